This is an optimization exercise on Yosys and OpenROAD, whose aim is small area, a short achievable clock period and few clock cycles, not a production implementation.
RTL that was checked went through simulation tests only; none was proved equivalent to the original.
The runs stand in the order in which they began. Some may have run side by side, so a run need not build on the results above it, and the first need not be the original design.
The series may have gaps, and a smaller design here may also do less where the tests do not look.
Function not checked in runs 5 to 10, 15, 18 and 20 to 23: the RTL went through the layout flow alone.
No activity file was given, so power comes from the tool's default toggle rates.

## flow/run.sh

```bash
#!/bin/bash
# synth_recipe.tcl (not shown) runs the flow's synth.tcl, then flattens the netlist and writes it again
# the make line also repeats each setting of config.mk as NAME=value (left out here)
make -C /OpenROAD-flow-scripts/flow DESIGN_CONFIG=/design/flow/config.mk WORK_HOME=/design/flow/orfs CLKGATE_MAP_FILE= SYNTH_SCRIPT=/design/flow/synth_recipe.tcl finish
```

## flow/config.mk

```make
export PLATFORM = sky130hd
export DESIGN_NAME = Core
export DESIGN_NICKNAME = Core
export VERILOG_FILES = /design/flow/design.v
export SDC_FILE = /design/flow/constraint.sdc
export NUM_CORES = 4
export LEC_CHECK = 0
export CAP_MARGIN = 20
export CORE_MARGIN = 2
export CORE_UTILIZATION = 40
export SLEW_MARGIN = 20
```

## flow/constraint.sdc

```tcl
create_clock -name core_clock -period 4.0 [get_ports {clk}]
set_input_delay 0.8000 -clock core_clock [delete_from_list [all_inputs] [get_ports {clk}]]
set_output_delay 0.8000 -clock core_clock [all_outputs]
set_load 0.01 [all_outputs]
```

## flow/design.v

```verilog
module ALU (
    A,
    B,
    cin,
    ALUOP,
    product,
    cout,
    Zero
);
parameter TERMINAL_RANGE = 8;
input [TERMINAL_RANGE-1:0] A, B;
input cin, ALUOP;
output reg [TERMINAL_RANGE-1:0] product;
output reg cout, Zero;
wire [TERMINAL_RANGE-1:0] cleaned_B;
assign cleaned_B = ALUOP ? -B : B;
always @(*) begin
    {cout, product} = A + cleaned_B + cin;
    Zero = (product == 0);
end
endmodule
module MUX (
    select,
    a,
    b,
    out
);
parameter WORD_RANGE = 16;
input select;
input [WORD_RANGE-1:0] a;
input [WORD_RANGE-1:0] b;
output reg [WORD_RANGE-1:0] out;
always @(select, a, b) begin
    if (~select) begin
        out = a;
    end else begin
        out = b;
    end
end
endmodule
module Stack(Clk, RstN, Enable, Data_in, Push, Pop, Data_out, Full, Empty);
	parameter WORD_RANGE = 8;
	parameter WORD_COUNT = 8;
	localparam PTR_BITS = $clog2(WORD_COUNT + 1);
	input Clk, RstN, Enable, Push, Pop;
	input [WORD_RANGE-1:0] Data_in;
	output reg [WORD_RANGE-1:0] Data_out;
	output reg Full, Empty;
	reg [PTR_BITS-1:0] ptr;
	reg [WORD_RANGE-1:0] vars[WORD_COUNT-1:0];
	always @(posedge Clk) begin
		if(RstN) begin
			ptr <= 0;
			Empty <= 1;
			Full <= 0;
			Data_out <= 0;
		end
		else begin
			if (Enable) begin
				if(Pop) begin
					if(~Empty) begin
						Full <= 0;
						ptr <= ptr - 1;
						Data_out <= vars[ptr - 1];
						if(ptr == 1)
							Empty <= 1;
					end else begin
						Data_out <= 0;
					end
				end
				else if(Push & ~Full) begin
					Empty <= 0;
					vars[ptr] <= Data_in;
					ptr <= ptr + 1;
					if(ptr == WORD_COUNT - 1)
						Full <= 1;
				end
			end
		end
	end
endmodule
module DataPath (
    clk,
    rst,
    data_in,
    load_a,
    push_alu_not_data,
    ALUOP,
    pop_operand,
    push_result,
    update_flags,
    datapath_stack_out,
    flags
);
parameter WORD_RANGE = 8;
parameter STACK_WORD_COUNT = 8;
parameter FLAGS_COUNT = 2;
input clk, rst;
input [WORD_RANGE-1:0] data_in;
input load_a, push_alu_not_data, ALUOP, pop_operand;
input push_result, update_flags;
output [WORD_RANGE-1:0] datapath_stack_out;
output reg [FLAGS_COUNT-1:0] flags;
reg [WORD_RANGE-1:0] cache_a;
wire [WORD_RANGE-1:0] alu_out;
wire [WORD_RANGE-1:0] stack_out;
wire cout, zero;
ALU alu(
    cache_a,
    stack_out,
    1'b0,
    ALUOP,
    alu_out,
    cout,
    zero
);
defparam alu.TERMINAL_RANGE = WORD_RANGE;
always @(posedge clk) begin
    if (rst) begin
        cache_a <= {WORD_RANGE{1'b0}};
        flags <= {FLAGS_COUNT{1'b0}};
    end else begin
        if (load_a)
            cache_a <= stack_out;
        if (update_flags) begin
            flags[0] <= zero;
            flags[1] <= alu_out[WORD_RANGE-1];
        end
    end
end
wire stack_enable;
assign stack_enable = push_result || pop_operand;
wire [WORD_RANGE-1:0] stack_in;
MUX push_mux(
    push_alu_not_data,
    data_in,
    alu_out,
    stack_in
);
defparam push_mux.WORD_RANGE = WORD_RANGE;
wire stack_full, stack_empty;
Stack stack(
	clk, rst, stack_enable, stack_in, push_result, pop_operand, stack_out,
	stack_full, stack_empty
);
defparam stack.WORD_RANGE = WORD_RANGE;
defparam stack.WORD_COUNT = STACK_WORD_COUNT;
assign datapath_stack_out = stack_out;
endmodule
module ControlUnit (
    clk,
    rst,
    init_PC,
    imem_addr,
    imem_rdata,
    dmem_rdata,
    stack_out,
    flags,
    load_a,
    push_alu_not_data,
    ALUOP,
    pop_operand,
    push_result,
    update_flags,
    datapath_in,
    data_memory_addr,
    write_mem_result,
    halted
);
parameter DATA_RANGE = 8;
parameter INST_RANGE = 12;
parameter OP_CODE_RANGE = 4;
parameter FLAGS_COUNT = 2;
localparam FETCH = 3'b000;
localparam START = 3'b001;
localparam MID = 3'b010;
localparam END = 3'b100;
localparam HALT = 3'b111;
input clk, rst;
input [DATA_RANGE-1:0] init_PC;
output [DATA_RANGE-1:0] imem_addr;
input [INST_RANGE-1:0] imem_rdata;
input [DATA_RANGE-1:0] dmem_rdata;
input [DATA_RANGE-1:0] stack_out;
input [FLAGS_COUNT-1:0] flags;
output reg load_a, push_alu_not_data, ALUOP, pop_operand, push_result, update_flags;
output reg write_mem_result;
output reg [DATA_RANGE-1:0] datapath_in;
output [DATA_RANGE-1:0] data_memory_addr;
output reg halted;
reg [2:0] states;
reg [DATA_RANGE-1:0] PC;
reg [INST_RANGE-1:0] IR;
wire [INST_RANGE-1:0] inst;
assign inst = (states == START) ? imem_rdata : IR;
wire [OP_CODE_RANGE-1:0] op_code;
assign op_code = inst[INST_RANGE-1:INST_RANGE-OP_CODE_RANGE];
assign imem_addr = PC;
assign data_memory_addr = inst[DATA_RANGE-1:0];
always @(posedge clk) begin
    if (rst) begin
        states <= FETCH;
        PC <= init_PC;
        IR <= {INST_RANGE{1'b0}};
        halted <= 1'b0;
    end else begin
        case (states)
            FETCH: states <= START;
            START: begin
                IR <= imem_rdata;
                case (op_code)
                    4'b0000: begin
                        PC <= PC + 1;
                        states <= FETCH;
                    end
                    4'b0001, 4'b0010, 4'b0011, 4'b0100, 4'b0101, 4'b0110, 4'b0111:
                        states <= MID;
                    default: begin
                        halted <= 1'b1;
                        states <= HALT;
                    end
                endcase
            end
            MID: begin
                case (op_code)
                    4'b0001, 4'b0010: begin
                        PC <= PC + 1;
                        states <= FETCH;
                    end
                    4'b0011: begin
                        PC <= stack_out;
                        states <= FETCH;
                    end
                    4'b0100: begin
                        PC <= flags[0] ? stack_out : PC + 1;
                        states <= FETCH;
                    end
                    4'b0101: begin
                        PC <= flags[1] ? stack_out : PC + 1;
                        states <= FETCH;
                    end
                    default: states <= END;
                endcase
            end
            END: begin
                PC <= PC + 1;
                states <= FETCH;
            end
            default: states <= HALT;
        endcase
    end
end
always @(*) begin
    load_a = 0;
    push_alu_not_data = 0;
    ALUOP = op_code[0];
    pop_operand = 0;
    push_result = 0;
    update_flags = 0;
    write_mem_result = 0;
    datapath_in = inst[DATA_RANGE-1:0];
    case (states)
        START: begin
            case (op_code)
                4'b0000: push_result = 1;
                4'b0010, 4'b0011, 4'b0100, 4'b0101, 4'b0110, 4'b0111:
                    pop_operand = 1;
                default: ;
            endcase
        end
        MID: begin
            case (op_code)
                4'b0001: begin
                    datapath_in = dmem_rdata;
                    push_result = 1;
                end
                4'b0010: write_mem_result = 1;
                4'b0110, 4'b0111: begin
                    load_a = 1;
                    pop_operand = 1;
                end
                default: ;
            endcase
        end
        END: begin
            push_alu_not_data = 1;
            push_result = 1;
            update_flags = 1;
        end
        default: ;
    endcase
end
endmodule
module Core (
    clk,
    rst,
    init_PC,
    imem_addr,
    imem_rdata,
    dmem_addr,
    dmem_we,
    dmem_wdata,
    dmem_rdata,
    halted
);
parameter WORD_RANGE = 8;
parameter STACK_WORD_COUNT = 8;
parameter INST_RANGE = 12;
parameter OP_CODE_RANGE = 4;
input clk;
input rst;
input [WORD_RANGE-1:0] init_PC;
output [WORD_RANGE-1:0] imem_addr;
input [INST_RANGE-1:0] imem_rdata;
output [WORD_RANGE-1:0] dmem_addr;
output dmem_we;
output [WORD_RANGE-1:0] dmem_wdata;
input [WORD_RANGE-1:0] dmem_rdata;
output halted;
wire [WORD_RANGE-1:0] datapath_in, datapath_stack_out;
wire [1:0] flags;
wire load_a, push_alu_not_data, ALUOP, pop_operand, push_result, update_flags;
DataPath dp(
    clk,
    rst,
    datapath_in,
    load_a,
    push_alu_not_data,
    ALUOP,
    pop_operand,
    push_result,
    update_flags,
    datapath_stack_out,
    flags
);
defparam dp.WORD_RANGE = WORD_RANGE;
defparam dp.STACK_WORD_COUNT = STACK_WORD_COUNT;
ControlUnit cu(
    clk,
    rst,
    init_PC,
    imem_addr,
    imem_rdata,
    dmem_rdata,
    datapath_stack_out,
    flags,
    load_a,
    push_alu_not_data,
    ALUOP,
    pop_operand,
    push_result,
    update_flags,
    datapath_in,
    dmem_addr,
    dmem_we,
    halted
);
defparam cu.DATA_RANGE = WORD_RANGE;
defparam cu.INST_RANGE = INST_RANGE;
defparam cu.OP_CODE_RANGE = OP_CODE_RANGE;
assign dmem_wdata = datapath_stack_out;
endmodule
```

==> impl_metrics.csv, run 1 <==
group,metric,value,unit
status,status,"finished clean",
layout,final_common_cell,"edfxtp_1",
clock_tree,cts_root_buffer,"clkbuf_16",
setup_path,r2r-start,"cu.states[0]$_SDFF_PP0_",
layout,drive_above_1_share,0.1711,
setup_path,worstRegToRegCells,10,
detailed_routing,via_per_inst,5.406,
floorplanning,core_area,0.01399,sq mm
global_routing,track_usage,0.1878,
place,dp.final_hpwl,9692,microns
timing,fmax,0.2788,GHz
detailed_routing,route.vias.total,4038,
setup_path,r2r_slack,0.54,ns
power_and_ir_drop,clkPwrFrac,0.325,
min_path,whs_endpoint,"cu.halted$_SDFFE_PP0P_",
logic_synthesis,synth_edf_count,72,
setup_path,cp.depth,11,
detailed_routing,drc,0,
global_routing,antenna_found_initial,0,
setup_path,worst-path-max-fanout,8,
min_path,min_path_type,"flop to flop",
setup_path,path_cells,"clkdlybuf4s50_1, and4bb_2, a21oi_1, nor2_1, xor2_1, ha_1, a211oi_1, o21ai_0, a21oi_1, xor2_1, a21oi_1",
floorplanning,io-pin-count,56,
power_and_ir_drop,swShare,0.2748,
global_routing,use_met2,0.3156,
layout,nFillCells,1285,
setup_path,crit_type,"input port to flop",
layout,nNetsFinal,605,
power_and_ir_drop,power_leakage,2.399,nW
floorplanning,initial_core_util,0.4127,
global_routing,grt_pass1_vias,3977,
global_routing,grt_max_degree,31,
timing,fin_crit_sh,0.8966,
place,port_buffers,55,
timing,rsz0062_at_grt,"no",
clock_tree,hold_buffers,0,
logic_synthesis,postSynthCellCount,500,
setup_path,endpoint_kind,"flop",
min_path,min_path_cells,2,
layout,final_cell_mix,"edfxtp_1 (72), clkdlybuf4s50_1 (55), nor2_1 (48)",
clock_tree,clock_path_buffers,2,
logic_synthesis,syn_area,0.005773,sq mm
detailed_routing,drt_iter0_drc,249,
timing,finalHoldViolations,0,
setup_path,crit_path_max_incr_delay,0.48,ns
clock_tree,post_cts_buffers,0,
logic_synthesis,avgSynthCellArea,11.55,sq um
floorplanning,die_area,0.01541,sq mm
detailed_routing,wl,13490,microns
global_routing,grt-busiest-layer,"met2",
power_and_ir_drop,p_comb_frac,0.180,
timing,period_needed,3.586,ns
floorplanning,rows,43,
clock_tree,cts_buffers,9,
power_and_ir_drop,p_int,0.001978,W
floorplanning,die_x,124.1,microns
timing,finalSetupViolations,0,
global_routing,overflow,0,
logic_synthesis,synth.area.top_cells,"edfxtp_1 (37%), dfxtp_1 (14%), mux4_2 (6.2%)",
logic_synthesis,synthArstFlopShare,0,
logic_synthesis,yosysTopAreaCell,"edfxtp_1",
setup_path,start_kind,"input port",
logic_synthesis,synth.top_cell.area_share,0.3745,
detailed_routing,wire_per_inst,18.06,microns
setup_path,critPathSlowestCell,"a21oi_1",
place,routabilityCongestion,0.8396,
timing,worst_pin_slew,0.8494,ns
global_routing,grt_util_met3,0.03297,
detailed_routing,ant_nets,0,
power_and_ir_drop,p_per_area,395.9,mW/mm^2
job,max_cap_viol_count,0,
setup_path,crit_required,4.09,ns
logic_synthesis,ys_seq_area_frac,0.5132,
setup_path,worst-path-buf-inv,1,
logic_synthesis,yosys_register_bits,112,
timing,slew_viol_final,0,
setup_path,arrival,3.68,ns
power_and_ir_drop,p_switching,0.0007496,W
timing,skew,0.01380,ns
timing,slew_headroom,0.4337,
place,place_area,0.006590,sq mm
logic_synthesis,synth-warning-count,5,
min_path,min_from,"cu.halted$_SDFFE_PP0P_",
global_routing,grt_pass1_wl,21530,microns
clock_tree,cts_sinks,112,
clock_tree,htree_levels,3,
power_and_ir_drop,peakVddDrop,0.3029,mV
floorplanning,die_h,124.1,microns
logic_synthesis,syn-num-nets,543,
clock_tree,cts_tree,"done",
setup_path,crit_family,"compound AO/OA/AOI/OAI gates",
setup_path,r2r-end,"dp.stack.vars[4][7]$_DFFE_PP_",
power_and_ir_drop,pwr-share-seq,0.495,
clock_tree,ctsResizeCount,0,
clock_tree,insertion_delay,0.36,ns
layout,areaGrowthSynthToFinish,19.35,%
clock_tree,clkTransAtPathRegs,0.08,ns
layout,n_antenna_cell,0,
detailed_routing,dr.pass1.iters,4,
layout,final_cell_area,0.006890,sq mm
logic_synthesis,synthDistinctLibCells,69,
setup_path,crit_path_frequent_cell,"a21oi_1",
timing,totalNegativeSetupSlack,0,ns
global_routing,global_route.usage.met1,0.2490,
logic_synthesis,yosys_most_used_dff,"edfxtp_1",
[Yosys cell counts, drive strengths merged, types with 9 or more instances]
library cell / number
nand3: 11
a21oi: 28
mux2i: 14
and2: 9
a22oi: 9
mux4: 16
ha: 12
clkbuf: 17
xor2: 9
inv: 19
nor3: 20
edfxtp: 72
dfxtp: 40
buf: 18
o21ai: 15
nor2: 50
nand2: 29
mux2: 22
[worst max-delay path by stage]
stage                  start                            end  slack [ns]
3_3_place_gp   imem_rdata[8]  dp.stack.vars[1][6]$_DFFE_PP_        0.13
5_1_grt        imem_rdata[8]  dp.stack.vars[4][7]$_DFFE_PP_        0.11
4_1_cts        imem_rdata[8]  dp.stack.vars[4][7]$_DFFE_PP_        0.45
3_5_place_dp   imem_rdata[8]  dp.stack.vars[2][7]$_DFFE_PP_        0.09
2_1_floorplan  imem_rdata[8]  dp.stack.vars[0][7]$_DFFE_PP_        0.80
6_report       imem_rdata[8]  dp.stack.vars[4][7]$_DFFE_PP_        0.41
[metal layers]
layer	wire [microns]	part of all wire
met1	6284	0.47
met2	6607	0.49
met3	522	0.039
met4	78	0.0058
met5	0	0
[metrics by stage]
stage | std cells | total power, W | utilization | setup slack, ns | hold slack (ns)
2_1_floorplan | 500 | 0.001695 | - | 0.7964 | 0.4646
3_3_place_gp | 731 | 0.001864 | 0.4711 | 0.1349 | 0.4564
3_5_place_dp | 731 | 0.001872 | 0.4711 | 0.08689 | 0.4623
4_1_cts | 747 | 0.002760 | 0.4926 | 0.4481 | 0.4890
5_1_grt | 747 | 0.002851 | 0.4926 | 0.1099 | 0.5308
6_report | 747 | 0.002728 | 0.4926 | 0.4136 | 0.4843
[cells by family (layout without fill, tap and decap cells)]
kind of cell,count (synthesis),after routing,share of synthesized area
buffers and inverters,54,121,0.04551
flip-flops,112,112,0.5132
multiplexers,52,52,0.1303
AND/OR/NAND/NOR,156,156,0.1422
adder cells (fa/ha/maj),13,13,0.02947
XOR/XNOR,17,17,0.02579
AO/OA/AOI/OAI,96,96,0.1136
[power groups by stage]
stage          clock (W)  combinational [W]  sequential, W
2_1_floorplan          0           0.000333        0.00136
3_3_place_gp           0           0.000489        0.00138
3_5_place_dp           0           0.000495        0.00138
4_1_cts         0.000913           0.000497        0.00135
5_1_grt         0.000952           0.000541        0.00136
6_report        0.000886           0.000491        0.00135
[layout make-up]
| cell class | instances | area [sq um] | share of cell area |
|---|---|---|---|
| clock buffers | 9 | 225.2 | 0.03269 |
| clock inverters | 7 | 75.07 | 0.01090 |
| repair buffers | 86 | 783.3 | 0.1137 |
| multi-input cells | 334 | 2547 | 0.3697 |
| inverters | 19 | 71.32 | 0.01035 |
| flip-flops and latches | 112 | 2963 | 0.4300 |
| well taps | 180 | 225.2 | 0.03269 |
[registers in the layout, summed over array words and instances, names as in the netlist]
register / count
cu.IR: 12
cu.PC: 8
cu.halted: 1
cu.states: 3
dp.cache_a: 8
dp.flags: 2
dp.stack.Data_out: 8
dp.stack.Empty: 1
dp.stack.Full: 1
dp.stack.ptr: 4
dp.stack.vars: 64
[worst reg2reg max path: stages (launching register included)]
cell and delay [ns]:
dfxtp_1 0.55, or3b_1 0.44, a21oi_1 0.36, nor2_1 0.09, xor2_1 0.16, ha_1 0.27, a211oi_1 0.30, o21ai_0 0.14
a21oi_1 0.26, xor2_1 0.14, a21oi_1 0.48
Testbench counts, summed over its fixed seeds: cycles 92,608.
==> run 2, diff against run 1 <==
==> flow/design.v (replaced) <==
module Core (
    clk,
    rst,
    init_PC,
    imem_addr,
    imem_rdata,
    dmem_addr,
    dmem_we,
    dmem_wdata,
    dmem_rdata,
    halted
);
input clk;
input rst;
input [7:0] init_PC;
output [7:0] imem_addr;
input [11:0] imem_rdata;
output [7:0] dmem_addr;
output dmem_we;
output [7:0] dmem_wdata;
input [7:0] dmem_rdata;
output reg halted;
reg [7:0] sa;        
reg fv;              
reg [3:0] op;
reg [7:0] imm;
reg xv;              
reg pend;            
reg z, n;
reg [3:0] cnt;       
reg [7:0] s0, s1, s2, s3, s4, s5, s6, s7;
wire full = cnt[3];
wire is_push = (op[3:1] == 3'b000);
wire is_ld   = (op == 4'd1);
wire is_st   = (op == 4'd2);
wire is_pop  = (op[3:1] == 3'b001) | (op[3:1] == 3'b010);
wire is_alu  = (op[3:1] == 3'b011);
wire uses_tos = is_pop | is_alu;
wire stall = pend & xv & uses_tos;
wire go = xv & ~stall;
wire taken = go & ((op == 4'd3) | ((op == 4'd4) & z) | ((op == 4'd5) & n));
assign imem_addr = taken ? s0 : sa;
assign dmem_addr = imm;
assign dmem_we = go & is_st;
assign dmem_wdata = s0;
wire [3:0] rop = imem_rdata[11:8];
wire capture = fv & ~stall & ~taken & ~halted;
wire r_halt = rop[3];
wire r_uses = (rop[3:1] != 3'b000);
wire push_go = go & is_push & ~full;
wire shift_up = go & (is_pop | is_alu);
wire stall_next = go & is_ld & ~full & capture & r_uses & ~r_halt;
wire [7:0] alu_r = op[0] ? (s0 - s1) : (s0 + s1);
always @(posedge clk) begin
    if (rst) begin
        sa <= init_PC;
        fv <= 1'b0;
        xv <= 1'b0;
        pend <= 1'b0;
        halted <= 1'b0;
        z <= 1'b0;
        n <= 1'b0;
        cnt <= 4'd0;
        s0 <= 8'd0;
        s1 <= 8'd0;
    end else begin
        fv <= 1'b1;
        if (taken)
            sa <= s0 + 8'd1;
        else if (!stall_next)
            sa <= sa + 8'd1;
        if (!stall) begin
            op <= rop;
            imm <= imem_rdata[7:0];
            xv <= capture & ~r_halt;
        end
        if (capture & r_halt)
            halted <= 1'b1;
        pend <= go & is_ld & ~full;
        if (push_go)
            cnt <= cnt + 4'd1;
        else if (go & is_pop & (cnt != 4'd0))
            cnt <= cnt - 4'd1;
        else if (go & is_alu & (cnt != 4'd1))
            cnt <= (cnt == 4'd0) ? 4'd1 : cnt - 4'd1;
        if (push_go)
            s0 <= imm;
        else if (go & is_pop)
            s0 <= s1;
        else if (go & is_alu)
            s0 <= alu_r;
        else if (pend)
            s0 <= dmem_rdata;
        if (push_go)
            s1 <= pend ? dmem_rdata : s0;
        else if (shift_up)
            s1 <= (cnt[3] | (cnt[1] & cnt[0]) | cnt[2]) ? s2 : 8'd0;
        if (go & is_alu) begin
            z <= (alu_r == 8'd0);
            n <= alu_r[7];
        end
    end
end
always @(posedge clk) begin
    if (push_go) begin
        s2 <= s1; s3 <= s2; s4 <= s3; s5 <= s4; s6 <= s5; s7 <= s6;
    end else if (shift_up) begin
        s2 <= s3; s3 <= s4; s4 <= s5; s5 <= s6; s6 <= s7;
    end
end
endmodule
==> run 2 against run 1 <==
Compared with the run above: flip-flop and latch count is 18 lower; clock skew decreased by 0.0045 ns; register-to-register slack improved by 0.50 ns; clock power down 7.6%.
==> impl_metrics.csv, run 2 <==
group,metric,value,unit
logic_synthesis,synthDistinctLibCells,63,
floorplanning,die_x,115.8,microns
clock_tree,cts_root_buffer,"clkbuf_16",
setup_path,worst-path-max-fanout,11,
floorplanning,core_area,0.01211,sq mm
power_and_ir_drop,clkPwrFrac,0.370,
logic_synthesis,yosys_register_bits,94,
layout,drive_above_1_share,0.06491,
detailed_routing,ant_nets,0,
layout,final_cell_mix,"nand2_1 (146), edfxtp_1 (68), clkdlybuf4s50_1 (55)",
logic_synthesis,postSynthCellCount,522,
clock_tree,htree_levels,3,
place,port_buffers,55,
global_routing,grt_pass1_wl,19190,microns
timing,slew_headroom,0.5289,
floorplanning,io-pin-count,56,
place,dp.final_hpwl,8456,microns
timing,skew,0.009304,ns
power_and_ir_drop,p_comb_frac,0.128,
detailed_routing,wl,12110,microns
power_and_ir_drop,p_switching,0.0005700,W
clock_tree,clkTransAtPathRegs,0.07,ns
detailed_routing,dr.max_layer_used,"met4",
clock_tree,ctsResizeCount,0,
status,status,"finished clean",
clock_tree,insertion_delay,0.35,ns
place,routabilityCongestion,0.8768,
timing,totalNegativeSetupSlack,0,ns
clock_tree,cts_buffers,9,
global_routing,track_usage,0.1844,
floorplanning,die_area,0.01340,sq mm
layout,final_cell_area,0.005939,sq mm
logic_synthesis,yosys_most_used_dff,"edfxtp_1",
power_and_ir_drop,swShare,0.2572,
power_and_ir_drop,pwr-share-seq,0.503,
global_routing,grt_max_degree,70,
logic_synthesis,post-synth-top-count-cell,"nand2_1",
timing,finalSetupViolations,0,
logic_synthesis,syn-num-nets,565,
logic_synthesis,synth-warning-count,1,
floorplanning,rows,40,
clock_tree,post_cts_buffers,0,
global_routing,overflow,0,
power_and_ir_drop,p_per_area,373.1,mW/mm^2
detailed_routing,dr.pass1.iters,6,
layout,areaGrowthSynthToFinish,18.85,%
logic_synthesis,synth_commonest_cells,"nand2_1 (146), edfxtp_1 (68), nor2_1 (39), dfxtp_1 (26), o21ai_0 (24)",
timing,slew_viol_final,0,
logic_synthesis,yosysTopAreaCell,"edfxtp_1",
setup_path,arrival,2.64,ns
logic_synthesis,synth_edf_count,68,
detailed_routing,drc,0,
logic_synthesis,synth.area.top_cells,"edfxtp_1 (41%), nand2_1 (11%), dfxtp_1 (10%)",
detailed_routing,drt_iter0_drc,426,
power_and_ir_drop,p_int,0.001646,W
timing,fin_crit_sh,0.8589,
clock_tree,clock_path_buffers,2,
min_path,min_path_type,"flop to flop",
clock_tree,hold_buffers,0,
logic_synthesis,avgSynthCellArea,9.573,sq um
place,place_area,0.005659,sq mm
floorplanning,die_h,115.8,microns
setup_path,start_kind,"flop",
floorplanning,initial_core_util,0.4126,
detailed_routing,wl_met2,5546,microns
timing,period_needed,3.436,ns
timing,worst_pin_slew,0.7067,ns
global_routing,antenna_found_initial,0,
setup_path,crit_type,"flop to output pin",
timing,rsz0062_at_grt,"no",
detailed_routing,wire_per_inst,16.40,microns
job,max_cap_viol_count,0,
power_and_ir_drop,peakVddDrop,0.1691,mV
layout,final_common_cell,"nand2_1",
logic_synthesis,syn_area,0.004997,sq mm
layout,nNetsFinal,608,
detailed_routing,via_per_inst,5.423,
detailed_routing,route.vias.total,4002,
logic_synthesis,ys_seq_area_frac,0.5128,
clock_tree,cts_sinks,94,
clock_tree,cts_tree,"done",
setup_path,crit_required,3.20,ns
logic_synthesis,synthArstFlopShare,0,
detailed_routing,m1WireLength,5712,microns
detailed_routing,route.met3.wl,551,microns
layout,n_antenna_cell,0,
timing,fmax,0.2911,GHz
timing,finalHoldViolations,0,
setup_path,endpoint_kind,"output pin",
logic_synthesis,synth.top_cell.area_share,0.4086,
power_and_ir_drop,power_leakage,2.225,nW
global_routing,grt_pass1_vias,3732,
[run 2: cell types whose count changed after synthesis, sizes merged, moves of 12 or more]
cell	change
mux4	-16
a311oi	+12
dfxtp	-14
nand2	+118
a21oi	-14
mux2	-15
nor3	-14
[run 2: logic make-up after synthesis]
family          count (synthesis)  share of synthesized area
buf+inv                        45                    0.04006
flops                          94                     0.5128
compound gates                 98                     0.1400
fa+ha+maj                      13                    0.03405
xor+xnor                       16                    0.02804
simple gates                  238                     0.2073
mux                            18                    0.03781
[run 2: metrics by stage]
stage | std cells | hold WS (ns) | setup WS (ns) | utilization | total power [W]
global placement | 722 | 0.4301 | 1.002 | 0.4673 | 0.001409
global route | 738 | 0.4699 | 0.3661 | 0.4904 | 0.002301
finish | 738 | 0.4535 | 0.5643 | 0.4904 | 0.002216
CTS | 738 | 0.4509 | 0.5903 | 0.4904 | 0.002232
detailed placement | 722 | 0.4320 | 0.9741 | 0.4673 | 0.001415
floorplan | 522 | 0.4262 | 1.352 | - | 0.001292
[run 2: metal layers]
layer  vias to the layer above  global-route usage
met4                         0             0.08492
met2                       126              0.2901
met3                        17             0.03033
met5                         -                   0
met1                      1905              0.2509
li1                       1954                   -
[run 2: worst paths after layout]
check	from	to	slack, ns	cells after the start
setup / recovery	op[0]$_DFFE_PP_	imem_addr[0]	0.56	5
hold / removal	s6[4]$_DFFE_PP_	s7[4]$_DFFE_PP_	0.45	0
setup reg to reg	op[0]$_DFFE_PP_	sa[6]$_DFFE_PP_	1.04	9
hold reg to reg	s6[4]$_DFFE_PP_	s7[4]$_DFFE_PP_	0.45	0
[run 2: power groups by stage]
| stage | registers (W) | logic (W) | clock network, W |
|---|---|---|---|
| floorplan | 0.00112 | 0.000168 | 0 |
| global placement | 0.00113 | 0.000274 | 0 |
| detailed placement | 0.00114 | 0.000280 | 0 |
| CTS | 0.00111 | 0.000282 | 0.000837 |
| global route | 0.00112 | 0.000310 | 0.000872 |
| finish | 0.00111 | 0.000283 | 0.000819 |
[run 2: cell type report]
cell class,instances,area [sq um]
inverter,17,63.81
sequential,94,2562
tap,168,210.2
clock inverter,7,55.05
clock buffer,9,225.2
multi-input combinational,383,2235
fill,1144,6172
timing repair buffer,60,588.1
[run 2: worst max-delay path: stages (launching register included)]
cell and delay (ns):
edfxtp_1 0.60, mux2i_1 0.18, o22ai_2 0.33, nand2_2 0.25
o21ai_0 0.34, clkdlybuf4s50_1 0.61
Testbench counts for the RTL of run 2, summed over its fixed seeds: cycles 39,427.
==> run 3, diff against run 2 <==
--- a/flow/config.mk
+++ b/flow/config.mk
@@ -5,7 +5,9 @@
 export SDC_FILE = /design/flow/constraint.sdc
 export NUM_CORES = 4
 export LEC_CHECK = 0
+export ABC_CLOCK_PERIOD_IN_PS = 2500
 export CAP_MARGIN = 20
 export CORE_MARGIN = 2
 export CORE_UTILIZATION = 40
+export SETUP_SLACK_MARGIN = 1.5
 export SLEW_MARGIN = 20
==> run 3 against run 2 <==
Compared with the run above: cell count grew 4.9%; largest cell class unchanged; highest routed layer unchanged; die area is the same; sequential power is essentially flat; global-route usage grew 1.1 points; total power grew 11%; sequential share of layout area shrank 3.5 points; non-clock buffer count grew 36.
==> impl_metrics.csv, run 3 <==
group,metric,value,unit
status,status,"finished clean",
timing,skew,0.01184,ns
job,max_cap_viol_count,0,
detailed_routing,drc,0,
logic_synthesis,synthArstFlopShare,0,
layout,drive_above_1_share,0.1848,
clock_tree,insertion_delay,0.35,ns
power_and_ir_drop,p_per_area,378.2,mW/mm^2
logic_synthesis,yosys_register_bits,94,
logic_synthesis,synthDistinctLibCells,63,
layout,final_cell_area,0.006500,sq mm
clock_tree,htree_levels,3,
place,routabilityCongestion,0.8629,
timing,worst_pin_slew,0.7015,ns
floorplanning,initial_core_util,0.4126,
logic_synthesis,syn-num-nets,565,
layout,final_cell_mix,"nand2_1 (145), edfxtp_1 (68), clkdlybuf4s50_1 (46)",
floorplanning,rows,40,
setup_path,crit_path_max_incr_delay,0.44,ns
setup_path,endpoint_kind,"output pin",
logic_synthesis,post-synth-top-count-cell,"nand2_1",
layout,nNetsFinal,644,
timing,finalSetupViolations,0,
min_path,min_path_type,"flop to flop",
clock_tree,clkTransAtPathRegs,0.07,ns
floorplanning,core_area,0.01211,sq mm
place,port_buffers,55,
logic_synthesis,synth_edf_count,68,
logic_synthesis,synth.top_cell.area_share,0.4086,
timing,period_needed,2.679,ns
floorplanning,die_h,115.8,microns
power_and_ir_drop,peakVddDrop,0.1963,mV
timing,slew_headroom,0.5323,
layout,final_common_cell,"nand2_1",
setup_path,r2r-start,"op[0]$_DFFE_PP_",
logic_synthesis,yosys_most_used_dff,"edfxtp_1",
min_path,min_from,"s6[0]$_DFFE_PP_",
setup_path,crit_required,3.20,ns
power_and_ir_drop,p_comb_frac,0.143,
power_and_ir_drop,power_leakage,2.494,nW
power_and_ir_drop,total_power,0.002458,W
timing,timing.hold.ws,0.4486,ns
global_routing,track_usage,0.1954,
power_and_ir_drop,clkPwrFrac,0.404,
timing,finalHoldViolations,0,
clock_tree,cts_sinks,94,
timing,fin_crit_sh,0.6698,
clock_tree,cts_root_buffer,"clkbuf_16",
logic_synthesis,postSynthCellCount,522,
floorplanning,die_x,115.8,microns
power_and_ir_drop,pwr-share-seq,0.453,
layout,n_antenna_cell,0,
logic_synthesis,synth-warning-count,1,
power_and_ir_drop,p_switching,0.0005843,W
detailed_routing,wire_per_inst,16.73,microns
layout,final_core_utilization,0.5367,
global_routing,overflow,0,
timing,totalNegativeSetupSlack,0,ns
global_routing,grt_pass1_vias,3953,
layout,areaGrowthSynthToFinish,30.07,%
global_routing,grt_pass1_wl,20130,microns
floorplanning,io-pin-count,56,
place,dp.final_hpwl,8285,microns
detailed_routing,drt_iter0_drc,353,
detailed_routing,wl,12950,microns
setup_path,path_cells,"o21a_2, nor2_4, nand2_4, buf_6, mux2_4, buf_6",
timing,slew_viol_final,0,
detailed_routing,via_per_inst,5.399,
setup_path,crit_path_start,"op[2]$_DFFE_PP_",
setup_path,start_kind,"flop",
global_routing,antenna_found_initial,0,
timing,fmax,0.3732,GHz
logic_synthesis,avgSynthCellArea,9.573,sq um
global_routing,grt_max_degree,70,
power_and_ir_drop,p_int,0.001874,W
clock_tree,cts_tree,"done",
logic_synthesis,synth.area.top_cells,"edfxtp_1 (41%), nand2_1 (11%), dfxtp_1 (10%)",
setup_path,critPathSlowestCell,"edfxtp_1",
clock_tree,clock_path_buffers,2,
setup_path,crit_type,"flop to output pin",
timing,rsz0062_at_grt,"yes",
clock_tree,cts_buffers,9,
floorplanning,die_area,0.01340,sq mm
place,place_area,0.005663,sq mm
detailed_routing,route.vias.total,4179,
setup_path,crit_path_frequent_cell,"buf_6",
setup_path,arrival,1.88,ns
logic_synthesis,synth_commonest_cells,"nand2_1 (146), edfxtp_1 (68), nor2_1 (39), dfxtp_1 (26), o21ai_0 (24)",
setup_path,worst-path-max-fanout,5,
logic_synthesis,yosysTopAreaCell,"edfxtp_1",
detailed_routing,ant_nets,0,
logic_synthesis,ys_seq_area_frac,0.5128,
detailed_routing,dr.pass1.iters,7,
logic_synthesis,syn_area,0.004997,sq mm
power_and_ir_drop,swShare,0.2377,
[run 3: per-stage QoR]
step / cells / worst slack, ns
floorplan: 522 / 1.552
global placement: 722 / 1.051
detailed placement: 722 / 0.9697
CTS: 766 / 1.336
global route: 774 / 1.268
finish: 774 / 1.321
[run 3: cell type report]
class,count,area [sq um]
flip-flops and latches,94,2574
clock buffers,10,229.0
repair buffers,96,874.6
inverters,17,63.81
clock inverters,6,116.4
fillers,1064,5612
multi-input cells,383,2432
well taps,168,210.2
[run 3: power by group through the flow]
stage	sequential (W)	clock [W]	combinational, W
2_1_floorplan	0.00112	0	0.000169
4_1_cts	0.00111	0.00101	0.000332
3_5_place_dp	0.00114	0	0.000280
5_1_grt	0.00112	0.00106	0.000379
6_report	0.00111	0.000992	0.000352
3_3_place_gp	0.00114	0	0.000278
[run 3: path summary, 6_finish.rpt]
check,end,slack (ns),cells after the start
max,imem_addr[1],1.32,6
min,s7[0]$_DFFE_PP_,0.45,0
max reg2reg,s0[6]$_SDFF_PP0_,1.44,9
min reg2reg,s7[0]$_DFFE_PP_,0.45,0
[run 3: cell families (layout without fill, tap and decap cells)]
family,Yosys count,count (layout),share of synthesized area
XOR/XNOR,16,16,0.02804
buffers and inverters,45,129,0.04006
adder cells (fa/ha/maj),13,13,0.03405
flip-flops,94,94,0.5128
AO/OA/AOI/OAI,98,98,0.1400
AND/OR/NAND/NOR,238,238,0.2073
multiplexers,18,18,0.03781
[run 3: worst max-delay path: cells and delay by family (launching register included)]
family | cells | cell delay, ns
AO/OA/AOI/OAI | 1 | 0.26
buffers and inverters | 2 | 0.25
flip-flops | 1 | 0.44
multiplexers | 1 | 0.30
AND/OR/NAND/NOR | 2 | 0.28
[run 3: layer usage]
layer	vias to the layer above	wire length, microns	global-route usage	share of wire
met5	-	0	0	0
met1	1983	5981	0.2612	0.46
met4	0	261	0.07381	0.020
met3	26	736	0.04184	0.057
li1	2028	-	-	-
met2	142	5968	0.3135	0.46
[run 3: what timing repair did]
action	in CTS	in global routing
resized for setup	76	21
hold buffers	0	0
setup buffers	28	8
pin swaps	14	14
setup endpoints to repair	17	19
==> run 4, diff against run 3 <==
==> flow/config.mk (replaced) <==
export PLATFORM = sky130hd
export DESIGN_NAME = Core
export DESIGN_NICKNAME = Core
export VERILOG_FILES = /design/flow/design.v
export SDC_FILE = /design/flow/constraint.sdc
export NUM_CORES = 4
export LEC_CHECK = 0
export ABC_CLOCK_PERIOD_IN_PS = 1799
export CAP_MARGIN = 20
export CORE_MARGIN = 2
export CORE_UTILIZATION = 40
export SETUP_SLACK_MARGIN = 2.2
export SLEW_MARGIN = 20
==> run 4 against run 3 <==
Compared with the run above: combinational power up 46%; fmax down 2.2%; setup slack worse by 0.061 ns; total power up 2.4%; first-iteration DRC count up 10%; largest power group unchanged; sequential power about the same; flip-flop and latch count unchanged; critical endpoint unchanged; design area up 33%; synthesized cell count unchanged; register-to-register slack worse by 0.08 ns; die area unchanged; hold slack better by 0.019 ns.
==> impl_metrics.csv, run 4 <==
group,metric,value,unit
place,port_buffers,55,
power_and_ir_drop,pwr-share-seq,0.444,
timing,finalHoldViolations,0,
global_routing,track_usage,0.2527,
global_routing,grt-busiest-layer,"met2",
place,routabilityCongestion,0.8316,
setup_path,arrival,1.94,ns
timing,fin_crit_sh,0.6850,
logic_synthesis,yosys_register_bits,94,
power_and_ir_drop,power_leakage,3.383,nW
power_and_ir_drop,p_int,0.001838,W
timing,skew,0.009739,ns
global_routing,grt_pass1_wl,25550,microns
detailed_routing,wl,18480,microns
timing,worst_pin_slew,0.4997,ns
floorplanning,die_x,115.8,microns
logic_synthesis,post-synth-top-count-cell,"nand2_1",
detailed_routing,drc,0,
logic_synthesis,postSynthCellCount,522,
setup_path,start_kind,"flop",
clock_tree,cts_sinks,94,
logic_synthesis,yosysTopAreaCell,"edfxtp_1",
detailed_routing,drt_iter0_drc,389,
job,max_cap_viol_count,0,
timing,slew_headroom,0.6660,
timing,period_needed,2.740,ns
global_routing,grt_pass1_vias,4755,
logic_synthesis,syn_area,0.004997,sq mm
global_routing,use_met2,0.4347,
floorplanning,die_area,0.01340,sq mm
clock_tree,cts_tree,"done",
clock_tree,cts_buffers,9,
floorplanning,initial_core_util,0.4126,
setup_path,endpoint_kind,"output pin",
power_and_ir_drop,p_comb_frac,0.204,
detailed_routing,ant_nets,0,
logic_synthesis,syn-num-nets,565,
clock_tree,cts_root_buffer,"clkbuf_16",
power_and_ir_drop,p_switching,0.0006790,W
detailed_routing,via_per_inst,5.729,
logic_synthesis,yosys_most_used_dff,"edfxtp_1",
detailed_routing,wire_per_inst,21.19,microns
setup_path,worst-path-max-fanout,4,
detailed_routing,route.vias.total,4996,
layout,final_cell_area,0.008675,sq mm
clock_tree,clock_path_buffers,2,
global_routing,overflow,0,
timing,totalNegativeSetupSlack,0,ns
logic_synthesis,synth-warning-count,1,
logic_synthesis,synthArstFlopShare,0,
setup_path,worstRegToRegCells,12,
detailed_routing,dr.pass1.iters,5,
setup_path,crit_type,"flop to output pin",
layout,n_antenna_cell,0,
clock_tree,insertion_delay,0.36,ns
timing,rsz0062_at_grt,"yes",
status,status,"finished clean",
logic_synthesis,synth.area.top_cells,"edfxtp_1 (41%), nand2_1 (11%), dfxtp_1 (10%)",
layout,drive_above_1_share,0.5071,
logic_synthesis,synth.top_cell.area_share,0.4086,
logic_synthesis,synth_commonest_cells,"nand2_1 (146), edfxtp_1 (68), nor2_1 (39), dfxtp_1 (26), o21ai_0 (24)",
layout,final_cell_mix,"nand2_1 (81), edfxtp_1 (68), buf_4 (56)",
timing,slew_viol_final,0,
logic_synthesis,synthDistinctLibCells,63,
global_routing,grt_max_degree,20,
setup_path,r2r_slack,1.36,ns
floorplanning,rows,40,
global_routing,antenna_found_initial,0,
min_path,min_path_cells,0,
power_and_ir_drop,peakVddDrop,0.2598,mV
timing,fmax,0.3649,GHz
power_and_ir_drop,clkPwrFrac,0.352,
layout,nNetsFinal,742,
clock_tree,htree_levels,3,
layout,areaGrowthSynthToFinish,73.59,%
timing,finalSetupViolations,0,
global_routing,grt_util_met3,0.05073,
clock_tree,hold_buffers,0,
power_and_ir_drop,p_per_area,290.2,mW/mm^2
layout,final_common_cell,"nand2_1",
floorplanning,io-pin-count,56,
logic_synthesis,ys_seq_area_frac,0.5128,
min_path,min_path_type,"flop to flop",
floorplanning,die_h,115.8,microns
logic_synthesis,avgSynthCellArea,9.573,sq um
place,place_area,0.005807,sq mm
clock_tree,clkTransAtPathRegs,0.07,ns
setup_path,crit_required,3.20,ns
floorplanning,core_area,0.01211,sq mm
power_and_ir_drop,swShare,0.2697,
global_routing,global_route.usage.met1,0.3001,
place,dp.final_hpwl,8539,microns
logic_synthesis,synth_edf_count,68,
-- run 4: worst max-delay path, cell delays in order, from the launching register on --
cell	delay, ns
edfxtp_1	0.45
mux2i_2	0.34
o22ai_4	0.15
nand2_4	0.11
buf_6	0.11
mux2_4	0.30
buf_6	0.12
-- run 4: cells by family after synthesis --
| kind of cell | Yosys count | share of synthesized area |
|---|---|---|
| buffers and inverters | 45 | 0.04006 |
| adder cells (fa/ha/maj) | 13 | 0.03405 |
| AO/OA/AOI/OAI | 98 | 0.1400 |
| flip-flops | 94 | 0.5128 |
| XOR/XNOR | 16 | 0.02804 |
| multiplexers | 18 | 0.03781 |
| AND/OR/NAND/NOR | 238 | 0.2073 |
-- run 4: stage by stage --
stage | utilization | power, W | worst slack [ns] | cells | hold slack [ns]
2_1_floorplan | - | 0.001317 | 1.782 | 522 | 0.4262
3_3_place_gp | 0.4794 | 0.001433 | 1.121 | 722 | 0.4294
3_5_place_dp | 0.4794 | 0.001437 | 1.094 | 722 | 0.4343
4_1_cts | 0.6566 | 0.002448 | 1.344 | 837 | 0.4526
5_1_grt | 0.7162 | 0.002592 | 1.217 | 872 | 0.5000
6_report | 0.7162 | 0.002517 | 1.260 | 872 | 0.4676
-- run 4: routing by layer --
metal  wire length [microns]  up-vias
li1                        -     2236
met1                    7099     2439
met2                    9360      248
met3                    1144       73
met4                     872        0
met5                       0        -
-- run 4: power groups by stage --
| stage | Sequential (W) | Clock (W) | Combinational (W) |
|---|---|---|---|
| after floorplan | 0.00113 | 0 | 0.000191 |
| after global routing | 0.00112 | 0.000930 | 0.000542 |
| after CTS | 0.00111 | 0.000893 | 0.000445 |
| after detailed placement | 0.00114 | 0 | 0.000298 |
| final | 0.00112 | 0.000887 | 0.000514 |
| after global placement | 0.00114 | 0 | 0.000296 |
-- run 4: timing repair --
| action | CTS | global route |
|---|---|---|
| endpoints found under the setup margin | 156 | 149 |
| pin swaps | 90 | 59 |
| resized for setup | 271 | 138 |
| cloned | 17 | 5 |
| buffers inserted | 82 | 30 |
-- run 4: final cells by class --
class                      count  area (sq um)
timing repair inverter         1         8.758
multi-input combinational    383          3209
timing repair buffer         193          2270
clock inverter                 7         72.57
sequential                    94          2599
fill                         747          3437
inverter                      17         80.08
tap                          168         210.2
clock buffer                   9         225.2
-- run 4: path summary, 6_finish.rpt --
kind                        start         endpoint
hold / removal    s6[6]$_DFFE_PP_  s7[6]$_DFFE_PP_
setup / recovery  op[0]$_DFFE_PP_     imem_addr[1]
hold reg to reg   s6[6]$_DFFE_PP_  s7[6]$_DFFE_PP_
setup reg to reg  op[0]$_DFFE_PP_  sa[4]$_DFFE_PP_
==> run 5, diff against run 4 <==
--- a/flow/design.v
+++ b/flow/design.v
@@ -22,14 +22,17 @@
 output reg halted;
 reg [7:0] sa;        
 reg fv;              
+reg kill;            
 reg [3:0] op;
 reg [7:0] imm;
 reg xv;              
+reg jres;            
 reg pend;            
 reg z, n;
 reg [3:0] cnt;       
 reg [7:0] s0, s1, s2, s3, s4, s5, s6, s7;
 wire full = cnt[3];
+wire is_pushi = (op == 4'd0);
 wire is_push = (op[3:1] == 3'b000);
 wire is_ld   = (op == 4'd1);
 wire is_st   = (op == 4'd2);
@@ -38,16 +41,22 @@
 wire uses_tos = is_pop | is_alu;
 wire stall = pend & xv & uses_tos;
 wire go = xv & ~stall;
-wire taken = go & ((op == 4'd3) | ((op == 4'd4) & z) | ((op == 4'd5) & n));
-assign imem_addr = taken ? s0 : sa;
+wire ex_taken = go & ~jres & ((op == 4'd3) | ((op == 4'd4) & z) | ((op == 4'd5) & n));
+assign imem_addr = sa;
 assign dmem_addr = imm;
 assign dmem_we = go & is_st;
 assign dmem_wdata = s0;
 wire [3:0] rop = imem_rdata[11:8];
-wire capture = fv & ~stall & ~taken & ~halted;
 wire r_halt = rop[3];
 wire r_uses = (rop[3:1] != 3'b000);
+wire r_jmp = (rop == 4'd3);
+wire r_jz = (rop == 4'd4);
+wire r_jn = (rop == 4'd5);
+wire capture = fv & ~kill & ~halted & ~stall & ~ex_taken;
 wire push_go = go & is_push & ~full;
+wire early_ok = capture & xv & is_pushi & ~full;
+wire early_res = early_ok & (r_jmp | r_jz | r_jn);
+wire early_taken = early_ok & (r_jmp | (r_jz & z) | (r_jn & n));
 wire shift_up = go & (is_pop | is_alu);
 wire stall_next = go & is_ld & ~full & capture & r_uses & ~r_halt;
 wire [7:0] alu_r = op[0] ? (s0 - s1) : (s0 + s1);
@@ -55,6 +64,7 @@
     if (rst) begin
         sa <= init_PC;
         fv <= 1'b0;
+        kill <= 1'b0;
         xv <= 1'b0;
         pend <= 1'b0;
         halted <= 1'b0;
@@ -65,14 +75,18 @@
         s1 <= 8'd0;
     end else begin
         fv <= 1'b1;
-        if (taken)
-            sa <= s0 + 8'd1;
+        kill <= ex_taken | early_taken;
+        if (ex_taken)
+            sa <= s0;
+        else if (early_taken)
+            sa <= imm;
         else if (!stall_next)
             sa <= sa + 8'd1;
         if (!stall) begin
             op <= rop;
             imm <= imem_rdata[7:0];
             xv <= capture & ~r_halt;
+            jres <= early_res;
         end
         if (capture & r_halt)
             halted <= 1'b1;
@@ -94,7 +108,7 @@
         if (push_go)
             s1 <= pend ? dmem_rdata : s0;
         else if (shift_up)
-            s1 <= (cnt[3] | (cnt[1] & cnt[0]) | cnt[2]) ? s2 : 8'd0;
+            s1 <= (cnt[3] | cnt[2] | (cnt[1] & cnt[0])) ? s2 : 8'd0;
         if (go & is_alu) begin
             z <= (alu_r == 8'd0);
             n <= alu_r[7];
==> flow/config.mk (replaced) <==
export PLATFORM = sky130hd
export DESIGN_NAME = Core
export DESIGN_NICKNAME = Core
export VERILOG_FILES = /design/flow/design.v
export SDC_FILE = /design/flow/constraint.sdc
export NUM_CORES = 4
export LEC_CHECK = 0
export ABC_CLOCK_PERIOD_IN_PS = 2000
export CAP_MARGIN = 20
export CORE_MARGIN = 2
export CORE_UTILIZATION = 40
export SETUP_SLACK_MARGIN = 2.0
export SLEW_MARGIN = 20
==> run 5 against run 4 <==
Compared with the run above: combinational power fell by 39%; still clean; largest cell class is now sequential cells; synthesized area decreased by 0.35%; global-route usage shrank 4.2 points; first-iteration DRC count decreased by 14%; flip-flop and latch count rose by 2.
==> impl_metrics.csv, run 5 <==
group,metric,value,unit
setup_path,worst-path-max-fanout,4,
detailed_routing,dr.pass1.iters,7,
logic_synthesis,avgSynthCellArea,10.10,sq um
clock_tree,cts_root_buffer,"clkbuf_16",
setup_path,arrival,2.85,ns
place,dp.final_hpwl,8174,microns
timing,fin_crit_sh,0.6372,
logic_synthesis,syn-num-nets,536,
setup_path,worst-path-buf-inv,4,
detailed_routing,route.vias.total,4200,
global_routing,grt_pass1_wl,21690,microns
logic_synthesis,synth_commonest_cells,"nand2_1 (137), edfxtp_1 (69), nor2_1 (34), dfxtp_1 (27), xnor2_1 (15)",
setup_path,path_cells,"buf_6, a21oi_4, xnor2_2, ha_1, nor2b_4, a221o_1, a211oi_2, buf_4, buf_6, buf_6, a41o_1",
logic_synthesis,synthArstFlopShare,0,
logic_synthesis,ys_seq_area_frac,0.5246,
global_routing,track_usage,0.2110,
logic_synthesis,syn_area,0.004980,sq mm
timing,skew,0.007325,ns
global_routing,overflow,0,
global_routing,grt_util_met3,0.04916,
logic_synthesis,yosysTopAreaCell,"edfxtp_1",
status,status,"finished clean",
layout,final_common_cell,"nand2_1",
logic_synthesis,post-synth-top-count-cell,"nand2_1",
clock_tree,clkTransAtPathRegs,0.07,ns
layout,drive_above_1_share,0.3149,
logic_synthesis,yosys_register_bits,96,
layout,final_cell_mix,"nand2_1 (135), edfxtp_1 (69), buf_4 (38)",
floorplanning,rows,40,
logic_synthesis,yosys_most_used_dff,"edfxtp_1",
floorplanning,core_area,0.01206,sq mm
global_routing,global_route.usage.met1,0.2805,
timing,slew_headroom,0.5804,
setup_path,crit_type,"flop to flop",
timing,fmax,0.3924,GHz
timing,rsz0062_at_grt,"yes",
power_and_ir_drop,power_leakage,2.818,nW
detailed_routing,wl,14040,microns
job,max_cap_viol_count,0,
setup_path,crit_path_frequent_cell,"buf_6",
global_routing,antenna_found_initial,0,
clock_tree,insertion_delay,0.36,ns
clock_tree,clock_path_buffers,2,
logic_synthesis,synthDistinctLibCells,70,
global_routing,grt_max_degree,47,
logic_synthesis,synth.area.top_cells,"edfxtp_1 (42%), dfxtp_1 (11%), nand2_1 (10%)",
floorplanning,die_area,0.01336,sq mm
global_routing,grt_pass1_vias,4120,
logic_synthesis,postSynthCellCount,493,
floorplanning,io-pin-count,56,
timing,totalNegativeSetupSlack,0,ns
setup_path,endpoint_kind,"flop",
detailed_routing,via_per_inst,5.357,
min_path,min_path_type,"flop to flop",
setup_path,crit_path_max_incr_delay,0.55,ns
place,routabilityCongestion,0.9086,
timing,finalHoldViolations,0,
timing,slew_viol_final,0,
clock_tree,cts_tree,"done",
power_and_ir_drop,p_per_area,324.1,mW/mm^2
power_and_ir_drop,peakVddDrop,0.3536,mV
floorplanning,die_h,115.6,microns
layout,n_antenna_cell,0,
clock_tree,htree_levels,3,
logic_synthesis,synth.top_cell.area_share,0.4161,
setup_path,crit_family,"compound AO/OA/AOI/OAI gates",
layout,nNetsFinal,654,
detailed_routing,drc,0,
detailed_routing,wire_per_inst,17.90,microns
floorplanning,initial_core_util,0.4129,
clock_tree,cts_buffers,9,
clock_tree,cts_sinks,96,
timing,timing.hold.ws,0.4538,ns
timing,period_needed,2.549,ns
timing,worst_pin_slew,0.6271,ns
logic_synthesis,synth_edf_count,69,
setup_path,crit_required,4.30,ns
timing,finalSetupViolations,0,
layout,areaGrowthSynthToFinish,43.34,%
global_routing,use_met2,0.3458,
global_routing,grt-busiest-layer,"met2",
setup_path,start_kind,"flop",
setup_path,critPathSlowestCell,"edfxtp_1",
detailed_routing,drt_iter0_drc,335,
place,port_buffers,55,
logic_synthesis,synth-warning-count,1,
floorplanning,die_x,115.6,microns
detailed_routing,ant_nets,0,
[run 5: cell types whose count changed in the layout (fill, tap and decap cells not counted), sizes merged, moves of 8 or more]
cell         previous run  this run
inv                    18        10
dlygate4sd2             0        24
clkbuf                 21        10
nand3                  12         2
a311oi                 13         0
o21ai                  26        16
nand2                 147       138
buf                   151        73
[run 5: cell type report]
cell class | count | area, sq um
Clock inverter | 7 | 70.07
Timing Repair inverter | 6 | 45.04
Multi-Input combinational cell | 361 | 2620
Fill cell | 1006 | 4923
Inverter | 11 | 57.56
Sequential cell | 96 | 2634
Tap cell | 168 | 210.2
Timing Repair Buffer | 126 | 1276
Clock buffer | 9 | 225.2
[run 5: final timing paths]
| kind | depth (start not counted) | slack (ns) | start | to |
|---|---|---|---|---|
| max | 11 | 1.45 | op[0]$_DFFE_PP_ | z$_SDFFE_PP0P_ |
| min | 0 | 0.45 | s6[5]$_DFFE_PP_ | s7[5]$_DFFE_PP_ |
| max reg2reg | 11 | 1.45 | op[0]$_DFFE_PP_ | z$_SDFFE_PP0P_ |
| min reg2reg | 0 | 0.45 | s6[5]$_DFFE_PP_ | s7[5]$_DFFE_PP_ |
[run 5: metrics by stage]
stage          instance area [sq um]  setup slack [ns]  utilization  instances  power, W
6_report                        7138             1.451       0.5918        784  0.002313
5_1_grt                         7138             1.362       0.5918        784  0.002393
4_1_cts                         6705             1.544       0.5559        764  0.002304
3_5_place_dp                    5741            0.7404       0.4759        693  0.001384
3_3_place_gp                    5741            0.7825       0.4759        693  0.001382
2_1_floorplan                   5119             1.563            -        493  0.001280
[run 5: kinds of logic (layout without fill, tap and decap cells)]
kind of cell	Yosys count	in the layout	synth area share
simple gates	227	228	0.2108
buf+inv	37	159	0.03593
fa+ha+maj	13	13	0.03417
compound gates	84	84	0.1246
mux	17	17	0.03643
xor+xnor	19	19	0.03342
flops	96	96	0.5246
[run 5: power breakdown]
part           total, W  internal, W  leakage [nW]  switching [W]
registers       0.00113      0.00110         0.876      0.0000321
logic          0.000313     0.000169          1.80       0.000144
clock network  0.000866     0.000484         0.146       0.000381
total           0.00231      0.00176          2.82       0.000557
[run 5: what timing repair did]
| item | CTS | global route |
|---|---|---|
| buffers inserted | 49 | 16 |
| endpoints found under the setup margin | 164 | 127 |
| hold endpoints to repair | 0 | 0 |
| gates resized for setup | 100 | 63 |
| cloned | 6 | 4 |
| hold buffers | 0 | 0 |
| pin swaps | 46 | 36 |
[run 5: layer usage]
metal  vias up  routed length, microns
met2       103                    6813
met1      2062                    6348
met5         -                       0
met3        24                     619
met4         0                     256
li1       2011                       -
==> run 6, diff against run 5 <==
==> flow/config.mk (replaced) <==
export PLATFORM = sky130hd
export DESIGN_NAME = Core
export DESIGN_NICKNAME = Core
export VERILOG_FILES = /design/flow/design.v
export SDC_FILE = /design/flow/constraint.sdc
export NUM_CORES = 4
export LEC_CHECK = 0
export ABC_CLOCK_PERIOD_IN_PS = 1500
export CAP_MARGIN = 20
export CORE_MARGIN = 2
export CORE_UTILIZATION = 40
export SETUP_SLACK_MARGIN = 2.5
export SLEW_MARGIN = 20
==> run 6 against run 5 <==
Compared with the run above: still clean on timing, DRC and antenna; via count grew 14%; clock-buffer cell count stayed put; hold slack got worse by 0.0060 ns; routed wire length rose by 26%; setup slack improved by 0.10 ns; global-route usage is 4.9 points higher; cell count is 7.8% higher; total power rose by 4.8%.
==> impl_metrics.csv, run 6 <==
group,metric,value,unit
logic_synthesis,syn_area,0.004980,sq mm
logic_synthesis,syn-num-nets,536,
timing,period_needed,2.448,ns
floorplanning,die_h,115.6,microns
setup_path,endpoint_kind,"flop",
logic_synthesis,synth-warning-count,1,
min_path,min_path_cells,0,
timing,slew_viol_final,0,
timing,rsz0062_at_grt,"yes",
layout,areaGrowthSynthToFinish,66.91,%
clock_tree,clock_path_buffers,2,
power_and_ir_drop,total_power,0.002424,W
logic_synthesis,avgSynthCellArea,10.10,sq um
detailed_routing,dr.pass1.iters,8,
power_and_ir_drop,clkPwrFrac,0.368,
logic_synthesis,synth_commonest_cells,"nand2_1 (137), edfxtp_1 (69), nor2_1 (34), dfxtp_1 (27), xnor2_1 (15)",
timing,finalSetupViolations,0,
floorplanning,rows,40,
logic_synthesis,synth.area.top_cells,"edfxtp_1 (42%), dfxtp_1 (11%), nand2_1 (10%)",
floorplanning,initial_core_util,0.4129,
setup_path,arrival,2.69,ns
logic_synthesis,ys_seq_area_frac,0.5246,
clock_tree,insertion_delay,0.36,ns
clock_tree,cts_sinks,96,
place,post-place-ws,0.7841,ns
min_path,min_path_type,"flop to flop",
logic_synthesis,yosys_register_bits,96,
timing,slew_headroom,0.7044,
floorplanning,io-pin-count,56,
logic_synthesis,synthDistinctLibCells,70,
place,port_buffers,55,
logic_synthesis,postSynthCellCount,493,
timing,finalHoldViolations,0,
detailed_routing,ant_nets,0,
power_and_ir_drop,power_leakage,3.366,nW
floorplanning,core_area,0.01206,sq mm
layout,final_cell_mix,"edfxtp_1 (69), buf_4 (63), nand2_2 (62)",
power_and_ir_drop,pwr-share-seq,0.465,
power_and_ir_drop,p_switching,0.0006151,W
global_routing,grt_pass1_wl,25890,microns
detailed_routing,route.vias.total,4780,
place,dp.final_hpwl,8405,microns
logic_synthesis,synth_edf_count,69,
global_routing,antenna_found_initial,0,
floorplanning,die_area,0.01336,sq mm
timing,fmax,0.4086,GHz
timing,totalNegativeSetupSlack,0,ns
setup_path,worstRegToRegCells,12,
global_routing,grt_pass1_vias,4722,
detailed_routing,drc,0,
layout,nNetsFinal,716,
power_and_ir_drop,swShare,0.2538,
detailed_routing,via_per_inst,5.657,
detailed_routing,wire_per_inst,20.89,microns
job,max_cap_viol_count,0,
detailed_routing,wl,17660,microns
timing,fin_crit_sh,0.6119,
setup_path,start_kind,"flop",
global_routing,grt_max_degree,30,
timing,skew,0.009864,ns
power_and_ir_drop,p_int,0.001809,W
timing,fin_ws,1.552,ns
global_routing,track_usage,0.2599,
logic_synthesis,synthArstFlopShare,0,
setup_path,crit_type,"flop to flop",
clock_tree,clkTransAtPathRegs,0.07,ns
power_and_ir_drop,p_per_area,291.6,mW/mm^2
clock_tree,htree_levels,3,
logic_synthesis,synth.top_cell.area_share,0.4161,
timing,worst_pin_slew,0.4424,ns
clock_tree,cts_tree,"done",
global_routing,overflow,0,
layout,n_antenna_cell,0,
clock_tree,cts_root_buffer,"clkbuf_16",
power_and_ir_drop,peakVddDrop,0.2151,mV
power_and_ir_drop,p_comb_frac,0.167,
place,routabilityCongestion,0.8645,
setup_path,crit_required,4.24,ns
setup_path,worst-path-max-fanout,4,
floorplanning,die_x,115.6,microns
clock_tree,cts_buffers,9,
detailed_routing,drt_iter0_drc,498,
logic_synthesis,yosys_most_used_dff,"edfxtp_1",
logic_synthesis,post-synth-top-count-cell,"nand2_1",
layout,drive_above_1_share,0.5362,
layout,final_common_cell,"edfxtp_1",
status,status,"finished clean",
logic_synthesis,yosysTopAreaCell,"edfxtp_1",
-- run 6: cell types whose count changed in the layout (fill, tap and decap cells not counted), sizes merged --
cell,delta
clkdlybuf4s50,-1
clkinvlp,-6
clkbuf,+1
clkinv,-2
or3,+6
dlygate4sd2,-23
buf,+86
dlymetal6s2s,-1
clkdlybuf4s15,-1
inv,+2
-- run 6: area by class of cell --
type	instances	area, sq um
Clock buffer	9	225.2
Clock inverter	6	67.56
Fill cell	839	3750
Inverter	11	62.56
Multi-Input combinational cell	367	2958
Sequential cell	96	2661
Tap cell	168	210.2
Timing Repair Buffer	187	2118
Timing Repair inverter	1	8.758
-- run 6: metrics by stage --
step | util | instance area, sq um | hold WS [ns] | cells
2_1_floorplan | - | 5254 | 0.4268 | 493
3_3_place_gp | 0.4812 | 5804 | 0.4298 | 695
3_5_place_dp | 0.4812 | 5804 | 0.4426 | 695
4_1_cts | 0.6433 | 7759 | 0.4534 | 823
5_1_grt | 0.6891 | 8312 | 0.4663 | 845
6_report | 0.6891 | 8312 | 0.4478 | 845
-- run 6: metal layers --
layer | GRT usage | routed length (microns) | vias up
li1 | - | - | 2150
met1 | 0.3133 | 7032 | 2368
met2 | 0.4444 | 8939 | 218
met3 | 0.05387 | 1124 | 44
met4 | 0.1245 | 558 | 0
met5 | 0 | 0 | -
-- run 6: timing repair --
item                       CTS  global route
setup buffers               91            21
gates resized for setup    281           103
hold buffers                 0             0
pin swaps                   99            64
cloned                      22             1
setup endpoints to repair  170           170
-- run 6: cell families after synthesis --
group	synth area share
compound gates	0.1246
xor+xnor	0.03342
fa+ha+maj	0.03417
buf+inv	0.03593
flops	0.5246
mux	0.03643
simple gates	0.2108
-- run 6: final timing paths --
check / start / slack (ns) / end
max: s1[0]$_SDFFE_PP0P_ / 1.55 / s0[5]$_SDFF_PP0_
min: s6[6]$_DFFE_PP_ / 0.45 / s7[6]$_DFFE_PP_
max reg2reg: s1[0]$_SDFFE_PP0P_ / 1.55 / s0[5]$_SDFF_PP0_
min reg2reg: s6[6]$_DFFE_PP_ / 0.45 / s7[6]$_DFFE_PP_
-- run 6: critical path: stages (launching register included) --
cell      delay, ns
dfxtp_4        0.39
inv_4          0.06
ha_4           0.18
a21oi_4        0.17
xnor2_1        0.09
ha_1           0.35
buf_4          0.14
nor3b_2        0.04
a221o_1        0.28
a211oi_2       0.23
a211oi_1       0.13
a211oi_1       0.19
nor3_1         0.07
-- run 6: power groups by stage --
stage	clock network, W	logic [W]	registers, W
after floorplan	0	0.000126	0.00116
after global placement	0	0.000223	0.00117
after detailed placement	0	0.000225	0.00117
after CTS	0.000900	0.000358	0.00112
after global routing	0.000941	0.000426	0.00113
final	0.000892	0.000404	0.00113
==> run 7, diff against run 6 <==
==> flow/design.v (replaced) <==
module Core (
    clk,
    rst,
    init_PC,
    imem_addr,
    imem_rdata,
    dmem_addr,
    dmem_we,
    dmem_wdata,
    dmem_rdata,
    halted
);
input clk;
input rst;
input [7:0] init_PC;
output [7:0] imem_addr;
input [11:0] imem_rdata;
output [7:0] dmem_addr;
output dmem_we;
output [7:0] dmem_wdata;
input [7:0] dmem_rdata;
output reg halted;
reg [7:0] sa;        
reg fv;              
reg kill;            
reg [3:0] op;        
reg [7:0] imm;
reg jres;            
reg stall;           
reg pend;            
reg z, n;
reg [3:0] cnt;       
reg [7:0] s0, s1;
reg [7:0] below;     
reg e_push;          
reg e_pushi;         
reg e_ld;            
reg e_pop;           
reg e_st;
reg e_alu;
reg e_sub;
reg e_jmp, e_jz, e_jn;   
wire ex_taken = e_jmp | (e_jz & z) | (e_jn & n);
assign imem_addr = sa;
assign dmem_addr = imm;
assign dmem_we = e_st;
assign dmem_wdata = s0;
wire [3:0] rop = imem_rdata[11:8];
wire r_halt = rop[3];
wire r_jmp = (rop == 4'd3);
wire r_jz = (rop == 4'd4);
wire r_jn = (rop == 4'd5);
wire capture = fv & ~kill & ~halted & ~stall & ~ex_taken;
wire early_ok = capture & e_pushi;
wire early_res = early_ok & (r_jmp | r_jz | r_jn);
wire early_taken = early_ok & (r_jmp | (r_jz & z) | (r_jn & n));
wire [3:0] nop = stall ? op : rop;
wire nv = stall | (capture & ~r_halt);
wire njres = stall ? jres : early_res;
wire n_uses = (nop[3:1] != 3'b000);
wire n_stall = e_ld & nv & n_uses;
wire ngo = nv & ~n_stall;
wire n_full = e_push ? (cnt == 4'd7) : ((e_pop | e_alu) ? 1'b0 : cnt[3]);
wire [7:0] alu_b = e_sub ? ~s1 : s1;
wire [7:0] alu_r = s0 + alu_b + {7'd0, e_sub};
wire [7:0] cz = {s0[6:0] | s1[6:0], 1'b0};
wire z_add = &((s0 ^ s1) ~^ cz);
wire z_sub = (s0 == s1);
always @(posedge clk) begin
    if (rst) begin
        sa <= init_PC;
        fv <= 1'b0;
        kill <= 1'b0;
        stall <= 1'b0;
        pend <= 1'b0;
        halted <= 1'b0;
        z <= 1'b0;
        n <= 1'b0;
        cnt <= 4'd0;
        s0 <= 8'd0;
        s1 <= 8'd0;
        e_push <= 1'b0;
        e_pushi <= 1'b0;
        e_ld <= 1'b0;
        e_pop <= 1'b0;
        e_st <= 1'b0;
        e_alu <= 1'b0;
        e_jmp <= 1'b0;
        e_jz <= 1'b0;
        e_jn <= 1'b0;
    end else begin
        fv <= 1'b1;
        kill <= ex_taken | early_taken;
        if (ex_taken)
            sa <= s0;
        else if (early_taken)
            sa <= imm;
        else if (!n_stall)
            sa <= sa + 8'd1;
        if (!stall) begin
            op <= rop;
            imm <= imem_rdata[7:0];
            jres <= early_res;
        end
        if (capture & r_halt)
            halted <= 1'b1;
        stall <= n_stall;
        pend <= e_ld;
        e_push <= ngo & (nop[3:1] == 3'b000) & ~n_full;
        e_pushi <= ngo & (nop == 4'd0) & ~n_full;
        e_ld <= ngo & (nop == 4'd1) & ~n_full;
        e_pop <= ngo & ((nop[3:1] == 3'b001) | (nop[3:1] == 3'b010));
        e_st <= ngo & (nop == 4'd2);
        e_alu <= ngo & (nop[3:1] == 3'b011);
        e_jmp <= ngo & ~njres & (nop == 4'd3);
        e_jz <= ngo & ~njres & (nop == 4'd4);
        e_jn <= ngo & ~njres & (nop == 4'd5);
        if (e_push)
            cnt <= cnt + 4'd1;
        else if (e_pop & (cnt != 4'd0))
            cnt <= cnt - 4'd1;
        else if (e_alu & (cnt != 4'd1))
            cnt <= (cnt == 4'd0) ? 4'd1 : cnt - 4'd1;
        if (e_pushi)
            s0 <= imm;
        else if (e_pop)
            s0 <= s1;
        else if (e_alu)
            s0 <= alu_r;
        else if (pend)
            s0 <= dmem_rdata;
        if (e_push)
            s1 <= pend ? dmem_rdata : s0;
        else if (e_pop | e_alu)
            s1 <= below;
        if (e_alu) begin
            z <= e_sub ? z_sub : z_add;
            n <= alu_r[7];
        end
    end
end
always @(posedge clk)
    e_sub <= (nop == 4'd7);
reg [7:0] f0, f1, f2, f3, f4, f5;
always @(posedge clk) begin
    if (e_push) begin
        case (cnt)
            4'd2: f0 <= s1;
            4'd3: f1 <= s1;
            4'd4: f2 <= s1;
            4'd5: f3 <= s1;
            4'd6: f4 <= s1;
            4'd7: f5 <= s1;
            default: ;
        endcase
    end
end
always @(*) begin
    case (cnt)
        4'd3: below = f0;
        4'd4: below = f1;
        4'd5: below = f2;
        4'd6: below = f3;
        4'd7: below = f4;
        4'd8: below = f5;
        default: below = 8'd0;
    endcase
end
endmodule
==> flow/config.mk (replaced) <==
export PLATFORM = sky130hd
export DESIGN_NAME = Core
export DESIGN_NICKNAME = Core
export VERILOG_FILES = /design/flow/design.v
export SDC_FILE = /design/flow/constraint.sdc
export NUM_CORES = 4
export LEC_CHECK = 0
export ABC_CLOCK_PERIOD_IN_PS = 4000
export CAP_MARGIN = 20
export CORE_MARGIN = 2
export CORE_UTILIZATION = 40
export SETUP_SLACK_MARGIN = 0
export SLEW_MARGIN = 20
==> run 7 against run 6 <==
Compared with the run above: design area fell by 25%; hold slack improved by 0.056 ns; synthesized cell count fell by 2.4%.
==> impl_metrics.csv, run 7 <==
group,metric,value,unit
status,status,"finished clean",
timing,finalSetupViolations,0,
setup_path,endpoint_kind,"flop",
detailed_routing,ant_nets,0,
timing,skew,0.005265,ns
detailed_routing,wl,12960,microns
power_and_ir_drop,total_power,0.002298,W
timing,rsz0062_at_grt,"no",
logic_synthesis,postSynthCellCount,481,
logic_synthesis,post-synth-top-count-cell,"edfxtp_1",
timing,fin_crit_sh,0.6979,
setup_path,crit_type,"flop to flop",
setup_path,crit_required,4.25,ns
clock_tree,hold_buffers,0,
setup_path,arrival,3.04,ns
floorplanning,io-pin-count,56,
global_routing,grt_max_degree,23,
logic_synthesis,synth-warning-count,1,
global_routing,antenna_found_initial,0,
timing,slew_viol_final,0,
place,place_area,0.005928,sq mm
timing,period_needed,2.792,ns
layout,final_cell_mix,"edfxtp_1 (69), clkdlybuf4s50_1 (55), dfxtp_1 (37)",
floorplanning,rows,41,
clock_tree,post_cts_buffers,0,
timing,fmax,0.3582,GHz
clock_tree,insertion_delay,0.35,ns
clock_tree,htree_levels,3,
power_and_ir_drop,p_switching,0.0005536,W
detailed_routing,dr.pass1.iters,5,
layout,drive_above_1_share,0.04744,
logic_synthesis,avgSynthCellArea,10.90,sq um
power_and_ir_drop,pwr-share-seq,0.539,
logic_synthesis,synth.area.top_cells,"edfxtp_1 (40%), dfxtp_1 (14%), ha_1 (4.3%)",
logic_synthesis,ys_seq_area_frac,0.5363,
floorplanning,die_area,0.01404,sq mm
global_routing,grt_pass1_wl,20870,microns
timing,totalNegativeSetupSlack,0,ns
place,dp.final_hpwl,9147,microns
clock_tree,clkTransAtPathRegs,0.07,ns
timing,fin_ws,1.208,ns
detailed_routing,wire_per_inst,18.54,microns
layout,nNetsFinal,571,
power_and_ir_drop,clkPwrFrac,0.358,
logic_synthesis,synth_edf_count,69,
setup_path,worst-path-max-fanout,10,
layout,nFillCells,1209,
logic_synthesis,syn-num-nets,530,
timing,slew_headroom,0.3667,
global_routing,track_usage,0.1895,
floorplanning,initial_core_util,0.4123,
logic_synthesis,synth_commonest_cells,"edfxtp_1 (69), dfxtp_1 (37), a21oi_1 (31), clkbuf_1 (28), nand2_1 (26)",
logic_synthesis,synth.top_cell.area_share,0.3950,
place,routabilityCongestion,0.8682,
logic_synthesis,yosysTopAreaCell,"edfxtp_1",
clock_tree,cts_buffers,9,
layout,final_common_cell,"edfxtp_1",
layout,n_antenna_cell,0,
timing,finalHoldViolations,0,
floorplanning,die_x,118.5,microns
logic_synthesis,synthDistinctLibCells,58,
detailed_routing,drt_iter0_drc,300,
detailed_routing,via_per_inst,5.618,
logic_synthesis,synthArstFlopShare,0,
power_and_ir_drop,peakVddDrop,0.3584,mV
power_and_ir_drop,p_int,0.001745,W
timing,worst_pin_slew,0.9500,ns
logic_synthesis,yosys_register_bits,106,
power_and_ir_drop,p_comb_frac,0.103,
setup_path,start_kind,"flop",
place,dp.cells,683,
global_routing,overflow,0,
clock_tree,ctsResizeCount,0,
logic_synthesis,yosys_most_used_dff,"edfxtp_1",
clock_tree,cts_tree,"done",
clock_tree,cts_root_buffer,"clkbuf_16",
layout,final_cells,699,
layout,areaGrowthSynthToFinish,18.18,%
floorplanning,die_h,118.5,microns
layout,final_cell_area,0.006198,sq mm
logic_synthesis,syn_area,0.005245,sq mm
clock_tree,clock_path_buffers,2,
detailed_routing,route.vias.total,3927,
power_and_ir_drop,swShare,0.2409,
power_and_ir_drop,p_per_area,370.8,mW/mm^2
place,post-place-ws,0.8699,ns
detailed_routing,drc,0,
job,max_cap_viol_count,0,
clock_tree,cts_sinks,106,
global_routing,grt_pass1_vias,4019,
power_and_ir_drop,power_leakage,2.185,nW
min_path,min_path_type,"flop to flop",
floorplanning,core_area,0.01272,sq mm
place,port_buffers,55,
[run 7: metal layers]
| metal | vias up | track usage | wire length, microns |
|---|---|---|---|
| met5 | - | 0 | 0 |
| li1 | 1876 | - | - |
| met1 | 1901 | 0.2508 | 5793 |
| met2 | 138 | 0.3064 | 6163 |
| met3 | 12 | 0.05309 | 859 |
| met4 | 0 | 0.04985 | 142 |
[run 7: logic make-up after synthesis]
logic type	after synthesis	synth area share
flops	106	0.5363
simple gates	143	0.1474
buf+inv	52	0.03721
mux	19	0.03674
compound gates	115	0.1505
fa+ha+maj	19	0.04676
xor+xnor	27	0.04509
[run 7: worst max-delay path: stages, from the launching register on]
cell      delay, ns
dfxtp_1        0.37
inv_1          0.13
ha_1           0.43
or3b_2         0.48
a221oi_1       0.83
a211oi_1       0.24
and2_1         0.21
[run 7: power groups by stage]
stage	Clock, W	Sequential [W]	Combinational, W
final	0.000823	0.00124	0.000238
after detailed placement	0	0.00126	0.000236
after floorplan	0	0.00125	0.000136
after global routing	0.000883	0.00124	0.000262
after CTS	0.000844	0.00124	0.000238
after global placement	0	0.00126	0.000233
[run 7: final cells by class]
| class | instances | area (sq um) | share of cell area |
|---|---|---|---|
| flip-flops and latches | 106 | 2813 | 0.4538 |
| multi-input cells | 323 | 2237 | 0.3609 |
| repair buffers | 58 | 573.1 | 0.09245 |
| clock buffers | 10 | 229.0 | 0.03694 |
| well taps | 172 | 215.2 | 0.03472 |
| inverters | 24 | 90.09 | 0.01453 |
| clock inverters | 6 | 41.29 | 0.006661 |
[run 7: final timing paths]
path	endpoint	slack (ns)	depth (start not counted)	start
max	e_ld$_SDFF_PP0_	1.21	6	cnt[1]$_SDFFE_PP0P_
min	halted$_SDFFE_PP0P_	0.50	1	halted$_SDFFE_PP0P_
max reg2reg	e_ld$_SDFF_PP0_	1.21	6	cnt[1]$_SDFFE_PP0P_
min reg2reg	halted$_SDFFE_PP0P_	0.50	1	halted$_SDFFE_PP0P_
[run 7: through the flow]
| step | hold slack [ns] | util |
|---|---|---|
| after floorplan | 0.4632 | - |
| after global placement | 0.4991 | 0.4660 |
| after detailed placement | 0.4908 | 0.4660 |
| after CTS | 0.5073 | 0.4872 |
| after global routing | 0.5325 | 0.4872 |
| final | 0.5042 | 0.4872 |
==> run 8, diff against run 7 <==
==> flow/config.mk (replaced) <==
export PLATFORM = sky130hd
export DESIGN_NAME = Core
export DESIGN_NICKNAME = Core
export VERILOG_FILES = /design/flow/design.v
export SDC_FILE = /design/flow/constraint.sdc
export NUM_CORES = 4
export LEC_CHECK = 0
export ABC_CLOCK_PERIOD_IN_PS = 2500
export CAP_MARGIN = 20
export CORE_MARGIN = 2
export CORE_UTILIZATION = 40
export SETUP_SLACK_MARGIN = 1.5
export SLEW_MARGIN = 20
==> run 8 against run 7 <==
Compared with the run above: still clean; flip-flop and latch count did not move; clock power is 3.5% higher; fmax up 19%; synthesized area unchanged; total power increased by 1.6%; setup slack improved by 0.44 ns; die area unchanged; non-clock buffer count grew 8; register-to-register slack gained 0.44 ns; combinational power grew 4%.
==> impl_metrics.csv, run 8 <==
group,metric,value,unit
clock_tree,cts_sinks,106,
logic_synthesis,synthDistinctLibCells,58,
timing,worst_pin_slew,0.7888,ns
logic_synthesis,syn-num-nets,530,
place,dp.final_hpwl,9408,microns
detailed_routing,dr.pass1.iters,5,
timing,fmax,0.4255,GHz
min_path,min_path_type,"flop to flop",
setup_path,worstRegToRegCells,7,
place,routabilityCongestion,0.8347,
power_and_ir_drop,power_leakage,2.271,nW
clock_tree,clock_path_buffers,2,
global_routing,track_usage,0.1981,
floorplanning,die_h,118.5,microns
logic_synthesis,synth_commonest_cells,"edfxtp_1 (69), dfxtp_1 (37), a21oi_1 (31), clkbuf_1 (28), nand2_1 (26)",
layout,drive_above_1_share,0.08037,
logic_synthesis,yosysTopAreaCell,"edfxtp_1",
global_routing,grt_pass1_vias,4011,
power_and_ir_drop,p_per_area,369.6,mW/mm^2
setup_path,arrival,2.45,ns
setup_path,endpoint,"sa[2]$_DFFE_PP_",
clock_tree,cts_tree,"done",
setup_path,crit_required,4.10,ns
global_routing,grt_max_degree,23,
timing,finalHoldViolations,0,
timing,finalSetupViolations,0,
floorplanning,rows,41,
layout,n_antenna_cell,0,
layout,final_cell_mix,"edfxtp_1 (69), clkdlybuf4s50_1 (50), dfxtp_1 (33)",
global_routing,antenna_found_initial,0,
clock_tree,clkTransAtPathRegs,0.07,ns
setup_path,start_kind,"flop",
timing,fin_ws,1.650,ns
timing,fin_crit_sh,0.5875,
place,post-place-ws,0.6575,ns
logic_synthesis,ys_seq_area_frac,0.5363,
status,status,"finished clean",
setup_path,r2r_slack,1.65,ns
global_routing,overflow,0,
detailed_routing,drc,0,
clock_tree,insertion_delay,0.35,ns
logic_synthesis,yosys_most_used_dff,"edfxtp_1",
floorplanning,die_area,0.01404,sq mm
setup_path,worst-path-max-fanout,8,
logic_synthesis,syn_area,0.005245,sq mm
setup_path,r2r-end,"sa[2]$_DFFE_PP_",
setup_path,crit_path_start,"z$_SDFFE_PP0P_",
job,max_cap_viol_count,0,
place,port_buffers,55,
clock_tree,htree_levels,3,
floorplanning,die_x,118.5,microns
timing,timing.hold.ws,0.5071,ns
logic_synthesis,synth.top_cell.area_share,0.3950,
detailed_routing,route.vias.total,3954,
layout,final_cells,707,
detailed_routing,wl,13350,microns
logic_synthesis,synth.area.top_cells,"edfxtp_1 (40%), dfxtp_1 (14%), ha_1 (4.3%)",
layout,areaGrowthSynthToFinish,20.49,%
logic_synthesis,avgSynthCellArea,10.90,sq um
floorplanning,core_area,0.01272,sq mm
timing,period_needed,2.350,ns
logic_synthesis,synthArstFlopShare,0,
setup_path,crit_type,"flop to flop",
power_and_ir_drop,peakVddDrop,0.2002,mV
layout,nNetsFinal,579,
place,dp.cells,682,
detailed_routing,drt_iter0_drc,282,
detailed_routing,ant_nets,0,
timing,slew_viol_final,0,
floorplanning,initial_core_util,0.4123,
logic_synthesis,synth_edf_count,69,
timing,slew_headroom,0.4734,
global_routing,grt_pass1_wl,21790,microns
layout,nFillCells,1201,
floorplanning,io-pin-count,56,
timing,skew,0.009247,ns
timing,rsz0062_at_grt,"no",
setup_path,r2r-start,"z$_SDFFE_PP0P_",
detailed_routing,via_per_inst,5.593,
setup_path,endpoint_kind,"flop",
clock_tree,cts_buffers,9,
logic_synthesis,post-synth-top-count-cell,"edfxtp_1",
clock_tree,hold_buffers,0,
logic_synthesis,yosys_register_bits,106,
clock_tree,cts_root_buffer,"clkbuf_16",
timing,totalNegativeSetupSlack,0,ns
detailed_routing,wire_per_inst,18.88,microns
layout,final_common_cell,"edfxtp_1",
logic_synthesis,synth-warning-count,1,
logic_synthesis,postSynthCellCount,481,
[run 8: worst max-delay path, stage by stage (launching register included)]
cell	delay, ns
dfxtp_1	0.34
a221o_2	0.42
or4_4	0.53
a2111oi_4	0.23
buf_6	0.19
buf_4	0.13
mux2i_1	0.18
o21ai_0	0.09
[run 8: kinds of logic (layout without fill, tap and decap cells)]
family | after synthesis | after routing | synth area share
mux | 19 | 19 | 0.03674
xor+xnor | 27 | 27 | 0.04509
flops | 106 | 106 | 0.5363
buf+inv | 52 | 106 | 0.03721
compound gates | 115 | 115 | 0.1505
fa+ha+maj | 19 | 19 | 0.04676
simple gates | 143 | 143 | 0.1474
[run 8: layout make-up]
cell class	instances	area (sq um)	share of cell area
Tap cell	172	215.2	0.03405
Sequential cell	106	2818	0.4459
Clock buffer	10	229.0	0.03623
Multi-Input combinational cell	323	2270	0.3591
Timing Repair Buffer	66	645.6	0.1022
Clock inverter	6	48.80	0.007721
Inverter	24	93.84	0.01485
[run 8: stage by stage]
| stage | util | instance area (sq um) | total power [W] |
|---|---|---|---|
| floorplan | - | 5248 | 0.001387 |
| global placement | 0.4656 | 5923 | 0.001495 |
| detailed placement | 0.4656 | 5923 | 0.001501 |
| CTS | 0.4936 | 6280 | 0.002348 |
| global route | 0.4968 | 6320 | 0.002425 |
| finish | 0.4968 | 6320 | 0.002336 |
[run 8: repair_timing]
action | 4_1_cts | 5_1_grt
setup endpoints to repair | 22 | 16
resized for setup | 7 | 11
buffers inserted | 9 | 0
pin swaps | 3 | 2
[run 8: power breakdown]
part	internal, W	switching (W)
clock	0.000432	0.000420
sequential	0.00119	0.0000433
combinational	0.000129	0.000117
total	0.00176	0.000580
[run 8: worst min path at each step]
stage,start,endpoint,depth (start not counted)
3_3_place_gp,halted$_SDFFE_PP0P_,halted$_SDFFE_PP0P_,1
6_report,halted$_SDFFE_PP0P_,halted$_SDFFE_PP0P_,1
5_1_grt,e_ld$_SDFF_PP0_,pend$_SDFF_PP0_,1
2_1_floorplan,e_ld$_SDFF_PP0_,pend$_SDFF_PP0_,1
3_5_place_dp,e_ld$_SDFF_PP0_,pend$_SDFF_PP0_,1
4_1_cts,e_ld$_SDFF_PP0_,pend$_SDFF_PP0_,1
[run 8: metal layers]
metal  vias up  track usage  wire, microns
met5         -            0              0
met1      1917       0.2622           5957
met3        15      0.04199            762
li1       1902            -              -
met2       120       0.3233           6471
met4         0      0.06622            159
==> run 9, diff against run 8 <==
==> flow/config.mk (replaced) <==
export PLATFORM = sky130hd
export DESIGN_NAME = Core
export DESIGN_NICKNAME = Core
export VERILOG_FILES = /design/flow/design.v
export SDC_FILE = /design/flow/constraint.sdc
export NUM_CORES = 4
export LEC_CHECK = 0
export ABC_CLOCK_PERIOD_IN_PS = 2000
export CAP_MARGIN = 20
export CORE_MARGIN = 2
export CORE_UTILIZATION = 40
export SETUP_SLACK_MARGIN = 2.0
export SLEW_MARGIN = 20
==> run 9 against run 8 <==
Compared with the run above: largest power group unchanged; sequential share of layout area decreased by 2.1 points; still clean on timing, DRC and antenna; routed wire length increased by 2.8%; non-clock buffer count up 21; first-iteration DRC count up 20%; total power rose by 2.3%; fmax fell by 0.77%; highest routed layer unchanged.
==> impl_metrics.csv, run 9 <==
group,metric,value,unit
floorplanning,initial_core_util,0.4123,
floorplanning,die_area,0.01404,sq mm
logic_synthesis,syn_area,0.005245,sq mm
logic_synthesis,yosys_most_used_dff,"edfxtp_1",
clock_tree,insertion_delay,0.35,ns
clock_tree,cts_tree,"done",
layout,final_cell_mix,"edfxtp_1 (69), a21oi_1 (29), dlygate4sd2_1 (26)",
layout,n_antenna_cell,0,
floorplanning,die_x,118.5,microns
min_path,min_from,"e_ld$_SDFF_PP0_",
floorplanning,core_area,0.01272,sq mm
timing,worst_pin_slew,0.8085,ns
setup_path,start_kind,"flop",
logic_synthesis,synth_edf_count,69,
logic_synthesis,avgSynthCellArea,10.90,sq um
setup_path,r2r-start,"stall$_SDFF_PP0_",
layout,final_common_cell,"edfxtp_1",
global_routing,grt_max_degree,36,
power_and_ir_drop,p_int,0.001773,W
clock_tree,htree_levels,3,
detailed_routing,route.vias.total,4120,
min_path,min_path_cells,1,
setup_path,critPathSlowestCell,"or4_4",
detailed_routing,dr.pass1.iters,4,
layout,drive_above_1_share,0.1942,
logic_synthesis,synth-warning-count,1,
setup_path,worst-path-max-fanout,5,
logic_synthesis,yosys_register_bits,106,
logic_synthesis,synth_commonest_cells,"edfxtp_1 (69), dfxtp_1 (37), a21oi_1 (31), clkbuf_1 (28), nand2_1 (26)",
setup_path,crit_type,"flop to flop",
clock_tree,cts_root_buffer,"clkbuf_16",
global_routing,grt_pass1_wl,22100,microns
timing,finalHoldViolations,0,
setup_path,r2r_slack,1.63,ns
power_and_ir_drop,power_leakage,2.517,nW
logic_synthesis,synth.area.top_cells,"edfxtp_1 (40%), dfxtp_1 (14%), ha_1 (4.3%)",
global_routing,overflow,0,
detailed_routing,via_per_inst,5.659,
place,port_buffers,55,
timing,skew,0.01384,ns
power_and_ir_drop,p_switching,0.0006158,W
logic_synthesis,synth.top_cell.area_share,0.3950,
clock_tree,clock_path_buffers,2,
logic_synthesis,post-synth-top-count-cell,"edfxtp_1",
setup_path,path_cells,"or3b_4, or4_4, a2111oi_4, buf_4, buf_12, mux2i_1, a221o_1",
clock_tree,hold_buffers,0,
timing,fin_crit_sh,0.5921,
power_and_ir_drop,p_comb_frac,0.114,
min_path,whs_endpoint,"pend$_SDFF_PP0_",
setup_path,worstRegToRegCells,7,
job,max_cap_viol_count,0,
setup_path,crit_family,"simple AND/OR/NAND/NOR gates",
logic_synthesis,yosysTopAreaCell,"edfxtp_1",
place,dp.cells,683,
logic_synthesis,synthDistinctLibCells,58,
power_and_ir_drop,pwr-share-seq,0.515,
timing,slew_headroom,0.4603,
global_routing,antenna_found_initial,0,
setup_path,crit_path_max_incr_delay,0.52,ns
timing,rsz0062_at_grt,"yes",
logic_synthesis,synthArstFlopShare,0,
logic_synthesis,ys_seq_area_frac,0.5363,
clock_tree,cts_buffers,9,
logic_synthesis,syn-num-nets,530,
timing,finalSetupViolations,0,
detailed_routing,wire_per_inst,18.85,microns
power_and_ir_drop,clkPwrFrac,0.371,
layout,areaGrowthSynthToFinish,27.60,%
power_and_ir_drop,p_per_area,357.0,mW/mm^2
power_and_ir_drop,peakVddDrop,0.2160,mV
timing,fmax,0.4222,GHz
detailed_routing,drt_iter0_drc,338,
setup_path,r2r-end,"sa[4]$_DFFE_PP_",
clock_tree,clkTransAtPathRegs,0.08,ns
setup_path,endpoint_kind,"flop",
detailed_routing,ant_nets,0,
layout,nNetsFinal,600,
setup_path,arrival,2.48,ns
power_and_ir_drop,swShare,0.2578,
min_path,min_path_type,"flop to flop",
setup_path,worst-path-buf-inv,2,
global_routing,grt_pass1_vias,4168,
place,routabilityCongestion,0.8440,
clock_tree,cts_sinks,106,
timing,period_needed,2.368,ns
place,dp.final_hpwl,8993,microns
setup_path,crit_required,4.11,ns
timing,slew_viol_final,0,
timing,totalNegativeSetupSlack,0,ns
detailed_routing,drc,0,
floorplanning,die_h,118.5,microns
status,status,"finished clean",
floorplanning,rows,41,
layout,final_cells,728,
floorplanning,io-pin-count,56,
logic_synthesis,postSynthCellCount,481,
detailed_routing,wl,13730,microns
global_routing,track_usage,0.1997,
## run 9: cells by family after synthesis
logic type / after synthesis / share of synthesized area
compound gates: 115 / 0.1505
mux: 19 / 0.03674
fa+ha+maj: 19 / 0.04676
flops: 106 / 0.5363
buf+inv: 52 / 0.03721
xor+xnor: 27 / 0.04509
simple gates: 143 / 0.1474
## run 9: what timing repair did
action,CTS,global route
setup buffers,21,7
gates cloned,1,0
pin swaps,9,12
gates resized for setup,69,32
setup endpoints to repair,115,49
## run 9: area by class of cell
type / count / area (sq um)
Tap cell: 172 / 215.2
Clock inverter: 7 / 71.32
Clock buffer: 9 / 225.2
Multi-Input combinational cell: 323 / 2425
Fill cell: 1155 / 6030
Timing Repair Buffer: 87 / 823.3
Inverter: 24 / 90.09
Sequential cell: 106 / 2843
## run 9: stage by stage
| stage | hold WS, ns | util | power [W] | cell area (sq um) | setup WS (ns) |
|---|---|---|---|---|---|
| global placement | 0.4934 | 0.4687 | 0.001499 | 5963 | 0.7578 |
| CTS | 0.5052 | 0.5146 | 0.002389 | 6546 | 1.497 |
| detailed placement | 0.4885 | 0.4687 | 0.001502 | 5963 | 0.7352 |
| finish | 0.5099 | 0.5261 | 0.002389 | 6693 | 1.632 |
| floorplan | 0.4632 | - | 0.001391 | 5289 | 1.393 |
| global route | 0.5211 | 0.5261 | 0.002477 | 6693 | 1.523 |
## run 9: routing by layer
| metal | global-route usage | up-vias | part of all wire |
|---|---|---|---|
| li1 | - | 1948 | - |
| met1 | 0.2655 | 2014 | 0.46 |
| met2 | 0.3255 | 142 | 0.48 |
| met3 | 0.04247 | 16 | 0.053 |
| met4 | 0.06473 | 0 | 0.010 |
| met5 | 0 | - | 0 |
## run 9: how the worst max path moves through the flow
| stage | startpoint | to | slack (ns) | depth (start not counted) |
|---|---|---|---|---|
| 5_1_grt | stall$_SDFF_PP0_ | sa[6]$_DFFE_PP_ | 1.52 | 7 |
| 6_report | stall$_SDFF_PP0_ | sa[4]$_DFFE_PP_ | 1.63 | 7 |
| 3_3_place_gp | imem_rdata[11] | sa[4]$_DFFE_PP_ | 0.76 | 5 |
| 4_1_cts | z$_SDFFE_PP0P_ | sa[7]$_DFFE_PP_ | 1.50 | 6 |
| 3_5_place_dp | imem_rdata[11] | sa[4]$_DFFE_PP_ | 0.74 | 5 |
| 2_1_floorplan | imem_rdata[11] | sa[4]$_DFFE_PP_ | 1.39 | 4 |
## run 9: power groups by stage
stage	Combinational (W)	Sequential [W]	Clock [W]
2_1_floorplan	0.000139	0.00125	0
3_3_place_gp	0.000239	0.00126	0
3_5_place_dp	0.000243	0.00126	0
4_1_cts	0.000262	0.00123	0.000897
5_1_grt	0.000301	0.00123	0.000941
6_report	0.000272	0.00123	0.000886
## run 9: worst register-to-register path: cells and delay by family (launching register included)
kind	cells	cell delay [ns]
AO/OA/AOI/OAI	2	0.52
buffers and inverters	2	0.29
flip-flops	1	0.36
multiplexers	1	0.07
AND/OR/NAND/NOR	2	0.89
==> run 10, diff against run 9 <==
==> flow/config.mk (replaced) <==
export PLATFORM = sky130hd
export DESIGN_NAME = Core
export DESIGN_NICKNAME = Core
export VERILOG_FILES = /design/flow/design.v
export SDC_FILE = /design/flow/constraint.sdc
export NUM_CORES = 4
export LEC_CHECK = 0
export ABC_CLOCK_PERIOD_IN_PS = 1500
export CAP_MARGIN = 20
export CORE_MARGIN = 2
export CORE_UTILIZATION = 40
export SETUP_SLACK_MARGIN = 2.5
export SLEW_MARGIN = 20
==> run 10 against run 9 <==
Compared with the run above: setup slack improved by 0.060 ns; highest routed layer unchanged; still clean on timing, DRC and antenna; via count rose by 7.4%; largest cell class unchanged; critical endpoint is now sa[1]$_DFFE_PP_; critical path type unchanged; clock skew fell by 0.0079 ns.
==> impl_metrics.csv, run 10 <==
group,metric,value,unit
global_routing,grt_max_degree,23,
logic_synthesis,yosys_most_used_dff,"edfxtp_1",
layout,nNetsFinal,655,
logic_synthesis,ys_seq_area_frac,0.5363,
clock_tree,insertion_delay,0.35,ns
logic_synthesis,synthMuxAreaShare,0.03674,
logic_synthesis,synthDistinctLibCells,58,
timing,finalHoldViolations,0,
setup_path,start_kind,"flop",
detailed_routing,drt_iter0_drc,367,
global_routing,track_usage,0.2130,
detailed_routing,via_per_inst,5.651,
floorplanning,initial_core_util,0.4123,
layout,n_antenna_cell,0,
floorplanning,core_area,0.01272,sq mm
global_routing,antenna_found_initial,0,
logic_synthesis,synth_fa_ha_area_frac,0.04676,
timing,totalNegativeSetupSlack,0,ns
floorplanning,die_x,118.5,microns
timing,slew_headroom,0.7110,
detailed_routing,wl,15270,microns
clock_tree,cts_tree,"done",
floorplanning,rows,41,
logic_synthesis,synth-xor-area-share,0.04509,
timing,skew,0.005928,ns
timing,fin_crit_sh,0.5771,
place,routabilityCongestion,0.8566,
place,place_area,0.006047,sq mm
clock_tree,clock_path_buffers,2,
global_routing,grt_pass1_wl,23320,microns
layout,final_cell_mix,"edfxtp_1 (69), buf_4 (62), buf_6 (27)",
logic_synthesis,synthArstFlopShare,0,
floorplanning,die_h,118.5,microns
logic_synthesis,synth_top_family_by_area,"compound AO/OA/AOI/OAI gates",
timing,worst_pin_slew,0.4326,ns
clock_tree,cts_root_buffer,"clkbuf_16",
timing,period_needed,2.308,ns
setup_path,crit_type,"flop to flop",
detailed_routing,drc,0,
clock_tree,clkTransAtPathRegs,0.08,ns
detailed_routing,ant_nets,0,
clock_tree,cts_buffers,9,
layout,drive_above_1_share,0.4239,
logic_synthesis,synth_commonest_cells,"edfxtp_1 (69), dfxtp_1 (37), a21oi_1 (31), clkbuf_1 (28), nand2_1 (26)",
clock_tree,htree_levels,3,
power_and_ir_drop,power_leakage,2.826,nW
detailed_routing,route.vias.total,4425,
logic_synthesis,synth-warning-count,1,
logic_synthesis,synth.top_cell.area_share,0.3950,
logic_synthesis,syn-num-nets,530,
logic_synthesis,synth.area.top_cells,"edfxtp_1 (40%), dfxtp_1 (14%), ha_1 (4.3%)",
place,dp.final_hpwl,9375,microns
power_and_ir_drop,peakVddDrop,0.2710,mV
layout,final_common_cell,"edfxtp_1",
clock_tree,hold_buffers,0,
timing,slew_viol_final,0,
logic_synthesis,synth_compound_area_frac,0.1505,
power_and_ir_drop,p_per_area,328.5,mW/mm^2
logic_synthesis,avgSynthCellArea,10.90,sq um
clock_tree,cts_sinks,106,
logic_synthesis,post-synth-top-count-cell,"edfxtp_1",
floorplanning,die_area,0.01404,sq mm
job,max_cap_viol_count,0,
power_and_ir_drop,total_power,0.002502,W
logic_synthesis,syn_area,0.005245,sq mm
timing,rsz0062_at_grt,"yes",
global_routing,grt_pass1_vias,4355,
logic_synthesis,synth_edf_count,69,
timing,timing.hold.ws,0.4834,ns
logic_synthesis,yosys.area_share.simple,0.1474,
floorplanning,io-pin-count,56,
logic_synthesis,yosys_register_bits,106,
setup_path,crit_required,4.11,ns
setup_path,endpoint_kind,"flop",
setup_path,worst-path-max-fanout,8,
min_path,min_path_type,"flop to flop",
layout,final_core_utilization,0.5986,
logic_synthesis,postSynthCellCount,481,
detailed_routing,wire_per_inst,19.50,microns
status,status,"finished clean",
layout,final_cell_area,0.007616,sq mm
timing,fmax,0.4332,GHz
logic_synthesis,yosysTopAreaCell,"edfxtp_1",
global_routing,overflow,0,
layout,areaGrowthSynthToFinish,45.21,%
detailed_routing,dr.pass1.iters,5,
timing,finalSetupViolations,0,
setup_path,arrival,2.42,ns
place,port_buffers,55,
## run 10: cell counts after synthesis
Identical to the previous run, type by type.
## run 10: through the flow
stage / cells / setup WS [ns]
finish: 783 / 1.692
CTS: 767 / 1.639
detailed placement: 681 / 0.7159
global route: 783 / 1.608
floorplan: 481 / 1.393
global placement: 681 / 0.7761
## run 10: routing by layer
metal | vias up | global-route usage | routed length, microns
met5 | - | 0 | 0
met2 | 185 | 0.3465 | 7418
met4 | 0 | 0.07664 | 288
met3 | 27 | 0.04923 | 930
met1 | 2150 | 0.2781 | 6634
li1 | 2063 | - | -
## run 10: path summary, 6_finish.rpt
path                            cells past startpoint          startpoint  slack (ns)         endpoint
worst min-delay path                                0  s1[6]$_SDFFE_PP0P_        0.48  f5[6]$_DFFE_PP_
worst max register to register                      7    stall$_SDFF_PP0_        1.69  sa[1]$_DFFE_PP_
worst min register to register                      0  s1[6]$_SDFFE_PP0P_        0.48  f5[6]$_DFFE_PP_
worst max-delay path                                7    stall$_SDFF_PP0_        1.69  sa[1]$_DFFE_PP_
## run 10: power breakdown
part | total, W | internal, W | switching, W
clock | 0.000924 | 0.000497 | 0.000427
sequential | 0.00122 | 0.00118 | 0.0000351
combinational | 0.000359 | 0.000189 | 0.000171
total | 0.00250 | 0.00187 | 0.000633
## run 10: kinds of logic (layout without fill, tap and decap cells)
kind of cell	after synthesis	count (layout)
AND/OR/NAND/NOR	143	143
AO/OA/AOI/OAI	115	115
flip-flops	106	106
buffers and inverters	52	182
XOR/XNOR	27	27
adder cells (fa/ha/maj)	19	19
multiplexers	19	19
## run 10: what timing repair did
item                       in CTS  in global routing
resized for setup             232                 63
gates cloned                    1                  0
setup endpoints to repair     144                104
pin swaps                      51                 49
setup buffers                  69                 16
## run 10: critical path, cell delays in order, from the launching register on
cell	delay, ns
dfxtp_4	0.35
or3b_1	0.36
or4_4	0.54
a2111oi_4	0.23
buf_6	0.20
buf_6	0.11
mux2i_1	0.19
a21oi_1	0.09
## run 10: area by class of cell
cell class	instances	area, sq um
inverter	24	107.6
tap	172	215.2
sequential	106	2910
multi-input combinational	323	2808
clock inverter	7	80.08
clock buffer	9	225.2
timing repair buffer	142	1270
fill	1057	5106
==> run 11, diff against run 10 <==
--- a/flow/design.v
+++ b/flow/design.v
@@ -21,18 +21,15 @@
 input [7:0] dmem_rdata;
 output reg halted;
 reg [7:0] sa;        
-reg fv;              
 reg kill;            
 reg [3:0] op;        
 reg [7:0] imm;
-reg jres;            
 reg stall;           
 reg pend;            
 reg z, n;
 reg [3:0] cnt;       
 reg [7:0] s0, s1;
 reg [7:0] below;     
-reg e_push;          
 reg e_pushi;         
 reg e_ld;            
 reg e_pop;           
@@ -40,6 +37,7 @@
 reg e_alu;
 reg e_sub;
 reg e_jmp, e_jz, e_jn;   
+wire e_push = e_pushi | e_ld;    
 wire ex_taken = e_jmp | (e_jz & z) | (e_jn & n);
 assign imem_addr = sa;
 assign dmem_addr = imm;
@@ -50,17 +48,16 @@
 wire r_jmp = (rop == 4'd3);
 wire r_jz = (rop == 4'd4);
 wire r_jn = (rop == 4'd5);
-wire capture = fv & ~kill & ~halted & ~stall & ~ex_taken;
-wire early_ok = capture & e_pushi;
-wire early_res = early_ok & (r_jmp | r_jz | r_jn);
-wire early_taken = early_ok & (r_jmp | (r_jz & z) | (r_jn & n));
+wire capture = ~kill & ~halted & ~stall & ~ex_taken;
+wire early_res = e_pushi & (r_jmp | r_jz | r_jn);
+wire early_taken = e_pushi & (r_jmp | (r_jz & z) | (r_jn & n));
 wire [3:0] nop = stall ? op : rop;
 wire nv = stall | (capture & ~r_halt);
-wire njres = stall ? jres : early_res;
-wire n_uses = (nop[3:1] != 3'b000);
-wire n_stall = e_ld & nv & n_uses;
+wire njres = ~stall & early_res;    
+wire n_stall = e_ld & ~r_halt & (rop[3:1] != 3'b000);
 wire ngo = nv & ~n_stall;
 wire n_full = e_push ? (cnt == 4'd7) : ((e_pop | e_alu) ? 1'b0 : cnt[3]);
+wire [7:0] sa_inc = sa + 8'd1;
 wire [7:0] alu_b = e_sub ? ~s1 : s1;
 wire [7:0] alu_r = s0 + alu_b + {7'd0, e_sub};
 wire [7:0] cz = {s0[6:0] | s1[6:0], 1'b0};
@@ -69,8 +66,7 @@
 always @(posedge clk) begin
     if (rst) begin
         sa <= init_PC;
-        fv <= 1'b0;
-        kill <= 1'b0;
+        kill <= 1'b1;
         stall <= 1'b0;
         pend <= 1'b0;
         halted <= 1'b0;
@@ -79,7 +75,6 @@
         cnt <= 4'd0;
         s0 <= 8'd0;
         s1 <= 8'd0;
-        e_push <= 1'b0;
         e_pushi <= 1'b0;
         e_ld <= 1'b0;
         e_pop <= 1'b0;
@@ -89,24 +84,17 @@
         e_jz <= 1'b0;
         e_jn <= 1'b0;
     end else begin
-        fv <= 1'b1;
         kill <= ex_taken | early_taken;
-        if (ex_taken)
-            sa <= s0;
-        else if (early_taken)
-            sa <= imm;
-        else if (!n_stall)
-            sa <= sa + 8'd1;
+        sa <= ({8{ex_taken}} & s0) | ({8{early_taken}} & imm) |
+              ({8{n_stall}} & sa) | ({8{~(ex_taken | early_taken | n_stall)}} & sa_inc);
         if (!stall) begin
             op <= rop;
             imm <= imem_rdata[7:0];
-            jres <= early_res;
         end
         if (capture & r_halt)
             halted <= 1'b1;
         stall <= n_stall;
         pend <= e_ld;
-        e_push <= ngo & (nop[3:1] == 3'b000) & ~n_full;
         e_pushi <= ngo & (nop == 4'd0) & ~n_full;
         e_ld <= ngo & (nop == 4'd1) & ~n_full;
         e_pop <= ngo & ((nop[3:1] == 3'b001) | (nop[3:1] == 3'b010));
==> flow/config.mk (replaced) <==
export PLATFORM = sky130hd
export DESIGN_NAME = Core
export DESIGN_NICKNAME = Core
export VERILOG_FILES = /design/flow/design.v
export SDC_FILE = /design/flow/constraint.sdc
export NUM_CORES = 4
export LEC_CHECK = 0
export ABC_CLOCK_PERIOD_IN_PS = 2500
export CAP_MARGIN = 20
export CORE_MARGIN = 2
export CORE_UTILIZATION = 40
export SETUP_SLACK_MARGIN = 1.5
export SLEW_MARGIN = 20
==> run 11 against run 10 <==
Compared with the run above: combinational power fell by 45%; setup slack got worse by 0.041 ns; first-iteration DRC count rose by 9.3%; total power shrank 11%; die area fell by 2.3%; fmax is 1.8% lower; design area fell by 20%; clock-buffer cell count unchanged; flip-flop and latch count shrank 3; synthesized area down 2.4%; largest cell class unchanged.
==> impl_metrics.csv, run 11 <==
group,metric,value,unit
status,status,"finished clean",
setup_path,worst-path-max-fanout,9,
global_routing,global_route.usage.met1,0.2943,
clock_tree,ctsResizeCount,0,
clock_tree,clkTransAtPathRegs,0.07,ns
global_routing,overflow,0,
setup_path,start_kind,"input port",
global_routing,grt_max_degree,26,
global_routing,use_met2,0.3098,
detailed_routing,wire_per_inst,18.94,microns
timing,slew_viol_final,0,
floorplanning,io-pin-count,56,
logic_synthesis,synth_commonest_cells,"edfxtp_1 (60), dfxtp_1 (43), a21oi_1 (37), nand2_1 (36), inv_1 (32)",
setup_path,path_cells,"clkdlybuf4s50_1, nand2b_1, nor2_1, nor2_1, o21ai_1, nor4_1",
logic_synthesis,postSynthCellCount,482,
setup_path,critPathSlowestCell,"clkdlybuf4s50_1",
timing,skew,0.009004,ns
detailed_routing,drc,0,
setup_path,endpoint_kind,"flop",
clock_tree,post_cts_buffers,0,
logic_synthesis,synthArstFlopShare,0,
power_and_ir_drop,power_leakage,2.182,nW
power_and_ir_drop,p_switching,0.0005486,W
layout,drive_above_1_share,0.06805,
power_and_ir_drop,peakVddDrop,0.2499,mV
setup_path,crit_type,"input port to flop",
layout,final_cells,701,
logic_synthesis,synth-warning-count,1,
logic_synthesis,syn-num-nets,532,
power_and_ir_drop,swShare,0.2460,
timing,slew_headroom,0.4600,
logic_synthesis,yosysTopAreaCell,"edfxtp_1",
floorplanning,die_area,0.01372,sq mm
logic_synthesis,synthDistinctLibCells,56,
setup_path,crit_required,4.21,ns
layout,final_common_cell,"edfxtp_1",
timing,totalNegativeSetupSlack,0,ns
detailed_routing,via_per_inst,5.700,
place,port_buffers,55,
place,dp.final_hpwl,9553,microns
clock_tree,insertion_delay,0.35,ns
logic_synthesis,synth.area.top_cells,"edfxtp_1 (35%), dfxtp_1 (17%), ha_1 (4.6%)",
layout,areaGrowthSynthToFinish,18.97,%
timing,finalSetupViolations,0,
global_routing,grt_pass1_vias,3816,
setup_path,arrival,2.56,ns
place,dp.cells,685,
global_routing,grt-busiest-layer,"met2",
clock_tree,cts_root_buffer,"clkbuf_16",
clock_tree,cts_buffers,9,
logic_synthesis,yosys_register_bits,103,
timing,fin_crit_sh,0.5874,
setup_path,r2r-start,"s1[0]$_SDFFE_PP0P_",
job,max_cap_viol_count,0,
logic_synthesis,syn_area,0.005119,sq mm
layout,nNetsFinal,574,
detailed_routing,dr.pass1.iters,6,
clock_tree,cts_tree,"done",
layout,n_antenna_cell,0,
power_and_ir_drop,pwr-share-seq,0.526,
timing,fmax,0.4256,GHz
timing,finalHoldViolations,0,
timing,period_needed,2.350,ns
power_and_ir_drop,p_comb_frac,0.089,
detailed_routing,route.vias.total,3996,
power_and_ir_drop,p_int,0.001681,W
floorplanning,die_h,117.1,microns
logic_synthesis,ys_seq_area_frac,0.5202,
floorplanning,initial_core_util,0.4073,
setup_path,worst-path-buf-inv,1,
min_path,min_path_type,"flop to flop",
setup_path,crit_family,"simple AND/OR/NAND/NOR gates",
setup_path,r2r_slack,1.67,ns
floorplanning,rows,41,
timing,worst_pin_slew,0.8089,ns
global_routing,track_usage,0.2028,
detailed_routing,wl,13280,microns
detailed_routing,drt_iter0_drc,401,
clock_tree,cts_sinks,103,
global_routing,antenna_found_initial,0,
setup_path,crit_path_frequent_cell,"nor2_1",
power_and_ir_drop,p_per_area,366.1,mW/mm^2
logic_synthesis,avgSynthCellArea,10.62,sq um
setup_path,crit_path_start,"imem_rdata[11]",
logic_synthesis,synth.top_cell.area_share,0.3520,
global_routing,grt_pass1_wl,20650,microns
setup_path,crit_path_max_incr_delay,0.53,ns
logic_synthesis,post-synth-top-count-cell,"edfxtp_1",
clock_tree,htree_levels,3,
logic_synthesis,yosys_most_used_dff,"edfxtp_1",
layout,final_cell_mix,"edfxtp_1 (60), clkdlybuf4s50_1 (55), dfxtp_1 (41)",
timing,rsz0062_at_grt,"no",
layout,final_core_utilization,0.4845,
clock_tree,hold_buffers,0,
global_routing,grt_util_met3,0.04480,
logic_synthesis,synth_edf_count,60,
power_and_ir_drop,clkPwrFrac,0.385,
place,routabilityCongestion,0.8652,
floorplanning,die_x,117.1,microns
detailed_routing,ant_nets,0,
floorplanning,core_area,0.01257,sq mm
power_and_ir_drop,total_power,0.002230,W
min_path,min_from,"halted$_SDFFE_PP0P_",
clock_tree,clock_path_buffers,2,
[run 11: cell types whose count changed in the layout (fill, tap and decap cells not counted), sizes merged, moves of 10 or more]
cell / previous run / this run
buf: 114 / 3
mux2i: 17 / 4
inv: 26 / 36
nand2: 26 / 36
a221oi: 1 / 14
clkdlybuf4s50: 22 / 55
[run 11: metrics by stage]
stage / cell area [sq um] / hold WS (ns) / worst slack [ns]
after floorplan: 5119 / 0.4698 / 2.064
after global placement: 5796 / 0.5015 / 1.338
after detailed placement: 5796 / 0.4940 / 1.293
after CTS: 6085 / 0.5115 / 1.618
after global routing: 6090 / 0.5395 / 1.510
final: 6090 / 0.5065 / 1.650
[run 11: area by class of cell]
class / count / area [sq um]
fillers: 1184 / 6479
flip-flops and latches: 103 / 2665
multi-input cells: 320 / 2227
repair buffers: 58 / 573.1
clock buffers: 9 / 225.2
well taps: 172 / 215.2
inverters: 32 / 120.1
clock inverters: 7 / 63.81
[run 11: worst paths after layout]
check | end | cells after the start
setup / recovery | e_st$_SDFF_PP0_ | 6
hold / removal | halted$_SDFFE_PP0P_ | 2
setup reg to reg | s0[6]$_SDFF_PP0_ | 8
hold reg to reg | halted$_SDFFE_PP0P_ | 2
[run 11: cell families after synthesis]
family / Yosys count / synth area share
DFF: 103 / 0.5202
adders and majority gates: 20 / 0.05035
buffers and inverters: 59 / 0.04522
AOI/OAI and AO/OA: 137 / 0.1912
and+or+nand+nor: 124 / 0.1205
xor gates and xnor gates: 28 / 0.04938
muxes: 11 / 0.02322
[run 11: layer usage]
metal | share of wire | vias to the layer above
met5 | 0 | -
met4 | 0.0090 | 0
met3 | 0.043 | 9
met2 | 0.48 | 92
met1 | 0.47 | 1989
li1 | - | 1906
[run 11: tightest hold or removal path: cells and delay by family, from the launching register on]
kind | cells | cell delay (ns)
DFF | 1 | 0.32
and+or+nand+nor | 2 | 0.14
[run 11: power groups by stage]
stage	clock network (W)	registers, W	logic [W]
floorplan	0	0.00119	0.000102
finish	0.000858	0.00117	0.000199
global route	0.000917	0.00118	0.000218
CTS	0.000875	0.00117	0.000200
global placement	0	0.00119	0.000196
detailed placement	0	0.00119	0.000199
Testbench counts for the RTL of run 11, summed over its fixed seeds: cycles 39,427.
==> run 12, diff against run 11 <==
--- a/flow/config.mk
+++ b/flow/config.mk
@@ -8,6 +8,7 @@
 export ABC_CLOCK_PERIOD_IN_PS = 2500
 export CAP_MARGIN = 20
 export CORE_MARGIN = 2
-export CORE_UTILIZATION = 40
+export CORE_UTILIZATION = 65
+export CTS_BUF_LIST = sky130_fd_sc_hd__clkbuf_4 sky130_fd_sc_hd__clkbuf_8
 export SETUP_SLACK_MARGIN = 1.5
 export SLEW_MARGIN = 20
==> run 12 against run 11 <==
Compared with the run above: still clean on timing, DRC and antenna; combinational power about the same; first-iteration DRC count fell by 21%; non-clock buffer count unchanged; clock skew rose by 0.00077 ns; design area is 2.5% lower; critical path type unchanged; highest routed layer unchanged.
==> impl_metrics.csv, run 12 <==
group,metric,value,unit
global_routing,antenna_found_initial,0,
layout,nNetsFinal,574,
detailed_routing,wire_per_inst,19.18,microns
timing,finalHoldViolations,0,
clock_tree,post_cts_buffers,0,
global_routing,grt_pass1_vias,4037,
layout,multi_input_area,0.002227,sq mm
power_and_ir_drop,peakVddDrop,0.2205,mV
floorplanning,core_area,0.007687,sq mm
logic_synthesis,synth.top_cell.area_share,0.3520,
logic_synthesis,synthArstFlopShare,0,
floorplanning,rows,32,
logic_synthesis,synth_edf_count,60,
setup_path,worst-path-max-fanout,9,
floorplanning,io-pin-count,56,
logic_synthesis,yosys_most_used_dff,"edfxtp_1",
place,routabilityCongestion,0.8764,
logic_synthesis,avgSynthCellArea,10.62,sq um
logic_synthesis,synth_commonest_cells,"edfxtp_1 (60), dfxtp_1 (43), a21oi_1 (37), nand2_1 (36), inv_1 (32)",
timing,totalNegativeSetupSlack,0,ns
layout,areaGrowthSynthToFinish,16.01,%
timing,rsz0062_at_grt,"no",
logic_synthesis,synth-warning-count,1,
logic_synthesis,post-synth-top-count-cell,"edfxtp_1",
job,max_cap_viol_count,0,
setup_path,arrival,2.62,ns
logic_synthesis,ys_seq_area_frac,0.5202,
clock_tree,hold_buffers,0,
timing,period_needed,2.397,ns
timing,slew_viol_final,0,
clock_tree,cts_root_buffer,"clkbuf_8",
clock_tree,cts_tree,"done",
clock_tree,ctsResizeCount,0,
detailed_routing,route.vias.total,4066,
detailed_routing,wl,12100,microns
timing,finalSetupViolations,0,
power_and_ir_drop,p_per_area,353.0,mW/mm^2
clock_tree,cts_sinks,103,
detailed_routing,drc,0,
layout,seq_area,0.002664,sq mm
place,dp.final_hpwl,8572,microns
floorplanning,die_area,0.008601,sq mm
floorplanning,die_h,92.74,microns
layout,nFillCells,517,
layout,final_cell_area,0.005938,sq mm
clock_tree,clkTransAtPathRegs,0.10,ns
detailed_routing,drt_iter0_drc,318,
status,status,"finished clean",
min_path,min_path_type,"flop to flop",
place,port_buffers,55,
setup_path,crit_required,4.23,ns
clock_tree,insertion_delay,0.36,ns
timing,fmax,0.4171,GHz
place,place_area,0.005708,sq mm
layout,drive_above_1_share,0.06616,
setup_path,crit_type,"input port to flop",
global_routing,grt_max_degree,23,
logic_synthesis,synth.area.top_cells,"edfxtp_1 (35%), dfxtp_1 (17%), ha_1 (4.6%)",
power_and_ir_drop,power_leakage,2.157,nW
logic_synthesis,yosysTopAreaCell,"edfxtp_1",
detailed_routing,via_per_inst,6.444,
global_routing,grt_pass1_wl,19980,microns
logic_synthesis,postSynthCellCount,482,
layout,final_cell_mix,"edfxtp_1 (60), clkdlybuf4s50_1 (55), dfxtp_1 (42)",
timing,skew,0.009777,ns
logic_synthesis,syn_area,0.005119,sq mm
detailed_routing,ant_nets,0,
global_routing,overflow,0,
detailed_routing,dr.pass1.iters,5,
setup_path,endpoint_kind,"flop",
timing,worst_pin_slew,0.7682,ns
global_routing,track_usage,0.2981,
layout,final_common_cell,"edfxtp_1",
floorplanning,initial_core_util,0.6659,
logic_synthesis,synthDistinctLibCells,56,
clock_tree,clock_path_buffers,2,
clock_tree,cts_buffers,9,
logic_synthesis,syn-num-nets,532,
floorplanning,die_x,92.74,microns
logic_synthesis,yosys_register_bits,103,
setup_path,start_kind,"input port",
clock_tree,htree_levels,3,
timing,slew_headroom,0.4872,
timing,fin_crit_sh,0.5994,
layout,n_antenna_cell,0,
layout,final_core_utilization,0.7725,
==> run 12: cell counts after synthesis <==
Identical to the previous run, type by type.
==> run 12: worst paths after layout <==
path / start / to / slack, ns / cells past startpoint
min: halted$_SDFFE_PP0P_ / halted$_SDFFE_PP0P_ / 0.52 / 2
max reg2reg: s1[0]$_SDFFE_PP0P_ / s0[6]$_SDFF_PP0_ / 1.69 / 8
max: imem_rdata[11] / e_pushi$_SDFF_PP0_ / 1.60 / 6
min reg2reg: halted$_SDFFE_PP0P_ / halted$_SDFFE_PP0P_ / 0.52 / 2
==> run 12: layout make-up <==
class,count,area share
tap,102,0.02149
clock buffer,9,0.02086
sequential,103,0.4486
clock inverter,7,0.01728
timing repair buffer,58,0.09650
multi-input combinational,320,0.3751
inverter,32,0.02023
==> run 12: kinds of logic after synthesis <==
family / synth area share
flops: 0.5202
fa+ha+maj: 0.05035
mux: 0.02322
xor+xnor: 0.04938
simple gates: 0.1205
buf+inv: 0.04522
compound gates: 0.1912
==> run 12: routing by layer <==
layer  global-route usage  routed length, microns  vias up
met5                    0                       0        -
met4               0.1189                     267        0
met3              0.05614                     954       25
met2               0.4933                    5978      207
met1               0.3895                    4899     1933
li1                     -                       -     1901
==> run 12: where the power goes <==
group          internal [W]  switching (W)
Clock              0.000360       0.000365
Sequential          0.00114      0.0000337
Combinational      0.000108      0.0000919
==> run 12: worst max-delay path, stage by stage <==
cell and delay, ns:
clkdlybuf4s50_1 0.53, nand2b_1 0.24, nor2_1 0.49, nor2_1 0.09, o21ai_1 0.35, nor4_1 0.12
==> run 12: stage by stage <==
step                worst slack [ns]  total power, W  instances  hold slack (ns)
global placement               1.312        0.001385        615           0.5004
detailed placement             1.264        0.001390        615           0.5054
floorplan                      2.064        0.001292        482           0.4698
global route                   1.505        0.002177        631           0.5304
CTS                            1.534        0.002099        631           0.5254
finish                         1.603        0.002096        631           0.5159
==> run 13, diff against run 12 <==
==> flow/flow/run.sh (new file) <==
#!/bin/bash
# The standard layout (standard.sh), except that the port buffers
# are sky130_fd_sc_hd__buf_1 cells rather than the delay buffers that
# buffer_ports picks by default. make's full output goes to standard.log;
# ORFS keeps each step's own log under orfs/logs/.
set -euo pipefail
export BUFFER_PORTS_ARGS="-buffer_cell sky130_fd_sc_hd__buf_1"
bash standard.sh > standard.log 2>&1
==> flow/standard.sh (new file) <==
#!/bin/bash
# synth_recipe.tcl (not shown) runs the flow's synth.tcl, then flattens the netlist and writes it again
# the make line also repeats each setting of config.mk as NAME=value (left out here)
make -C /OpenROAD-flow-scripts/flow DESIGN_CONFIG=/design/flow/config.mk WORK_HOME=/design/flow/orfs CLKGATE_MAP_FILE= SYNTH_SCRIPT=/design/flow/synth_recipe.tcl "${@:-finish}"
--- a/flow/config.mk
+++ b/flow/config.mk
@@ -8,7 +8,6 @@
 export ABC_CLOCK_PERIOD_IN_PS = 2500
 export CAP_MARGIN = 20
 export CORE_MARGIN = 2
-export CORE_UTILIZATION = 65
-export CTS_BUF_LIST = sky130_fd_sc_hd__clkbuf_4 sky130_fd_sc_hd__clkbuf_8
+export CORE_UTILIZATION = 40
 export SETUP_SLACK_MARGIN = 1.5
 export SLEW_MARGIN = 20
removed: flow/run.sh
==> run 13 against run 12 <==
Compared with the run above: sequential power hardly changed; synthesized area stayed put; largest power group unchanged; fmax is 6.3% higher; still clean; clock skew is 0.0041 ns lower; register-to-register slack better by 0.05 ns; critical endpoint is now s0[6]$_SDFF_PP0_; critical path depth is 2 higher; largest cell class unchanged; synthesized cell count stayed put; clock power is 31% higher.
==> impl_metrics.csv, run 13 <==
group,metric,value,unit
clock_tree,ctsResizeCount,0,
layout,seq_area,0.002664,sq mm
min_path,whs_endpoint,"halted$_SDFFE_PP0P_",
setup_path,crit_required,4.21,ns
setup_path,r2r-start,"s1[0]$_SDFFE_PP0P_",
detailed_routing,via_per_inst,5.769,
global_routing,global_route.usage.met1,0.2953,
layout,nFillCells,1188,
global_routing,grt-busiest-layer,"met2",
logic_synthesis,yosys_register_bits,103,
clock_tree,htree_levels,3,
power_and_ir_drop,peakVddDrop,0.2102,mV
setup_path,crit_path_frequent_cell,"a21oi_1",
setup_path,crit_family,"compound AO/OA/AOI/OAI gates",
setup_path,endpoint_kind,"flop",
clock_tree,hold_buffers,0,
clock_tree,cts_tree,"done",
logic_synthesis,synth_edf_count,60,
layout,drive_above_1_share,0.06250,
clock_tree,cts_sinks,103,
layout,multi_input_area,0.002227,sq mm
detailed_routing,route.vias.total,4038,
timing,period_needed,2.255,ns
timing,skew,0.005724,ns
setup_path,worst-path-max-fanout,10,
layout,nNetsFinal,573,
floorplanning,rows,41,
timing,worst_pin_slew,0.8055,ns
logic_synthesis,ys_seq_area_frac,0.5202,
setup_path,crit_path_max_incr_delay,0.46,ns
min_path,min_path_type,"flop to flop",
layout,areaGrowthSynthToFinish,12.71,%
timing,finalHoldViolations,0,
clock_tree,insertion_delay,0.35,ns
logic_synthesis,avgSynthCellArea,10.62,sq um
logic_synthesis,synth_commonest_cells,"edfxtp_1 (60), dfxtp_1 (43), a21oi_1 (37), nand2_1 (36), inv_1 (32)",
global_routing,grt_pass1_wl,20690,microns
place,port_buffers,55,
timing,totalNegativeSetupSlack,0,ns
setup_path,r2r-end,"s0[6]$_SDFF_PP0_",
clock_tree,clkTransAtPathRegs,0.07,ns
setup_path,crit_type,"flop to flop",
layout,final_core_utilization,0.4590,
detailed_routing,dr.pass1.iters,4,
min_path,min_from,"halted$_SDFFE_PP0P_",
global_routing,track_usage,0.2028,
global_routing,grt_max_degree,31,
setup_path,worst-path-buf-inv,1,
timing,rsz0062_at_grt,"no",
timing,finalSetupViolations,0,
logic_synthesis,synth-warning-count,1,
detailed_routing,wl,13550,microns
job,max_cap_viol_count,0,
floorplanning,io-pin-count,56,
logic_synthesis,yosys_most_used_dff,"edfxtp_1",
floorplanning,die_area,0.01372,sq mm
min_path,min_path_cells,2,
timing,slew_headroom,0.4622,
detailed_routing,wire_per_inst,19.35,microns
setup_path,path_cells,"mux2i_1, inv_1, fa_1, a21oi_1, o21ai_0, a21oi_1, xor2_1, o22ai_1",
layout,final_cell_mix,"edfxtp_1 (60), buf_1 (54), dfxtp_1 (42)",
global_routing,grt_util_met3,0.04943,
detailed_routing,drt_iter0_drc,344,
timing,slew_viol_final,0,
detailed_routing,drc,0,
global_routing,use_met2,0.2963,
clock_tree,cts_root_buffer,"clkbuf_16",
layout,n_antenna_cell,0,
status,status,"finished clean",
timing,fin_crit_sh,0.5638,
setup_path,worstRegToRegCells,8,
logic_synthesis,postSynthCellCount,482,
logic_synthesis,syn_area,0.005119,sq mm
setup_path,start_kind,"flop",
power_and_ir_drop,p_per_area,395.2,mW/mm^2
place,dp.final_hpwl,9525,microns
floorplanning,die_x,117.1,microns
place,routabilityCongestion,0.9531,
logic_synthesis,syn-num-nets,532,
global_routing,grt_pass1_vias,3771,
logic_synthesis,post-synth-top-count-cell,"edfxtp_1",
logic_synthesis,yosysTopAreaCell,"edfxtp_1",
layout,final_common_cell,"edfxtp_1",
setup_path,cp.depth,8,
logic_synthesis,synthArstFlopShare,0,
timing,fmax,0.4434,GHz
logic_synthesis,synthDistinctLibCells,56,
logic_synthesis,synth.area.top_cells,"edfxtp_1 (35%), dfxtp_1 (17%), ha_1 (4.6%)",
setup_path,critPathSlowestCell,"dfxtp_2",
clock_tree,clock_path_buffers,2,
logic_synthesis,synth.top_cell.area_share,0.3520,
floorplanning,die_h,117.1,microns
clock_tree,post_cts_buffers,0,
detailed_routing,ant_nets,0,
setup_path,r2r_slack,1.74,ns
floorplanning,initial_core_util,0.4073,
clock_tree,cts_buffers,9,
global_routing,overflow,0,
power_and_ir_drop,power_leakage,2.047,nW
setup_path,arrival,2.46,ns
global_routing,antenna_found_initial,0,
floorplanning,core_area,0.01257,sq mm
-- run 13: cell counts after synthesis --
No cell type changed its count.
-- run 13: worst register-to-register path, stage by stage, from the launching register on --
cell	delay, ns
dfxtp_2	0.46
mux2i_1	0.36
inv_1	0.10
fa_1	0.41
a21oi_1	0.21
o21ai_0	0.13
a21oi_1	0.19
xor2_1	0.17
o22ai_1	0.09
-- run 13: where the power goes --
group	internal, W	leakage, nW	switching, W
Sequential	0.00114	0.914	0.0000354
Combinational	0.0000681	0.980	0.0000915
Clock	0.000553	0.153	0.000395
-- run 13: worst max path at each step --
stage                                   from  slack, ns               end
after floorplan                          rst       2.06  imm[0]$_DFFE_PP_
after global placement    s1[0]$_SDFFE_PP0P_       1.67  s0[6]$_SDFF_PP0_
after detailed placement      imem_rdata[10]       1.68     sa[6]$_DFF_P_
after CTS                 s1[0]$_SDFFE_PP0P_       1.66  s0[6]$_SDFF_PP0_
after global routing      e_pushi$_SDFF_PP0_       1.56     sa[6]$_DFF_P_
final                     s1[0]$_SDFFE_PP0P_       1.74  s0[6]$_SDFF_PP0_
-- run 13: kinds of logic (layout without fill, tap and decap cells) --
kind of cell | after synthesis | after routing | synth area share
flops | 103 | 103 | 0.5202
simple gates | 124 | 124 | 0.1205
compound gates | 137 | 137 | 0.1912
buf+inv | 59 | 105 | 0.04522
xor+xnor | 28 | 28 | 0.04938
fa+ha+maj | 20 | 20 | 0.05035
mux | 11 | 11 | 0.02322
-- run 13: per-layer routing --
layer	wire [microns]	part of all wire
met1	6191	0.46
met2	6140	0.45
met3	970	0.072
met4	245	0.018
met5	0	0
-- run 13: per-stage QoR --
step           hold slack (ns)  cell area [sq um]  setup WS, ns  total power, W  cells
2_1_floorplan           0.4698               5119         2.064        0.001292    482
3_3_place_gp            0.4833               5445         1.671        0.001350    684
3_5_place_dp            0.5137               5445         1.679        0.001353    684
4_1_cts                 0.5233               5766         1.664        0.002296    700
5_1_grt                 0.5471               5769         1.560        0.002369    700
6_report                0.5137               5769         1.745        0.002280    700
-- run 13: final cells by class --
type	instances	area share
sequential	103	0.4617
multi-input combinational	320	0.3860
clock buffer	10	0.03969
timing repair buffer	57	0.03860
tap	172	0.03730
inverter	32	0.02082
clock inverter	6	0.01583
==> run 14, diff against run 13 <==
==> flow/flow/run.sh (replaced) <==
#!/bin/bash
# The standard layout (standard.sh), except that the port buffers
# are sky130_fd_sc_hd__buf_2 cells rather than the delay buffers that
# buffer_ports picks by default. make's full output goes to standard.log;
# ORFS keeps each step's own log under orfs/logs/.
set -euo pipefail
export BUFFER_PORTS_ARGS="-buffer_cell sky130_fd_sc_hd__buf_2"
bash standard.sh > standard.log 2>&1
==> run 14 against run 13 <==
Compared with the run above: sequential share of layout area shrank 0.54 points; clock skew up 0.0035 ns; critical path depth down 1; flip-flop and latch count is the same; clock-buffer cell count stayed put; non-clock buffer count fell by 1; register-to-register slack better by 0.02 ns; critical path type unchanged.
==> impl_metrics.csv, run 14 <==
group,metric,value,unit
status,status,"finished clean",
global_routing,grt_max_degree,44,
timing,finalHoldViolations,0,
floorplanning,core_area,0.01257,sq mm
timing,totalNegativeSetupSlack,0,ns
timing,slew_headroom,0.4429,
setup_path,critPathSlowestCell,"dfxtp_1",
global_routing,grt_pass1_vias,3842,
timing,period_needed,2.240,ns
timing,skew,0.009193,ns
logic_synthesis,syn-num-nets,532,
logic_synthesis,synth.top_cell.area_share,0.3520,
setup_path,crit_type,"flop to flop",
logic_synthesis,synth.area.top_cells,"edfxtp_1 (35%), dfxtp_1 (17%), ha_1 (4.6%)",
place,routabilityCongestion,0.9270,
setup_path,r2r_slack,1.76,ns
setup_path,worstRegToRegCells,7,
logic_synthesis,postSynthCellCount,482,
layout,final_common_cell,"edfxtp_1",
setup_path,arrival,2.45,ns
layout,nNetsFinal,572,
detailed_routing,route.met3.wl,852,microns
timing,timing.hold.ws,0.4995,ns
timing,finalSetupViolations,0,
setup_path,start_kind,"flop",
clock_tree,insertion_delay,0.35,ns
timing,fmax,0.4465,GHz
layout,seq_area,0.002664,sq mm
logic_synthesis,synth-warning-count,1,
setup_path,crit_required,4.21,ns
layout,drive_above_1_share,0.1670,
clock_tree,cts_buffers,9,
clock_tree,cts_root_buffer,"clkbuf_16",
logic_synthesis,syn_area,0.005119,sq mm
timing,rsz0062_at_grt,"no",
min_path,min_from,"halted$_SDFFE_PP0P_",
layout,areaGrowthSynthToFinish,14.06,%
setup_path,r2r-start,"e_sub$_DFF_P_",
layout,final_cell_mix,"edfxtp_1 (60), buf_2 (55), dfxtp_1 (42)",
floorplanning,io-pin-count,56,
detailed_routing,dr.max_layer_used,"met4",
power_and_ir_drop,p_per_area,394.0,mW/mm^2
logic_synthesis,synth_edf_count,60,
setup_path,endpoint_kind,"flop",
job,max_cap_viol_count,0,
logic_synthesis,yosys_most_used_dff,"edfxtp_1",
detailed_routing,dr.pass1.iters,5,
setup_path,worst-path-max-fanout,10,
power_and_ir_drop,power_leakage,2.210,nW
floorplanning,initial_core_util,0.4073,
clock_tree,ctsResizeCount,0,
detailed_routing,wl,13290,microns
layout,n_antenna_cell,0,
logic_synthesis,ys_seq_area_frac,0.5202,
layout,nFillCells,1201,
logic_synthesis,post-synth-top-count-cell,"edfxtp_1",
timing,worst_pin_slew,0.8356,ns
detailed_routing,wl_met2,6154,microns
timing,slew_viol_final,0,
logic_synthesis,yosysTopAreaCell,"edfxtp_1",
power_and_ir_drop,peakVddDrop,0.2741,mV
setup_path,endpoint,"s0[7]$_SDFF_PP0_",
layout,multi_input_area,0.002230,sq mm
min_path,min_path_type,"flop to flop",
global_routing,overflow,0,
logic_synthesis,yosys_register_bits,103,
clock_tree,cts_tree,"done",
floorplanning,rows,41,
setup_path,r2r-end,"s0[7]$_SDFF_PP0_",
place,dp.final_hpwl,9405,microns
detailed_routing,drc,0,
layout,final_core_utilization,0.4645,
global_routing,track_usage,0.2031,
clock_tree,post_cts_buffers,0,
logic_synthesis,synthDistinctLibCells,56,
clock_tree,htree_levels,3,
floorplanning,die_x,117.1,microns
floorplanning,die_area,0.01372,sq mm
setup_path,crit_path_max_incr_delay,0.62,ns
detailed_routing,ant_nets,0,
global_routing,antenna_found_initial,0,
power_and_ir_drop,total_power,0.002300,W
clock_tree,cts_sinks,103,
setup_path,path_cells,"xor2_1, ha_1, nand2_1, nor4_1, nor3b_1, xnor2_1, o22ai_1",
clock_tree,hold_buffers,0,
logic_synthesis,synth_commonest_cells,"edfxtp_1 (60), dfxtp_1 (43), a21oi_1 (37), nand2_1 (36), inv_1 (32)",
global_routing,grt_pass1_wl,20930,microns
detailed_routing,via_per_inst,5.801,
timing,fin_crit_sh,0.5599,
floorplanning,die_h,117.1,microns
place,port_buffers,55,
detailed_routing,wire_per_inst,19.01,microns
clock_tree,clkTransAtPathRegs,0.07,ns
detailed_routing,m1WireLength,6026,microns
logic_synthesis,avgSynthCellArea,10.62,sq um
logic_synthesis,synthArstFlopShare,0,
detailed_routing,drt_iter0_drc,378,
setup_path,crit_path_start,"e_sub$_DFF_P_",
clock_tree,clock_path_buffers,2,
detailed_routing,route.vias.total,4055,
run 14: cell type report:
class,instances,share of cell area
clock buffers,10,0.03922
clock inverters,6,0.01672
inverters,32,0.02057
multi-input cells,320,0.3819
flip-flops and latches,103,0.4563
well taps,172,0.03686
repair buffers,56,0.04844
run 14: cell families after synthesis:
group | after synthesis | synth area share
adder cells (fa/ha/maj) | 20 | 0.05035
buffers and inverters | 59 | 0.04522
AND/OR/NAND/NOR | 124 | 0.1205
multiplexers | 11 | 0.02322
XOR/XNOR | 28 | 0.04938
flip-flops | 103 | 0.5202
AO/OA/AOI/OAI | 137 | 0.1912
run 14: stage by stage:
step	area (sq um)	std cells	setup WS, ns
floorplan	5119	482	2.064
global placement	5505	683	1.628
detailed placement	5505	683	1.578
CTS	5832	699	1.676
global route	5838	699	1.567
finish	5838	699	1.760
run 14: per-layer routing:
metal,vias up,track usage
met5,-,0
met4,0,0.07137
met3,24,0.04480
met2,162,0.3013
met1,1961,0.2932
li1,1908,-
run 14: critical path, delay by kind of cell, from the launching register on:
kind	cells	cell delay, ns
flops	1	0.62
simple gates	3	0.68
xor+xnor	2	0.35
compound gates	1	0.08
fa+ha+maj	1	0.37
run 14: how the worst min path moves through the flow:
stage | end | slack [ns] | cells past startpoint
CTS | halted$_SDFFE_PP0P_ | 0.50 | 2
floorplan | pend$_SDFF_PP0_ | 0.47 | 1
detailed placement | halted$_SDFFE_PP0P_ | 0.48 | 2
global route | z$_SDFFE_PP0P_ | 0.56 | 2
finish | halted$_SDFFE_PP0P_ | 0.50 | 2
global placement | halted$_SDFFE_PP0P_ | 0.49 | 2
run 14: power by group:
part | total (W) | internal (W) | leakage [nW] | switching (W)
logic | 0.000166 | 0.0000760 | 1.14 | 0.0000904
clock network | 0.000963 | 0.000559 | 0.160 | 0.000404
registers | 0.00117 | 0.00114 | 0.914 | 0.0000337
==> run 15, diff against run 14 <==
--- a/flow/design.v
+++ b/flow/design.v
@@ -54,15 +54,16 @@
 wire [3:0] nop = stall ? op : rop;
 wire nv = stall | (capture & ~r_halt);
 wire njres = ~stall & early_res;    
-wire n_stall = e_ld & ~r_halt & (rop[3:1] != 3'b000);
+wire n_stall = e_ld & ((rop[3:1] == 3'b001) | (rop[3:1] == 3'b010));
 wire ngo = nv & ~n_stall;
 wire n_full = e_push ? (cnt == 4'd7) : ((e_pop | e_alu) ? 1'b0 : cnt[3]);
 wire [7:0] sa_inc = sa + 8'd1;
 wire [7:0] alu_b = e_sub ? ~s1 : s1;
-wire [7:0] alu_r = s0 + alu_b + {7'd0, e_sub};
-wire [7:0] cz = {s0[6:0] | s1[6:0], 1'b0};
-wire z_add = &((s0 ^ s1) ~^ cz);
-wire z_sub = (s0 == s1);
+wire [7:0] alu_a = pend ? dmem_rdata : s0;
+wire [7:0] alu_r = alu_a + alu_b + {7'd0, e_sub};
+wire [7:0] cz = {alu_a[6:0] | s1[6:0], 1'b0};
+wire z_add = &((alu_a ^ s1) ~^ cz);
+wire z_sub = (alu_a == s1);
 always @(posedge clk) begin
     if (rst) begin
         sa <= init_PC;
==> flow/flow/run.sh (replaced) <==
#!/bin/bash
# The standard layout (standard.sh), except that the port buffers
# are sky130_fd_sc_hd__buf_1 cells rather than the delay buffers that
# buffer_ports picks by default. make's full output goes to standard.log;
# ORFS keeps each step's own log under orfs/logs/.
set -euo pipefail
export BUFFER_PORTS_ARGS="-buffer_cell sky130_fd_sc_hd__buf_1"
bash standard.sh > standard.log 2>&1
==> flow/config.mk (replaced) <==
export PLATFORM = sky130hd
export DESIGN_NAME = Core
export DESIGN_NICKNAME = Core
export VERILOG_FILES = /design/flow/design.v
export SDC_FILE = /design/flow/constraint.sdc
export NUM_CORES = 4
export LEC_CHECK = 0
export ABC_CLOCK_PERIOD_IN_PS = 1800
export CAP_MARGIN = 20
export CORE_MARGIN = 2
export CORE_UTILIZATION = 40
export SETUP_SLACK_MARGIN = 2.0
export SLEW_MARGIN = 20
==> run 15 against run 14 <==
Compared with the run above: total power rose by 3.3%; design area rose by 8.1%; via count increased by 1.1%; flip-flop and latch count is the same; global-route usage is 0.25 points lower; synthesized cell count shrank 0.41%; critical path depth grew 4; die area increased by 0.40%; non-clock buffer count grew 15; clock power decreased by 2.2%; combinational power up 47%; still clean on timing, DRC and antenna; utilization is 3.8 points higher.
==> impl_metrics.csv, run 15 <==
group,metric,value,unit
status,status,"finished clean",
floorplanning,die_x,117.4,microns
setup_path,endpoint_kind,"flop",
power_and_ir_drop,p_per_area,376.5,mW/mm^2
logic_synthesis,avgSynthCellArea,10.71,sq um
power_and_ir_drop,swShare,0.2561,
detailed_routing,drc,0,
floorplanning,io-pin-count,56,
place,port_buffers,55,
clock_tree,clock_path_buffers,2,
logic_synthesis,postSynthCellCount,480,
timing,fin_crit_sh,0.5209,
floorplanning,core_area,0.01257,sq mm
setup_path,crit_path_max_incr_delay,0.37,ns
logic_synthesis,syn_area,0.005140,sq mm
logic_synthesis,yosys_most_used_dff,"edfxtp_1",
logic_synthesis,yosysTopAreaCell,"edfxtp_1",
layout,final_cell_mix,"edfxtp_1 (60), buf_1 (54), nor2_1 (36)",
layout,n_antenna_cell,0,
job,max_cap_viol_count,0,
logic_synthesis,synth.top_cell.area_share,0.3505,
logic_synthesis,yosys_register_bits,103,
setup_path,crit_required,4.23,ns
detailed_routing,via_per_inst,5.731,
clock_tree,cts_buffers,9,
power_and_ir_drop,pwr-share-seq,0.501,
setup_path,worstRegToRegCells,7,
power_and_ir_drop,p_switching,0.0006087,W
layout,drive_above_1_share,0.2007,
timing,finalHoldViolations,0,
global_routing,grt_max_degree,32,
logic_synthesis,synthDistinctLibCells,62,
detailed_routing,drt_iter0_drc,351,
place,dp.final_hpwl,9490,microns
logic_synthesis,syn-num-nets,529,
floorplanning,die_area,0.01377,sq mm
setup_path,arrival,2.32,ns
clock_tree,clkTransAtPathRegs,0.08,ns
setup_path,path_cells,"buf_1, mux2_4, inv_4, nor2_4, a21oi_2, fa_2, nand2b_4, a21oi_4, a21oi_1, a211oi_1, o41ai_1",
power_and_ir_drop,peakVddDrop,0.2570,mV
min_path,min_path_cells,2,
layout,areaGrowthSynthToFinish,22.83,%
logic_synthesis,synth.area.top_cells,"edfxtp_1 (35%), dfxtp_1 (17%), ha_1 (4.4%)",
timing,skew,0.01168,ns
detailed_routing,route.vias.total,4098,
power_and_ir_drop,clkPwrFrac,0.396,
layout,final_common_cell,"edfxtp_1",
setup_path,critPathSlowestCell,"fa_2",
timing,totalNegativeSetupSlack,0,ns
layout,final_cell_area,0.006314,sq mm
timing,finalSetupViolations,0,
place,place_area,0.005680,sq mm
timing,slew_headroom,0.4435,
setup_path,worst-path-max-fanout,3,
clock_tree,cts_sinks,103,
setup_path,crit_type,"input port to flop",
floorplanning,die_h,117.4,microns
power_and_ir_drop,p_int,0.001768,W
detailed_routing,wl,13500,microns
timing,rsz0062_at_grt,"yes",
power_and_ir_drop,p_comb_frac,0.103,
timing,worst_pin_slew,0.8291,ns
place,routabilityCongestion,0.9038,
detailed_routing,dr.pass1.iters,5,
detailed_routing,wire_per_inst,18.88,microns
place,post-place-ws,1.426,ns
detailed_routing,ant_nets,0,
logic_synthesis,synthArstFlopShare,0,
clock_tree,htree_levels,3,
global_routing,overflow,0,
logic_synthesis,ys_seq_area_frac,0.5180,
timing,slew_viol_final,0,
logic_synthesis,synth-warning-count,1,
global_routing,grt_pass1_wl,22050,microns
clock_tree,insertion_delay,0.35,ns
logic_synthesis,post-synth-top-count-cell,"edfxtp_1",
floorplanning,rows,41,
global_routing,track_usage,0.2005,
clock_tree,cts_tree,"done",
power_and_ir_drop,power_leakage,2.220,nW
layout,final_core_utilization,0.5023,
logic_synthesis,synth_commonest_cells,"edfxtp_1 (60), dfxtp_1 (43), nor2_1 (40), inv_1 (26), nand2_1 (25)",
clock_tree,cts_root_buffer,"clkbuf_16",
timing,fmax,0.4799,GHz
min_path,min_path_type,"flop to flop",
global_routing,grt_pass1_vias,4130,
timing,period_needed,2.084,ns
floorplanning,initial_core_util,0.4090,
timing,fin_ws,1.916,ns
global_routing,antenna_found_initial,0,
logic_synthesis,synth_edf_count,60,
layout,nNetsFinal,587,
setup_path,start_kind,"input port",
[run 15: layout make-up]
type	instances	area, sq um
repair buffers	71	347.8
multi-input cells	327	2644
clock inverters	7	101.3
fillers	1104	6255
inverters	26	100.1
clock buffers	9	225.2
well taps	172	215.2
flip-flops and latches	103	2680
[run 15: cell families (layout without fill, tap and decap cells)]
group / count (synthesis) / after routing / share of synthesized area
simple gates: 148 / 148 / 0.1456
compound gates: 119 / 119 / 0.1731
flops: 103 / 103 / 0.5180
buf+inv: 50 / 113 / 0.03870
xor+xnor: 24 / 24 / 0.04090
fa+ha+maj: 19 / 19 / 0.04771
mux: 17 / 17 / 0.03603
[run 15: layer usage]
metal	share of wire	vias up	GRT usage
met2	0.47	104	0.3180
met3	0.047	14	0.03940
li1	-	1939	-
met4	0.010	0	0.05497
met5	0	-	0
met1	0.47	2041	0.2811
[run 15: stage by stage]
stage | hold WS, ns | instances | total power, W
2_1_floorplan | 0.4645 | 480 | 0.001360
3_3_place_gp | 0.4894 | 688 | 0.001433
3_5_place_dp | 0.5001 | 688 | 0.001437
4_1_cts | 0.5106 | 713 | 0.002384
5_1_grt | 0.5311 | 715 | 0.002455
6_report | 0.5084 | 715 | 0.002377
[run 15: worst paths after layout]
kind / startpoint / end / slack, ns
max: dmem_rdata[0] / s0[4]$_SDFF_PP0_ / 1.92
min reg2reg: halted$_SDFFE_PP0P_ / halted$_SDFFE_PP0P_ / 0.51
min: halted$_SDFFE_PP0P_ / halted$_SDFFE_PP0P_ / 0.51
max reg2reg: pend$_SDFF_PP0_ / s0[5]$_SDFF_PP0_ / 1.93
[run 15: power groups by stage]
stage	combinational, W	clock, W	sequential [W]
floorplan	0.000152	0	0.00121
global placement	0.000219	0	0.00121
CTS	0.000234	0.000961	0.00119
global route	0.000265	0.000994	0.00120
detailed placement	0.000223	0	0.00121
finish	0.000244	0.000942	0.00119
[run 15: critical path, delay by kind of cell]
| kind | cells | cell delay (ns) |
|---|---|---|
| adder cells (fa/ha/maj) | 1 | 0.37 |
| buffers and inverters | 2 | 0.12 |
| multiplexers | 1 | 0.17 |
| AND/OR/NAND/NOR | 2 | 0.25 |
| AO/OA/AOI/OAI | 5 | 0.60 |
[run 15: repair_timing]
| item | 4_1_cts | 5_1_grt |
|---|---|---|
| pin swaps | 18 | 10 |
| endpoints found under the setup margin | 55 | 65 |
| setup buffers | 9 | 2 |
| gates resized for setup | 31 | 29 |
| hold buffers | 0 | 0 |
==> run 16, diff against run 15 <==
--- a/flow/design.v
+++ b/flow/design.v
@@ -54,16 +54,15 @@
 wire [3:0] nop = stall ? op : rop;
 wire nv = stall | (capture & ~r_halt);
 wire njres = ~stall & early_res;    
-wire n_stall = e_ld & ((rop[3:1] == 3'b001) | (rop[3:1] == 3'b010));
+wire n_stall = e_ld & ~r_halt & (rop[3:1] != 3'b000);
 wire ngo = nv & ~n_stall;
 wire n_full = e_push ? (cnt == 4'd7) : ((e_pop | e_alu) ? 1'b0 : cnt[3]);
 wire [7:0] sa_inc = sa + 8'd1;
 wire [7:0] alu_b = e_sub ? ~s1 : s1;
-wire [7:0] alu_a = pend ? dmem_rdata : s0;
-wire [7:0] alu_r = alu_a + alu_b + {7'd0, e_sub};
-wire [7:0] cz = {alu_a[6:0] | s1[6:0], 1'b0};
-wire z_add = &((alu_a ^ s1) ~^ cz);
-wire z_sub = (alu_a == s1);
+wire [7:0] alu_r = s0 + alu_b + {7'd0, e_sub};
+wire [7:0] cz = {s0[6:0] | s1[6:0], 1'b0};
+wire z_add = &((s0 ^ s1) ~^ cz);
+wire z_sub = (s0 == s1);
 always @(posedge clk) begin
     if (rst) begin
         sa <= init_PC;
==> run 16 against run 15 <==
Compared with the run above: combinational power fell by 32%; still clean; sequential power about the same; clock power is 1% higher; fmax increased by 4.9%; highest routed layer unchanged; largest power group unchanged; via count down 0.63%; critical path depth down 3.
==> impl_metrics.csv, run 16 <==
group,metric,value,unit
setup_path,critPathSlowestCell,"fa_1",
setup_path,crit_path_max_incr_delay,0.41,ns
timing,worst_pin_slew,0.7199,ns
min_path,min_path_type,"flop to flop",
logic_synthesis,synth.area.top_cells,"edfxtp_1 (35%), dfxtp_1 (17%), ha_1 (4.6%)",
layout,multi_input_area,0.002350,sq mm
layout,nNetsFinal,576,
detailed_routing,via_per_inst,5.792,
global_routing,grt_util_met3,0.04943,
clock_tree,cts_buffers,9,
setup_path,worstRegToRegCells,8,
timing,slew_headroom,0.5194,
floorplanning,core_area,0.01257,sq mm
logic_synthesis,synthArstFlopShare,0,
power_and_ir_drop,p_per_area,384.7,mW/mm^2
timing,fin_crit_sh,0.4965,
clock_tree,clock_path_buffers,2,
place,post-place-ws,1.679,ns
global_routing,global_route.usage.met1,0.2952,
layout,nFillCells,1176,
logic_synthesis,synth-warning-count,1,
floorplanning,die_area,0.01372,sq mm
global_routing,grt_pass1_vias,3785,
clock_tree,hold_buffers,0,
clock_tree,clkTransAtPathRegs,0.07,ns
detailed_routing,ant_nets,0,
setup_path,worst-path-buf-inv,1,
logic_synthesis,avgSynthCellArea,10.62,sq um
timing,totalNegativeSetupSlack,0,ns
timing,fin_ws,2.014,ns
global_routing,antenna_found_initial,0,
setup_path,arrival,2.20,ns
power_and_ir_drop,peakVddDrop,0.2115,mV
timing,fmax,0.5035,GHz
layout,seq_area,0.002694,sq mm
setup_path,endpoint_kind,"flop",
logic_synthesis,post-synth-top-count-cell,"edfxtp_1",
clock_tree,cts_tree,"done",
place,port_buffers,55,
setup_path,crit_required,4.21,ns
layout,final_cells,703,
floorplanning,die_x,117.1,microns
layout,drive_above_1_share,0.1318,
setup_path,start_kind,"flop",
timing,finalHoldViolations,0,
detailed_routing,drt_iter0_drc,366,
logic_synthesis,synth.top_cell.area_share,0.3520,
timing,skew,0.006360,ns
min_path,min_path_cells,2,
global_routing,grt_pass1_wl,20780,microns
logic_synthesis,syn_area,0.005119,sq mm
floorplanning,rows,41,
layout,final_cell_mix,"edfxtp_1 (60), buf_1 (54), nand2_1 (36)",
detailed_routing,wire_per_inst,19.58,microns
place,routabilityCongestion,0.9531,
layout,areaGrowthSynthToFinish,16.13,%
power_and_ir_drop,power_leakage,2.093,nW
global_routing,track_usage,0.2033,
logic_synthesis,postSynthCellCount,482,
timing,rsz0062_at_grt,"yes",
logic_synthesis,yosys_most_used_dff,"edfxtp_1",
setup_path,crit_type,"flop to flop",
floorplanning,initial_core_util,0.4073,
logic_synthesis,ys_seq_area_frac,0.5202,
detailed_routing,route.vias.total,4072,
detailed_routing,dr.pass1.iters,5,
clock_tree,cts_root_buffer,"clkbuf_16",
floorplanning,die_h,117.1,microns
global_routing,overflow,0,
setup_path,worst-path-max-fanout,4,
setup_path,cp.depth,8,
floorplanning,io-pin-count,56,
timing,period_needed,1.986,ns
setup_path,crit_family,"compound AO/OA/AOI/OAI gates",
setup_path,path_cells,"mux2i_4, inv_1, fa_1, a21oi_2, o21ai_0, a21oi_1, xor2_1, o22ai_1",
logic_synthesis,syn-num-nets,532,
clock_tree,cts_sinks,103,
layout,final_common_cell,"edfxtp_1",
logic_synthesis,synth_commonest_cells,"edfxtp_1 (60), dfxtp_1 (43), a21oi_1 (37), nand2_1 (36), inv_1 (32)",
clock_tree,htree_levels,3,
global_routing,grt-busiest-layer,"met2",
timing,finalSetupViolations,0,
status,status,"finished clean",
detailed_routing,drc,0,
global_routing,grt_max_degree,31,
place,dp.final_hpwl,9525,microns
timing,slew_viol_final,0,
place,dp.cells,684,
layout,n_antenna_cell,0,
logic_synthesis,yosys_register_bits,103,
clock_tree,insertion_delay,0.35,ns
logic_synthesis,synth_edf_count,60,
timing,timing.hold.ws,0.5202,ns
logic_synthesis,yosysTopAreaCell,"edfxtp_1",
global_routing,use_met2,0.2979,
job,max_cap_viol_count,0,
logic_synthesis,synthDistinctLibCells,56,
detailed_routing,wl,13770,microns
[run 16: area by class of cell]
cell class	instances	area share
Sequential cell	103	0.4532
Clock inverter	6	0.01537
Tap cell	172	0.03620
Clock buffer	10	0.03852
Inverter	32	0.02021
Multi-Input combinational cell	320	0.3953
Timing Repair Buffer	60	0.04125
[run 16: power by group]
part	leakage (nW)	internal (W)	switching [W]
logic	1.02	0.0000711	0.0000937
registers	0.922	0.00113	0.0000357
clock network	0.153	0.000553	0.000398
total	2.09	0.00176	0.000528
[run 16: metal layers]
metal | share of wire | wire, microns
met5 | 0 | 0
met4 | 0.014 | 198
met3 | 0.063 | 868
met2 | 0.46 | 6349
met1 | 0.46 | 6351
[run 16: through the flow]
stage,total power (W),util,instance area (sq um)
6_report,0.002287,0.4730,5944
5_1_grt,0.002373,0.4730,5944
4_1_cts,0.002296,0.4609,5793
3_5_place_dp,0.001353,0.4333,5445
3_3_place_gp,0.001350,0.4333,5445
2_1_floorplan,0.001292,-,5119
[run 16: worst paths after layout]
path / from / slack (ns) / end
worst max-delay path: s1[0]$_SDFFE_PP0P_ / 2.01 / s0[6]$_SDFF_PP0_
worst min register to register: halted$_SDFFE_PP0P_ / 0.52 / halted$_SDFFE_PP0P_
worst max register to register: s1[0]$_SDFFE_PP0P_ / 2.01 / s0[6]$_SDFF_PP0_
worst min-delay path: halted$_SDFFE_PP0P_ / 0.52 / halted$_SDFFE_PP0P_
[run 16: logic make-up after synthesis]
| kind of cell | Yosys count | synth area share |
|---|---|---|
| XOR/XNOR | 28 | 0.04938 |
| buffers and inverters | 59 | 0.04522 |
| AO/OA/AOI/OAI | 137 | 0.1912 |
| adder cells (fa/ha/maj) | 20 | 0.05035 |
| flip-flops | 103 | 0.5202 |
| AND/OR/NAND/NOR | 124 | 0.1205 |
| multiplexers | 11 | 0.02322 |
[run 16: what timing repair did]
item                       4_1_cts  5_1_grt
pin swaps                        0        1
setup endpoints to repair       78       57
resized for setup               16       34
setup buffers                    0        3
[run 16: tightest hold or removal path, stage by stage (launching register included)]
cell     delay (ns)
dfxtp_1        0.33
nor2_1         0.10
nor2_1         0.05
Testbench counts for the RTL of run 16, summed over its fixed seeds: cycles 39,427.
==> run 17, diff against run 16 <==
==> flow/config.mk (replaced) <==
export PLATFORM = sky130hd
export DESIGN_NAME = Core
export DESIGN_NICKNAME = Core
export VERILOG_FILES = /design/flow/design.v
export SDC_FILE = /design/flow/constraint.sdc
export NUM_CORES = 4
export LEC_CHECK = 0
export ABC_CLOCK_PERIOD_IN_PS = 1500
export CAP_MARGIN = 20
export CORE_MARGIN = 2
export CORE_UTILIZATION = 40
export SETUP_SLACK_MARGIN = 2.5
export SLEW_MARGIN = 20
==> run 17 against run 16 <==
Compared with the run above: critical path depth did not move; utilization rose by 12 points; design area rose by 25%; global-route usage rose by 2.6 points; largest cell class is now multi-input gates; routed wire length rose by 17%; total power rose by 4.6%; register-to-register slack improved by 0.09 ns.
==> impl_metrics.csv, run 17 <==
group,metric,value,unit
detailed_routing,ant_nets,0,
setup_path,r2r_slack,2.10,ns
timing,finalHoldViolations,0,
timing,fmax,0.5267,GHz
setup_path,endpoint_kind,"flop",
floorplanning,die_h,117.1,microns
timing,slew_headroom,0.6868,
timing,skew,0.01286,ns
job,max_cap_viol_count,0,
global_routing,track_usage,0.2291,
clock_tree,htree_levels,3,
timing,slew_viol_final,0,
floorplanning,rows,41,
detailed_routing,wire_per_inst,20.66,microns
logic_synthesis,ys_seq_area_frac,0.5202,
status,status,"finished clean",
layout,areaGrowthSynthToFinish,44.68,%
timing,finalSetupViolations,0,
place,routabilityCongestion,0.8967,
detailed_routing,drc,0,
logic_synthesis,synth.area.top_cells,"edfxtp_1 (35%), dfxtp_1 (17%), ha_1 (4.6%)",
clock_tree,cts_root_buffer,"clkbuf_16",
global_routing,grt_pass1_wl,23070,microns
detailed_routing,via_per_inst,5.738,
logic_synthesis,synth_edf_count,60,
place,port_buffers,55,
power_and_ir_drop,p_comb_frac,0.121,
logic_synthesis,synth-warning-count,1,
floorplanning,core_area,0.01257,sq mm
timing,rsz0062_at_grt,"yes",
detailed_routing,drt_iter0_drc,381,
setup_path,worst-path-max-fanout,2,
logic_synthesis,postSynthCellCount,482,
layout,drive_above_1_share,0.4457,
layout,n_antenna_cell,0,
logic_synthesis,synth.top_cell.area_share,0.3520,
floorplanning,initial_core_util,0.4073,
power_and_ir_drop,p_switching,0.0006114,W
layout,final_cell_mix,"buf_4 (68), edfxtp_1 (60), nand2_1 (32)",
clock_tree,clock_path_buffers,2,
floorplanning,die_area,0.01372,sq mm
power_and_ir_drop,pwr-share-seq,0.483,
logic_synthesis,post-synth-top-count-cell,"edfxtp_1",
timing,fin_ws,2.102,ns
clock_tree,cts_sinks,103,
global_routing,grt_max_degree,44,
setup_path,crit_required,4.24,ns
power_and_ir_drop,total_power,0.002392,W
min_path,min_path_type,"flop to flop",
timing,period_needed,1.898,ns
clock_tree,cts_buffers,9,
place,dp.final_hpwl,9660,microns
logic_synthesis,yosys_register_bits,103,
power_and_ir_drop,peakVddDrop,0.3094,mV
floorplanning,io-pin-count,56,
setup_path,arrival,2.14,ns
logic_synthesis,syn_area,0.005119,sq mm
global_routing,overflow,0,
setup_path,crit_type,"flop to flop",
timing,timing.hold.ws,0.5233,ns
clock_tree,clkTransAtPathRegs,0.08,ns
layout,final_common_cell,"buf_4",
clock_tree,insertion_delay,0.37,ns
clock_tree,cts_tree,"done",
logic_synthesis,avgSynthCellArea,10.62,sq um
setup_path,start_kind,"flop",
floorplanning,die_x,117.1,microns
layout,nNetsFinal,653,
timing,totalNegativeSetupSlack,0,ns
detailed_routing,route.vias.total,4476,
power_and_ir_drop,clkPwrFrac,0.396,
power_and_ir_drop,p_per_area,322.9,mW/mm^2
global_routing,antenna_found_initial,0,
logic_synthesis,synthArstFlopShare,0,
timing,fin_crit_sh,0.4746,
power_and_ir_drop,p_int,0.001780,W
place,post-place-ws,1.497,ns
logic_synthesis,yosys_most_used_dff,"edfxtp_1",
logic_synthesis,syn-num-nets,532,
detailed_routing,wl,16110,microns
power_and_ir_drop,swShare,0.2556,
power_and_ir_drop,power_leakage,2.744,nW
timing,worst_pin_slew,0.4691,ns
global_routing,grt_pass1_vias,4034,
logic_synthesis,synthDistinctLibCells,56,
detailed_routing,dr.pass1.iters,4,
logic_synthesis,yosysTopAreaCell,"edfxtp_1",
logic_synthesis,synth_commonest_cells,"edfxtp_1 (60), dfxtp_1 (43), a21oi_1 (37), nand2_1 (36), inv_1 (32)",
## run 17: cell counts after synthesis
Identical to the previous run, type by type.
## run 17: power groups by stage
stage,registers [W],logic [W],clock network (W)
2_1_floorplan,0.00119,0.000122,0
3_3_place_gp,0.00119,0.000170,0
3_5_place_dp,0.00119,0.000173,0
4_1_cts,0.00116,0.000246,0.000956
5_1_grt,0.00116,0.000310,0.000999
6_report,0.00115,0.000290,0.000948
## run 17: worst paths after layout
path,to,from,depth (start not counted)
worst min register to register,s1[4]$_SDFFE_PP0P_,s1[4]$_SDFFE_PP0P_,2
worst max register to register,s0[6]$_SDFF_PP0_,s1[0]$_SDFFE_PP0P_,8
worst min-delay path,s1[4]$_SDFFE_PP0P_,s1[4]$_SDFFE_PP0P_,2
worst max-delay path,s0[6]$_SDFF_PP0_,s1[0]$_SDFFE_PP0P_,8
## run 17: worst max-delay path, stage by stage, from the launching register on
cell and delay [ns]:
dfxtp_4 0.37, mux2i_4 0.25, inv_2 0.06, fa_2 0.42, a21oi_4 0.17, o21ai_1 0.09, a21oi_1 0.16, xor2_1 0.17
o22ai_1 0.08
## run 17: final cells by class
class | instances | area [sq um]
Clock inverter | 7 | 92.59
Sequential cell | 103 | 2784
Multi-Input combinational cell | 322 | 2882
Inverter | 32 | 127.6
Fill cell | 1029 | 5162
Tap cell | 172 | 215.2
Timing Repair Buffer | 135 | 1080
Clock buffer | 9 | 225.2
## run 17: cell families (layout without fill, tap and decap cells)
| logic type | Yosys count | in the layout | share of synthesized area |
|---|---|---|---|
| and+or+nand+nor | 124 | 126 | 0.1205 |
| buffers and inverters | 59 | 183 | 0.04522 |
| xor gates and xnor gates | 28 | 28 | 0.04938 |
| DFF | 103 | 103 | 0.5202 |
| AOI/OAI and AO/OA | 137 | 137 | 0.1912 |
| muxes | 11 | 11 | 0.02322 |
| adders and majority gates | 20 | 20 | 0.05035 |
## run 17: per-stage QoR
stage               instance area [sq um]  std cells    util
global route                         7406        780  0.5892
CTS                                  6905        756  0.5494
detailed placement                   5663        683  0.4506
finish                               7406        780  0.5892
global placement                     5663        683  0.4506
floorplan                            5420        482       -
## run 17: layer usage
metal | global-route usage | wire [microns] | part of all wire
met1 | 0.3181 | 6908 | 0.43
met2 | 0.3522 | 7743 | 0.48
met3 | 0.05458 | 1160 | 0.072
met4 | 0.08000 | 298 | 0.018
met5 | 0 | 0 | 0
## run 17: timing repair
| item | 4_1_cts | 5_1_grt |
|---|---|---|
| setup buffers | 55 | 24 |
| gates resized for setup | 141 | 76 |
| pin swaps | 34 | 32 |
| gates cloned | 2 | 0 |
| hold buffers | 0 | 0 |
| setup endpoints to repair | 125 | 97 |
| hold endpoints to repair | 0 | 0 |
==> run 18, diff against run 17 <==
--- a/flow/design.v
+++ b/flow/design.v
@@ -31,7 +31,9 @@
 reg [7:0] s0, s1;
 reg [7:0] below;     
 reg e_pushi;         
-reg e_ld;            
+reg e_ldp;           
+reg e_ldl;           
+wire e_ld = e_ldp | e_ldl;
 reg e_pop;           
 reg e_st;
 reg e_alu;
@@ -40,7 +42,8 @@
 wire e_push = e_pushi | e_ld;    
 wire ex_taken = e_jmp | (e_jz & z) | (e_jn & n);
 assign imem_addr = sa;
-assign dmem_addr = imm;
+wire port_x = e_st | e_ldl;     
+assign dmem_addr = port_x ? imm : imem_rdata[7:0];
 assign dmem_we = e_st;
 assign dmem_wdata = s0;
 wire [3:0] rop = imem_rdata[11:8];
@@ -54,7 +57,7 @@
 wire [3:0] nop = stall ? op : rop;
 wire nv = stall | (capture & ~r_halt);
 wire njres = ~stall & early_res;    
-wire n_stall = e_ld & ~r_halt & (rop[3:1] != 3'b000);
+wire n_stall = e_ldl & ~r_halt & (rop[3:1] != 3'b000);
 wire ngo = nv & ~n_stall;
 wire n_full = e_push ? (cnt == 4'd7) : ((e_pop | e_alu) ? 1'b0 : cnt[3]);
 wire [7:0] sa_inc = sa + 8'd1;
@@ -76,7 +79,8 @@
         s0 <= 8'd0;
         s1 <= 8'd0;
         e_pushi <= 1'b0;
-        e_ld <= 1'b0;
+        e_ldp <= 1'b0;
+        e_ldl <= 1'b0;
         e_pop <= 1'b0;
         e_st <= 1'b0;
         e_alu <= 1'b0;
@@ -94,9 +98,10 @@
         if (capture & r_halt)
             halted <= 1'b1;
         stall <= n_stall;
-        pend <= e_ld;
+        pend <= e_ldl;
         e_pushi <= ngo & (nop == 4'd0) & ~n_full;
-        e_ld <= ngo & (nop == 4'd1) & ~n_full;
+        e_ldp <= ngo & (nop == 4'd1) & ~n_full & ~stall & ~port_x;
+        e_ldl <= ngo & (nop == 4'd1) & ~n_full & (stall | port_x);
         e_pop <= ngo & ((nop[3:1] == 3'b001) | (nop[3:1] == 3'b010));
         e_st <= ngo & (nop == 4'd2);
         e_alu <= ngo & (nop[3:1] == 3'b011);
@@ -115,7 +120,7 @@
             s0 <= s1;
         else if (e_alu)
             s0 <= alu_r;
-        else if (pend)
+        else if (e_ld | pend)
             s0 <= dmem_rdata;
         if (e_push)
             s1 <= pend ? dmem_rdata : s0;
==> flow/config.mk (replaced) <==
export PLATFORM = sky130hd
export DESIGN_NAME = Core
export DESIGN_NICKNAME = Core
export VERILOG_FILES = /design/flow/design.v
export SDC_FILE = /design/flow/constraint.sdc
export NUM_CORES = 4
export LEC_CHECK = 0
export ABC_CLOCK_PERIOD_IN_PS = 1800
export CAP_MARGIN = 20
export CORE_MARGIN = 2
export CORE_UTILIZATION = 40
export SETUP_SLACK_MARGIN = 2.0
export SLEW_MARGIN = 20
==> run 18 against run 17 <==
Compared with the run above: sequential share of layout area increased by 2.6 points; utilization decreased by 7.8 points; sequential power increased by 4%; synthesized cell count increased by 5.0%; global-route usage decreased by 2.6 points; cell count decreased by 2.9%; hold slack improved by 0.014 ns; first-iteration DRC count decreased by 21%; total power decreased by 0.38%; setup slack got worse by 0.31 ns; combinational power decreased by 2%; clock skew decreased by 0.0017 ns; largest power group unchanged.
==> impl_metrics.csv, run 18 <==
group,metric,value,unit
status,status,"finished clean",
detailed_routing,dr.max_layer_used,"met4",
timing,fin_crit_sh,0.5530,
place,place_area,0.005801,sq mm
layout,n_antenna_cell,0,
logic_synthesis,synth_commonest_cells,"edfxtp_1 (60), dfxtp_1 (44), o21ai_0 (29), a21oi_1 (26), nor2_1 (26)",
layout,final_common_cell,"edfxtp_1",
setup_path,crit_family,"flip-flops",
logic_synthesis,yosys_register_bits,104,
logic_synthesis,synth.area.top_cells,"edfxtp_1 (33%), dfxtp_1 (16%), ha_1 (4.4%)",
layout,final_cell_area,0.006775,sq mm
timing,slew_headroom,0.5774,
floorplanning,die_x,120.5,microns
timing,period_needed,2.212,ns
global_routing,track_usage,0.2029,
setup_path,worst-path-max-fanout,8,
detailed_routing,via_per_inst,5.795,
min_path,min_path_type,"flop to flop",
setup_path,arrival,1.41,ns
power_and_ir_drop,p_per_area,351.7,mW/mm^2
logic_synthesis,syn-num-nets,556,
timing,slew_viol_final,0,
detailed_routing,wl,14420,microns
setup_path,worst-path-buf-inv,2,
floorplanning,io-pin-count,56,
global_routing,grt_max_degree,29,
floorplanning,die_area,0.01452,sq mm
detailed_routing,m1WireLength,6442,microns
clock_tree,cts_root_buffer,"clkbuf_16",
logic_synthesis,ys_seq_area_frac,0.4942,
floorplanning,core_area,0.01324,sq mm
setup_path,endpoint_kind,"output pin",
detailed_routing,drc,0,
place,port_buffers,55,
clock_tree,clock_path_buffers,2,
logic_synthesis,synth-warning-count,1,
setup_path,path_cells,"nor2_4, buf_12, mux2_4, buf_6",
logic_synthesis,yosysTopAreaCell,"edfxtp_1",
timing,worst_pin_slew,0.6331,ns
detailed_routing,ant_nets,0,
logic_synthesis,postSynthCellCount,506,
logic_synthesis,synthArstFlopShare,0,
place,routabilityCongestion,0.8696,
global_routing,grt_pass1_wl,23000,microns
power_and_ir_drop,power_leakage,2.434,nW
timing,skew,0.01120,ns
layout,final_cell_mix,"edfxtp_1 (60), buf_1 (44), dfxtp_1 (28)",
timing,fmax,0.4521,GHz
job,max_cap_viol_count,0,
global_routing,antenna_found_initial,0,
clock_tree,hold_buffers,0,
logic_synthesis,avgSynthCellArea,10.73,sq um
setup_path,crit_type,"flop to output pin",
logic_synthesis,synthDistinctLibCells,69,
timing,rsz0062_at_grt,"yes",
layout,final_cells,757,
floorplanning,initial_core_util,0.4099,
clock_tree,htree_levels,3,
logic_synthesis,synth_edf_count,60,
global_routing,grt_pass1_vias,4362,
place,post-place-ws,1.335,ns
layout,nNetsFinal,626,
clock_tree,cts_tree,"done",
layout,areaGrowthSynthToFinish,24.83,%
floorplanning,die_h,120.5,microns
logic_synthesis,synth.top_cell.area_share,0.3320,
detailed_routing,dr.pass1.iters,4,
detailed_routing,route.met3.wl,658,microns
detailed_routing,wl_met2,7054,microns
logic_synthesis,syn_area,0.005428,sq mm
clock_tree,clkTransAtPathRegs,0.08,ns
detailed_routing,drt_iter0_drc,300,
logic_synthesis,post-synth-top-count-cell,"edfxtp_1",
place,dp.final_hpwl,9561,microns
timing,finalHoldViolations,0,
detailed_routing,route.vias.total,4387,
place,dp.cells,712,
clock_tree,cts_buffers,9,
setup_path,critPathSlowestCell,"dfxtp_4",
setup_path,crit_required,3.20,ns
timing,finalSetupViolations,0,
logic_synthesis,yosys_most_used_dff,"edfxtp_1",
layout,drive_above_1_share,0.2392,
timing,totalNegativeSetupSlack,0,ns
power_and_ir_drop,peakVddDrop,0.2765,mV
timing,fin_ws,1.788,ns
setup_path,crit_path_max_incr_delay,0.35,ns
setup_path,start_kind,"flop",
clock_tree,insertion_delay,0.36,ns
detailed_routing,wire_per_inst,19.05,microns
setup_path,r2r_slack,1.93,ns
global_routing,overflow,0,
floorplanning,rows,42,
clock_tree,cts_sinks,104,
run 18: worst register-to-register path: stages (launching register included):
cell and delay [ns]:
dfxtp_4 0.40, xor2_2 0.19, ha_1 0.32, and3_4 0.20, a31oi_4 0.23, a21boi_2 0.10, or4_1 0.39, and3_1 0.15
run 18: stage by stage:
stage          power, W  hold WS, ns    util
6_report       0.002383       0.5375  0.5116
5_1_grt        0.002471       0.5560  0.5116
3_3_place_gp   0.001453       0.4851  0.4380
4_1_cts        0.002382       0.5220  0.5012
2_1_floorplan  0.001384       0.4893       -
3_5_place_dp   0.001461       0.4856  0.4380
run 18: final cells by class:
| class | instances | area (sq um) |
|---|---|---|
| sequential | 104 | 2725 |
| timing repair buffer | 87 | 583.1 |
| clock buffer | 9 | 225.2 |
| multi-input combinational | 353 | 2853 |
| inverter | 21 | 85.08 |
| tap | 176 | 220.2 |
| clock inverter | 7 | 83.83 |
| fill | 1199 | 6467 |
run 18: report_power, final:
group / switching (W) / internal [W] / total [W]
Clock: 0.000453 / 0.000448 / 0.000901
Combinational: 0.000144 / 0.000141 / 0.000285
Sequential: 0.0000435 / 0.00115 / 0.00120
run 18: timing repair:
item,in CTS,in global routing
pin swaps,18,12
setup endpoints to repair,51,37
setup buffers,28,1
gates resized for setup,73,34
run 18: path summary, 6_finish.rpt:
kind,start,to,depth (start not counted)
max,e_st$_SDFF_PP0_,dmem_addr[2],4
min,halted$_SDFFE_PP0P_,halted$_SDFFE_PP0P_,2
max reg2reg,e_sub$_DFF_P_,n$_SDFFE_PP0P_,7
min reg2reg,halted$_SDFFE_PP0P_,halted$_SDFFE_PP0P_,2
run 18: logic make-up (layout without fill, tap and decap cells):
kind of cell | Yosys count | count (layout) | share of synthesized area
xor gates and xnor gates | 22 | 22 | 0.03827
DFF | 104 | 104 | 0.4942
muxes | 23 | 23 | 0.04518
adders and majority gates | 20 | 20 | 0.04749
AOI/OAI and AO/OA | 150 | 150 | 0.1957
and+or+nand+nor | 138 | 138 | 0.1425
buffers and inverters | 49 | 124 | 0.03665
run 18: per-layer routing:
| layer | vias to the layer above | track usage |
|---|---|---|
| met5 | - | 0 |
| met4 | 0 | 0.05814 |
| met2 | 132 | 0.3340 |
| met1 | 2137 | 0.2740 |
| met3 | 23 | 0.03679 |
| li1 | 2095 | - |
==> run 19, diff against run 18 <==
--- a/flow/design.v
+++ b/flow/design.v
@@ -31,9 +31,7 @@
 reg [7:0] s0, s1;
 reg [7:0] below;     
 reg e_pushi;         
-reg e_ldp;           
-reg e_ldl;           
-wire e_ld = e_ldp | e_ldl;
+reg e_ld;            
 reg e_pop;           
 reg e_st;
 reg e_alu;
@@ -42,8 +40,7 @@
 wire e_push = e_pushi | e_ld;    
 wire ex_taken = e_jmp | (e_jz & z) | (e_jn & n);
 assign imem_addr = sa;
-wire port_x = e_st | e_ldl;     
-assign dmem_addr = port_x ? imm : imem_rdata[7:0];
+assign dmem_addr = imm;
 assign dmem_we = e_st;
 assign dmem_wdata = s0;
 wire [3:0] rop = imem_rdata[11:8];
@@ -57,7 +54,7 @@
 wire [3:0] nop = stall ? op : rop;
 wire nv = stall | (capture & ~r_halt);
 wire njres = ~stall & early_res;    
-wire n_stall = e_ldl & ~r_halt & (rop[3:1] != 3'b000);
+wire n_stall = e_ld & ~r_halt & (rop[3:1] != 3'b000);
 wire ngo = nv & ~n_stall;
 wire n_full = e_push ? (cnt == 4'd7) : ((e_pop | e_alu) ? 1'b0 : cnt[3]);
 wire [7:0] sa_inc = sa + 8'd1;
@@ -79,8 +76,7 @@
         s0 <= 8'd0;
         s1 <= 8'd0;
         e_pushi <= 1'b0;
-        e_ldp <= 1'b0;
-        e_ldl <= 1'b0;
+        e_ld <= 1'b0;
         e_pop <= 1'b0;
         e_st <= 1'b0;
         e_alu <= 1'b0;
@@ -98,10 +94,9 @@
         if (capture & r_halt)
             halted <= 1'b1;
         stall <= n_stall;
-        pend <= e_ldl;
+        pend <= e_ld;
         e_pushi <= ngo & (nop == 4'd0) & ~n_full;
-        e_ldp <= ngo & (nop == 4'd1) & ~n_full & ~stall & ~port_x;
-        e_ldl <= ngo & (nop == 4'd1) & ~n_full & (stall | port_x);
+        e_ld <= ngo & (nop == 4'd1) & ~n_full;
         e_pop <= ngo & ((nop[3:1] == 3'b001) | (nop[3:1] == 3'b010));
         e_st <= ngo & (nop == 4'd2);
         e_alu <= ngo & (nop[3:1] == 3'b011);
@@ -120,7 +115,7 @@
             s0 <= s1;
         else if (e_alu)
             s0 <= alu_r;
-        else if (e_ld | pend)
+        else if (pend)
             s0 <= dmem_rdata;
         if (e_push)
             s1 <= pend ? dmem_rdata : s0;
--- a/flow/config.mk
+++ b/flow/config.mk
@@ -8,6 +8,7 @@
 export ABC_CLOCK_PERIOD_IN_PS = 1800
 export CAP_MARGIN = 20
 export CORE_MARGIN = 2
-export CORE_UTILIZATION = 40
+export CORE_UTILIZATION = 60
+export CTS_BUF_LIST = sky130_fd_sc_hd__clkbuf_4 sky130_fd_sc_hd__clkbuf_8
 export SETUP_SLACK_MARGIN = 2.0
 export SLEW_MARGIN = 20
==> run 19 against run 18 <==
Compared with the run above: die area down 36%; clock skew up 0.0072 ns; sequential power about the same; critical path depth up 2; design area down 16%; highest routed layer unchanged; routed wire length down 8.4%; synthesized cell count down 4.7%; sequential share of layout area up 6.9 points; clock-buffer cell count unchanged; largest cell class is now sequential cells; clock power down 28%; combinational power down 44%.
==> impl_metrics.csv, run 19 <==
group,metric,value,unit
power_and_ir_drop,peakVddDrop,0.1994,mV
timing,worst_pin_slew,0.8188,ns
layout,final_common_cell,"edfxtp_1",
timing,skew,0.01843,ns
detailed_routing,drt_iter0_drc,328,
logic_synthesis,syn_area,0.005119,sq mm
detailed_routing,route.vias.total,4020,
floorplanning,core_area,0.008258,sq mm
layout,final_core_utilization,0.6902,
timing,finalSetupViolations,0,
layout,seq_area,0.002688,sq mm
layout,nNetsFinal,572,
logic_synthesis,synth_edf_count,60,
detailed_routing,ant_nets,0,
job,max_cap_viol_count,0,
logic_synthesis,syn-num-nets,532,
logic_synthesis,synth-warning-count,1,
clock_tree,hold_buffers,0,
logic_synthesis,synthDistinctLibCells,56,
detailed_routing,drc,0,
clock_tree,insertion_delay,0.39,ns
logic_synthesis,yosys_register_bits,103,
logic_synthesis,synth.area.top_cells,"edfxtp_1 (35%), dfxtp_1 (17%), ha_1 (4.6%)",
logic_synthesis,avgSynthCellArea,10.62,sq um
clock_tree,cts_buffers,9,
layout,multi_input_area,0.002342,sq mm
logic_synthesis,synth_commonest_cells,"edfxtp_1 (60), dfxtp_1 (43), a21oi_1 (37), nand2_1 (36), inv_1 (32)",
timing,rsz0062_at_grt,"yes",
detailed_routing,wl,13210,microns
detailed_routing,wire_per_inst,20.91,microns
global_routing,grt_max_degree,44,
global_routing,track_usage,0.2971,
layout,final_cell_mix,"edfxtp_1 (60), buf_1 (54), nand2_1 (36), a21oi_1 (36), inv_1 (32)",
logic_synthesis,postSynthCellCount,482,
clock_tree,htree_levels,3,
setup_path,endpoint_kind,"flop",
timing,period_needed,1.997,ns
setup_path,crit_type,"flop to flop",
setup_path,arrival,2.31,ns
setup_path,worst-path-max-fanout,9,
detailed_routing,dr.pass1.iters,5,
layout,areaGrowthSynthToFinish,11.34,%
setup_path,endpoint,"n$_SDFFE_PP0P_",
setup_path,r2r-end,"n$_SDFFE_PP0P_",
global_routing,overflow,0,
timing,slew_viol_final,0,
power_and_ir_drop,p_per_area,347.6,mW/mm^2
detailed_routing,via_per_inst,6.361,
floorplanning,die_x,96.37,microns
place,dp.final_hpwl,9325,microns
timing,totalNegativeSetupSlack,0,ns
clock_tree,cts_tree,"done",
place,port_buffers,55,
min_path,min_path_type,"flop to flop",
global_routing,grt_pass1_vias,3725,
floorplanning,die_h,96.37,microns
setup_path,start_kind,"flop",
logic_synthesis,post-synth-top-count-cell,"edfxtp_1",
logic_synthesis,yosysTopAreaCell,"edfxtp_1",
setup_path,r2r-start,"s1[2]$_SDFFE_PP0P_",
timing,slew_headroom,0.4534,
setup_path,crit_required,4.32,ns
layout,drive_above_1_share,0.1214,
power_and_ir_drop,power_leakage,2.004,nW
floorplanning,io-pin-count,56,
status,status,"finished clean",
place,routabilityCongestion,0.9631,
timing,fin_crit_sh,0.4992,
layout,nFillCells,672,
setup_path,r2r_slack,2.00,ns
setup_path,crit_path_start,"s1[2]$_SDFFE_PP0P_",
timing,fmax,0.5008,GHz
clock_tree,cts_root_buffer,"clkbuf_8",
logic_synthesis,synth.top_cell.area_share,0.3520,
floorplanning,rows,33,
setup_path,worstRegToRegCells,6,
floorplanning,die_area,0.009286,sq mm
min_path,min_from,"halted$_SDFFE_PP0P_",
clock_tree,cts_sinks,103,
global_routing,antenna_found_initial,0,
clock_tree,clock_path_buffers,2,
layout,n_antenna_cell,0,
clock_tree,clkTransAtPathRegs,0.12,ns
logic_synthesis,ys_seq_area_frac,0.5202,
floorplanning,initial_core_util,0.6198,
logic_synthesis,yosys_most_used_dff,"edfxtp_1",
timing,finalHoldViolations,0,
global_routing,grt_pass1_wl,20200,microns
logic_synthesis,synthArstFlopShare,0,
==> run 19: kinds of logic after synthesis <==
| kind of cell | count (synthesis) | synth area share |
|---|---|---|
| buf+inv | 59 | 0.04522 |
| xor+xnor | 28 | 0.04938 |
| mux | 11 | 0.02322 |
| compound gates | 137 | 0.1912 |
| fa+ha+maj | 20 | 0.05035 |
| flops | 103 | 0.5202 |
| simple gates | 124 | 0.1205 |
==> run 19: per-stage QoR <==
step / area (sq um) / hold WS, ns / setup slack, ns / power [W] / instances
2_1_floorplan: 5119 / 0.4698 / 2.064 / 0.001292 / 482
3_3_place_gp: 5346 / 0.5010 / 1.593 / 0.001347 / 615
3_5_place_dp: 5346 / 0.5006 / 1.541 / 0.001350 / 615
4_1_cts: 5598 / 0.5220 / 1.956 / 0.001979 / 632
5_1_grt: 5699 / 0.5453 / 1.908 / 0.002049 / 632
6_report: 5699 / 0.5217 / 2.003 / 0.001981 / 632
==> run 19: critical path, cell delays in order, from the launching register on <==
cell and delay (ns):
dfxtp_2 0.46, xor2_1 0.18, ha_1 0.31, a21oi_1 0.21, o22ai_1 0.16, or4_1 0.50, nand3_1 0.10
==> run 19: power by group <==
group / switching (W) / internal [W] / leakage (nW)
Combinational: 0.0000905 / 0.0000704 / 0.984
Clock: 0.000402 / 0.000245 / 0.0988
Sequential: 0.0000368 / 0.00114 / 0.921
==> run 19: cell type report <==
class / count / share of cell area
Tap cell: 105 / 0.02305
Clock inverter: 7 / 0.01339
Inverter: 32 / 0.02108
Sequential cell: 103 / 0.4716
Clock buffer: 9 / 0.02173
Timing Repair Buffer: 56 / 0.03820
Multi-Input combinational cell: 320 / 0.4110
==> run 19: worst min-delay path by stage <==
| stage | to | slack (ns) | cells past startpoint |
|---|---|---|---|
| floorplan | pend$_SDFF_PP0_ | 0.47 | 1 |
| global placement | halted$_SDFFE_PP0P_ | 0.50 | 2 |
| detailed placement | halted$_SDFFE_PP0P_ | 0.50 | 2 |
| CTS | halted$_SDFFE_PP0P_ | 0.52 | 2 |
| global route | halted$_SDFFE_PP0P_ | 0.55 | 2 |
| finish | halted$_SDFFE_PP0P_ | 0.52 | 2 |
==> run 19: what timing repair did <==
| action | in CTS | in global routing |
|---|---|---|
| pin swaps | 0 | 2 |
| gates resized for setup | 19 | 26 |
| buffers inserted | 1 | 0 |
| setup endpoints to repair | 78 | 51 |
| endpoints found under the hold margin | 0 | 0 |
==> run 19: metal layers <==
metal  wire, microns  track usage
met5               0            0
met2            6084       0.4363
met3            1089      0.07283
met4             263      0.09742
met1            5775       0.4327
Testbench counts for the RTL of run 19, summed over its fixed seeds: cycles 39,427.
==> run 20, diff against run 19 <==
--- a/flow/design.v
+++ b/flow/design.v
@@ -31,7 +31,9 @@
 reg [7:0] s0, s1;
 reg [7:0] below;     
 reg e_pushi;         
-reg e_ld;            
+reg e_ldp;           
+reg e_ldl;           
+wire e_ld = e_ldp | e_ldl;
 reg e_pop;           
 reg e_st;
 reg e_alu;
@@ -40,7 +42,8 @@
 wire e_push = e_pushi | e_ld;    
 wire ex_taken = e_jmp | (e_jz & z) | (e_jn & n);
 assign imem_addr = sa;
-assign dmem_addr = imm;
+wire port_x = e_st | e_ldl;     
+assign dmem_addr = port_x ? imm : imem_rdata[7:0];
 assign dmem_we = e_st;
 assign dmem_wdata = s0;
 wire [3:0] rop = imem_rdata[11:8];
@@ -54,7 +57,7 @@
 wire [3:0] nop = stall ? op : rop;
 wire nv = stall | (capture & ~r_halt);
 wire njres = ~stall & early_res;    
-wire n_stall = e_ld & ~r_halt & (rop[3:1] != 3'b000);
+wire n_stall = e_ldl & ~r_halt & (rop[3:1] != 3'b000);
 wire ngo = nv & ~n_stall;
 wire n_full = e_push ? (cnt == 4'd7) : ((e_pop | e_alu) ? 1'b0 : cnt[3]);
 wire [7:0] sa_inc = sa + 8'd1;
@@ -76,7 +79,8 @@
         s0 <= 8'd0;
         s1 <= 8'd0;
         e_pushi <= 1'b0;
-        e_ld <= 1'b0;
+        e_ldp <= 1'b0;
+        e_ldl <= 1'b0;
         e_pop <= 1'b0;
         e_st <= 1'b0;
         e_alu <= 1'b0;
@@ -94,9 +98,10 @@
         if (capture & r_halt)
             halted <= 1'b1;
         stall <= n_stall;
-        pend <= e_ld;
+        pend <= e_ldl;
         e_pushi <= ngo & (nop == 4'd0) & ~n_full;
-        e_ld <= ngo & (nop == 4'd1) & ~n_full;
+        e_ldp <= ngo & (nop == 4'd1) & ~n_full & ~stall & ~port_x;
+        e_ldl <= ngo & (nop == 4'd1) & ~n_full & (stall | port_x);
         e_pop <= ngo & ((nop[3:1] == 3'b001) | (nop[3:1] == 3'b010));
         e_st <= ngo & (nop == 4'd2);
         e_alu <= ngo & (nop[3:1] == 3'b011);
@@ -115,7 +120,7 @@
             s0 <= s1;
         else if (e_alu)
             s0 <= alu_r;
-        else if (pend)
+        else if (e_ld | pend)
             s0 <= dmem_rdata;
         if (e_push)
             s1 <= pend ? dmem_rdata : s0;
==> flow/config.mk (replaced) <==
export PLATFORM = sky130hd
export DESIGN_NAME = Core
export DESIGN_NICKNAME = Core
export VERILOG_FILES = /design/flow/design.v
export SDC_FILE = /design/flow/constraint.sdc
export NUM_CORES = 4
export LEC_CHECK = 0
export ABC_CLOCK_PERIOD_IN_PS = 2250
export CAP_MARGIN = 20
export CORE_MARGIN = 2
export CORE_UTILIZATION = 40
export SETUP_SLACK_MARGIN = 1.75
export SLEW_MARGIN = 20
==> run 20 against run 19 <==
Compared with the run above: utilization shrank 21 points; global-route usage shrank 10 points; clock-buffer cell count is the same; synthesized area grew 6.0%; critical path type is now flop to output pin; largest power group unchanged.
==> impl_metrics.csv, run 20 <==
group,metric,value,unit
detailed_routing,drc,0,
detailed_routing,dr.pass1.iters,5,
logic_synthesis,synth.area.top_cells,"edfxtp_1 (33%), dfxtp_1 (16%), ha_1 (4.4%)",
setup_path,r2r_slack,1.79,ns
clock_tree,cts_tree,"done",
timing,timing.hold.ws,0.5064,ns
timing,worst_pin_slew,0.7829,ns
global_routing,grt_pass1_vias,4100,
logic_synthesis,syn_area,0.005428,sq mm
timing,finalHoldViolations,0,
global_routing,grt_max_degree,22,
setup_path,path_cells,"nor2_4, buf_12, mux2_2, clkbuf_2",
clock_tree,clock_path_buffers,2,
setup_path,crit_type,"flop to output pin",
layout,final_cell_area,0.006387,sq mm
floorplanning,die_area,0.01452,sq mm
detailed_routing,ant_nets,0,
logic_synthesis,synthDistinctLibCells,69,
floorplanning,die_x,120.5,microns
setup_path,crit_path_max_incr_delay,0.37,ns
place,port_buffers,55,
logic_synthesis,synthArstFlopShare,0,
clock_tree,insertion_delay,0.36,ns
logic_synthesis,synth_edf_count,60,
status,status,"finished clean",
global_routing,grt_pass1_wl,22270,microns
clock_tree,cts_root_buffer,"clkbuf_16",
logic_synthesis,synth.top_cell.area_share,0.3320,
floorplanning,rows,42,
logic_synthesis,synth_commonest_cells,"edfxtp_1 (60), dfxtp_1 (44), o21ai_0 (29), a21oi_1 (26), nor2_1 (26)",
min_path,min_from,"s1[2]$_SDFFE_PP0P_",
layout,final_cell_mix,"edfxtp_1 (60), buf_1 (47), dfxtp_1 (35)",
clock_tree,clkTransAtPathRegs,0.07,ns
floorplanning,core_area,0.01324,sq mm
detailed_routing,via_per_inst,5.873,
timing,slew_viol_final,0,
setup_path,r2r-start,"cnt[1]$_SDFFE_PP0P_",
job,max_cap_viol_count,0,
power_and_ir_drop,p_per_area,361.5,mW/mm^2
power_and_ir_drop,peakVddDrop,0.3093,mV
clock_tree,cts_buffers,9,
layout,nFillCells,1241,
min_path,min_path_type,"flop to flop",
timing,rsz0062_at_grt,"yes",
global_routing,antenna_found_initial,0,
floorplanning,initial_core_util,0.4099,
power_and_ir_drop,power_leakage,2.295,nW
setup_path,endpoint_kind,"output pin",
logic_synthesis,postSynthCellCount,506,
logic_synthesis,avgSynthCellArea,10.73,sq um
timing,fmax,0.4436,GHz
timing,period_needed,2.254,ns
setup_path,start_kind,"flop",
detailed_routing,drt_iter0_drc,349,
setup_path,crit_family,"flip-flops",
place,routabilityCongestion,0.8907,
clock_tree,htree_levels,3,
place,place_area,0.005772,sq mm
setup_path,worstRegToRegCells,8,
logic_synthesis,yosys_register_bits,104,
logic_synthesis,yosysTopAreaCell,"edfxtp_1",
setup_path,r2r-end,"cnt[1]$_SDFFE_PP0P_",
logic_synthesis,yosys_most_used_dff,"edfxtp_1",
layout,nNetsFinal,612,
setup_path,worst-path-buf-inv,2,
logic_synthesis,post-synth-top-count-cell,"edfxtp_1",
setup_path,arrival,1.45,ns
setup_path,crit_required,3.20,ns
clock_tree,cts_sinks,104,
layout,areaGrowthSynthToFinish,17.68,%
timing,skew,0.007199,ns
logic_synthesis,synth-warning-count,1,
layout,n_antenna_cell,0,
place,dp.final_hpwl,9625,microns
setup_path,worst-path-max-fanout,8,
floorplanning,io-pin-count,56,
timing,finalSetupViolations,0,
logic_synthesis,ys_seq_area_frac,0.4942,
min_path,whs_endpoint,"f5[2]$_DFFE_PP_",
global_routing,track_usage,0.1973,
timing,fin_crit_sh,0.5636,
floorplanning,die_h,120.5,microns
layout,final_common_cell,"edfxtp_1",
setup_path,critPathSlowestCell,"dfxtp_4",
timing,slew_headroom,0.4761,
timing,totalNegativeSetupSlack,0,ns
detailed_routing,wire_per_inst,19.05,microns
power_and_ir_drop,total_power,0.002309,W
logic_synthesis,syn-num-nets,556,
global_routing,overflow,0,
layout,drive_above_1_share,0.1640,
detailed_routing,route.vias.total,4364,
min_path,min_path_cells,0,
detailed_routing,wl,14150,microns
==> run 20: changes by cell type in the layout (fill, tap and decap cells not counted), sizes merged, moves of 11 or more <==
cell   change
o21ai     +13
buf       +17
a21oi     -11
a22o      +11
nand2     -12
inv       -11
==> run 20: worst max-delay path by stage <==
stage | from | endpoint | cells past startpoint
6_report | e_ldl$_SDFF_PP0_ | dmem_addr[2] | 4
5_1_grt | e_pushi$_SDFF_PP0_ | sa[2]$_DFF_P_ | 5
3_5_place_dp | rst | n$_SDFFE_PP0P_ | 5
2_1_floorplan | e_sub$_DFF_P_ | n$_SDFFE_PP0P_ | 8
4_1_cts | e_ldl$_SDFF_PP0_ | dmem_addr[6] | 4
3_3_place_gp | rst | n$_SDFFE_PP0P_ | 5
==> run 20: cell families (layout without fill, tap and decap cells) <==
group | count (synthesis) | in the layout | share of synthesized area
compound gates | 150 | 150 | 0.1957
buf+inv | 49 | 110 | 0.03665
flops | 104 | 104 | 0.4942
xor+xnor | 22 | 22 | 0.03827
mux | 23 | 23 | 0.04518
fa+ha+maj | 20 | 20 | 0.04749
simple gates | 138 | 138 | 0.1425
==> run 20: cell type report <==
| type | count | area (sq um) | share of cell area |
|---|---|---|---|
| Clock inverter | 7 | 55.05 | 0.008619 |
| Tap cell | 176 | 220.2 | 0.03448 |
| Timing Repair Buffer | 73 | 407.9 | 0.06386 |
| Inverter | 21 | 80.08 | 0.01254 |
| Multi-Input combinational cell | 353 | 2688 | 0.4208 |
| Clock buffer | 9 | 225.2 | 0.03526 |
| Sequential cell | 104 | 2711 | 0.4245 |
==> run 20: report_power, final <==
| part | leakage, nW | internal [W] | total (W) | switching, W |
|---|---|---|---|---|
| Combinational | 1.24 | 0.000124 | 0.000258 | 0.000135 |
| Clock | 0.138 | 0.000430 | 0.000851 | 0.000421 |
| Sequential | 0.916 | 0.00115 | 0.00120 | 0.0000456 |
| Total | 2.29 | 0.00171 | 0.00231 | 0.000601 |
==> run 20: metrics by stage <==
stage | std cells | setup slack [ns] | utilization
after global routing | 743 | 1.668 | 0.4823
after CTS | 731 | 1.747 | 0.4654
after global placement | 713 | 1.227 | 0.4358
after floorplan | 506 | 1.759 | -
final | 743 | 1.746 | 0.4823
after detailed placement | 713 | 1.200 | 0.4358
==> run 20: layer usage <==
layer,up-vias,global-route usage,routed length (microns)
met4,0,0.05160,187
li1,2071,-,-
met1,2134,0.2628,6493
met2,145,0.3238,6780
met5,-,0,0
met3,14,0.04575,692
==> run 20: timing repair <==
| item | CTS | global route |
|---|---|---|
| setup buffers | 2 | 12 |
| pin swaps | 1 | 8 |
| hold buffers | 0 | 0 |
| endpoints found under the setup margin | 37 | 26 |
| resized for setup | 26 | 44 |
==> run 20: worst register-to-register path: stages, from the launching register on <==
cell and delay, ns:
dfxtp_1 0.37, inv_1 0.15, ha_2 0.33, or3b_2 0.49, a22oi_2 0.19, buf_4 0.17, a21o_1 0.10, a2bb2oi_1 0.16
a211oi_1 0.09
==> run 21, diff against run 20 <==
--- a/flow/design.v
+++ b/flow/design.v
@@ -22,9 +22,7 @@
 output reg halted;
 reg [7:0] sa;        
 reg kill;            
-reg [3:0] op;        
-reg [7:0] imm;
-reg stall;           
+reg [7:0] imm;       
 reg pend;            
 reg z, n;
 reg [3:0] cnt;       
@@ -33,16 +31,16 @@
 reg e_pushi;         
 reg e_ldp;           
 reg e_ldl;           
-wire e_ld = e_ldp | e_ldl;
 reg e_pop;           
 reg e_st;
 reg e_alu;
 reg e_sub;
 reg e_jmp, e_jz, e_jn;   
+wire e_ld = e_ldp | e_ldl;
 wire e_push = e_pushi | e_ld;    
 wire ex_taken = e_jmp | (e_jz & z) | (e_jn & n);
+wire port_x = e_st | e_ldl;      
 assign imem_addr = sa;
-wire port_x = e_st | e_ldl;     
 assign dmem_addr = port_x ? imm : imem_rdata[7:0];
 assign dmem_we = e_st;
 assign dmem_wdata = s0;
@@ -51,14 +49,11 @@
 wire r_jmp = (rop == 4'd3);
 wire r_jz = (rop == 4'd4);
 wire r_jn = (rop == 4'd5);
-wire capture = ~kill & ~halted & ~stall & ~ex_taken;
+wire capture = ~kill & ~halted & ~ex_taken & ~e_ldl;
 wire early_res = e_pushi & (r_jmp | r_jz | r_jn);
 wire early_taken = e_pushi & (r_jmp | (r_jz & z) | (r_jn & n));
-wire [3:0] nop = stall ? op : rop;
-wire nv = stall | (capture & ~r_halt);
-wire njres = ~stall & early_res;    
-wire n_stall = e_ldl & ~r_halt & (rop[3:1] != 3'b000);
-wire ngo = nv & ~n_stall;
+wire late = capture & (rop == 4'd1) & port_x;
+wire nv = capture & ~r_halt;
 wire n_full = e_push ? (cnt == 4'd7) : ((e_pop | e_alu) ? 1'b0 : cnt[3]);
 wire [7:0] sa_inc = sa + 8'd1;
 wire [7:0] alu_b = e_sub ? ~s1 : s1;
@@ -70,7 +65,6 @@
     if (rst) begin
         sa <= init_PC;
         kill <= 1'b1;
-        stall <= 1'b0;
         pend <= 1'b0;
         halted <= 1'b0;
         z <= 1'b0;
@@ -88,26 +82,21 @@
         e_jz <= 1'b0;
         e_jn <= 1'b0;
     end else begin
-        kill <= ex_taken | early_taken;
+        kill <= ex_taken | early_taken | late;
         sa <= ({8{ex_taken}} & s0) | ({8{early_taken}} & imm) |
-              ({8{n_stall}} & sa) | ({8{~(ex_taken | early_taken | n_stall)}} & sa_inc);
-        if (!stall) begin
-            op <= rop;
-            imm <= imem_rdata[7:0];
-        end
+              ({8{late}} & sa) | ({8{~(ex_taken | early_taken | late)}} & sa_inc);
         if (capture & r_halt)
             halted <= 1'b1;
-        stall <= n_stall;
         pend <= e_ldl;
-        e_pushi <= ngo & (nop == 4'd0) & ~n_full;
-        e_ldp <= ngo & (nop == 4'd1) & ~n_full & ~stall & ~port_x;
-        e_ldl <= ngo & (nop == 4'd1) & ~n_full & (stall | port_x);
-        e_pop <= ngo & ((nop[3:1] == 3'b001) | (nop[3:1] == 3'b010));
-        e_st <= ngo & (nop == 4'd2);
-        e_alu <= ngo & (nop[3:1] == 3'b011);
-        e_jmp <= ngo & ~njres & (nop == 4'd3);
-        e_jz <= ngo & ~njres & (nop == 4'd4);
-        e_jn <= ngo & ~njres & (nop == 4'd5);
+        e_pushi <= nv & (rop == 4'd0) & ~n_full;
+        e_ldp <= nv & (rop == 4'd1) & ~n_full & ~port_x;
+        e_ldl <= nv & (rop == 4'd1) & ~n_full & port_x;
+        e_pop <= nv & ((rop[3:1] == 3'b001) | (rop[3:1] == 3'b010));
+        e_st <= nv & (rop == 4'd2);
+        e_alu <= nv & (rop[3:1] == 3'b011);
+        e_jmp <= nv & ~early_res & (rop == 4'd3);
+        e_jz <= nv & ~early_res & (rop == 4'd4);
+        e_jn <= nv & ~early_res & (rop == 4'd5);
         if (e_push)
             cnt <= cnt + 4'd1;
         else if (e_pop & (cnt != 4'd0))
@@ -123,7 +112,7 @@
         else if (e_ld | pend)
             s0 <= dmem_rdata;
         if (e_push)
-            s1 <= pend ? dmem_rdata : s0;
+            s1 <= s0;
         else if (e_pop | e_alu)
             s1 <= below;
         if (e_alu) begin
@@ -132,8 +121,10 @@
         end
     end
 end
-always @(posedge clk)
-    e_sub <= (nop == 4'd7);
+always @(posedge clk) begin
+    imm <= imem_rdata[7:0];
+    e_sub <= (rop == 4'd7);
+end
 reg [7:0] f0, f1, f2, f3, f4, f5;
 always @(posedge clk) begin
     if (e_push) begin
==> flow/config.mk (replaced) <==
export PLATFORM = sky130hd
export DESIGN_NAME = Core
export DESIGN_NICKNAME = Core
export VERILOG_FILES = /design/flow/design.v
export SDC_FILE = /design/flow/constraint.sdc
export NUM_CORES = 4
export LEC_CHECK = 0
export ABC_CLOCK_PERIOD_IN_PS = 1800
export CAP_MARGIN = 20
export CORE_MARGIN = 2
export CORE_UTILIZATION = 40
export SETUP_SLACK_MARGIN = 2.0
export SLEW_MARGIN = 20
==> run 21 against run 20 <==
Compared with the run above: highest routed layer unchanged; clock power is 4.2% lower; critical path depth is the same; first-iteration DRC count up 8.9%; clock-buffer cell count is 1 higher; total power decreased by 3.1%; global-route usage is 1.4 points higher; critical path type unchanged; still clean; utilization grew 1.5 points; largest power group unchanged.
==> impl_metrics.csv, run 21 <==
group,metric,value,unit
place,dp.final_hpwl,9637,microns
logic_synthesis,postSynthCellCount,484,
min_path,min_from,"cnt[0]$_SDFFE_PP0P_",
power_and_ir_drop,total_power,0.002237,W
detailed_routing,dr.pass1.iters,7,
clock_tree,cts_buffers,9,
logic_synthesis,syn_area,0.004932,sq mm
power_and_ir_drop,peakVddDrop,0.1866,mV
logic_synthesis,yosys_register_bits,99,
floorplanning,core_area,0.01201,sq mm
clock_tree,insertion_delay,0.35,ns
floorplanning,die_x,115.0,microns
floorplanning,initial_core_util,0.4106,
timing,fin_crit_sh,0.5566,
logic_synthesis,avgSynthCellArea,10.19,sq um
min_path,min_path_type,"flop to flop",
global_routing,antenna_found_initial,0,
setup_path,endpoint_kind,"output pin",
logic_synthesis,synth-warning-count,1,
global_routing,grt_pass1_vias,4104,
place,routabilityCongestion,0.8884,
detailed_routing,wl,13560,microns
timing,fmax,0.4491,GHz
power_and_ir_drop,swShare,0.2649,
detailed_routing,wire_per_inst,19.48,microns
floorplanning,io-pin-count,56,
timing,finalHoldViolations,0,
logic_synthesis,synth_commonest_cells,"dfxtp_1 (51), edfxtp_1 (48), nand2_1 (34), nor2_1 (31), inv_1 (26)",
clock_tree,htree_levels,3,
clock_tree,cts_sinks,99,
clock_tree,clkTransAtPathRegs,0.07,ns
logic_synthesis,synth.top_cell.area_share,0.2922,
logic_synthesis,synth.area.top_cells,"edfxtp_1 (29%), dfxtp_1 (21%), ha_1 (4.6%)",
logic_synthesis,ys_seq_area_frac,0.4992,
place,dp.cells,666,
setup_path,crit_type,"flop to output pin",
clock_tree,cts_tree,"done",
global_routing,grt_max_degree,43,
power_and_ir_drop,clkPwrFrac,0.364,
global_routing,track_usage,0.2117,
layout,drive_above_1_share,0.1858,
floorplanning,die_area,0.01324,sq mm
status,status,"finished clean",
power_and_ir_drop,p_per_area,374.6,mW/mm^2
setup_path,arrival,1.43,ns
logic_synthesis,yosys_most_used_dff,"dfxtp_1",
logic_synthesis,syn-num-nets,533,
layout,final_common_cell,"buf_1",
timing,period_needed,2.227,ns
setup_path,path_cells,"nor2_4, buf_12, mux2_2, buf_1",
floorplanning,die_h,115.0,microns
detailed_routing,route.vias.total,4108,
floorplanning,rows,40,
layout,final_cell_mix,"buf_1 (53), edfxtp_1 (48), dfxtp_1 (35)",
timing,worst_pin_slew,1.111,ns
timing,skew,0.008101,ns
place,port_buffers,55,
detailed_routing,drc,0,
setup_path,crit_path_max_incr_delay,0.35,ns
setup_path,r2r-start,"e_sub$_DFF_P_",
clock_tree,clock_path_buffers,2,
place,place_area,0.005284,sq mm
setup_path,critPathSlowestCell,"dfxtp_2",
layout,final_cell_area,0.005972,sq mm
layout,nNetsFinal,593,
setup_path,crit_required,3.20,ns
logic_synthesis,post-synth-top-count-cell,"dfxtp_1",
clock_tree,cts_root_buffer,"clkbuf_16",
global_routing,overflow,0,
job,max_cap_viol_count,0,
detailed_routing,drt_iter0_drc,380,
timing,slew_viol_final,0,
setup_path,crit_path_start,"e_st$_SDFF_PP0_",
timing,totalNegativeSetupSlack,0,ns
logic_synthesis,synth_edf_count,48,
logic_synthesis,yosysTopAreaCell,"edfxtp_1",
power_and_ir_drop,power_leakage,2.062,nW
timing,finalSetupViolations,0,
logic_synthesis,synthArstFlopShare,0,
detailed_routing,via_per_inst,5.902,
timing,slew_headroom,0.2595,
layout,areaGrowthSynthToFinish,21.08,%
layout,n_antenna_cell,0,
layout,final_cells,696,
setup_path,worst-path-max-fanout,10,
detailed_routing,ant_nets,0,
timing,rsz0062_at_grt,"yes",
power_and_ir_drop,p_int,0.001645,W
power_and_ir_drop,pwr-share-seq,0.509,
global_routing,grt_pass1_wl,21460,microns
setup_path,start_kind,"flop",
logic_synthesis,synthDistinctLibCells,59,
power_and_ir_drop,p_comb_frac,0.126,
power_and_ir_drop,p_switching,0.0005927,W
clock_tree,hold_buffers,0,
==> run 21: layer usage <==
metal / up-vias / GRT usage / wire (microns) / part of all wire
met5: - / 0 / 0 / 0
met4: 0 / 0.07952 / 281 / 0.021
met3: 23 / 0.04323 / 629 / 0.046
met2: 126 / 0.3675 / 6877 / 0.51
met1: 1997 / 0.2599 / 5771 / 0.43
li1: 1962 / - / - / -
==> run 21: layout make-up <==
type                            count  area, sq um
Sequential cell                    99         2502
Clock buffer                       10        229.0
Clock inverter                      6        47.55
Fill cell                        1117         6040
Multi-Input combinational cell    335         2535
Tap cell                          147        183.9
Timing Repair Buffer               73        376.6
Inverter                           26        97.59
==> run 21: logic make-up (layout without fill, tap and decap cells) <==
| kind of cell | after synthesis | after routing | share of synthesized area |
|---|---|---|---|
| compound gates | 119 | 119 | 0.1740 |
| xor+xnor | 22 | 22 | 0.03907 |
| fa+ha+maj | 19 | 19 | 0.04972 |
| buf+inv | 50 | 115 | 0.03932 |
| flops | 99 | 99 | 0.4992 |
| mux | 11 | 11 | 0.02435 |
| simple gates | 164 | 164 | 0.1743 |
==> run 21: path summary, 6_finish.rpt <==
check / end / slack [ns] / depth (start not counted)
worst min-delay path: cnt[0]$_SDFFE_PP0P_ / 0.51 / 1
worst min register to register: cnt[0]$_SDFFE_PP0P_ / 0.51 / 1
worst max register to register: s0[6]$_SDFFE_PP0P_ / 1.84 / 8
worst max-delay path: dmem_addr[3] / 1.77 / 4
==> run 21: worst max-delay path: cells and delay by family, from the launching register on <==
family                 cells  cell delay (ns)
buffers and inverters      2             0.26
DFF                        1             0.35
muxes                      1             0.33
and+or+nand+nor            1             0.13
==> run 21: repair_timing <==
action | 4_1_cts | 5_1_grt
pin swaps | 12 | 10
endpoints found under the setup margin | 86 | 78
gates resized for setup | 54 | 28
buffers inserted | 8 | 6
==> run 21: through the flow <==
stage / util / hold slack (ns) / setup WS, ns
global route: 0.4972 / 0.5369 / 1.726
floorplan: - / 0.4855 / 1.970
CTS: 0.4846 / 0.5239 / 1.759
finish: 0.4972 / 0.5104 / 1.773
global placement: 0.4399 / 0.5068 / 1.557
detailed placement: 0.4399 / 0.5136 / 1.464
==> run 21: power groups by stage <==
| stage | clock, W | combinational (W) | sequential (W) |
|---|---|---|---|
| 2_1_floorplan | 0 | 0.000169 | 0.00115 |
| 3_3_place_gp | 0 | 0.000237 | 0.00116 |
| 3_5_place_dp | 0 | 0.000242 | 0.00116 |
| 4_1_cts | 0.000831 | 0.000264 | 0.00114 |
| 5_1_grt | 0.000875 | 0.000310 | 0.00114 |
| 6_report | 0.000815 | 0.000282 | 0.00114 |
==> run 22, diff against run 21 <==
==> flow/design.v (replaced) <==
module Core (
    clk,
    rst,
    init_PC,
    imem_addr,
    imem_rdata,
    dmem_addr,
    dmem_we,
    dmem_wdata,
    dmem_rdata,
    halted
);
input clk;
input rst;
input [7:0] init_PC;
output [7:0] imem_addr;
input [11:0] imem_rdata;
output [7:0] dmem_addr;
output dmem_we;
output [7:0] dmem_wdata;
input [7:0] dmem_rdata;
output reg halted;
reg [7:0] sa;        
reg kill;            
reg [3:0] op;        
reg [7:0] imm;
reg stall;           
reg pend;            
reg z, n;
reg [3:0] cnt;       
reg [7:0] s0, s1;
reg [7:0] below;     
reg e_pushi;         
reg e_ld;            
reg e_pop;           
reg e_st;
reg e_alu;
reg e_sub;
reg e_jmp, e_jz, e_jn;   
wire e_push = e_pushi | e_ld;    
wire ex_taken = e_jmp | (e_jz & z) | (e_jn & n);
assign imem_addr = sa;
assign dmem_addr = imm;
assign dmem_we = e_st;
assign dmem_wdata = s0;
wire [3:0] rop = imem_rdata[11:8];
wire r_halt = rop[3];
wire r_jmp = (rop == 4'd3);
wire r_jz = (rop == 4'd4);
wire r_jn = (rop == 4'd5);
wire capture = ~kill & ~halted & ~stall & ~ex_taken;
wire early_res = e_pushi & (r_jmp | r_jz | r_jn);
wire early_taken = e_pushi & (r_jmp | (r_jz & z) | (r_jn & n));
wire [3:0] nop = stall ? op : rop;
wire nv = stall | (capture & ~r_halt);
wire njres = ~stall & early_res;    
wire n_stall = e_ld & ~r_halt & (rop[3:1] != 3'b000);
wire ngo = nv & ~n_stall;
wire n_full = e_push ? (cnt == 4'd7) : ((e_pop | e_alu) ? 1'b0 : cnt[3]);
wire [7:0] sa_inc = sa + 8'd1;
wire [7:0] s1_next = e_push ? (pend ? dmem_rdata : s0) : ((e_pop | e_alu) ? below : s1);
reg [7:0] alu_b;     
wire [7:0] alu_r = s0 + alu_b + {7'd0, e_sub};
wire [7:0] cz = {s0[6:0] | s1[6:0], 1'b0};
wire z_add = &((s0 ^ s1) ~^ cz);
wire z_sub = (s0 == s1);
always @(posedge clk) begin
    if (rst) begin
        sa <= init_PC;
        kill <= 1'b1;
        stall <= 1'b0;
        pend <= 1'b0;
        halted <= 1'b0;
        z <= 1'b0;
        n <= 1'b0;
        cnt <= 4'd0;
        s0 <= 8'd0;
        s1 <= 8'd0;
        e_pushi <= 1'b0;
        e_ld <= 1'b0;
        e_pop <= 1'b0;
        e_st <= 1'b0;
        e_alu <= 1'b0;
        e_jmp <= 1'b0;
        e_jz <= 1'b0;
        e_jn <= 1'b0;
    end else begin
        kill <= ex_taken | early_taken;
        sa <= ({8{ex_taken}} & s0) | ({8{early_taken}} & imm) |
              ({8{n_stall}} & sa) | ({8{~(ex_taken | early_taken | n_stall)}} & sa_inc);
        if (!stall) begin
            op <= rop;
            imm <= imem_rdata[7:0];
        end
        if (capture & r_halt)
            halted <= 1'b1;
        stall <= n_stall;
        pend <= e_ld;
        e_pushi <= ngo & (nop == 4'd0) & ~n_full;
        e_ld <= ngo & (nop == 4'd1) & ~n_full;
        e_pop <= ngo & ((nop[3:1] == 3'b001) | (nop[3:1] == 3'b010));
        e_st <= ngo & (nop == 4'd2);
        e_alu <= ngo & (nop[3:1] == 3'b011);
        e_jmp <= ngo & ~njres & (nop == 4'd3);
        e_jz <= ngo & ~njres & (nop == 4'd4);
        e_jn <= ngo & ~njres & (nop == 4'd5);
        if (e_push)
            cnt <= cnt + 4'd1;
        else if (e_pop & (cnt != 4'd0))
            cnt <= cnt - 4'd1;
        else if (e_alu & (cnt != 4'd1))
            cnt <= (cnt == 4'd0) ? 4'd1 : cnt - 4'd1;
        if (e_pushi)
            s0 <= imm;
        else if (e_pop)
            s0 <= s1;
        else if (e_alu)
            s0 <= alu_r;
        else if (pend)
            s0 <= dmem_rdata;
        s1 <= s1_next;
        if (e_alu) begin
            z <= e_sub ? z_sub : z_add;
            n <= alu_r[7];
        end
    end
end
always @(posedge clk) begin
    e_sub <= (nop == 4'd7);
    alu_b <= (nop == 4'd7) ? ~s1_next : s1_next;
end
reg [7:0] f0, f1, f2, f3, f4, f5;
always @(posedge clk) begin
    if (e_push) begin
        case (cnt)
            4'd2: f0 <= s1;
            4'd3: f1 <= s1;
            4'd4: f2 <= s1;
            4'd5: f3 <= s1;
            4'd6: f4 <= s1;
            4'd7: f5 <= s1;
            default: ;
        endcase
    end
end
always @(*) begin
    case (cnt)
        4'd3: below = f0;
        4'd4: below = f1;
        4'd5: below = f2;
        4'd6: below = f3;
        4'd7: below = f4;
        4'd8: below = f5;
        default: below = 8'd0;
    endcase
end
endmodule
==> flow/config.mk (replaced) <==
export PLATFORM = sky130hd
export DESIGN_NAME = Core
export DESIGN_NICKNAME = Core
export VERILOG_FILES = /design/flow/design.v
export SDC_FILE = /design/flow/constraint.sdc
export NUM_CORES = 4
export LEC_CHECK = 0
export ABC_CLOCK_PERIOD_IN_PS = 1700
export CAP_MARGIN = 20
export CORE_MARGIN = 2
export CORE_UTILIZATION = 60
export CTS_BUF_LIST = sky130_fd_sc_hd__clkbuf_8
export SETUP_SLACK_MARGIN = 2.3
export SLEW_MARGIN = 20
==> run 22 against run 21 <==
Compared with the run above: sequential share of layout area grew 0.94 points; clock skew increased by 0.00053 ns; critical path depth up 4; fmax increased by 18%; synthesized cell count increased by 1.7%; clock power fell by about 20%; still clean on timing, DRC and antenna; combinational power increased by 12%; cell count rose by 1.6%.
==> impl_metrics.csv, run 22 <==
group,metric,value,unit
status,status,"finished clean",
layout,areaGrowthSynthToFinish,27.30,%
logic_synthesis,synth.top_cell.area_share,0.3378,
layout,multi_input_area,0.002634,sq mm
logic_synthesis,synth_edf_count,60,
place,port_buffers,55,
logic_synthesis,synth_top_family_by_area,"compound AO/OA/AOI/OAI gates",
setup_path,arrival,2.18,ns
power_and_ir_drop,peakVddDrop,0.2236,mV
floorplanning,io-pin-count,56,
detailed_routing,drc,0,
clock_tree,cts_tree,"done",
setup_path,crit_path_frequent_cell,"fa_2",
min_path,min_path_type,"flop to flop",
detailed_routing,ant_nets,0,
layout,nNetsFinal,644,
clock_tree,clock_path_buffers,2,
floorplanning,die_h,98.29,microns
setup_path,r2r-start,"e_sub$_DFF_P_",
timing,fmax,0.5289,GHz
min_path,min_from,"n$_SDFFE_PP0P_",
layout,final_common_cell,"edfxtp_1",
timing,slew_headroom,0.5761,
logic_synthesis,synth_commonest_cells,"edfxtp_1 (60), dfxtp_1 (51), inv_1 (33), nor2_1 (32)",
logic_synthesis,syn-num-nets,542,
detailed_routing,dr.pass1.iters,6,
detailed_routing,wl_met2,7032,microns
clock_tree,insertion_delay,0.38,ns
timing,totalNegativeSetupSlack,0,ns
global_routing,track_usage,0.2947,
clock_tree,cts_buffers,9,
clock_tree,cts_sinks,111,
setup_path,critPathSlowestCell,"fa_2",
logic_synthesis,postSynthCellCount,492,
timing,slew_viol_final,0,
place,place_area,0.005675,sq mm
floorplanning,die_area,0.009660,sq mm
setup_path,crit_path_max_incr_delay,0.37,ns
power_and_ir_drop,p_per_area,327.8,mW/mm^2
global_routing,grt_max_degree,38,
min_path,whs_endpoint,"n$_SDFFE_PP0P_",
floorplanning,die_x,98.29,microns
detailed_routing,wl,14940,microns
place,routabilityCongestion,0.9742,
logic_synthesis,yosysTopAreaCell,"edfxtp_1",
setup_path,start_kind,"flop",
floorplanning,core_area,0.008678,sq mm
floorplanning,rows,34,
logic_synthesis,synth-xor-area-share,0.03941,
min_path,min_path_cells,2,
logic_synthesis,synth_fa_ha_area_frac,0.04973,
clock_tree,htree_levels,3,
detailed_routing,via_per_inst,6.412,
logic_synthesis,synthDistinctLibCells,63,
logic_synthesis,ys_seq_area_frac,0.5292,
logic_synthesis,synth.area.top_cells,"edfxtp_1 (34%), dfxtp_1 (19%), ha_1 (4.2%)",
timing,finalHoldViolations,0,
power_and_ir_drop,clkPwrFrac,0.292,
detailed_routing,route.vias.total,4533,
layout,final_cell_area,0.006790,sq mm
setup_path,worstRegToRegCells,8,
place,dp.final_hpwl,9226,microns
timing,rsz0062_at_grt,"yes",
setup_path,endpoint_kind,"flop",
logic_synthesis,yosys_most_used_dff,"edfxtp_1",
timing,finalSetupViolations,0,
detailed_routing,m1WireLength,6479,microns
floorplanning,initial_core_util,0.6146,
setup_path,crit_type,"flop to flop",
power_and_ir_drop,p_int,0.001619,W
detailed_routing,dr.max_layer_used,"met4",
global_routing,antenna_found_initial,0,
detailed_routing,route.met3.wl,1181,microns
setup_path,r2r_slack,2.11,ns
setup_path,r2r-end,"s0[4]$_SDFF_PP0_",
setup_path,crit_required,4.29,ns
logic_synthesis,synth-warning-count,1,
global_routing,overflow,0,
logic_synthesis,yosys.area_share.simple,0.1311,
setup_path,path_cells,"fa_2, inv_2, fa_2, nand2b_4, a21oi_2, nor2_1, o31a_1, o32ai_1",
logic_synthesis,yosys_register_bits,111,
power_and_ir_drop,power_leakage,2.498,nW
clock_tree,clkTransAtPathRegs,0.11,ns
detailed_routing,drt_iter0_drc,363,
layout,final_cell_mix,"edfxtp_1 (60), buf_4 (53), buf_1 (29)",
detailed_routing,wire_per_inst,21.13,microns
logic_synthesis,avgSynthCellArea,10.84,sq um
logic_synthesis,syn_area,0.005334,sq mm
power_and_ir_drop,p_switching,0.0006062,W
global_routing,grt_pass1_vias,4269,
logic_synthesis,synth_compound_area_frac,0.1771,
layout,nFillCells,539,
timing,worst_pin_slew,0.6182,ns
layout,seq_area,0.002909,sq mm
global_routing,grt_pass1_wl,22400,microns
power_and_ir_drop,p_comb_frac,0.141,
setup_path,worst-path-max-fanout,2,
layout,drive_above_1_share,0.3422,
logic_synthesis,synthMuxAreaShare,0.02745,
logic_synthesis,synthArstFlopShare,0,
timing,fin_crit_sh,0.4727,
clock_tree,cts_root_buffer,"clkbuf_8",
timing,period_needed,1.891,ns
power_and_ir_drop,swShare,0.2724,
layout,n_antenna_cell,0,
logic_synthesis,post-synth-top-count-cell,"edfxtp_1",
job,max_cap_viol_count,0,
power_and_ir_drop,pwr-share-seq,0.567,
timing,skew,0.008628,ns
clock_tree,hold_buffers,0,
[run 22: cell types whose count changed after synthesis, sizes merged, moves of 7 or more]
cell and delta:
a21oi +9, edfxtp +12, a2111oi -7, clkbuf -8, nor4 -8, a221o +9
inv +7, nand2b +8, nand2 -8, nor3 -10, a31oi +13, buf +8
nand3 -7, and2 +7
[run 22: per-stage QoR]
step / instances / worst slack [ns] / hold WS, ns / util / total power (W)
after floorplan: 492 / 1.977 / 0.4646 / - / 0.001438
after global placement: 634 / 1.706 / 0.5072 / 0.6540 / 0.001502
after detailed placement: 634 / 1.649 / 0.5058 / 0.6540 / 0.001508
after CTS: 680 / 2.143 / 0.5185 / 0.7385 / 0.002194
after global routing: 707 / 2.017 / 0.5753 / 0.7824 / 0.002299
final: 707 / 2.109 / 0.5383 / 0.7824 / 0.002226
[run 22: cells by family (layout without fill, tap and decap cells)]
logic type	count (synthesis)	in the layout
AND/OR/NAND/NOR	135	136
buffers and inverters	58	164
flip-flops	111	111
adder cells (fa/ha/maj)	20	20
AO/OA/AOI/OAI	130	130
XOR/XNOR	24	24
multiplexers	14	14
[run 22: area by class of cell]
class,instances,area share
Clock inverter,7,0.009397
Sequential cell,111,0.4284
Inverter,34,0.01972
Tap cell,108,0.01990
Clock buffer,9,0.01824
Multi-Input combinational cell,324,0.3879
Timing Repair Buffer,114,0.1165
[run 22: worst max path at each step]
| stage | slack (ns) | from | endpoint |
|---|---|---|---|
| finish | 2.11 | e_sub$_DFF_P_ | s0[4]$_SDFF_PP0_ |
| global route | 2.02 | alu_b[0]$_DFF_P_ | s0[7]$_SDFF_PP0_ |
| CTS | 2.14 | e_sub$_DFF_P_ | s0[4]$_SDFF_PP0_ |
| detailed placement | 1.65 | imem_rdata[11] | sa[6]$_DFF_P_ |
| global placement | 1.71 | rst | s0[6]$_SDFF_PP0_ |
| floorplan | 1.98 | imem_rdata[11] | sa[1]$_DFF_P_ |
[run 22: what timing repair did]
action,4_1_cts,5_1_grt
setup endpoints to repair,117,87
gates cloned,0,2
endpoints found under the hold margin,0,0
buffers inserted,30,25
pin swaps,18,15
gates resized for setup,106,39
[run 22: per-layer routing]
metal | up-vias | track usage
met5 | - | 0
met4 | 0 | 0.07376
met3 | 31 | 0.04581
met2 | 234 | 0.4532
met1 | 2232 | 0.4420
li1 | 2036 | -
[run 22: power by group through the flow]
| stage | Sequential [W] | Clock (W) | Combinational (W) |
|---|---|---|---|
| floorplan | 0.00130 | 0 | 0.000140 |
| CTS | 0.00126 | 0.000657 | 0.000273 |
| detailed placement | 0.00130 | 0 | 0.000204 |
| global placement | 0.00130 | 0 | 0.000199 |
| global route | 0.00127 | 0.000694 | 0.000338 |
| finish | 0.00126 | 0.000649 | 0.000315 |
[run 22: worst max-delay path: cells and delay by family (launching register included)]
family          cells  cell delay (ns)
flops               1             0.36
simple gates        2             0.21
compound gates      3             0.56
fa+ha+maj           2             0.61
buf+inv             1             0.05
==> run 23, diff against run 22 <==
==> flow/design.v (replaced) <==
module Core (
    clk,
    rst,
    init_PC,
    imem_addr,
    imem_rdata,
    dmem_addr,
    dmem_we,
    dmem_wdata,
    dmem_rdata,
    halted
);
input clk;
input rst;
input [7:0] init_PC;
output [7:0] imem_addr;
input [11:0] imem_rdata;
output [7:0] dmem_addr;
output dmem_we;
output [7:0] dmem_wdata;
input [7:0] dmem_rdata;
output reg halted;
reg [7:0] sa;        
reg kill;            
reg [7:0] imm;       
reg pend;            
reg z, n;
reg [3:0] cnt;       
reg [7:0] s0, s1;
reg [7:0] below;     
reg e_pushi;         
reg e_ldp;           
reg e_ldl;           
reg e_pop;           
reg e_st;
reg e_alu;
reg e_sub;
reg e_jmp, e_jz, e_jn;   
wire e_ld = e_ldp | e_ldl;
wire e_push = e_pushi | e_ld;    
wire ex_taken = e_jmp | (e_jz & z) | (e_jn & n);
reg port_x;          
assign imem_addr = sa;
assign dmem_addr = port_x ? imm : imem_rdata[7:0];
assign dmem_we = e_st;
assign dmem_wdata = s0;
wire [3:0] rop = imem_rdata[11:8];
wire r_halt = rop[3];
wire r_jmp = (rop == 4'd3);
wire r_jz = (rop == 4'd4);
wire r_jn = (rop == 4'd5);
wire capture = ~kill & ~halted & ~ex_taken & ~e_ldl;
wire early_res = e_pushi & (r_jmp | r_jz | r_jn);
wire early_taken = e_pushi & (r_jmp | (r_jz & z) | (r_jn & n));
wire late = capture & (rop == 4'd1) & port_x;
wire nv = capture & ~r_halt;
wire n_full = e_push ? (cnt == 4'd7) : ((e_pop | e_alu) ? 1'b0 : cnt[3]);
wire [7:0] sa_inc = sa + 8'd1;
wire [7:0] s1_next = e_push ? s0 : ((e_pop | e_alu) ? below : s1);
reg [7:0] alu_b;     
wire [7:0] alu_r = s0 + alu_b + {7'd0, e_sub};
wire [7:0] cz = {s0[6:0] | s1[6:0], 1'b0};
wire z_add = &((s0 ^ s1) ~^ cz);
wire z_sub = (s0 == s1);
always @(posedge clk) begin
    if (rst) begin
        sa <= init_PC;
        kill <= 1'b1;
        pend <= 1'b0;
        halted <= 1'b0;
        z <= 1'b0;
        n <= 1'b0;
        cnt <= 4'd0;
        s0 <= 8'd0;
        s1 <= 8'd0;
        e_pushi <= 1'b0;
        e_ldp <= 1'b0;
        e_ldl <= 1'b0;
        e_pop <= 1'b0;
        e_st <= 1'b0;
        e_alu <= 1'b0;
        e_jmp <= 1'b0;
        e_jz <= 1'b0;
        e_jn <= 1'b0;
        port_x <= 1'b0;
    end else begin
        kill <= ex_taken | early_taken | late;
        sa <= ({8{ex_taken}} & s0) | ({8{early_taken}} & imm) |
              ({8{late}} & sa) | ({8{~(ex_taken | early_taken | late)}} & sa_inc);
        if (capture & r_halt)
            halted <= 1'b1;
        pend <= e_ldl;
        e_pushi <= nv & (rop == 4'd0) & ~n_full;
        e_ldp <= nv & (rop == 4'd1) & ~n_full & ~port_x;
        e_ldl <= nv & (rop == 4'd1) & ~n_full & port_x;
        e_pop <= nv & ((rop[3:1] == 3'b001) | (rop[3:1] == 3'b010));
        e_st <= nv & (rop == 4'd2);
        port_x <= nv & ((rop == 4'd2) | ((rop == 4'd1) & ~n_full & port_x));
        e_alu <= nv & (rop[3:1] == 3'b011);
        e_jmp <= nv & ~early_res & (rop == 4'd3);
        e_jz <= nv & ~early_res & (rop == 4'd4);
        e_jn <= nv & ~early_res & (rop == 4'd5);
        if (e_push)
            cnt <= cnt + 4'd1;
        else if (e_pop & (cnt != 4'd0))
            cnt <= cnt - 4'd1;
        else if (e_alu & (cnt != 4'd1))
            cnt <= (cnt == 4'd0) ? 4'd1 : cnt - 4'd1;
        if (e_pushi)
            s0 <= imm;
        else if (e_pop)
            s0 <= s1;
        else if (e_alu)
            s0 <= alu_r;
        else if (e_ld | pend)
            s0 <= dmem_rdata;
        s1 <= s1_next;
        if (e_alu) begin
            z <= e_sub ? z_sub : z_add;
            n <= alu_r[7];
        end
    end
end
always @(posedge clk) begin
    imm <= imem_rdata[7:0];
    e_sub <= (rop == 4'd7);
    alu_b <= (rop == 4'd7) ? ~s1_next : s1_next;
end
reg [7:0] f0, f1, f2, f3, f4, f5;
always @(posedge clk) begin
    if (e_push) begin
        case (cnt)
            4'd2: f0 <= s1;
            4'd3: f1 <= s1;
            4'd4: f2 <= s1;
            4'd5: f3 <= s1;
            4'd6: f4 <= s1;
            4'd7: f5 <= s1;
            default: ;
        endcase
    end
end
always @(*) begin
    case (cnt)
        4'd3: below = f0;
        4'd4: below = f1;
        4'd5: below = f2;
        4'd6: below = f3;
        4'd7: below = f4;
        4'd8: below = f5;
        default: below = 8'd0;
    endcase
end
endmodule
==> flow/config.mk (replaced) <==
export PLATFORM = sky130hd
export DESIGN_NAME = Core
export DESIGN_NICKNAME = Core
export VERILOG_FILES = /design/flow/design.v
export SDC_FILE = /design/flow/constraint.sdc
export NUM_CORES = 4
export LEC_CHECK = 0
export ABC_CLOCK_PERIOD_IN_PS = 1900
export CAP_MARGIN = 20
export CORE_MARGIN = 2
export CORE_UTILIZATION = 60
export CTS_BUF_LIST = sky130_fd_sc_hd__clkbuf_4 sky130_fd_sc_hd__clkbuf_8
export SETUP_SLACK_MARGIN = 1.9
export SLEW_MARGIN = 20
==> run 23 against run 22 <==
Compared with the run above: register-to-register slack worse by 0.16 ns; design area decreased by 13%; combinational power is essentially flat; hold slack lost 0.027 ns; non-clock buffer count shrank 45; sequential share of layout area grew 2.2 points; fmax fell by 11%; critical endpoint is now dmem_addr[4].
==> impl_metrics.csv, run 23 <==
group,metric,value,unit
logic_synthesis,yosys_register_bits,108,
job,max_cap_viol_count,0,
timing,worst_pin_slew,0.5974,ns
layout,final_cell_mix,"buf_1 (52), dfxtp_1 (49), edfxtp_1 (48)",
status,status,"finished clean",
logic_synthesis,synth.area.top_cells,"edfxtp_1 (28%), dfxtp_1 (23%), ha_1 (4.3%)",
logic_synthesis,synth-warning-count,1,
layout,final_core_utilization,0.7119,
layout,multi_input_area,0.002441,sq mm
setup_path,crit_type,"flop to output pin",
detailed_routing,wire_per_inst,20.05,microns
logic_synthesis,syn-num-nets,545,
timing,fmax,0.4690,GHz
layout,seq_area,0.002664,sq mm
min_path,min_path_type,"input port to flop",
timing,totalNegativeSetupSlack,0,ns
setup_path,r2r_slack,1.95,ns
layout,n_antenna_cell,0,
detailed_routing,wl,13230,microns
logic_synthesis,synthDistinctLibCells,64,
logic_synthesis,ys_seq_area_frac,0.5071,
clock_tree,clock_path_buffers,2,
place,routabilityCongestion,1.003,
place,port_buffers,55,
layout,drive_above_1_share,0.1495,
detailed_routing,drt_iter0_drc,339,
setup_path,crit_required,3.20,ns
power_and_ir_drop,p_per_area,383.2,mW/mm^2
setup_path,start_kind,"flop",
logic_synthesis,synth_commonest_cells,"dfxtp_1 (60), edfxtp_1 (48), nand2_1 (41), nor2_1 (38), inv_1 (29)",
power_and_ir_drop,power_leakage,2.120,nW
global_routing,overflow,0,
floorplanning,core_area,0.008299,sq mm
setup_path,worst-path-max-fanout,10,
global_routing,antenna_found_initial,0,
global_routing,grt_pass1_wl,21270,microns
setup_path,arrival,1.33,ns
detailed_routing,drc,0,
clock_tree,insertion_delay,0.39,ns
layout,nFillCells,665,
setup_path,endpoint_kind,"output pin",
setup_path,endpoint,"dmem_addr[4]",
clock_tree,cts_buffers,9,
timing,fin_crit_sh,0.5331,
layout,final_common_cell,"buf_1",
clock_tree,htree_levels,3,
logic_synthesis,avgSynthCellArea,10.53,sq um
detailed_routing,route.vias.total,4215,
timing,finalSetupViolations,0,
floorplanning,die_h,97.20,microns
timing,rsz0062_at_grt,"yes",
logic_synthesis,yosysTopAreaCell,"edfxtp_1",
logic_synthesis,post-synth-top-count-cell,"dfxtp_1",
place,place_area,0.005492,sq mm
floorplanning,initial_core_util,0.6279,
place,dp.final_hpwl,9273,microns
setup_path,crit_path_start,"port_x$_SDFF_PP0_",
clock_tree,cts_sinks,108,
timing,period_needed,2.132,ns
timing,slew_headroom,0.6017,
timing,skew,0.01583,ns
clock_tree,clkTransAtPathRegs,0.12,ns
timing,slew_viol_final,0,
setup_path,r2r-end,"sa[2]$_DFF_P_",
clock_tree,cts_tree,"done",
setup_path,worstRegToRegCells,8,
floorplanning,rows,33,
layout,final_cell_area,0.005908,sq mm
global_routing,grt_max_degree,24,
logic_synthesis,synth.top_cell.area_share,0.2766,
floorplanning,die_area,0.009447,sq mm
floorplanning,die_x,97.20,microns
power_and_ir_drop,peakVddDrop,0.2733,mV
global_routing,grt_pass1_vias,4066,
layout,areaGrowthSynthToFinish,13.37,%
clock_tree,cts_root_buffer,"clkbuf_8",
timing,finalHoldViolations,0,
logic_synthesis,syn_area,0.005211,sq mm
global_routing,track_usage,0.2863,
logic_synthesis,synth_edf_count,48,
logic_synthesis,postSynthCellCount,495,
detailed_routing,dr.pass1.iters,5,
floorplanning,io-pin-count,56,
layout,nNetsFinal,600,
detailed_routing,via_per_inst,6.386,
setup_path,r2r-start,"e_ldl$_SDFF_PP0_",
power_and_ir_drop,total_power,0.002264,W
logic_synthesis,yosys_most_used_dff,"dfxtp_1",
detailed_routing,ant_nets,0,
logic_synthesis,synthArstFlopShare,0,
run 23: logic make-up after synthesis:
family	count (synthesis)	synth area share
AO/OA/AOI/OAI	122	0.1784
buffers and inverters	56	0.04177
AND/OR/NAND/NOR	149	0.1491
flip-flops	108	0.5071
adder cells (fa/ha/maj)	20	0.05090
XOR/XNOR	26	0.04370
multiplexers	14	0.02905
run 23: layout make-up:
type / instances / share of cell area
Multi-Input combinational cell: 331 / 0.4132
Clock inverter: 7 / 0.01546
Sequential cell: 108 / 0.4509
Tap cell: 105 / 0.02224
Inverter: 31 / 0.01970
Clock buffer: 9 / 0.02097
Timing Repair Buffer: 69 / 0.05760
run 23: per-stage QoR:
step | hold slack, ns | instances | setup WS, ns
2_1_floorplan | 0.4709 | 495 | 1.892
3_3_place_gp | 0.5078 | 634 | 1.492
3_5_place_dp | 0.5046 | 634 | 1.385
4_1_cts | 0.4988 | 652 | 1.852
5_1_grt | 0.4986 | 660 | 1.810
6_report | 0.5116 | 660 | 1.868
run 23: timing repair:
action,CTS,global route
buffers inserted,2,8
gates resized for setup,20,15
setup endpoints to repair,60,36
hold buffers,0,0
pin swaps,1,9
run 23: worst min path at each step:
| stage | startpoint | cells after the start | slack, ns | end |
|---|---|---|---|---|
| 4_1_cts | imem_rdata[0] | 1 | 0.50 | imm[0]$_DFF_P_ |
| 5_1_grt | imem_rdata[2] | 1 | 0.50 | imm[2]$_DFF_P_ |
| 2_1_floorplan | imm[0]$_DFF_P_ | 2 | 0.47 | sa[0]$_DFF_P_ |
| 3_3_place_gp | imm[6]$_DFF_P_ | 2 | 0.51 | sa[6]$_DFF_P_ |
| 6_report | imem_rdata[0] | 1 | 0.51 | imm[0]$_DFF_P_ |
| 3_5_place_dp | imm[4]$_DFF_P_ | 2 | 0.50 | sa[4]$_DFF_P_ |
run 23: critical path: stages, from the launching register on:
cell	delay, ns
dfxtp_4	0.46
mux2_2	0.35
buf_1	0.12
run 23: power by group:
group          internal, W  switching [W]  leakage, nW
combinational     0.000138       0.000175         1.07
clock             0.000260       0.000440        0.108
sequential         0.00119      0.0000570        0.943
total              0.00159       0.000672         2.12
run 23: per-layer routing:
layer	GRT usage	wire length, microns	vias to the layer above
li1	-	-	1960
met1	0.4182	5977	2054
met2	0.4316	6099	185
met3	0.06619	993	16
met4	0.07584	164	0
met5	0	0	-
==> run 24, diff against run 23 <==
--- a/flow/design.v
+++ b/flow/design.v
@@ -56,8 +56,7 @@
 wire nv = capture & ~r_halt;
 wire n_full = e_push ? (cnt == 4'd7) : ((e_pop | e_alu) ? 1'b0 : cnt[3]);
 wire [7:0] sa_inc = sa + 8'd1;
-wire [7:0] s1_next = e_push ? s0 : ((e_pop | e_alu) ? below : s1);
-reg [7:0] alu_b;     
+wire [7:0] alu_b = e_sub ? ~s1 : s1;
 wire [7:0] alu_r = s0 + alu_b + {7'd0, e_sub};
 wire [7:0] cz = {s0[6:0] | s1[6:0], 1'b0};
 wire z_add = &((s0 ^ s1) ~^ cz);
@@ -114,7 +113,10 @@
             s0 <= alu_r;
         else if (e_ld | pend)
             s0 <= dmem_rdata;
-        s1 <= s1_next;
+        if (e_push)
+            s1 <= s0;
+        else if (e_pop | e_alu)
+            s1 <= below;
         if (e_alu) begin
             z <= e_sub ? z_sub : z_add;
             n <= alu_r[7];
@@ -124,7 +126,6 @@
 always @(posedge clk) begin
     imm <= imem_rdata[7:0];
     e_sub <= (rop == 4'd7);
-    alu_b <= (rop == 4'd7) ? ~s1_next : s1_next;
 end
 reg [7:0] f0, f1, f2, f3, f4, f5;
 always @(posedge clk) begin
==> run 24 against run 23 <==
Compared with the run above: non-clock buffer count up 5; combinational power down 9.3%; routed wire length up 1.5%; via count down 2.7%; sequential share of layout area down 2.1 points; synthesized cell count down 4.2%; setup slack better by 0.047 ns; fmax up 2.2%; clock-buffer cell count unchanged; clock power down 13%; critical path type unchanged; highest routed layer unchanged; critical endpoint is now dmem_addr[0]; die area down 3.8%; utilization up 0.86 points.
==> impl_metrics.csv, run 24 <==
group,metric,value,unit
logic_synthesis,syn-num-nets,523,
min_path,min_path_type,"flop to flop",
detailed_routing,via_per_inst,6.370,
floorplanning,core_area,0.008134,sq mm
detailed_routing,drc,0,
logic_synthesis,synth.top_cell.area_share,0.2881,
timing,slew_headroom,0.4658,
detailed_routing,m1WireLength,5610,microns
setup_path,worst-path-max-fanout,9,
setup_path,start_kind,"flop",
timing,slew_viol_final,0,
job,max_cap_viol_count,0,
logic_synthesis,yosys_most_used_dff,"dfxtp_1",
clock_tree,cts_buffers,9,
logic_synthesis,ys_seq_area_frac,0.4962,
layout,drive_above_1_share,0.1967,
clock_tree,clkTransAtPathRegs,0.10,ns
clock_tree,clock_path_buffers,2,
detailed_routing,drt_iter0_drc,204,
clock_tree,hold_buffers,0,
logic_synthesis,synth_commonest_cells,"dfxtp_1 (52), edfxtp_1 (48), nor2_1 (30), nand2_1 (26), a21oi_1 (23)",
timing,timing.hold.ws,0.5052,ns
power_and_ir_drop,p_per_area,348.9,mW/mm^2
timing,period_needed,2.086,ns
clock_tree,cts_root_buffer,"clkbuf_8",
detailed_routing,wl,13430,microns
timing,rsz0062_at_grt,"yes",
timing,worst_pin_slew,0.8014,ns
setup_path,endpoint_kind,"output pin",
detailed_routing,ant_nets,0,
min_path,min_from,"s1[2]$_SDFFE_PP0P_",
clock_tree,cts_tree,"done",
logic_synthesis,post-synth-top-count-cell,"dfxtp_1",
timing,fin_crit_sh,0.5214,
layout,final_cell_area,0.005861,sq mm
detailed_routing,wire_per_inst,20.85,microns
detailed_routing,wl_met2,6766,microns
logic_synthesis,synth_edf_count,48,
timing,finalSetupViolations,0,
setup_path,crit_type,"flop to output pin",
floorplanning,die_x,95.31,microns
logic_synthesis,synthDistinctLibCells,67,
power_and_ir_drop,peakVddDrop,0.1860,mV
clock_tree,htree_levels,3,
place,port_buffers,55,
timing,fmax,0.4794,GHz
setup_path,path_cells,"mux2_2, buf_1",
floorplanning,die_area,0.009084,sq mm
floorplanning,rows,33,
setup_path,crit_path_start,"port_x$_SDFF_PP0_",
min_path,min_path_cells,0,
status,status,"finished clean",
floorplanning,die_h,95.31,microns
global_routing,track_usage,0.3002,
logic_synthesis,postSynthCellCount,474,
logic_synthesis,synthArstFlopShare,0,
logic_synthesis,synth.area.top_cells,"edfxtp_1 (29%), dfxtp_1 (21%), ha_1 (4.5%)",
global_routing,antenna_found_initial,0,
global_routing,grt_pass1_wl,20380,microns
layout,n_antenna_cell,0,
logic_synthesis,yosysTopAreaCell,"edfxtp_1",
detailed_routing,route.vias.total,4102,
floorplanning,initial_core_util,0.6150,
setup_path,critPathSlowestCell,"dfxtp_4",
detailed_routing,dr.pass1.iters,7,
layout,final_common_cell,"buf_1",
clock_tree,cts_sinks,100,
detailed_routing,route.met3.wl,850,microns
setup_path,crit_required,3.20,ns
logic_synthesis,avgSynthCellArea,10.55,sq um
place,dp.final_hpwl,9201,microns
global_routing,grt_max_degree,29,
layout,areaGrowthSynthToFinish,17.16,%
layout,final_cell_mix,"buf_1 (51), edfxtp_1 (48), dfxtp_1 (39)",
logic_synthesis,yosys_register_bits,100,
place,routabilityCongestion,0.9154,
setup_path,arrival,1.29,ns
place,place_area,0.005255,sq mm
detailed_routing,dr.max_layer_used,"met4",
floorplanning,io-pin-count,56,
setup_path,crit_path_max_incr_delay,0.44,ns
layout,nNetsFinal,583,
clock_tree,insertion_delay,0.37,ns
global_routing,overflow,0,
setup_path,r2r-start,"e_pushi$_SDFF_PP0_",
global_routing,grt_pass1_vias,3780,
timing,finalHoldViolations,0,
power_and_ir_drop,power_leakage,2.037,nW
setup_path,worstRegToRegCells,5,
timing,skew,0.01199,ns
logic_synthesis,synth-warning-count,1,
logic_synthesis,syn_area,0.005002,sq mm
timing,totalNegativeSetupSlack,0,ns
run 24: cell count changes in the layout (fill, tap and decap cells not counted), moves of 7 or more:
cell	previous run	this run
nand2_1	41	26
inv_1	28	20
nand3_1	12	5
nor2_1	38	28
a32oi_1	13	5
xnor2_1	20	10
buf_4	12	20
dfxtp_1	49	39
run 24: cell families after synthesis:
kind of cell | count (synthesis) | share of synthesized area
compound gates | 136 | 0.2089
xor+xnor | 21 | 0.03677
fa+ha+maj | 19 | 0.04903
buf+inv | 50 | 0.03927
flops | 100 | 0.4962
mux | 12 | 0.02626
simple gates | 136 | 0.1436
run 24: layer usage:
metal	global-route usage	vias up
met2	0.5170	165
met5	0	-
li1	-	1965
met4	0.09179	0
met1	0.3959	1955
met3	0.03715	17
run 24: power by group:
part / switching (W) / internal, W
sequential: 0.0000551 / 0.00110
clock: 0.000372 / 0.000236
combinational: 0.000151 / 0.000133
run 24: worst paths after layout:
path | endpoint | slack, ns
worst max-delay path | dmem_addr[0] | 1.91
worst min register to register | f3[2]$_DFFE_PP_ | 0.51
worst max register to register | port_x$_SDFF_PP0_ | 1.95
worst min-delay path | f3[2]$_DFFE_PP_ | 0.51
run 24: what timing repair did:
action / in CTS / in global routing
endpoints found under the setup margin: 86 / 46
pin swaps: 3 / 7
gates resized for setup: 36 / 39
cloned: 0 / 1
setup buffers: 3 / 14
run 24: per-stage QoR:
step	setup WS, ns	utilization	instances	power [W]
floorplan	1.788	-	474	0.001337
global placement	1.496	0.6461	610	0.001416
detailed placement	1.367	0.6461	610	0.001421
CTS	1.818	0.6860	629	0.002019
global route	1.831	0.7205	644	0.002126
finish	1.914	0.7205	644	0.002045
run 24: area by class of cell:
class / count / area (sq um)
multi-input cells: 325 / 2576
flip-flops and latches: 100 / 2519
fillers: 619 / 2273
repair buffers: 74 / 356.6
well taps: 105 / 131.4
clock buffers: 9 / 123.9
inverters: 24 / 93.84
clock inverters: 7 / 60.06
run 24: worst max-delay path, delay by kind of cell, from the launching register on:
family	cells	cell delay, ns
buffers and inverters	1	0.13
muxes	1	0.35
DFF	1	0.44
Testbench counts for the RTL of run 24, summed over its fixed seeds: cycles 36,554.
==> run 25, diff against run 24 <==
--- a/flow/config.mk
+++ b/flow/config.mk
@@ -5,6 +5,7 @@
 export SDC_FILE = /design/flow/constraint.sdc
 export NUM_CORES = 4
 export LEC_CHECK = 0
+export ABC_AREA = 1
 export ABC_CLOCK_PERIOD_IN_PS = 1900
 export CAP_MARGIN = 20
 export CORE_MARGIN = 2
==> run 25 against run 24 <==
Compared with the run above: hold slack lost 0.0040 ns; utilization shrank 3.5 points; die area shrank 0.31%; cell count grew 14%; routed wire length shrank 1.5%; combinational power shrank 5%; synthesized cell count grew 19%; total power grew 1.9%; non-clock buffer count shrank 13; highest routed layer unchanged.
==> impl_metrics.csv, run 25 <==
group,metric,value,unit
clock_tree,cts_buffers,9,
logic_synthesis,avgSynthCellArea,8.872,sq um
global_routing,track_usage,0.3077,
layout,nNetsFinal,672,
layout,n_antenna_cell,0,
setup_path,r2r-end,"s0[7]$_SDFFE_PP0P_",
clock_tree,cts_tree,"done",
floorplanning,die_h,95.16,microns
logic_synthesis,synth_edf_count,48,
floorplanning,initial_core_util,0.6130,
setup_path,crit_path_max_incr_delay,0.44,ns
logic_synthesis,synth-warning-count,1,
clock_tree,cts_root_buffer,"clkbuf_8",
floorplanning,io-pin-count,56,
global_routing,overflow,0,
global_routing,grt_pass1_vias,4171,
min_path,min_from,"halted$_SDFFE_PP0P_",
setup_path,worst-path-buf-inv,1,
timing,rsz0062_at_grt,"yes",
logic_synthesis,synthArstFlopShare,0,
detailed_routing,drt_iter0_drc,371,
global_routing,grt_max_degree,30,
logic_synthesis,yosys_most_used_dff,"dfxtp_1",
timing,finalSetupViolations,0,
logic_synthesis,yosys_register_bits,100,
power_and_ir_drop,p_per_area,373.9,mW/mm^2
setup_path,critPathSlowestCell,"dfxtp_4",
timing,fmax,0.4816,GHz
logic_synthesis,ys_seq_area_frac,0.4979,
clock_tree,htree_levels,3,
logic_synthesis,synth_commonest_cells,"nand2_1 (115), inv_1 (69), dfxtp_1 (52), a21oi_1 (49), edfxtp_1 (48)",
layout,final_cell_area,0.005575,sq mm
timing,slew_viol_final,0,
clock_tree,hold_buffers,0,
setup_path,r2r-start,"s1[4]$_SDFFE_PP0P_",
detailed_routing,wire_per_inst,18.04,microns
detailed_routing,route.vias.total,4356,
logic_synthesis,postSynthCellCount,562,
setup_path,crit_family,"flip-flops",
timing,skew,0.01960,ns
detailed_routing,drc,0,
job,max_cap_viol_count,0,
logic_synthesis,yosysTopAreaCell,"edfxtp_1",
logic_synthesis,synth.area.top_cells,"edfxtp_1 (29%), dfxtp_1 (21%), nand2_1 (8.7%)",
global_routing,antenna_found_initial,0,
layout,final_cell_mix,"nand2_1 (115), inv_1 (68), buf_1 (55)",
timing,fin_crit_sh,0.5191,
clock_tree,clkTransAtPathRegs,0.10,ns
logic_synthesis,syn_area,0.004986,sq mm
status,status,"finished clean",
floorplanning,rows,33,
detailed_routing,via_per_inst,5.943,
timing,totalNegativeSetupSlack,0,ns
floorplanning,die_area,0.009055,sq mm
timing,finalHoldViolations,0,
floorplanning,core_area,0.008134,sq mm
logic_synthesis,post-synth-top-count-cell,"nand2_1",
layout,drive_above_1_share,0.09713,
setup_path,worstRegToRegCells,11,
clock_tree,cts_sinks,100,
detailed_routing,ant_nets,0,
setup_path,path_cells,"mux2_2, buf_1",
layout,nFillCells,675,
min_path,whs_endpoint,"halted$_SDFFE_PP0P_",
setup_path,endpoint_kind,"output pin",
global_routing,grt_pass1_wl,20990,microns
logic_synthesis,syn-num-nets,611,
power_and_ir_drop,power_leakage,2.233,nW
detailed_routing,wl,13230,microns
detailed_routing,dr.pass1.iters,7,
floorplanning,die_x,95.16,microns
layout,areaGrowthSynthToFinish,11.82,%
setup_path,crit_type,"flop to output pin",
logic_synthesis,synthDistinctLibCells,42,
setup_path,r2r_slack,2.01,ns
place,port_buffers,55,
place,dp.final_hpwl,9510,microns
timing,slew_headroom,0.5974,
clock_tree,insertion_delay,0.36,ns
setup_path,crit_required,3.20,ns
layout,final_common_cell,"nand2_1",
power_and_ir_drop,total_power,0.002084,W
setup_path,worst-path-max-fanout,10,
logic_synthesis,synth.top_cell.area_share,0.2891,
setup_path,start_kind,"flop",
layout,multi_input_area,0.002205,sq mm
min_path,min_path_cells,1,
clock_tree,clock_path_buffers,2,
layout,seq_area,0.002501,sq mm
power_and_ir_drop,peakVddDrop,0.2108,mV
min_path,min_path_type,"flop to flop",
timing,worst_pin_slew,0.6031,ns
place,place_area,0.005293,sq mm
setup_path,arrival,1.28,ns
layout,final_core_utilization,0.6854,
timing,period_needed,2.076,ns
place,routabilityCongestion,0.9134,
run 25: changes by cell type after synthesis, moves of 9 or more:
cell	before	now
o21ai_0	12	23
and3_1	9	0
a21oi_1	23	49
nand3_1	6	32
inv_1	22	69
nand2_1	26	115
nor2_1	30	42
clkbuf_1	18	7
run 25: worst register-to-register path, delay by kind of cell (launching register included):
| kind | cells | cell delay [ns] |
|---|---|---|
| simple gates | 7 | 0.63 |
| flops | 1 | 0.45 |
| compound gates | 2 | 0.38 |
| xor+xnor | 1 | 0.18 |
| fa+ha+maj | 1 | 0.30 |
run 25: power breakdown:
| group | total (W) | internal [W] | switching [W] |
|---|---|---|---|
| combinational | 0.000270 | 0.000108 | 0.000162 |
| clock | 0.000653 | 0.000306 | 0.000347 |
| sequential | 0.00116 | 0.00110 | 0.0000589 |
| total | 0.00208 | 0.00152 | 0.000568 |
run 25: how the worst max path moves through the flow:
| stage | start | end | slack (ns) | cells past startpoint |
|---|---|---|---|---|
| after global routing | s1[1]$_SDFFE_PP0P_ | s0[7]$_SDFFE_PP0P_ | 1.80 | 13 |
| after global placement | rst | s1[6]$_SDFFE_PP0P_ | 1.71 | 5 |
| after floorplan | imem_rdata[0] | dmem_addr[0] | 2.13 | 1 |
| after detailed placement | rst | s1[0]$_SDFFE_PP0P_ | 1.64 | 5 |
| after CTS | e_pushi$_SDFF_PP0_ | f4[3]$_DFFE_PP_ | 1.89 | 3 |
| final | port_x$_SDFF_PP0_ | dmem_addr[2] | 1.92 | 2 |
run 25: timing repair:
item	in CTS	in global routing
resized for setup	7	13
gates cloned	0	0
pin swaps	1	1
buffers inserted	1	3
endpoints found under the hold margin	0	0
endpoints found under the setup margin	52	47
run 25: cell families (layout without fill, tap and decap cells):
| kind of cell | Yosys count | in the layout | synth area share |
|---|---|---|---|
| AO/OA/AOI/OAI | 119 | 119 | 0.1488 |
| XOR/XNOR | 15 | 15 | 0.02635 |
| adder cells (fa/ha/maj) | 19 | 19 | 0.04919 |
| buffers and inverters | 83 | 149 | 0.06349 |
| flip-flops | 100 | 100 | 0.4979 |
| multiplexers | 8 | 8 | 0.01807 |
| AND/OR/NAND/NOR | 218 | 218 | 0.1962 |
run 25: cell type report:
type,instances,area share
Multi-Input combinational cell,379,0.3954
Tap cell,105,0.02356
Inverter,72,0.04915
Clock buffer,11,0.02491
Timing Repair Buffer,61,0.04735
Sequential cell,100,0.4486
Clock inverter,5,0.01100
run 25: per-layer routing:
layer	up-vias	GRT usage	wire length, microns
li1	2064	-	-
met5	-	0	0
met2	203	0.5082	6478
met4	0	0.1171	340
met1	2061	0.4083	5365
met3	28	0.04822	1041
run 25: metrics by stage:
| step | hold slack, ns | setup WS (ns) | std cells |
|---|---|---|---|
| 6_report | 0.5011 | 1.924 | 733 |
| 5_1_grt | 0.5289 | 1.797 | 733 |
| 4_1_cts | 0.5088 | 1.894 | 730 |
| 3_5_place_dp | 0.4835 | 1.644 | 713 |
| 3_3_place_gp | 0.4761 | 1.710 | 713 |
| 2_1_floorplan | 0.4572 | 2.128 | 562 |
==> run 26, diff against run 25 <==
--- a/flow/config.mk
+++ b/flow/config.mk
@@ -11,5 +11,5 @@
 export CORE_MARGIN = 2
 export CORE_UTILIZATION = 60
 export CTS_BUF_LIST = sky130_fd_sc_hd__clkbuf_4 sky130_fd_sc_hd__clkbuf_8
-export SETUP_SLACK_MARGIN = 1.9
+export SETUP_SLACK_MARGIN = 2.05
 export SLEW_MARGIN = 20
==> run 26 against run 25 <==
Compared with the run above: still clean on timing, DRC and antenna; synthesized area is the same; utilization grew 1.6 points; via count grew 2.3%; combinational power grew 5%; hold slack gained 0.0025 ns; clock-buffer cell count is the same; clock power is essentially flat; critical path depth grew 1; critical endpoint is now dmem_addr[0].
==> impl_metrics.csv, run 26 <==
group,metric,value,unit
global_routing,grt_pass1_wl,21010,microns
logic_synthesis,synth.area.top_cells,"edfxtp_1 (29%), dfxtp_1 (21%), nand2_1 (8.7%)",
logic_synthesis,yosys_most_used_dff,"dfxtp_1",
place,port_buffers,55,
layout,nFillCells,675,
timing,worst_pin_slew,0.7101,ns
layout,areaGrowthSynthToFinish,14.43,%
timing,totalNegativeSetupSlack,0,ns
logic_synthesis,synthDistinctLibCells,42,
detailed_routing,drt_iter0_drc,321,
timing,skew,0.01796,ns
clock_tree,cts_buffers,9,
setup_path,crit_required,3.20,ns
logic_synthesis,postSynthCellCount,562,
status,status,"finished clean",
layout,final_core_utilization,0.7014,
floorplanning,die_x,95.16,microns
detailed_routing,dr.pass1.iters,7,
setup_path,start_kind,"input port",
clock_tree,htree_levels,3,
place,dp.final_hpwl,9510,microns
global_routing,antenna_found_initial,0,
place,place_area,0.005293,sq mm
detailed_routing,wire_per_inst,18.10,microns
timing,rsz0062_at_grt,"yes",
logic_synthesis,syn_area,0.004986,sq mm
logic_synthesis,post-synth-top-count-cell,"nand2_1",
timing,period_needed,2.066,ns
global_routing,grt_max_degree,30,
logic_synthesis,syn-num-nets,611,
layout,drive_above_1_share,0.1330,
timing,slew_headroom,0.5240,
layout,seq_area,0.002512,sq mm
clock_tree,cts_root_buffer,"clkbuf_8",
setup_path,endpoint_kind,"output pin",
global_routing,grt_pass1_vias,4181,
min_path,min_path_type,"flop to flop",
logic_synthesis,synth-warning-count,1,
logic_synthesis,yosys_register_bits,100,
layout,final_common_cell,"nand2_1",
floorplanning,io-pin-count,56,
timing,finalHoldViolations,0,
logic_synthesis,avgSynthCellArea,8.872,sq um
floorplanning,die_h,95.16,microns
job,max_cap_viol_count,0,
timing,fin_ws,1.934,ns
detailed_routing,via_per_inst,5.988,
clock_tree,clkTransAtPathRegs,0.10,ns
layout,n_antenna_cell,0,
global_routing,overflow,0,
timing,finalSetupViolations,0,
timing,slew_viol_final,0,
detailed_routing,ant_nets,0,
layout,final_cell_area,0.005705,sq mm
clock_tree,cts_tree,"done",
floorplanning,rows,33,
layout,multi_input_area,0.002243,sq mm
power_and_ir_drop,p_per_area,367.6,mW/mm^2
global_routing,track_usage,0.3080,
floorplanning,initial_core_util,0.6130,
timing,fin_crit_sh,0.5165,
layout,nNetsFinal,683,
detailed_routing,drc,0,
clock_tree,hold_buffers,0,
logic_synthesis,synth_commonest_cells,"nand2_1 (115), inv_1 (69), dfxtp_1 (52), a21oi_1 (49), edfxtp_1 (48)",
power_and_ir_drop,power_leakage,2.285,nW
logic_synthesis,synthArstFlopShare,0,
timing,timing.hold.ws,0.5036,ns
layout,final_cell_mix,"nand2_1 (113), inv_1 (67), buf_1 (55)",
logic_synthesis,yosysTopAreaCell,"edfxtp_1",
clock_tree,clock_path_buffers,2,
clock_tree,insertion_delay,0.36,ns
floorplanning,core_area,0.008134,sq mm
logic_synthesis,ys_seq_area_frac,0.4979,
logic_synthesis,synth.top_cell.area_share,0.2891,
detailed_routing,route.vias.total,4455,
floorplanning,die_area,0.009055,sq mm
clock_tree,cts_sinks,100,
detailed_routing,wl,13460,microns
setup_path,worst-path-max-fanout,2,
place,routabilityCongestion,0.9134,
setup_path,crit_type,"input port to output pin",
place,post-place-ws,1.644,ns
power_and_ir_drop,peakVddDrop,0.2126,mV
setup_path,arrival,1.27,ns
logic_synthesis,synth_edf_count,48,
timing,fmax,0.4841,GHz
## run 26: cell counts after synthesis
Identical to the previous run, type by type.
## run 26: worst paths after layout
check | start | to | slack (ns) | cells past startpoint
max | imem_rdata[0] | dmem_addr[0] | 1.93 | 3
min | halted$_SDFFE_PP0P_ | halted$_SDFFE_PP0P_ | 0.50 | 1
max reg2reg | e_sub$_DFF_P_ | s0[7]$_SDFFE_PP0P_ | 2.02 | 12
min reg2reg | halted$_SDFFE_PP0P_ | halted$_SDFFE_PP0P_ | 0.50 | 1
## run 26: what timing repair did
item                       CTS  global route
pin swaps                    1             4
setup endpoints to repair   71            63
resized for setup           15            22
gates cloned                 0             1
buffers inserted             2            12
## run 26: worst max-delay path, stage by stage
cell and delay [ns]:
buf_1 0.09, mux2_2 0.25, buf_1 0.13
## run 26: logic make-up after synthesis
logic type / Yosys count / synth area share
AO/OA/AOI/OAI: 119 / 0.1488
flip-flops: 100 / 0.4979
multiplexers: 8 / 0.01807
adder cells (fa/ha/maj): 19 / 0.04919
XOR/XNOR: 15 / 0.02635
buffers and inverters: 83 / 0.06349
AND/OR/NAND/NOR: 218 / 0.1962
## run 26: through the flow
step	total power (W)	std cells
2_1_floorplan	0.001348	562
3_5_place_dp	0.001443	713
3_3_place_gp	0.001434	713
6_report	0.002097	744
4_1_cts	0.002073	731
5_1_grt	0.002182	744
## run 26: layout make-up
class                           count  share of cell area
Sequential cell                   100              0.4404
Inverter                           72             0.04803
Clock inverter                      5             0.01075
Timing Repair inverter              1           0.0008772
Tap cell                          105             0.02303
Timing Repair Buffer               71             0.05943
Multi-Input combinational cell    379              0.3932
Clock buffer                       11             0.02434
## run 26: power breakdown
group,switching [W],internal [W]
registers,0.0000584,0.00110
logic,0.000168,0.000116
clock network,0.000348,0.000306
## run 26: routing by layer
metal / wire, microns / up-vias / share of wire / global-route usage
li1: - / 2086 / - / -
met1: 5351 / 2095 / 0.40 / 0.4078
met2: 6590 / 240 / 0.49 / 0.5100
met3: 1144 / 34 / 0.085 / 0.04822
met4: 376 / 0 / 0.028 / 0.1171
met5: 0 / - / 0 / 0
==> run 27, diff against run 26 <==
--- a/flow/design.v
+++ b/flow/design.v
@@ -40,8 +40,9 @@
 wire e_push = e_pushi | e_ld;    
 wire ex_taken = e_jmp | (e_jz & z) | (e_jn & n);
 reg port_x;          
+reg port_f;          
 assign imem_addr = sa;
-assign dmem_addr = port_x ? imm : imem_rdata[7:0];
+assign dmem_addr = ({8{port_x}} & imm) | ({8{port_f}} & imem_rdata[7:0]);
 assign dmem_we = e_st;
 assign dmem_wdata = s0;
 wire [3:0] rop = imem_rdata[11:8];
@@ -82,6 +83,7 @@
         e_jz <= 1'b0;
         e_jn <= 1'b0;
         port_x <= 1'b0;
+        port_f <= 1'b1;
     end else begin
         kill <= ex_taken | early_taken | late;
         sa <= ({8{ex_taken}} & s0) | ({8{early_taken}} & imm) |
@@ -95,6 +97,7 @@
         e_pop <= nv & ((rop[3:1] == 3'b001) | (rop[3:1] == 3'b010));
         e_st <= nv & (rop == 4'd2);
         port_x <= nv & ((rop == 4'd2) | ((rop == 4'd1) & ~n_full & port_x));
+        port_f <= ~(nv & ((rop == 4'd2) | ((rop == 4'd1) & ~n_full & port_x)));
         e_alu <= nv & (rop[3:1] == 3'b011);
         e_jmp <= nv & ~early_res & (rop == 4'd3);
         e_jz <= nv & ~early_res & (rop == 4'd4);
--- a/flow/config.mk
+++ b/flow/config.mk
@@ -11,5 +11,5 @@
 export CORE_MARGIN = 2
 export CORE_UTILIZATION = 60
 export CTS_BUF_LIST = sky130_fd_sc_hd__clkbuf_4 sky130_fd_sc_hd__clkbuf_8
-export SETUP_SLACK_MARGIN = 2.05
+export SETUP_SLACK_MARGIN = 1.95
 export SLEW_MARGIN = 20
==> run 27 against run 26 <==
Compared with the run above: clock skew decreased by 0.0057 ns; highest routed layer unchanged; critical path depth unchanged; design area down 1.2%; sequential power barely moved; fmax increased by 1.1%; sequential share of layout area up 0.81 points; setup slack gained 0.023 ns; synthesized cell count is 1.8% lower; utilization shrank 1.2 points; clock-buffer cell count decreased by 1; hold slack improved by 0.020 ns; clock power grew 0.9%.
==> impl_metrics.csv, run 27 <==
group,metric,value,unit
layout,areaGrowthSynthToFinish,12.06,%
detailed_routing,wl,12470,microns
logic_synthesis,synthMuxAreaShare,0,
timing,period_needed,2.043,ns
logic_synthesis,post-synth-top-count-cell,"nand2_1",
place,port_buffers,55,
power_and_ir_drop,peakVddDrop,0.2459,mV
logic_synthesis,synthDistinctLibCells,55,
global_routing,overflow,0,
logic_synthesis,synth_edf_count,48,
logic_synthesis,synth.top_cell.area_share,0.2864,
logic_synthesis,postSynthCellCount,552,
detailed_routing,route.vias.total,4233,
floorplanning,io-pin-count,56,
logic_synthesis,synth-warning-count,1,
logic_synthesis,synth.area.top_cells,"edfxtp_1 (29%), dfxtp_1 (21%), nand2_1 (7.8%)",
timing,finalHoldViolations,0,
job,max_cap_viol_count,0,
detailed_routing,wire_per_inst,17.20,microns
setup_path,crit_type,"flop to output pin",
timing,skew,0.01225,ns
timing,fin_crit_sh,0.5108,
timing,totalNegativeSetupSlack,0,ns
timing,fmax,0.4894,GHz
layout,nFillCells,658,
power_and_ir_drop,power_leakage,2.206,nW
power_and_ir_drop,p_per_area,370.7,mW/mm^2
global_routing,antenna_found_initial,0,
timing,finalSetupViolations,0,
logic_synthesis,yosys_most_used_dff,"dfxtp_1",
logic_synthesis,yosysTopAreaCell,"edfxtp_1",
logic_synthesis,synth_compound_area_frac,0.1678,
global_routing,grt_pass1_vias,4080,
clock_tree,htree_levels,3,
floorplanning,core_area,0.008175,sq mm
setup_path,endpoint_kind,"output pin",
floorplanning,die_x,95.58,microns
power_and_ir_drop,p_comb_frac,0.126,
logic_synthesis,yosys.area_share.simple,0.1997,
power_and_ir_drop,p_int,0.001518,W
timing,fin_ws,1.957,ns
power_and_ir_drop,swShare,0.2739,
layout,drive_above_1_share,0.1258,
logic_synthesis,synth_commonest_cells,"nand2_1 (104), a21oi_1 (57), inv_1 (54), dfxtp_1 (53), edfxtp_1 (48)",
power_and_ir_drop,p_switching,0.0005726,W
timing,rsz0062_at_grt,"yes",
setup_path,start_kind,"flop",
clock_tree,insertion_delay,0.38,ns
logic_synthesis,synthArstFlopShare,0,
layout,n_antenna_cell,0,
logic_synthesis,synth_top_family_by_area,"simple AND/OR/NAND/NOR gates",
place,post-place-ws,1.648,ns
clock_tree,clock_path_buffers,2,
logic_synthesis,synth-xor-area-share,0.02611,
detailed_routing,drt_iter0_drc,343,
logic_synthesis,yosys_register_bits,101,
place,routabilityCongestion,0.9411,
clock_tree,clkTransAtPathRegs,0.09,ns
logic_synthesis,syn-num-nets,601,
setup_path,worstRegToRegCells,7,
timing,worst_pin_slew,0.8413,ns
global_routing,grt_pass1_wl,20050,microns
global_routing,track_usage,0.2915,
floorplanning,rows,33,
setup_path,arrival,1.24,ns
layout,final_cell_mix,"nand2_1 (104), a21oi_1 (55), inv_1 (54), buf_1 (54), edfxtp_1 (48)",
min_path,min_path_cells,1,
layout,nNetsFinal,664,
setup_path,r2r_slack,2.07,ns
timing,slew_headroom,0.4371,
clock_tree,cts_buffers,9,
floorplanning,die_h,95.58,microns
timing,slew_viol_final,0,
detailed_routing,ant_nets,0,
logic_synthesis,ys_seq_area_frac,0.4973,
place,dp.final_hpwl,9246,microns
logic_synthesis,avgSynthCellArea,9.117,sq um
clock_tree,cts_sinks,101,
clock_tree,cts_root_buffer,"clkbuf_8",
global_routing,grt_max_degree,29,
floorplanning,die_area,0.009136,sq mm
logic_synthesis,synth_fa_ha_area_frac,0.04873,
setup_path,worst-path-max-fanout,4,
status,status,"finished clean",
detailed_routing,dr.pass1.iters,5,
detailed_routing,drc,0,
power_and_ir_drop,clkPwrFrac,0.315,
setup_path,crit_required,3.20,ns
detailed_routing,via_per_inst,5.839,
min_path,min_path_type,"flop to flop",
logic_synthesis,syn_area,0.005032,sq mm
power_and_ir_drop,pwr-share-seq,0.559,
floorplanning,initial_core_util,0.6155,
layout,final_common_cell,"nand2_1",
clock_tree,cts_tree,"done",
clock_tree,hold_buffers,0,
## run 27: cell count changes after synthesis, moves of 3 or more
cell / before / now
inv_1: 69 / 54
nor2_1: 42 / 32
a211oi_1: 5 / 1
nand3_1: 32 / 28
nand2_2: 0 / 6
nor2_2: 0 / 3
clkbuf_1: 7 / 4
inv_2: 3 / 8
nand2_1: 115 / 104
a22o_1: 1 / 13
mux2_2: 8 / 0
a21oi_1: 49 / 57
## run 27: layout make-up
class                           instances  area, sq um  area share
Sequential cell                       101         2529      0.4484
Multi-Input combinational cell        376         2260      0.4007
Timing Repair Buffer                   63        271.5     0.04815
Inverter                               64        246.5     0.04371
Clock buffer                           10        131.4     0.02330
Tap cell                              105        131.4     0.02330
Clock inverter                          6        70.07     0.01243
## run 27: power by group through the flow
stage | clock (W) | sequential [W] | combinational [W]
floorplan | 0 | 0.00118 | 0.000179
global placement | 0 | 0.00119 | 0.000248
detailed placement | 0 | 0.00119 | 0.000254
CTS | 0.000665 | 0.00117 | 0.000257
global route | 0.000695 | 0.00117 | 0.000297
finish | 0.000659 | 0.00117 | 0.000263
## run 27: logic make-up (layout without fill, tap and decap cells)
kind of cell | count (synthesis) | in the layout
simple gates | 208 | 208
fa+ha+maj | 19 | 19
compound gates | 134 | 134
buf+inv | 75 | 143
flops | 101 | 101
xor+xnor | 15 | 15
## run 27: what timing repair did
action	in CTS	in global routing
gates resized for setup	4	25
setup endpoints to repair	26	60
pin swaps	1	1
buffers inserted	2	4
## run 27: per-stage QoR
stage	instances	utilization	power, W	instance area (sq um)	hold slack [ns]
2_1_floorplan	552	-	0.001358	5032	0.4690
3_3_place_gp	703	0.6512	0.001440	5324	0.5124
3_5_place_dp	703	0.6512	0.001446	5324	0.4996
4_1_cts	721	0.6785	0.002091	5547	0.5229
5_1_grt	725	0.6898	0.002166	5639	0.5405
6_report	725	0.6898	0.002091	5639	0.5233
## run 27: worst max-delay path: stages (launching register included)
cell     delay [ns]
dfxtp_4        0.37
buf_4          0.15
a22o_1         0.23
buf_1          0.12
## run 27: routing by layer
metal / track usage / part of all wire / vias up
met5: 0 / 0 / -
met4: 0.1536 / 0.041 / 0
met3: 0.06087 / 0.060 / 43
met2: 0.4883 / 0.49 / 161
met1: 0.3522 / 0.41 / 1967
li1: - / - / 2062
## run 27: worst paths after layout
check | from | endpoint
setup / recovery | port_x$_SDFF_PP0_ | dmem_addr[1]
hold / removal | halted$_SDFFE_PP0P_ | halted$_SDFFE_PP0P_
setup reg to reg | cnt[0]$_SDFFE_PP0P_ | s1[5]$_SDFFE_PP0P_
hold reg to reg | halted$_SDFFE_PP0P_ | halted$_SDFFE_PP0P_
Testbench counts for the RTL of run 27, summed over its fixed seeds: cycles 36,554.
==> run 28, diff against run 27 <==
--- a/flow/config.mk
+++ b/flow/config.mk
@@ -11,5 +11,5 @@
 export CORE_MARGIN = 2
 export CORE_UTILIZATION = 60
 export CTS_BUF_LIST = sky130_fd_sc_hd__clkbuf_4 sky130_fd_sc_hd__clkbuf_8
-export SETUP_SLACK_MARGIN = 1.95
+export SETUP_SLACK_MARGIN = 2.05
 export SLEW_MARGIN = 20
==> run 28 against run 27 <==
Compared with the run above: still clean on timing, DRC and antenna; sequential power about the same; setup slack better by 0.023 ns; combinational power up 3%; critical endpoint is now dmem_addr[5]; largest cell class unchanged.
==> impl_metrics.csv, run 28 <==
group,metric,value,unit
detailed_routing,route.vias.total,4255,
logic_synthesis,ys_seq_area_frac,0.4973,
floorplanning,die_x,95.58,microns
logic_synthesis,syn-num-nets,601,
logic_synthesis,yosys_register_bits,101,
layout,final_common_cell,"nand2_1",
timing,slew_viol_final,0,
detailed_routing,via_per_inst,5.837,
timing,finalSetupViolations,0,
setup_path,crit_type,"flop to output pin",
global_routing,track_usage,0.2940,
timing,fmax,0.4950,GHz
detailed_routing,m1WireLength,5287,microns
setup_path,start_kind,"flop",
logic_synthesis,syn_area,0.005032,sq mm
detailed_routing,wire_per_inst,17.38,microns
floorplanning,die_area,0.009136,sq mm
detailed_routing,dr.max_layer_used,"met4",
setup_path,endpoint_kind,"output pin",
global_routing,antenna_found_initial,0,
layout,drive_above_1_share,0.1619,
logic_synthesis,synthArstFlopShare,0,
clock_tree,insertion_delay,0.38,ns
detailed_routing,drc,0,
place,routabilityCongestion,0.9411,
logic_synthesis,post-synth-top-count-cell,"nand2_1",
timing,skew,0.01495,ns
logic_synthesis,yosysTopAreaCell,"edfxtp_1",
logic_synthesis,synth-warning-count,1,
detailed_routing,ant_nets,0,
logic_synthesis,synth-xor-area-share,0.02611,
logic_synthesis,synth.area.top_cells,"edfxtp_1 (29%), dfxtp_1 (21%), nand2_1 (7.8%)",
power_and_ir_drop,peakVddDrop,0.2448,mV
setup_path,path_cells,"buf_12, a22o_1, buf_2",
detailed_routing,dr.pass1.iters,6,
job,max_cap_viol_count,0,
setup_path,crit_required,3.20,ns
timing,fin_crit_sh,0.5050,
clock_tree,clkTransAtPathRegs,0.09,ns
setup_path,crit_path_max_incr_delay,0.37,ns
global_routing,grt_pass1_vias,4121,
place,port_buffers,55,
logic_synthesis,synth_commonest_cells,"nand2_1 (104), a21oi_1 (57), inv_1 (54), dfxtp_1 (53), edfxtp_1 (48)",
timing,period_needed,2.020,ns
detailed_routing,drt_iter0_drc,290,
timing,rsz0062_at_grt,"yes",
logic_synthesis,synth_compound_area_frac,0.1678,
global_routing,grt_max_degree,29,
status,status,"finished clean",
timing,slew_headroom,0.4914,
floorplanning,core_area,0.008175,sq mm
logic_synthesis,synthMuxAreaShare,0,
timing,totalNegativeSetupSlack,0,ns
layout,areaGrowthSynthToFinish,13.65,%
detailed_routing,wl_met2,6203,microns
floorplanning,rows,33,
setup_path,critPathSlowestCell,"dfxtp_4",
clock_tree,cts_sinks,101,
setup_path,worst-path-max-fanout,5,
detailed_routing,wl,12670,microns
timing,worst_pin_slew,0.7601,ns
setup_path,arrival,1.22,ns
logic_synthesis,yosys_most_used_dff,"dfxtp_1",
power_and_ir_drop,power_leakage,2.275,nW
logic_synthesis,synth_fa_ha_area_frac,0.04873,
global_routing,grt_pass1_wl,20220,microns
layout,final_cell_mix,"nand2_1 (104), a21oi_1 (54), inv_1 (53)",
floorplanning,io-pin-count,56,
clock_tree,htree_levels,3,
power_and_ir_drop,p_per_area,367.9,mW/mm^2
logic_synthesis,yosys.area_share.simple,0.1997,
clock_tree,cts_root_buffer,"clkbuf_8",
timing,finalHoldViolations,0,
timing,fin_ws,1.980,ns
floorplanning,initial_core_util,0.6155,
clock_tree,clock_path_buffers,2,
logic_synthesis,avgSynthCellArea,9.117,sq um
layout,nNetsFinal,668,
global_routing,overflow,0,
logic_synthesis,synthDistinctLibCells,55,
min_path,min_path_type,"flop to flop",
clock_tree,hold_buffers,0,
floorplanning,die_h,95.58,microns
clock_tree,cts_tree,"done",
detailed_routing,route.met3.wl,730,microns
logic_synthesis,synth.top_cell.area_share,0.2864,
clock_tree,cts_buffers,9,
place,dp.final_hpwl,9246,microns
logic_synthesis,synth_edf_count,48,
place,post-place-ws,1.648,ns
layout,n_antenna_cell,0,
logic_synthesis,synth_top_family_by_area,"simple AND/OR/NAND/NOR gates",
logic_synthesis,postSynthCellCount,552,
run 28: final cells by class:
class                   instances  area [sq um]
flip-flops and latches        101          2531
multi-input cells             376          2278
inverters                      64         249.0
well taps                     105         131.4
repair buffers                 67         327.8
clock buffers                  10         131.4
fillers                       652          2456
clock inverters                 6         70.07
run 28: worst paths after layout:
check	start	cells past startpoint	endpoint	slack (ns)
max	port_x$_SDFF_PP0_	3	dmem_addr[5]	1.98
min	halted$_SDFFE_PP0P_	1	halted$_SDFFE_PP0P_	0.52
max reg2reg	s1[2]$_SDFFE_PP0P_	12	s0[7]$_SDFFE_PP0P_	2.12
min reg2reg	halted$_SDFFE_PP0P_	1	halted$_SDFFE_PP0P_	0.52
run 28: timing repair:
action                     in CTS  in global routing
gates resized for setup        23                 25
setup endpoints to repair      60                 56
setup buffers                   4                  6
pin swaps                       7                  8
run 28: cell families (layout without fill, tap and decap cells):
family / after synthesis / count (layout)
fa+ha+maj: 19 / 19
flops: 101 / 101
compound gates: 134 / 134
buf+inv: 75 / 147
xor+xnor: 15 / 15
simple gates: 208 / 208
run 28: worst max-delay path, delay by kind of cell (launching register included):
kind	cells	cell delay [ns]
buffers and inverters	2	0.28
DFF	1	0.37
AOI/OAI and AO/OA	1	0.21
run 28: per-stage QoR:
stage	area (sq um)	utilization	hold slack [ns]	power (W)	cells
after CTS	5604	0.6855	0.5229	0.002091	723
after floorplan	5032	-	0.4690	0.001358	552
after global placement	5324	0.6512	0.5124	0.001440	703
after detailed placement	5324	0.6512	0.4996	0.001446	703
after global routing	5719	0.6996	0.5405	0.002173	729
final	5719	0.6996	0.5239	0.002104	729
run 28: power breakdown:
part           internal (W)  switching [W]
Clock              0.000300       0.000365
Combinational      0.000110       0.000160
Sequential          0.00111      0.0000565
Total               0.00152       0.000581
run 28: routing by layer:
| layer | global-route usage | vias to the layer above |
|---|---|---|
| met2 | 0.4983 | 160 |
| li1 | - | 2062 |
| met4 | 0.1500 | 0 |
| met5 | 0 | - |
| met3 | 0.06008 | 35 |
| met1 | 0.3531 | 1998 |
==> run 29, diff against run 28 <==
--- a/flow/config.mk
+++ b/flow/config.mk
@@ -11,5 +11,6 @@
 export CORE_MARGIN = 2
 export CORE_UTILIZATION = 60
 export CTS_BUF_LIST = sky130_fd_sc_hd__clkbuf_4 sky130_fd_sc_hd__clkbuf_8
-export SETUP_SLACK_MARGIN = 2.05
+export SETUP_SLACK_MARGIN = 2.0
 export SLEW_MARGIN = 20
+export TNS_END_PERCENT = 5
==> run 29 against run 28 <==
Compared with the run above: die area did not move; highest routed layer unchanged; setup slack worse by 0.034 ns; total power is 0.47% lower; global-route usage decreased by 0.28 points; hold slack lost 0.0032 ns; via count fell by 0.73%; synthesized cell count stayed put; largest cell class unchanged; critical endpoint is now dmem_addr[2].
==> impl_metrics.csv, run 29 <==
group,metric,value,unit
power_and_ir_drop,swShare,0.2756,
power_and_ir_drop,pwr-share-seq,0.558,
layout,nFillCells,675,
logic_synthesis,yosys_register_bits,101,
clock_tree,clock_path_buffers,2,
logic_synthesis,yosys_most_used_dff,"dfxtp_1",
min_path,min_path_type,"flop to flop",
detailed_routing,ant_nets,0,
setup_path,r2r-end,"s0[7]$_SDFFE_PP0P_",
floorplanning,die_h,95.58,microns
place,port_buffers,55,
timing,period_needed,2.054,ns
logic_synthesis,syn_area,0.005032,sq mm
detailed_routing,route.vias.total,4224,
place,routabilityCongestion,0.9411,
layout,nNetsFinal,664,
setup_path,cp.depth,3,
setup_path,crit_family,"flip-flops",
place,dp.final_hpwl,9246,microns
logic_synthesis,yosysTopAreaCell,"edfxtp_1",
logic_synthesis,post-synth-top-count-cell,"nand2_1",
detailed_routing,drt_iter0_drc,296,
logic_synthesis,syn-num-nets,601,
power_and_ir_drop,peakVddDrop,0.2457,mV
logic_synthesis,synth-warning-count,1,
timing,totalNegativeSetupSlack,0,ns
timing,fin_crit_sh,0.5136,
setup_path,critPathSlowestCell,"dfxtp_4",
place,dp.cells,703,
power_and_ir_drop,clkPwrFrac,0.318,
logic_synthesis,synth.top_cell.area_share,0.2864,
layout,final_cells,725,
clock_tree,insertion_delay,0.38,ns
floorplanning,die_x,95.58,microns
setup_path,start_kind,"flop",
power_and_ir_drop,p_int,0.001517,W
logic_synthesis,synthArstFlopShare,0,
setup_path,r2r_slack,2.02,ns
detailed_routing,wire_per_inst,17.21,microns
setup_path,path_cells,"buf_2, a22o_1, buf_1",
floorplanning,rows,33,
logic_synthesis,synth_commonest_cells,"nand2_1 (104), a21oi_1 (57), inv_1 (54), dfxtp_1 (53), edfxtp_1 (48)",
clock_tree,cts_sinks,101,
setup_path,endpoint_kind,"output pin",
floorplanning,io-pin-count,56,
timing,slew_viol_final,0,
detailed_routing,drc,0,
clock_tree,clkTransAtPathRegs,0.09,ns
global_routing,overflow,0,
logic_synthesis,synth_edf_count,48,
setup_path,r2r-start,"s1[6]$_SDFFE_PP0P_",
layout,areaGrowthSynthToFinish,11.26,%
global_routing,grt_pass1_vias,4074,
detailed_routing,dr.pass1.iters,5,
clock_tree,htree_levels,3,
floorplanning,initial_core_util,0.6155,
setup_path,crit_path_max_incr_delay,0.36,ns
global_routing,grt_max_degree,29,
logic_synthesis,synthDistinctLibCells,55,
power_and_ir_drop,p_per_area,374.0,mW/mm^2
logic_synthesis,ys_seq_area_frac,0.4973,
status,status,"finished clean",
clock_tree,cts_root_buffer,"clkbuf_8",
power_and_ir_drop,p_switching,0.0005770,W
timing,skew,0.01314,ns
power_and_ir_drop,p_comb_frac,0.124,
setup_path,worst-path-max-fanout,4,
setup_path,crit_path_start,"port_x$_SDFF_PP0_",
detailed_routing,wl,12480,microns
setup_path,arrival,1.25,ns
timing,fmax,0.4867,GHz
setup_path,worst-path-buf-inv,2,
detailed_routing,via_per_inst,5.826,
timing,slew_headroom,0.4285,
floorplanning,core_area,0.008175,sq mm
setup_path,endpoint,"dmem_addr[2]",
layout,final_common_cell,"nand2_1",
floorplanning,die_area,0.009136,sq mm
clock_tree,cts_buffers,9,
layout,final_cell_mix,"nand2_1 (103), a21oi_1 (57), inv_1 (54)",
timing,finalSetupViolations,0,
logic_synthesis,avgSynthCellArea,9.117,sq um
global_routing,track_usage,0.2912,
timing,finalHoldViolations,0,
global_routing,grt_pass1_wl,20020,microns
layout,drive_above_1_share,0.1177,
clock_tree,cts_tree,"done",
timing,rsz0062_at_grt,"yes",
setup_path,crit_type,"flop to output pin",
setup_path,worstRegToRegCells,10,
power_and_ir_drop,power_leakage,2.206,nW
setup_path,crit_required,3.20,ns
layout,n_antenna_cell,0,
timing,worst_pin_slew,0.8540,ns
logic_synthesis,synth.area.top_cells,"edfxtp_1 (29%), dfxtp_1 (21%), nand2_1 (7.8%)",
global_routing,antenna_found_initial,0,
job,max_cap_viol_count,0,
logic_synthesis,postSynthCellCount,552,
==> run 29: cell counts after synthesis <==
No cell type changed its count.
==> run 29: metal layers <==
metal,vias to the layer above,track usage,share of wire
met3,42,0.06087,0.054
met5,-,0,0
met1,1976,0.3522,0.43
met2,146,0.4872,0.48
met4,0,0.1536,0.040
li1,2060,-,-
==> run 29: logic make-up (layout without fill, tap and decap cells) <==
kind of cell / Yosys count / after routing / share of synthesized area
adders and majority gates: 19 / 19 / 0.04873
AOI/OAI and AO/OA: 134 / 134 / 0.1678
xor gates and xnor gates: 15 / 15 / 0.02611
DFF: 101 / 101 / 0.4973
and+or+nand+nor: 208 / 208 / 0.1997
buffers and inverters: 75 / 143 / 0.06042
==> run 29: area by class of cell <==
cell class	count	area, sq um	area share
sequential	101	2524	0.4507
clock inverter	6	70.07	0.01251
clock buffer	10	131.4	0.02346
inverter	64	242.7	0.04335
multi-input combinational	376	2233	0.3989
timing repair buffer	63	266.5	0.04760
tap	105	131.4	0.02346
==> run 29: what timing repair did <==
action / 4_1_cts / 5_1_grt
pin swaps: 1 / 2
endpoints found under the setup margin: 49 / 82
buffers inserted: 2 / 4
hold buffers: 0 / 0
hold endpoints to repair: 0 / 0
gates resized for setup: 0 / 20
==> run 29: power by group through the flow <==
stage	clock network [W]	registers, W	logic, W
after floorplan	0	0.00118	0.000179
after global placement	0	0.00119	0.000248
after detailed placement	0	0.00119	0.000254
after CTS	0.000665	0.00117	0.000257
after global routing	0.000697	0.00117	0.000295
final	0.000665	0.00117	0.000260
==> run 29: metrics by stage <==
stage	util	hold slack (ns)	cell area, sq um	worst slack [ns]	power (W)
after floorplan	-	0.4690	5032	2.184	0.001358
after CTS	0.6777	0.5229	5540	1.813	0.002090
after global routing	0.6849	0.5381	5599	1.789	0.002165
after global placement	0.6512	0.5124	5324	1.640	0.001440
final	0.6849	0.5207	5599	1.946	0.002094
after detailed placement	0.6512	0.4996	5324	1.648	0.001446
==> run 29: worst min path at each step <==
stage	startpoint	endpoint	slack (ns)	cells past startpoint
after floorplan	n$_SDFFE_PP0P_	n$_SDFFE_PP0P_	0.47	2
after global placement	f0[5]$_DFFE_PP_	s1[5]$_SDFFE_PP0P_	0.51	2
after detailed placement	halted$_SDFFE_PP0P_	halted$_SDFFE_PP0P_	0.50	1
after CTS	halted$_SDFFE_PP0P_	halted$_SDFFE_PP0P_	0.52	1
after global routing	imem_rdata[6]	imm[6]$_DFF_P_	0.54	1
final	halted$_SDFFE_PP0P_	halted$_SDFFE_PP0P_	0.52	1
==> run 30, diff against run 29 <==
--- a/flow/config.mk
+++ b/flow/config.mk
@@ -13,4 +13,4 @@
 export CTS_BUF_LIST = sky130_fd_sc_hd__clkbuf_4 sky130_fd_sc_hd__clkbuf_8
 export SETUP_SLACK_MARGIN = 2.0
 export SLEW_MARGIN = 20
-export TNS_END_PERCENT = 5
+export TNS_END_PERCENT = 30
==> run 30 against run 29 <==
Compared with the run above: still clean; utilization increased by 0.21 points; register-to-register slack about the same; sequential share of layout area decreased by 0.096 points; flip-flop and latch count unchanged; via count decreased by 1.3%; die area unchanged; total power decreased by 0.16%.
==> impl_metrics.csv, run 30 <==
group,metric,value,unit
status,status,"finished clean",
clock_tree,cts_tree,"done",
layout,final_cell_mix,"nand2_1 (103), a21oi_1 (55), inv_1 (54), buf_1 (54), edfxtp_1 (48)",
setup_path,path_cells,"buf_1, a22o_1, buf_2",
clock_tree,cts_root_buffer,"clkbuf_8",
logic_synthesis,ys_seq_area_frac,0.4973,
detailed_routing,route.vias.total,4171,
clock_tree,clock_path_buffers,2,
timing,fmax,0.4983,GHz
setup_path,r2r-end,"s0[4]$_SDFFE_PP0P_",
floorplanning,core_area,0.008175,sq mm
timing,fin_ws,1.993,ns
global_routing,grt-busiest-layer,"met2",
detailed_routing,ant_nets,0,
setup_path,crit_path_max_incr_delay,0.18,ns
power_and_ir_drop,power_leakage,2.200,nW
detailed_routing,wl,12330,microns
global_routing,antenna_found_initial,0,
logic_synthesis,synth_edf_count,48,
logic_synthesis,yosys.area_share.simple,0.1997,
layout,drive_above_1_share,0.1230,
detailed_routing,via_per_inst,5.769,
timing,finalSetupViolations,0,
logic_synthesis,synthDistinctLibCells,55,
global_routing,track_usage,0.2910,
layout,final_cells,723,
logic_synthesis,yosys_most_used_dff,"dfxtp_1",
setup_path,crit_path_start,"imem_rdata[5]",
logic_synthesis,synth_fa_ha_area_frac,0.04873,
layout,seq_area,0.002526,sq mm
power_and_ir_drop,clkPwrFrac,0.316,
logic_synthesis,avgSynthCellArea,9.117,sq um
setup_path,arrival,1.21,ns
timing,slew_headroom,0.4221,
place,dp.final_hpwl,9246,microns
clock_tree,htree_levels,3,
global_routing,grt_pass1_vias,4075,
logic_synthesis,synth_top_family_by_area,"simple AND/OR/NAND/NOR gates",
timing,rsz0062_at_grt,"yes",
layout,multi_input_area,0.002262,sq mm
layout,areaGrowthSynthToFinish,11.61,%
layout,nFillCells,660,
setup_path,worstRegToRegCells,10,
floorplanning,rows,33,
logic_synthesis,syn_area,0.005032,sq mm
global_routing,grt_util_met3,0.06087,
place,routabilityCongestion,0.9411,
floorplanning,initial_core_util,0.6155,
detailed_routing,dr.pass1.iters,5,
min_path,min_path_type,"flop to flop",
clock_tree,cts_sinks,101,
global_routing,grt_pass1_wl,20010,microns
detailed_routing,drc,0,
logic_synthesis,synth-warning-count,1,
logic_synthesis,synth_commonest_cells,"nand2_1 (104), a21oi_1 (57), inv_1 (54), dfxtp_1 (53), edfxtp_1 (48)",
power_and_ir_drop,pwr-share-seq,0.559,
place,port_buffers,55,
setup_path,start_kind,"input port",
setup_path,worst-path-max-fanout,2,
setup_path,endpoint,"dmem_addr[5]",
clock_tree,insertion_delay,0.38,ns
layout,nNetsFinal,662,
timing,fin_crit_sh,0.5017,
logic_synthesis,yosysTopAreaCell,"edfxtp_1",
layout,n_antenna_cell,0,
setup_path,endpoint_kind,"output pin",
timing,totalNegativeSetupSlack,0,ns
logic_synthesis,synth.top_cell.area_share,0.2864,
place,post-place-ws,1.648,ns
timing,slew_viol_final,0,
logic_synthesis,synthMuxAreaShare,0,
timing,finalHoldViolations,0,
detailed_routing,wire_per_inst,17.05,microns
timing,period_needed,2.007,ns
place,dp.cells,703,
power_and_ir_drop,swShare,0.2740,
setup_path,r2r_slack,2.03,ns
setup_path,crit_type,"input port to output pin",
global_routing,use_met2,0.4872,
setup_path,crit_required,3.20,ns
global_routing,global_route.usage.met1,0.3517,
timing,timing.hold.ws,0.5228,ns
timing,worst_pin_slew,0.8637,ns
floorplanning,io-pin-count,56,
job,max_cap_viol_count,0,
floorplanning,die_x,95.58,microns
setup_path,critPathSlowestCell,"a22o_1",
layout,final_core_utilization,0.6870,
clock_tree,clkTransAtPathRegs,0.09,ns
global_routing,grt_max_degree,29,
detailed_routing,drt_iter0_drc,280,
floorplanning,die_h,95.58,microns
global_routing,overflow,0,
logic_synthesis,yosys_register_bits,101,
timing,skew,0.01148,ns
power_and_ir_drop,p_switching,0.0005727,W
logic_synthesis,synthArstFlopShare,0,
power_and_ir_drop,p_per_area,372.2,mW/mm^2
power_and_ir_drop,p_int,0.001518,W
clock_tree,cts_buffers,9,
logic_synthesis,synth_compound_area_frac,0.1678,
logic_synthesis,synth-xor-area-share,0.02611,
logic_synthesis,syn-num-nets,601,
setup_path,r2r-start,"s1[0]$_SDFFE_PP0P_",
floorplanning,die_area,0.009136,sq mm
logic_synthesis,synth.area.top_cells,"edfxtp_1 (29%), dfxtp_1 (21%), nand2_1 (7.8%)",
logic_synthesis,post-synth-top-count-cell,"nand2_1",
logic_synthesis,postSynthCellCount,552,
power_and_ir_drop,peakVddDrop,0.2444,mV
power_and_ir_drop,p_comb_frac,0.125,
clock_tree,hold_buffers,0,
layout,final_common_cell,"nand2_1",
-- run 30: per-layer routing --
layer  part of all wire  vias to the layer above
li1                   -                     2056
met1               0.43                     1941
met2               0.49                      136
met3              0.052                       38
met4              0.036                        0
met5                  0                        -
-- run 30: stage by stage --
stage	cell area (sq um)	power, W
CTS	5550	0.002090
floorplan	5032	0.001358
global placement	5324	0.001440
finish	5617	0.002091
global route	5617	0.002168
detailed placement	5324	0.001446
-- run 30: worst max-delay path: cells and delay by family --
kind / cells / cell delay, ns
buffers and inverters: 2 / 0.23
AO/OA/AOI/OAI: 1 / 0.18
-- run 30: cells by family after synthesis --
| logic type | after synthesis |
|---|---|
| xor+xnor | 15 |
| simple gates | 208 |
| compound gates | 134 |
| flops | 101 |
| fa+ha+maj | 19 |
| buf+inv | 75 |
-- run 30: timing repair --
item                                   4_1_cts  5_1_grt
setup endpoints to repair                   49       81
pin swaps                                    2        0
endpoints found under the hold margin        0        0
buffers inserted                             2        2
resized for setup                            7       17
cloned                                       0        0
-- run 30: worst min path at each step --
stage                        startpoint                   to  slack [ns]  depth (start not counted)
floorplan                n$_SDFFE_PP0P_       n$_SDFFE_PP0P_        0.47                          2
global placement        f0[5]$_DFFE_PP_   s1[5]$_SDFFE_PP0P_        0.51                          2
detailed placement  halted$_SDFFE_PP0P_  halted$_SDFFE_PP0P_        0.50                          1
CTS                 halted$_SDFFE_PP0P_  halted$_SDFFE_PP0P_        0.52                          1
global route              imem_rdata[7]       imm[7]$_DFF_P_        0.54                          1
finish              halted$_SDFFE_PP0P_  halted$_SDFFE_PP0P_        0.52                          1
-- run 30: power groups by stage --
stage,registers (W),clock network (W),logic [W]
after detailed placement,0.00119,0,0.000254
final,0.00117,0.000660,0.000261
after CTS,0.00117,0.000665,0.000257
after floorplan,0.00118,0,0.000179
after global routing,0.00117,0.000697,0.000296
after global placement,0.00119,0,0.000248
-- run 30: layout make-up --
type | instances | area share
sequential | 101 | 0.4498
multi-input combinational | 376 | 0.4028
timing repair buffer | 61 | 0.04500
inverter | 64 | 0.04322
clock buffer | 10 | 0.02339
tap | 105 | 0.02339
clock inverter | 6 | 0.01247
==> run 31, diff against run 30 <==
--- a/flow/config.mk
+++ b/flow/config.mk
@@ -9,8 +9,10 @@
 export ABC_CLOCK_PERIOD_IN_PS = 1900
 export CAP_MARGIN = 20
 export CORE_MARGIN = 2
-export CORE_UTILIZATION = 60
-export CTS_BUF_LIST = sky130_fd_sc_hd__clkbuf_4 sky130_fd_sc_hd__clkbuf_8
+export CORE_UTILIZATION = 75
+export CTS_BUF_LIST = sky130_fd_sc_hd__clkbuf_8 sky130_fd_sc_hd__clkbuf_16
+export CTS_CLUSTER_DIAMETER = 100
+export CTS_CLUSTER_SIZE = 40
 export SETUP_SLACK_MARGIN = 2.0
 export SLEW_MARGIN = 20
 export TNS_END_PERCENT = 30
==> run 31 against run 30 <==
Compared with the run above: sequential power about the same; combinational power grew 6%; cell count is 3.5% lower; first-iteration DRC count up 110%; still clean on timing, DRC and antenna; synthesized area is the same; die area shrank 19%; highest routed layer unchanged; critical path type is now flop to flop.
==> impl_metrics.csv, run 31 <==
group,metric,value,unit
global_routing,grt_pass1_wl,21160,microns
layout,final_cell_mix,"nand2_1 (103), buf_1 (55), inv_1 (54)",
timing,timing.hold.ws,0.5130,ns
clock_tree,htree_levels,3,
setup_path,arrival,2.07,ns
global_routing,track_usage,0.3761,
layout,n_antenna_cell,0,
layout,multi_input_area,0.002301,sq mm
floorplanning,rows,29,
clock_tree,cts_sinks,101,
global_routing,grt_max_degree,29,
timing,period_needed,2.079,ns
layout,areaGrowthSynthToFinish,12.41,%
setup_path,r2r-end,"f0[6]$_DFFE_PP_",
logic_synthesis,avgSynthCellArea,9.117,sq um
logic_synthesis,synth.top_cell.area_share,0.2864,
clock_tree,cts_buffers,9,
detailed_routing,via_per_inst,6.597,
detailed_routing,wire_per_inst,19.70,microns
setup_path,start_kind,"flop",
min_path,min_path_cells,2,
place,dp.final_hpwl,9317,microns
global_routing,overflow,0,
clock_tree,clkTransAtPathRegs,0.09,ns
setup_path,crit_required,3.99,ns
logic_synthesis,post-synth-top-count-cell,"nand2_1",
timing,skew,0.01280,ns
layout,nNetsFinal,665,
timing,finalSetupViolations,0,
logic_synthesis,synth.area.top_cells,"edfxtp_1 (29%), dfxtp_1 (21%), nand2_1 (7.8%)",
min_path,min_path_type,"flop to flop",
logic_synthesis,synth_edf_count,48,
timing,fmax,0.4809,GHz
floorplanning,die_area,0.007381,sq mm
clock_tree,cts_root_buffer,"clkbuf_8",
logic_synthesis,ys_seq_area_frac,0.4973,
detailed_routing,ant_nets,0,
global_routing,grt_pass1_vias,4323,
layout,final_common_cell,"nand2_1",
power_and_ir_drop,peakVddDrop,0.3331,mV
timing,totalNegativeSetupSlack,0,ns
min_path,whs_endpoint,"n$_SDFFE_PP0P_",
timing,rsz0062_at_grt,"yes",
layout,nFillCells,312,
clock_tree,cts_tree,"done",
detailed_routing,wl,13750,microns
detailed_routing,route.vias.total,4605,
timing,slew_headroom,0.4331,
place,port_buffers,55,
floorplanning,die_h,85.92,microns
timing,slew_viol_final,0,
layout,drive_above_1_share,0.1353,
setup_path,r2r-start,"e_pushi$_SDFF_PP0_",
setup_path,endpoint_kind,"flop",
logic_synthesis,syn_area,0.005032,sq mm
floorplanning,die_x,85.92,microns
logic_synthesis,synthArstFlopShare,0,
setup_path,crit_type,"flop to flop",
logic_synthesis,synth-warning-count,1,
detailed_routing,dr.pass1.iters,5,
timing,fin_crit_sh,0.5198,
detailed_routing,drc,0,
logic_synthesis,syn-num-nets,601,
logic_synthesis,postSynthCellCount,552,
logic_synthesis,synthDistinctLibCells,55,
timing,worst_pin_slew,0.8472,ns
place,routabilityCongestion,0.9599,
status,status,"finished clean",
timing,finalHoldViolations,0,
logic_synthesis,yosys_register_bits,101,
setup_path,r2r_slack,1.92,ns
detailed_routing,drt_iter0_drc,593,
clock_tree,clock_path_buffers,2,
min_path,min_from,"n$_SDFFE_PP0P_",
job,max_cap_viol_count,0,
clock_tree,insertion_delay,0.37,ns
setup_path,worstRegToRegCells,3,
floorplanning,core_area,0.006422,sq mm
power_and_ir_drop,power_leakage,2.216,nW
layout,seq_area,0.002530,sq mm
logic_synthesis,yosys_most_used_dff,"dfxtp_1",
floorplanning,io-pin-count,56,
logic_synthesis,synth_commonest_cells,"nand2_1 (104), a21oi_1 (57), inv_1 (54), dfxtp_1 (53), edfxtp_1 (48)",
logic_synthesis,yosysTopAreaCell,"edfxtp_1",
floorplanning,initial_core_util,0.7836,
global_routing,antenna_found_initial,0,
power_and_ir_drop,p_per_area,375.2,mW/mm^2
setup_path,worst-path-max-fanout,16,
[run 31: cell counts after synthesis]
Identical to the previous run, type by type.
[run 31: per-layer routing]
metal	GRT usage	wire [microns]	share of wire	vias up
met2	0.5997	6474	0.47	326
li1	-	-	-	2066
met3	0.06930	1316	0.096	77
met4	0.2092	754	0.055	0
met1	0.4859	5203	0.38	2136
met5	0	0	0	-
[run 31: worst max-delay path: stages (launching register included)]
cell and delay [ns]:
dfxtp_1 0.75, nor3_4 0.14, buf_12 0.18, nor2_1 0.64
[run 31: cells by family after synthesis]
family / synth area share
xor gates and xnor gates: 0.02611
buffers and inverters: 0.06042
AOI/OAI and AO/OA: 0.1678
DFF: 0.4973
adders and majority gates: 0.04873
and+or+nand+nor: 0.1997
[run 31: area by class of cell]
type,instances,share of cell area
sequential,101,0.4472
tap,77,0.01703
timing repair buffer,63,0.04955
multi-input combinational,377,0.4068
clock buffer,9,0.02190
clock inverter,7,0.01393
inverter,64,0.04357
[run 31: report_power, final]
group          switching (W)  leakage [nW]  internal (W)  total [W]
clock network       0.000371         0.101      0.000298   0.000669
logic               0.000169          1.26      0.000108   0.000277
registers          0.0000641         0.855       0.00111    0.00118
[run 31: worst max path at each step]
| stage | from | to | slack (ns) | depth (start not counted) |
|---|---|---|---|---|
| after floorplan | imem_rdata[0] | dmem_addr[0] | 2.18 | 1 |
| after global placement | rst | s1[4]$_SDFFE_PP0P_ | 1.81 | 5 |
| after detailed placement | rst | sa[7]$_DFF_P_ | 1.74 | 5 |
| after CTS | e_pushi$_SDFF_PP0_ | f1[2]$_DFFE_PP_ | 1.96 | 3 |
| after global routing | e_sub$_DFF_P_ | s0[6]$_SDFFE_PP0P_ | 1.87 | 13 |
| final | e_pushi$_SDFF_PP0_ | f0[6]$_DFFE_PP_ | 1.92 | 3 |
[run 31: repair_timing]
action                     CTS  global route
pin swaps                    1             4
setup endpoints to repair   28            68
gates resized for setup     10            26
setup buffers                2             5
hold buffers                 0             0
cloned                       1             0
[run 31: per-stage QoR]
step | setup WS [ns] | instance area (sq um) | power, W | std cells | util
final | 1.921 | 5657 | 0.002122 | 698 | 0.8808
after global routing | 1.868 | 5657 | 0.002191 | 698 | 0.8808
after CTS | 1.962 | 5537 | 0.002094 | 693 | 0.8621
after detailed placement | 1.743 | 5281 | 0.001450 | 674 | 0.8223
after global placement | 1.814 | 5281 | 0.001438 | 674 | 0.8223
after floorplan | 2.184 | 5032 | 0.001358 | 552 | -
==> run 32, diff against run 31 <==
==> flow/config.mk (replaced) <==
export PLATFORM = sky130hd
export DESIGN_NAME = Core
export DESIGN_NICKNAME = Core
export VERILOG_FILES = /design/flow/design.v
export SDC_FILE = /design/flow/constraint.sdc
export NUM_CORES = 4
export LEC_CHECK = 0
export ABC_AREA = 1
export ABC_CLOCK_PERIOD_IN_PS = 1900
export CAP_MARGIN = 20
export CORE_MARGIN = 2
export CORE_UTILIZATION = 60
export CTS_BUF_LIST = sky130_fd_sc_hd__clkbuf_4 sky130_fd_sc_hd__clkbuf_8
export PLACE_DENSITY = 0.75
export SETUP_SLACK_MARGIN = 2.0
export SLEW_MARGIN = 20
export TNS_END_PERCENT = 30
==> run 32 against run 31 <==
Compared with the run above: critical path depth stayed put; utilization fell by 20 points; fmax grew 1.6%; setup slack better by 0.034 ns; sequential share of layout area up 0.28 points; largest power group unchanged; non-clock buffer count fell by 6.
==> impl_metrics.csv, run 32 <==
group,metric,value,unit
clock_tree,cts_root_buffer,"clkbuf_8",
timing,fin_crit_sh,0.5114,
power_and_ir_drop,power_leakage,2.190,nW
timing,finalHoldViolations,0,
detailed_routing,dr.pass1.iters,7,
logic_synthesis,synth_commonest_cells,"nand2_1 (104), a21oi_1 (57), inv_1 (54), dfxtp_1 (53), edfxtp_1 (48)",
place,dp.final_hpwl,9245,microns
clock_tree,cts_buffers,9,
logic_synthesis,synthArstFlopShare,0,
floorplanning,rows,33,
logic_synthesis,yosys_most_used_dff,"dfxtp_1",
layout,multi_input_area,0.002248,sq mm
job,max_cap_viol_count,0,
timing,finalSetupViolations,0,
timing,slew_headroom,0.4162,
setup_path,crit_path_max_incr_delay,0.54,ns
logic_synthesis,post-synth-top-count-cell,"nand2_1",
detailed_routing,wire_per_inst,17.94,microns
detailed_routing,drc,0,
logic_synthesis,synth.area.top_cells,"edfxtp_1 (29%), dfxtp_1 (21%), nand2_1 (7.8%)",
timing,worst_pin_slew,0.8757,ns
timing,period_needed,2.046,ns
logic_synthesis,synth_edf_count,48,
place,post-place-ws,1.083,ns
place,port_buffers,55,
clock_tree,clkTransAtPathRegs,0.10,ns
logic_synthesis,yosys_register_bits,101,
clock_tree,clock_path_buffers,2,
clock_tree,hold_buffers,0,
min_path,min_path_cells,2,
power_and_ir_drop,total_power,0.002162,W
layout,final_cell_mix,"nand2_1 (104), a21oi_1 (57), buf_1 (55)",
timing,totalNegativeSetupSlack,0,ns
setup_path,critPathSlowestCell,"dfxtp_1",
clock_tree,insertion_delay,0.37,ns
setup_path,arrival,1.25,ns
power_and_ir_drop,p_per_area,387.3,mW/mm^2
floorplanning,die_x,95.58,microns
setup_path,r2r_slack,1.96,ns
layout,final_common_cell,"nand2_1",
layout,seq_area,0.002512,sq mm
layout,areaGrowthSynthToFinish,10.94,%
floorplanning,initial_core_util,0.6155,
logic_synthesis,synth.top_cell.area_share,0.2864,
timing,skew,0.01104,ns
logic_synthesis,ys_seq_area_frac,0.4973,
setup_path,r2r-start,"s1[1]$_SDFFE_PP0P_",
setup_path,worst-path-max-fanout,8,
global_routing,antenna_found_initial,0,
timing,slew_viol_final,0,
place,routabilityCongestion,0.8727,
floorplanning,die_h,95.58,microns
power_and_ir_drop,peakVddDrop,0.2544,mV
setup_path,crit_type,"flop to output pin",
clock_tree,htree_levels,3,
logic_synthesis,syn-num-nets,601,
min_path,min_path_type,"flop to flop",
timing,timing.hold.ws,0.5245,ns
detailed_routing,route.vias.total,4351,
clock_tree,cts_sinks,101,
setup_path,path_cells,"nand2_1, o21ai_0, buf_1",
timing,fin_ws,1.954,ns
min_path,whs_endpoint,"n$_SDFFE_PP0P_",
setup_path,start_kind,"flop",
detailed_routing,ant_nets,0,
global_routing,overflow,0,
setup_path,worstRegToRegCells,8,
layout,n_antenna_cell,0,
setup_path,r2r-end,"s0[4]$_SDFFE_PP0P_",
layout,final_cells,720,
logic_synthesis,syn_area,0.005032,sq mm
floorplanning,io-pin-count,56,
clock_tree,cts_tree,"done",
layout,drive_above_1_share,0.1057,
logic_synthesis,avgSynthCellArea,9.117,sq um
layout,nNetsFinal,659,
global_routing,grt_pass1_vias,4065,
detailed_routing,wl,12920,microns
detailed_routing,via_per_inst,6.043,
timing,rsz0062_at_grt,"yes",
floorplanning,core_area,0.008175,sq mm
status,status,"finished clean",
setup_path,endpoint_kind,"output pin",
place,dp.cells,701,
logic_synthesis,yosysTopAreaCell,"edfxtp_1",
layout,nFillCells,679,
timing,fmax,0.4888,GHz
global_routing,grt_pass1_wl,20330,microns
global_routing,track_usage,0.2966,
floorplanning,die_area,0.009136,sq mm
logic_synthesis,synth-warning-count,1,
detailed_routing,drt_iter0_drc,341,
setup_path,crit_required,3.20,ns
global_routing,grt_max_degree,29,
logic_synthesis,postSynthCellCount,552,
logic_synthesis,synthDistinctLibCells,55,
min_path,min_from,"n$_SDFFE_PP0P_",
==> run 32: how the worst max path moves through the flow <==
stage | from | end | depth (start not counted)
2_1_floorplan | imem_rdata[0] | dmem_addr[0] | 1
3_3_place_gp | rst | sa[7]$_DFF_P_ | 4
3_5_place_dp | rst | sa[7]$_DFF_P_ | 4
4_1_cts | e_pushi$_SDFF_PP0_ | f4[7]$_DFFE_PP_ | 3
5_1_grt | s1[5]$_SDFFE_PP0P_ | s0[6]$_SDFFE_PP0P_ | 12
6_report | port_f$_SDFF_PP1_ | dmem_addr[6] | 3
==> run 32: per-layer routing <==
metal  share of wire  GRT usage  routed length, microns  vias to the layer above
li1                -          -                       -                     2050
met1            0.40     0.3826                    5232                     2071
met2            0.50     0.5099                    6453                      198
met3           0.069    0.04111                     888                       32
met4           0.027     0.1048                     346                        0
met5               0          0                       0                        -
==> run 32: cells by family (layout without fill, tap and decap cells) <==
logic type | after synthesis | count (layout) | synth area share
DFF | 101 | 101 | 0.4973
and+or+nand+nor | 208 | 209 | 0.1997
adders and majority gates | 19 | 19 | 0.04873
buffers and inverters | 75 | 137 | 0.06042
xor gates and xnor gates | 15 | 15 | 0.02611
AOI/OAI and AO/OA | 134 | 134 | 0.1678
==> run 32: worst max-delay path, delay by kind of cell (launching register included) <==
family,cells,cell delay (ns)
buf+inv,1,0.17
simple gates,1,0.10
flops,1,0.54
compound gates,1,0.08
==> run 32: timing repair <==
action / 4_1_cts / 5_1_grt
setup buffers: 2 / 0
gates resized for setup: 9 / 5
endpoints found under the setup margin: 92 / 69
hold endpoints to repair: 0 / 0
pin swaps: 1 / 0
cloned: 1 / 0
==> run 32: through the flow <==
stage	util	area, sq um
floorplan	-	5032
global placement	0.6494	5309
detailed placement	0.6494	5309
CTS	0.6815	5572
global route	0.6829	5583
finish	0.6829	5583
==> run 32: where the power goes <==
part           internal [W]  leakage [nW]  switching, W
Combinational      0.000103          1.23      0.000160
Sequential          0.00111         0.853     0.0000589
Clock              0.000356         0.108      0.000372
Total               0.00157          2.19      0.000591
==> run 32: final cells by class <==
type                    count  share of cell area
well taps                 105             0.02353
multi-input cells         377              0.4027
clock inverters             7             0.01748
flip-flops and latches    101              0.4500
inverters                  64             0.04437
clock buffers               9             0.02219
repair buffers             57             0.03967
==> run 33, diff against run 32 <==
--- a/flow/config.mk
+++ b/flow/config.mk
@@ -9,9 +9,8 @@
 export ABC_CLOCK_PERIOD_IN_PS = 1900
 export CAP_MARGIN = 20
 export CORE_MARGIN = 2
-export CORE_UTILIZATION = 60
+export CORE_UTILIZATION = 50
 export CTS_BUF_LIST = sky130_fd_sc_hd__clkbuf_4 sky130_fd_sc_hd__clkbuf_8
-export PLACE_DENSITY = 0.75
 export SETUP_SLACK_MARGIN = 2.0
 export SLEW_MARGIN = 20
 export TNS_END_PERCENT = 30
==> run 33 against run 32 <==
Compared with the run above: still clean; first-iteration DRC count is 11% lower; fmax is 1.4% higher; hold slack better by 0.0066 ns; synthesized cell count stayed put; global-route usage is 4.4 points lower; critical path depth is 2 higher; critical path type is now input port to flop; critical endpoint is now sa[7]$_DFF_P_.
==> impl_metrics.csv, run 33 <==
group,metric,value,unit
status,status,"finished clean",
setup_path,r2r_slack,2.01,ns
clock_tree,insertion_delay,0.37,ns
setup_path,worst-path-max-fanout,28,
global_routing,overflow,0,
setup_path,r2r-end,"s0[7]$_SDFFE_PP0P_",
setup_path,arrival,2.28,ns
logic_synthesis,avgSynthCellArea,9.117,sq um
clock_tree,hold_buffers,0,
min_path,min_path_cells,2,
logic_synthesis,syn-num-nets,601,
power_and_ir_drop,pwr-share-seq,0.558,
clock_tree,cts_root_buffer,"clkbuf_8",
min_path,min_from,"f4[5]$_DFFE_PP_",
place,dp.final_hpwl,9624,microns
setup_path,crit_type,"input port to flop",
logic_synthesis,synth_commonest_cells,"nand2_1 (104), a21oi_1 (57), inv_1 (54), dfxtp_1 (53), edfxtp_1 (48)",
detailed_routing,via_per_inst,5.621,
power_and_ir_drop,p_int,0.001543,W
detailed_routing,drt_iter0_drc,303,
detailed_routing,ant_nets,0,
logic_synthesis,synth_top_family_by_area,"simple AND/OR/NAND/NOR gates",
logic_synthesis,synth_compound_area_frac,0.1678,
setup_path,r2r-start,"s1[2]$_SDFFE_PP0P_",
timing,finalSetupViolations,0,
timing,fin_crit_sh,0.5044,
layout,final_cell_mix,"nand2_1 (104), a21oi_1 (57), buf_1 (55)",
min_path,whs_endpoint,"s1[5]$_SDFFE_PP0P_",
logic_synthesis,yosys_register_bits,101,
logic_synthesis,synthDistinctLibCells,55,
timing,rsz0062_at_grt,"yes",
power_and_ir_drop,p_comb_frac,0.123,
logic_synthesis,post-synth-top-count-cell,"nand2_1",
clock_tree,clkTransAtPathRegs,0.09,ns
layout,n_antenna_cell,0,
timing,finalHoldViolations,0,
layout,final_cell_area,0.005605,sq mm
setup_path,crit_required,4.26,ns
logic_synthesis,synth.top_cell.area_share,0.2864,
clock_tree,cts_buffers,9,
timing,worst_pin_slew,0.8365,ns
floorplanning,die_h,104.3,microns
timing,skew,0.01096,ns
detailed_routing,route.vias.total,4210,
timing,slew_viol_final,0,
logic_synthesis,synthArstFlopShare,0,
floorplanning,initial_core_util,0.5148,
floorplanning,die_x,104.3,microns
global_routing,track_usage,0.2529,
setup_path,start_kind,"input port",
power_and_ir_drop,peakVddDrop,0.1611,mV
power_and_ir_drop,power_leakage,2.184,nW
layout,drive_above_1_share,0.1088,
power_and_ir_drop,clkPwrFrac,0.320,
floorplanning,core_area,0.009774,sq mm
clock_tree,htree_levels,3,
place,place_area,0.005351,sq mm
power_and_ir_drop,p_switching,0.0005618,W
clock_tree,clock_path_buffers,2,
layout,final_common_cell,"nand2_1",
logic_synthesis,ys_seq_area_frac,0.4973,
setup_path,endpoint_kind,"flop",
global_routing,grt_max_degree,29,
clock_tree,cts_tree,"done",
layout,nNetsFinal,660,
floorplanning,rows,36,
detailed_routing,wire_per_inst,17.79,microns
global_routing,grt_pass1_vias,4073,
setup_path,worstRegToRegCells,11,
layout,final_core_utilization,0.5735,
floorplanning,io-pin-count,56,
timing,slew_headroom,0.4389,
setup_path,critPathSlowestCell,"clkinv_1",
setup_path,path_cells,"buf_1, buf_4, clkinv_1, o21ai_1, o21ai_2",
place,routabilityCongestion,0.8789,
global_routing,antenna_found_initial,0,
timing,period_needed,2.018,ns
timing,fmax,0.4956,GHz
detailed_routing,drc,0,
logic_synthesis,synth-xor-area-share,0.02611,
place,port_buffers,55,
timing,totalNegativeSetupSlack,0,ns
min_path,min_path_type,"flop to flop",
clock_tree,cts_sinks,101,
detailed_routing,dr.pass1.iters,5,
logic_synthesis,yosys_most_used_dff,"dfxtp_1",
logic_synthesis,postSynthCellCount,552,
logic_synthesis,synth_fa_ha_area_frac,0.04873,
global_routing,grt_pass1_wl,21310,microns
logic_synthesis,syn_area,0.005032,sq mm
logic_synthesis,yosys.area_share.simple,0.1997,
detailed_routing,wl,13330,microns
setup_path,crit_path_max_incr_delay,0.71,ns
layout,areaGrowthSynthToFinish,11.39,%
logic_synthesis,synth_edf_count,48,
job,max_cap_viol_count,0,
layout,nFillCells,937,
floorplanning,die_area,0.01088,sq mm
logic_synthesis,synth.area.top_cells,"edfxtp_1 (29%), dfxtp_1 (21%), nand2_1 (7.8%)",
power_and_ir_drop,swShare,0.2669,
power_and_ir_drop,p_per_area,375.6,mW/mm^2
logic_synthesis,synthMuxAreaShare,0,
logic_synthesis,synth-warning-count,1,
logic_synthesis,yosysTopAreaCell,"edfxtp_1",
==> run 33: worst max path at each step <==
| stage | from | to | slack [ns] | depth (start not counted) |
|---|---|---|---|---|
| CTS | e_pushi$_SDFF_PP0_ | f5[4]$_DFFE_PP_ | 1.79 | 3 |
| finish | rst | sa[7]$_DFF_P_ | 1.98 | 5 |
| detailed placement | e_pushi$_SDFF_PP0_ | port_x$_SDFF_PP0_ | 1.44 | 6 |
| floorplan | imem_rdata[0] | dmem_addr[0] | 2.18 | 1 |
| global route | e_sub$_DFF_P_ | s0[7]$_SDFFE_PP0P_ | 1.80 | 11 |
| global placement | e_pushi$_SDFF_PP0_ | port_x$_SDFF_PP0_ | 1.41 | 6 |
==> run 33: what timing repair did <==
action | in CTS | in global routing
endpoints found under the setup margin | 83 | 87
pin swaps | 1 | 0
cloned | 1 | 0
resized for setup | 6 | 7
setup buffers | 2 | 0
==> run 33: stage by stage <==
step | instances | worst slack [ns] | hold slack [ns] | power, W
after CTS | 749 | 1.794 | 0.5235 | 0.002106
final | 749 | 1.982 | 0.5311 | 0.002105
after detailed placement | 730 | 1.442 | 0.5034 | 0.001452
after global placement | 730 | 1.410 | 0.4960 | 0.001447
after global routing | 749 | 1.799 | 0.5438 | 0.002188
after floorplan | 552 | 2.184 | 0.4690 | 0.001358
==> run 33: power by group through the flow <==
stage / logic (W) / clock network, W / registers, W
global route: 0.000292 / 0.000717 / 0.00118
CTS: 0.000257 / 0.000676 / 0.00117
global placement: 0.000251 / 0 / 0.00120
finish: 0.000258 / 0.000673 / 0.00117
floorplan: 0.000179 / 0 / 0.00118
detailed placement: 0.000255 / 0 / 0.00120
==> run 33: layout make-up <==
| cell class | count | area [sq um] | share of cell area |
|---|---|---|---|
| clock inverter | 3 | 45.04 | 0.008036 |
| sequential | 101 | 2514 | 0.4484 |
| multi-input combinational | 377 | 2248 | 0.4011 |
| clock buffer | 13 | 160.2 | 0.02857 |
| tap | 133 | 166.4 | 0.02969 |
| timing repair buffer | 58 | 229.0 | 0.04085 |
| inverter | 64 | 242.7 | 0.04330 |
==> run 33: cell families after synthesis <==
| family | Yosys count |
|---|---|
| AOI/OAI and AO/OA | 134 |
| buffers and inverters | 75 |
| xor gates and xnor gates | 15 |
| and+or+nand+nor | 208 |
| DFF | 101 |
| adders and majority gates | 19 |
==> run 33: metal layers <==
layer  wire length, microns  vias up  GRT usage
li1                       -     2057          -
met1                   5884     2013     0.3235
met2                   6527      112     0.4239
met3                    542       28    0.03947
met4                    370        0     0.1100
met5                      0        -          0
==> run 33: critical path, delay by kind of cell <==
kind / cells / cell delay (ns)
buffers and inverters: 3 / 1.01
AOI/OAI and AO/OA: 2 / 0.46
==> run 34, diff against run 33 <==
--- a/flow/config.mk
+++ b/flow/config.mk
@@ -6,11 +6,11 @@
 export NUM_CORES = 4
 export LEC_CHECK = 0
 export ABC_AREA = 1
-export ABC_CLOCK_PERIOD_IN_PS = 1900
+export ABC_CLOCK_PERIOD_IN_PS = 2000
 export CAP_MARGIN = 20
 export CORE_MARGIN = 2
-export CORE_UTILIZATION = 50
+export CORE_UTILIZATION = 60
 export CTS_BUF_LIST = sky130_fd_sc_hd__clkbuf_4 sky130_fd_sc_hd__clkbuf_8
-export SETUP_SLACK_MARGIN = 2.0
+export SETUP_SLACK_MARGIN = 1.8
 export SLEW_MARGIN = 20
 export TNS_END_PERCENT = 30
==> run 34 against run 33 <==
Compared with the run above: still clean; fmax fell by 7.5%; clock-buffer cell count fell by 3; global-route usage rose by 3.8 points; sequential power barely moved; clock skew rose by 0.0020 ns; total power fell by 0.83%.
==> impl_metrics.csv, run 34 <==
group,metric,value,unit
global_routing,grt_pass1_wl,20000,microns
setup_path,critPathSlowestCell,"nor2_1",
logic_synthesis,yosys_most_used_dff,"dfxtp_1",
global_routing,grt_max_degree,29,
logic_synthesis,synthDistinctLibCells,55,
floorplanning,initial_core_util,0.6155,
floorplanning,rows,33,
place,dp.final_hpwl,9246,microns
timing,skew,0.01292,ns
global_routing,overflow,0,
detailed_routing,via_per_inst,5.765,
logic_synthesis,synth-warning-count,1,
place,routabilityCongestion,0.9411,
floorplanning,die_h,95.58,microns
logic_synthesis,yosys_register_bits,101,
clock_tree,cts_buffers,9,
power_and_ir_drop,p_per_area,377.1,mW/mm^2
clock_tree,clock_path_buffers,2,
timing,timing.hold.ws,0.5248,ns
global_routing,grt_pass1_vias,4068,
logic_synthesis,synth_commonest_cells,"nand2_1 (104), a21oi_1 (57), inv_1 (54), dfxtp_1 (53), edfxtp_1 (48)",
detailed_routing,drc,0,
timing,fmax,0.4585,GHz
detailed_routing,dr.pass1.iters,5,
clock_tree,cts_tree,"done",
setup_path,r2r_slack,1.82,ns
logic_synthesis,avgSynthCellArea,9.117,sq um
min_path,min_path_type,"flop to flop",
setup_path,r2r-end,"f3[1]$_DFFE_PP_",
global_routing,track_usage,0.2908,
timing,slew_headroom,0.3470,
logic_synthesis,post-synth-top-count-cell,"nand2_1",
floorplanning,die_x,95.58,microns
layout,final_cell_mix,"nand2_1 (104), a21oi_1 (57), buf_1 (55)",
timing,finalHoldViolations,0,
logic_synthesis,yosysTopAreaCell,"edfxtp_1",
setup_path,crit_type,"flop to flop",
setup_path,start_kind,"flop",
detailed_routing,drt_iter0_drc,289,
timing,worst_pin_slew,0.9758,ns
logic_synthesis,syn-num-nets,601,
status,status,"finished clean",
timing,rsz0062_at_grt,"yes",
detailed_routing,wire_per_inst,17.11,microns
layout,nFillCells,684,
clock_tree,htree_levels,3,
setup_path,worst-path-max-fanout,15,
setup_path,worstRegToRegCells,3,
logic_synthesis,synth_edf_count,48,
layout,final_common_cell,"nand2_1",
logic_synthesis,ys_seq_area_frac,0.4973,
clock_tree,clkTransAtPathRegs,0.09,ns
detailed_routing,wl,12320,microns
floorplanning,io-pin-count,56,
logic_synthesis,synth.area.top_cells,"edfxtp_1 (29%), dfxtp_1 (21%), nand2_1 (7.8%)",
layout,drive_above_1_share,0.09268,
layout,areaGrowthSynthToFinish,10.02,%
timing,period_needed,2.181,ns
layout,final_core_utilization,0.6772,
setup_path,r2r-start,"e_pushi$_SDFF_PP0_",
clock_tree,cts_sinks,101,
setup_path,arrival,2.18,ns
detailed_routing,route.vias.total,4151,
floorplanning,die_area,0.009136,sq mm
setup_path,crit_path_max_incr_delay,0.74,ns
clock_tree,cts_root_buffer,"clkbuf_8",
setup_path,endpoint_kind,"flop",
floorplanning,core_area,0.008175,sq mm
timing,finalSetupViolations,0,
place,port_buffers,55,
timing,slew_viol_final,0,
logic_synthesis,postSynthCellCount,552,
logic_synthesis,synthArstFlopShare,0,
layout,nNetsFinal,659,
clock_tree,hold_buffers,0,
min_path,min_path_cells,1,
power_and_ir_drop,power_leakage,2.174,nW
detailed_routing,ant_nets,0,
logic_synthesis,synth.top_cell.area_share,0.2864,
job,max_cap_viol_count,0,
timing,totalNegativeSetupSlack,0,ns
setup_path,crit_required,4.00,ns
power_and_ir_drop,peakVddDrop,0.2447,mV
clock_tree,insertion_delay,0.38,ns
min_path,min_from,"halted$_SDFFE_PP0P_",
global_routing,antenna_found_initial,0,
logic_synthesis,syn_area,0.005032,sq mm
min_path,whs_endpoint,"halted$_SDFFE_PP0P_",
timing,fin_crit_sh,0.5453,
layout,n_antenna_cell,0,
setup_path,path_cells,"nor3_4, buf_4, nor2_1",
[run 34: changes by cell type in the layout (fill, tap and decap cells not counted), moves of 2 or more]
cell	previous run	this run
clkbuf_4	3	1
dfxtp_1	46	50
dfxtp_2	6	3
inv_6	0	2
nor2_1	27	32
nor2_2	8	3
[run 34: cell families (layout without fill, tap and decap cells)]
kind of cell,Yosys count,after routing,synth area share
simple gates,208,208,0.1997
compound gates,134,134,0.1678
flops,101,101,0.4973
buf+inv,75,138,0.06042
fa+ha+maj,19,19,0.04873
xor+xnor,15,15,0.02611
[run 34: how the worst max path moves through the flow]
stage / start / end / slack [ns] / depth (start not counted)
3_5_place_dp: rst / sa[7]$_DFF_P_ / 1.65 / 5
2_1_floorplan: imem_rdata[0] / dmem_addr[0] / 2.18 / 1
3_3_place_gp: rst / sa[7]$_DFF_P_ / 1.64 / 5
4_1_cts: e_pushi$_SDFF_PP0_ / port_f$_SDFF_PP1_ / 1.80 / 7
5_1_grt: port_x$_SDFF_PP0_ / dmem_addr[6] / 1.70 / 3
6_report: e_pushi$_SDFF_PP0_ / f3[1]$_DFFE_PP_ / 1.82 / 3
[run 34: stage by stage]
step	area, sq um	total power, W	instances	setup WS, ns
after floorplan	5032	0.001358	552	2.184
after global placement	5324	0.001440	703	1.640
after detailed placement	5324	0.001446	703	1.648
after CTS	5525	0.002090	719	1.802
after global routing	5537	0.002165	720	1.702
final	5537	0.002088	720	1.819
[run 34: area by class of cell]
type | instances | area, sq um | share of cell area
inverters | 64 | 242.7 | 0.04384
clock inverters | 6 | 70.07 | 0.01266
multi-input cells | 376 | 2226 | 0.4020
repair buffers | 58 | 229.0 | 0.04136
flip-flops and latches | 101 | 2506 | 0.4527
well taps | 105 | 131.4 | 0.02373
clock buffers | 10 | 131.4 | 0.02373
[run 34: worst max-delay path: cells and delay by family, from the launching register on]
kind | cells | cell delay [ns]
simple gates | 2 | 0.88
buf+inv | 1 | 0.21
flops | 1 | 0.71
[run 34: what timing repair did]
action                                  CTS  global route
hold endpoints to repair                  0             0
resized for setup                         0             3
endpoints found under the setup margin    0            14
buffers inserted                          0             1
[run 34: power breakdown]
group	total (W)	internal (W)	leakage [nW]	switching, W
Clock	0.000660	0.000300	0.0929	0.000359
Sequential	0.00117	0.00111	0.851	0.0000568
Combinational	0.000258	0.000103	1.23	0.000155
[run 34: layer usage]
layer | routed length [microns] | vias to the layer above | global-route usage
li1 | - | 2045 | -
met1 | 5281 | 1931 | 0.3512
met2 | 5932 | 141 | 0.4866
met3 | 669 | 34 | 0.06087
met4 | 437 | 0 | 0.1548
met5 | 0 | - | 0
==> run 35, diff against run 34 <==
--- a/flow/config.mk
+++ b/flow/config.mk
@@ -6,11 +6,11 @@
 export NUM_CORES = 4
 export LEC_CHECK = 0
 export ABC_AREA = 1
-export ABC_CLOCK_PERIOD_IN_PS = 2000
+export ABC_CLOCK_PERIOD_IN_PS = 1500
 export CAP_MARGIN = 20
 export CORE_MARGIN = 2
 export CORE_UTILIZATION = 60
 export CTS_BUF_LIST = sky130_fd_sc_hd__clkbuf_4 sky130_fd_sc_hd__clkbuf_8
-export SETUP_SLACK_MARGIN = 1.8
+export SETUP_SLACK_MARGIN = 2.0
 export SLEW_MARGIN = 20
 export TNS_END_PERCENT = 30
==> run 35 against run 34 <==
Compared with the run above: global-route usage hardly changed; register-to-register slack better by 0.21 ns; die area stayed put; total power is 0.14% higher; clock skew is 0.0014 ns lower; largest power group unchanged.
==> impl_metrics.csv, run 35 <==
group,metric,value,unit
status,status,"finished clean",
floorplanning,core_area,0.008175,sq mm
setup_path,r2r-end,"s0[4]$_SDFFE_PP0P_",
place,routabilityCongestion,0.9411,
logic_synthesis,yosysTopAreaCell,"edfxtp_1",
setup_path,endpoint,"dmem_addr[5]",
floorplanning,io-pin-count,56,
floorplanning,rows,33,
setup_path,r2r_slack,2.03,ns
layout,nNetsFinal,662,
global_routing,grt_pass1_wl,20010,microns
detailed_routing,ant_nets,0,
floorplanning,die_h,95.58,microns
layout,n_antenna_cell,0,
layout,final_core_utilization,0.6870,
clock_tree,htree_levels,3,
setup_path,worstRegToRegCells,10,
timing,period_needed,2.007,ns
setup_path,r2r-start,"s1[0]$_SDFFE_PP0P_",
logic_synthesis,synth_commonest_cells,"nand2_1 (104), a21oi_1 (57), inv_1 (54), dfxtp_1 (53), edfxtp_1 (48)",
detailed_routing,wire_per_inst,17.05,microns
logic_synthesis,postSynthCellCount,552,
layout,drive_above_1_share,0.1230,
setup_path,worst-path-max-fanout,2,
global_routing,overflow,0,
place,dp.final_hpwl,9246,microns
clock_tree,cts_tree,"done",
place,port_buffers,55,
detailed_routing,wl,12330,microns
setup_path,crit_path_start,"imem_rdata[5]",
clock_tree,clock_path_buffers,2,
timing,slew_viol_final,0,
layout,areaGrowthSynthToFinish,11.61,%
power_and_ir_drop,peakVddDrop,0.2444,mV
global_routing,track_usage,0.2910,
global_routing,grt_max_degree,29,
timing,worst_pin_slew,0.8637,ns
timing,timing.hold.ws,0.5228,ns
job,max_cap_viol_count,0,
clock_tree,cts_root_buffer,"clkbuf_8",
timing,finalHoldViolations,0,
power_and_ir_drop,power_leakage,2.200,nW
logic_synthesis,ys_seq_area_frac,0.4973,
power_and_ir_drop,p_per_area,372.2,mW/mm^2
clock_tree,clkTransAtPathRegs,0.09,ns
detailed_routing,drc,0,
floorplanning,die_x,95.58,microns
detailed_routing,route.vias.total,4171,
logic_synthesis,synthArstFlopShare,0,
logic_synthesis,syn-num-nets,601,
logic_synthesis,post-synth-top-count-cell,"nand2_1",
setup_path,endpoint_kind,"output pin",
logic_synthesis,synth_edf_count,48,
detailed_routing,drt_iter0_drc,280,
global_routing,antenna_found_initial,0,
logic_synthesis,syn_area,0.005032,sq mm
detailed_routing,via_per_inst,5.769,
logic_synthesis,yosys_register_bits,101,
timing,skew,0.01148,ns
floorplanning,initial_core_util,0.6155,
logic_synthesis,synth.area.top_cells,"edfxtp_1 (29%), dfxtp_1 (21%), nand2_1 (7.8%)",
logic_synthesis,yosys_most_used_dff,"dfxtp_1",
min_path,min_path_cells,1,
setup_path,crit_type,"input port to output pin",
timing,fmax,0.4983,GHz
timing,finalSetupViolations,0,
clock_tree,cts_buffers,9,
logic_synthesis,synth.top_cell.area_share,0.2864,
setup_path,start_kind,"input port",
logic_synthesis,synth-warning-count,1,
min_path,min_path_type,"flop to flop",
setup_path,arrival,1.21,ns
timing,rsz0062_at_grt,"yes",
logic_synthesis,avgSynthCellArea,9.117,sq um
timing,fin_crit_sh,0.5017,
clock_tree,hold_buffers,0,
setup_path,crit_required,3.20,ns
clock_tree,cts_sinks,101,
global_routing,grt_pass1_vias,4075,
layout,final_cell_mix,"nand2_1 (103), a21oi_1 (55), inv_1 (54), buf_1 (54), edfxtp_1 (48)",
power_and_ir_drop,total_power,0.002091,W
logic_synthesis,synthDistinctLibCells,55,
floorplanning,die_area,0.009136,sq mm
timing,slew_headroom,0.4221,
detailed_routing,dr.pass1.iters,5,
clock_tree,insertion_delay,0.38,ns
timing,totalNegativeSetupSlack,0,ns
layout,final_common_cell,"nand2_1",
## run 35: cell counts after synthesis
No cell type changed its count.
## run 35: cell type report
class                           instances  area, sq um
Sequential cell                       101         2526
Inverter                               64        242.7
Clock buffer                           10        131.4
Multi-Input combinational cell        376         2262
Fill cell                             660         2559
Timing Repair Buffer                   61        252.7
Clock inverter                          6        70.07
Tap cell                              105        131.4
## run 35: how the worst min path moves through the flow
| stage | to | startpoint |
|---|---|---|
| global route | imm[7]$_DFF_P_ | imem_rdata[7] |
| finish | halted$_SDFFE_PP0P_ | halted$_SDFFE_PP0P_ |
| global placement | s1[5]$_SDFFE_PP0P_ | f0[5]$_DFFE_PP_ |
| floorplan | n$_SDFFE_PP0P_ | n$_SDFFE_PP0P_ |
| CTS | halted$_SDFFE_PP0P_ | halted$_SDFFE_PP0P_ |
| detailed placement | halted$_SDFFE_PP0P_ | halted$_SDFFE_PP0P_ |
## run 35: cell families after synthesis
| logic type | count (synthesis) | share of synthesized area |
|---|---|---|
| buffers and inverters | 75 | 0.06042 |
| DFF | 101 | 0.4973 |
| xor gates and xnor gates | 15 | 0.02611 |
| adders and majority gates | 19 | 0.04873 |
| AOI/OAI and AO/OA | 134 | 0.1678 |
| and+or+nand+nor | 208 | 0.1997 |
## run 35: stage by stage
| stage | cells | area, sq um | worst slack (ns) |
|---|---|---|---|
| 6_report | 723 | 5617 | 1.993 |
| 4_1_cts | 721 | 5550 | 1.856 |
| 2_1_floorplan | 552 | 5032 | 2.184 |
| 5_1_grt | 723 | 5617 | 1.864 |
| 3_3_place_gp | 703 | 5324 | 1.640 |
| 3_5_place_dp | 703 | 5324 | 1.648 |
## run 35: power breakdown
| part | switching (W) | internal, W | leakage [nW] |
|---|---|---|---|
| combinational | 0.000156 | 0.000105 | 1.25 |
| clock | 0.000360 | 0.000300 | 0.0929 |
| sequential | 0.0000569 | 0.00111 | 0.855 |
## run 35: what timing repair did
action | in CTS | in global routing
buffers inserted | 2 | 2
endpoints found under the setup margin | 49 | 81
gates resized for setup | 7 | 17
pin swaps | 2 | 0
## run 35: worst max-delay path, stage by stage
cell and delay (ns):
buf_1 0.09, a22o_1 0.18, buf_2 0.14
## run 35: routing by layer
layer  track usage  share of wire  up-vias
met3       0.06087          0.052       38
met1        0.3517           0.43     1941
li1              -              -     2056
met5             0              0        -
met4        0.1536          0.036        0
met2        0.4872           0.49      136
==> run 36, diff against run 35 <==
--- a/flow/config.mk
+++ b/flow/config.mk
@@ -6,11 +6,12 @@
 export NUM_CORES = 4
 export LEC_CHECK = 0
 export ABC_AREA = 1
-export ABC_CLOCK_PERIOD_IN_PS = 1500
+export ABC_CLOCK_PERIOD_IN_PS = 1900
 export CAP_MARGIN = 20
 export CORE_MARGIN = 2
 export CORE_UTILIZATION = 60
 export CTS_BUF_LIST = sky130_fd_sc_hd__clkbuf_4 sky130_fd_sc_hd__clkbuf_8
+export GPL_TIMING_DRIVEN = 0
 export SETUP_SLACK_MARGIN = 2.0
 export SLEW_MARGIN = 20
 export TNS_END_PERCENT = 30
==> run 36 against run 35 <==
Compared with the run above: still clean; first-iteration DRC count is 20% higher; sequential power about the same; critical path depth unchanged; design area up 0.74%; routed wire length up 2.4%; via count is 1.4% higher.
==> impl_metrics.csv, run 36 <==
group,metric,value,unit
timing,finalSetupViolations,0,
detailed_routing,via_per_inst,5.768,
logic_synthesis,synthDistinctLibCells,55,
timing,period_needed,2.000,ns
power_and_ir_drop,p_per_area,369.4,mW/mm^2
detailed_routing,wire_per_inst,17.21,microns
clock_tree,insertion_delay,0.36,ns
layout,n_antenna_cell,0,
job,max_cap_viol_count,0,
floorplanning,die_h,95.58,microns
layout,multi_input_area,0.002246,sq mm
logic_synthesis,syn-num-nets,601,
detailed_routing,wl,12620,microns
timing,slew_viol_final,0,
logic_synthesis,post-synth-top-count-cell,"nand2_1",
timing,totalNegativeSetupSlack,0,ns
detailed_routing,drt_iter0_drc,335,
floorplanning,rows,33,
timing,finalHoldViolations,0,
place,dp.final_hpwl,9307,microns
layout,drive_above_1_share,0.1258,
layout,final_common_cell,"nand2_1",
floorplanning,die_area,0.009136,sq mm
layout,nNetsFinal,672,
layout,nFillCells,682,
setup_path,crit_type,"input port to output pin",
global_routing,antenna_found_initial,0,
detailed_routing,route.vias.total,4228,
setup_path,arrival,1.20,ns
logic_synthesis,yosysTopAreaCell,"edfxtp_1",
timing,worst_pin_slew,0.8174,ns
global_routing,overflow,0,
clock_tree,clock_path_buffers,2,
setup_path,worst-path-max-fanout,2,
timing,fin_crit_sh,0.4999,
logic_synthesis,postSynthCellCount,552,
setup_path,endpoint_kind,"output pin",
global_routing,grt_max_degree,18,
floorplanning,initial_core_util,0.6155,
logic_synthesis,ys_seq_area_frac,0.4973,
timing,slew_headroom,0.4531,
floorplanning,core_area,0.008175,sq mm
global_routing,grt_pass1_wl,20210,microns
logic_synthesis,synth-warning-count,1,
setup_path,start_kind,"input port",
timing,rsz0062_at_grt,"yes",
detailed_routing,dr.pass1.iters,5,
global_routing,track_usage,0.2928,
layout,areaGrowthSynthToFinish,12.43,%
floorplanning,io-pin-count,56,
clock_tree,htree_levels,3,
layout,final_cell_mix,"nand2_1 (104), a21oi_1 (55), inv_1 (54), buf_1 (54), edfxtp_1 (48)",
timing,fin_ws,2.000,ns
logic_synthesis,yosys_register_bits,101,
logic_synthesis,synth.top_cell.area_share,0.2864,
power_and_ir_drop,peakVddDrop,0.2018,mV
detailed_routing,ant_nets,0,
detailed_routing,drc,0,
clock_tree,clkTransAtPathRegs,0.10,ns
global_routing,grt_pass1_vias,4079,
clock_tree,cts_sinks,101,
setup_path,crit_required,3.20,ns
logic_synthesis,avgSynthCellArea,9.117,sq um
logic_synthesis,syn_area,0.005032,sq mm
logic_synthesis,synth.area.top_cells,"edfxtp_1 (29%), dfxtp_1 (21%), nand2_1 (7.8%)",
clock_tree,cts_tree,"done",
floorplanning,die_x,95.58,microns
clock_tree,cts_root_buffer,"clkbuf_8",
power_and_ir_drop,total_power,0.002090,W
clock_tree,cts_buffers,9,
place,routabilityCongestion,0.9383,
layout,seq_area,0.002515,sq mm
power_and_ir_drop,power_leakage,2.231,nW
min_path,min_path_type,"flop to flop",
logic_synthesis,yosys_most_used_dff,"dfxtp_1",
place,post-place-ws,1.674,ns
timing,skew,0.01066,ns
logic_synthesis,synth_edf_count,48,
status,status,"finished clean",
timing,fmax,0.5001,GHz
place,port_buffers,55,
logic_synthesis,synthArstFlopShare,0,
logic_synthesis,synth_commonest_cells,"nand2_1 (104), a21oi_1 (57), inv_1 (54), dfxtp_1 (53), edfxtp_1 (48)",
run 36: cell counts after synthesis:
No cell type changed its count.
run 36: critical path: stages:
cell    delay (ns)
buf_1         0.08
a22o_1        0.19
buf_1         0.12
run 36: repair_timing:
| item | 4_1_cts | 5_1_grt |
|---|---|---|
| pin swaps | 0 | 1 |
| endpoints found under the setup margin | 11 | 48 |
| setup buffers | 0 | 4 |
| resized for setup | 3 | 23 |
| hold buffers | 0 | 0 |
| cloned | 0 | 1 |
run 36: metrics by stage:
step | hold slack [ns] | std cells | instance area (sq um) | utilization
global placement | 0.4984 | 712 | 5370 | 0.6569
global route | 0.5287 | 733 | 5658 | 0.6921
detailed placement | 0.5030 | 712 | 5370 | 0.6569
finish | 0.5173 | 733 | 5658 | 0.6921
floorplan | 0.4690 | 552 | 5032 | -
CTS | 0.5172 | 728 | 5577 | 0.6821
run 36: routing by layer:
layer  GRT usage  share of wire
met1      0.3590           0.42
met2      0.5041           0.50
met3     0.04822          0.056
met4      0.1333          0.025
met5           0              0
run 36: power breakdown:
part	switching (W)	total, W	internal (W)
Sequential	0.0000547	0.00117	0.00111
Combinational	0.000162	0.000269	0.000107
Clock	0.000353	0.000653	0.000301
run 36: path summary, 6_finish.rpt:
path | startpoint | end | slack (ns) | cells past startpoint
min reg2reg | n$_SDFFE_PP0P_ | n$_SDFFE_PP0P_ | 0.52 | 2
max | imem_rdata[2] | dmem_addr[2] | 2.00 | 3
min | n$_SDFFE_PP0P_ | n$_SDFFE_PP0P_ | 0.52 | 2
max reg2reg | e_pushi$_SDFF_PP0_ | f0[2]$_DFFE_PP_ | 2.06 | 4
run 36: final cells by class:
type                    count  area share
clock inverters             6     0.01238
clock buffers              10     0.02322
plain buffers              11     0.01327
inverters                  64     0.04356
multi-input cells         376      0.3969
flip-flops and latches    101      0.4445
well taps                 105     0.02322
repair buffers             60     0.04290
run 36: logic make-up (layout without fill, tap and decap cells):
group / after synthesis / in the layout / synth area share
simple gates: 208 / 208 / 0.1997
xor+xnor: 15 / 15 / 0.02611
compound gates: 134 / 134 / 0.1678
flops: 101 / 101 / 0.4973
fa+ha+maj: 19 / 19 / 0.04873
buf+inv: 75 / 151 / 0.06042
==> run 37, diff against run 36 <==
--- a/flow/config.mk
+++ b/flow/config.mk
@@ -7,11 +7,11 @@
 export LEC_CHECK = 0
 export ABC_AREA = 1
 export ABC_CLOCK_PERIOD_IN_PS = 1900
-export CAP_MARGIN = 20
+export CAP_MARGIN = 5
 export CORE_MARGIN = 2
 export CORE_UTILIZATION = 60
 export CTS_BUF_LIST = sky130_fd_sc_hd__clkbuf_4 sky130_fd_sc_hd__clkbuf_8
 export GPL_TIMING_DRIVEN = 0
 export SETUP_SLACK_MARGIN = 2.0
-export SLEW_MARGIN = 20
+export SLEW_MARGIN = 5
 export TNS_END_PERCENT = 30
==> run 37 against run 36 <==
Compared with the run above: critical path depth stayed put; still clean; die area stayed put; routed wire length stayed put; first-iteration DRC count stayed put; largest power group unchanged; clock skew stayed put; non-clock buffer count stayed put; flip-flop and latch count stayed put; largest cell class unchanged.
==> impl_metrics.csv, run 37 <==
group,metric,value,unit
logic_synthesis,post-synth-top-count-cell,"nand2_1",
setup_path,crit_type,"input port to output pin",
floorplanning,die_x,95.58,microns
floorplanning,rows,33,
logic_synthesis,synthArstFlopShare,0,
clock_tree,clkTransAtPathRegs,0.10,ns
global_routing,track_usage,0.2928,
job,max_cap_viol_count,0,
detailed_routing,wire_per_inst,17.21,microns
timing,finalSetupViolations,0,
layout,nNetsFinal,672,
setup_path,path_cells,"buf_1, a22o_1, buf_1",
setup_path,endpoint_kind,"output pin",
detailed_routing,dr.pass1.iters,5,
timing,skew,0.01066,ns
layout,n_antenna_cell,0,
floorplanning,io-pin-count,56,
place,place_area,0.005370,sq mm
layout,final_common_cell,"nand2_1",
power_and_ir_drop,p_per_area,369.4,mW/mm^2
setup_path,arrival,1.20,ns
detailed_routing,wl,12620,microns
place,dp.final_hpwl,9307,microns
setup_path,crit_path_start,"imem_rdata[2]",
logic_synthesis,yosysTopAreaCell,"edfxtp_1",
timing,finalHoldViolations,0,
layout,final_cell_area,0.005658,sq mm
logic_synthesis,synth.area.top_cells,"edfxtp_1 (29%), dfxtp_1 (21%), nand2_1 (7.8%)",
logic_synthesis,avgSynthCellArea,9.117,sq um
detailed_routing,via_per_inst,5.768,
place,port_buffers,55,
logic_synthesis,yosys_register_bits,101,
global_routing,grt_max_degree,18,
clock_tree,cts_tree,"done",
timing,timing.hold.ws,0.5173,ns
setup_path,start_kind,"input port",
layout,areaGrowthSynthToFinish,12.43,%
timing,slew_viol_final,0,
setup_path,worst-path-max-fanout,2,
setup_path,crit_required,3.20,ns
detailed_routing,route.vias.total,4228,
detailed_routing,drc,0,
detailed_routing,drt_iter0_drc,335,
layout,drive_above_1_share,0.1258,
clock_tree,htree_levels,3,
global_routing,overflow,0,
min_path,min_path_type,"flop to flop",
logic_synthesis,synth_commonest_cells,"nand2_1 (104), a21oi_1 (57), inv_1 (54), dfxtp_1 (53), edfxtp_1 (48)",
timing,fmax,0.5001,GHz
logic_synthesis,yosys_most_used_dff,"dfxtp_1",
global_routing,grt_pass1_wl,20210,microns
logic_synthesis,synth.top_cell.area_share,0.2864,
setup_path,r2r_slack,2.06,ns
setup_path,r2r-start,"e_pushi$_SDFF_PP0_",
logic_synthesis,synth_edf_count,48,
floorplanning,initial_core_util,0.6155,
timing,worst_pin_slew,0.8174,ns
status,status,"finished clean",
clock_tree,hold_buffers,0,
setup_path,worstRegToRegCells,4,
setup_path,crit_path_frequent_cell,"buf_1",
power_and_ir_drop,power_leakage,2.231,nW
logic_synthesis,synthDistinctLibCells,55,
logic_synthesis,ys_seq_area_frac,0.4973,
layout,final_cell_mix,"nand2_1 (104), a21oi_1 (55), inv_1 (54), buf_1 (54), edfxtp_1 (48)",
clock_tree,insertion_delay,0.36,ns
clock_tree,clock_path_buffers,2,
clock_tree,cts_root_buffer,"clkbuf_8",
timing,totalNegativeSetupSlack,0,ns
global_routing,grt_pass1_vias,4079,
setup_path,crit_path_max_incr_delay,0.19,ns
logic_synthesis,postSynthCellCount,552,
setup_path,critPathSlowestCell,"a22o_1",
clock_tree,cts_buffers,9,
detailed_routing,ant_nets,0,
floorplanning,core_area,0.008175,sq mm
timing,period_needed,2.000,ns
timing,fin_crit_sh,0.4999,
timing,slew_headroom,0.4531,
place,routabilityCongestion,0.9383,
setup_path,r2r-end,"f0[2]$_DFFE_PP_",
floorplanning,die_area,0.009136,sq mm
power_and_ir_drop,peakVddDrop,0.2018,mV
global_routing,antenna_found_initial,0,
logic_synthesis,syn-num-nets,601,
setup_path,endpoint,"dmem_addr[2]",
logic_synthesis,synth-warning-count,1,
logic_synthesis,syn_area,0.005032,sq mm
clock_tree,cts_sinks,101,
floorplanning,die_h,95.58,microns
timing,rsz0062_at_grt,"yes",
## run 37: cell counts in the layout (fill, tap and decap cells not counted)
Identical to the previous run, type by type.
## run 37: logic make-up after synthesis
logic type / Yosys count / share of synthesized area
buf+inv: 75 / 0.06042
fa+ha+maj: 19 / 0.04873
flops: 101 / 0.4973
compound gates: 134 / 0.1678
xor+xnor: 15 / 0.02611
simple gates: 208 / 0.1997
## run 37: worst min path at each step
stage                              start             end  slack, ns  cells past startpoint
final                     n$_SDFFE_PP0P_  n$_SDFFE_PP0P_       0.52                      2
after global routing      n$_SDFFE_PP0P_  n$_SDFFE_PP0P_       0.53                      2
after CTS                 n$_SDFFE_PP0P_  n$_SDFFE_PP0P_       0.52                      2
after detailed placement  n$_SDFFE_PP0P_  n$_SDFFE_PP0P_       0.50                      2
after global placement    n$_SDFFE_PP0P_  n$_SDFFE_PP0P_       0.50                      2
after floorplan           n$_SDFFE_PP0P_  n$_SDFFE_PP0P_       0.47                      2
## run 37: metal layers
metal	track usage	routed length, microns
met2	0.5041	6330
met5	0	0
met3	0.04822	712
met4	0.1333	311
met1	0.3590	5262
## run 37: cell type report
type                    instances  area (sq um)
plain buffers                  11         75.07
clock buffers                  10         131.4
clock inverters                 6         70.07
fillers                       682          2517
inverters                      64         246.5
multi-input cells             376          2246
flip-flops and latches        101          2515
well taps                     105         131.4
repair buffers                 60         242.7
## run 37: timing repair
item,CTS,global route
resized for setup,3,23
cloned,0,1
setup buffers,0,4
pin swaps,0,1
endpoints found under the setup margin,11,48
## run 37: report_power, final
group | switching [W] | total [W] | internal (W)
Combinational | 0.000162 | 0.000269 | 0.000107
Clock | 0.000353 | 0.000653 | 0.000301
Sequential | 0.0000547 | 0.00117 | 0.00111
## run 37: worst max-delay path: cells and delay by family
family	cells	cell delay [ns]
compound gates	1	0.19
buf+inv	2	0.20
## run 37: metrics by stage
stage	worst slack, ns	total power, W	util	cells
final	2.000	0.002090	0.6921	733
after global routing	1.919	0.002178	0.6921	733
after CTS	1.962	0.002081	0.6821	728
after detailed placement	1.674	0.001447	0.6569	712
after global placement	1.669	0.001442	0.6569	712
after floorplan	2.184	0.001358	-	552
==> run 38, diff against run 37 <==
--- a/flow/config.mk
+++ b/flow/config.mk
@@ -7,11 +7,11 @@
 export LEC_CHECK = 0
 export ABC_AREA = 1
 export ABC_CLOCK_PERIOD_IN_PS = 1900
-export CAP_MARGIN = 5
+export CAP_MARGIN = 20
 export CORE_MARGIN = 2
 export CORE_UTILIZATION = 60
 export CTS_BUF_LIST = sky130_fd_sc_hd__clkbuf_4 sky130_fd_sc_hd__clkbuf_8
 export GPL_TIMING_DRIVEN = 0
-export SETUP_SLACK_MARGIN = 2.0
-export SLEW_MARGIN = 5
+export SETUP_SLACK_MARGIN = 2.05
+export SLEW_MARGIN = 20
 export TNS_END_PERCENT = 30
==> run 38 against run 37 <==
Compared with the run above: still clean on timing, DRC and antenna; first-iteration DRC count is 3.6% lower; flip-flop and latch count stayed put; hold slack worse by 0.0027 ns; non-clock buffer count stayed put; register-to-register slack hardly changed; fmax is 0.29% higher.
==> impl_metrics.csv, run 38 <==
group,metric,value,unit
layout,drive_above_1_share,0.1354,
logic_synthesis,avgSynthCellArea,9.117,sq um
floorplanning,core_area,0.008175,sq mm
clock_tree,cts_sinks,101,
clock_tree,clkTransAtPathRegs,0.10,ns
logic_synthesis,yosys_most_used_dff,"dfxtp_1",
place,place_area,0.005370,sq mm
status,status,"finished clean",
global_routing,grt_pass1_vias,4082,
global_routing,overflow,0,
logic_synthesis,synth_commonest_cells,"nand2_1 (104), a21oi_1 (57), inv_1 (54), dfxtp_1 (53), edfxtp_1 (48)",
clock_tree,cts_tree,"done",
clock_tree,clock_path_buffers,2,
setup_path,path_cells,"buf_1, a22o_1, buf_2",
global_routing,track_usage,0.2931,
layout,final_cells,733,
setup_path,arrival,1.19,ns
place,routabilityCongestion,0.9383,
setup_path,crit_path_max_incr_delay,0.17,ns
clock_tree,cts_buffers,9,
power_and_ir_drop,p_comb_frac,0.129,
setup_path,crit_required,3.20,ns
power_and_ir_drop,swShare,0.2716,
detailed_routing,dr.pass1.iters,5,
detailed_routing,via_per_inst,5.799,
global_routing,grt_pass1_wl,20220,microns
detailed_routing,route.vias.total,4251,
timing,timing.hold.ws,0.5146,ns
power_and_ir_drop,p_int,0.001522,W
floorplanning,die_x,95.58,microns
timing,fin_crit_sh,0.4984,
place,dp.final_hpwl,9307,microns
clock_tree,cts_root_buffer,"clkbuf_8",
logic_synthesis,syn_area,0.005032,sq mm
clock_tree,hold_buffers,0,
layout,nFillCells,682,
timing,finalSetupViolations,0,
logic_synthesis,yosys_register_bits,101,
timing,worst_pin_slew,0.8288,ns
detailed_routing,wl,12530,microns
timing,slew_headroom,0.4454,
logic_synthesis,synth.top_cell.area_share,0.2864,
clock_tree,htree_levels,3,
layout,final_cell_mix,"nand2_1 (104), a21oi_1 (55), inv_1 (54)",
detailed_routing,drc,0,
power_and_ir_drop,p_per_area,368.7,mW/mm^2
timing,period_needed,1.994,ns
layout,areaGrowthSynthToFinish,12.63,%
logic_synthesis,synthArstFlopShare,0,
timing,totalNegativeSetupSlack,0,ns
timing,skew,0.009923,ns
global_routing,antenna_found_initial,0,
logic_synthesis,postSynthCellCount,552,
min_path,min_path_type,"flop to flop",
power_and_ir_drop,clkPwrFrac,0.312,
layout,final_cell_area,0.005668,sq mm
global_routing,grt_max_degree,18,
logic_synthesis,ys_seq_area_frac,0.4973,
clock_tree,insertion_delay,0.36,ns
floorplanning,io-pin-count,56,
floorplanning,die_area,0.009136,sq mm
timing,finalHoldViolations,0,
setup_path,critPathSlowestCell,"a22o_1",
detailed_routing,ant_nets,0,
logic_synthesis,synthDistinctLibCells,55,
power_and_ir_drop,pwr-share-seq,0.559,
logic_synthesis,synth-warning-count,1,
place,dp.cells,712,
timing,fmax,0.5016,GHz
timing,rsz0062_at_grt,"yes",
logic_synthesis,yosysTopAreaCell,"edfxtp_1",
setup_path,endpoint_kind,"output pin",
floorplanning,initial_core_util,0.6155,
setup_path,start_kind,"input port",
layout,multi_input_area,0.002246,sq mm
layout,nNetsFinal,672,
logic_synthesis,synth_edf_count,48,
logic_synthesis,syn-num-nets,601,
place,port_buffers,55,
detailed_routing,drt_iter0_drc,323,
logic_synthesis,synth.area.top_cells,"edfxtp_1 (29%), dfxtp_1 (21%), nand2_1 (7.8%)",
floorplanning,die_h,95.58,microns
setup_path,worst-path-max-fanout,2,
power_and_ir_drop,p_switching,0.0005675,W
detailed_routing,wire_per_inst,17.09,microns
logic_synthesis,post-synth-top-count-cell,"nand2_1",
layout,n_antenna_cell,0,
layout,final_common_cell,"nand2_1",
setup_path,crit_type,"input port to output pin",
power_and_ir_drop,peakVddDrop,0.2082,mV
power_and_ir_drop,power_leakage,2.249,nW
floorplanning,rows,33,
job,max_cap_viol_count,0,
timing,slew_viol_final,0,
layout,seq_area,0.002515,sq mm
-- run 38: cells by family after synthesis --
logic type      after synthesis  synth area share
compound gates              134            0.1678
xor+xnor                     15           0.02611
fa+ha+maj                    19           0.04873
buf+inv                      75           0.06042
flops                       101            0.4973
simple gates                208            0.1997
-- run 38: path summary, 6_finish.rpt --
path              slack (ns)  cells past startpoint               start               to
setup / recovery        2.01                      3       imem_rdata[0]     dmem_addr[0]
hold / removal          0.51                      2      n$_SDFFE_PP0P_   n$_SDFFE_PP0P_
hold reg to reg         0.51                      2      n$_SDFFE_PP0P_   n$_SDFFE_PP0P_
setup reg to reg        2.05                      4  e_pushi$_SDFF_PP0_  f4[3]$_DFFE_PP_
-- run 38: power groups by stage --
stage	Sequential [W]	Combinational [W]	Clock (W)
after floorplan	0.00118	0.000179	0
after global placement	0.00119	0.000254	0
after detailed placement	0.00119	0.000258	0
after CTS	0.00117	0.000262	0.000655
after global routing	0.00117	0.000304	0.000701
final	0.00117	0.000269	0.000652
-- run 38: layout make-up --
| cell class | instances | share of cell area |
|---|---|---|
| tap | 105 | 0.02318 |
| multi-input combinational | 376 | 0.3962 |
| inverter | 64 | 0.04349 |
| buffer | 11 | 0.01325 |
| sequential | 101 | 0.4437 |
| clock inverter | 6 | 0.01236 |
| clock buffer | 10 | 0.02318 |
| timing repair buffer | 60 | 0.04459 |
-- run 38: layer usage --
layer | track usage | up-vias | part of all wire
li1 | - | 2069 | -
met5 | 0 | - | 0
met2 | 0.5047 | 156 | 0.49
met1 | 0.3595 | 1991 | 0.41
met3 | 0.04822 | 35 | 0.063
met4 | 0.1333 | 0 | 0.028
-- run 38: what timing repair did --
item | in CTS | in global routing
endpoints found under the setup margin | 22 | 73
gates resized for setup | 12 | 16
pin swaps | 6 | 1
buffers inserted | 1 | 4
-- run 38: worst max-delay path: cells and delay by family --
kind / cells / cell delay (ns)
AO/OA/AOI/OAI: 1 / 0.17
buffers and inverters: 2 / 0.22
-- run 38: stage by stage --
step           power [W]  setup WS [ns]  utilization
6_report        0.002090          2.006       0.6933
3_5_place_dp    0.001447          1.674       0.6569
2_1_floorplan   0.001358          2.184            -
3_3_place_gp    0.001442          1.669       0.6569
4_1_cts         0.002083          2.011       0.6849
5_1_grt         0.002179          1.936       0.6933

[what the ideal ports hide]
The results above use ideal ports. As a check the final layouts listed here were re-extracted and re-timed, cells and wires unchanged. Step 1 (the two cells are an assumption about what drives the block):
set clk [get_ports {clk}]
set_driving_cell -lib_cell sky130_fd_sc_hd__clkbuf_16 $clk
set_driving_cell -lib_cell sky130_fd_sc_hd__buf_2 [delete_from_list [all_inputs] $clk]
Step 2 moves the port delays by t, midway between the first and last clock arrival at a register: inputs arrive t later, outputs are due t later. That takes back most of the time a late clock gives input paths. Slacks: ideal / step 1 / step 2; pairs: ideal / step 1.
| run | t, ns | slack for setup (ns) | worst register clock-pin slew, ns | worst slew at a driven data input, ns | cell pins on the clock port's net |
|---|---|---|---|---|---|
| run 1 | 0.392 | 0.414 / 0.425 / 0.033 | 0.08 / 0.08 | 0.04 | 1 |
| run 2 | 0.380 | 0.564 / 0.524 / 0.904 | 0.07 / 0.07 | 0.04 | 1 |
| run 3 | 0.387 | 1.321 / 1.278 / 1.425 | 0.07 / 0.07 | 0.04 | 1 |
| run 4 | 0.388 | 1.260 / 1.222 / 1.359 | 0.07 / 0.07 | 0.05 | 1 |
| run 5 | 0.391 | 1.451 / 1.451 / 1.232 | 0.07 / 0.07 | 0.05 | 1 |
| run 6 | 0.393 | 1.552 / 1.552 / 1.341 | 0.07 / 0.07 | 0.05 | 1 |
| run 7 | 0.390 | 1.208 / 1.208 / 0.873 | 0.07 / 0.07 | 0.05 | 1 |
| run 8 | 0.387 | 1.650 / 1.650 / 1.289 | 0.07 / 0.07 | 0.05 | 1 |
| run 9 | 0.386 | 1.632 / 1.632 / 1.360 | 0.08 / 0.08 | 0.06 | 1 |
| run 10 | 0.388 | 1.692 / 1.692 / 1.407 | 0.08 / 0.08 | 0.05 | 1 |
| run 11 | 0.389 | 1.650 / 1.655 / 1.281 | 0.08 / 0.08 | 0.05 | 1 |
| run 12 | 0.388 | 1.603 / 1.613 / 1.226 | 0.10 / 0.10 | 0.04 | 1 |
| run 13 | 0.388 | 1.745 / 1.745 / 1.658 | 0.07 / 0.07 | 0.06 | 1 |
| run 14 | 0.385 | 1.760 / 1.760 / 1.518 | 0.08 / 0.08 | 0.04 | 1 |
| run 15 | 0.390 | 1.916 / 1.933 / 1.543 | 0.08 / 0.08 | 0.04 | 1 |
| run 16 | 0.388 | 2.014 / 2.014 / 1.732 | 0.07 / 0.07 | 0.06 | 1 |
| run 17 | 0.403 | 2.102 / 2.102 / 1.960 | 0.08 / 0.08 | 0.06 | 1 |
| run 18 | 0.392 | 1.788 / 1.748 / 1.610 | 0.08 / 0.08 | 0.05 | 1 |
| run 19 | 0.413 | 2.003 / 2.003 / 1.765 | 0.12 / 0.12 | 0.04 | 1 |
| run 20 | 0.395 | 1.746 / 1.705 / 1.458 | 0.07 / 0.07 | 0.05 | 1 |
| run 21 | 0.385 | 1.773 / 1.738 / 1.543 | 0.07 / 0.07 | 0.04 | 1 |
| run 22 | 0.412 | 2.109 / 2.109 / 1.732 | 0.11 / 0.11 | 0.10 | 1 |
| run 23 | 0.417 | 1.868 / 1.833 / 1.636 | 0.12 / 0.12 | 0.03 | 1 |
| run 24 | 0.391 | 1.914 / 1.884 / 1.566 | 0.11 / 0.11 | 0.04 | 1 |
| run 25 | 0.388 | 1.924 / 1.890 / 1.712 | 0.10 / 0.10 | 0.03 | 1 |
| run 26 | 0.387 | 1.934 / 1.901 / 1.741 | 0.10 / 0.10 | 0.03 | 1 |
| run 27 | 0.408 | 1.957 / 1.922 / 1.824 | 0.10 / 0.10 | 0.04 | 1 |
| run 28 | 0.409 | 1.980 / 1.946 / 1.829 | 0.11 / 0.11 | 0.04 | 1 |
| run 29 | 0.408 | 1.946 / 1.911 / 1.632 | 0.10 / 0.10 | 0.04 | 1 |
| run 30 | 0.403 | 1.993 / 1.973 / 1.638 | 0.10 / 0.10 | 0.04 | 1 |
| run 31 | 0.393 | 1.921 / 1.921 / 1.740 | 0.10 / 0.10 | 0.05 | 1 |
| run 32 | 0.402 | 1.954 / 1.918 / 1.684 | 0.10 / 0.10 | 0.04 | 1 |
| run 33 | 0.402 | 1.982 / 1.977 / 1.593 | 0.10 / 0.10 | 0.03 | 1 |
| run 34 | 0.405 | 1.819 / 1.804 / 1.638 | 0.10 / 0.10 | 0.04 | 1 |
| run 35 | 0.403 | 1.993 / 1.973 / 1.638 | 0.10 / 0.10 | 0.04 | 1 |
| run 36 | 0.389 | 2.000 / 1.977 / 1.748 | 0.10 / 0.10 | 0.06 | 1 |
| run 37 | 0.389 | 2.000 / 1.977 / 1.748 | 0.10 / 0.10 | 0.06 | 1 |
| run 38 | 0.387 | 2.006 / 1.985 / 1.773 | 0.10 / 0.10 | 0.06 | 1 |
After both steps setup and hold are still met in every run listed. The setup slack of run 33, which loses most, moves by -0.005 ns with the drivers and by -0.389 ns with both steps.
